From an optimization exercise on the open Yosys and OpenROAD flow, aimed at small area and a short achievable clock period; shortcuts taken in it are not production practice.
RTL that was checked went through simulation tests only; none was proved equivalent to the original.
The runs stand in the order in which they began. Some may have run side by side, so a run need not build on the results above it, and the first need not be the original design.
Not every run is shown, and edits may drop behaviour that the tests do not exercise.
The RTL of runs 2 to 10, 19, 20 and 22 to 25 was laid out without a check of its function.
Power and IR drop assume default switching activity.

==> design.v <==
`timescale 1ns / 1ps
module MAF( 
    input clk,  
    input  [31:0] A, B,C,
    input  [1:0]  func,
    output [63:0] Result
    );
    wire [63:0] mult_out_reg;
    Pipeline1 P1(clk,A, B, func, mult_out_reg);
    Pipeline2 P2(clk,C, mult_out_reg, func, Result);
endmodule
module Pipeline1(
    input clk,
    input  [31:0] A,
    input  [31:0] B,
    input  [1:0] func,
    output [63:0] mult_out
    );
    reg [31:0] mux_w;
    always @(*) begin
        case(func)
            2'b00: mux_w <= B;
            2'b01: mux_w <= 32'h1;
            2'b10: mux_w <= B;
            2'b11: mux_w <= 32'h1;
        endcase
    end    
   assign mult_out = A * mux_w; 
endmodule
module Pipeline2(
    input clk,
    input  [31:0] c_reg,
    input  [63:0] mult_out_reg,
    input  [1:0] func_reg,
    output reg [63:0] Result
    );
    reg [31:0] mux_w;
    always @(*) begin
        case(func_reg)
            2'b00: mux_w <= 0;
            2'b01: mux_w <= c_reg;
            2'b10: mux_w <= c_reg;
            2'b11: mux_w <= 0;
        endcase
    end
   always @(posedge clk) begin
   Result <= mult_out_reg + mux_w;
   end
endmodule
==> run.sh <==
#!/bin/bash
# synth_recipe.tcl (not shown) runs the flow's synth.tcl, then flattens the netlist and writes it again
# the make line also repeats each setting of config.mk as NAME=value (left out here)
make -C /OpenROAD-flow-scripts/flow DESIGN_CONFIG=/design/flow/config.mk WORK_HOME=/design/flow/orfs CLKGATE_MAP_FILE= SYNTH_SCRIPT=/design/flow/synth_recipe.tcl finish
==> config.mk <==
export PLATFORM = sky130hd
export DESIGN_NAME = MAF
export DESIGN_NICKNAME = MAF
export VERILOG_FILES = /design/flow/design.v
export SDC_FILE = /design/flow/constraint.sdc
export NUM_CORES = 4
export LEC_CHECK = 0
export CAP_MARGIN = 20
export CORE_MARGIN = 2
export CORE_UTILIZATION = 40
export SLEW_MARGIN = 20
==> constraint.sdc <==
create_clock -name core_clock -period 10.0 [get_ports {clk}]
set_input_delay 2.0000 -clock core_clock [delete_from_list [all_inputs] [get_ports {clk}]]
set_output_delay 2.0000 -clock core_clock [all_outputs]
set_load 0.01 [all_outputs]
==> flow_metrics.py, run 1 <==
metrics = {
    "final_layout": {
        "mostFrequentLayoutCell": "inv_1",
        "drive_gt1_share_pct": 11.4,
        "layout_common_cells": "970 x inv_1, 920 x fa_1, 594 x and3_1",
        "area_delta_synth_final_pct": 17.4,
        "reg.largest.list": "P2.Result: 64 flops",
        "nets": 5604,
        "regMostFlops": "P2.Result",
        "largest_reg_flops": 64,
        "fillers": 8657,
    },
    "critical_path": {
        "cpMostUsedCell": "fa_1",
        "crit_family": "adder cells",
        "cp-start-kind": "primary input",
        "max_stage_delay_ps": 610,
        "crit_path_end_kind": "flop",
        "path_class": "primary input to flop",
        "worstPathArrival_ps": 10000,
        "path_max_fanout": 18,
        "worst_path_max_delay_cell": "fa_1",
        "worst-path-buf-inv": 13,
        "cp_data_required_time_ps": 10260,
    },
    "clock_network": {
        "cts_buffers": 9,
        "cts_hold_buf": 0,
        "cts_buffer_depth": 2,
        "htreeDepth": 3,
        "cts_sinks": 64,
        "clk_pin_slew_worst_paths_ps": 60,
        "cts_tree": "built",
        "cts_root_buffer": "clkbuf_16",
    },
    "grt": {
        "overflow": 0,
        "first_global_vias": 30900,
        "grt_max_degree": 53,
        "grt_pass1_wl_um": 177000,
        "antenna_found_initial": 2,
        "grt_use_total_pct": 24.7,
    },
    "timing": {
        "hold_viol_final": 0,
        "maxSlewHeadroom_pct": 62.6,
        "rsz0062_at_grt": "no",
        "hold_ws_ps": 2380,
        "slew_violations": 0,
        "timing.fmax_ghz": 0.103,
        "setup_tns_ps": 0,
        "period_share_pct": 97.4,
        "fin_crit_ps": 9740,
        "worst_pin_slew_ps": 555,
        "setup_viol": 0,
    },
    "yosys": {
        "synthArstFlopShare_pct": 0,
        "synth_flop_cell": "dfxtp_1",
        "synth_seq_cells": 64,
        "yosysSeqAreaShare_pct": 3.52,
        "ys.warnings.count": 2,
        "syn_avg_cell_area_um2": 9.03,
        "synth_nets": 5317,
        "synth_area_mm2": 0.0364,
        "yosysUniqueCellTypes": 56,
        "syn_inst": 4025,
        "synth_edf_count": 0,
    },
    "placement": {
        "io_buffers": 162,
        "gp_congestion": 0.935,
        "dp_hpwl_um": 94100,
    },
    "job": {
        "drv_cap": 0,
    },
    "route": {
        "wl_per_cell_um": 20.5,
        "vias": 28700,
        "viasPerCell": 5.23,
        "drtIter0Drc": 2035,
        "ant_nets": 0,
        "drt-total-wl_um": 113000,
        "firstDrtPassIters": 5,
        "drc_errors": 0,
    },
    "floorplan": {
        "dieWidth_um": 305,
        "pin_count": 163,
        "fp.coreArea_mm2": 0.0900,
        "placementRows": 110,
        "die_y_um": 305,
        "dieArea_mm2": 0.0933,
        "initial_utilization_pct": 40.4,
    },
    "outcome": {
        "status": "finished clean",
    },
    "hold_path": {
        "min_path_type": "primary input to flop",
    },
}
[logic make-up (layout without fill, tap and decap cells)]
kind of cell	count (synthesis)	after routing	share of synthesized area, %
other	0	2	0
AOI/OAI and AO/OA	211	211	3.86
xor gates and xnor gates	62	62	1.49
muxes	1	1	0.0275
DFF	64	64	3.52
buffers and inverters	1259	1551	13.0
and+or+nand+nor	1235	1235	17.9
adders and majority gates	1193	1193	60.2
[final timing paths]
path  depth (start not counted)     from       endpoint
max                          32  func[1]  P2.Result[61]
min                           3     C[0]   P2.Result[0]
[layout make-up]
class                           instances  area (um2)  area share, %
Antenna cell                            2        5.00         0.0117
Clock buffer                           11         233          0.545
Clock inverter                          5        33.8         0.0792
Inverter                              973        3650           8.56
Multi-Input combinational cell       2702       30700           72.0
Sequential cell                        64        1280           3.00
Tap cell                             1176        1470           3.45
Timing Repair Buffer                  562        5290           12.4
[through the flow]
stage | util, % | std cells | setup slack [ps] | instance area, um2
global placement | 46.3 | 5456 | -655 | 41700
detailed placement | 46.3 | 5456 | -671 | 41700
CTS | 46.8 | 5477 | -0.0133 | 42100
global route | 47.4 | 5493 | 80.0 | 42700
finish | 47.4 | 5495 | 261 | 42700
floorplan | - | 4025 | 97.3 | 36400
[layer usage]
layer  up-vias  share of wire, %  wire length [um]  global-route usage [%]
li1      12700                 -                 -                       -
met1     14900                39             44000                    31.7
met2      1004                51             57400                    43.2
met3       206               6.0              6800                    2.93
met4         0               4.0              4450                    8.52
met5         -                 0                 0                       0
[timing repair]
item                                    in CTS  in global routing
buffers inserted                             5                 13
pin swaps                                    8                 36
gates resized for setup                     32                 79
endpoints found under the setup margin      17                 29
gates cloned                                 1                  4
[synthesized netlist by cell type, drive strengths merged (23+ instances only)]
cell      n  area (um2)
a21oi    62         318
a21o     45         338
inv     973        3650
dfxtp    64        1280
and2     47         294
xor2     29         254
nor2     29         109
o21ai    34         170
nand2   461        1730
and3    599        3750
xnor2    33         289
nor2b    23         144
ha      265        3320
clkbuf  280        1050
fa      928       18600
Power of run 1 is left out: the tool's default activity adds up to more than one toggle a clock period on the data nets, which glitch-free logic cannot reach.
## Run 2: large edit since run 1, in outline
design.v: 49 -> 2395 lines; modules unchanged: 0
  MAF: edited, 10 -> 2394 lines, shown in part
  removed: Pipeline1, Pipeline2
==> module MAF, changes in run 2, first 110 of 2402 lines <==
@@ -1,10 +1,2394 @@
-module MAF( 
-    input clk,  
-    input  [31:0] A, B,C,
+module MAF(
+    input clk,
+    input  [31:0] A, B, C,
     input  [1:0]  func,
-    output [63:0] Result
+    output reg [63:0] Result
     );
-    wire [63:0] mult_out_reg;
-    Pipeline1 P1(clk,A, B, func, mult_out_reg);
-    Pipeline2 P2(clk,C, mult_out_reg, func, Result);
+    wire s1;
+    wire c2;
+    wire s3;
+    wire c4;
+    wire s5;
+    wire c6;
+    wire s7;
+    wire c8;
+    wire s9;
+    wire c10;
+    wire s11;
+    wire c12;
+    wire s13;
+    wire c14;
+    wire s15;
+    wire c16;
+    wire s17;
+    wire c18;
+    wire s19;
+    wire c20;
+    wire s21;
+    wire c22;
+    wire s23;
+    wire c24;
+    wire s25;
+    wire c26;
+    wire s27;
+    wire c28;
+    wire s29;
+    wire c30;
+    wire s31;
+    wire c32;
+    wire s33;
+    wire c34;
+    wire s35;
+    wire c36;
+    wire s37;
+    wire c38;
+    wire s39;
+    wire c40;
+    wire s41;
+    wire c42;
+    wire s43;
+    wire c44;
+    wire s45;
+    wire c46;
+    wire s47;
+    wire c48;
+    wire s49;
+    wire c50;
+    wire s51;
+    wire c52;
+    wire s53;
+    wire c54;
+    wire s55;
+    wire c56;
+    wire s57;
+    wire c58;
+    wire s59;
+    wire c60;
+    wire s61;
+    wire c62;
+    wire s63;
+    wire c64;
+    wire s65;
+    wire c66;
+    wire s67;
+    wire c68;
+    wire s69;
+    wire c70;
+    wire s71;
+    wire c72;
+    wire s73;
+    wire c74;
+    wire s75;
+    wire c76;
+    wire s77;
+    wire c78;
+    wire s79;
+    wire c80;
+    wire s81;
+    wire c82;
+    wire s83;
+    wire c84;
+    wire s85;
+    wire c86;
+    wire s87;
+    wire c88;
+    wire s89;
+    wire c90;
+    wire s91;
+    wire c92;
+    wire s93;
+    wire c94;
+    wire s95;
+    wire c96;
removed: run.sh
==> flow/run.sh (new file) <==
#!/bin/bash
# Standard ORFS layout, except that synthesis skips the quick generic ABC run
# inside `synth` (synth -noabc), so extract_fa sees the RTL's own XOR/majority
# structure and maps full adders without inverters around them.
set -euo pipefail
here=$(pwd)
sed '1s/yosys synth -nofsm -noshare/yosys synth -nofsm -noshare -noabc/' synth_recipe.tcl > my_synth.tcl
grep -q -- '-noabc' my_synth.tcl
sed "s#SYNTH_SCRIPT=[^ ]*#SYNTH_SCRIPT=$here/my_synth.tcl#" standard.sh > my_standard.sh
grep -q "SYNTH_SCRIPT=$here/my_synth.tcl" my_standard.sh
bash my_standard.sh synth > synth.log 2>&1
bash my_standard.sh finish > layout.log 2>&1
test -f out/final.def
==> standard.sh (new file) <==
#!/bin/bash
# synth_recipe.tcl (not shown) runs the flow's synth.tcl, then flattens the netlist and writes it again
# the make line also repeats each setting of config.mk as NAME=value (left out here)
make -C /OpenROAD-flow-scripts/flow DESIGN_CONFIG=/design/flow/config.mk WORK_HOME=/design/flow/orfs CLKGATE_MAP_FILE= SYNTH_SCRIPT=/design/flow/synth_recipe.tcl "${@:-finish}"
==> run 2 against run 1 <==
- non-clock buffer count shrank 210
- global-route usage grew 6.1 points
- cell count down 31%
- critical endpoint is now Result[35]
- die area down 25%
- area after synthesis fell by 25%
- via count is 16% lower
- sequential share of layout area is 1.1 points higher
- sequential cell count did not move
- count of clock-buffer cells in the layout fell by 2
- maximum frequency rose by 4.9%
- setup slack improved by 450 ps
==> flow_metrics.py, run 2 <==
metrics = {
    "critical_path": {
        "crit_family": "adder cells",
        "path_class": "primary input to flop",
        "cp-start-kind": "primary input",
        "worst_path_max_delay_cell": "clkdlybuf4s50_1",
        "crit_chain": "clkdlybuf4s50_1 -> or3b_2 -> a21oi_2 -> buf_12 -> buf_4 -> a22oi_1 -> xnor2_1 -> fa_1 -> fa_1 -> fa_1 -> fa_1 -> fa_1 -> ha_1 -> ha_1 -> nand4_1 -> nor3_1 -> o211ai_1 -> nand3_1 -> buf_4 -> a21boi_0 -> nor3_1 -> nor2_1 -> xnor2_1",
        "cp_data_required_time_ps": 10260,
        "crit_path_end_kind": "flop",
        "worst-path-buf-inv": 4,
        "cpMostUsedCell": "fa_1",
        "path_max_fanout": 15,
        "worstPathArrival_ps": 9550,
        "crit_start": "B[5]",
        "max_stage_delay_ps": 570,
    },
    "yosys": {
        "yosysSeqAreaShare_pct": 4.69,
        "synth_seq_cells": 64,
        "synth_flop_cell": "dfxtp_1",
        "yosys.area_share.simple_pct": 7.34,
        "ys.warnings.count": 1,
        "synth-compound-area-share_pct": 20.3,
        "synthMuxAreaShare_pct": 0.623,
        "synth_top_area_cell": "fa_1",
        "synth_top_family_by_area": "adder cells",
        "synth_area_mm2": 0.0273,
        "synthArstFlopShare_pct": 0,
        "yosysUniqueCellTypes": 66,
        "yosys.area.top_type_share_pct": 37.4,
        "synthXorXnorAreaFrac_pct": 18.3,
        "synth.most_common_cell": "xnor2_1",
        "netlist_top_cells_area": "fa_1 37%, xnor2_1 18%, a22oi_1 13%",
        "syn_inst": 2866,
        "syn_avg_cell_area_um2": 9.52,
        "synth_common_cells": "546 x xnor2_1, 510 x fa_1, 465 x a22oi_1",
        "synth_edf_count": 0,
        "synthAdderAreaFrac_pct": 43.2,
        "synth_nets": 3601,
    },
    "route": {
        "vias": 24100,
        "viasPerCell": 6.38,
        "wl_per_cell_um": 28.8,
        "drt-total-wl_um": 109000,
        "drc_errors": 0,
        "drtIter0Drc": 3116,
        "firstDrtPassIters": 8,
        "ant_nets": 0,
    },
    "hold_path": {
        "hold_start": "C[0]",
        "min_path_type": "primary input to flop",
    },
    "final_layout": {
        "reg.largest.list": "Result: 64 flops",
        "largest_reg_flops": 64,
        "drive_gt1_share_pct": 9.30,
        "fin_cells": 3778,
        "nets": 3632,
        "area_delta_synth_final_pct": 13.3,
        "layout_common_cells": "546 x xnor2_1, 510 x fa_1, 465 x a22oi_1",
        "mostFrequentLayoutCell": "xnor2_1",
        "regMostFlops": "Result",
    },
    "clock_network": {
        "post_cts_resized": 0,
        "cts_hold_buf": 0,
        "cts_buffer_depth": 2,
        "cts_root_buffer": "clkbuf_16",
        "cts_buffers": 9,
        "post-cts-setup-buffer-count": 0,
        "cts_sinks": 64,
        "htreeDepth": 3,
        "clk_pin_slew_worst_paths_ps": 70,
        "cts_tree": "built",
    },
    "grt": {
        "overflow": 0,
        "grt_pass1_wl_um": 162000,
        "grt_use_total_pct": 30.8,
        "first_global_vias": 25200,
        "grt_max_degree": 55,
        "antenna_found_initial": 3,
    },
    "placement": {
        "dp_slack_ps": 378,
        "dp_hpwl_um": 83400,
        "dp_cells": 3759,
        "io_buffers": 162,
        "gp_congestion": 1.01,
    },
    "outcome": {
        "status": "finished clean",
    },
    "floorplan": {
        "dieArea_mm2": 0.0703,
        "initial_utilization_pct": 40.5,
        "pin_count": 163,
        "fp.coreArea_mm2": 0.0674,
        "placementRows": 95,
        "die_y_um": 265,
        "dieWidth_um": 265,
    },
    "timing": {
        "worst_pin_slew_ps": 1160,
        "period_share_pct": 92.9,
        "rsz0062_at_grt": "no",
        "setup_viol": 0,
        "maxSlewHeadroom_pct": 22.5,
        "hold_ws_ps": 2470,
        "timing.fmax_ghz": 0.108,
        "setup_tns_ps": 0,
        "hold_viol_final": 0,
        "slew_violations": 0,
        "fin_crit_ps": 9290,
        "setup_ws_ps": 715,
    },
    "job": {
        "drv_cap": 0,
    },
}
## run 2: changes by cell type after synthesis, sizes merged, moves of 47 or more
cell,change
a21oi,+47
a22oi,+464
and3,-594
buf,+55
fa,-418
ha,-139
inv,-904
nand2,-352
nor2,+74
xnor2,+513
## run 2: path summary, 6_finish.rpt
check	to	slack, ps	cells past startpoint
worst max-delay path	Result[35]	710	23
worst min-delay path	Result[0]	2470	4
## run 2: area by class of cell
type | count | area (um2)
fill | 6328 | 36500
multi-input combinational | 2400 | 24700
timing repair buffer | 352 | 3250
sequential | 64 | 1280
tap | 873 | 1090
inverter | 70 | 263
clock buffer | 9 | 225
clock inverter | 7 | 103
antenna | 3 | 7.51
## run 2: cell families (layout without fill, tap and decap cells)
group,after synthesis,count (layout)
xor+xnor,571,571
compound gates,766,766
fa+ha+maj,636,636
buf+inv,402,438
other cells,0,3
mux,17,17
flops,64,64
simple gates,410,410
## run 2: per-layer routing
metal / global-route usage (%) / wire (um)
met3: 8.65 / 13600
met5: 0 / 0
met1: 43.0 / 44800
met4: 12.1 / 4300
met2: 44.9 / 46300
## run 2: worst min-delay path: stages
cell             delay [ps]
clkdlybuf4s50_1         460
and2_1                  120
ha_1                    130
ha_1                    120
## run 2: through the flow
| stage | util, % | area (um2) |
|---|---|---|
| floorplan | - | 27300 |
| global placement | 45.4 | 30600 |
| detailed placement | 45.4 | 30600 |
| CTS | 45.9 | 30900 |
| global route | 45.9 | 30900 |
| finish | 45.9 | 30900 |
Power of run 2 is left out for the same reason.
==> inputs of run 3 (changes only) <==
--- a/design.v
+++ b/design.v
@@ -1155,2 +1155,581 @@
     wire c1148;
+    wire pg1149;
+    wire pg1150;
+    wire pp1151;
+    wire pg1152;
+    wire pp1153;
+    wire pg1154;
+    wire pp1155;
+    wire pg1156;
+    wire pp1157;
+    wire pg1158;
+    wire pp1159;
+    wire pg1160;
+    wire pp1161;
+    wire pg1162;
+    wire pp1163;
+    wire pg1164;
+    wire pp1165;
+    wire pg1166;
+    wire pp1167;
+    wire pg1168;
+    wire pp1169;
+    wire pg1170;
+    wire pp1171;
+    wire pg1172;
+    wire pp1173;
+    wire pg1174;
+    wire pp1175;
+    wire pg1176;
+    wire pp1177;
+    wire pg1178;
+    wire pp1179;
+    wire pg1180;
+    wire pp1181;
+    wire pg1182;
+    wire pp1183;
+    wire pg1184;
+    wire pp1185;
+    wire pg1186;
+    wire pp1187;
+    wire pg1188;
+    wire pp1189;
+    wire pg1190;
+    wire pp1191;
+    wire pg1192;
+    wire pp1193;
+    wire pg1194;
+    wire pp1195;
+    wire pg1196;
+    wire pp1197;
+    wire pg1198;
+    wire pp1199;
+    wire pg1200;
+    wire pp1201;
+    wire pg1202;
+    wire pp1203;
+    wire pg1204;
+    wire pp1205;
+    wire pg1206;
+    wire pp1207;
+    wire pg1208;
+    wire pp1209;
+    wire pg1210;
+    wire pp1211;
+    wire pg1212;
+    wire pp1213;
+    wire pg1214;
+    wire pp1215;
+    wire pg1216;
+    wire pp1217;
+    wire pg1218;
+    wire pp1219;
+    wire pg1220;
+    wire pp1221;
+    wire pg1222;
+    wire pp1223;
+    wire pg1224;
+    wire pp1225;
+    wire pg1226;
+    wire pp1227;
+    wire pg1228;
+    wire pp1229;
+    wire pg1230;
+    wire pp1231;
+    wire pg1232;
+    wire pp1233;
+    wire pg1234;
+    wire pp1235;
+    wire pg1236;
+    wire pp1237;
+    wire pg1238;
+    wire pp1239;
+    wire pg1240;
+    wire pp1241;
+    wire pg1242;
+    wire pp1243;
+    wire pg1244;
+    wire pp1245;
+    wire pg1246;
+    wire pp1247;
+    wire pg1248;
+    wire pp1249;
+    wire pg1250;
+    wire pp1251;
+    wire pg1252;
+    wire pp1253;
+    wire pg1254;
+    wire pp1255;
+    wire pg1256;
+    wire pp1257;
+    wire pg1258;
+    wire pp1259;
+    wire pg1260;
+    wire pp1261;
+    wire pg1262;
+    wire pp1263;
+    wire pg1264;
+    wire pp1265;
+    wire pg1266;
+    wire pp1267;
+    wire pg1268;
+    wire pp1269;
+    wire pg1270;
+    wire pp1271;
+    wire pg1272;
+    wire pp1273;
+    wire pg1274;
+    wire pg1275;
+    wire pg1276;
+    wire pp1277;
+    wire pg1278;
+    wire pp1279;
+    wire pg1280;
+    wire pp1281;
+    wire pg1282;
+    wire pp1283;
+    wire pg1284;
+    wire pp1285;
+    wire pg1286;
+    wire pp1287;
+    wire pg1288;
+    wire pp1289;
+    wire pg1290;
+    wire pp1291;
+    wire pg1292;
+    wire pp1293;
+    wire pg1294;
+    wire pp1295;
+    wire pg1296;
+    wire pp1297;
+    wire pg1298;
+    wire pp1299;
+    wire pg1300;
+    wire pp1301;
+    wire pg1302;
+    wire pp1303;
+    wire pg1304;
+    wire pp1305;
+    wire pg1306;
+    wire pp1307;
+    wire pg1308;
+    wire pp1309;
+    wire pg1310;
+    wire pp1311;
+    wire pg1312;
+    wire pp1313;
+    wire pg1314;
+    wire pp1315;
+    wire pg1316;
+    wire pp1317;
+    wire pg1318;
+    wire pp1319;
+    wire pg1320;
+    wire pp1321;
+    wire pg1322;
+    wire pp1323;
+    wire pg1324;
+    wire pp1325;
+    wire pg1326;
+    wire pp1327;
+    wire pg1328;
+    wire pp1329;
+    wire pg1330;
+    wire pp1331;
+    wire pg1332;
+    wire pp1333;
+    wire pg1334;
+    wire pp1335;
+    wire pg1336;
+    wire pp1337;
+    wire pg1338;
+    wire pp1339;
+    wire pg1340;
+    wire pp1341;
+    wire pg1342;
+    wire pp1343;
+    wire pg1344;
+    wire pp1345;
+    wire pg1346;
+    wire pp1347;
+    wire pg1348;
+    wire pp1349;
+    wire pg1350;
+    wire pp1351;
+    wire pg1352;
+    wire pp1353;
+    wire pg1354;
+    wire pp1355;
+    wire pg1356;
+    wire pp1357;
+    wire pg1358;
+    wire pp1359;
+    wire pg1360;
+    wire pp1361;
+    wire pg1362;
+    wire pp1363;
+    wire pg1364;
+    wire pp1365;
+    wire pg1366;
+    wire pp1367;
+    wire pg1368;
+    wire pp1369;
+    wire pg1370;
+    wire pp1371;
+    wire pg1372;
+    wire pp1373;
+    wire pg1374;
+    wire pp1375;
+    wire pg1376;
+    wire pp1377;
+    wire pg1378;
+    wire pp1379;
+    wire pg1380;
+    wire pp1381;
+    wire pg1382;
+    wire pp1383;
+    wire pg1384;
+    wire pp1385;
+    wire pg1386;
+    wire pp1387;
+    wire pg1388;
+    wire pp1389;
+    wire pg1390;
+    wire pp1391;
+    wire pg1392;
+    wire pp1393;
+    wire pg1394;
+    wire pp1395;
+    wire pg1396;
+    wire pg1397;
+    wire pg1398;
+    wire pg1399;
+    wire pg1400;
+    wire pp1401;
+    wire pg1402;
+    wire pp1403;
+    wire pg1404;
+    wire pp1405;
+    wire pg1406;
+    wire pp1407;
+    wire pg1408;
+    wire pp1409;
+    wire pg1410;
+    wire pp1411;
+    wire pg1412;
+    wire pp1413;
+    wire pg1414;
+    wire pp1415;
+    wire pg1416;
+    wire pp1417;
+    wire pg1418;
+    wire pp1419;
+    wire pg1420;
+    wire pp1421;
+    wire pg1422;
+    wire pp1423;
+    wire pg1424;
+    wire pp1425;
+    wire pg1426;
+    wire pp1427;
+    wire pg1428;
+    wire pp1429;
+    wire pg1430;
+    wire pp1431;
+    wire pg1432;
+    wire pp1433;
+    wire pg1434;
+    wire pp1435;
+    wire pg1436;
+    wire pp1437;
+    wire pg1438;
+    wire pp1439;
+    wire pg1440;
+    wire pp1441;
+    wire pg1442;
+    wire pp1443;
+    wire pg1444;
+    wire pp1445;
+    wire pg1446;
+    wire pp1447;
+    wire pg1448;
+    wire pp1449;
+    wire pg1450;
+    wire pp1451;
+    wire pg1452;
+    wire pp1453;
+    wire pg1454;
+    wire pp1455;
+    wire pg1456;
+    wire pp1457;
+    wire pg1458;
+    wire pp1459;
+    wire pg1460;
+    wire pp1461;
+    wire pg1462;
+    wire pp1463;
+    wire pg1464;
+    wire pp1465;
+    wire pg1466;
+    wire pp1467;
+    wire pg1468;
+    wire pp1469;
+    wire pg1470;
+    wire pp1471;
+    wire pg1472;
+    wire pp1473;
+    wire pg1474;
+    wire pp1475;
+    wire pg1476;
+    wire pp1477;
+    wire pg1478;
+    wire pp1479;
+    wire pg1480;
+    wire pp1481;
+    wire pg1482;
+    wire pp1483;
+    wire pg1484;
+    wire pp1485;
+    wire pg1486;
+    wire pp1487;
+    wire pg1488;
+    wire pp1489;
+    wire pg1490;
+    wire pp1491;
+    wire pg1492;
+    wire pp1493;
+    wire pg1494;
+    wire pp1495;
+    wire pg1496;
+    wire pp1497;
+    wire pg1498;
+    wire pp1499;
+    wire pg1500;
+    wire pp1501;
+    wire pg1502;
+    wire pp1503;
+    wire pg1504;
+    wire pp1505;
+    wire pg1506;
+    wire pp1507;
+    wire pg1508;
+    wire pp1509;
+    wire pg1510;
+    wire pp1511;
+    wire pg1512;
+    wire pg1513;
+    wire pg1514;
+    wire pg1515;
+    wire pg1516;
+    wire pg1517;
+    wire pg1518;
+    wire pg1519;
+    wire pg1520;
+    wire pp1521;
+    wire pg1522;
+    wire pp1523;
+    wire pg1524;
+    wire pp1525;
+    wire pg1526;
+    wire pp1527;
+    wire pg1528;
+    wire pp1529;
+    wire pg1530;
+    wire pp1531;
+    wire pg1532;
+    wire pp1533;
+    wire pg1534;
+    wire pp1535;
+    wire pg1536;
+    wire pp1537;
+    wire pg1538;
+    wire pp1539;
+    wire pg1540;
+    wire pp1541;
+    wire pg1542;
+    wire pp1543;
+    wire pg1544;
+    wire pp1545;
+    wire pg1546;
+    wire pp1547;
+    wire pg1548;
+    wire pp1549;
+    wire pg1550;
+    wire pp1551;
+    wire pg1552;
+    wire pp1553;
+    wire pg1554;
+    wire pp1555;
+    wire pg1556;
+    wire pp1557;
+    wire pg1558;
+    wire pp1559;
+    wire pg1560;
+    wire pp1561;
+    wire pg1562;
+    wire pp1563;
+    wire pg1564;
+    wire pp1565;
+    wire pg1566;
+    wire pp1567;
+    wire pg1568;
+    wire pp1569;
+    wire pg1570;
+    wire pp1571;
+    wire pg1572;
+    wire pp1573;
+    wire pg1574;
+    wire pp1575;
+    wire pg1576;
+    wire pp1577;
+    wire pg1578;
+    wire pp1579;
+    wire pg1580;
+    wire pp1581;
+    wire pg1582;
+    wire pp1583;
+    wire pg1584;
+    wire pp1585;
+    wire pg1586;
+    wire pp1587;
+    wire pg1588;
+    wire pp1589;
+    wire pg1590;
+    wire pp1591;
+    wire pg1592;
+    wire pp1593;
+    wire pg1594;
+    wire pp1595;
+    wire pg1596;
+    wire pp1597;
+    wire pg1598;
+    wire pp1599;
+    wire pg1600;
+    wire pp1601;
+    wire pg1602;
+    wire pp1603;
+    wire pg1604;
+    wire pp1605;
+    wire pg1606;
+    wire pp1607;
+    wire pg1608;
+    wire pp1609;
+    wire pg1610;
+    wire pp1611;
+    wire pg1612;
+    wire pp1613;
+    wire pg1614;
+    wire pp1615;
+    wire pg1616;
+    wire pg1617;
+    wire pg1618;
+    wire pg1619;
+    wire pg1620;
+    wire pg1621;
+    wire pg1622;
+    wire pg1623;
+    wire pg1624;
+    wire pg1625;
+    wire pg1626;
+    wire pg1627;
+    wire pg1628;
+    wire pg1629;
+    wire pg1630;
+    wire pg1631;
+    wire pg1632;
+    wire pp1633;
+    wire pg1634;
+    wire pp1635;
+    wire pg1636;
+    wire pp1637;
+    wire pg1638;
+    wire pp1639;
+    wire pg1640;
+    wire pp1641;
+    wire pg1642;
+    wire pp1643;
+    wire pg1644;
+    wire pp1645;
+    wire pg1646;
+    wire pp1647;
+    wire pg1648;
+    wire pp1649;
+    wire pg1650;
+    wire pp1651;
+    wire pg1652;
+    wire pp1653;
+    wire pg1654;
+    wire pp1655;
+    wire pg1656;
+    wire pp1657;
+    wire pg1658;
+    wire pp1659;
+    wire pg1660;
+    wire pp1661;
+    wire pg1662;
+    wire pp1663;
+    wire pg1664;
+    wire pp1665;
+    wire pg1666;
+    wire pp1667;
+    wire pg1668;
+    wire pp1669;
+    wire pg1670;
+    wire pp1671;
+    wire pg1672;
+    wire pp1673;
+    wire pg1674;
+    wire pp1675;
+    wire pg1676;
+    wire pp1677;
+    wire pg1678;
+    wire pp1679;
+    wire pg1680;
+    wire pp1681;
+    wire pg1682;
+    wire pp1683;
+    wire pg1684;
+    wire pp1685;
+    wire pg1686;
+    wire pp1687;
+    wire pg1688;
+    wire pp1689;
+    wire pg1690;
+    wire pp1691;
+    wire pg1692;
+    wire pp1693;
+    wire pg1694;
+    wire pp1695;
+    wire pg1696;
+    wire pg1697;
+    wire pg1698;
+    wire pg1699;
+    wire pg1700;
+    wire pg1701;
+    wire pg1702;
+    wire pg1703;
+    wire pg1704;
+    wire pg1705;
+    wire pg1706;
+    wire pg1707;
+    wire pg1708;
+    wire pg1709;
+    wire pg1710;
+    wire pg1711;
+    wire pg1712;
+    wire pg1713;
+    wire pg1714;
+    wire pg1715;
+    wire pg1716;
+    wire pg1717;
+    wire pg1718;
+    wire pg1719;
+    wire pg1720;
+    wire pg1721;
+    wire pg1722;
+    wire pg1723;
+    wire pg1724;
+    wire pg1725;
+    wire pg1726;
+    wire pg1727;
     wire mul_n = func[0];
@@ -2392,3 +2971,584 @@
     wire [63:0] sum;
-    assign sum = ra + rb;
+    wire [63:0] g0 = ra & rb, p0 = ra ^ rb;
+    assign pg1149 = g0[1] | (p0[1] & g0[0]);
+    assign pg1150 = g0[2] | (p0[2] & g0[1]);
+    assign pp1151 = p0[2] & p0[1];
+    assign pg1152 = g0[3] | (p0[3] & g0[2]);
+    assign pp1153 = p0[3] & p0[2];
+    assign pg1154 = g0[4] | (p0[4] & g0[3]);
+    assign pp1155 = p0[4] & p0[3];
+    assign pg1156 = g0[5] | (p0[5] & g0[4]);
+    assign pp1157 = p0[5] & p0[4];
+    assign pg1158 = g0[6] | (p0[6] & g0[5]);
+    assign pp1159 = p0[6] & p0[5];
+    assign pg1160 = g0[7] | (p0[7] & g0[6]);
+    assign pp1161 = p0[7] & p0[6];
+    assign pg1162 = g0[8] | (p0[8] & g0[7]);
+    assign pp1163 = p0[8] & p0[7];
+    assign pg1164 = g0[9] | (p0[9] & g0[8]);
+    assign pp1165 = p0[9] & p0[8];
+    assign pg1166 = g0[10] | (p0[10] & g0[9]);
+    assign pp1167 = p0[10] & p0[9];
+    assign pg1168 = g0[11] | (p0[11] & g0[10]);
+    assign pp1169 = p0[11] & p0[10];
+    assign pg1170 = g0[12] | (p0[12] & g0[11]);
+    assign pp1171 = p0[12] & p0[11];
+    assign pg1172 = g0[13] | (p0[13] & g0[12]);
+    assign pp1173 = p0[13] & p0[12];
+    assign pg1174 = g0[14] | (p0[14] & g0[13]);
+    assign pp1175 = p0[14] & p0[13];
+    assign pg1176 = g0[15] | (p0[15] & g0[14]);
+    assign pp1177 = p0[15] & p0[14];
+    assign pg1178 = g0[16] | (p0[16] & g0[15]);
+    assign pp1179 = p0[16] & p0[15];
+    assign pg1180 = g0[17] | (p0[17] & g0[16]);
+    assign pp1181 = p0[17] & p0[16];
+    assign pg1182 = g0[18] | (p0[18] & g0[17]);
+    assign pp1183 = p0[18] & p0[17];
+    assign pg1184 = g0[19] | (p0[19] & g0[18]);
+    assign pp1185 = p0[19] & p0[18];
+    assign pg1186 = g0[20] | (p0[20] & g0[19]);
+    assign pp1187 = p0[20] & p0[19];
+    assign pg1188 = g0[21] | (p0[21] & g0[20]);
+    assign pp1189 = p0[21] & p0[20];
+    assign pg1190 = g0[22] | (p0[22] & g0[21]);
+    assign pp1191 = p0[22] & p0[21];
+    assign pg1192 = g0[23] | (p0[23] & g0[22]);
+    assign pp1193 = p0[23] & p0[22];
+    assign pg1194 = g0[24] | (p0[24] & g0[23]);
+    assign pp1195 = p0[24] & p0[23];
+    assign pg1196 = g0[25] | (p0[25] & g0[24]);
+    assign pp1197 = p0[25] & p0[24];
+    assign pg1198 = g0[26] | (p0[26] & g0[25]);
+    assign pp1199 = p0[26] & p0[25];
+    assign pg1200 = g0[27] | (p0[27] & g0[26]);
+    assign pp1201 = p0[27] & p0[26];
+    assign pg1202 = g0[28] | (p0[28] & g0[27]);
+    assign pp1203 = p0[28] & p0[27];
+    assign pg1204 = g0[29] | (p0[29] & g0[28]);
+    assign pp1205 = p0[29] & p0[28];
+    assign pg1206 = g0[30] | (p0[30] & g0[29]);
+    assign pp1207 = p0[30] & p0[29];
+    assign pg1208 = g0[31] | (p0[31] & g0[30]);
+    assign pp1209 = p0[31] & p0[30];
+    assign pg1210 = g0[32] | (p0[32] & g0[31]);
+    assign pp1211 = p0[32] & p0[31];
+    assign pg1212 = g0[33] | (p0[33] & g0[32]);
+    assign pp1213 = p0[33] & p0[32];
+    assign pg1214 = g0[34] | (p0[34] & g0[33]);
+    assign pp1215 = p0[34] & p0[33];
+    assign pg1216 = g0[35] | (p0[35] & g0[34]);
+    assign pp1217 = p0[35] & p0[34];
+    assign pg1218 = g0[36] | (p0[36] & g0[35]);
+    assign pp1219 = p0[36] & p0[35];
+    assign pg1220 = g0[37] | (p0[37] & g0[36]);
+    assign pp1221 = p0[37] & p0[36];
+    assign pg1222 = g0[38] | (p0[38] & g0[37]);
+    assign pp1223 = p0[38] & p0[37];
+    assign pg1224 = g0[39] | (p0[39] & g0[38]);
+    assign pp1225 = p0[39] & p0[38];
+    assign pg1226 = g0[40] | (p0[40] & g0[39]);
+    assign pp1227 = p0[40] & p0[39];
+    assign pg1228 = g0[41] | (p0[41] & g0[40]);
+    assign pp1229 = p0[41] & p0[40];
+    assign pg1230 = g0[42] | (p0[42] & g0[41]);
+    assign pp1231 = p0[42] & p0[41];
+    assign pg1232 = g0[43] | (p0[43] & g0[42]);
+    assign pp1233 = p0[43] & p0[42];
+    assign pg1234 = g0[44] | (p0[44] & g0[43]);
+    assign pp1235 = p0[44] & p0[43];
+    assign pg1236 = g0[45] | (p0[45] & g0[44]);
+    assign pp1237 = p0[45] & p0[44];
+    assign pg1238 = g0[46] | (p0[46] & g0[45]);
+    assign pp1239 = p0[46] & p0[45];
+    assign pg1240 = g0[47] | (p0[47] & g0[46]);
+    assign pp1241 = p0[47] & p0[46];
+    assign pg1242 = g0[48] | (p0[48] & g0[47]);
+    assign pp1243 = p0[48] & p0[47];
+    assign pg1244 = g0[49] | (p0[49] & g0[48]);
+    assign pp1245 = p0[49] & p0[48];
+    assign pg1246 = g0[50] | (p0[50] & g0[49]);
+    assign pp1247 = p0[50] & p0[49];
+    assign pg1248 = g0[51] | (p0[51] & g0[50]);
+    assign pp1249 = p0[51] & p0[50];
+    assign pg1250 = g0[52] | (p0[52] & g0[51]);
+    assign pp1251 = p0[52] & p0[51];
+    assign pg1252 = g0[53] | (p0[53] & g0[52]);
+    assign pp1253 = p0[53] & p0[52];
+    assign pg1254 = g0[54] | (p0[54] & g0[53]);
+    assign pp1255 = p0[54] & p0[53];
+    assign pg1256 = g0[55] | (p0[55] & g0[54]);
+    assign pp1257 = p0[55] & p0[54];
+    assign pg1258 = g0[56] | (p0[56] & g0[55]);
+    assign pp1259 = p0[56] & p0[55];
+    assign pg1260 = g0[57] | (p0[57] & g0[56]);
+    assign pp1261 = p0[57] & p0[56];
+    assign pg1262 = g0[58] | (p0[58] & g0[57]);
+    assign pp1263 = p0[58] & p0[57];
+    assign pg1264 = g0[59] | (p0[59] & g0[58]);
+    assign pp1265 = p0[59] & p0[58];
+    assign pg1266 = g0[60] | (p0[60] & g0[59]);
+    assign pp1267 = p0[60] & p0[59];
+    assign pg1268 = g0[61] | (p0[61] & g0[60]);
+    assign pp1269 = p0[61] & p0[60];
+    assign pg1270 = g0[62] | (p0[62] & g0[61]);
+    assign pp1271 = p0[62] & p0[61];
+    assign pg1272 = g0[63] | (p0[63] & g0[62]);
+    assign pp1273 = p0[63] & p0[62];
+    assign pg1274 = pg1150 | (pp1151 & g0[0]);
+    assign pg1275 = pg1152 | (pp1153 & pg1149);
+    assign pg1276 = pg1154 | (pp1155 & pg1150);
+    assign pp1277 = pp1155 & pp1151;
+    assign pg1278 = pg1156 | (pp1157 & pg1152);
+    assign pp1279 = pp1157 & pp1153;
+    assign pg1280 = pg1158 | (pp1159 & pg1154);
+    assign pp1281 = pp1159 & pp1155;
+    assign pg1282 = pg1160 | (pp1161 & pg1156);
+    assign pp1283 = pp1161 & pp1157;
+    assign pg1284 = pg1162 | (pp1163 & pg1158);
+    assign pp1285 = pp1163 & pp1159;
+    assign pg1286 = pg1164 | (pp1165 & pg1160);
+    assign pp1287 = pp1165 & pp1161;
+    assign pg1288 = pg1166 | (pp1167 & pg1162);
+    assign pp1289 = pp1167 & pp1163;
+    assign pg1290 = pg1168 | (pp1169 & pg1164);
+    assign pp1291 = pp1169 & pp1165;
+    assign pg1292 = pg1170 | (pp1171 & pg1166);
+    assign pp1293 = pp1171 & pp1167;
+    assign pg1294 = pg1172 | (pp1173 & pg1168);
+    assign pp1295 = pp1173 & pp1169;
+    assign pg1296 = pg1174 | (pp1175 & pg1170);
+    assign pp1297 = pp1175 & pp1171;
+    assign pg1298 = pg1176 | (pp1177 & pg1172);
+    assign pp1299 = pp1177 & pp1173;
+    assign pg1300 = pg1178 | (pp1179 & pg1174);
+    assign pp1301 = pp1179 & pp1175;
+    assign pg1302 = pg1180 | (pp1181 & pg1176);
+    assign pp1303 = pp1181 & pp1177;
+    assign pg1304 = pg1182 | (pp1183 & pg1178);
+    assign pp1305 = pp1183 & pp1179;
+    assign pg1306 = pg1184 | (pp1185 & pg1180);
+    assign pp1307 = pp1185 & pp1181;
+    assign pg1308 = pg1186 | (pp1187 & pg1182);
+    assign pp1309 = pp1187 & pp1183;
+    assign pg1310 = pg1188 | (pp1189 & pg1184);
+    assign pp1311 = pp1189 & pp1185;
+    assign pg1312 = pg1190 | (pp1191 & pg1186);
+    assign pp1313 = pp1191 & pp1187;
+    assign pg1314 = pg1192 | (pp1193 & pg1188);
+    assign pp1315 = pp1193 & pp1189;
+    assign pg1316 = pg1194 | (pp1195 & pg1190);
+    assign pp1317 = pp1195 & pp1191;
+    assign pg1318 = pg1196 | (pp1197 & pg1192);
+    assign pp1319 = pp1197 & pp1193;
+    assign pg1320 = pg1198 | (pp1199 & pg1194);
+    assign pp1321 = pp1199 & pp1195;
+    assign pg1322 = pg1200 | (pp1201 & pg1196);
+    assign pp1323 = pp1201 & pp1197;
+    assign pg1324 = pg1202 | (pp1203 & pg1198);
+    assign pp1325 = pp1203 & pp1199;
+    assign pg1326 = pg1204 | (pp1205 & pg1200);
+    assign pp1327 = pp1205 & pp1201;
+    assign pg1328 = pg1206 | (pp1207 & pg1202);
+    assign pp1329 = pp1207 & pp1203;
+    assign pg1330 = pg1208 | (pp1209 & pg1204);
+    assign pp1331 = pp1209 & pp1205;
+    assign pg1332 = pg1210 | (pp1211 & pg1206);
+    assign pp1333 = pp1211 & pp1207;
+    assign pg1334 = pg1212 | (pp1213 & pg1208);
+    assign pp1335 = pp1213 & pp1209;
+    assign pg1336 = pg1214 | (pp1215 & pg1210);
+    assign pp1337 = pp1215 & pp1211;
+    assign pg1338 = pg1216 | (pp1217 & pg1212);
+    assign pp1339 = pp1217 & pp1213;
+    assign pg1340 = pg1218 | (pp1219 & pg1214);
+    assign pp1341 = pp1219 & pp1215;
+    assign pg1342 = pg1220 | (pp1221 & pg1216);
+    assign pp1343 = pp1221 & pp1217;
+    assign pg1344 = pg1222 | (pp1223 & pg1218);
+    assign pp1345 = pp1223 & pp1219;
+    assign pg1346 = pg1224 | (pp1225 & pg1220);
+    assign pp1347 = pp1225 & pp1221;
+    assign pg1348 = pg1226 | (pp1227 & pg1222);
+    assign pp1349 = pp1227 & pp1223;
+    assign pg1350 = pg1228 | (pp1229 & pg1224);
+    assign pp1351 = pp1229 & pp1225;
+    assign pg1352 = pg1230 | (pp1231 & pg1226);
+    assign pp1353 = pp1231 & pp1227;
+    assign pg1354 = pg1232 | (pp1233 & pg1228);
+    assign pp1355 = pp1233 & pp1229;
+    assign pg1356 = pg1234 | (pp1235 & pg1230);
+    assign pp1357 = pp1235 & pp1231;
+    assign pg1358 = pg1236 | (pp1237 & pg1232);
+    assign pp1359 = pp1237 & pp1233;
+    assign pg1360 = pg1238 | (pp1239 & pg1234);
+    assign pp1361 = pp1239 & pp1235;
+    assign pg1362 = pg1240 | (pp1241 & pg1236);
+    assign pp1363 = pp1241 & pp1237;
+    assign pg1364 = pg1242 | (pp1243 & pg1238);
+    assign pp1365 = pp1243 & pp1239;
+    assign pg1366 = pg1244 | (pp1245 & pg1240);
+    assign pp1367 = pp1245 & pp1241;
+    assign pg1368 = pg1246 | (pp1247 & pg1242);
+    assign pp1369 = pp1247 & pp1243;
+    assign pg1370 = pg1248 | (pp1249 & pg1244);
+    assign pp1371 = pp1249 & pp1245;
+    assign pg1372 = pg1250 | (pp1251 & pg1246);
+    assign pp1373 = pp1251 & pp1247;
+    assign pg1374 = pg1252 | (pp1253 & pg1248);
+    assign pp1375 = pp1253 & pp1249;
+    assign pg1376 = pg1254 | (pp1255 & pg1250);
+    assign pp1377 = pp1255 & pp1251;
+    assign pg1378 = pg1256 | (pp1257 & pg1252);
+    assign pp1379 = pp1257 & pp1253;
+    assign pg1380 = pg1258 | (pp1259 & pg1254);
+    assign pp1381 = pp1259 & pp1255;
+    assign pg1382 = pg1260 | (pp1261 & pg1256);
+    assign pp1383 = pp1261 & pp1257;
+    assign pg1384 = pg1262 | (pp1263 & pg1258);
+    assign pp1385 = pp1263 & pp1259;
+    assign pg1386 = pg1264 | (pp1265 & pg1260);
+    assign pp1387 = pp1265 & pp1261;
+    assign pg1388 = pg1266 | (pp1267 & pg1262);
+    assign pp1389 = pp1267 & pp1263;
+    assign pg1390 = pg1268 | (pp1269 & pg1264);
+    assign pp1391 = pp1269 & pp1265;
+    assign pg1392 = pg1270 | (pp1271 & pg1266);
+    assign pp1393 = pp1271 & pp1267;
+    assign pg1394 = pg1272 | (pp1273 & pg1268);
+    assign pp1395 = pp1273 & pp1269;
+    assign pg1396 = pg1276 | (pp1277 & g0[0]);
+    assign pg1397 = pg1278 | (pp1279 & pg1149);
+    assign pg1398 = pg1280 | (pp1281 & pg1274);
+    assign pg1399 = pg1282 | (pp1283 & pg1275);
+    assign pg1400 = pg1284 | (pp1285 & pg1276);
+    assign pp1401 = pp1285 & pp1277;
+    assign pg1402 = pg1286 | (pp1287 & pg1278);
+    assign pp1403 = pp1287 & pp1279;
+    assign pg1404 = pg1288 | (pp1289 & pg1280);
+    assign pp1405 = pp1289 & pp1281;
+    assign pg1406 = pg1290 | (pp1291 & pg1282);
+    assign pp1407 = pp1291 & pp1283;
+    assign pg1408 = pg1292 | (pp1293 & pg1284);
+    assign pp1409 = pp1293 & pp1285;
+    assign pg1410 = pg1294 | (pp1295 & pg1286);
+    assign pp1411 = pp1295 & pp1287;
+    assign pg1412 = pg1296 | (pp1297 & pg1288);
+    assign pp1413 = pp1297 & pp1289;
+    assign pg1414 = pg1298 | (pp1299 & pg1290);
+    assign pp1415 = pp1299 & pp1291;
+    assign pg1416 = pg1300 | (pp1301 & pg1292);
+    assign pp1417 = pp1301 & pp1293;
+    assign pg1418 = pg1302 | (pp1303 & pg1294);
+    assign pp1419 = pp1303 & pp1295;
+    assign pg1420 = pg1304 | (pp1305 & pg1296);
+    assign pp1421 = pp1305 & pp1297;
+    assign pg1422 = pg1306 | (pp1307 & pg1298);
+    assign pp1423 = pp1307 & pp1299;
+    assign pg1424 = pg1308 | (pp1309 & pg1300);
+    assign pp1425 = pp1309 & pp1301;
+    assign pg1426 = pg1310 | (pp1311 & pg1302);
+    assign pp1427 = pp1311 & pp1303;
+    assign pg1428 = pg1312 | (pp1313 & pg1304);
+    assign pp1429 = pp1313 & pp1305;
+    assign pg1430 = pg1314 | (pp1315 & pg1306);
+    assign pp1431 = pp1315 & pp1307;
+    assign pg1432 = pg1316 | (pp1317 & pg1308);
+    assign pp1433 = pp1317 & pp1309;
+    assign pg1434 = pg1318 | (pp1319 & pg1310);
+    assign pp1435 = pp1319 & pp1311;
+    assign pg1436 = pg1320 | (pp1321 & pg1312);
+    assign pp1437 = pp1321 & pp1313;
+    assign pg1438 = pg1322 | (pp1323 & pg1314);
+    assign pp1439 = pp1323 & pp1315;
+    assign pg1440 = pg1324 | (pp1325 & pg1316);
+    assign pp1441 = pp1325 & pp1317;
+    assign pg1442 = pg1326 | (pp1327 & pg1318);
+    assign pp1443 = pp1327 & pp1319;
+    assign pg1444 = pg1328 | (pp1329 & pg1320);
+    assign pp1445 = pp1329 & pp1321;
+    assign pg1446 = pg1330 | (pp1331 & pg1322);
+    assign pp1447 = pp1331 & pp1323;
+    assign pg1448 = pg1332 | (pp1333 & pg1324);
+    assign pp1449 = pp1333 & pp1325;
+    assign pg1450 = pg1334 | (pp1335 & pg1326);
+    assign pp1451 = pp1335 & pp1327;
+    assign pg1452 = pg1336 | (pp1337 & pg1328);
+    assign pp1453 = pp1337 & pp1329;
+    assign pg1454 = pg1338 | (pp1339 & pg1330);
+    assign pp1455 = pp1339 & pp1331;
+    assign pg1456 = pg1340 | (pp1341 & pg1332);
+    assign pp1457 = pp1341 & pp1333;
+    assign pg1458 = pg1342 | (pp1343 & pg1334);
+    assign pp1459 = pp1343 & pp1335;
+    assign pg1460 = pg1344 | (pp1345 & pg1336);
+    assign pp1461 = pp1345 & pp1337;
+    assign pg1462 = pg1346 | (pp1347 & pg1338);
+    assign pp1463 = pp1347 & pp1339;
+    assign pg1464 = pg1348 | (pp1349 & pg1340);
+    assign pp1465 = pp1349 & pp1341;
+    assign pg1466 = pg1350 | (pp1351 & pg1342);
+    assign pp1467 = pp1351 & pp1343;
+    assign pg1468 = pg1352 | (pp1353 & pg1344);
+    assign pp1469 = pp1353 & pp1345;
+    assign pg1470 = pg1354 | (pp1355 & pg1346);
+    assign pp1471 = pp1355 & pp1347;
+    assign pg1472 = pg1356 | (pp1357 & pg1348);
+    assign pp1473 = pp1357 & pp1349;
+    assign pg1474 = pg1358 | (pp1359 & pg1350);
+    assign pp1475 = pp1359 & pp1351;
+    assign pg1476 = pg1360 | (pp1361 & pg1352);
+    assign pp1477 = pp1361 & pp1353;
+    assign pg1478 = pg1362 | (pp1363 & pg1354);
+    assign pp1479 = pp1363 & pp1355;
+    assign pg1480 = pg1364 | (pp1365 & pg1356);
+    assign pp1481 = pp1365 & pp1357;
+    assign pg1482 = pg1366 | (pp1367 & pg1358);
+    assign pp1483 = pp1367 & pp1359;
+    assign pg1484 = pg1368 | (pp1369 & pg1360);
+    assign pp1485 = pp1369 & pp1361;
+    assign pg1486 = pg1370 | (pp1371 & pg1362);
+    assign pp1487 = pp1371 & pp1363;
+    assign pg1488 = pg1372 | (pp1373 & pg1364);
+    assign pp1489 = pp1373 & pp1365;
+    assign pg1490 = pg1374 | (pp1375 & pg1366);
+    assign pp1491 = pp1375 & pp1367;
+    assign pg1492 = pg1376 | (pp1377 & pg1368);
+    assign pp1493 = pp1377 & pp1369;
+    assign pg1494 = pg1378 | (pp1379 & pg1370);
+    assign pp1495 = pp1379 & pp1371;
+    assign pg1496 = pg1380 | (pp1381 & pg1372);
+    assign pp1497 = pp1381 & pp1373;
+    assign pg1498 = pg1382 | (pp1383 & pg1374);
+    assign pp1499 = pp1383 & pp1375;
+    assign pg1500 = pg1384 | (pp1385 & pg1376);
+    assign pp1501 = pp1385 & pp1377;
+    assign pg1502 = pg1386 | (pp1387 & pg1378);
+    assign pp1503 = pp1387 & pp1379;
+    assign pg1504 = pg1388 | (pp1389 & pg1380);
+    assign pp1505 = pp1389 & pp1381;
+    assign pg1506 = pg1390 | (pp1391 & pg1382);
+    assign pp1507 = pp1391 & pp1383;
+    assign pg1508 = pg1392 | (pp1393 & pg1384);
+    assign pp1509 = pp1393 & pp1385;
+    assign pg1510 = pg1394 | (pp1395 & pg1386);
+    assign pp1511 = pp1395 & pp1387;
+    assign pg1512 = pg1400 | (pp1401 & g0[0]);
+    assign pg1513 = pg1402 | (pp1403 & pg1149);
+    assign pg1514 = pg1404 | (pp1405 & pg1274);
+    assign pg1515 = pg1406 | (pp1407 & pg1275);
+    assign pg1516 = pg1408 | (pp1409 & pg1396);
+    assign pg1517 = pg1410 | (pp1411 & pg1397);
+    assign pg1518 = pg1412 | (pp1413 & pg1398);
+    assign pg1519 = pg1414 | (pp1415 & pg1399);
+    assign pg1520 = pg1416 | (pp1417 & pg1400);
+    assign pp1521 = pp1417 & pp1401;
+    assign pg1522 = pg1418 | (pp1419 & pg1402);
+    assign pp1523 = pp1419 & pp1403;
+    assign pg1524 = pg1420 | (pp1421 & pg1404);
+    assign pp1525 = pp1421 & pp1405;
+    assign pg1526 = pg1422 | (pp1423 & pg1406);
+    assign pp1527 = pp1423 & pp1407;
+    assign pg1528 = pg1424 | (pp1425 & pg1408);
+    assign pp1529 = pp1425 & pp1409;
+    assign pg1530 = pg1426 | (pp1427 & pg1410);
+    assign pp1531 = pp1427 & pp1411;
+    assign pg1532 = pg1428 | (pp1429 & pg1412);
+    assign pp1533 = pp1429 & pp1413;
+    assign pg1534 = pg1430 | (pp1431 & pg1414);
+    assign pp1535 = pp1431 & pp1415;
+    assign pg1536 = pg1432 | (pp1433 & pg1416);
+    assign pp1537 = pp1433 & pp1417;
+    assign pg1538 = pg1434 | (pp1435 & pg1418);
+    assign pp1539 = pp1435 & pp1419;
+    assign pg1540 = pg1436 | (pp1437 & pg1420);
+    assign pp1541 = pp1437 & pp1421;
+    assign pg1542 = pg1438 | (pp1439 & pg1422);
+    assign pp1543 = pp1439 & pp1423;
+    assign pg1544 = pg1440 | (pp1441 & pg1424);
+    assign pp1545 = pp1441 & pp1425;
+    assign pg1546 = pg1442 | (pp1443 & pg1426);
+    assign pp1547 = pp1443 & pp1427;
+    assign pg1548 = pg1444 | (pp1445 & pg1428);
+    assign pp1549 = pp1445 & pp1429;
+    assign pg1550 = pg1446 | (pp1447 & pg1430);
+    assign pp1551 = pp1447 & pp1431;
+    assign pg1552 = pg1448 | (pp1449 & pg1432);
+    assign pp1553 = pp1449 & pp1433;
+    assign pg1554 = pg1450 | (pp1451 & pg1434);
+    assign pp1555 = pp1451 & pp1435;
+    assign pg1556 = pg1452 | (pp1453 & pg1436);
+    assign pp1557 = pp1453 & pp1437;
+    assign pg1558 = pg1454 | (pp1455 & pg1438);
+    assign pp1559 = pp1455 & pp1439;
+    assign pg1560 = pg1456 | (pp1457 & pg1440);
+    assign pp1561 = pp1457 & pp1441;
+    assign pg1562 = pg1458 | (pp1459 & pg1442);
+    assign pp1563 = pp1459 & pp1443;
+    assign pg1564 = pg1460 | (pp1461 & pg1444);
+    assign pp1565 = pp1461 & pp1445;
+    assign pg1566 = pg1462 | (pp1463 & pg1446);
+    assign pp1567 = pp1463 & pp1447;
+    assign pg1568 = pg1464 | (pp1465 & pg1448);
+    assign pp1569 = pp1465 & pp1449;
+    assign pg1570 = pg1466 | (pp1467 & pg1450);
+    assign pp1571 = pp1467 & pp1451;
+    assign pg1572 = pg1468 | (pp1469 & pg1452);
+    assign pp1573 = pp1469 & pp1453;
+    assign pg1574 = pg1470 | (pp1471 & pg1454);
+    assign pp1575 = pp1471 & pp1455;
+    assign pg1576 = pg1472 | (pp1473 & pg1456);
+    assign pp1577 = pp1473 & pp1457;
+    assign pg1578 = pg1474 | (pp1475 & pg1458);
+    assign pp1579 = pp1475 & pp1459;
+    assign pg1580 = pg1476 | (pp1477 & pg1460);
+    assign pp1581 = pp1477 & pp1461;
+    assign pg1582 = pg1478 | (pp1479 & pg1462);
+    assign pp1583 = pp1479 & pp1463;
+    assign pg1584 = pg1480 | (pp1481 & pg1464);
+    assign pp1585 = pp1481 & pp1465;
+    assign pg1586 = pg1482 | (pp1483 & pg1466);
+    assign pp1587 = pp1483 & pp1467;
+    assign pg1588 = pg1484 | (pp1485 & pg1468);
+    assign pp1589 = pp1485 & pp1469;
+    assign pg1590 = pg1486 | (pp1487 & pg1470);
+    assign pp1591 = pp1487 & pp1471;
+    assign pg1592 = pg1488 | (pp1489 & pg1472);
+    assign pp1593 = pp1489 & pp1473;
+    assign pg1594 = pg1490 | (pp1491 & pg1474);
+    assign pp1595 = pp1491 & pp1475;
+    assign pg1596 = pg1492 | (pp1493 & pg1476);
+    assign pp1597 = pp1493 & pp1477;
+    assign pg1598 = pg1494 | (pp1495 & pg1478);
+    assign pp1599 = pp1495 & pp1479;
+    assign pg1600 = pg1496 | (pp1497 & pg1480);
+    assign pp1601 = pp1497 & pp1481;
+    assign pg1602 = pg1498 | (pp1499 & pg1482);
+    assign pp1603 = pp1499 & pp1483;
+    assign pg1604 = pg1500 | (pp1501 & pg1484);
+    assign pp1605 = pp1501 & pp1485;
+    assign pg1606 = pg1502 | (pp1503 & pg1486);
+    assign pp1607 = pp1503 & pp1487;
+    assign pg1608 = pg1504 | (pp1505 & pg1488);
+    assign pp1609 = pp1505 & pp1489;
+    assign pg1610 = pg1506 | (pp1507 & pg1490);
+    assign pp1611 = pp1507 & pp1491;
+    assign pg1612 = pg1508 | (pp1509 & pg1492);
+    assign pp1613 = pp1509 & pp1493;
+    assign pg1614 = pg1510 | (pp1511 & pg1494);
+    assign pp1615 = pp1511 & pp1495;
+    assign pg1616 = pg1520 | (pp1521 & g0[0]);
+    assign pg1617 = pg1522 | (pp1523 & pg1149);
+    assign pg1618 = pg1524 | (pp1525 & pg1274);
+    assign pg1619 = pg1526 | (pp1527 & pg1275);
+    assign pg1620 = pg1528 | (pp1529 & pg1396);
+    assign pg1621 = pg1530 | (pp1531 & pg1397);
+    assign pg1622 = pg1532 | (pp1533 & pg1398);
+    assign pg1623 = pg1534 | (pp1535 & pg1399);
+    assign pg1624 = pg1536 | (pp1537 & pg1512);
+    assign pg1625 = pg1538 | (pp1539 & pg1513);
+    assign pg1626 = pg1540 | (pp1541 & pg1514);
+    assign pg1627 = pg1542 | (pp1543 & pg1515);
+    assign pg1628 = pg1544 | (pp1545 & pg1516);
+    assign pg1629 = pg1546 | (pp1547 & pg1517);
+    assign pg1630 = pg1548 | (pp1549 & pg1518);
+    assign pg1631 = pg1550 | (pp1551 & pg1519);
+    assign pg1632 = pg1552 | (pp1553 & pg1520);
+    assign pp1633 = pp1553 & pp1521;
+    assign pg1634 = pg1554 | (pp1555 & pg1522);
+    assign pp1635 = pp1555 & pp1523;
+    assign pg1636 = pg1556 | (pp1557 & pg1524);
+    assign pp1637 = pp1557 & pp1525;
+    assign pg1638 = pg1558 | (pp1559 & pg1526);
+    assign pp1639 = pp1559 & pp1527;
+    assign pg1640 = pg1560 | (pp1561 & pg1528);
+    assign pp1641 = pp1561 & pp1529;
+    assign pg1642 = pg1562 | (pp1563 & pg1530);
+    assign pp1643 = pp1563 & pp1531;
+    assign pg1644 = pg1564 | (pp1565 & pg1532);
+    assign pp1645 = pp1565 & pp1533;
+    assign pg1646 = pg1566 | (pp1567 & pg1534);
+    assign pp1647 = pp1567 & pp1535;
+    assign pg1648 = pg1568 | (pp1569 & pg1536);
+    assign pp1649 = pp1569 & pp1537;
+    assign pg1650 = pg1570 | (pp1571 & pg1538);
+    assign pp1651 = pp1571 & pp1539;
+    assign pg1652 = pg1572 | (pp1573 & pg1540);
+    assign pp1653 = pp1573 & pp1541;
+    assign pg1654 = pg1574 | (pp1575 & pg1542);
+    assign pp1655 = pp1575 & pp1543;
+    assign pg1656 = pg1576 | (pp1577 & pg1544);
+    assign pp1657 = pp1577 & pp1545;
+    assign pg1658 = pg1578 | (pp1579 & pg1546);
+    assign pp1659 = pp1579 & pp1547;
+    assign pg1660 = pg1580 | (pp1581 & pg1548);
+    assign pp1661 = pp1581 & pp1549;
+    assign pg1662 = pg1582 | (pp1583 & pg1550);
+    assign pp1663 = pp1583 & pp1551;
+    assign pg1664 = pg1584 | (pp1585 & pg1552);
+    assign pp1665 = pp1585 & pp1553;
+    assign pg1666 = pg1586 | (pp1587 & pg1554);
+    assign pp1667 = pp1587 & pp1555;
+    assign pg1668 = pg1588 | (pp1589 & pg1556);
+    assign pp1669 = pp1589 & pp1557;
+    assign pg1670 = pg1590 | (pp1591 & pg1558);
+    assign pp1671 = pp1591 & pp1559;
+    assign pg1672 = pg1592 | (pp1593 & pg1560);
+    assign pp1673 = pp1593 & pp1561;
+    assign pg1674 = pg1594 | (pp1595 & pg1562);
+    assign pp1675 = pp1595 & pp1563;
+    assign pg1676 = pg1596 | (pp1597 & pg1564);
+    assign pp1677 = pp1597 & pp1565;
+    assign pg1678 = pg1598 | (pp1599 & pg1566);
+    assign pp1679 = pp1599 & pp1567;
+    assign pg1680 = pg1600 | (pp1601 & pg1568);
+    assign pp1681 = pp1601 & pp1569;
+    assign pg1682 = pg1602 | (pp1603 & pg1570);
+    assign pp1683 = pp1603 & pp1571;
+    assign pg1684 = pg1604 | (pp1605 & pg1572);
+    assign pp1685 = pp1605 & pp1573;
+    assign pg1686 = pg1606 | (pp1607 & pg1574);
+    assign pp1687 = pp1607 & pp1575;
+    assign pg1688 = pg1608 | (pp1609 & pg1576);
+    assign pp1689 = pp1609 & pp1577;
+    assign pg1690 = pg1610 | (pp1611 & pg1578);
+    assign pp1691 = pp1611 & pp1579;
+    assign pg1692 = pg1612 | (pp1613 & pg1580);
+    assign pp1693 = pp1613 & pp1581;
+    assign pg1694 = pg1614 | (pp1615 & pg1582);
+    assign pp1695 = pp1615 & pp1583;
+    assign pg1696 = pg1632 | (pp1633 & g0[0]);
+    assign pg1697 = pg1634 | (pp1635 & pg1149);
+    assign pg1698 = pg1636 | (pp1637 & pg1274);
+    assign pg1699 = pg1638 | (pp1639 & pg1275);
+    assign pg1700 = pg1640 | (pp1641 & pg1396);
+    assign pg1701 = pg1642 | (pp1643 & pg1397);
+    assign pg1702 = pg1644 | (pp1645 & pg1398);
+    assign pg1703 = pg1646 | (pp1647 & pg1399);
+    assign pg1704 = pg1648 | (pp1649 & pg1512);
+    assign pg1705 = pg1650 | (pp1651 & pg1513);
+    assign pg1706 = pg1652 | (pp1653 & pg1514);
+    assign pg1707 = pg1654 | (pp1655 & pg1515);
+    assign pg1708 = pg1656 | (pp1657 & pg1516);
+    assign pg1709 = pg1658 | (pp1659 & pg1517);
+    assign pg1710 = pg1660 | (pp1661 & pg1518);
+    assign pg1711 = pg1662 | (pp1663 & pg1519);
+    assign pg1712 = pg1664 | (pp1665 & pg1616);
+    assign pg1713 = pg1666 | (pp1667 & pg1617);
+    assign pg1714 = pg1668 | (pp1669 & pg1618);
+    assign pg1715 = pg1670 | (pp1671 & pg1619);
+    assign pg1716 = pg1672 | (pp1673 & pg1620);
+    assign pg1717 = pg1674 | (pp1675 & pg1621);
+    assign pg1718 = pg1676 | (pp1677 & pg1622);
+    assign pg1719 = pg1678 | (pp1679 & pg1623);
+    assign pg1720 = pg1680 | (pp1681 & pg1624);
+    assign pg1721 = pg1682 | (pp1683 & pg1625);
+    assign pg1722 = pg1684 | (pp1685 & pg1626);
+    assign pg1723 = pg1686 | (pp1687 & pg1627);
+    assign pg1724 = pg1688 | (pp1689 & pg1628);
+    assign pg1725 = pg1690 | (pp1691 & pg1629);
+    assign pg1726 = pg1692 | (pp1693 & pg1630);
+    assign pg1727 = pg1694 | (pp1695 & pg1631);
+    wire [63:0] cin = {pg1726, pg1725, pg1724, pg1723, pg1722, pg1721, pg1720, pg1719, pg1718, pg1717, pg1716, pg1715, pg1714, pg1713, pg1712, pg1711, pg1710, pg1709, pg1708, pg1707, pg1706, pg1705, pg1704, pg1703, pg1702, pg1701, pg1700, pg1699, pg1698, pg1697, pg1696, pg1631, pg1630, pg1629, pg1628, pg1627, pg1626, pg1625, pg1624, pg1623, pg1622, pg1621, pg1620, pg1619, pg1618, pg1617, pg1616, pg1519, pg1518, pg1517, pg1516, pg1515, pg1514, pg1513, pg1512, pg1399, pg1398, pg1397, pg1396, pg1275, pg1274, pg1149, g0[0], 1'b0};
+    assign sum = p0 ^ cin;
     always @(posedge clk) Result <= sum;
==> flow/run.sh (replaced) <==
#!/bin/bash
# Standard ORFS layout with two changes:
#  - synthesis runs `synth -noabc` (the quick generic ABC pass inside synth is
#    skipped), so extract_fa sees the RTL's XOR/majority structure and maps
#    full adders without the inverters it otherwise puts around them;
#  - extra make variables from flow/make_args.txt (e.g. the port buffer cell).
# Each tool's output goes to its own log here and under orfs/logs.
set -euo pipefail
here=$(pwd)
sed '1s/yosys synth -nofsm -noshare/yosys synth -nofsm -noshare -noabc/' synth_recipe.tcl > my_synth.tcl
grep -q -- '-noabc' my_synth.tcl
sed "s#SYNTH_SCRIPT=[^ ]*#SYNTH_SCRIPT=$here/my_synth.tcl#" standard.sh > my_standard.sh
grep -q "SYNTH_SCRIPT=$here/my_synth.tcl" my_standard.sh
extra=()
if [[ -f flow/make_args.txt ]]; then
  while IFS= read -r line; do [[ -n "$line" ]] && extra+=("$line"); done < flow/make_args.txt
fi
bash my_standard.sh "${extra[@]}" synth > synth.log 2>&1
bash my_standard.sh "${extra[@]}" finish > layout.log 2>&1
test -f out/final.def
==> flow/make_args.txt (new file) <==
BUFFER_PORTS_ARGS=-buffer_cell sky130_fd_sc_hd__buf_2
--- a/config.mk
+++ b/config.mk
@@ -7,2 +7,3 @@
 export LEC_CHECK = 0
+export ABC_CLOCK_PERIOD_IN_PS = 4000
 export CAP_MARGIN = 20
==> run 3 against run 2 <==
- core utilization decreased by 2.1 points
- maximum frequency shrank 2.8%
- still clean
- global-route usage decreased by 0.090 points
- via count down 1.3%
- critical endpoint is now Result[54]
==> flow_metrics.py, run 3 <==
metrics = {
    "route": {
        "drt-total-wl_um": 108000,
        "drtIter0Drc": 3504,
        "drc_errors": 0,
        "ant_nets": 0,
        "wl_per_cell_um": 28.9,
        "firstDrtPassIters": 7,
        "vias": 23800,
        "viasPerCell": 6.40,
    },
    "critical_path": {
        "cpMostUsedCell": "fa_1",
        "crit_path_end_kind": "flop",
        "max_stage_delay_ps": 840,
        "crit_chain": "buf_4 -> nor2_2 -> buf_4 -> a22oi_1 -> xnor2_1 -> fa_1 -> fa_1 -> fa_1 -> fa_1 -> fa_1 -> fa_1 -> ha_1 -> ha_1 -> a21o_1 -> a21o_1 -> a21oi_1 -> buf_4 -> o21ai_0 -> a21oi_1 -> buf_4 -> buf_4 -> o21a_1 -> nand2_1 -> a221o_1",
        "worst-path-buf-inv": 5,
        "cp_data_required_time_ps": 10290,
        "crit_family": "adder cells",
        "worstPathArrival_ps": 9850,
        "path_max_fanout": 39,
        "cp-start-kind": "primary input",
        "path_class": "primary input to flop",
        "worst_path_max_delay_cell": "nor2_2",
    },
    "placement": {
        "dp_cells": 3701,
        "gp_congestion": 1.01,
        "io_buffers": 162,
        "dp_hpwl_um": 81800,
    },
    "final_layout": {
        "layout_common_cells": "548 x xnor2_1, 510 x fa_1, 465 x a22oi_1",
        "nets": 3574,
        "regArea_mm2": 0.00128,
        "area_delta_synth_final_pct": 8.50,
        "fin_cells": 3720,
        "multiInputGateArea_mm2": 0.0243,
        "largest_reg_flops": 64,
        "drive_gt1_share_pct": 13.3,
        "fillers": 6567,
        "regMostFlops": "Result",
        "reg.largest.list": "Result: 64 flops",
        "mostFrequentLayoutCell": "xnor2_1",
    },
    "grt": {
        "grt_max_degree": 40,
        "first_global_vias": 24400,
        "antenna_found_initial": 2,
        "grt_use_total_pct": 30.7,
        "grt_pass1_wl_um": 161000,
        "overflow": 0,
    },
    "yosys": {
        "yosys.area.top_type_share_pct": 37.8,
        "synth_nets": 3599,
        "syn_avg_cell_area_um2": 9.44,
        "yosysUniqueCellTypes": 63,
        "synth_edf_count": 0,
        "yosysSeqAreaShare_pct": 4.74,
        "synthArstFlopShare_pct": 0,
        "netlist_top_cells_area": "fa_1 38%, xnor2_1 18%, a22oi_1 13%",
        "synth_common_cells": "548 x xnor2_1, 510 x fa_1, 465 x a22oi_1",
        "synth_flop_cell": "dfxtp_1",
        "ys.warnings.count": 1,
        "syn_inst": 2864,
        "synth_seq_cells": 64,
        "synth_top_area_cell": "fa_1",
        "synth_area_mm2": 0.0270,
        "synth.most_common_cell": "xnor2_1",
    },
    "clock_network": {
        "cts_sinks": 64,
        "cts_buffer_depth": 2,
        "cts_tree": "built",
        "clk_pin_slew_worst_paths_ps": 70,
        "cts_buffers": 9,
        "htreeDepth": 3,
        "cts_root_buffer": "clkbuf_16",
        "cts_hold_buf": 0,
        "post-cts-setup-buffer-count": 0,
        "post_cts_resized": 0,
    },
    "floorplan": {
        "placementRows": 95,
        "pin_count": 163,
        "fp.coreArea_mm2": 0.0670,
        "dieArea_mm2": 0.0697,
        "dieWidth_um": 264,
        "initial_utilization_pct": 40.3,
        "die_y_um": 264,
    },
    "timing": {
        "period_share_pct": 95.5,
        "slew_violations": 0,
        "setup_viol": 0,
        "worst_pin_slew_ps": 1080,
        "setup_tns_ps": 0,
        "maxSlewHeadroom_pct": 27.8,
        "timing.fmax_ghz": 0.105,
        "rsz0062_at_grt": "no",
        "hold_viol_final": 0,
        "fin_crit_ps": 9550,
    },
    "hold_path": {
        "hold_end": "Result[0]",
        "min_path_type": "primary input to flop",
        "min_path_cells": 4,
        "hold_start": "C[0]",
    },
    "outcome": {
        "status": "finished clean",
    },
    "job": {
        "drv_cap": 0,
    },
}
==> run 3: changes by cell type after synthesis, moves of 10 or more <==
cell,before,now
mux2i_1,17,1
nor2b_1,34,19
nor3_1,20,10
a21oi_1,108,156
nand2b_1,21,2
a32o_1,31,0
inv_1,69,95
o22a_1,0,32
==> run 3: worst max path at each step <==
stage             from    endpoint  slack, ps  cells after the start
4_1_cts        func[0]  Result[49]        660                     24
2_1_floorplan  func[0]  Result[59]       1370                     24
5_1_grt        func[0]  Result[49]        310                     24
6_report       func[0]  Result[54]        450                     24
3_5_place_dp   func[0]  Result[49]        270                     24
3_3_place_gp   func[0]  Result[49]        410                     24
==> run 3: logic make-up (layout without fill, tap and decap cells) <==
| family | after synthesis | in the layout | share of synthesized area, % |
|---|---|---|---|
| AOI/OAI and AO/OA | 804 | 804 | 20.9 |
| adders and majority gates | 636 | 636 | 43.6 |
| xor gates and xnor gates | 571 | 571 | 18.5 |
| buffers and inverters | 434 | 414 | 6.02 |
| and+or+nand+nor | 353 | 353 | 6.20 |
| DFF | 64 | 64 | 4.74 |
| muxes | 2 | 2 | 0.0787 |
| other | 0 | 3 | 0 |
==> run 3: area by class of cell <==
type	count	share of cell area, %
diodes	3	0.0256
clock inverters	6	0.205
multi-input cells	2366	82.9
well taps	873	3.72
flip-flops and latches	64	4.37
repair buffers	303	6.76
inverters	95	1.22
clock buffers	10	0.780
==> run 3: layer usage <==
layer	wire length [um]	up-vias	part of all wire (%)	track usage [%]
met5	13	-	0.012	0
met4	3000	2	2.8	8.05
met3	16000	243	15	12.1
met2	44900	1815	42	44.0
met1	43600	12000	41	42.9
li1	-	9740	-	-
==> run 3: stage by stage <==
stage / setup WS (ps) / util [%] / instance area [um2] / hold slack [ps]
after floorplan: 1370 / - / 27000 / 2300
after global placement: 411 / 43.3 / 29000 / 2400
after detailed placement: 269 / 43.3 / 29000 / 2390
after CTS: 658 / 43.8 / 29300 / 2040
after global routing: 315 / 43.8 / 29300 / 2100
final: 447 / 43.8 / 29300 / 2050
Power of run 3 is left out for the same reason.
==> inputs of run 4 (changes only) <==
--- a/config.mk
+++ b/config.mk
@@ -10,3 +10,4 @@
 export CORE_MARGIN = 2
-export CORE_UTILIZATION = 40
+export CORE_UTILIZATION = 55
+export SETUP_SLACK_MARGIN = 2
 export SLEW_MARGIN = 20
==> run 4 against run 3 <==
- still clean on timing, DRC and antenna
- setup slack better by 1300 ps
- non-clock buffer count up 184
- hold slack better by 84 ps
- design area is 12% higher
- global-route usage up 13 points
- sequential cell count stayed put
==> flow_metrics.py, run 4 <==
metrics = {
    "job": {
        "drv_cap": 0,
    },
    "clock_network": {
        "cts_hold_buf": 0,
        "clk_pin_slew_worst_paths_ps": 70,
        "cts_tree": "built",
        "cts_root_buffer": "clkbuf_16",
        "htreeDepth": 3,
        "cts_sinks": 64,
        "cts_buffers": 9,
        "cts_buffer_depth": 2,
    },
    "yosys": {
        "synthArstFlopShare_pct": 0,
        "yosysSeqAreaShare_pct": 4.74,
        "synth_seq_cells": 64,
        "synth_edf_count": 0,
        "netlist_top_cells_area": "fa_1 38%, xnor2_1 18%, a22oi_1 13%",
        "yosysUniqueCellTypes": 63,
        "synth_nets": 3599,
        "synth.most_common_cell": "xnor2_1",
        "synth_flop_cell": "dfxtp_1",
        "synth_common_cells": "548 x xnor2_1, 510 x fa_1, 465 x a22oi_1",
        "yosys.area.top_type_share_pct": 37.8,
        "syn_avg_cell_area_um2": 9.44,
        "ys.warnings.count": 1,
        "synth_area_mm2": 0.0270,
        "synth_top_area_cell": "fa_1",
        "syn_inst": 2864,
    },
    "final_layout": {
        "reg.largest.list": "Result: 64 flops",
        "area_delta_synth_final_pct": 21.8,
        "regMostFlops": "Result",
        "drive_gt1_share_pct": 28.0,
        "nets": 3759,
        "largest_reg_flops": 64,
        "layout_common_cells": "528 x xnor2_1, 449 x a22oi_1, 394 x fa_1",
        "mostFrequentLayoutCell": "xnor2_1",
    },
    "route": {
        "wl_per_cell_um": 30.8,
        "ant_nets": 0,
        "viasPerCell": 6.87,
        "vias": 25400,
        "drt-total-wl_um": 114000,
        "drc_errors": 0,
        "firstDrtPassIters": 9,
        "drtIter0Drc": 3490,
    },
    "grt": {
        "grt_pass1_wl_um": 163000,
        "overflow": 0,
        "antenna_found_initial": 4,
        "grt_use_total_pct": 43.9,
        "first_global_vias": 25200,
        "grt_max_degree": 46,
    },
    "critical_path": {
        "worst-path-buf-inv": 4,
        "cp_data_required_time_ps": 10300,
        "max_stage_delay_ps": 570,
        "worstPathArrival_ps": 8580,
        "cp-start-kind": "primary input",
        "crit_path_end_kind": "flop",
        "path_class": "primary input to flop",
        "crit_family": "adder cells",
        "worst_path_max_delay_cell": "fa_1",
        "path_max_fanout": 6,
    },
    "floorplan": {
        "fp.coreArea_mm2": 0.0487,
        "placementRows": 81,
        "dieArea_mm2": 0.0510,
        "die_y_um": 226,
        "dieWidth_um": 226,
        "initial_utilization_pct": 55.5,
        "pin_count": 163,
    },
    "timing": {
        "hold_viol_final": 0,
        "setup_ws_ps": 1720,
        "timing.fmax_ghz": 0.121,
        "setup_viol": 0,
        "period_share_pct": 82.8,
        "slew_violations": 0,
        "worst_pin_slew_ps": 780,
        "hold_ws_ps": 2140,
        "setup_tns_ps": 0,
        "fin_crit_ps": 8280,
        "maxSlewHeadroom_pct": 48.0,
        "rsz0062_at_grt": "yes",
    },
    "outcome": {
        "status": "finished clean",
    },
    "hold_path": {
        "min_path_type": "primary input to flop",
        "hold_end": "Result[0]",
        "hold_start": "C[0]",
        "min_path_cells": 4,
    },
    "placement": {
        "dp_hpwl_um": 82000,
        "gp_congestion": 1.00,
        "io_buffers": 162,
        "dp_slack_ps": 149,
    },
}
## run 4: area by class of cell
| cell class | instances | area, um2 |
|---|---|---|
| clock inverters | 6 | 115 |
| flip-flops and latches | 64 | 1280 |
| diodes | 2 | 5.00 |
| multi-input cells | 2367 | 26000 |
| fillers | 3855 | 15800 |
| well taps | 664 | 831 |
| inverters | 95 | 357 |
| repair buffers | 487 | 4160 |
| clock buffers | 10 | 239 |
## run 4: metrics by stage
| stage | utilization [%] | instances | area, um2 |
|---|---|---|---|
| floorplan | - | 2864 | 27700 |
| global placement | 59.7 | 3525 | 29100 |
| detailed placement | 59.7 | 3525 | 29100 |
| CTS | 64.7 | 3652 | 31600 |
| global route | 67.6 | 3693 | 32900 |
| finish | 67.6 | 3695 | 32900 |
## run 4: timing repair
action	in CTS	in global routing
gates resized for setup	233	231
setup buffers	106	38
setup endpoints to repair	34	29
pin swaps	98	159
cloned	5	3
## run 4: logic make-up after synthesis
| kind of cell | count (synthesis) | synth area share [%] |
|---|---|---|
| multiplexers | 2 | 0.0787 |
| AND/OR/NAND/NOR | 353 | 6.20 |
| buffers and inverters | 434 | 6.02 |
| AO/OA/AOI/OAI | 804 | 20.9 |
| flip-flops | 64 | 4.74 |
| adder cells (fa/ha/maj) | 636 | 43.6 |
| XOR/XNOR | 571 | 18.5 |
## run 4: worst max path at each step
stage / start / end / slack [ps] / depth (start not counted)
CTS: B[9] / Result[59] / 1860 / 27
global placement: func[0] / Result[59] / 160 / 23
floorplan: func[0] / Result[59] / 1940 / 23
finish: B[8] / Result[63] / 1720 / 27
global route: B[23] / Result[61] / 1700 / 26
detailed placement: func[0] / Result[59] / 150 / 21
## run 4: routing by layer
metal	vias to the layer above	global-route usage [%]	share of wire [%]
met5	-	0	0.070
met4	8	18.5	5.5
met3	483	17.6	15
met2	2122	62.2	41
met1	12700	59.3	38
li1	10100	-	-
## run 4: worst min-delay path: cells and delay by family
kind / cells / cell delay, ps
buf+inv: 1 / 70
simple gates: 1 / 160
fa+ha+maj: 2 / 270
Power of run 4 is left out for the same reason.
--- run 5: outline of the changes from run 4 ---
design.v: 3555 -> 3538 lines; modules unchanged: 0
  MAF: edited, 3554 -> 3537 lines, shown in part
==> module MAF, changes in run 5, first 39 of 1793 lines <==
@@ -1733,88 +1733,71 @@
     wire pg1727;
-    wire mul_n = func[0];
-    wire addc  = func[0] ^ func[1];
-    wire [31:0] be = {B[31:1] & {31{~mul_n}}, B[0] | mul_n};
+    wire f0 = func[0];
+    wire addc = func[0] ^ func[1];
+    wire [31:0] be = {B[31:1] & {31{~f0}}, B[0] | f0};
     wire [31:0] ce = C & {32{addc}};
     wire [34:0] bx = {2'b00, be, 1'b0};
-    wire b0_2 = bx[2], b0_1 = bx[1], b0_0 = bx[0];
-    wire one0 = b0_1 ^ b0_0;
-    wire two0 = (b0_2 & ~b0_1 & ~b0_0) | (~b0_2 & b0_1 & b0_0);
-    wire neg0 = b0_2;
+    wire one0 = bx[1] ^ bx[0];
+    wire two0 = (bx[2] & ~bx[1] & ~bx[0]) | (~bx[2] & bx[1] & bx[0]);
+    wire neg0 = bx[2];
     wire [32:0] pp0 = (({1'b0, A} & {33{one0}}) | ({A, 1'b0} & {33{two0}})) ^ {33{neg0}};
-    wire b1_2 = bx[4], b1_1 = bx[3], b1_0 = bx[2];
-    wire one1 = b1_1 ^ b1_0;
-    wire two1 = (b1_2 & ~b1_1 & ~b1_0) | (~b1_2 & b1_1 & b1_0);
-    wire neg1 = b1_2;
+    wire one1 = bx[3] ^ bx[2];
+    wire two1 = (bx[4] & ~bx[3] & ~bx[2]) | (~bx[4] & bx[3] & bx[2]);
+    wire neg1 = bx[4];
     wire [32:0] pp1 = (({1'b0, A} & {33{one1}}) | ({A, 1'b0} & {33{two1}})) ^ {33{neg1}};
-    wire b2_2 = bx[6], b2_1 = bx[5], b2_0 = bx[4];
-    wire one2 = b2_1 ^ b2_0;
-    wire two2 = (b2_2 & ~b2_1 & ~b2_0) | (~b2_2 & b2_1 & b2_0);
-    wire neg2 = b2_2;
+    wire one2 = bx[5] ^ bx[4];
+    wire two2 = (bx[6] & ~bx[5] & ~bx[4]) | (~bx[6] & bx[5] & bx[4]);
+    wire neg2 = bx[6];
     wire [32:0] pp2 = (({1'b0, A} & {33{one2}}) | ({A, 1'b0} & {33{two2}})) ^ {33{neg2}};
-    wire b3_2 = bx[8], b3_1 = bx[7], b3_0 = bx[6];
-    wire one3 = b3_1 ^ b3_0;
-    wire two3 = (b3_2 & ~b3_1 & ~b3_0) | (~b3_2 & b3_1 & b3_0);
-    wire neg3 = b3_2;
+    wire one3 = bx[7] ^ bx[6];
==> flow/make_args.txt (replaced) <==
BUFFER_PORTS_ARGS=-buffer_cell sky130_fd_sc_hd__buf_4
--- a/config.mk
+++ b/config.mk
@@ -7,7 +7,6 @@
 export LEC_CHECK = 0
-export ABC_CLOCK_PERIOD_IN_PS = 4000
+export ABC_CLOCK_PERIOD_IN_PS = 1000
 export CAP_MARGIN = 20
 export CORE_MARGIN = 2
-export CORE_UTILIZATION = 55
-export SETUP_SLACK_MARGIN = 2
+export CORE_UTILIZATION = 40
 export SLEW_MARGIN = 20
==> run 5 against run 4 <==
- non-clock buffer count fell by 234
- design area fell by 10%
- setup slack got worse by 1000 ps
- still clean
==> flow_metrics.py, run 5 <==
metrics = {
    "placement": {
        "io_buffers": 162,
        "gp_congestion": 0.944,
        "dp_hpwl_um": 74600,
        "dp_cells": 3675,
    },
    "clock_network": {
        "cts_buffer_depth": 2,
        "cts_hold_buf": 0,
        "cts_root_buffer": "clkbuf_16",
        "post-cts-setup-buffer-count": 0,
        "clk_pin_slew_worst_paths_ps": 60,
        "cts_buffers": 9,
        "htreeDepth": 3,
        "post_cts_resized": 0,
        "cts_sinks": 64,
        "cts_tree": "built",
    },
    "final_layout": {
        "reg.largest.list": "Result: 64 flops",
        "fillers": 6343,
        "fin_cells": 3692,
        "largest_reg_flops": 64,
        "nets": 3548,
        "drive_gt1_share_pct": 12.2,
        "area_delta_synth_final_pct": 8.39,
        "final_util_pct": 43.9,
        "multiInputGateArea_mm2": 0.0245,
        "layout_common_cells": "548 x xnor2_1, 510 x fa_1, 466 x a22oi_1",
        "regMostFlops": "Result",
        "mostFrequentLayoutCell": "xnor2_1",
        "regArea_mm2": 0.00128,
    },
    "grt": {
        "antenna_found_initial": 2,
        "grt_max_degree": 42,
        "overflow": 0,
        "grt_use_total_pct": 29.2,
        "grt_pass1_wl_um": 156000,
        "first_global_vias": 24700,
    },
    "route": {
        "drtIter0Drc": 2891,
        "wl_per_cell_um": 28.3,
        "drt-total-wl_um": 104000,
        "drc_errors": 0,
        "firstDrtPassIters": 8,
        "viasPerCell": 6.38,
        "ant_nets": 0,
        "vias": 23500,
    },
    "floorplan": {
        "die_y_um": 265,
        "fp.coreArea_mm2": 0.0674,
        "placementRows": 95,
        "initial_utilization_pct": 40.5,
        "pin_count": 163,
        "dieWidth_um": 265,
        "dieArea_mm2": 0.0703,
    },
    "critical_path": {
        "path_class": "primary input to flop",
        "crit_start": "func[0]",
        "path_max_fanout": 41,
        "crit_path_end_kind": "flop",
        "cp_data_required_time_ps": 10230,
        "cp-start-kind": "primary input",
        "worstPathArrival_ps": 9540,
        "cp-endpoint": "Result[60]",
    },
    "timing": {
        "fin_crit_ps": 9300,
        "setup_tns_ps": 0,
        "period_share_pct": 93.0,
        "slew_violations": 0,
        "setup_viol": 0,
        "worst_pin_slew_ps": 1110,
        "rsz0062_at_grt": "no",
        "timing.fmax_ghz": 0.107,
        "maxSlewHeadroom_pct": 25.5,
        "hold_ws_ps": 2110,
        "hold_viol_final": 0,
    },
    "yosys": {
        "synth_flop_cell": "dfxtp_1",
        "syn_inst": 2880,
        "yosysUniqueCellTypes": 76,
        "synthMuxAreaShare_pct": 0,
        "ys.warnings.count": 1,
        "yosys.area_share.simple_pct": 6.35,
        "synth.most_common_cell": "xnor2_1",
        "synth_top_area_cell": "fa_1",
        "synth_area_mm2": 0.0273,
        "synthArstFlopShare_pct": 0,
        "synthAdderAreaFrac_pct": 43.2,
        "synthXorXnorAreaFrac_pct": 18.3,
        "netlist_top_cells_area": "fa_1 37%, xnor2_1 18%, a22oi_1 13%",
        "yosys.area.top_type_share_pct": 37.4,
        "syn_avg_cell_area_um2": 9.48,
        "synth_top_family_by_area": "adder cells",
        "yosysSeqAreaShare_pct": 4.69,
        "synth_common_cells": "548 x xnor2_1, 510 x fa_1, 466 x a22oi_1",
        "synth_edf_count": 0,
        "synth-compound-area-share_pct": 21.1,
        "synth_seq_cells": 64,
        "synth_nets": 3615,
    },
    "hold_path": {
        "min_path_type": "primary input to flop",
    },
    "job": {
        "drv_cap": 0,
    },
    "outcome": {
        "status": "finished clean",
    },
}
==> run 5: cell count changes after synthesis, sizes merged, moves of 3 or more <==
cell    before  now
inv         95  115
a21oi      157  153
a211oi       5    8
buf         63   42
clkbuf     276  289
o31ai        8    5
o21bai      12   16
o221ai       1    4
o21ai       45   36
nand2      106  109
==> run 5: per-layer routing <==
layer	up-vias	global-route usage, %	share of wire (%)	wire length, um
li1	9686	-	-	-
met1	11800	39.8	40	41700
met2	1796	43.3	43	44800
met3	260	10.3	14	14600
met4	2	9.38	3.0	3130
met5	-	0	0.012	13
==> run 5: final cells by class <==
cell class                 instances  area share, %
antenna                            1        0.00846
clock buffer                      10          0.774
clock inverter                     6          0.313
inverter                         115           1.46
multi-input combinational       2370           82.8
sequential                        64           4.33
tap                              873           3.69
timing repair buffer             253           6.63
==> run 5: worst min path at each step <==
stage,slack (ps),cells past startpoint,end,startpoint
final,2110,4,Result[0],C[0]
after global routing,2130,4,Result[0],C[0]
after CTS,2110,4,Result[0],C[0]
after detailed placement,2390,1,Result[57],Result[57]
after global placement,2390,1,Result[50],Result[50]
after floorplan,2300,0,Result[0],Result[0]
==> run 5: worst max-delay path, cell delays in order <==
cell and delay, ps:
buf_4 340, nor2_2 800, buf_4 350, a22oi_1 120, xnor2_1 190, fa_1 440, fa_1 480, fa_1 510
fa_1 430, fa_1 550, fa_1 420, ha_1 290, ha_1 440, nand2_1 210, a21o_1 200, a2111o_1 430
nor4_2 320, a211o_1 250, a311o_2 260, a41o_1 210, a31oi_1 100, xnor2_1 160
==> run 5: kinds of logic (layout without fill, tap and decap cells) <==
family | after synthesis | after routing
compound gates | 805 | 805
xor+xnor | 571 | 571
fa+ha+maj | 636 | 636
buf+inv | 446 | 384
flops | 64 | 64
other cells | 0 | 1
simple gates | 358 | 358
==> run 5: stage by stage <==
stage | setup slack (ps) | instance area, um2
floorplan | 1320 | 27300
global placement | 477 | 29300
detailed placement | 393 | 29300
CTS | 758 | 29600
global route | 376 | 29600
finish | 697 | 29600
Power of run 5 is left out for the same reason.
--- run 6: outline of the changes from run 5 ---
design.v: 3538 -> 3539 lines; modules unchanged: 0
  MAF: edited, 3537 -> 3538 lines, shown in part
==> module MAF as of run 6, first 125 of 3538 lines <==
module MAF(
    input clk,
    input  [31:0] A, B, C,
    input  [1:0]  func,
    output [63:0] Result
    );
    wire s1;
    wire c2;
    wire s3;
    wire c4;
    wire s5;
    wire c6;
    wire s7;
    wire c8;
    wire s9;
    wire c10;
    wire s11;
    wire c12;
    wire s13;
    wire c14;
    wire s15;
    wire c16;
    wire s17;
    wire c18;
    wire s19;
    wire c20;
    wire s21;
    wire c22;
    wire s23;
    wire c24;
    wire s25;
    wire c26;
    wire s27;
    wire c28;
    wire s29;
    wire c30;
    wire s31;
    wire c32;
    wire s33;
    wire c34;
    wire s35;
    wire c36;
    wire s37;
    wire c38;
    wire s39;
    wire c40;
    wire s41;
    wire c42;
    wire s43;
    wire c44;
    wire s45;
    wire c46;
    wire s47;
    wire c48;
    wire s49;
    wire c50;
    wire s51;
    wire c52;
    wire s53;
    wire c54;
    wire s55;
    wire c56;
    wire s57;
    wire c58;
    wire s59;
    wire c60;
    wire s61;
    wire c62;
    wire s63;
    wire c64;
    wire s65;
    wire c66;
    wire s67;
    wire c68;
    wire s69;
    wire c70;
    wire s71;
    wire c72;
    wire s73;
    wire c74;
    wire s75;
    wire c76;
    wire s77;
    wire c78;
    wire s79;
    wire c80;
    wire s81;
    wire c82;
    wire s83;
    wire c84;
    wire s85;
    wire c86;
    wire s87;
    wire c88;
    wire s89;
    wire c90;
    wire s91;
    wire c92;
    wire s93;
    wire c94;
    wire s95;
    wire c96;
    wire s97;
    wire c98;
    wire s99;
    wire c100;
    wire s101;
    wire c102;
    wire s103;
    wire c104;
    wire s105;
    wire c106;
    wire s107;
    wire c108;
    wire s109;
    wire c110;
    wire s111;
    wire c112;
    wire s113;
    wire c114;
    wire s115;
    wire c116;
    wire s117;
    wire c118;
    wire s119;
==> run 6 against run 5 <==
- count of clock-buffer cells in the layout grew 7
- critical path depth shrank 11
- sequential cell count grew 64
- largest cell class unchanged
- via count up 2.4%
- core utilization down 0.20 points
- routed wire length up 5.1%
- die area is 3.4% higher
==> flow_metrics.py, run 6 <==
metrics = {
    "final_layout": {
        "reg.largest.list": "r_a: 64 flops, r_b: 64 flops",
        "multiInputGateArea_mm2": 0.0243,
        "nets": 3534,
        "layout_common_cells": "542 x xnor2_1, 510 x fa_1, 465 x a22oi_1",
        "fillers": 6749,
        "regArea_mm2": 0.00256,
        "area_delta_synth_final_pct": 8.22,
        "fin_cells": 3753,
        "mostFrequentLayoutCell": "xnor2_1",
        "drive_gt1_share_pct": 10.9,
        "final_util_pct": 43.7,
    },
    "clock_network": {
        "cts_tree": "built",
        "cts_hold_buf": 0,
        "cts_buffer_depth": 2,
        "post_cts_resized": 0,
        "htreeDepth": 4,
        "cts_buffers": 17,
        "cts_root_buffer": "clkbuf_16",
        "cts_sinks": 128,
        "post-cts-setup-buffer-count": 0,
        "clk_pin_slew_worst_paths_ps": 60,
    },
    "critical_path": {
        "worstPathArrival_ps": 7030,
        "cp-start-kind": "primary input",
        "crit_path_end_kind": "flop",
        "path_max_fanout": 45,
        "path_class": "primary input to flop",
        "cp_data_required_time_ps": 10360,
    },
    "placement": {
        "dp_hpwl_um": 72700,
        "dp_slack_ps": 2790,
        "io_buffers": 162,
        "gp_congestion": 0.965,
        "dp_cells": 3718,
    },
    "yosys": {
        "syn_avg_cell_area_um2": 9.71,
        "yosysUniqueCellTypes": 61,
        "synthArstFlopShare_pct": 0,
        "syn_inst": 2906,
        "yosysSeqAreaShare_pct": 9.08,
        "synth_flop_cell": "dfxtp_1",
        "synth_edf_count": 0,
        "synth_common_cells": "542 x xnor2_1, 510 x fa_1, 465 x a22oi_1",
        "synth_top_area_cell": "fa_1",
        "yosys.area.top_type_share_pct": 36.2,
        "synth_seq_cells": 128,
        "synth.most_common_cell": "xnor2_1",
        "synth_area_mm2": 0.0282,
        "netlist_top_cells_area": "fa_1 36%, xnor2_1 17%, a22oi_1 12%",
        "synth_nets": 3641,
        "ys.warnings.count": 1,
    },
    "hold_path": {
        "hold_end": "r_a[0]",
        "min_path_type": "primary input to flop",
        "hold_start": "C[0]",
        "min_path_cells": 3,
    },
    "route": {
        "wl_per_cell_um": 29.2,
        "ant_nets": 0,
        "drtIter0Drc": 3139,
        "drc_errors": 0,
        "drt-total-wl_um": 110000,
        "viasPerCell": 6.42,
        "firstDrtPassIters": 7,
        "vias": 24100,
    },
    "timing": {
        "rsz0062_at_grt": "no",
        "hold_viol_final": 0,
        "period_share_pct": 66.8,
        "maxSlewHeadroom_pct": 23.5,
        "worst_pin_slew_ps": 1150,
        "timing.fmax_ghz": 0.150,
        "fin_crit_ps": 6680,
        "setup_viol": 0,
        "setup_tns_ps": 0,
        "slew_violations": 0,
        "setup_ws_ps": 3320,
    },
    "grt": {
        "overflow": 0,
        "grt_max_degree": 46,
        "first_global_vias": 25800,
        "grt_pass1_wl_um": 164000,
        "antenna_found_initial": 2,
        "grt_use_total_pct": 29.8,
    },
    "floorplan": {
        "placementRows": 97,
        "die_y_um": 270,
        "dieArea_mm2": 0.0727,
        "dieWidth_um": 270,
        "fp.coreArea_mm2": 0.0699,
        "initial_utilization_pct": 40.4,
        "pin_count": 163,
    },
    "pwr": {
        "p_leak_nw": 11.7,
        "ir_worst_vdd_v": 0.000198,
        "total_power_w": 0.0106,
        "p_per_area_mw_per_mm2": 346,
    },
    "outcome": {
        "status": "finished clean",
    },
    "job": {
        "drv_cap": 0,
    },
}
run 6: worst max-delay path by stage:
stage	startpoint	end	slack [ps]
after floorplan	func[0]	r_b[35]	3690
after global placement	func[0]	r_b[34]	2880
after detailed placement	func[0]	r_b[33]	2790
after CTS	func[0]	r_b[33]	3310
after global routing	func[0]	r_b[33]	3090
final	func[0]	r_b[33]	3320
run 6: worst max-delay path: stages:
cell and delay (ps):
buf_4 710, buf_4 560, xor2_2 320, buf_4 360
and2_1 230, fa_1 430, fa_1 530, fa_1 430
fa_1 470, fa_1 550, fa_1 420
run 6: area by class of cell:
| type | count | share of cell area [%] |
|---|---|---|
| multi-input cells | 2344 | 79.4 |
| flip-flops and latches | 128 | 8.39 |
| repair buffers | 209 | 5.24 |
| well taps | 940 | 3.85 |
| clock buffers | 17 | 1.39 |
| inverters | 99 | 1.22 |
| clock inverters | 15 | 0.483 |
| diodes | 1 | 0.00819 |
run 6: per-stage QoR:
stage | instance area [um2] | hold slack (ps)
5_1_grt | 30500 | 1890
2_1_floorplan | 28200 | 2250
3_3_place_gp | 29900 | 2390
6_report | 30500 | 1900
4_1_cts | 30500 | 1860
3_5_place_dp | 29900 | 2380
run 6: kinds of logic after synthesis:
logic type / count (synthesis) / share of synthesized area (%)
AO/OA/AOI/OAI: 779 / 19.4
buffers and inverters: 434 / 5.85
XOR/XNOR: 575 / 17.8
AND/OR/NAND/NOR: 353 / 6.01
multiplexers: 1 / 0.0355
flip-flops: 128 / 9.08
adder cells (fa/ha/maj): 636 / 41.8
run 6: per-layer routing:
metal | track usage [%] | share of wire (%) | up-vias
li1 | - | - | 9679
met1 | 38.5 | 38 | 12200
met2 | 45.1 | 44 | 1865
met3 | 9.31 | 13 | 407
met4 | 14.9 | 5.4 | 0
met5 | 0 | 0 | -
run 6: power by group:
group / switching [W] / internal [W] / leakage (nW)
sequential: 0.000107 / 0.000921 / 1.08
clock: 0.000283 / 0.000347 / 0.279
combinational: 0.00505 / 0.00386 / 10.3
total: 0.00544 / 0.00513 / 11.7
==> inputs of run 7 (changes only) <==
--- a/design.v
+++ b/design.v
@@ -5,3 +5,3 @@
     input  [1:0]  func,
-    output [63:0] Result
+    output reg [63:0] Result
     );
@@ -1155,3 +1155,2 @@
     wire c1148;
-    reg [63:0] r_a, r_b;
     wire pg1149;
@@ -2954,131 +2953,130 @@
     wire [63:0] rb = {s1147, s1145, s1143, s1141, s1139, s1137, s1135, s1133, s1131, s1129, s1127, s1125, s1123, s1121, s1119, s1117, s1115, s1113, s1111, s1109, s1107, s1105, s1103, s1101, s1099, s1097, s1095, s1093, s1091, s1089, s1087, s1085, s1083, s1081, s1079, s1077, s1075, s1073, s1071, s1069, s1067, s1065, s1063, s1061, s1059, s1057, s1055, s1053, s1051, s1049, s1047, s1045, s1043, s1041, s1039, s1037, s1035, s1033, s1031, s1029, s1027, s1025, s1023, pp0[0]};
-    always @(posedge clk) begin r_a <= ra[63:0]; r_b <= rb[63:0]; end
-    wire [63:0] hi_g = r_a[63:0] & r_b[63:0];
-    wire [63:0] hi_p = r_a[63:0] ^ r_b[63:0];
-    assign pg1149 = hi_g[1] | (hi_p[1] & hi_g[0]);
-    assign pg1150 = hi_g[2] | (hi_p[2] & hi_g[1]);
-    assign pp1151 = hi_p[2] & hi_p[1];
-    assign pg1152 = hi_g[3] | (hi_p[3] & hi_g[2]);
-    assign pp1153 = hi_p[3] & hi_p[2];
-    assign pg1154 = hi_g[4] | (hi_p[4] & hi_g[3]);
-    assign pp1155 = hi_p[4] & hi_p[3];
-    assign pg1156 = hi_g[5] | (hi_p[5] & hi_g[4]);
-    assign pp1157 = hi_p[5] & hi_p[4];
-    assign pg1158 = hi_g[6] | (hi_p[6] & hi_g[5]);
-    assign pp1159 = hi_p[6] & hi_p[5];
-    assign pg1160 = hi_g[7] | (hi_p[7] & hi_g[6]);
-    assign pp1161 = hi_p[7] & hi_p[6];
-    assign pg1162 = hi_g[8] | (hi_p[8] & hi_g[7]);
-    assign pp1163 = hi_p[8] & hi_p[7];
-    assign pg1164 = hi_g[9] | (hi_p[9] & hi_g[8]);
-    assign pp1165 = hi_p[9] & hi_p[8];
-    assign pg1166 = hi_g[10] | (hi_p[10] & hi_g[9]);
-    assign pp1167 = hi_p[10] & hi_p[9];
-    assign pg1168 = hi_g[11] | (hi_p[11] & hi_g[10]);
-    assign pp1169 = hi_p[11] & hi_p[10];
-    assign pg1170 = hi_g[12] | (hi_p[12] & hi_g[11]);
-    assign pp1171 = hi_p[12] & hi_p[11];
-    assign pg1172 = hi_g[13] | (hi_p[13] & hi_g[12]);
-    assign pp1173 = hi_p[13] & hi_p[12];
-    assign pg1174 = hi_g[14] | (hi_p[14] & hi_g[13]);
-    assign pp1175 = hi_p[14] & hi_p[13];
-    assign pg1176 = hi_g[15] | (hi_p[15] & hi_g[14]);
-    assign pp1177 = hi_p[15] & hi_p[14];
-    assign pg1178 = hi_g[16] | (hi_p[16] & hi_g[15]);
-    assign pp1179 = hi_p[16] & hi_p[15];
-    assign pg1180 = hi_g[17] | (hi_p[17] & hi_g[16]);
-    assign pp1181 = hi_p[17] & hi_p[16];
-    assign pg1182 = hi_g[18] | (hi_p[18] & hi_g[17]);
-    assign pp1183 = hi_p[18] & hi_p[17];
-    assign pg1184 = hi_g[19] | (hi_p[19] & hi_g[18]);
-    assign pp1185 = hi_p[19] & hi_p[18];
-    assign pg1186 = hi_g[20] | (hi_p[20] & hi_g[19]);
-    assign pp1187 = hi_p[20] & hi_p[19];
-    assign pg1188 = hi_g[21] | (hi_p[21] & hi_g[20]);
-    assign pp1189 = hi_p[21] & hi_p[20];
-    assign pg1190 = hi_g[22] | (hi_p[22] & hi_g[21]);
-    assign pp1191 = hi_p[22] & hi_p[21];
-    assign pg1192 = hi_g[23] | (hi_p[23] & hi_g[22]);
-    assign pp1193 = hi_p[23] & hi_p[22];
-    assign pg1194 = hi_g[24] | (hi_p[24] & hi_g[23]);
-    assign pp1195 = hi_p[24] & hi_p[23];
-    assign pg1196 = hi_g[25] | (hi_p[25] & hi_g[24]);
-    assign pp1197 = hi_p[25] & hi_p[24];
-    assign pg1198 = hi_g[26] | (hi_p[26] & hi_g[25]);
-    assign pp1199 = hi_p[26] & hi_p[25];
-    assign pg1200 = hi_g[27] | (hi_p[27] & hi_g[26]);
-    assign pp1201 = hi_p[27] & hi_p[26];
-    assign pg1202 = hi_g[28] | (hi_p[28] & hi_g[27]);
-    assign pp1203 = hi_p[28] & hi_p[27];
-    assign pg1204 = hi_g[29] | (hi_p[29] & hi_g[28]);
-    assign pp1205 = hi_p[29] & hi_p[28];
-    assign pg1206 = hi_g[30] | (hi_p[30] & hi_g[29]);
-    assign pp1207 = hi_p[30] & hi_p[29];
-    assign pg1208 = hi_g[31] | (hi_p[31] & hi_g[30]);
-    assign pp1209 = hi_p[31] & hi_p[30];
-    assign pg1210 = hi_g[32] | (hi_p[32] & hi_g[31]);
-    assign pp1211 = hi_p[32] & hi_p[31];
-    assign pg1212 = hi_g[33] | (hi_p[33] & hi_g[32]);
-    assign pp1213 = hi_p[33] & hi_p[32];
-    assign pg1214 = hi_g[34] | (hi_p[34] & hi_g[33]);
-    assign pp1215 = hi_p[34] & hi_p[33];
-    assign pg1216 = hi_g[35] | (hi_p[35] & hi_g[34]);
-    assign pp1217 = hi_p[35] & hi_p[34];
-    assign pg1218 = hi_g[36] | (hi_p[36] & hi_g[35]);
-    assign pp1219 = hi_p[36] & hi_p[35];
-    assign pg1220 = hi_g[37] | (hi_p[37] & hi_g[36]);
-    assign pp1221 = hi_p[37] & hi_p[36];
-    assign pg1222 = hi_g[38] | (hi_p[38] & hi_g[37]);
-    assign pp1223 = hi_p[38] & hi_p[37];
-    assign pg1224 = hi_g[39] | (hi_p[39] & hi_g[38]);
-    assign pp1225 = hi_p[39] & hi_p[38];
-    assign pg1226 = hi_g[40] | (hi_p[40] & hi_g[39]);
-    assign pp1227 = hi_p[40] & hi_p[39];
-    assign pg1228 = hi_g[41] | (hi_p[41] & hi_g[40]);
-    assign pp1229 = hi_p[41] & hi_p[40];
-    assign pg1230 = hi_g[42] | (hi_p[42] & hi_g[41]);
-    assign pp1231 = hi_p[42] & hi_p[41];
-    assign pg1232 = hi_g[43] | (hi_p[43] & hi_g[42]);
-    assign pp1233 = hi_p[43] & hi_p[42];
-    assign pg1234 = hi_g[44] | (hi_p[44] & hi_g[43]);
-    assign pp1235 = hi_p[44] & hi_p[43];
-    assign pg1236 = hi_g[45] | (hi_p[45] & hi_g[44]);
-    assign pp1237 = hi_p[45] & hi_p[44];
-    assign pg1238 = hi_g[46] | (hi_p[46] & hi_g[45]);
-    assign pp1239 = hi_p[46] & hi_p[45];
-    assign pg1240 = hi_g[47] | (hi_p[47] & hi_g[46]);
-    assign pp1241 = hi_p[47] & hi_p[46];
-    assign pg1242 = hi_g[48] | (hi_p[48] & hi_g[47]);
-    assign pp1243 = hi_p[48] & hi_p[47];
-    assign pg1244 = hi_g[49] | (hi_p[49] & hi_g[48]);
-    assign pp1245 = hi_p[49] & hi_p[48];
-    assign pg1246 = hi_g[50] | (hi_p[50] & hi_g[49]);
-    assign pp1247 = hi_p[50] & hi_p[49];
-    assign pg1248 = hi_g[51] | (hi_p[51] & hi_g[50]);
-    assign pp1249 = hi_p[51] & hi_p[50];
-    assign pg1250 = hi_g[52] | (hi_p[52] & hi_g[51]);
-    assign pp1251 = hi_p[52] & hi_p[51];
-    assign pg1252 = hi_g[53] | (hi_p[53] & hi_g[52]);
-    assign pp1253 = hi_p[53] & hi_p[52];
-    assign pg1254 = hi_g[54] | (hi_p[54] & hi_g[53]);
-    assign pp1255 = hi_p[54] & hi_p[53];
-    assign pg1256 = hi_g[55] | (hi_p[55] & hi_g[54]);
-    assign pp1257 = hi_p[55] & hi_p[54];
-    assign pg1258 = hi_g[56] | (hi_p[56] & hi_g[55]);
-    assign pp1259 = hi_p[56] & hi_p[55];
-    assign pg1260 = hi_g[57] | (hi_p[57] & hi_g[56]);
-    assign pp1261 = hi_p[57] & hi_p[56];
-    assign pg1262 = hi_g[58] | (hi_p[58] & hi_g[57]);
-    assign pp1263 = hi_p[58] & hi_p[57];
-    assign pg1264 = hi_g[59] | (hi_p[59] & hi_g[58]);
-    assign pp1265 = hi_p[59] & hi_p[58];
-    assign pg1266 = hi_g[60] | (hi_p[60] & hi_g[59]);
-    assign pp1267 = hi_p[60] & hi_p[59];
-    assign pg1268 = hi_g[61] | (hi_p[61] & hi_g[60]);
-    assign pp1269 = hi_p[61] & hi_p[60];
-    assign pg1270 = hi_g[62] | (hi_p[62] & hi_g[61]);
-    assign pp1271 = hi_p[62] & hi_p[61];
-    assign pg1272 = hi_g[63] | (hi_p[63] & hi_g[62]);
-    assign pp1273 = hi_p[63] & hi_p[62];
-    assign pg1274 = pg1150 | (pp1151 & hi_g[0]);
+    wire [63:0] fa_g = ra[63:0] & rb[63:0];
+    wire [63:0] fa_p = ra[63:0] ^ rb[63:0];
+    assign pg1149 = fa_g[1] | (fa_p[1] & fa_g[0]);
+    assign pg1150 = fa_g[2] | (fa_p[2] & fa_g[1]);
+    assign pp1151 = fa_p[2] & fa_p[1];
+    assign pg1152 = fa_g[3] | (fa_p[3] & fa_g[2]);
+    assign pp1153 = fa_p[3] & fa_p[2];
+    assign pg1154 = fa_g[4] | (fa_p[4] & fa_g[3]);
+    assign pp1155 = fa_p[4] & fa_p[3];
+    assign pg1156 = fa_g[5] | (fa_p[5] & fa_g[4]);
+    assign pp1157 = fa_p[5] & fa_p[4];
+    assign pg1158 = fa_g[6] | (fa_p[6] & fa_g[5]);
+    assign pp1159 = fa_p[6] & fa_p[5];
+    assign pg1160 = fa_g[7] | (fa_p[7] & fa_g[6]);
+    assign pp1161 = fa_p[7] & fa_p[6];
+    assign pg1162 = fa_g[8] | (fa_p[8] & fa_g[7]);
+    assign pp1163 = fa_p[8] & fa_p[7];
+    assign pg1164 = fa_g[9] | (fa_p[9] & fa_g[8]);
+    assign pp1165 = fa_p[9] & fa_p[8];
+    assign pg1166 = fa_g[10] | (fa_p[10] & fa_g[9]);
+    assign pp1167 = fa_p[10] & fa_p[9];
+    assign pg1168 = fa_g[11] | (fa_p[11] & fa_g[10]);
+    assign pp1169 = fa_p[11] & fa_p[10];
+    assign pg1170 = fa_g[12] | (fa_p[12] & fa_g[11]);
+    assign pp1171 = fa_p[12] & fa_p[11];
+    assign pg1172 = fa_g[13] | (fa_p[13] & fa_g[12]);
+    assign pp1173 = fa_p[13] & fa_p[12];
+    assign pg1174 = fa_g[14] | (fa_p[14] & fa_g[13]);
+    assign pp1175 = fa_p[14] & fa_p[13];
+    assign pg1176 = fa_g[15] | (fa_p[15] & fa_g[14]);
+    assign pp1177 = fa_p[15] & fa_p[14];
+    assign pg1178 = fa_g[16] | (fa_p[16] & fa_g[15]);
+    assign pp1179 = fa_p[16] & fa_p[15];
+    assign pg1180 = fa_g[17] | (fa_p[17] & fa_g[16]);
+    assign pp1181 = fa_p[17] & fa_p[16];
+    assign pg1182 = fa_g[18] | (fa_p[18] & fa_g[17]);
+    assign pp1183 = fa_p[18] & fa_p[17];
+    assign pg1184 = fa_g[19] | (fa_p[19] & fa_g[18]);
+    assign pp1185 = fa_p[19] & fa_p[18];
+    assign pg1186 = fa_g[20] | (fa_p[20] & fa_g[19]);
+    assign pp1187 = fa_p[20] & fa_p[19];
+    assign pg1188 = fa_g[21] | (fa_p[21] & fa_g[20]);
+    assign pp1189 = fa_p[21] & fa_p[20];
+    assign pg1190 = fa_g[22] | (fa_p[22] & fa_g[21]);
+    assign pp1191 = fa_p[22] & fa_p[21];
+    assign pg1192 = fa_g[23] | (fa_p[23] & fa_g[22]);
+    assign pp1193 = fa_p[23] & fa_p[22];
+    assign pg1194 = fa_g[24] | (fa_p[24] & fa_g[23]);
+    assign pp1195 = fa_p[24] & fa_p[23];
+    assign pg1196 = fa_g[25] | (fa_p[25] & fa_g[24]);
+    assign pp1197 = fa_p[25] & fa_p[24];
+    assign pg1198 = fa_g[26] | (fa_p[26] & fa_g[25]);
+    assign pp1199 = fa_p[26] & fa_p[25];
+    assign pg1200 = fa_g[27] | (fa_p[27] & fa_g[26]);
+    assign pp1201 = fa_p[27] & fa_p[26];
+    assign pg1202 = fa_g[28] | (fa_p[28] & fa_g[27]);
+    assign pp1203 = fa_p[28] & fa_p[27];
+    assign pg1204 = fa_g[29] | (fa_p[29] & fa_g[28]);
+    assign pp1205 = fa_p[29] & fa_p[28];
+    assign pg1206 = fa_g[30] | (fa_p[30] & fa_g[29]);
+    assign pp1207 = fa_p[30] & fa_p[29];
+    assign pg1208 = fa_g[31] | (fa_p[31] & fa_g[30]);
+    assign pp1209 = fa_p[31] & fa_p[30];
+    assign pg1210 = fa_g[32] | (fa_p[32] & fa_g[31]);
+    assign pp1211 = fa_p[32] & fa_p[31];
+    assign pg1212 = fa_g[33] | (fa_p[33] & fa_g[32]);
+    assign pp1213 = fa_p[33] & fa_p[32];
+    assign pg1214 = fa_g[34] | (fa_p[34] & fa_g[33]);
+    assign pp1215 = fa_p[34] & fa_p[33];
+    assign pg1216 = fa_g[35] | (fa_p[35] & fa_g[34]);
+    assign pp1217 = fa_p[35] & fa_p[34];
+    assign pg1218 = fa_g[36] | (fa_p[36] & fa_g[35]);
+    assign pp1219 = fa_p[36] & fa_p[35];
+    assign pg1220 = fa_g[37] | (fa_p[37] & fa_g[36]);
+    assign pp1221 = fa_p[37] & fa_p[36];
+    assign pg1222 = fa_g[38] | (fa_p[38] & fa_g[37]);
+    assign pp1223 = fa_p[38] & fa_p[37];
+    assign pg1224 = fa_g[39] | (fa_p[39] & fa_g[38]);
+    assign pp1225 = fa_p[39] & fa_p[38];
+    assign pg1226 = fa_g[40] | (fa_p[40] & fa_g[39]);
+    assign pp1227 = fa_p[40] & fa_p[39];
+    assign pg1228 = fa_g[41] | (fa_p[41] & fa_g[40]);
+    assign pp1229 = fa_p[41] & fa_p[40];
+    assign pg1230 = fa_g[42] | (fa_p[42] & fa_g[41]);
+    assign pp1231 = fa_p[42] & fa_p[41];
+    assign pg1232 = fa_g[43] | (fa_p[43] & fa_g[42]);
+    assign pp1233 = fa_p[43] & fa_p[42];
+    assign pg1234 = fa_g[44] | (fa_p[44] & fa_g[43]);
+    assign pp1235 = fa_p[44] & fa_p[43];
+    assign pg1236 = fa_g[45] | (fa_p[45] & fa_g[44]);
+    assign pp1237 = fa_p[45] & fa_p[44];
+    assign pg1238 = fa_g[46] | (fa_p[46] & fa_g[45]);
+    assign pp1239 = fa_p[46] & fa_p[45];
+    assign pg1240 = fa_g[47] | (fa_p[47] & fa_g[46]);
+    assign pp1241 = fa_p[47] & fa_p[46];
+    assign pg1242 = fa_g[48] | (fa_p[48] & fa_g[47]);
+    assign pp1243 = fa_p[48] & fa_p[47];
+    assign pg1244 = fa_g[49] | (fa_p[49] & fa_g[48]);
+    assign pp1245 = fa_p[49] & fa_p[48];
+    assign pg1246 = fa_g[50] | (fa_p[50] & fa_g[49]);
+    assign pp1247 = fa_p[50] & fa_p[49];
+    assign pg1248 = fa_g[51] | (fa_p[51] & fa_g[50]);
+    assign pp1249 = fa_p[51] & fa_p[50];
+    assign pg1250 = fa_g[52] | (fa_p[52] & fa_g[51]);
+    assign pp1251 = fa_p[52] & fa_p[51];
+    assign pg1252 = fa_g[53] | (fa_p[53] & fa_g[52]);
+    assign pp1253 = fa_p[53] & fa_p[52];
+    assign pg1254 = fa_g[54] | (fa_p[54] & fa_g[53]);
+    assign pp1255 = fa_p[54] & fa_p[53];
+    assign pg1256 = fa_g[55] | (fa_p[55] & fa_g[54]);
+    assign pp1257 = fa_p[55] & fa_p[54];
+    assign pg1258 = fa_g[56] | (fa_p[56] & fa_g[55]);
+    assign pp1259 = fa_p[56] & fa_p[55];
+    assign pg1260 = fa_g[57] | (fa_p[57] & fa_g[56]);
+    assign pp1261 = fa_p[57] & fa_p[56];
+    assign pg1262 = fa_g[58] | (fa_p[58] & fa_g[57]);
+    assign pp1263 = fa_p[58] & fa_p[57];
+    assign pg1264 = fa_g[59] | (fa_p[59] & fa_g[58]);
+    assign pp1265 = fa_p[59] & fa_p[58];
+    assign pg1266 = fa_g[60] | (fa_p[60] & fa_g[59]);
+    assign pp1267 = fa_p[60] & fa_p[59];
+    assign pg1268 = fa_g[61] | (fa_p[61] & fa_g[60]);
+    assign pp1269 = fa_p[61] & fa_p[60];
+    assign pg1270 = fa_g[62] | (fa_p[62] & fa_g[61]);
+    assign pp1271 = fa_p[62] & fa_p[61];
+    assign pg1272 = fa_g[63] | (fa_p[63] & fa_g[62]);
+    assign pp1273 = fa_p[63] & fa_p[62];
+    assign pg1274 = pg1150 | (pp1151 & fa_g[0]);
     assign pg1275 = pg1152 | (pp1153 & pg1149);
@@ -3204,3 +3202,3 @@
     assign pp1395 = pp1273 & pp1269;
-    assign pg1396 = pg1276 | (pp1277 & hi_g[0]);
+    assign pg1396 = pg1276 | (pp1277 & fa_g[0]);
     assign pg1397 = pg1278 | (pp1279 & pg1149);
@@ -3320,3 +3318,3 @@
     assign pp1511 = pp1395 & pp1387;
-    assign pg1512 = pg1400 | (pp1401 & hi_g[0]);
+    assign pg1512 = pg1400 | (pp1401 & fa_g[0]);
     assign pg1513 = pg1402 | (pp1403 & pg1149);
@@ -3424,3 +3422,3 @@
     assign pp1615 = pp1511 & pp1495;
-    assign pg1616 = pg1520 | (pp1521 & hi_g[0]);
+    assign pg1616 = pg1520 | (pp1521 & fa_g[0]);
     assign pg1617 = pg1522 | (pp1523 & pg1149);
@@ -3504,3 +3502,3 @@
     assign pp1695 = pp1615 & pp1583;
-    assign pg1696 = pg1632 | (pp1633 & hi_g[0]);
+    assign pg1696 = pg1632 | (pp1633 & fa_g[0]);
     assign pg1697 = pg1634 | (pp1635 & pg1149);
@@ -3536,4 +3534,5 @@
     assign pg1727 = pg1694 | (pp1695 & pg1631);
-    wire [63:0] hi_sum = hi_p ^ {pg1726, pg1725, pg1724, pg1723, pg1722, pg1721, pg1720, pg1719, pg1718, pg1717, pg1716, pg1715, pg1714, pg1713, pg1712, pg1711, pg1710, pg1709, pg1708, pg1707, pg1706, pg1705, pg1704, pg1703, pg1702, pg1701, pg1700, pg1699, pg1698, pg1697, pg1696, pg1631, pg1630, pg1629, pg1628, pg1627, pg1626, pg1625, pg1624, pg1623, pg1622, pg1621, pg1620, pg1619, pg1618, pg1617, pg1616, pg1519, pg1518, pg1517, pg1516, pg1515, pg1514, pg1513, pg1512, pg1399, pg1398, pg1397, pg1396, pg1275, pg1274, pg1149, hi_g[0], 1'b0};
-    assign Result = hi_sum;
+    wire [63:0] fa_sum = fa_p ^ {pg1726, pg1725, pg1724, pg1723, pg1722, pg1721, pg1720, pg1719, pg1718, pg1717, pg1716, pg1715, pg1714, pg1713, pg1712, pg1711, pg1710, pg1709, pg1708, pg1707, pg1706, pg1705, pg1704, pg1703, pg1702, pg1701, pg1700, pg1699, pg1698, pg1697, pg1696, pg1631, pg1630, pg1629, pg1628, pg1627, pg1626, pg1625, pg1624, pg1623, pg1622, pg1621, pg1620, pg1619, pg1618, pg1617, pg1616, pg1519, pg1518, pg1517, pg1516, pg1515, pg1514, pg1513, pg1512, pg1399, pg1398, pg1397, pg1396, pg1275, pg1274, pg1149, fa_g[0], 1'b0};
+    wire [63:0] sum = fa_sum;
+    always @(posedge clk) Result <= sum;
 endmodule
==> run 7 against run 6 <==
- still clean on timing, DRC and antenna
- setup slack worse by 2700 ps
- cell count is 3.2% lower
- critical path depth is 9 higher
- die area is 4.4% lower
- sequential share of layout area is 4.0 points lower
- global-route usage is 0.063 points higher
- largest cell class unchanged
==> flow_metrics.py, run 7 <==
metrics = {
    "route": {
        "wl_per_cell_um": 28.8,
        "viasPerCell": 6.38,
        "vias": 23200,
        "firstDrtPassIters": 6,
        "drtIter0Drc": 2823,
        "ant_nets": 0,
        "drc_errors": 0,
        "drt-total-wl_um": 104000,
    },
    "critical_path": {
        "path_class": "primary input to flop",
        "cp-endpoint": "Result[62]",
        "path_max_fanout": 51,
        "cp_data_required_time_ps": 10260,
        "crit_path_end_kind": "flop",
        "crit_chain": "buf_4 -> nor2b_4 -> inv_1 -> xnor2_1 -> fa_1 -> inv_1 -> fa_1 -> fa_1 -> fa_1 -> fa_1 -> fa_1 -> ha_1 -> nand4_1 -> or3_1 -> nor4_1 -> o21ai_1 -> nand3_1 -> a21oi_1 -> o31ai_1 -> xor2_1",
        "worst_path_max_delay_cell": "nor2b_4",
        "cp-start-kind": "primary input",
        "crit_start": "func[0]",
        "max_stage_delay_ps": 920,
        "cpMostUsedCell": "fa_1",
        "worstPathArrival_ps": 9630,
    },
    "placement": {
        "place_area_mm2": 0.0288,
        "gp_congestion": 0.956,
        "dp_hpwl_um": 75200,
        "dp_cells": 3617,
        "io_buffers": 162,
    },
    "grt": {
        "antenna_found_initial": 0,
        "first_global_vias": 24200,
        "grt_use_total_pct": 29.9,
        "grt_max_degree": 52,
        "overflow": 0,
        "grt_pass1_wl_um": 156000,
    },
    "final_layout": {
        "regMostFlops": "Result",
        "mostFrequentLayoutCell": "xnor2_1",
        "final_cell_area_mm2": 0.0291,
        "area_delta_synth_final_pct": 7.88,
        "largest_reg_flops": 64,
        "reg.largest.list": "Result: 64 flops",
        "diodes": 0,
        "nets": 3490,
        "fin_cells": 3633,
        "drive_gt1_share_pct": 12.0,
        "layout_common_cells": "542 x xnor2_1, 510 x fa_1, 465 x a22oi_1",
    },
    "floorplan": {
        "placementRows": 95,
        "dieArea_mm2": 0.0695,
        "fp.coreArea_mm2": 0.0669,
        "pin_count": 163,
        "initial_utilization_pct": 40.3,
        "die_y_um": 264,
        "dieWidth_um": 264,
    },
    "clock_network": {
        "cts_buffers": 9,
        "cts_buffer_depth": 2,
        "cts_sinks": 64,
        "cts_hold_buf": 0,
        "post_cts_resized": 0,
        "cts_tree": "built",
        "post-cts-setup-buffer-count": 0,
        "htreeDepth": 3,
        "clk_pin_slew_worst_paths_ps": 70,
        "cts_root_buffer": "clkbuf_16",
    },
    "yosys": {
        "yosys.area.top_type_share_pct": 37.9,
        "ys.warnings.count": 1,
        "syn_inst": 2836,
        "syn_avg_cell_area_um2": 9.51,
        "yosysSeqAreaShare_pct": 4.75,
        "synth_flop_cell": "dfxtp_1",
        "synth_area_mm2": 0.0270,
        "synth.most_common_cell": "xnor2_1",
        "synthArstFlopShare_pct": 0,
        "synth_common_cells": "542 x xnor2_1, 510 x fa_1, 465 x a22oi_1",
        "synth_nets": 3571,
        "netlist_top_cells_area": "fa_1 38%, xnor2_1 18%, a22oi_1 13%",
        "yosysUniqueCellTypes": 71,
        "synth_edf_count": 0,
        "synth_top_area_cell": "fa_1",
        "synth_seq_cells": 64,
    },
    "timing": {
        "hold_viol_final": 0,
        "setup_viol": 0,
        "setup_tns_ps": 0,
        "worst_pin_slew_ps": 1050,
        "maxSlewHeadroom_pct": 29.5,
        "rsz0062_at_grt": "no",
        "slew_violations": 0,
        "timing.fmax_ghz": 0.107,
        "fin_crit_ps": 9360,
        "period_share_pct": 93.6,
    },
    "outcome": {
        "status": "finished clean",
    },
    "hold_path": {
        "min_path_type": "primary input to flop",
        "hold_start": "C[0]",
    },
    "job": {
        "drv_cap": 0,
    },
}
==> run 7: cell types whose count changed in the layout (fill, tap and decap cells not counted), sizes merged, moves of 3 or more <==
cell    previous run  this run
inv              106       102
o21ai             36        40
a21oi            154       151
clkbuf            17        10
dfxtp            128        64
buf              209       239
==> run 7: final cells by class <==
class / instances / area [um2]
tap: 873 / 1090
sequential: 64 / 1280
clock buffer: 10 / 239
multi-input combinational: 2341 / 24200
inverter: 100 / 375
fill: 6381 / 37800
timing repair buffer: 239 / 1810
clock inverter: 6 / 66.3
==> run 7: worst min path at each step <==
| stage | endpoint | cells after the start |
|---|---|---|
| final | Result[0] | 4 |
| after global routing | Result[0] | 4 |
| after CTS | Result[0] | 4 |
| after detailed placement | Result[15] | 1 |
| after global placement | Result[6] | 1 |
| after floorplan | Result[0] | 0 |
==> run 7: worst max-delay path: cells and delay by family <==
family                   cells  cell delay (ps)
buffers and inverters        3              690
XOR/XNOR                     2              370
adder cells (fa/ha/maj)      7             3350
AO/OA/AOI/OAI                3             1020
AND/OR/NAND/NOR              5             2100
==> run 7: cell families after synthesis <==
logic type	synth area share (%)
AOI/OAI and AO/OA	20.4
adders and majority gates	43.7
xor gates and xnor gates	18.6
buffers and inverters	6.13
and+or+nand+nor	6.38
DFF	4.75
muxes	0.0371
==> run 7: layer usage <==
| layer | up-vias | routed length [um] | track usage, % | share of wire, % |
|---|---|---|---|---|
| met2 | 1517 | 47900 | 47.2 | 46 |
| met4 | 0 | 7720 | 19.1 | 7.4 |
| met1 | 11800 | 39000 | 37.1 | 37 |
| met3 | 399 | 9770 | 6.51 | 9.4 |
| met5 | - | 0 | 0 | 0 |
| li1 | 9497 | - | - | - |
==> run 7: stage by stage <==
step / setup slack (ps) / utilization, % / hold slack [ps]
finish: 638 / 43.5 / 2070
global placement: 409 / 43.0 / 2390
CTS: 795 / 43.5 / 2070
global route: 425 / 43.5 / 2110
floorplan: 1720 / - / 2300
detailed placement: 354 / 43.0 / 2390
Power of run 7 is left out: the tool's default activity adds up to more than one toggle a clock period on the data nets, which glitch-free logic cannot reach.
## Run 8: large edit since run 7, in outline
design.v: 3538 -> 2861 lines; modules unchanged: 0
  MAF: edited, 3537 -> 2860 lines, shown in part
==> module MAF, changes in run 8, first 98 of 1836 lines <==
@@ -4,3 +4,3 @@
     input  [1:0]  func,
-    output reg [63:0] Result
+    output [63:0] Result
     );
@@ -1154,581 +1154,243 @@
     wire c1148;
+    reg [63:0] r_a, r_b;
     wire pg1149;
-    wire pg1150;
-    wire pp1151;
-    wire pg1152;
-    wire pp1153;
-    wire pg1154;
-    wire pp1155;
-    wire pg1156;
-    wire pp1157;
-    wire pg1158;
-    wire pp1159;
-    wire pg1160;
-    wire pp1161;
-    wire pg1162;
-    wire pp1163;
-    wire pg1164;
-    wire pp1165;
-    wire pg1166;
-    wire pp1167;
-    wire pg1168;
-    wire pp1169;
-    wire pg1170;
-    wire pp1171;
-    wire pg1172;
-    wire pp1173;
-    wire pg1174;
-    wire pp1175;
-    wire pg1176;
-    wire pp1177;
-    wire pg1178;
-    wire pp1179;
-    wire pg1180;
-    wire pp1181;
-    wire pg1182;
-    wire pp1183;
-    wire pg1184;
-    wire pp1185;
-    wire pg1186;
-    wire pp1187;
-    wire pg1188;
-    wire pp1189;
-    wire pg1190;
-    wire pp1191;
-    wire pg1192;
-    wire pp1193;
-    wire pg1194;
-    wire pp1195;
-    wire pg1196;
-    wire pp1197;
-    wire pg1198;
-    wire pp1199;
-    wire pg1200;
-    wire pp1201;
-    wire pg1202;
-    wire pp1203;
-    wire pg1204;
-    wire pp1205;
-    wire pg1206;
-    wire pp1207;
-    wire pg1208;
-    wire pp1209;
-    wire pg1210;
-    wire pp1211;
-    wire pg1212;
-    wire pp1213;
-    wire pg1214;
-    wire pp1215;
-    wire pg1216;
-    wire pp1217;
-    wire pg1218;
-    wire pp1219;
-    wire pg1220;
-    wire pp1221;
-    wire pg1222;
-    wire pp1223;
-    wire pg1224;
-    wire pp1225;
-    wire pg1226;
-    wire pp1227;
-    wire pg1228;
-    wire pp1229;
-    wire pg1230;
-    wire pp1231;
-    wire pg1232;
-    wire pp1233;
-    wire pg1234;
-    wire pp1235;
-    wire pg1236;
-    wire pp1237;
-    wire pg1238;
--- a/config.mk
+++ b/config.mk
@@ -7,3 +7,2 @@
 export LEC_CHECK = 0
-export ABC_CLOCK_PERIOD_IN_PS = 1000
 export CAP_MARGIN = 20
@@ -11,2 +10,3 @@
 export CORE_UTILIZATION = 40
+export SETUP_SLACK_MARGIN = 3.5
 export SLEW_MARGIN = 20
==> run 8 against run 7 <==
- hold slack got worse by 190 ps
- still clean
- die area increased by 1.0%
- area after synthesis increased by 1.1%
- count of clock-buffer cells in the layout increased by 12
- largest cell class unchanged
==> flow_metrics.py, run 8 <==
metrics = {
    "final_layout": {
        "reg.largest.list": "r_a: 64 flops, r_b: 64 flops",
        "layout_common_cells": "540 x fa_1, 508 x xnor2_1, 465 x a22oi_1",
        "multiInputGateArea_mm2": 0.0236,
        "diodes": 0,
        "drive_gt1_share_pct": 12.2,
        "area_delta_synth_final_pct": 8.91,
        "regArea_mm2": 0.00256,
        "fillers": 6382,
        "nets": 3311,
        "mostFrequentLayoutCell": "fa_1",
    },
    "floorplan": {
        "dieWidth_um": 265,
        "dieArea_mm2": 0.0702,
        "die_y_um": 265,
        "fp.coreArea_mm2": 0.0673,
        "pin_count": 163,
        "placementRows": 95,
        "initial_utilization_pct": 40.5,
    },
    "route": {
        "vias": 21900,
        "drtIter0Drc": 2753,
        "wl_per_cell_um": 28.9,
        "drc_errors": 0,
        "firstDrtPassIters": 7,
        "drt-total-wl_um": 99100,
        "viasPerCell": 6.38,
        "ant_nets": 0,
    },
    "yosys": {
        "ys.warnings.count": 1,
        "syn_avg_cell_area_um2": 10.4,
        "synth_top_area_cell": "fa_1",
        "yosysSeqAreaShare_pct": 9.40,
        "yosys.area.top_type_share_pct": 39.7,
        "synth.most_common_cell": "fa_1",
        "synth_seq_cells": 128,
        "synth_area_mm2": 0.0273,
        "syn_inst": 2619,
        "synth_flop_cell": "dfxtp_1",
        "synth_common_cells": "541 x fa_1, 509 x xnor2_1, 465 x a22oi_1",
        "synth_nets": 3383,
        "synthArstFlopShare_pct": 0,
        "synth_edf_count": 0,
        "yosysUniqueCellTypes": 56,
        "netlist_top_cells_area": "fa_1 40%, xnor2_1 16%, a22oi_1 13%",
    },
    "hold_path": {
        "hold_start": "C[1]",
        "min_path_cells": 3,
        "min_path_type": "primary input to flop",
        "hold_end": "r_a[2]",
    },
    "grt": {
        "overflow": 0,
        "grt_pass1_wl_um": 149000,
        "grt_max_degree": 46,
        "grt_use_total_pct": 28.6,
        "first_global_vias": 23800,
        "antenna_found_initial": 2,
    },
    "critical_path": {
        "cp_data_required_time_ps": 8000,
        "path_max_fanout": 3,
        "cp-start-kind": "flop",
        "worstPathArrival_ps": 4450,
        "crit_path_end_kind": "primary output",
        "path_class": "flop to primary output",
    },
    "pwr": {
        "p_leak_nw": 11.4,
        "ir_worst_vdd_v": 0.000383,
        "p_per_area_mw_per_mm2": 308,
    },
    "clock_network": {
        "cts_root_buffer": "clkbuf_16",
        "cts_sinks": 128,
        "cts_tree": "built",
        "htreeDepth": 4,
        "cts_buffers": 17,
        "clk_pin_slew_worst_paths_ps": 70,
        "cts_buffer_depth": 2,
    },
    "timing": {
        "hold_viol_final": 0,
        "maxSlewHeadroom_pct": 24.4,
        "hold_ws_ps": 1880,
        "setup_viol": 0,
        "fin_crit_ps": 6450,
        "timing.fmax_ghz": 0.155,
        "setup_ws_ps": 3550,
        "slew_violations": 0,
        "setup_tns_ps": 0,
        "rsz0062_at_grt": "yes",
        "period_share_pct": 64.5,
        "worst_pin_slew_ps": 1130,
    },
    "placement": {
        "dp_slack_ps": 3030,
        "dp_hpwl_um": 65400,
        "io_buffers": 162,
        "gp_congestion": 0.878,
    },
    "outcome": {
        "status": "finished clean",
    },
    "job": {
        "drv_cap": 0,
    },
}
[run 8: cell families after synthesis]
family | Yosys count | synth area share [%]
compound gates | 612 | 16.7
simple gates | 282 | 5.19
buf+inv | 368 | 5.08
fa+ha+maj | 665 | 45.4
mux | 19 | 0.698
flops | 128 | 9.40
xor+xnor | 545 | 17.5
[run 8: worst max path at each step]
stage | cells past startpoint | from | slack, ps | endpoint
after floorplan | 12 | func[0] | 3680 | r_b[41]
after global placement | 13 | func[0] | 3070 | r_b[39]
after detailed placement | 13 | func[0] | 3030 | r_b[39]
after CTS | 15 | r_a[0] | 3520 | Result[63]
after global routing | 15 | r_a[0] | 3400 | Result[63]
final | 15 | r_a[0] | 3550 | Result[63]
[run 8: what timing repair did]
item | CTS | global route
pin swaps | 4 | 2
hold buffers | 0 | 0
setup buffers | 1 | 3
gates resized for setup | 8 | 4
setup endpoints to repair | 16 | 18
cloned | 0 | 0
[run 8: stage by stage]
step / power, W / instance area [um2] / utilization [%] / std cells
3_3_place_gp: 0.00827 / 29000 / 43.1 / 3397
6_report: 0.00915 / 29700 / 44.1 / 3433
4_1_cts: 0.00924 / 29600 / 44.1 / 3430
2_1_floorplan: 0.00586 / 27300 / - / 2619
3_5_place_dp: 0.00851 / 29000 / 43.1 / 3397
5_1_grt: 0.0101 / 29700 / 44.1 / 3433
[run 8: critical path, cell delays in order, from the launching register on]
cell	delay, ps
dfxtp_1	310
ha_1	220
fa_2	400
a211oi_4	270
o311a_1	270
or4_4	180
a211oi_4	100
or3_4	420
nor2b_4	170
o21a_4	220
a31o_4	250
a31o_1	220
fa_1	410
xnor2_2	160
xnor2_1	170
buf_4	160
[run 8: area by class of cell]
cell class              count  share of cell area (%)
multi-input cells        2123                    79.5
clock buffers              22                    1.60
flip-flops and latches    128                    8.63
well taps                 873                    3.68
clock inverters            10                   0.371
inverters                  62                   0.784
repair buffers            215                    5.45
[run 8: layer usage]
metal  wire length (um)  vias up  share of wire, %  track usage (%)
met5                 13        -             0.013                0
met1              36700    11300                37             35.2
met4               5370        2               5.4             15.7
met3               9640      347               9.7             6.55
li1                   -     8709                 -                -
met2              47400     1501                48             46.6
[run 8: power breakdown]
group	total (W)	leakage, nW	internal, W	switching (W)
clock network	0.000649	0.278	0.000382	0.000267
registers	0.00109	1.08	0.000922	0.000172
logic	0.00741	10.1	0.00344	0.00397
==> inputs of run 9 (changes only) <==
--- a/config.mk
+++ b/config.mk
@@ -7,2 +7,3 @@
 export LEC_CHECK = 0
+export ABC_AREA = 1
 export CAP_MARGIN = 20
==> run 9 against run 8 <==
- maximum frequency grew 0.17%
- global-route usage shrank 0.088 points
- cell count grew 4.7%
- power grew 3.0%
- clock power shrank 7.6%
- core utilization shrank 0.12 points
- design area grew 3.6%
- sequential share of layout area shrank 0.30 points
- area after synthesis grew 3.5%
- sequential cell count is the same
- first-iteration DRC count shrank 15%
- largest cell class unchanged
- largest power group unchanged
==> flow_metrics.py, run 9 <==
metrics = {
    "route": {
        "drc_errors": 0,
        "vias": 22100,
        "drtIter0Drc": 2342,
        "drt-total-wl_um": 102000,
        "ant_nets": 0,
        "wl_per_cell_um": 28.5,
        "viasPerCell": 6.14,
        "firstDrtPassIters": 5,
    },
    "outcome": {
        "status": "finished clean",
    },
    "yosys": {
        "synth-compound-area-share_pct": 18.1,
        "synth_nets": 3393,
        "synth_common_cells": "558 x xor2_1, 541 x fa_1, 280 x o22ai_1",
        "synthMuxAreaShare_pct": 0,
        "synthXorXnorAreaFrac_pct": 17.4,
        "synth_top_family_by_area": "adder cells",
        "synthArstFlopShare_pct": 0,
        "synth.most_common_cell": "xor2_1",
        "synth_top_area_cell": "fa_1",
        "yosys.area_share.simple_pct": 4.58,
        "synthAdderAreaFrac_pct": 43.9,
        "netlist_top_cells_area": "fa_1 38%, xor2_1 17%, o22ai_2 9.6%",
        "yosysSeqAreaShare_pct": 9.08,
        "synth_area_mm2": 0.0282,
        "synth_seq_cells": 128,
        "yosysUniqueCellTypes": 43,
        "syn_inst": 2629,
        "syn_avg_cell_area_um2": 10.7,
        "synth_edf_count": 0,
        "synth_flop_cell": "dfxtp_1",
        "yosys.area.top_type_share_pct": 38.4,
        "ys.warnings.count": 1,
    },
    "final_layout": {
        "area_delta_synth_final_pct": 9.01,
        "fillers": 6643,
        "layout_common_cells": "558 x xor2_1, 541 x fa_1, 280 x o22ai_1",
        "mostFrequentLayoutCell": "xor2_1",
        "reg.largest.list": "r_a: 64 flops, r_b: 64 flops",
        "drive_gt1_share_pct": 22.4,
        "nets": 3406,
    },
    "floorplan": {
        "fp.coreArea_mm2": 0.0699,
        "dieWidth_um": 270,
        "die_y_um": 270,
        "dieArea_mm2": 0.0727,
        "placementRows": 97,
        "pin_count": 163,
        "initial_utilization_pct": 40.4,
    },
    "critical_path": {
        "max_stage_delay_ps": 570,
        "crit_chain": "buf_12 -> nor2_4 -> buf_4 -> inv_2 -> o21ai_2 -> inv_4 -> o22ai_1 -> xor2_1 -> ha_1 -> fa_1 -> fa_1 -> fa_1 -> fa_1 -> fa_1",
        "worst_path_max_delay_cell": "buf_4",
        "cpMostUsedCell": "fa_1",
        "path_max_fanout": 32,
        "cp-start-kind": "primary input",
        "crit_path_end_kind": "flop",
        "worst-path-buf-inv": 4,
        "crit_family": "adder cells",
        "cp_data_required_time_ps": 10380,
        "worstPathArrival_ps": 6820,
        "path_class": "primary input to flop",
    },
    "clock_network": {
        "cts_root_buffer": "clkbuf_16",
        "cts_buffers": 17,
        "cts_sinks": 128,
        "htreeDepth": 4,
        "cts_hold_buf": 0,
        "clk_pin_slew_worst_paths_ps": 60,
        "cts_buffer_depth": 2,
        "cts_tree": "built",
    },
    "timing": {
        "timing.fmax_ghz": 0.155,
        "setup_tns_ps": 0,
        "hold_viol_final": 0,
        "rsz0062_at_grt": "no",
        "fin_crit_ps": 6440,
        "setup_viol": 0,
        "maxSlewHeadroom_pct": 27.2,
        "period_share_pct": 64.4,
        "worst_pin_slew_ps": 1090,
        "setup_ws_ps": 3560,
        "slew_violations": 0,
        "hold_ws_ps": 1860,
    },
    "placement": {
        "io_buffers": 162,
        "dp_hpwl_um": 68700,
        "gp_congestion": 0.936,
        "dp_slack_ps": 2410,
    },
    "pwr": {
        "ir_worst_vdd_v": 0.000233,
        "p_leak_nw": 14.3,
        "p_per_area_mw_per_mm2": 306,
    },
    "job": {
        "drv_cap": 0,
    },
    "hold_path": {
        "min_path_cells": 4,
        "min_path_type": "primary input to flop",
        "hold_start": "C[0]",
        "hold_end": "r_a[0]",
    },
    "grt": {
        "first_global_vias": 24500,
        "overflow": 0,
        "grt_use_total_pct": 28.5,
        "grt_pass1_wl_um": 155000,
        "antenna_found_initial": 2,
        "grt_max_degree": 37,
    },
}
-- run 9: what timing repair did --
item | 4_1_cts | 5_1_grt
endpoints found under the setup margin | 69 | 35
gates resized for setup | 17 | 19
gates cloned | 2 | 1
pin swaps | 5 | 3
setup buffers | 7 | 7
-- run 9: logic make-up after synthesis --
| family | Yosys count |
|---|---|
| AO/OA/AOI/OAI | 567 |
| buffers and inverters | 438 |
| flip-flops | 128 |
| adder cells (fa/ha/maj) | 665 |
| XOR/XNOR | 561 |
| AND/OR/NAND/NOR | 270 |
-- run 9: how the worst max path moves through the flow --
stage,to,depth (start not counted),slack (ps),start
after floorplan,r_b[34],16,3720,func[0]
after global placement,r_b[35],14,2410,func[0]
after detailed placement,r_b[28],14,2410,func[0]
after CTS,r_b[43],12,3500,func[0]
after global routing,r_b[38],15,3500,func[0]
final,r_b[37],14,3560,func[0]
-- run 9: layout make-up --
cell class                      count  area (um2)  share of cell area (%)
Antenna cell                        1        2.50                 0.00814
Clock buffer                       21         460                    1.50
Clock inverter                     11        81.3                   0.264
Inverter                          186         728                    2.37
Multi-Input combinational cell   2066       23800                    77.4
Sequential cell                   128        2560                    8.33
Tap cell                          940        1180                    3.82
Timing Repair Buffer              243        1950                    6.33
-- run 9: layer usage --
layer | vias to the layer above | part of all wire, % | track usage, %
met5 | - | 0.079 | 0.592
li1 | 8821 | - | -
met4 | 2 | 6.8 | 18.6
met1 | 11200 | 36 | 34.1
met3 | 436 | 11 | 8.25
met2 | 1610 | 46 | 44.7
-- run 9: report_power, final --
group / leakage, nW / internal [W] / switching [W] / total [W]
logic: 13.0 / 0.00354 / 0.00419 / 0.00772
registers: 1.08 / 0.000941 / 0.000159 / 0.00110
clock network: 0.260 / 0.000329 / 0.000271 / 0.000600
-- run 9: stage by stage --
stage	area [um2]	util [%]	std cells	total power (W)
floorplan	28200	-	2629	0.00615
global placement	29900	42.8	3546	0.00871
detailed placement	29900	42.8	3546	0.00893
CTS	30600	43.8	3587	0.00959
global route	30800	44.0	3595	0.0105
finish	30800	44.0	3596	0.00942
==> run 10: too many edits to list; what changed since run 9 <==
design.v: 2861 -> 3539 lines; modules unchanged: 0
  MAF: edited, 2860 -> 3538 lines, shown in part
==> module MAF, changes in run 10, first 99 of 1641 lines <==
@@ -1156,241 +1156,580 @@
     wire pg1149;
-    wire pp1150;
-    wire pg1151;
-    wire pp1152;
-    wire pg1153;
-    wire pp1154;
-    wire pg1155;
-    wire pp1156;
-    wire pg1157;
-    wire pp1158;
-    wire pg1159;
-    wire pp1160;
-    wire pg1161;
-    wire pp1162;
-    wire pg1163;
-    wire pp1164;
-    wire pg1165;
-    wire pp1166;
-    wire pg1167;
-    wire pp1168;
-    wire pg1169;
-    wire pp1170;
-    wire pg1171;
-    wire pp1172;
-    wire pg1173;
-    wire pp1174;
-    wire pg1175;
-    wire pp1176;
-    wire pg1177;
-    wire pp1178;
-    wire pg1179;
-    wire pp1180;
-    wire pg1181;
-    wire pp1182;
-    wire pg1183;
-    wire pp1184;
-    wire pg1185;
-    wire pp1186;
-    wire pg1187;
-    wire pp1188;
-    wire pg1189;
-    wire pp1190;
-    wire pg1191;
-    wire pp1192;
-    wire pg1193;
-    wire pp1194;
-    wire pg1195;
-    wire pp1196;
-    wire pg1197;
-    wire pp1198;
-    wire pg1199;
-    wire pp1200;
-    wire pg1201;
-    wire pp1202;
-    wire pg1203;
-    wire pp1204;
-    wire pg1205;
-    wire pp1206;
-    wire pg1207;
-    wire pp1208;
-    wire pg1209;
-    wire pp1210;
-    wire pg1211;
-    wire pp1212;
-    wire pg1213;
-    wire pp1214;
-    wire pg1215;
-    wire pp1216;
-    wire pg1217;
-    wire pp1218;
-    wire pg1219;
-    wire pp1220;
-    wire pg1221;
-    wire pp1222;
-    wire pg1223;
-    wire pp1224;
-    wire pg1225;
-    wire pp1226;
-    wire pg1227;
-    wire pp1228;
-    wire pg1229;
-    wire pp1230;
-    wire pg1231;
-    wire pp1232;
-    wire pg1233;
-    wire pp1234;
-    wire pg1235;
-    wire pp1236;
-    wire pg1237;
-    wire pp1238;
-    wire pg1239;
-    wire pp1240;
-    wire pg1241;
-    wire pp1242;
-    wire pg1243;
-    wire pp1244;
-    wire pg1245;
-    wire pp1246;
--- a/config.mk
+++ b/config.mk
@@ -7,3 +7,2 @@
 export LEC_CHECK = 0
-export ABC_AREA = 1
 export CAP_MARGIN = 20
@@ -11,3 +10,3 @@
 export CORE_UTILIZATION = 40
-export SETUP_SLACK_MARGIN = 3.5
+export SETUP_SLACK_MARGIN = 3.9
 export SLEW_MARGIN = 20
==> run 10 against run 9 <==
- setup slack gained 390 ps
- area after synthesis about the same
- critical endpoint is now r_b[29]
- clock power rose by 5.5%
- maximum frequency up 6.5%
- still clean on timing, DRC and antenna
- critical path depth down 4
- first-iteration DRC count up 31%
- sequential cell count is the same
- routed wire length rose by 5.4%
==> flow_metrics.py, run 10 <==
metrics = {
    "yosys": {
        "synth_nets": 3641,
        "yosys.area_share.simple_pct": 6.01,
        "synthXorXnorAreaFrac_pct": 17.8,
        "syn_avg_cell_area_um2": 9.71,
        "synth_flop_cell": "dfxtp_1",
        "synth_area_mm2": 0.0282,
        "synth_top_area_cell": "fa_1",
        "yosysSeqAreaShare_pct": 9.08,
        "synthArstFlopShare_pct": 0,
        "yosys.area.top_type_share_pct": 36.2,
        "netlist_top_cells_area": "fa_1 36%, xnor2_1 17%, a22oi_1 12%",
        "synthAdderAreaFrac_pct": 41.8,
        "syn_inst": 2906,
        "synth_edf_count": 0,
        "synth_common_cells": "542 x xnor2_1, 510 x fa_1, 465 x a22oi_1",
        "ys.warnings.count": 1,
        "synth_seq_cells": 128,
        "synth_top_family_by_area": "adder cells",
        "yosysUniqueCellTypes": 61,
        "synth-compound-area-share_pct": 19.4,
        "synth.most_common_cell": "xnor2_1",
        "synthMuxAreaShare_pct": 0.0355,
    },
    "timing": {
        "worst_pin_slew_ps": 1120,
        "hold_ws_ps": 1870,
        "rsz0062_at_grt": "yes",
        "period_share_pct": 60.5,
        "hold_viol_final": 0,
        "setup_viol": 0,
        "maxSlewHeadroom_pct": 25.4,
        "fin_crit_ps": 6050,
        "slew_violations": 0,
        "timing.fmax_ghz": 0.165,
        "setup_tns_ps": 0,
    },
    "grt": {
        "overflow": 0,
        "antenna_found_initial": 1,
        "grt_max_degree": 38,
        "grt_pass1_wl_um": 162000,
        "first_global_vias": 25300,
        "grt_use_total_pct": 29.6,
    },
    "route": {
        "firstDrtPassIters": 6,
        "drtIter0Drc": 3075,
        "viasPerCell": 6.31,
        "vias": 23800,
        "drc_errors": 0,
        "wl_per_cell_um": 28.6,
        "drt-total-wl_um": 108000,
        "ant_nets": 0,
    },
    "floorplan": {
        "pin_count": 163,
        "placementRows": 97,
        "dieWidth_um": 270,
        "die_y_um": 270,
        "fp.coreArea_mm2": 0.0699,
        "dieArea_mm2": 0.0727,
        "initial_utilization_pct": 40.4,
    },
    "placement": {
        "gp_congestion": 0.908,
        "place_area_mm2": 0.0299,
        "dp_cells": 3722,
        "io_buffers": 162,
        "dp_hpwl_um": 72700,
    },
    "final_layout": {
        "area_delta_synth_final_pct": 9.43,
        "multiInputGateArea_mm2": 0.0244,
        "drive_gt1_share_pct": 11.6,
        "final_cell_area_mm2": 0.0309,
        "reg.largest.list": "r_a: 64 flops, r_b: 64 flops",
        "regArea_mm2": 0.00256,
        "nets": 3550,
        "mostFrequentLayoutCell": "xnor2_1",
        "layout_common_cells": "541 x xnor2_1, 510 x fa_1, 464 x a22oi_1",
        "fin_cells": 3769,
        "fillers": 6749,
    },
    "critical_path": {
        "path_max_fanout": 25,
        "cp_data_required_time_ps": 10360,
        "cp-start-kind": "primary input",
        "worstPathArrival_ps": 6410,
        "crit_family": "adder cells",
        "worst-path-buf-inv": 2,
        "worst_path_max_delay_cell": "nor2b_4",
        "crit_chain": "buf_6 -> nor2b_4 -> buf_4 -> xnor2_1 -> fa_1 -> fa_1 -> fa_1 -> fa_1 -> fa_1 -> fa_1",
        "cpMostUsedCell": "fa_1",
        "max_stage_delay_ps": 610,
        "crit_path_end_kind": "flop",
        "path_class": "primary input to flop",
    },
    "clock_network": {
        "cts_buffer_depth": 2,
        "cts_root_buffer": "clkbuf_16",
        "clk_pin_slew_worst_paths_ps": 60,
        "cts_hold_buf": 0,
        "cts_tree": "built",
        "cts_sinks": 128,
        "cts_buffers": 17,
        "htreeDepth": 4,
    },
    "pwr": {
        "ir_worst_vdd_v": 0.000235,
        "p_leak_nw": 11.8,
        "p_per_area_mw_per_mm2": 339,
    },
    "outcome": {
        "status": "finished clean",
    },
    "hold_path": {
        "min_path_type": "primary input to flop",
    },
    "job": {
        "drv_cap": 0,
    },
}
## run 10: cell count changes after synthesis, moves of 33 or more
cell / previous run / this run
xnor2_1: 3 / 542
xor2_1: 558 / 33
a22oi_1: 0 / 465
o22ai_1: 280 / 0
o22ai_2: 216 / 0
clkbuf_1: 66 / 279
a21oi_1: 20 / 154
inv_1: 161 / 99
and2_1: 0 / 61
buf_2: 54 / 5
buf_1: 86 / 47
o21ai_0: 1 / 34
## run 10: timing repair
action,in CTS,in global routing
buffers inserted,3,8
setup endpoints to repair,55,39
gates resized for setup,20,22
gates cloned,0,1
pin swaps,0,6
## run 10: layout make-up
cell class | instances | area share (%)
Antenna cell | 1 | 0.00810
Clock buffer | 18 | 1.39
Clock inverter | 14 | 0.470
Inverter | 99 | 1.20
Multi-Input combinational cell | 2344 | 78.9
Sequential cell | 128 | 8.30
Tap cell | 940 | 3.81
Timing Repair Buffer | 225 | 5.97
## run 10: metal layers
layer	wire length, um	GRT usage [%]	vias to the layer above
li1	-	-	9705
met1	40800	37.8	11900
met3	14300	9.88	363
met5	13	0.197	-
met2	47000	44.4	1795
met4	5780	15.3	2
## run 10: tightest hold or removal path: stages
cell and delay [ps]:
buf_4 70, and2_1 110, ha_1 120
## run 10: power by group
group | internal, W | switching [W] | leakage [nW]
Sequential | 0.000921 | 0.000106 | 1.08
Clock | 0.000349 | 0.000284 | 0.273
Combinational | 0.00385 | 0.00496 | 10.5
Total | 0.00512 | 0.00535 | 11.8
## run 10: worst paths after layout
path,start,to,slack (ps),cells past startpoint
worst min-delay path,C[1],r_b[1],1870,3
worst max-delay path,func[0],r_b[29],3950,10
## run 10: logic make-up (layout without fill, tap and decap cells)
| kind of cell | after synthesis | after routing |
|---|---|---|
| adders and majority gates | 636 | 636 |
| buffers and inverters | 434 | 356 |
| other | 0 | 1 |
| muxes | 1 | 1 |
| AOI/OAI and AO/OA | 779 | 779 |
| DFF | 128 | 128 |
| xor gates and xnor gates | 575 | 575 |
| and+or+nand+nor | 353 | 353 |
## run 10: stage by stage
stage	util (%)	worst slack, ps	power, W
2_1_floorplan	-	3900	0.00650
6_report	44.2	3950	0.0105
5_1_grt	44.2	3860	0.0115
3_5_place_dp	42.8	3090	0.00976
4_1_cts	43.8	3930	0.0105
3_3_place_gp	42.8	3170	0.00958
==> inputs of run 11 (changes only) <==
--- a/design.v
+++ b/design.v
@@ -1220,3 +1220,3 @@
     wire pg1212;
-    wire pp1213;
+    wire pg1213;
     wire pg1214;
@@ -1284,3 +1284,3 @@
     wire pg1276;
-    wire pp1277;
+    wire pg1277;
     wire pg1278;
@@ -1342,9 +1342,9 @@
     wire pg1334;
-    wire pp1335;
+    wire pg1335;
     wire pg1336;
-    wire pp1337;
+    wire pg1337;
     wire pg1338;
-    wire pp1339;
+    wire pg1339;
     wire pg1340;
-    wire pp1341;
+    wire pg1341;
     wire pg1342;
@@ -1398,7 +1398,7 @@
     wire pg1390;
-    wire pp1391;
+    wire pg1391;
     wire pg1392;
-    wire pp1393;
+    wire pg1393;
     wire pg1394;
-    wire pp1395;
+    wire pg1395;
     wire pg1396;
@@ -1408,7 +1408,7 @@
     wire pg1400;
-    wire pp1401;
+    wire pg1401;
     wire pg1402;
-    wire pp1403;
+    wire pg1403;
     wire pg1404;
-    wire pp1405;
+    wire pg1405;
     wire pg1406;
@@ -1446,291 +1446,33 @@
     wire pg1438;
-    wire pp1439;
+    wire pg1439;
     wire pg1440;
-    wire pp1441;
+    wire pg1441;
     wire pg1442;
-    wire pp1443;
+    wire pg1443;
     wire pg1444;
-    wire pp1445;
+    wire pg1445;
     wire pg1446;
-    wire pp1447;
+    wire pg1447;
     wire pg1448;
-    wire pp1449;
+    wire pg1449;
     wire pg1450;
-    wire pp1451;
+    wire pg1451;
     wire pg1452;
-    wire pp1453;
+    wire pg1453;
     wire pg1454;
-    wire pp1455;
+    wire pg1455;
     wire pg1456;
-    wire pp1457;
+    wire pg1457;
     wire pg1458;
-    wire pp1459;
+    wire pg1459;
     wire pg1460;
-    wire pp1461;
+    wire pg1461;
     wire pg1462;
-    wire pp1463;
+    wire pg1463;
     wire pg1464;
-    wire pp1465;
+    wire pg1465;
     wire pg1466;
-    wire pp1467;
+    wire pg1467;
     wire pg1468;
-    wire pp1469;
-    wire pg1470;
-    wire pp1471;
-    wire pg1472;
-    wire pp1473;
-    wire pg1474;
-    wire pp1475;
-    wire pg1476;
-    wire pp1477;
-    wire pg1478;
-    wire pp1479;
-    wire pg1480;
-    wire pp1481;
-    wire pg1482;
-    wire pp1483;
-    wire pg1484;
-    wire pp1485;
-    wire pg1486;
-    wire pp1487;
-    wire pg1488;
-    wire pp1489;
-    wire pg1490;
-    wire pp1491;
-    wire pg1492;
-    wire pp1493;
-    wire pg1494;
-    wire pp1495;
-    wire pg1496;
-    wire pp1497;
-    wire pg1498;
-    wire pp1499;
-    wire pg1500;
-    wire pp1501;
-    wire pg1502;
-    wire pp1503;
-    wire pg1504;
-    wire pp1505;
-    wire pg1506;
-    wire pp1507;
-    wire pg1508;
-    wire pp1509;
-    wire pg1510;
-    wire pp1511;
-    wire pg1512;
-    wire pg1513;
-    wire pg1514;
-    wire pg1515;
-    wire pg1516;
-    wire pg1517;
-    wire pg1518;
-    wire pg1519;
-    wire pg1520;
-    wire pp1521;
-    wire pg1522;
-    wire pp1523;
-    wire pg1524;
-    wire pp1525;
-    wire pg1526;
-    wire pp1527;
-    wire pg1528;
-    wire pp1529;
-    wire pg1530;
-    wire pp1531;
-    wire pg1532;
-    wire pp1533;
-    wire pg1534;
-    wire pp1535;
-    wire pg1536;
-    wire pp1537;
-    wire pg1538;
-    wire pp1539;
-    wire pg1540;
-    wire pp1541;
-    wire pg1542;
-    wire pp1543;
-    wire pg1544;
-    wire pp1545;
-    wire pg1546;
-    wire pp1547;
-    wire pg1548;
-    wire pp1549;
-    wire pg1550;
-    wire pp1551;
-    wire pg1552;
-    wire pp1553;
-    wire pg1554;
-    wire pp1555;
-    wire pg1556;
-    wire pp1557;
-    wire pg1558;
-    wire pp1559;
-    wire pg1560;
-    wire pp1561;
-    wire pg1562;
-    wire pp1563;
-    wire pg1564;
-    wire pp1565;
-    wire pg1566;
-    wire pp1567;
-    wire pg1568;
-    wire pp1569;
-    wire pg1570;
-    wire pp1571;
-    wire pg1572;
-    wire pp1573;
-    wire pg1574;
-    wire pp1575;
-    wire pg1576;
-    wire pp1577;
-    wire pg1578;
-    wire pp1579;
-    wire pg1580;
-    wire pp1581;
-    wire pg1582;
-    wire pp1583;
-    wire pg1584;
-    wire pp1585;
-    wire pg1586;
-    wire pp1587;
-    wire pg1588;
-    wire pp1589;
-    wire pg1590;
-    wire pp1591;
-    wire pg1592;
-    wire pp1593;
-    wire pg1594;
-    wire pp1595;
-    wire pg1596;
-    wire pp1597;
-    wire pg1598;
-    wire pp1599;
-    wire pg1600;
-    wire pp1601;
-    wire pg1602;
-    wire pp1603;
-    wire pg1604;
-    wire pp1605;
-    wire pg1606;
-    wire pp1607;
-    wire pg1608;
-    wire pp1609;
-    wire pg1610;
-    wire pp1611;
-    wire pg1612;
-    wire pp1613;
-    wire pg1614;
-    wire pp1615;
-    wire pg1616;
-    wire pg1617;
-    wire pg1618;
-    wire pg1619;
-    wire pg1620;
-    wire pg1621;
-    wire pg1622;
-    wire pg1623;
-    wire pg1624;
-    wire pg1625;
-    wire pg1626;
-    wire pg1627;
-    wire pg1628;
-    wire pg1629;
-    wire pg1630;
-    wire pg1631;
-    wire pg1632;
-    wire pp1633;
-    wire pg1634;
-    wire pp1635;
-    wire pg1636;
-    wire pp1637;
-    wire pg1638;
-    wire pp1639;
-    wire pg1640;
-    wire pp1641;
-    wire pg1642;
-    wire pp1643;
-    wire pg1644;
-    wire pp1645;
-    wire pg1646;
-    wire pp1647;
-    wire pg1648;
-    wire pp1649;
-    wire pg1650;
-    wire pp1651;
-    wire pg1652;
-    wire pp1653;
-    wire pg1654;
-    wire pp1655;
-    wire pg1656;
-    wire pp1657;
-    wire pg1658;
-    wire pp1659;
-    wire pg1660;
-    wire pp1661;
-    wire pg1662;
-    wire pp1663;
-    wire pg1664;
-    wire pp1665;
-    wire pg1666;
-    wire pp1667;
-    wire pg1668;
-    wire pp1669;
-    wire pg1670;
-    wire pp1671;
-    wire pg1672;
-    wire pp1673;
-    wire pg1674;
-    wire pp1675;
-    wire pg1676;
-    wire pp1677;
-    wire pg1678;
-    wire pp1679;
-    wire pg1680;
-    wire pp1681;
-    wire pg1682;
-    wire pp1683;
-    wire pg1684;
-    wire pp1685;
-    wire pg1686;
-    wire pp1687;
-    wire pg1688;
-    wire pp1689;
-    wire pg1690;
-    wire pp1691;
-    wire pg1692;
-    wire pp1693;
-    wire pg1694;
-    wire pp1695;
-    wire pg1696;
-    wire pg1697;
-    wire pg1698;
-    wire pg1699;
-    wire pg1700;
-    wire pg1701;
-    wire pg1702;
-    wire pg1703;
-    wire pg1704;
-    wire pg1705;
-    wire pg1706;
-    wire pg1707;
-    wire pg1708;
-    wire pg1709;
-    wire pg1710;
-    wire pg1711;
-    wire pg1712;
-    wire pg1713;
-    wire pg1714;
-    wire pg1715;
-    wire pg1716;
-    wire pg1717;
-    wire pg1718;
-    wire pg1719;
-    wire pg1720;
-    wire pg1721;
-    wire pg1722;
-    wire pg1723;
-    wire pg1724;
-    wire pg1725;
-    wire pg1726;
-    wire pg1727;
+    wire pg1469;
     wire f0 = func[0];
@@ -2958,581 +2700,323 @@
     assign pg1149 = hi_g[1] | (hi_p[1] & hi_g[0]);
-    assign pg1150 = hi_g[2] | (hi_p[2] & hi_g[1]);
-    assign pp1151 = hi_p[2] & hi_p[1];
-    assign pg1152 = hi_g[3] | (hi_p[3] & hi_g[2]);
-    assign pp1153 = hi_p[3] & hi_p[2];
-    assign pg1154 = hi_g[4] | (hi_p[4] & hi_g[3]);
-    assign pp1155 = hi_p[4] & hi_p[3];
-    assign pg1156 = hi_g[5] | (hi_p[5] & hi_g[4]);
-    assign pp1157 = hi_p[5] & hi_p[4];
-    assign pg1158 = hi_g[6] | (hi_p[6] & hi_g[5]);
-    assign pp1159 = hi_p[6] & hi_p[5];
-    assign pg1160 = hi_g[7] | (hi_p[7] & hi_g[6]);
-    assign pp1161 = hi_p[7] & hi_p[6];
-    assign pg1162 = hi_g[8] | (hi_p[8] & hi_g[7]);
-    assign pp1163 = hi_p[8] & hi_p[7];
-    assign pg1164 = hi_g[9] | (hi_p[9] & hi_g[8]);
-    assign pp1165 = hi_p[9] & hi_p[8];
-    assign pg1166 = hi_g[10] | (hi_p[10] & hi_g[9]);
-    assign pp1167 = hi_p[10] & hi_p[9];
-    assign pg1168 = hi_g[11] | (hi_p[11] & hi_g[10]);
-    assign pp1169 = hi_p[11] & hi_p[10];
-    assign pg1170 = hi_g[12] | (hi_p[12] & hi_g[11]);
-    assign pp1171 = hi_p[12] & hi_p[11];
-    assign pg1172 = hi_g[13] | (hi_p[13] & hi_g[12]);
-    assign pp1173 = hi_p[13] & hi_p[12];
-    assign pg1174 = hi_g[14] | (hi_p[14] & hi_g[13]);
-    assign pp1175 = hi_p[14] & hi_p[13];
-    assign pg1176 = hi_g[15] | (hi_p[15] & hi_g[14]);
-    assign pp1177 = hi_p[15] & hi_p[14];
-    assign pg1178 = hi_g[16] | (hi_p[16] & hi_g[15]);
-    assign pp1179 = hi_p[16] & hi_p[15];
-    assign pg1180 = hi_g[17] | (hi_p[17] & hi_g[16]);
-    assign pp1181 = hi_p[17] & hi_p[16];
-    assign pg1182 = hi_g[18] | (hi_p[18] & hi_g[17]);
-    assign pp1183 = hi_p[18] & hi_p[17];
-    assign pg1184 = hi_g[19] | (hi_p[19] & hi_g[18]);
-    assign pp1185 = hi_p[19] & hi_p[18];
-    assign pg1186 = hi_g[20] | (hi_p[20] & hi_g[19]);
-    assign pp1187 = hi_p[20] & hi_p[19];
-    assign pg1188 = hi_g[21] | (hi_p[21] & hi_g[20]);
-    assign pp1189 = hi_p[21] & hi_p[20];
-    assign pg1190 = hi_g[22] | (hi_p[22] & hi_g[21]);
-    assign pp1191 = hi_p[22] & hi_p[21];
-    assign pg1192 = hi_g[23] | (hi_p[23] & hi_g[22]);
-    assign pp1193 = hi_p[23] & hi_p[22];
-    assign pg1194 = hi_g[24] | (hi_p[24] & hi_g[23]);
-    assign pp1195 = hi_p[24] & hi_p[23];
-    assign pg1196 = hi_g[25] | (hi_p[25] & hi_g[24]);
-    assign pp1197 = hi_p[25] & hi_p[24];
-    assign pg1198 = hi_g[26] | (hi_p[26] & hi_g[25]);
-    assign pp1199 = hi_p[26] & hi_p[25];
-    assign pg1200 = hi_g[27] | (hi_p[27] & hi_g[26]);
-    assign pp1201 = hi_p[27] & hi_p[26];
-    assign pg1202 = hi_g[28] | (hi_p[28] & hi_g[27]);
-    assign pp1203 = hi_p[28] & hi_p[27];
-    assign pg1204 = hi_g[29] | (hi_p[29] & hi_g[28]);
-    assign pp1205 = hi_p[29] & hi_p[28];
-    assign pg1206 = hi_g[30] | (hi_p[30] & hi_g[29]);
-    assign pp1207 = hi_p[30] & hi_p[29];
-    assign pg1208 = hi_g[31] | (hi_p[31] & hi_g[30]);
-    assign pp1209 = hi_p[31] & hi_p[30];
-    assign pg1210 = hi_g[32] | (hi_p[32] & hi_g[31]);
-    assign pp1211 = hi_p[32] & hi_p[31];
-    assign pg1212 = hi_g[33] | (hi_p[33] & hi_g[32]);
-    assign pp1213 = hi_p[33] & hi_p[32];
-    assign pg1214 = hi_g[34] | (hi_p[34] & hi_g[33]);
-    assign pp1215 = hi_p[34] & hi_p[33];
-    assign pg1216 = hi_g[35] | (hi_p[35] & hi_g[34]);
-    assign pp1217 = hi_p[35] & hi_p[34];
-    assign pg1218 = hi_g[36] | (hi_p[36] & hi_g[35]);
-    assign pp1219 = hi_p[36] & hi_p[35];
-    assign pg1220 = hi_g[37] | (hi_p[37] & hi_g[36]);
-    assign pp1221 = hi_p[37] & hi_p[36];
-    assign pg1222 = hi_g[38] | (hi_p[38] & hi_g[37]);
-    assign pp1223 = hi_p[38] & hi_p[37];
-    assign pg1224 = hi_g[39] | (hi_p[39] & hi_g[38]);
-    assign pp1225 = hi_p[39] & hi_p[38];
-    assign pg1226 = hi_g[40] | (hi_p[40] & hi_g[39]);
-    assign pp1227 = hi_p[40] & hi_p[39];
-    assign pg1228 = hi_g[41] | (hi_p[41] & hi_g[40]);
-    assign pp1229 = hi_p[41] & hi_p[40];
-    assign pg1230 = hi_g[42] | (hi_p[42] & hi_g[41]);
-    assign pp1231 = hi_p[42] & hi_p[41];
-    assign pg1232 = hi_g[43] | (hi_p[43] & hi_g[42]);
-    assign pp1233 = hi_p[43] & hi_p[42];
-    assign pg1234 = hi_g[44] | (hi_p[44] & hi_g[43]);
-    assign pp1235 = hi_p[44] & hi_p[43];
-    assign pg1236 = hi_g[45] | (hi_p[45] & hi_g[44]);
-    assign pp1237 = hi_p[45] & hi_p[44];
-    assign pg1238 = hi_g[46] | (hi_p[46] & hi_g[45]);
-    assign pp1239 = hi_p[46] & hi_p[45];
-    assign pg1240 = hi_g[47] | (hi_p[47] & hi_g[46]);
-    assign pp1241 = hi_p[47] & hi_p[46];
-    assign pg1242 = hi_g[48] | (hi_p[48] & hi_g[47]);
-    assign pp1243 = hi_p[48] & hi_p[47];
-    assign pg1244 = hi_g[49] | (hi_p[49] & hi_g[48]);
-    assign pp1245 = hi_p[49] & hi_p[48];
-    assign pg1246 = hi_g[50] | (hi_p[50] & hi_g[49]);
-    assign pp1247 = hi_p[50] & hi_p[49];
-    assign pg1248 = hi_g[51] | (hi_p[51] & hi_g[50]);
-    assign pp1249 = hi_p[51] & hi_p[50];
-    assign pg1250 = hi_g[52] | (hi_p[52] & hi_g[51]);
-    assign pp1251 = hi_p[52] & hi_p[51];
-    assign pg1252 = hi_g[53] | (hi_p[53] & hi_g[52]);
-    assign pp1253 = hi_p[53] & hi_p[52];
-    assign pg1254 = hi_g[54] | (hi_p[54] & hi_g[53]);
-    assign pp1255 = hi_p[54] & hi_p[53];
-    assign pg1256 = hi_g[55] | (hi_p[55] & hi_g[54]);
-    assign pp1257 = hi_p[55] & hi_p[54];
-    assign pg1258 = hi_g[56] | (hi_p[56] & hi_g[55]);
-    assign pp1259 = hi_p[56] & hi_p[55];
-    assign pg1260 = hi_g[57] | (hi_p[57] & hi_g[56]);
-    assign pp1261 = hi_p[57] & hi_p[56];
-    assign pg1262 = hi_g[58] | (hi_p[58] & hi_g[57]);
-    assign pp1263 = hi_p[58] & hi_p[57];
-    assign pg1264 = hi_g[59] | (hi_p[59] & hi_g[58]);
-    assign pp1265 = hi_p[59] & hi_p[58];
-    assign pg1266 = hi_g[60] | (hi_p[60] & hi_g[59]);
-    assign pp1267 = hi_p[60] & hi_p[59];
-    assign pg1268 = hi_g[61] | (hi_p[61] & hi_g[60]);
-    assign pp1269 = hi_p[61] & hi_p[60];
-    assign pg1270 = hi_g[62] | (hi_p[62] & hi_g[61]);
-    assign pp1271 = hi_p[62] & hi_p[61];
-    assign pg1272 = hi_g[63] | (hi_p[63] & hi_g[62]);
-    assign pp1273 = hi_p[63] & hi_p[62];
-    assign pg1274 = pg1150 | (pp1151 & hi_g[0]);
-    assign pg1275 = pg1152 | (pp1153 & pg1149);
-    assign pg1276 = pg1154 | (pp1155 & pg1150);
-    assign pp1277 = pp1155 & pp1151;
-    assign pg1278 = pg1156 | (pp1157 & pg1152);
-    assign pp1279 = pp1157 & pp1153;
-    assign pg1280 = pg1158 | (pp1159 & pg1154);
-    assign pp1281 = pp1159 & pp1155;
-    assign pg1282 = pg1160 | (pp1161 & pg1156);
-    assign pp1283 = pp1161 & pp1157;
-    assign pg1284 = pg1162 | (pp1163 & pg1158);
-    assign pp1285 = pp1163 & pp1159;
-    assign pg1286 = pg1164 | (pp1165 & pg1160);
-    assign pp1287 = pp1165 & pp1161;
-    assign pg1288 = pg1166 | (pp1167 & pg1162);
-    assign pp1289 = pp1167 & pp1163;
-    assign pg1290 = pg1168 | (pp1169 & pg1164);
-    assign pp1291 = pp1169 & pp1165;
-    assign pg1292 = pg1170 | (pp1171 & pg1166);
-    assign pp1293 = pp1171 & pp1167;
-    assign pg1294 = pg1172 | (pp1173 & pg1168);
-    assign pp1295 = pp1173 & pp1169;
-    assign pg1296 = pg1174 | (pp1175 & pg1170);
-    assign pp1297 = pp1175 & pp1171;
-    assign pg1298 = pg1176 | (pp1177 & pg1172);
-    assign pp1299 = pp1177 & pp1173;
-    assign pg1300 = pg1178 | (pp1179 & pg1174);
-    assign pp1301 = pp1179 & pp1175;
-    assign pg1302 = pg1180 | (pp1181 & pg1176);
-    assign pp1303 = pp1181 & pp1177;
-    assign pg1304 = pg1182 | (pp1183 & pg1178);
-    assign pp1305 = pp1183 & pp1179;
-    assign pg1306 = pg1184 | (pp1185 & pg1180);
-    assign pp1307 = pp1185 & pp1181;
-    assign pg1308 = pg1186 | (pp1187 & pg1182);
-    assign pp1309 = pp1187 & pp1183;
-    assign pg1310 = pg1188 | (pp1189 & pg1184);
-    assign pp1311 = pp1189 & pp1185;
-    assign pg1312 = pg1190 | (pp1191 & pg1186);
-    assign pp1313 = pp1191 & pp1187;
-    assign pg1314 = pg1192 | (pp1193 & pg1188);
-    assign pp1315 = pp1193 & pp1189;
-    assign pg1316 = pg1194 | (pp1195 & pg1190);
-    assign pp1317 = pp1195 & pp1191;
-    assign pg1318 = pg1196 | (pp1197 & pg1192);
-    assign pp1319 = pp1197 & pp1193;
-    assign pg1320 = pg1198 | (pp1199 & pg1194);
-    assign pp1321 = pp1199 & pp1195;
-    assign pg1322 = pg1200 | (pp1201 & pg1196);
-    assign pp1323 = pp1201 & pp1197;
-    assign pg1324 = pg1202 | (pp1203 & pg1198);
-    assign pp1325 = pp1203 & pp1199;
-    assign pg1326 = pg1204 | (pp1205 & pg1200);
-    assign pp1327 = pp1205 & pp1201;
-    assign pg1328 = pg1206 | (pp1207 & pg1202);
-    assign pp1329 = pp1207 & pp1203;
-    assign pg1330 = pg1208 | (pp1209 & pg1204);
-    assign pp1331 = pp1209 & pp1205;
-    assign pg1332 = pg1210 | (pp1211 & pg1206);
-    assign pp1333 = pp1211 & pp1207;
-    assign pg1334 = pg1212 | (pp1213 & pg1208);
-    assign pp1335 = pp1213 & pp1209;
-    assign pg1336 = pg1214 | (pp1215 & pg1210);
-    assign pp1337 = pp1215 & pp1211;
-    assign pg1338 = pg1216 | (pp1217 & pg1212);
-    assign pp1339 = pp1217 & pp1213;
-    assign pg1340 = pg1218 | (pp1219 & pg1214);
-    assign pp1341 = pp1219 & pp1215;
-    assign pg1342 = pg1220 | (pp1221 & pg1216);
-    assign pp1343 = pp1221 & pp1217;
-    assign pg1344 = pg1222 | (pp1223 & pg1218);
-    assign pp1345 = pp1223 & pp1219;
-    assign pg1346 = pg1224 | (pp1225 & pg1220);
-    assign pp1347 = pp1225 & pp1221;
-    assign pg1348 = pg1226 | (pp1227 & pg1222);
-    assign pp1349 = pp1227 & pp1223;
-    assign pg1350 = pg1228 | (pp1229 & pg1224);
-    assign pp1351 = pp1229 & pp1225;
-    assign pg1352 = pg1230 | (pp1231 & pg1226);
-    assign pp1353 = pp1231 & pp1227;
-    assign pg1354 = pg1232 | (pp1233 & pg1228);
-    assign pp1355 = pp1233 & pp1229;
-    assign pg1356 = pg1234 | (pp1235 & pg1230);
-    assign pp1357 = pp1235 & pp1231;
-    assign pg1358 = pg1236 | (pp1237 & pg1232);
-    assign pp1359 = pp1237 & pp1233;
-    assign pg1360 = pg1238 | (pp1239 & pg1234);
-    assign pp1361 = pp1239 & pp1235;
-    assign pg1362 = pg1240 | (pp1241 & pg1236);
-    assign pp1363 = pp1241 & pp1237;
-    assign pg1364 = pg1242 | (pp1243 & pg1238);
-    assign pp1365 = pp1243 & pp1239;
-    assign pg1366 = pg1244 | (pp1245 & pg1240);
-    assign pp1367 = pp1245 & pp1241;
-    assign pg1368 = pg1246 | (pp1247 & pg1242);
-    assign pp1369 = pp1247 & pp1243;
-    assign pg1370 = pg1248 | (pp1249 & pg1244);
-    assign pp1371 = pp1249 & pp1245;
-    assign pg1372 = pg1250 | (pp1251 & pg1246);
-    assign pp1373 = pp1251 & pp1247;
-    assign pg1374 = pg1252 | (pp1253 & pg1248);
-    assign pp1375 = pp1253 & pp1249;
-    assign pg1376 = pg1254 | (pp1255 & pg1250);
-    assign pp1377 = pp1255 & pp1251;
-    assign pg1378 = pg1256 | (pp1257 & pg1252);
-    assign pp1379 = pp1257 & pp1253;
-    assign pg1380 = pg1258 | (pp1259 & pg1254);
-    assign pp1381 = pp1259 & pp1255;
-    assign pg1382 = pg1260 | (pp1261 & pg1256);
-    assign pp1383 = pp1261 & pp1257;
-    assign pg1384 = pg1262 | (pp1263 & pg1258);
-    assign pp1385 = pp1263 & pp1259;
-    assign pg1386 = pg1264 | (pp1265 & pg1260);
-    assign pp1387 = pp1265 & pp1261;
-    assign pg1388 = pg1266 | (pp1267 & pg1262);
-    assign pp1389 = pp1267 & pp1263;
-    assign pg1390 = pg1268 | (pp1269 & pg1264);
-    assign pp1391 = pp1269 & pp1265;
-    assign pg1392 = pg1270 | (pp1271 & pg1266);
-    assign pp1393 = pp1271 & pp1267;
-    assign pg1394 = pg1272 | (pp1273 & pg1268);
-    assign pp1395 = pp1273 & pp1269;
-    assign pg1396 = pg1276 | (pp1277 & hi_g[0]);
-    assign pg1397 = pg1278 | (pp1279 & pg1149);
-    assign pg1398 = pg1280 | (pp1281 & pg1274);
-    assign pg1399 = pg1282 | (pp1283 & pg1275);
-    assign pg1400 = pg1284 | (pp1285 & pg1276);
-    assign pp1401 = pp1285 & pp1277;
-    assign pg1402 = pg1286 | (pp1287 & pg1278);
-    assign pp1403 = pp1287 & pp1279;
-    assign pg1404 = pg1288 | (pp1289 & pg1280);
-    assign pp1405 = pp1289 & pp1281;
-    assign pg1406 = pg1290 | (pp1291 & pg1282);
-    assign pp1407 = pp1291 & pp1283;
-    assign pg1408 = pg1292 | (pp1293 & pg1284);
-    assign pp1409 = pp1293 & pp1285;
-    assign pg1410 = pg1294 | (pp1295 & pg1286);
-    assign pp1411 = pp1295 & pp1287;
-    assign pg1412 = pg1296 | (pp1297 & pg1288);
-    assign pp1413 = pp1297 & pp1289;
-    assign pg1414 = pg1298 | (pp1299 & pg1290);
-    assign pp1415 = pp1299 & pp1291;
-    assign pg1416 = pg1300 | (pp1301 & pg1292);
-    assign pp1417 = pp1301 & pp1293;
-    assign pg1418 = pg1302 | (pp1303 & pg1294);
-    assign pp1419 = pp1303 & pp1295;
-    assign pg1420 = pg1304 | (pp1305 & pg1296);
-    assign pp1421 = pp1305 & pp1297;
-    assign pg1422 = pg1306 | (pp1307 & pg1298);
-    assign pp1423 = pp1307 & pp1299;
-    assign pg1424 = pg1308 | (pp1309 & pg1300);
-    assign pp1425 = pp1309 & pp1301;
-    assign pg1426 = pg1310 | (pp1311 & pg1302);
-    assign pp1427 = pp1311 & pp1303;
-    assign pg1428 = pg1312 | (pp1313 & pg1304);
-    assign pp1429 = pp1313 & pp1305;
-    assign pg1430 = pg1314 | (pp1315 & pg1306);
-    assign pp1431 = pp1315 & pp1307;
-    assign pg1432 = pg1316 | (pp1317 & pg1308);
-    assign pp1433 = pp1317 & pp1309;
-    assign pg1434 = pg1318 | (pp1319 & pg1310);
-    assign pp1435 = pp1319 & pp1311;
-    assign pg1436 = pg1320 | (pp1321 & pg1312);
-    assign pp1437 = pp1321 & pp1313;
-    assign pg1438 = pg1322 | (pp1323 & pg1314);
-    assign pp1439 = pp1323 & pp1315;
-    assign pg1440 = pg1324 | (pp1325 & pg1316);
-    assign pp1441 = pp1325 & pp1317;
-    assign pg1442 = pg1326 | (pp1327 & pg1318);
-    assign pp1443 = pp1327 & pp1319;
-    assign pg1444 = pg1328 | (pp1329 & pg1320);
-    assign pp1445 = pp1329 & pp1321;
-    assign pg1446 = pg1330 | (pp1331 & pg1322);
-    assign pp1447 = pp1331 & pp1323;
-    assign pg1448 = pg1332 | (pp1333 & pg1324);
-    assign pp1449 = pp1333 & pp1325;
-    assign pg1450 = pg1334 | (pp1335 & pg1326);
-    assign pp1451 = pp1335 & pp1327;
-    assign pg1452 = pg1336 | (pp1337 & pg1328);
-    assign pp1453 = pp1337 & pp1329;
-    assign pg1454 = pg1338 | (pp1339 & pg1330);
-    assign pp1455 = pp1339 & pp1331;
-    assign pg1456 = pg1340 | (pp1341 & pg1332);
-    assign pp1457 = pp1341 & pp1333;
-    assign pg1458 = pg1342 | (pp1343 & pg1334);
-    assign pp1459 = pp1343 & pp1335;
-    assign pg1460 = pg1344 | (pp1345 & pg1336);
-    assign pp1461 = pp1345 & pp1337;
-    assign pg1462 = pg1346 | (pp1347 & pg1338);
-    assign pp1463 = pp1347 & pp1339;
-    assign pg1464 = pg1348 | (pp1349 & pg1340);
-    assign pp1465 = pp1349 & pp1341;
-    assign pg1466 = pg1350 | (pp1351 & pg1342);
-    assign pp1467 = pp1351 & pp1343;
-    assign pg1468 = pg1352 | (pp1353 & pg1344);
-    assign pp1469 = pp1353 & pp1345;
-    assign pg1470 = pg1354 | (pp1355 & pg1346);
-    assign pp1471 = pp1355 & pp1347;
-    assign pg1472 = pg1356 | (pp1357 & pg1348);
-    assign pp1473 = pp1357 & pp1349;
-    assign pg1474 = pg1358 | (pp1359 & pg1350);
-    assign pp1475 = pp1359 & pp1351;
-    assign pg1476 = pg1360 | (pp1361 & pg1352);
-    assign pp1477 = pp1361 & pp1353;
-    assign pg1478 = pg1362 | (pp1363 & pg1354);
-    assign pp1479 = pp1363 & pp1355;
-    assign pg1480 = pg1364 | (pp1365 & pg1356);
-    assign pp1481 = pp1365 & pp1357;
-    assign pg1482 = pg1366 | (pp1367 & pg1358);
-    assign pp1483 = pp1367 & pp1359;
-    assign pg1484 = pg1368 | (pp1369 & pg1360);
-    assign pp1485 = pp1369 & pp1361;
-    assign pg1486 = pg1370 | (pp1371 & pg1362);
-    assign pp1487 = pp1371 & pp1363;
-    assign pg1488 = pg1372 | (pp1373 & pg1364);
-    assign pp1489 = pp1373 & pp1365;
-    assign pg1490 = pg1374 | (pp1375 & pg1366);
-    assign pp1491 = pp1375 & pp1367;
-    assign pg1492 = pg1376 | (pp1377 & pg1368);
-    assign pp1493 = pp1377 & pp1369;
-    assign pg1494 = pg1378 | (pp1379 & pg1370);
-    assign pp1495 = pp1379 & pp1371;
-    assign pg1496 = pg1380 | (pp1381 & pg1372);
-    assign pp1497 = pp1381 & pp1373;
-    assign pg1498 = pg1382 | (pp1383 & pg1374);
-    assign pp1499 = pp1383 & pp1375;
-    assign pg1500 = pg1384 | (pp1385 & pg1376);
-    assign pp1501 = pp1385 & pp1377;
-    assign pg1502 = pg1386 | (pp1387 & pg1378);
-    assign pp1503 = pp1387 & pp1379;
-    assign pg1504 = pg1388 | (pp1389 & pg1380);
-    assign pp1505 = pp1389 & pp1381;
-    assign pg1506 = pg1390 | (pp1391 & pg1382);
-    assign pp1507 = pp1391 & pp1383;
-    assign pg1508 = pg1392 | (pp1393 & pg1384);
-    assign pp1509 = pp1393 & pp1385;
-    assign pg1510 = pg1394 | (pp1395 & pg1386);
-    assign pp1511 = pp1395 & pp1387;
-    assign pg1512 = pg1400 | (pp1401 & hi_g[0]);
-    assign pg1513 = pg1402 | (pp1403 & pg1149);
-    assign pg1514 = pg1404 | (pp1405 & pg1274);
-    assign pg1515 = pg1406 | (pp1407 & pg1275);
-    assign pg1516 = pg1408 | (pp1409 & pg1396);
-    assign pg1517 = pg1410 | (pp1411 & pg1397);
-    assign pg1518 = pg1412 | (pp1413 & pg1398);
-    assign pg1519 = pg1414 | (pp1415 & pg1399);
-    assign pg1520 = pg1416 | (pp1417 & pg1400);
-    assign pp1521 = pp1417 & pp1401;
-    assign pg1522 = pg1418 | (pp1419 & pg1402);
-    assign pp1523 = pp1419 & pp1403;
-    assign pg1524 = pg1420 | (pp1421 & pg1404);
-    assign pp1525 = pp1421 & pp1405;
-    assign pg1526 = pg1422 | (pp1423 & pg1406);
-    assign pp1527 = pp1423 & pp1407;
-    assign pg1528 = pg1424 | (pp1425 & pg1408);
-    assign pp1529 = pp1425 & pp1409;
-    assign pg1530 = pg1426 | (pp1427 & pg1410);
-    assign pp1531 = pp1427 & pp1411;
-    assign pg1532 = pg1428 | (pp1429 & pg1412);
-    assign pp1533 = pp1429 & pp1413;
-    assign pg1534 = pg1430 | (pp1431 & pg1414);
-    assign pp1535 = pp1431 & pp1415;
-    assign pg1536 = pg1432 | (pp1433 & pg1416);
-    assign pp1537 = pp1433 & pp1417;
-    assign pg1538 = pg1434 | (pp1435 & pg1418);
-    assign pp1539 = pp1435 & pp1419;
-    assign pg1540 = pg1436 | (pp1437 & pg1420);
-    assign pp1541 = pp1437 & pp1421;
-    assign pg1542 = pg1438 | (pp1439 & pg1422);
-    assign pp1543 = pp1439 & pp1423;
-    assign pg1544 = pg1440 | (pp1441 & pg1424);
-    assign pp1545 = pp1441 & pp1425;
-    assign pg1546 = pg1442 | (pp1443 & pg1426);
-    assign pp1547 = pp1443 & pp1427;
-    assign pg1548 = pg1444 | (pp1445 & pg1428);
-    assign pp1549 = pp1445 & pp1429;
-    assign pg1550 = pg1446 | (pp1447 & pg1430);
-    assign pp1551 = pp1447 & pp1431;
-    assign pg1552 = pg1448 | (pp1449 & pg1432);
-    assign pp1553 = pp1449 & pp1433;
-    assign pg1554 = pg1450 | (pp1451 & pg1434);
-    assign pp1555 = pp1451 & pp1435;
-    assign pg1556 = pg1452 | (pp1453 & pg1436);
-    assign pp1557 = pp1453 & pp1437;
-    assign pg1558 = pg1454 | (pp1455 & pg1438);
-    assign pp1559 = pp1455 & pp1439;
-    assign pg1560 = pg1456 | (pp1457 & pg1440);
-    assign pp1561 = pp1457 & pp1441;
-    assign pg1562 = pg1458 | (pp1459 & pg1442);
-    assign pp1563 = pp1459 & pp1443;
-    assign pg1564 = pg1460 | (pp1461 & pg1444);
-    assign pp1565 = pp1461 & pp1445;
-    assign pg1566 = pg1462 | (pp1463 & pg1446);
-    assign pp1567 = pp1463 & pp1447;
-    assign pg1568 = pg1464 | (pp1465 & pg1448);
-    assign pp1569 = pp1465 & pp1449;
-    assign pg1570 = pg1466 | (pp1467 & pg1450);
-    assign pp1571 = pp1467 & pp1451;
-    assign pg1572 = pg1468 | (pp1469 & pg1452);
-    assign pp1573 = pp1469 & pp1453;
-    assign pg1574 = pg1470 | (pp1471 & pg1454);
-    assign pp1575 = pp1471 & pp1455;
-    assign pg1576 = pg1472 | (pp1473 & pg1456);
-    assign pp1577 = pp1473 & pp1457;
-    assign pg1578 = pg1474 | (pp1475 & pg1458);
-    assign pp1579 = pp1475 & pp1459;
-    assign pg1580 = pg1476 | (pp1477 & pg1460);
-    assign pp1581 = pp1477 & pp1461;
-    assign pg1582 = pg1478 | (pp1479 & pg1462);
-    assign pp1583 = pp1479 & pp1463;
-    assign pg1584 = pg1480 | (pp1481 & pg1464);
-    assign pp1585 = pp1481 & pp1465;
-    assign pg1586 = pg1482 | (pp1483 & pg1466);
-    assign pp1587 = pp1483 & pp1467;
-    assign pg1588 = pg1484 | (pp1485 & pg1468);
-    assign pp1589 = pp1485 & pp1469;
-    assign pg1590 = pg1486 | (pp1487 & pg1470);
-    assign pp1591 = pp1487 & pp1471;
-    assign pg1592 = pg1488 | (pp1489 & pg1472);
-    assign pp1593 = pp1489 & pp1473;
-    assign pg1594 = pg1490 | (pp1491 & pg1474);
-    assign pp1595 = pp1491 & pp1475;
-    assign pg1596 = pg1492 | (pp1493 & pg1476);
-    assign pp1597 = pp1493 & pp1477;
-    assign pg1598 = pg1494 | (pp1495 & pg1478);
-    assign pp1599 = pp1495 & pp1479;
-    assign pg1600 = pg1496 | (pp1497 & pg1480);
-    assign pp1601 = pp1497 & pp1481;
-    assign pg1602 = pg1498 | (pp1499 & pg1482);
-    assign pp1603 = pp1499 & pp1483;
-    assign pg1604 = pg1500 | (pp1501 & pg1484);
-    assign pp1605 = pp1501 & pp1485;
-    assign pg1606 = pg1502 | (pp1503 & pg1486);
-    assign pp1607 = pp1503 & pp1487;
-    assign pg1608 = pg1504 | (pp1505 & pg1488);
-    assign pp1609 = pp1505 & pp1489;
-    assign pg1610 = pg1506 | (pp1507 & pg1490);
-    assign pp1611 = pp1507 & pp1491;
-    assign pg1612 = pg1508 | (pp1509 & pg1492);
-    assign pp1613 = pp1509 & pp1493;
-    assign pg1614 = pg1510 | (pp1511 & pg1494);
-    assign pp1615 = pp1511 & pp1495;
-    assign pg1616 = pg1520 | (pp1521 & hi_g[0]);
-    assign pg1617 = pg1522 | (pp1523 & pg1149);
-    assign pg1618 = pg1524 | (pp1525 & pg1274);
-    assign pg1619 = pg1526 | (pp1527 & pg1275);
-    assign pg1620 = pg1528 | (pp1529 & pg1396);
-    assign pg1621 = pg1530 | (pp1531 & pg1397);
-    assign pg1622 = pg1532 | (pp1533 & pg1398);
-    assign pg1623 = pg1534 | (pp1535 & pg1399);
-    assign pg1624 = pg1536 | (pp1537 & pg1512);
-    assign pg1625 = pg1538 | (pp1539 & pg1513);
-    assign pg1626 = pg1540 | (pp1541 & pg1514);
-    assign pg1627 = pg1542 | (pp1543 & pg1515);
-    assign pg1628 = pg1544 | (pp1545 & pg1516);
-    assign pg1629 = pg1546 | (pp1547 & pg1517);
-    assign pg1630 = pg1548 | (pp1549 & pg1518);
-    assign pg1631 = pg1550 | (pp1551 & pg1519);
-    assign pg1632 = pg1552 | (pp1553 & pg1520);
-    assign pp1633 = pp1553 & pp1521;
-    assign pg1634 = pg1554 | (pp1555 & pg1522);
-    assign pp1635 = pp1555 & pp1523;
-    assign pg1636 = pg1556 | (pp1557 & pg1524);
-    assign pp1637 = pp1557 & pp1525;
-    assign pg1638 = pg1558 | (pp1559 & pg1526);
-    assign pp1639 = pp1559 & pp1527;
-    assign pg1640 = pg1560 | (pp1561 & pg1528);
-    assign pp1641 = pp1561 & pp1529;
-    assign pg1642 = pg1562 | (pp1563 & pg1530);
-    assign pp1643 = pp1563 & pp1531;
-    assign pg1644 = pg1564 | (pp1565 & pg1532);
-    assign pp1645 = pp1565 & pp1533;
-    assign pg1646 = pg1566 | (pp1567 & pg1534);
-    assign pp1647 = pp1567 & pp1535;
-    assign pg1648 = pg1568 | (pp1569 & pg1536);
-    assign pp1649 = pp1569 & pp1537;
-    assign pg1650 = pg1570 | (pp1571 & pg1538);
-    assign pp1651 = pp1571 & pp1539;
-    assign pg1652 = pg1572 | (pp1573 & pg1540);
-    assign pp1653 = pp1573 & pp1541;
-    assign pg1654 = pg1574 | (pp1575 & pg1542);
-    assign pp1655 = pp1575 & pp1543;
-    assign pg1656 = pg1576 | (pp1577 & pg1544);
-    assign pp1657 = pp1577 & pp1545;
-    assign pg1658 = pg1578 | (pp1579 & pg1546);
-    assign pp1659 = pp1579 & pp1547;
-    assign pg1660 = pg1580 | (pp1581 & pg1548);
-    assign pp1661 = pp1581 & pp1549;
-    assign pg1662 = pg1582 | (pp1583 & pg1550);
-    assign pp1663 = pp1583 & pp1551;
-    assign pg1664 = pg1584 | (pp1585 & pg1552);
-    assign pp1665 = pp1585 & pp1553;
-    assign pg1666 = pg1586 | (pp1587 & pg1554);
-    assign pp1667 = pp1587 & pp1555;
-    assign pg1668 = pg1588 | (pp1589 & pg1556);
-    assign pp1669 = pp1589 & pp1557;
-    assign pg1670 = pg1590 | (pp1591 & pg1558);
-    assign pp1671 = pp1591 & pp1559;
-    assign pg1672 = pg1592 | (pp1593 & pg1560);
-    assign pp1673 = pp1593 & pp1561;
-    assign pg1674 = pg1594 | (pp1595 & pg1562);
-    assign pp1675 = pp1595 & pp1563;
-    assign pg1676 = pg1596 | (pp1597 & pg1564);
-    assign pp1677 = pp1597 & pp1565;
-    assign pg1678 = pg1598 | (pp1599 & pg1566);
-    assign pp1679 = pp1599 & pp1567;
-    assign pg1680 = pg1600 | (pp1601 & pg1568);
-    assign pp1681 = pp1601 & pp1569;
-    assign pg1682 = pg1602 | (pp1603 & pg1570);
-    assign pp1683 = pp1603 & pp1571;
-    assign pg1684 = pg1604 | (pp1605 & pg1572);
-    assign pp1685 = pp1605 & pp1573;
-    assign pg1686 = pg1606 | (pp1607 & pg1574);
-    assign pp1687 = pp1607 & pp1575;
-    assign pg1688 = pg1608 | (pp1609 & pg1576);
-    assign pp1689 = pp1609 & pp1577;
-    assign pg1690 = pg1610 | (pp1611 & pg1578);
-    assign pp1691 = pp1611 & pp1579;
-    assign pg1692 = pg1612 | (pp1613 & pg1580);
-    assign pp1693 = pp1613 & pp1581;
-    assign pg1694 = pg1614 | (pp1615 & pg1582);
-    assign pp1695 = pp1615 & pp1583;
-    assign pg1696 = pg1632 | (pp1633 & hi_g[0]);
-    assign pg1697 = pg1634 | (pp1635 & pg1149);
-    assign pg1698 = pg1636 | (pp1637 & pg1274);
-    assign pg1699 = pg1638 | (pp1639 & pg1275);
-    assign pg1700 = pg1640 | (pp1641 & pg1396);
-    assign pg1701 = pg1642 | (pp1643 & pg1397);
-    assign pg1702 = pg1644 | (pp1645 & pg1398);
-    assign pg1703 = pg1646 | (pp1647 & pg1399);
-    assign pg1704 = pg1648 | (pp1649 & pg1512);
-    assign pg1705 = pg1650 | (pp1651 & pg1513);
-    assign pg1706 = pg1652 | (pp1653 & pg1514);
-    assign pg1707 = pg1654 | (pp1655 & pg1515);
-    assign pg1708 = pg1656 | (pp1657 & pg1516);
-    assign pg1709 = pg1658 | (pp1659 & pg1517);
-    assign pg1710 = pg1660 | (pp1661 & pg1518);
-    assign pg1711 = pg1662 | (pp1663 & pg1519);
-    assign pg1712 = pg1664 | (pp1665 & pg1616);
-    assign pg1713 = pg1666 | (pp1667 & pg1617);
-    assign pg1714 = pg1668 | (pp1669 & pg1618);
-    assign pg1715 = pg1670 | (pp1671 & pg1619);
-    assign pg1716 = pg1672 | (pp1673 & pg1620);
-    assign pg1717 = pg1674 | (pp1675 & pg1621);
-    assign pg1718 = pg1676 | (pp1677 & pg1622);
-    assign pg1719 = pg1678 | (pp1679 & pg1623);
-    assign pg1720 = pg1680 | (pp1681 & pg1624);
-    assign pg1721 = pg1682 | (pp1683 & pg1625);
-    assign pg1722 = pg1684 | (pp1685 & pg1626);
-    assign pg1723 = pg1686 | (pp1687 & pg1627);
-    assign pg1724 = pg1688 | (pp1689 & pg1628);
-    assign pg1725 = pg1690 | (pp1691 & pg1629);
-    assign pg1726 = pg1692 | (pp1693 & pg1630);
-    assign pg1727 = pg1694 | (pp1695 & pg1631);
-    wire [63:0] hi_sum = hi_p ^ {pg1726, pg1725, pg1724, pg1723, pg1722, pg1721, pg1720, pg1719, pg1718, pg1717, pg1716, pg1715, pg1714, pg1713, pg1712, pg1711, pg1710, pg1709, pg1708, pg1707, pg1706, pg1705, pg1704, pg1703, pg1702, pg1701, pg1700, pg1699, pg1698, pg1697, pg1696, pg1631, pg1630, pg1629, pg1628, pg1627, pg1626, pg1625, pg1624, pg1623, pg1622, pg1621, pg1620, pg1619, pg1618, pg1617, pg1616, pg1519, pg1518, pg1517, pg1516, pg1515, pg1514, pg1513, pg1512, pg1399, pg1398, pg1397, pg1396, pg1275, pg1274, pg1149, hi_g[0], 1'b0};
+    assign pg1150 = hi_g[3] | (hi_p[3] & hi_g[2]);
+    assign pp1151 = hi_p[3] & hi_p[2];
+    assign pg1152 = hi_g[5] | (hi_p[5] & hi_g[4]);
+    assign pp1153 = hi_p[5] & hi_p[4];
+    assign pg1154 = hi_g[7] | (hi_p[7] & hi_g[6]);
+    assign pp1155 = hi_p[7] & hi_p[6];
+    assign pg1156 = hi_g[9] | (hi_p[9] & hi_g[8]);
+    assign pp1157 = hi_p[9] & hi_p[8];
+    assign pg1158 = hi_g[11] | (hi_p[11] & hi_g[10]);
+    assign pp1159 = hi_p[11] & hi_p[10];
+    assign pg1160 = hi_g[13] | (hi_p[13] & hi_g[12]);
+    assign pp1161 = hi_p[13] & hi_p[12];
+    assign pg1162 = hi_g[15] | (hi_p[15] & hi_g[14]);
+    assign pp1163 = hi_p[15] & hi_p[14];
+    assign pg1164 = hi_g[17] | (hi_p[17] & hi_g[16]);
+    assign pp1165 = hi_p[17] & hi_p[16];
+    assign pg1166 = hi_g[19] | (hi_p[19] & hi_g[18]);
+    assign pp1167 = hi_p[19] & hi_p[18];
+    assign pg1168 = hi_g[21] | (hi_p[21] & hi_g[20]);
+    assign pp1169 = hi_p[21] & hi_p[20];
+    assign pg1170 = hi_g[23] | (hi_p[23] & hi_g[22]);
+    assign pp1171 = hi_p[23] & hi_p[22];
+    assign pg1172 = hi_g[25] | (hi_p[25] & hi_g[24]);
+    assign pp1173 = hi_p[25] & hi_p[24];
+    assign pg1174 = hi_g[27] | (hi_p[27] & hi_g[26]);
+    assign pp1175 = hi_p[27] & hi_p[26];
+    assign pg1176 = hi_g[29] | (hi_p[29] & hi_g[28]);
+    assign pp1177 = hi_p[29] & hi_p[28];
+    assign pg1178 = hi_g[31] | (hi_p[31] & hi_g[30]);
+    assign pp1179 = hi_p[31] & hi_p[30];
+    assign pg1180 = hi_g[33] | (hi_p[33] & hi_g[32]);
+    assign pp1181 = hi_p[33] & hi_p[32];
+    assign pg1182 = hi_g[35] | (hi_p[35] & hi_g[34]);
+    assign pp1183 = hi_p[35] & hi_p[34];
+    assign pg1184 = hi_g[37] | (hi_p[37] & hi_g[36]);
+    assign pp1185 = hi_p[37] & hi_p[36];
+    assign pg1186 = hi_g[39] | (hi_p[39] & hi_g[38]);
+    assign pp1187 = hi_p[39] & hi_p[38];
+    assign pg1188 = hi_g[41] | (hi_p[41] & hi_g[40]);
+    assign pp1189 = hi_p[41] & hi_p[40];
+    assign pg1190 = hi_g[43] | (hi_p[43] & hi_g[42]);
+    assign pp1191 = hi_p[43] & hi_p[42];
+    assign pg1192 = hi_g[45] | (hi_p[45] & hi_g[44]);
+    assign pp1193 = hi_p[45] & hi_p[44];
+    assign pg1194 = hi_g[47] | (hi_p[47] & hi_g[46]);
+    assign pp1195 = hi_p[47] & hi_p[46];
+    assign pg1196 = hi_g[49] | (hi_p[49] & hi_g[48]);
+    assign pp1197 = hi_p[49] & hi_p[48];
+    assign pg1198 = hi_g[51] | (hi_p[51] & hi_g[50]);
+    assign pp1199 = hi_p[51] & hi_p[50];
+    assign pg1200 = hi_g[53] | (hi_p[53] & hi_g[52]);
+    assign pp1201 = hi_p[53] & hi_p[52];
+    assign pg1202 = hi_g[55] | (hi_p[55] & hi_g[54]);
+    assign pp1203 = hi_p[55] & hi_p[54];
+    assign pg1204 = hi_g[57] | (hi_p[57] & hi_g[56]);
+    assign pp1205 = hi_p[57] & hi_p[56];
+    assign pg1206 = hi_g[59] | (hi_p[59] & hi_g[58]);
+    assign pp1207 = hi_p[59] & hi_p[58];
+    assign pg1208 = hi_g[61] | (hi_p[61] & hi_g[60]);
+    assign pp1209 = hi_p[61] & hi_p[60];
+    assign pg1210 = hi_g[63] | (hi_p[63] & hi_g[62]);
+    assign pp1211 = hi_p[63] & hi_p[62];
+    assign pg1212 = hi_g[2] | (hi_p[2] & pg1149);
+    assign pg1213 = pg1150 | (pp1151 & pg1149);
+    assign pg1214 = hi_g[6] | (hi_p[6] & pg1152);
+    assign pp1215 = hi_p[6] & pp1153;
+    assign pg1216 = pg1154 | (pp1155 & pg1152);
+    assign pp1217 = pp1155 & pp1153;
+    assign pg1218 = hi_g[10] | (hi_p[10] & pg1156);
+    assign pp1219 = hi_p[10] & pp1157;
+    assign pg1220 = pg1158 | (pp1159 & pg1156);
+    assign pp1221 = pp1159 & pp1157;
+    assign pg1222 = hi_g[14] | (hi_p[14] & pg1160);
+    assign pp1223 = hi_p[14] & pp1161;
+    assign pg1224 = pg1162 | (pp1163 & pg1160);
+    assign pp1225 = pp1163 & pp1161;
+    assign pg1226 = hi_g[18] | (hi_p[18] & pg1164);
+    assign pp1227 = hi_p[18] & pp1165;
+    assign pg1228 = pg1166 | (pp1167 & pg1164);
+    assign pp1229 = pp1167 & pp1165;
+    assign pg1230 = hi_g[22] | (hi_p[22] & pg1168);
+    assign pp1231 = hi_p[22] & pp1169;
+    assign pg1232 = pg1170 | (pp1171 & pg1168);
+    assign pp1233 = pp1171 & pp1169;
+    assign pg1234 = hi_g[26] | (hi_p[26] & pg1172);
+    assign pp1235 = hi_p[26] & pp1173;
+    assign pg1236 = pg1174 | (pp1175 & pg1172);
+    assign pp1237 = pp1175 & pp1173;
+    assign pg1238 = hi_g[30] | (hi_p[30] & pg1176);
+    assign pp1239 = hi_p[30] & pp1177;
+    assign pg1240 = pg1178 | (pp1179 & pg1176);
+    assign pp1241 = pp1179 & pp1177;
+    assign pg1242 = hi_g[34] | (hi_p[34] & pg1180);
+    assign pp1243 = hi_p[34] & pp1181;
+    assign pg1244 = pg1182 | (pp1183 & pg1180);
+    assign pp1245 = pp1183 & pp1181;
+    assign pg1246 = hi_g[38] | (hi_p[38] & pg1184);
+    assign pp1247 = hi_p[38] & pp1185;
+    assign pg1248 = pg1186 | (pp1187 & pg1184);
+    assign pp1249 = pp1187 & pp1185;
+    assign pg1250 = hi_g[42] | (hi_p[42] & pg1188);
+    assign pp1251 = hi_p[42] & pp1189;
+    assign pg1252 = pg1190 | (pp1191 & pg1188);
+    assign pp1253 = pp1191 & pp1189;
+    assign pg1254 = hi_g[46] | (hi_p[46] & pg1192);
+    assign pp1255 = hi_p[46] & pp1193;
+    assign pg1256 = pg1194 | (pp1195 & pg1192);
+    assign pp1257 = pp1195 & pp1193;
+    assign pg1258 = hi_g[50] | (hi_p[50] & pg1196);
+    assign pp1259 = hi_p[50] & pp1197;
+    assign pg1260 = pg1198 | (pp1199 & pg1196);
+    assign pp1261 = pp1199 & pp1197;
+    assign pg1262 = hi_g[54] | (hi_p[54] & pg1200);
+    assign pp1263 = hi_p[54] & pp1201;
+    assign pg1264 = pg1202 | (pp1203 & pg1200);
+    assign pp1265 = pp1203 & pp1201;
+    assign pg1266 = hi_g[58] | (hi_p[58] & pg1204);
+    assign pp1267 = hi_p[58] & pp1205;
+    assign pg1268 = pg1206 | (pp1207 & pg1204);
+    assign pp1269 = pp1207 & pp1205;
+    assign pg1270 = hi_g[62] | (hi_p[62] & pg1208);
+    assign pp1271 = hi_p[62] & pp1209;
+    assign pg1272 = pg1210 | (pp1211 & pg1208);
+    assign pp1273 = pp1211 & pp1209;
+    assign pg1274 = hi_g[4] | (hi_p[4] & pg1213);
+    assign pg1275 = pg1152 | (pp1153 & pg1213);
+    assign pg1276 = pg1214 | (pp1215 & pg1213);
+    assign pg1277 = pg1216 | (pp1217 & pg1213);
+    assign pg1278 = hi_g[12] | (hi_p[12] & pg1220);
+    assign pp1279 = hi_p[12] & pp1221;
+    assign pg1280 = pg1160 | (pp1161 & pg1220);
+    assign pp1281 = pp1161 & pp1221;
+    assign pg1282 = pg1222 | (pp1223 & pg1220);
+    assign pp1283 = pp1223 & pp1221;
+    assign pg1284 = pg1224 | (pp1225 & pg1220);
+    assign pp1285 = pp1225 & pp1221;
+    assign pg1286 = hi_g[20] | (hi_p[20] & pg1228);
+    assign pp1287 = hi_p[20] & pp1229;
+    assign pg1288 = pg1168 | (pp1169 & pg1228);
+    assign pp1289 = pp1169 & pp1229;
+    assign pg1290 = pg1230 | (pp1231 & pg1228);
+    assign pp1291 = pp1231 & pp1229;
+    assign pg1292 = pg1232 | (pp1233 & pg1228);
+    assign pp1293 = pp1233 & pp1229;
+    assign pg1294 = hi_g[28] | (hi_p[28] & pg1236);
+    assign pp1295 = hi_p[28] & pp1237;
+    assign pg1296 = pg1176 | (pp1177 & pg1236);
+    assign pp1297 = pp1177 & pp1237;
+    assign pg1298 = pg1238 | (pp1239 & pg1236);
+    assign pp1299 = pp1239 & pp1237;
+    assign pg1300 = pg1240 | (pp1241 & pg1236);
+    assign pp1301 = pp1241 & pp1237;
+    assign pg1302 = hi_g[36] | (hi_p[36] & pg1244);
+    assign pp1303 = hi_p[36] & pp1245;
+    assign pg1304 = pg1184 | (pp1185 & pg1244);
+    assign pp1305 = pp1185 & pp1245;
+    assign pg1306 = pg1246 | (pp1247 & pg1244);
+    assign pp1307 = pp1247 & pp1245;
+    assign pg1308 = pg1248 | (pp1249 & pg1244);
+    assign pp1309 = pp1249 & pp1245;
+    assign pg1310 = hi_g[44] | (hi_p[44] & pg1252);
+    assign pp1311 = hi_p[44] & pp1253;
+    assign pg1312 = pg1192 | (pp1193 & pg1252);
+    assign pp1313 = pp1193 & pp1253;
+    assign pg1314 = pg1254 | (pp1255 & pg1252);
+    assign pp1315 = pp1255 & pp1253;
+    assign pg1316 = pg1256 | (pp1257 & pg1252);
+    assign pp1317 = pp1257 & pp1253;
+    assign pg1318 = hi_g[52] | (hi_p[52] & pg1260);
+    assign pp1319 = hi_p[52] & pp1261;
+    assign pg1320 = pg1200 | (pp1201 & pg1260);
+    assign pp1321 = pp1201 & pp1261;
+    assign pg1322 = pg1262 | (pp1263 & pg1260);
+    assign pp1323 = pp1263 & pp1261;
+    assign pg1324 = pg1264 | (pp1265 & pg1260);
+    assign pp1325 = pp1265 & pp1261;
+    assign pg1326 = hi_g[60] | (hi_p[60] & pg1268);
+    assign pp1327 = hi_p[60] & pp1269;
+    assign pg1328 = pg1208 | (pp1209 & pg1268);
+    assign pp1329 = pp1209 & pp1269;
+    assign pg1330 = pg1270 | (pp1271 & pg1268);
+    assign pp1331 = pp1271 & pp1269;
+    assign pg1332 = pg1272 | (pp1273 & pg1268);
+    assign pp1333 = pp1273 & pp1269;
+    assign pg1334 = hi_g[8] | (hi_p[8] & pg1277);
+    assign pg1335 = pg1156 | (pp1157 & pg1277);
+    assign pg1336 = pg1218 | (pp1219 & pg1277);
+    assign pg1337 = pg1220 | (pp1221 & pg1277);
+    assign pg1338 = pg1278 | (pp1279 & pg1277);
+    assign pg1339 = pg1280 | (pp1281 & pg1277);
+    assign pg1340 = pg1282 | (pp1283 & pg1277);
+    assign pg1341 = pg1284 | (pp1285 & pg1277);
+    assign pg1342 = hi_g[24] | (hi_p[24] & pg1292);
+    assign pp1343 = hi_p[24] & pp1293;
+    assign pg1344 = pg1172 | (pp1173 & pg1292);
+    assign pp1345 = pp1173 & pp1293;
+    assign pg1346 = pg1234 | (pp1235 & pg1292);
+    assign pp1347 = pp1235 & pp1293;
+    assign pg1348 = pg1236 | (pp1237 & pg1292);
+    assign pp1349 = pp1237 & pp1293;
+    assign pg1350 = pg1294 | (pp1295 & pg1292);
+    assign pp1351 = pp1295 & pp1293;
+    assign pg1352 = pg1296 | (pp1297 & pg1292);
+    assign pp1353 = pp1297 & pp1293;
+    assign pg1354 = pg1298 | (pp1299 & pg1292);
+    assign pp1355 = pp1299 & pp1293;
+    assign pg1356 = pg1300 | (pp1301 & pg1292);
+    assign pp1357 = pp1301 & pp1293;
+    assign pg1358 = hi_g[40] | (hi_p[40] & pg1308);
+    assign pp1359 = hi_p[40] & pp1309;
+    assign pg1360 = pg1188 | (pp1189 & pg1308);
+    assign pp1361 = pp1189 & pp1309;
+    assign pg1362 = pg1250 | (pp1251 & pg1308);
+    assign pp1363 = pp1251 & pp1309;
+    assign pg1364 = pg1252 | (pp1253 & pg1308);
+    assign pp1365 = pp1253 & pp1309;
+    assign pg1366 = pg1310 | (pp1311 & pg1308);
+    assign pp1367 = pp1311 & pp1309;
+    assign pg1368 = pg1312 | (pp1313 & pg1308);
+    assign pp1369 = pp1313 & pp1309;
+    assign pg1370 = pg1314 | (pp1315 & pg1308);
+    assign pp1371 = pp1315 & pp1309;
+    assign pg1372 = pg1316 | (pp1317 & pg1308);
+    assign pp1373 = pp1317 & pp1309;
+    assign pg1374 = hi_g[56] | (hi_p[56] & pg1324);
+    assign pp1375 = hi_p[56] & pp1325;
+    assign pg1376 = pg1204 | (pp1205 & pg1324);
+    assign pp1377 = pp1205 & pp1325;
+    assign pg1378 = pg1266 | (pp1267 & pg1324);
+    assign pp1379 = pp1267 & pp1325;
+    assign pg1380 = pg1268 | (pp1269 & pg1324);
+    assign pp1381 = pp1269 & pp1325;
+    assign pg1382 = pg1326 | (pp1327 & pg1324);
+    assign pp1383 = pp1327 & pp1325;
+    assign pg1384 = pg1328 | (pp1329 & pg1324);
+    assign pp1385 = pp1329 & pp1325;
+    assign pg1386 = pg1330 | (pp1331 & pg1324);
+    assign pp1387 = pp1331 & pp1325;
+    assign pg1388 = pg1332 | (pp1333 & pg1324);
+    assign pp1389 = pp1333 & pp1325;
+    assign pg1390 = hi_g[16] | (hi_p[16] & pg1341);
+    assign pg1391 = pg1164 | (pp1165 & pg1341);
+    assign pg1392 = pg1226 | (pp1227 & pg1341);
+    assign pg1393 = pg1228 | (pp1229 & pg1341);
+    assign pg1394 = pg1286 | (pp1287 & pg1341);
+    assign pg1395 = pg1288 | (pp1289 & pg1341);
+    assign pg1396 = pg1290 | (pp1291 & pg1341);
+    assign pg1397 = pg1292 | (pp1293 & pg1341);
+    assign pg1398 = pg1342 | (pp1343 & pg1341);
+    assign pg1399 = pg1344 | (pp1345 & pg1341);
+    assign pg1400 = pg1346 | (pp1347 & pg1341);
+    assign pg1401 = pg1348 | (pp1349 & pg1341);
+    assign pg1402 = pg1350 | (pp1351 & pg1341);
+    assign pg1403 = pg1352 | (pp1353 & pg1341);
+    assign pg1404 = pg1354 | (pp1355 & pg1341);
+    assign pg1405 = pg1356 | (pp1357 & pg1341);
+    assign pg1406 = hi_g[48] | (hi_p[48] & pg1372);
+    assign pp1407 = hi_p[48] & pp1373;
+    assign pg1408 = pg1196 | (pp1197 & pg1372);
+    assign pp1409 = pp1197 & pp1373;
+    assign pg1410 = pg1258 | (pp1259 & pg1372);
+    assign pp1411 = pp1259 & pp1373;
+    assign pg1412 = pg1260 | (pp1261 & pg1372);
+    assign pp1413 = pp1261 & pp1373;
+    assign pg1414 = pg1318 | (pp1319 & pg1372);
+    assign pp1415 = pp1319 & pp1373;
+    assign pg1416 = pg1320 | (pp1321 & pg1372);
+    assign pp1417 = pp1321 & pp1373;
+    assign pg1418 = pg1322 | (pp1323 & pg1372);
+    assign pp1419 = pp1323 & pp1373;
+    assign pg1420 = pg1324 | (pp1325 & pg1372);
+    assign pp1421 = pp1325 & pp1373;
+    assign pg1422 = pg1374 | (pp1375 & pg1372);
+    assign pp1423 = pp1375 & pp1373;
+    assign pg1424 = pg1376 | (pp1377 & pg1372);
+    assign pp1425 = pp1377 & pp1373;
+    assign pg1426 = pg1378 | (pp1379 & pg1372);
+    assign pp1427 = pp1379 & pp1373;
+    assign pg1428 = pg1380 | (pp1381 & pg1372);
+    assign pp1429 = pp1381 & pp1373;
+    assign pg1430 = pg1382 | (pp1383 & pg1372);
+    assign pp1431 = pp1383 & pp1373;
+    assign pg1432 = pg1384 | (pp1385 & pg1372);
+    assign pp1433 = pp1385 & pp1373;
+    assign pg1434 = pg1386 | (pp1387 & pg1372);
+    assign pp1435 = pp1387 & pp1373;
+    assign pg1436 = pg1388 | (pp1389 & pg1372);
+    assign pp1437 = pp1389 & pp1373;
+    assign pg1438 = hi_g[32] | (hi_p[32] & pg1405);
+    assign pg1439 = pg1180 | (pp1181 & pg1405);
+    assign pg1440 = pg1242 | (pp1243 & pg1405);
+    assign pg1441 = pg1244 | (pp1245 & pg1405);
+    assign pg1442 = pg1302 | (pp1303 & pg1405);
+    assign pg1443 = pg1304 | (pp1305 & pg1405);
+    assign pg1444 = pg1306 | (pp1307 & pg1405);
+    assign pg1445 = pg1308 | (pp1309 & pg1405);
+    assign pg1446 = pg1358 | (pp1359 & pg1405);
+    assign pg1447 = pg1360 | (pp1361 & pg1405);
+    assign pg1448 = pg1362 | (pp1363 & pg1405);
+    assign pg1449 = pg1364 | (pp1365 & pg1405);
+    assign pg1450 = pg1366 | (pp1367 & pg1405);
+    assign pg1451 = pg1368 | (pp1369 & pg1405);
+    assign pg1452 = pg1370 | (pp1371 & pg1405);
+    assign pg1453 = pg1372 | (pp1373 & pg1405);
+    assign pg1454 = pg1406 | (pp1407 & pg1405);
+    assign pg1455 = pg1408 | (pp1409 & pg1405);
+    assign pg1456 = pg1410 | (pp1411 & pg1405);
+    assign pg1457 = pg1412 | (pp1413 & pg1405);
+    assign pg1458 = pg1414 | (pp1415 & pg1405);
+    assign pg1459 = pg1416 | (pp1417 & pg1405);
+    assign pg1460 = pg1418 | (pp1419 & pg1405);
+    assign pg1461 = pg1420 | (pp1421 & pg1405);
+    assign pg1462 = pg1422 | (pp1423 & pg1405);
+    assign pg1463 = pg1424 | (pp1425 & pg1405);
+    assign pg1464 = pg1426 | (pp1427 & pg1405);
+    assign pg1465 = pg1428 | (pp1429 & pg1405);
+    assign pg1466 = pg1430 | (pp1431 & pg1405);
+    assign pg1467 = pg1432 | (pp1433 & pg1405);
+    assign pg1468 = pg1434 | (pp1435 & pg1405);
+    assign pg1469 = pg1436 | (pp1437 & pg1405);
+    wire [63:0] hi_sum = hi_p ^ {pg1468, pg1467, pg1466, pg1465, pg1464, pg1463, pg1462, pg1461, pg1460, pg1459, pg1458, pg1457, pg1456, pg1455, pg1454, pg1453, pg1452, pg1451, pg1450, pg1449, pg1448, pg1447, pg1446, pg1445, pg1444, pg1443, pg1442, pg1441, pg1440, pg1439, pg1438, pg1405, pg1404, pg1403, pg1402, pg1401, pg1400, pg1399, pg1398, pg1397, pg1396, pg1395, pg1394, pg1393, pg1392, pg1391, pg1390, pg1341, pg1340, pg1339, pg1338, pg1337, pg1336, pg1335, pg1334, pg1277, pg1276, pg1275, pg1274, pg1213, pg1212, pg1149, hi_g[0], 1'b0};
     assign Result = hi_sum;
==> run 11 against run 10 <==
- die area fell by 3.2%
- power is 12% lower
- global-route usage fell by 2.0 points
- design area fell by 3.3%
- highest routed layer unchanged
- non-clock buffer count is 3 higher
- maximum frequency rose by 0.48%
- critical path depth stayed put
- cell count is 6.0% lower
- still clean
- largest power group unchanged
- combinational power down 14%
==> flow_metrics.py, run 11 <==
metrics = {
    "outcome": {
        "status": "finished clean",
    },
    "yosys": {
        "synth_top_family_by_area": "adder cells",
        "synth_flop_cell": "dfxtp_1",
        "synth_top_area_cell": "fa_1",
        "yosysUniqueCellTypes": 60,
        "synthArstFlopShare_pct": 0,
        "synthXorXnorAreaFrac_pct": 18.1,
        "synth_edf_count": 0,
        "ys.warnings.count": 1,
        "synthAdderAreaFrac_pct": 43.5,
        "synth-compound-area-share_pct": 18.4,
        "synth.most_common_cell": "xnor2_1",
        "yosysSeqAreaShare_pct": 9.39,
        "synth_common_cells": "531 x xnor2_1, 515 x fa_1, 465 x a22oi_1",
        "syn_inst": 2717,
        "synth_seq_cells": 128,
        "yosys.area_share.simple_pct": 4.84,
        "syn_avg_cell_area_um2": 10.0,
        "synthMuxAreaShare_pct": 0.0367,
        "yosys.area.top_type_share_pct": 37.8,
        "synth_area_mm2": 0.0273,
        "synth_nets": 3456,
        "netlist_top_cells_area": "fa_1 38%, xnor2_1 17%, a22oi_1 13%",
    },
    "floorplan": {
        "placementRows": 95,
        "die_y_um": 265,
        "dieArea_mm2": 0.0703,
        "fp.coreArea_mm2": 0.0674,
        "pin_count": 163,
        "initial_utilization_pct": 40.5,
        "dieWidth_um": 265,
    },
    "pwr": {
        "clockPowerShare_pct": 6.6,
        "p_sw_share_pct": 48.5,
        "p_int_w": 0.00476,
        "p_leak_nw": 11.6,
        "seq_power_share_pct": 11.2,
        "p_comb_share_pct": 82.1,
        "p_per_area_mw_per_mm2": 309,
        "power.switching_w": 0.00448,
        "ir_worst_vdd_v": 0.000286,
    },
    "critical_path": {
        "cp-start-kind": "primary input",
        "worstPathArrival_ps": 6390,
        "cp_data_required_time_ps": 10370,
        "path_class": "primary input to flop",
        "path_max_fanout": 48,
        "crit_path_end_kind": "flop",
    },
    "route": {
        "vias": 22100,
        "wl_per_cell_um": 27.0,
        "drtIter0Drc": 2463,
        "ant_nets": 0,
        "drc_errors": 0,
        "viasPerCell": 6.24,
        "firstDrtPassIters": 7,
        "drt-total-wl_um": 95700,
    },
    "timing": {
        "worst_pin_slew_ps": 896,
        "timing.fmax_ghz": 0.166,
        "hold_viol_final": 0,
        "setup_viol": 0,
        "hold_ws_ps": 1840,
        "slew_violations": 0,
        "period_share_pct": 60.2,
        "rsz0062_at_grt": "no",
        "setup_ws_ps": 3980,
        "maxSlewHeadroom_pct": 40.0,
        "setup_tns_ps": 0,
        "fin_crit_ps": 6020,
    },
    "clock_network": {
        "cts_buffers": 17,
        "cts_hold_buf": 0,
        "cts_tree": "built",
        "cts_sinks": 128,
        "htreeDepth": 4,
        "cts_buffer_depth": 2,
        "cts_root_buffer": "clkbuf_16",
        "clk_pin_slew_worst_paths_ps": 60,
    },
    "final_layout": {
        "mostFrequentLayoutCell": "xnor2_1",
        "fillers": 6291,
        "area_delta_synth_final_pct": 9.37,
        "nets": 3394,
        "drive_gt1_share_pct": 12.4,
        "layout_common_cells": "531 x xnor2_1, 514 x fa_1, 465 x a22oi_1",
        "reg.largest.list": "r_a: 64 flops, r_b: 64 flops",
    },
    "job": {
        "drv_cap": 0,
    },
    "placement": {
        "gp_congestion": 0.937,
        "dp_hpwl_um": 64200,
        "dp_slack_ps": 2910,
        "io_buffers": 162,
    },
    "hold_path": {
        "min_path_type": "primary input to flop",
    },
    "grt": {
        "grt_max_degree": 49,
        "first_global_vias": 23700,
        "antenna_found_initial": 4,
        "overflow": 0,
        "grt_pass1_wl_um": 146000,
        "grt_use_total_pct": 27.6,
    },
}
==> run 11: cell types whose count changed after synthesis, sizes merged, moves of 9 or more <==
cell    before  now
nand2      108   72
o211ai      10    1
a21oi      154  118
o21ai       36   17
clkbuf     279  268
xnor2      542  531
nand4       18    8
buf         56   43
nor2        94   82
==> run 11: worst paths after layout <==
path,start,cells past startpoint,slack (ps),to
max,func[0],10,3980,r_b[32]
min,C[0],3,1840,r_a[0]
==> run 11: logic make-up after synthesis <==
logic type	after synthesis
AOI/OAI and AO/OA	695
xor gates and xnor gates	563
adders and majority gates	640
buffers and inverters	418
DFF	128
muxes	1
and+or+nand+nor	272
==> run 11: per-stage QoR <==
step	instance area (um2)	total power, W	utilization [%]	cells
after detailed placement	29000	0.00857	43.1	3492
final	29900	0.00924	44.3	3542
after CTS	29800	0.00932	44.2	3541
after floorplan	27300	0.00599	-	2717
after global placement	29000	0.00835	43.1	3492
after global routing	29900	0.0103	44.3	3542
==> run 11: cell type report <==
type / count / area, um2 / area share (%)
flip-flops and latches: 128 / 2560 / 8.58
inverters: 107 / 402 / 1.35
multi-input cells: 2173 / 23500 / 78.6
well taps: 873 / 1090 / 3.66
clock inverters: 15 / 125 / 0.419
diodes: 1 / 2.50 / 0.00838
clock buffers: 17 / 425 / 1.43
repair buffers: 228 / 1770 / 5.93
==> run 11: power by group through the flow <==
stage	Combinational (W)	Sequential [W]	Clock, W
3_5_place_dp	0.00752	0.00105	0
5_1_grt	0.00855	0.00106	0.000647
6_report	0.00759	0.00104	0.000613
3_3_place_gp	0.00730	0.00105	0
2_1_floorplan	0.00499	0.000994	0
4_1_cts	0.00765	0.00104	0.000627
==> run 11: per-layer routing <==
layer	vias to the layer above	global-route usage (%)	share of wire, %
met5	-	0	0.043
met4	6	13.1	4.7
met3	287	7.92	11
met2	1453	42.7	45
met1	11300	35.6	39
li1	9063	-	-
==> run 11: worst max-delay path, cell delays in order <==
cell	delay, ps
buf_12	190
nor2b_4	640
buf_4	460
xnor2_1	150
fa_1	410
fa_1	610
fa_1	490
fa_1	410
fa_1	490
fa_1	470
==> run 11: timing repair <==
action	CTS	global route
buffers inserted	15	0
cloned	2	0
resized for setup	19	9
hold endpoints to repair	0	0
endpoints found under the setup margin	81	37
pin swaps	7	1
==> inputs of run 12 (changes only) <==
--- a/design.v
+++ b/design.v
@@ -1155,3 +1155,2 @@
     wire c1148;
-    reg [63:0] r_a, r_b;
     wire pg1149;
@@ -1168,3 +1167,3 @@
     wire pg1160;
-    wire pp1161;
+    wire pg1161;
     wire pg1162;
@@ -1178,11 +1177,14 @@
     wire pg1170;
-    wire pp1171;
+    wire pg1171;
     wire pg1172;
-    wire pp1173;
+    wire pg1173;
     wire pg1174;
-    wire pp1175;
+    wire pg1175;
     wire pg1176;
-    wire pp1177;
-    wire pg1178;
-    wire pp1179;
+    wire pg1177;
+    reg [11:0] r_lo;
+    reg r_c;
+    reg [51:0] r_a, r_b;
+    wire gc1178;
+    wire pg1179;
     wire pg1180;
@@ -1220,3 +1222,3 @@
     wire pg1212;
-    wire pg1213;
+    wire pp1213;
     wire pg1214;
@@ -1238,3 +1240,3 @@
     wire pg1230;
-    wire pp1231;
+    wire pg1231;
     wire pg1232;
@@ -1282,5 +1284,5 @@
     wire pg1274;
-    wire pg1275;
+    wire pp1275;
     wire pg1276;
-    wire pg1277;
+    wire pp1277;
     wire pg1278;
@@ -1288,5 +1290,5 @@
     wire pg1280;
-    wire pp1281;
+    wire pg1281;
     wire pg1282;
-    wire pp1283;
+    wire pg1283;
     wire pg1284;
@@ -1332,9 +1334,9 @@
     wire pg1324;
-    wire pp1325;
+    wire pg1325;
     wire pg1326;
-    wire pp1327;
+    wire pg1327;
     wire pg1328;
-    wire pp1329;
+    wire pg1329;
     wire pg1330;
-    wire pp1331;
+    wire pg1331;
     wire pg1332;
@@ -1342,9 +1344,9 @@
     wire pg1334;
-    wire pg1335;
+    wire pp1335;
     wire pg1336;
-    wire pg1337;
+    wire pp1337;
     wire pg1338;
-    wire pg1339;
+    wire pp1339;
     wire pg1340;
-    wire pg1341;
+    wire pp1341;
     wire pg1342;
@@ -1372,17 +1374,17 @@
     wire pg1364;
-    wire pp1365;
+    wire pg1365;
     wire pg1366;
-    wire pp1367;
+    wire pg1367;
     wire pg1368;
-    wire pp1369;
+    wire pg1369;
     wire pg1370;
-    wire pp1371;
+    wire pg1371;
     wire pg1372;
-    wire pp1373;
+    wire pg1373;
     wire pg1374;
-    wire pp1375;
+    wire pg1375;
     wire pg1376;
-    wire pp1377;
+    wire pg1377;
     wire pg1378;
-    wire pp1379;
+    wire pg1379;
     wire pg1380;
@@ -1396,3 +1398,3 @@
     wire pg1388;
-    wire pp1389;
+    wire pg1389;
     wire pg1390;
@@ -1414,65 +1416,3 @@
     wire pg1406;
-    wire pp1407;
-    wire pg1408;
-    wire pp1409;
-    wire pg1410;
-    wire pp1411;
-    wire pg1412;
-    wire pp1413;
-    wire pg1414;
-    wire pp1415;
-    wire pg1416;
-    wire pp1417;
-    wire pg1418;
-    wire pp1419;
-    wire pg1420;
-    wire pp1421;
-    wire pg1422;
-    wire pp1423;
-    wire pg1424;
-    wire pp1425;
-    wire pg1426;
-    wire pp1427;
-    wire pg1428;
-    wire pp1429;
-    wire pg1430;
-    wire pp1431;
-    wire pg1432;
-    wire pp1433;
-    wire pg1434;
-    wire pp1435;
-    wire pg1436;
-    wire pp1437;
-    wire pg1438;
-    wire pg1439;
-    wire pg1440;
-    wire pg1441;
-    wire pg1442;
-    wire pg1443;
-    wire pg1444;
-    wire pg1445;
-    wire pg1446;
-    wire pg1447;
-    wire pg1448;
-    wire pg1449;
-    wire pg1450;
-    wire pg1451;
-    wire pg1452;
-    wire pg1453;
-    wire pg1454;
-    wire pg1455;
-    wire pg1456;
-    wire pg1457;
-    wire pg1458;
-    wire pg1459;
-    wire pg1460;
-    wire pg1461;
-    wire pg1462;
-    wire pg1463;
-    wire pg1464;
-    wire pg1465;
-    wire pg1466;
-    wire pg1467;
-    wire pg1468;
-    wire pg1469;
+    wire pg1407;
     wire f0 = func[0];
@@ -2696,328 +2636,270 @@
     wire [63:0] rb = {s1147, s1145, s1143, s1141, s1139, s1137, s1135, s1133, s1131, s1129, s1127, s1125, s1123, s1121, s1119, s1117, s1115, s1113, s1111, s1109, s1107, s1105, s1103, s1101, s1099, s1097, s1095, s1093, s1091, s1089, s1087, s1085, s1083, s1081, s1079, s1077, s1075, s1073, s1071, s1069, s1067, s1065, s1063, s1061, s1059, s1057, s1055, s1053, s1051, s1049, s1047, s1045, s1043, s1041, s1039, s1037, s1035, s1033, s1031, s1029, s1027, s1025, s1023, pp0[0]};
-    always @(posedge clk) begin r_a <= ra[63:0]; r_b <= rb[63:0]; end
-    wire [63:0] hi_g = r_a[63:0] & r_b[63:0];
-    wire [63:0] hi_p = r_a[63:0] ^ r_b[63:0];
-    assign pg1149 = hi_g[1] | (hi_p[1] & hi_g[0]);
-    assign pg1150 = hi_g[3] | (hi_p[3] & hi_g[2]);
-    assign pp1151 = hi_p[3] & hi_p[2];
-    assign pg1152 = hi_g[5] | (hi_p[5] & hi_g[4]);
-    assign pp1153 = hi_p[5] & hi_p[4];
-    assign pg1154 = hi_g[7] | (hi_p[7] & hi_g[6]);
-    assign pp1155 = hi_p[7] & hi_p[6];
-    assign pg1156 = hi_g[9] | (hi_p[9] & hi_g[8]);
-    assign pp1157 = hi_p[9] & hi_p[8];
-    assign pg1158 = hi_g[11] | (hi_p[11] & hi_g[10]);
-    assign pp1159 = hi_p[11] & hi_p[10];
-    assign pg1160 = hi_g[13] | (hi_p[13] & hi_g[12]);
-    assign pp1161 = hi_p[13] & hi_p[12];
-    assign pg1162 = hi_g[15] | (hi_p[15] & hi_g[14]);
-    assign pp1163 = hi_p[15] & hi_p[14];
-    assign pg1164 = hi_g[17] | (hi_p[17] & hi_g[16]);
-    assign pp1165 = hi_p[17] & hi_p[16];
-    assign pg1166 = hi_g[19] | (hi_p[19] & hi_g[18]);
-    assign pp1167 = hi_p[19] & hi_p[18];
-    assign pg1168 = hi_g[21] | (hi_p[21] & hi_g[20]);
-    assign pp1169 = hi_p[21] & hi_p[20];
-    assign pg1170 = hi_g[23] | (hi_p[23] & hi_g[22]);
-    assign pp1171 = hi_p[23] & hi_p[22];
-    assign pg1172 = hi_g[25] | (hi_p[25] & hi_g[24]);
-    assign pp1173 = hi_p[25] & hi_p[24];
-    assign pg1174 = hi_g[27] | (hi_p[27] & hi_g[26]);
-    assign pp1175 = hi_p[27] & hi_p[26];
-    assign pg1176 = hi_g[29] | (hi_p[29] & hi_g[28]);
-    assign pp1177 = hi_p[29] & hi_p[28];
-    assign pg1178 = hi_g[31] | (hi_p[31] & hi_g[30]);
-    assign pp1179 = hi_p[31] & hi_p[30];
-    assign pg1180 = hi_g[33] | (hi_p[33] & hi_g[32]);
-    assign pp1181 = hi_p[33] & hi_p[32];
-    assign pg1182 = hi_g[35] | (hi_p[35] & hi_g[34]);
-    assign pp1183 = hi_p[35] & hi_p[34];
-    assign pg1184 = hi_g[37] | (hi_p[37] & hi_g[36]);
-    assign pp1185 = hi_p[37] & hi_p[36];
-    assign pg1186 = hi_g[39] | (hi_p[39] & hi_g[38]);
-    assign pp1187 = hi_p[39] & hi_p[38];
-    assign pg1188 = hi_g[41] | (hi_p[41] & hi_g[40]);
-    assign pp1189 = hi_p[41] & hi_p[40];
-    assign pg1190 = hi_g[43] | (hi_p[43] & hi_g[42]);
-    assign pp1191 = hi_p[43] & hi_p[42];
-    assign pg1192 = hi_g[45] | (hi_p[45] & hi_g[44]);
-    assign pp1193 = hi_p[45] & hi_p[44];
-    assign pg1194 = hi_g[47] | (hi_p[47] & hi_g[46]);
-    assign pp1195 = hi_p[47] & hi_p[46];
-    assign pg1196 = hi_g[49] | (hi_p[49] & hi_g[48]);
-    assign pp1197 = hi_p[49] & hi_p[48];
-    assign pg1198 = hi_g[51] | (hi_p[51] & hi_g[50]);
-    assign pp1199 = hi_p[51] & hi_p[50];
-    assign pg1200 = hi_g[53] | (hi_p[53] & hi_g[52]);
-    assign pp1201 = hi_p[53] & hi_p[52];
-    assign pg1202 = hi_g[55] | (hi_p[55] & hi_g[54]);
-    assign pp1203 = hi_p[55] & hi_p[54];
-    assign pg1204 = hi_g[57] | (hi_p[57] & hi_g[56]);
-    assign pp1205 = hi_p[57] & hi_p[56];
-    assign pg1206 = hi_g[59] | (hi_p[59] & hi_g[58]);
-    assign pp1207 = hi_p[59] & hi_p[58];
-    assign pg1208 = hi_g[61] | (hi_p[61] & hi_g[60]);
-    assign pp1209 = hi_p[61] & hi_p[60];
-    assign pg1210 = hi_g[63] | (hi_p[63] & hi_g[62]);
-    assign pp1211 = hi_p[63] & hi_p[62];
-    assign pg1212 = hi_g[2] | (hi_p[2] & pg1149);
-    assign pg1213 = pg1150 | (pp1151 & pg1149);
-    assign pg1214 = hi_g[6] | (hi_p[6] & pg1152);
-    assign pp1215 = hi_p[6] & pp1153;
-    assign pg1216 = pg1154 | (pp1155 & pg1152);
-    assign pp1217 = pp1155 & pp1153;
-    assign pg1218 = hi_g[10] | (hi_p[10] & pg1156);
-    assign pp1219 = hi_p[10] & pp1157;
-    assign pg1220 = pg1158 | (pp1159 & pg1156);
-    assign pp1221 = pp1159 & pp1157;
-    assign pg1222 = hi_g[14] | (hi_p[14] & pg1160);
-    assign pp1223 = hi_p[14] & pp1161;
-    assign pg1224 = pg1162 | (pp1163 & pg1160);
-    assign pp1225 = pp1163 & pp1161;
-    assign pg1226 = hi_g[18] | (hi_p[18] & pg1164);
-    assign pp1227 = hi_p[18] & pp1165;
-    assign pg1228 = pg1166 | (pp1167 & pg1164);
-    assign pp1229 = pp1167 & pp1165;
-    assign pg1230 = hi_g[22] | (hi_p[22] & pg1168);
-    assign pp1231 = hi_p[22] & pp1169;
-    assign pg1232 = pg1170 | (pp1171 & pg1168);
-    assign pp1233 = pp1171 & pp1169;
-    assign pg1234 = hi_g[26] | (hi_p[26] & pg1172);
-    assign pp1235 = hi_p[26] & pp1173;
-    assign pg1236 = pg1174 | (pp1175 & pg1172);
-    assign pp1237 = pp1175 & pp1173;
-    assign pg1238 = hi_g[30] | (hi_p[30] & pg1176);
-    assign pp1239 = hi_p[30] & pp1177;
-    assign pg1240 = pg1178 | (pp1179 & pg1176);
-    assign pp1241 = pp1179 & pp1177;
-    assign pg1242 = hi_g[34] | (hi_p[34] & pg1180);
-    assign pp1243 = hi_p[34] & pp1181;
-    assign pg1244 = pg1182 | (pp1183 & pg1180);
-    assign pp1245 = pp1183 & pp1181;
-    assign pg1246 = hi_g[38] | (hi_p[38] & pg1184);
-    assign pp1247 = hi_p[38] & pp1185;
-    assign pg1248 = pg1186 | (pp1187 & pg1184);
-    assign pp1249 = pp1187 & pp1185;
-    assign pg1250 = hi_g[42] | (hi_p[42] & pg1188);
-    assign pp1251 = hi_p[42] & pp1189;
-    assign pg1252 = pg1190 | (pp1191 & pg1188);
-    assign pp1253 = pp1191 & pp1189;
-    assign pg1254 = hi_g[46] | (hi_p[46] & pg1192);
-    assign pp1255 = hi_p[46] & pp1193;
-    assign pg1256 = pg1194 | (pp1195 & pg1192);
-    assign pp1257 = pp1195 & pp1193;
-    assign pg1258 = hi_g[50] | (hi_p[50] & pg1196);
-    assign pp1259 = hi_p[50] & pp1197;
-    assign pg1260 = pg1198 | (pp1199 & pg1196);
-    assign pp1261 = pp1199 & pp1197;
-    assign pg1262 = hi_g[54] | (hi_p[54] & pg1200);
-    assign pp1263 = hi_p[54] & pp1201;
-    assign pg1264 = pg1202 | (pp1203 & pg1200);
-    assign pp1265 = pp1203 & pp1201;
-    assign pg1266 = hi_g[58] | (hi_p[58] & pg1204);
-    assign pp1267 = hi_p[58] & pp1205;
-    assign pg1268 = pg1206 | (pp1207 & pg1204);
-    assign pp1269 = pp1207 & pp1205;
-    assign pg1270 = hi_g[62] | (hi_p[62] & pg1208);
-    assign pp1271 = hi_p[62] & pp1209;
-    assign pg1272 = pg1210 | (pp1211 & pg1208);
-    assign pp1273 = pp1211 & pp1209;
-    assign pg1274 = hi_g[4] | (hi_p[4] & pg1213);
-    assign pg1275 = pg1152 | (pp1153 & pg1213);
-    assign pg1276 = pg1214 | (pp1215 & pg1213);
-    assign pg1277 = pg1216 | (pp1217 & pg1213);
-    assign pg1278 = hi_g[12] | (hi_p[12] & pg1220);
-    assign pp1279 = hi_p[12] & pp1221;
-    assign pg1280 = pg1160 | (pp1161 & pg1220);
-    assign pp1281 = pp1161 & pp1221;
-    assign pg1282 = pg1222 | (pp1223 & pg1220);
-    assign pp1283 = pp1223 & pp1221;
-    assign pg1284 = pg1224 | (pp1225 & pg1220);
-    assign pp1285 = pp1225 & pp1221;
-    assign pg1286 = hi_g[20] | (hi_p[20] & pg1228);
-    assign pp1287 = hi_p[20] & pp1229;
-    assign pg1288 = pg1168 | (pp1169 & pg1228);
-    assign pp1289 = pp1169 & pp1229;
-    assign pg1290 = pg1230 | (pp1231 & pg1228);
-    assign pp1291 = pp1231 & pp1229;
-    assign pg1292 = pg1232 | (pp1233 & pg1228);
-    assign pp1293 = pp1233 & pp1229;
-    assign pg1294 = hi_g[28] | (hi_p[28] & pg1236);
-    assign pp1295 = hi_p[28] & pp1237;
-    assign pg1296 = pg1176 | (pp1177 & pg1236);
-    assign pp1297 = pp1177 & pp1237;
-    assign pg1298 = pg1238 | (pp1239 & pg1236);
-    assign pp1299 = pp1239 & pp1237;
-    assign pg1300 = pg1240 | (pp1241 & pg1236);
-    assign pp1301 = pp1241 & pp1237;
-    assign pg1302 = hi_g[36] | (hi_p[36] & pg1244);
-    assign pp1303 = hi_p[36] & pp1245;
-    assign pg1304 = pg1184 | (pp1185 & pg1244);
-    assign pp1305 = pp1185 & pp1245;
-    assign pg1306 = pg1246 | (pp1247 & pg1244);
-    assign pp1307 = pp1247 & pp1245;
-    assign pg1308 = pg1248 | (pp1249 & pg1244);
-    assign pp1309 = pp1249 & pp1245;
-    assign pg1310 = hi_g[44] | (hi_p[44] & pg1252);
-    assign pp1311 = hi_p[44] & pp1253;
-    assign pg1312 = pg1192 | (pp1193 & pg1252);
-    assign pp1313 = pp1193 & pp1253;
-    assign pg1314 = pg1254 | (pp1255 & pg1252);
-    assign pp1315 = pp1255 & pp1253;
-    assign pg1316 = pg1256 | (pp1257 & pg1252);
-    assign pp1317 = pp1257 & pp1253;
-    assign pg1318 = hi_g[52] | (hi_p[52] & pg1260);
-    assign pp1319 = hi_p[52] & pp1261;
-    assign pg1320 = pg1200 | (pp1201 & pg1260);
-    assign pp1321 = pp1201 & pp1261;
-    assign pg1322 = pg1262 | (pp1263 & pg1260);
-    assign pp1323 = pp1263 & pp1261;
-    assign pg1324 = pg1264 | (pp1265 & pg1260);
-    assign pp1325 = pp1265 & pp1261;
-    assign pg1326 = hi_g[60] | (hi_p[60] & pg1268);
-    assign pp1327 = hi_p[60] & pp1269;
-    assign pg1328 = pg1208 | (pp1209 & pg1268);
-    assign pp1329 = pp1209 & pp1269;
-    assign pg1330 = pg1270 | (pp1271 & pg1268);
-    assign pp1331 = pp1271 & pp1269;
-    assign pg1332 = pg1272 | (pp1273 & pg1268);
-    assign pp1333 = pp1273 & pp1269;
-    assign pg1334 = hi_g[8] | (hi_p[8] & pg1277);
-    assign pg1335 = pg1156 | (pp1157 & pg1277);
-    assign pg1336 = pg1218 | (pp1219 & pg1277);
-    assign pg1337 = pg1220 | (pp1221 & pg1277);
-    assign pg1338 = pg1278 | (pp1279 & pg1277);
-    assign pg1339 = pg1280 | (pp1281 & pg1277);
-    assign pg1340 = pg1282 | (pp1283 & pg1277);
-    assign pg1341 = pg1284 | (pp1285 & pg1277);
-    assign pg1342 = hi_g[24] | (hi_p[24] & pg1292);
-    assign pp1343 = hi_p[24] & pp1293;
-    assign pg1344 = pg1172 | (pp1173 & pg1292);
-    assign pp1345 = pp1173 & pp1293;
-    assign pg1346 = pg1234 | (pp1235 & pg1292);
-    assign pp1347 = pp1235 & pp1293;
-    assign pg1348 = pg1236 | (pp1237 & pg1292);
-    assign pp1349 = pp1237 & pp1293;
-    assign pg1350 = pg1294 | (pp1295 & pg1292);
-    assign pp1351 = pp1295 & pp1293;
-    assign pg1352 = pg1296 | (pp1297 & pg1292);
-    assign pp1353 = pp1297 & pp1293;
-    assign pg1354 = pg1298 | (pp1299 & pg1292);
-    assign pp1355 = pp1299 & pp1293;
-    assign pg1356 = pg1300 | (pp1301 & pg1292);
-    assign pp1357 = pp1301 & pp1293;
-    assign pg1358 = hi_g[40] | (hi_p[40] & pg1308);
-    assign pp1359 = hi_p[40] & pp1309;
-    assign pg1360 = pg1188 | (pp1189 & pg1308);
-    assign pp1361 = pp1189 & pp1309;
-    assign pg1362 = pg1250 | (pp1251 & pg1308);
-    assign pp1363 = pp1251 & pp1309;
-    assign pg1364 = pg1252 | (pp1253 & pg1308);
-    assign pp1365 = pp1253 & pp1309;
-    assign pg1366 = pg1310 | (pp1311 & pg1308);
-    assign pp1367 = pp1311 & pp1309;
-    assign pg1368 = pg1312 | (pp1313 & pg1308);
-    assign pp1369 = pp1313 & pp1309;
-    assign pg1370 = pg1314 | (pp1315 & pg1308);
-    assign pp1371 = pp1315 & pp1309;
-    assign pg1372 = pg1316 | (pp1317 & pg1308);
-    assign pp1373 = pp1317 & pp1309;
-    assign pg1374 = hi_g[56] | (hi_p[56] & pg1324);
-    assign pp1375 = hi_p[56] & pp1325;
-    assign pg1376 = pg1204 | (pp1205 & pg1324);
-    assign pp1377 = pp1205 & pp1325;
-    assign pg1378 = pg1266 | (pp1267 & pg1324);
-    assign pp1379 = pp1267 & pp1325;
-    assign pg1380 = pg1268 | (pp1269 & pg1324);
-    assign pp1381 = pp1269 & pp1325;
-    assign pg1382 = pg1326 | (pp1327 & pg1324);
-    assign pp1383 = pp1327 & pp1325;
-    assign pg1384 = pg1328 | (pp1329 & pg1324);
-    assign pp1385 = pp1329 & pp1325;
-    assign pg1386 = pg1330 | (pp1331 & pg1324);
-    assign pp1387 = pp1331 & pp1325;
-    assign pg1388 = pg1332 | (pp1333 & pg1324);
-    assign pp1389 = pp1333 & pp1325;
-    assign pg1390 = hi_g[16] | (hi_p[16] & pg1341);
-    assign pg1391 = pg1164 | (pp1165 & pg1341);
-    assign pg1392 = pg1226 | (pp1227 & pg1341);
-    assign pg1393 = pg1228 | (pp1229 & pg1341);
-    assign pg1394 = pg1286 | (pp1287 & pg1341);
-    assign pg1395 = pg1288 | (pp1289 & pg1341);
-    assign pg1396 = pg1290 | (pp1291 & pg1341);
-    assign pg1397 = pg1292 | (pp1293 & pg1341);
-    assign pg1398 = pg1342 | (pp1343 & pg1341);
-    assign pg1399 = pg1344 | (pp1345 & pg1341);
-    assign pg1400 = pg1346 | (pp1347 & pg1341);
-    assign pg1401 = pg1348 | (pp1349 & pg1341);
-    assign pg1402 = pg1350 | (pp1351 & pg1341);
-    assign pg1403 = pg1352 | (pp1353 & pg1341);
-    assign pg1404 = pg1354 | (pp1355 & pg1341);
-    assign pg1405 = pg1356 | (pp1357 & pg1341);
-    assign pg1406 = hi_g[48] | (hi_p[48] & pg1372);
-    assign pp1407 = hi_p[48] & pp1373;
-    assign pg1408 = pg1196 | (pp1197 & pg1372);
-    assign pp1409 = pp1197 & pp1373;
-    assign pg1410 = pg1258 | (pp1259 & pg1372);
-    assign pp1411 = pp1259 & pp1373;
-    assign pg1412 = pg1260 | (pp1261 & pg1372);
-    assign pp1413 = pp1261 & pp1373;
-    assign pg1414 = pg1318 | (pp1319 & pg1372);
-    assign pp1415 = pp1319 & pp1373;
-    assign pg1416 = pg1320 | (pp1321 & pg1372);
-    assign pp1417 = pp1321 & pp1373;
-    assign pg1418 = pg1322 | (pp1323 & pg1372);
-    assign pp1419 = pp1323 & pp1373;
-    assign pg1420 = pg1324 | (pp1325 & pg1372);
-    assign pp1421 = pp1325 & pp1373;
-    assign pg1422 = pg1374 | (pp1375 & pg1372);
-    assign pp1423 = pp1375 & pp1373;
-    assign pg1424 = pg1376 | (pp1377 & pg1372);
-    assign pp1425 = pp1377 & pp1373;
-    assign pg1426 = pg1378 | (pp1379 & pg1372);
-    assign pp1427 = pp1379 & pp1373;
-    assign pg1428 = pg1380 | (pp1381 & pg1372);
-    assign pp1429 = pp1381 & pp1373;
-    assign pg1430 = pg1382 | (pp1383 & pg1372);
-    assign pp1431 = pp1383 & pp1373;
-    assign pg1432 = pg1384 | (pp1385 & pg1372);
-    assign pp1433 = pp1385 & pp1373;
-    assign pg1434 = pg1386 | (pp1387 & pg1372);
-    assign pp1435 = pp1387 & pp1373;
-    assign pg1436 = pg1388 | (pp1389 & pg1372);
-    assign pp1437 = pp1389 & pp1373;
-    assign pg1438 = hi_g[32] | (hi_p[32] & pg1405);
-    assign pg1439 = pg1180 | (pp1181 & pg1405);
-    assign pg1440 = pg1242 | (pp1243 & pg1405);
-    assign pg1441 = pg1244 | (pp1245 & pg1405);
-    assign pg1442 = pg1302 | (pp1303 & pg1405);
-    assign pg1443 = pg1304 | (pp1305 & pg1405);
-    assign pg1444 = pg1306 | (pp1307 & pg1405);
-    assign pg1445 = pg1308 | (pp1309 & pg1405);
-    assign pg1446 = pg1358 | (pp1359 & pg1405);
-    assign pg1447 = pg1360 | (pp1361 & pg1405);
-    assign pg1448 = pg1362 | (pp1363 & pg1405);
-    assign pg1449 = pg1364 | (pp1365 & pg1405);
-    assign pg1450 = pg1366 | (pp1367 & pg1405);
-    assign pg1451 = pg1368 | (pp1369 & pg1405);
-    assign pg1452 = pg1370 | (pp1371 & pg1405);
-    assign pg1453 = pg1372 | (pp1373 & pg1405);
-    assign pg1454 = pg1406 | (pp1407 & pg1405);
-    assign pg1455 = pg1408 | (pp1409 & pg1405);
-    assign pg1456 = pg1410 | (pp1411 & pg1405);
-    assign pg1457 = pg1412 | (pp1413 & pg1405);
-    assign pg1458 = pg1414 | (pp1415 & pg1405);
-    assign pg1459 = pg1416 | (pp1417 & pg1405);
-    assign pg1460 = pg1418 | (pp1419 & pg1405);
-    assign pg1461 = pg1420 | (pp1421 & pg1405);
-    assign pg1462 = pg1422 | (pp1423 & pg1405);
-    assign pg1463 = pg1424 | (pp1425 & pg1405);
-    assign pg1464 = pg1426 | (pp1427 & pg1405);
-    assign pg1465 = pg1428 | (pp1429 & pg1405);
-    assign pg1466 = pg1430 | (pp1431 & pg1405);
-    assign pg1467 = pg1432 | (pp1433 & pg1405);
-    assign pg1468 = pg1434 | (pp1435 & pg1405);
-    assign pg1469 = pg1436 | (pp1437 & pg1405);
-    wire [63:0] hi_sum = hi_p ^ {pg1468, pg1467, pg1466, pg1465, pg1464, pg1463, pg1462, pg1461, pg1460, pg1459, pg1458, pg1457, pg1456, pg1455, pg1454, pg1453, pg1452, pg1451, pg1450, pg1449, pg1448, pg1447, pg1446, pg1445, pg1444, pg1443, pg1442, pg1441, pg1440, pg1439, pg1438, pg1405, pg1404, pg1403, pg1402, pg1401, pg1400, pg1399, pg1398, pg1397, pg1396, pg1395, pg1394, pg1393, pg1392, pg1391, pg1390, pg1341, pg1340, pg1339, pg1338, pg1337, pg1336, pg1335, pg1334, pg1277, pg1276, pg1275, pg1274, pg1213, pg1212, pg1149, hi_g[0], 1'b0};
-    assign Result = hi_sum;
+    wire [11:0] lo_g = ra[11:0] & rb[11:0];
+    wire [11:0] lo_p = ra[11:0] ^ rb[11:0];
+    assign pg1149 = lo_g[1] | (lo_p[1] & lo_g[0]);
+    assign pg1150 = lo_g[3] | (lo_p[3] & lo_g[2]);
+    assign pp1151 = lo_p[3] & lo_p[2];
+    assign pg1152 = lo_g[5] | (lo_p[5] & lo_g[4]);
+    assign pp1153 = lo_p[5] & lo_p[4];
+    assign pg1154 = lo_g[7] | (lo_p[7] & lo_g[6]);
+    assign pp1155 = lo_p[7] & lo_p[6];
+    assign pg1156 = lo_g[9] | (lo_p[9] & lo_g[8]);
+    assign pp1157 = lo_p[9] & lo_p[8];
+    assign pg1158 = lo_g[11] | (lo_p[11] & lo_g[10]);
+    assign pp1159 = lo_p[11] & lo_p[10];
+    assign pg1160 = lo_g[2] | (lo_p[2] & pg1149);
+    assign pg1161 = pg1150 | (pp1151 & pg1149);
+    assign pg1162 = lo_g[6] | (lo_p[6] & pg1152);
+    assign pp1163 = lo_p[6] & pp1153;
+    assign pg1164 = pg1154 | (pp1155 & pg1152);
+    assign pp1165 = pp1155 & pp1153;
+    assign pg1166 = lo_g[10] | (lo_p[10] & pg1156);
+    assign pp1167 = lo_p[10] & pp1157;
+    assign pg1168 = pg1158 | (pp1159 & pg1156);
+    assign pp1169 = pp1159 & pp1157;
+    assign pg1170 = lo_g[4] | (lo_p[4] & pg1161);
+    assign pg1171 = pg1152 | (pp1153 & pg1161);
+    assign pg1172 = pg1162 | (pp1163 & pg1161);
+    assign pg1173 = pg1164 | (pp1165 & pg1161);
+    assign pg1174 = lo_g[8] | (lo_p[8] & pg1173);
+    assign pg1175 = pg1156 | (pp1157 & pg1173);
+    assign pg1176 = pg1166 | (pp1167 & pg1173);
+    assign pg1177 = pg1168 | (pp1169 & pg1173);
+    wire [11:0] lo_sum = lo_p ^ {pg1176, pg1175, pg1174, pg1173, pg1172, pg1171, pg1170, pg1161, pg1160, pg1149, lo_g[0], 1'b0};
+    always @(posedge clk) begin r_lo <= lo_sum; r_c <= pg1177; end
+    always @(posedge clk) begin r_a <= ra[63:12]; r_b <= rb[63:12]; end
+    wire [51:0] hi_g = r_a[51:0] & r_b[51:0];
+    wire [51:0] hi_p = r_a[51:0] ^ r_b[51:0];
+    assign gc1178 = hi_g[0] | (hi_p[0] & r_c);
+    assign pg1179 = hi_g[1] | (hi_p[1] & gc1178);
+    assign pg1180 = hi_g[3] | (hi_p[3] & hi_g[2]);
+    assign pp1181 = hi_p[3] & hi_p[2];
+    assign pg1182 = hi_g[5] | (hi_p[5] & hi_g[4]);
+    assign pp1183 = hi_p[5] & hi_p[4];
+    assign pg1184 = hi_g[7] | (hi_p[7] & hi_g[6]);
+    assign pp1185 = hi_p[7] & hi_p[6];
+    assign pg1186 = hi_g[9] | (hi_p[9] & hi_g[8]);
+    assign pp1187 = hi_p[9] & hi_p[8];
+    assign pg1188 = hi_g[11] | (hi_p[11] & hi_g[10]);
+    assign pp1189 = hi_p[11] & hi_p[10];
+    assign pg1190 = hi_g[13] | (hi_p[13] & hi_g[12]);
+    assign pp1191 = hi_p[13] & hi_p[12];
+    assign pg1192 = hi_g[15] | (hi_p[15] & hi_g[14]);
+    assign pp1193 = hi_p[15] & hi_p[14];
+    assign pg1194 = hi_g[17] | (hi_p[17] & hi_g[16]);
+    assign pp1195 = hi_p[17] & hi_p[16];
+    assign pg1196 = hi_g[19] | (hi_p[19] & hi_g[18]);
+    assign pp1197 = hi_p[19] & hi_p[18];
+    assign pg1198 = hi_g[21] | (hi_p[21] & hi_g[20]);
+    assign pp1199 = hi_p[21] & hi_p[20];
+    assign pg1200 = hi_g[23] | (hi_p[23] & hi_g[22]);
+    assign pp1201 = hi_p[23] & hi_p[22];
+    assign pg1202 = hi_g[25] | (hi_p[25] & hi_g[24]);
+    assign pp1203 = hi_p[25] & hi_p[24];
+    assign pg1204 = hi_g[27] | (hi_p[27] & hi_g[26]);
+    assign pp1205 = hi_p[27] & hi_p[26];
+    assign pg1206 = hi_g[29] | (hi_p[29] & hi_g[28]);
+    assign pp1207 = hi_p[29] & hi_p[28];
+    assign pg1208 = hi_g[31] | (hi_p[31] & hi_g[30]);
+    assign pp1209 = hi_p[31] & hi_p[30];
+    assign pg1210 = hi_g[33] | (hi_p[33] & hi_g[32]);
+    assign pp1211 = hi_p[33] & hi_p[32];
+    assign pg1212 = hi_g[35] | (hi_p[35] & hi_g[34]);
+    assign pp1213 = hi_p[35] & hi_p[34];
+    assign pg1214 = hi_g[37] | (hi_p[37] & hi_g[36]);
+    assign pp1215 = hi_p[37] & hi_p[36];
+    assign pg1216 = hi_g[39] | (hi_p[39] & hi_g[38]);
+    assign pp1217 = hi_p[39] & hi_p[38];
+    assign pg1218 = hi_g[41] | (hi_p[41] & hi_g[40]);
+    assign pp1219 = hi_p[41] & hi_p[40];
+    assign pg1220 = hi_g[43] | (hi_p[43] & hi_g[42]);
+    assign pp1221 = hi_p[43] & hi_p[42];
+    assign pg1222 = hi_g[45] | (hi_p[45] & hi_g[44]);
+    assign pp1223 = hi_p[45] & hi_p[44];
+    assign pg1224 = hi_g[47] | (hi_p[47] & hi_g[46]);
+    assign pp1225 = hi_p[47] & hi_p[46];
+    assign pg1226 = hi_g[49] | (hi_p[49] & hi_g[48]);
+    assign pp1227 = hi_p[49] & hi_p[48];
+    assign pg1228 = hi_g[51] | (hi_p[51] & hi_g[50]);
+    assign pp1229 = hi_p[51] & hi_p[50];
+    assign pg1230 = hi_g[2] | (hi_p[2] & pg1179);
+    assign pg1231 = pg1180 | (pp1181 & pg1179);
+    assign pg1232 = hi_g[6] | (hi_p[6] & pg1182);
+    assign pp1233 = hi_p[6] & pp1183;
+    assign pg1234 = pg1184 | (pp1185 & pg1182);
+    assign pp1235 = pp1185 & pp1183;
+    assign pg1236 = hi_g[10] | (hi_p[10] & pg1186);
+    assign pp1237 = hi_p[10] & pp1187;
+    assign pg1238 = pg1188 | (pp1189 & pg1186);
+    assign pp1239 = pp1189 & pp1187;
+    assign pg1240 = hi_g[14] | (hi_p[14] & pg1190);
+    assign pp1241 = hi_p[14] & pp1191;
+    assign pg1242 = pg1192 | (pp1193 & pg1190);
+    assign pp1243 = pp1193 & pp1191;
+    assign pg1244 = hi_g[18] | (hi_p[18] & pg1194);
+    assign pp1245 = hi_p[18] & pp1195;
+    assign pg1246 = pg1196 | (pp1197 & pg1194);
+    assign pp1247 = pp1197 & pp1195;
+    assign pg1248 = hi_g[22] | (hi_p[22] & pg1198);
+    assign pp1249 = hi_p[22] & pp1199;
+    assign pg1250 = pg1200 | (pp1201 & pg1198);
+    assign pp1251 = pp1201 & pp1199;
+    assign pg1252 = hi_g[26] | (hi_p[26] & pg1202);
+    assign pp1253 = hi_p[26] & pp1203;
+    assign pg1254 = pg1204 | (pp1205 & pg1202);
+    assign pp1255 = pp1205 & pp1203;
+    assign pg1256 = hi_g[30] | (hi_p[30] & pg1206);
+    assign pp1257 = hi_p[30] & pp1207;
+    assign pg1258 = pg1208 | (pp1209 & pg1206);
+    assign pp1259 = pp1209 & pp1207;
+    assign pg1260 = hi_g[34] | (hi_p[34] & pg1210);
+    assign pp1261 = hi_p[34] & pp1211;
+    assign pg1262 = pg1212 | (pp1213 & pg1210);
+    assign pp1263 = pp1213 & pp1211;
+    assign pg1264 = hi_g[38] | (hi_p[38] & pg1214);
+    assign pp1265 = hi_p[38] & pp1215;
+    assign pg1266 = pg1216 | (pp1217 & pg1214);
+    assign pp1267 = pp1217 & pp1215;
+    assign pg1268 = hi_g[42] | (hi_p[42] & pg1218);
+    assign pp1269 = hi_p[42] & pp1219;
+    assign pg1270 = pg1220 | (pp1221 & pg1218);
+    assign pp1271 = pp1221 & pp1219;
+    assign pg1272 = hi_g[46] | (hi_p[46] & pg1222);
+    assign pp1273 = hi_p[46] & pp1223;
+    assign pg1274 = pg1224 | (pp1225 & pg1222);
+    assign pp1275 = pp1225 & pp1223;
+    assign pg1276 = hi_g[50] | (hi_p[50] & pg1226);
+    assign pp1277 = hi_p[50] & pp1227;
+    assign pg1278 = pg1228 | (pp1229 & pg1226);
+    assign pp1279 = pp1229 & pp1227;
+    assign pg1280 = hi_g[4] | (hi_p[4] & pg1231);
+    assign pg1281 = pg1182 | (pp1183 & pg1231);
+    assign pg1282 = pg1232 | (pp1233 & pg1231);
+    assign pg1283 = pg1234 | (pp1235 & pg1231);
+    assign pg1284 = hi_g[12] | (hi_p[12] & pg1238);
+    assign pp1285 = hi_p[12] & pp1239;
+    assign pg1286 = pg1190 | (pp1191 & pg1238);
+    assign pp1287 = pp1191 & pp1239;
+    assign pg1288 = pg1240 | (pp1241 & pg1238);
+    assign pp1289 = pp1241 & pp1239;
+    assign pg1290 = pg1242 | (pp1243 & pg1238);
+    assign pp1291 = pp1243 & pp1239;
+    assign pg1292 = hi_g[20] | (hi_p[20] & pg1246);
+    assign pp1293 = hi_p[20] & pp1247;
+    assign pg1294 = pg1198 | (pp1199 & pg1246);
+    assign pp1295 = pp1199 & pp1247;
+    assign pg1296 = pg1248 | (pp1249 & pg1246);
+    assign pp1297 = pp1249 & pp1247;
+    assign pg1298 = pg1250 | (pp1251 & pg1246);
+    assign pp1299 = pp1251 & pp1247;
+    assign pg1300 = hi_g[28] | (hi_p[28] & pg1254);
+    assign pp1301 = hi_p[28] & pp1255;
+    assign pg1302 = pg1206 | (pp1207 & pg1254);
+    assign pp1303 = pp1207 & pp1255;
+    assign pg1304 = pg1256 | (pp1257 & pg1254);
+    assign pp1305 = pp1257 & pp1255;
+    assign pg1306 = pg1258 | (pp1259 & pg1254);
+    assign pp1307 = pp1259 & pp1255;
+    assign pg1308 = hi_g[36] | (hi_p[36] & pg1262);
+    assign pp1309 = hi_p[36] & pp1263;
+    assign pg1310 = pg1214 | (pp1215 & pg1262);
+    assign pp1311 = pp1215 & pp1263;
+    assign pg1312 = pg1264 | (pp1265 & pg1262);
+    assign pp1313 = pp1265 & pp1263;
+    assign pg1314 = pg1266 | (pp1267 & pg1262);
+    assign pp1315 = pp1267 & pp1263;
+    assign pg1316 = hi_g[44] | (hi_p[44] & pg1270);
+    assign pp1317 = hi_p[44] & pp1271;
+    assign pg1318 = pg1222 | (pp1223 & pg1270);
+    assign pp1319 = pp1223 & pp1271;
+    assign pg1320 = pg1272 | (pp1273 & pg1270);
+    assign pp1321 = pp1273 & pp1271;
+    assign pg1322 = pg1274 | (pp1275 & pg1270);
+    assign pp1323 = pp1275 & pp1271;
+    assign pg1324 = hi_g[8] | (hi_p[8] & pg1283);
+    assign pg1325 = pg1186 | (pp1187 & pg1283);
+    assign pg1326 = pg1236 | (pp1237 & pg1283);
+    assign pg1327 = pg1238 | (pp1239 & pg1283);
+    assign pg1328 = pg1284 | (pp1285 & pg1283);
+    assign pg1329 = pg1286 | (pp1287 & pg1283);
+    assign pg1330 = pg1288 | (pp1289 & pg1283);
+    assign pg1331 = pg1290 | (pp1291 & pg1283);
+    assign pg1332 = hi_g[24] | (hi_p[24] & pg1298);
+    assign pp1333 = hi_p[24] & pp1299;
+    assign pg1334 = pg1202 | (pp1203 & pg1298);
+    assign pp1335 = pp1203 & pp1299;
+    assign pg1336 = pg1252 | (pp1253 & pg1298);
+    assign pp1337 = pp1253 & pp1299;
+    assign pg1338 = pg1254 | (pp1255 & pg1298);
+    assign pp1339 = pp1255 & pp1299;
+    assign pg1340 = pg1300 | (pp1301 & pg1298);
+    assign pp1341 = pp1301 & pp1299;
+    assign pg1342 = pg1302 | (pp1303 & pg1298);
+    assign pp1343 = pp1303 & pp1299;
+    assign pg1344 = pg1304 | (pp1305 & pg1298);
+    assign pp1345 = pp1305 & pp1299;
+    assign pg1346 = pg1306 | (pp1307 & pg1298);
+    assign pp1347 = pp1307 & pp1299;
+    assign pg1348 = hi_g[40] | (hi_p[40] & pg1314);
+    assign pp1349 = hi_p[40] & pp1315;
+    assign pg1350 = pg1218 | (pp1219 & pg1314);
+    assign pp1351 = pp1219 & pp1315;
+    assign pg1352 = pg1268 | (pp1269 & pg1314);
+    assign pp1353 = pp1269 & pp1315;
+    assign pg1354 = pg1270 | (pp1271 & pg1314);
+    assign pp1355 = pp1271 & pp1315;
+    assign pg1356 = pg1316 | (pp1317 & pg1314);
+    assign pp1357 = pp1317 & pp1315;
+    assign pg1358 = pg1318 | (pp1319 & pg1314);
+    assign pp1359 = pp1319 & pp1315;
+    assign pg1360 = pg1320 | (pp1321 & pg1314);
+    assign pp1361 = pp1321 & pp1315;
+    assign pg1362 = pg1322 | (pp1323 & pg1314);
+    assign pp1363 = pp1323 & pp1315;
+    assign pg1364 = hi_g[16] | (hi_p[16] & pg1331);
+    assign pg1365 = pg1194 | (pp1195 & pg1331);
+    assign pg1366 = pg1244 | (pp1245 & pg1331);
+    assign pg1367 = pg1246 | (pp1247 & pg1331);
+    assign pg1368 = pg1292 | (pp1293 & pg1331);
+    assign pg1369 = pg1294 | (pp1295 & pg1331);
+    assign pg1370 = pg1296 | (pp1297 & pg1331);
+    assign pg1371 = pg1298 | (pp1299 & pg1331);
+    assign pg1372 = pg1332 | (pp1333 & pg1331);
+    assign pg1373 = pg1334 | (pp1335 & pg1331);
+    assign pg1374 = pg1336 | (pp1337 & pg1331);
+    assign pg1375 = pg1338 | (pp1339 & pg1331);
+    assign pg1376 = pg1340 | (pp1341 & pg1331);
+    assign pg1377 = pg1342 | (pp1343 & pg1331);
+    assign pg1378 = pg1344 | (pp1345 & pg1331);
+    assign pg1379 = pg1346 | (pp1347 & pg1331);
+    assign pg1380 = hi_g[48] | (hi_p[48] & pg1362);
+    assign pp1381 = hi_p[48] & pp1363;
+    assign pg1382 = pg1226 | (pp1227 & pg1362);
+    assign pp1383 = pp1227 & pp1363;
+    assign pg1384 = pg1276 | (pp1277 & pg1362);
+    assign pp1385 = pp1277 & pp1363;
+    assign pg1386 = pg1278 | (pp1279 & pg1362);
+    assign pp1387 = pp1279 & pp1363;
+    assign pg1388 = hi_g[32] | (hi_p[32] & pg1379);
+    assign pg1389 = pg1210 | (pp1211 & pg1379);
+    assign pg1390 = pg1260 | (pp1261 & pg1379);
+    assign pg1391 = pg1262 | (pp1263 & pg1379);
+    assign pg1392 = pg1308 | (pp1309 & pg1379);
+    assign pg1393 = pg1310 | (pp1311 & pg1379);
+    assign pg1394 = pg1312 | (pp1313 & pg1379);
+    assign pg1395 = pg1314 | (pp1315 & pg1379);
+    assign pg1396 = pg1348 | (pp1349 & pg1379);
+    assign pg1397 = pg1350 | (pp1351 & pg1379);
+    assign pg1398 = pg1352 | (pp1353 & pg1379);
+    assign pg1399 = pg1354 | (pp1355 & pg1379);
+    assign pg1400 = pg1356 | (pp1357 & pg1379);
+    assign pg1401 = pg1358 | (pp1359 & pg1379);
+    assign pg1402 = pg1360 | (pp1361 & pg1379);
+    assign pg1403 = pg1362 | (pp1363 & pg1379);
+    assign pg1404 = pg1380 | (pp1381 & pg1379);
+    assign pg1405 = pg1382 | (pp1383 & pg1379);
+    assign pg1406 = pg1384 | (pp1385 & pg1379);
+    assign pg1407 = pg1386 | (pp1387 & pg1379);
+    wire [51:0] hi_sum = hi_p ^ {pg1406, pg1405, pg1404, pg1403, pg1402, pg1401, pg1400, pg1399, pg1398, pg1397, pg1396, pg1395, pg1394, pg1393, pg1392, pg1391, pg1390, pg1389, pg1388, pg1379, pg1378, pg1377, pg1376, pg1375, pg1374, pg1373, pg1372, pg1371, pg1370, pg1369, pg1368, pg1367, pg1366, pg1365, pg1364, pg1331, pg1330, pg1329, pg1328, pg1327, pg1326, pg1325, pg1324, pg1283, pg1282, pg1281, pg1280, pg1231, pg1230, pg1179, gc1178, r_c};
+    assign Result = {hi_sum, r_lo};
 endmodule
==> flow/make_args.txt (replaced) <==
BUFFER_PORTS_ARGS=-buffer_cell sky130_fd_sc_hd__buf_2
--- a/config.mk
+++ b/config.mk
@@ -10,3 +10,3 @@
 export CORE_UTILIZATION = 40
-export SETUP_SLACK_MARGIN = 3.9
+export SETUP_SLACK_MARGIN = 4.2
 export SLEW_MARGIN = 20
==> run 12 against run 11 <==
- sequential cell count down 11
- highest routed layer unchanged
- synthesized cell count down 1.1%
- sequential share of layout area fell by 0.86 points
- die area decreased by 1.3%
- core utilization increased by 1.0 points
- first-iteration DRC count rose by 20%
- maximum frequency rose by 2.3%
- critical endpoint is now r_b[25]
- via count increased by 1.4%
- combinational power fell by 1%
- global-route usage is 1.4 points higher
- critical path depth down 2
- largest power group unchanged
- non-clock buffer count grew 46
==> flow_metrics.py, run 12 <==
metrics = {
    "clock_network": {
        "htreeDepth": 4,
        "cts_root_buffer": "clkbuf_16",
        "clk_pin_slew_worst_paths_ps": 70,
        "cts_hold_buf": 0,
        "cts_sinks": 117,
        "cts_tree": "built",
        "cts_buffer_depth": 2,
        "cts_buffers": 17,
    },
    "grt": {
        "grt_use_total_pct": 28.9,
        "grt_use_met1_pct": 37.3,
        "first_global_vias": 24100,
        "met3_usage_pct": 12.2,
        "met2_usage_pct": 42.1,
        "busiest_layer": "met2",
        "overflow": 0,
        "grt_pass1_wl_um": 151000,
        "grt_max_degree": 38,
        "antenna_found_initial": 10,
    },
    "pwr": {
        "power.switching_w": 0.00452,
        "p_per_area_mw_per_mm2": 303,
        "p_comb_share_pct": 81.7,
        "p_leak_nw": 11.7,
        "ir_worst_vdd_v": 0.000201,
        "total_power_w": 0.00919,
        "clockPowerShare_pct": 7.3,
        "seq_power_share_pct": 11.0,
        "p_sw_share_pct": 49.2,
        "p_int_w": 0.00467,
    },
    "timing": {
        "maxSlewHeadroom_pct": 22.9,
        "worst_pin_slew_ps": 1160,
        "rsz0062_at_grt": "yes",
        "setup_viol": 0,
        "period_share_pct": 58.8,
        "slew_violations": 0,
        "fin_crit_ps": 5880,
        "timing.fmax_ghz": 0.170,
        "setup_tns_ps": 0,
        "hold_viol_final": 0,
    },
    "critical_path": {
        "worst_path_max_delay_cell": "buf_2",
        "worst-path-buf-inv": 1,
        "crit_family": "adder cells",
        "path_class": "primary input to flop",
        "crit_path_end_kind": "flop",
        "path_max_fanout": 34,
        "crit_chain": "buf_2 -> and2_1 -> fa_1 -> fa_1 -> fa_1 -> fa_1 -> fa_2 -> fa_1",
        "cp-start-kind": "primary input",
        "cp_data_required_time_ps": 10380,
        "worstPathArrival_ps": 6260,
        "cpMostUsedCell": "fa_1",
        "max_stage_delay_ps": 770,
    },
    "route": {
        "ant_nets": 0,
        "wl_per_cell_um": 28.1,
        "drtIter0Drc": 2949,
        "vias": 22400,
        "drt-total-wl_um": 100000,
        "firstDrtPassIters": 7,
        "viasPerCell": 6.29,
        "drc_errors": 0,
    },
    "yosys": {
        "syn_inst": 2686,
        "synth_nets": 3428,
        "synth_common_cells": "533 x xnor2_1, 520 x fa_1, 465 x a22oi_1",
        "yosysUniqueCellTypes": 53,
        "synth.most_common_cell": "xnor2_1",
        "ys.warnings.count": 1,
        "synth_area_mm2": 0.0269,
        "netlist_top_cells_area": "fa_1 39%, xnor2_1 17%, a22oi_1 13%",
        "syn_avg_cell_area_um2": 10.0,
        "synth_top_area_cell": "fa_1",
        "synth_seq_cells": 117,
        "yosysSeqAreaShare_pct": 8.69,
        "synth_flop_cell": "dfxtp_1",
        "synth_edf_count": 0,
        "yosys.area.top_type_share_pct": 38.6,
        "synthArstFlopShare_pct": 0,
    },
    "final_layout": {
        "regArea_mm2": 0.00234,
        "area_delta_synth_final_pct": 12.6,
        "reg.largest.list": "r_a: 52 flops, r_b: 52 flops, r_lo: 12 flops",
        "final_util_pct": 45.3,
        "multiInputGateArea_mm2": 0.0237,
        "mostFrequentLayoutCell": "xnor2_1",
        "fillers": 6257,
        "layout_common_cells": "527 x xnor2_1, 507 x fa_1, 465 x a22oi_1",
        "drive_gt1_share_pct": 15.5,
        "nets": 3419,
    },
    "placement": {
        "io_buffers": 162,
        "dp_hpwl_um": 64600,
        "gp_congestion": 0.922,
    },
    "outcome": {
        "status": "finished clean",
    },
    "floorplan": {
        "initial_utilization_pct": 40.3,
        "placementRows": 95,
        "dieWidth_um": 264,
        "fp.coreArea_mm2": 0.0669,
        "dieArea_mm2": 0.0695,
        "pin_count": 163,
        "die_y_um": 264,
    },
    "hold_path": {
        "hold_start": "C[0]",
        "min_path_cells": 4,
        "hold_end": "r_lo[0]",
        "min_path_type": "primary input to flop",
    },
    "job": {
        "drv_cap": 0,
    },
}
-- run 12: cell count changes after synthesis, sizes merged, moves of 8 or more --
| cell | delta |
|---|---|
| a21oi | -8 |
| dfxtp | -11 |
| nor2 | +8 |
| xor2 | -9 |
-- run 12: worst max path at each step --
stage | start | end | slack [ps] | cells past startpoint
6_report | A[3] | r_b[25] | 4120 | 8
5_1_grt | r_c | Result[62] | 4070 | 12
4_1_cts | r_c | Result[62] | 4110 | 12
3_5_place_dp | func[0] | r_b[26] | 2800 | 11
3_3_place_gp | func[0] | r_b[26] | 2850 | 11
2_1_floorplan | B[1] | r_b[18] | 4180 | 14
-- run 12: cell families (layout without fill, tap and decap cells) --
| family | Yosys count | count (layout) | share of synthesized area [%] |
|---|---|---|---|
| fa+ha+maj | 643 | 643 | 44.3 |
| other cells | 0 | 3 | 0 |
| xor+xnor | 556 | 556 | 18.1 |
| buf+inv | 410 | 407 | 5.71 |
| simple gates | 278 | 285 | 4.95 |
| flops | 117 | 117 | 8.69 |
| compound gates | 682 | 682 | 18.2 |
-- run 12: per-stage QoR --
| stage | hold WS, ps | instance area (um2) | setup WS (ps) | cells |
|---|---|---|---|---|
| finish | 1960 | 30300 | 4120 | 3566 |
| global route | 1980 | 30300 | 4070 | 3564 |
| CTS | 1930 | 29700 | 4110 | 3541 |
| detailed placement | 2400 | 28400 | 2800 | 3468 |
| global placement | 2400 | 28400 | 2850 | 3468 |
| floorplan | 2300 | 27500 | 4180 | 2686 |
-- run 12: per-layer routing --
layer	vias up	share of wire, %
li1	9090	-
met1	11300	39
met2	1688	43
met3	341	14
met4	18	4.4
met5	-	0.23
-- run 12: repair_timing --
item / in CTS / in global routing
endpoints found under the setup margin: 112 / 70
pin swaps: 20 / 23
gates resized for setup: 51 / 82
setup buffers: 33 / 19
cloned: 8 / 3
-- run 12: final cells by class --
class | count | area share (%)
multi-input cells | 2166 | 78.2
flip-flops and latches | 117 | 7.72
repair buffers | 274 | 7.13
well taps | 873 | 3.60
clock buffers | 18 | 1.45
inverters | 101 | 1.25
clock inverters | 14 | 0.577
diodes | 3 | 0.0247
-- run 12: power by group through the flow --
stage               registers, W  logic (W)  clock network (W)
finish                   0.00101    0.00751           0.000671
global route             0.00103    0.00850           0.000704
CTS                     0.000992    0.00743           0.000687
detailed placement       0.00100    0.00728                  0
global placement         0.00100    0.00704                  0
floorplan               0.000961    0.00502                  0
==> inputs of run 13 (changes only) <==
--- a/design.v
+++ b/design.v
@@ -5,3 +5,3 @@
     input  [1:0]  func,
-    output [63:0] Result
+    output reg [63:0] Result
     );
@@ -1167,3 +1167,3 @@
     wire pg1160;
-    wire pg1161;
+    wire pp1161;
     wire pg1162;
@@ -1177,14 +1177,11 @@
     wire pg1170;
-    wire pg1171;
+    wire pp1171;
     wire pg1172;
-    wire pg1173;
+    wire pp1173;
     wire pg1174;
-    wire pg1175;
+    wire pp1175;
     wire pg1176;
-    wire pg1177;
-    reg [11:0] r_lo;
-    reg r_c;
-    reg [51:0] r_a, r_b;
-    wire gc1178;
-    wire pg1179;
+    wire pp1177;
+    wire pg1178;
+    wire pp1179;
     wire pg1180;
@@ -1222,3 +1219,3 @@
     wire pg1212;
-    wire pp1213;
+    wire pg1213;
     wire pg1214;
@@ -1240,3 +1237,3 @@
     wire pg1230;
-    wire pg1231;
+    wire pp1231;
     wire pg1232;
@@ -1284,5 +1281,5 @@
     wire pg1274;
-    wire pp1275;
+    wire pg1275;
     wire pg1276;
-    wire pp1277;
+    wire pg1277;
     wire pg1278;
@@ -1290,5 +1287,5 @@
     wire pg1280;
-    wire pg1281;
+    wire pp1281;
     wire pg1282;
-    wire pg1283;
+    wire pp1283;
     wire pg1284;
@@ -1334,9 +1331,9 @@
     wire pg1324;
-    wire pg1325;
+    wire pp1325;
     wire pg1326;
-    wire pg1327;
+    wire pp1327;
     wire pg1328;
-    wire pg1329;
+    wire pp1329;
     wire pg1330;
-    wire pg1331;
+    wire pp1331;
     wire pg1332;
@@ -1344,9 +1341,9 @@
     wire pg1334;
-    wire pp1335;
+    wire pg1335;
     wire pg1336;
-    wire pp1337;
+    wire pg1337;
     wire pg1338;
-    wire pp1339;
+    wire pg1339;
     wire pg1340;
-    wire pp1341;
+    wire pg1341;
     wire pg1342;
@@ -1374,17 +1371,17 @@
     wire pg1364;
-    wire pg1365;
+    wire pp1365;
     wire pg1366;
-    wire pg1367;
+    wire pp1367;
     wire pg1368;
-    wire pg1369;
+    wire pp1369;
     wire pg1370;
-    wire pg1371;
+    wire pp1371;
     wire pg1372;
-    wire pg1373;
+    wire pp1373;
     wire pg1374;
-    wire pg1375;
+    wire pp1375;
     wire pg1376;
-    wire pg1377;
+    wire pp1377;
     wire pg1378;
-    wire pg1379;
+    wire pp1379;
     wire pg1380;
@@ -1398,3 +1395,3 @@
     wire pg1388;
-    wire pg1389;
+    wire pp1389;
     wire pg1390;
@@ -1416,3 +1413,65 @@
     wire pg1406;
-    wire pg1407;
+    wire pp1407;
+    wire pg1408;
+    wire pp1409;
+    wire pg1410;
+    wire pp1411;
+    wire pg1412;
+    wire pp1413;
+    wire pg1414;
+    wire pp1415;
+    wire pg1416;
+    wire pp1417;
+    wire pg1418;
+    wire pp1419;
+    wire pg1420;
+    wire pp1421;
+    wire pg1422;
+    wire pp1423;
+    wire pg1424;
+    wire pp1425;
+    wire pg1426;
+    wire pp1427;
+    wire pg1428;
+    wire pp1429;
+    wire pg1430;
+    wire pp1431;
+    wire pg1432;
+    wire pp1433;
+    wire pg1434;
+    wire pp1435;
+    wire pg1436;
+    wire pp1437;
+    wire pg1438;
+    wire pg1439;
+    wire pg1440;
+    wire pg1441;
+    wire pg1442;
+    wire pg1443;
+    wire pg1444;
+    wire pg1445;
+    wire pg1446;
+    wire pg1447;
+    wire pg1448;
+    wire pg1449;
+    wire pg1450;
+    wire pg1451;
+    wire pg1452;
+    wire pg1453;
+    wire pg1454;
+    wire pg1455;
+    wire pg1456;
+    wire pg1457;
+    wire pg1458;
+    wire pg1459;
+    wire pg1460;
+    wire pg1461;
+    wire pg1462;
+    wire pg1463;
+    wire pg1464;
+    wire pg1465;
+    wire pg1466;
+    wire pg1467;
+    wire pg1468;
+    wire pg1469;
     wire f0 = func[0];
@@ -2636,270 +2695,328 @@
     wire [63:0] rb = {s1147, s1145, s1143, s1141, s1139, s1137, s1135, s1133, s1131, s1129, s1127, s1125, s1123, s1121, s1119, s1117, s1115, s1113, s1111, s1109, s1107, s1105, s1103, s1101, s1099, s1097, s1095, s1093, s1091, s1089, s1087, s1085, s1083, s1081, s1079, s1077, s1075, s1073, s1071, s1069, s1067, s1065, s1063, s1061, s1059, s1057, s1055, s1053, s1051, s1049, s1047, s1045, s1043, s1041, s1039, s1037, s1035, s1033, s1031, s1029, s1027, s1025, s1023, pp0[0]};
-    wire [11:0] lo_g = ra[11:0] & rb[11:0];
-    wire [11:0] lo_p = ra[11:0] ^ rb[11:0];
-    assign pg1149 = lo_g[1] | (lo_p[1] & lo_g[0]);
-    assign pg1150 = lo_g[3] | (lo_p[3] & lo_g[2]);
-    assign pp1151 = lo_p[3] & lo_p[2];
-    assign pg1152 = lo_g[5] | (lo_p[5] & lo_g[4]);
-    assign pp1153 = lo_p[5] & lo_p[4];
-    assign pg1154 = lo_g[7] | (lo_p[7] & lo_g[6]);
-    assign pp1155 = lo_p[7] & lo_p[6];
-    assign pg1156 = lo_g[9] | (lo_p[9] & lo_g[8]);
-    assign pp1157 = lo_p[9] & lo_p[8];
-    assign pg1158 = lo_g[11] | (lo_p[11] & lo_g[10]);
-    assign pp1159 = lo_p[11] & lo_p[10];
-    assign pg1160 = lo_g[2] | (lo_p[2] & pg1149);
-    assign pg1161 = pg1150 | (pp1151 & pg1149);
-    assign pg1162 = lo_g[6] | (lo_p[6] & pg1152);
-    assign pp1163 = lo_p[6] & pp1153;
-    assign pg1164 = pg1154 | (pp1155 & pg1152);
-    assign pp1165 = pp1155 & pp1153;
-    assign pg1166 = lo_g[10] | (lo_p[10] & pg1156);
-    assign pp1167 = lo_p[10] & pp1157;
-    assign pg1168 = pg1158 | (pp1159 & pg1156);
-    assign pp1169 = pp1159 & pp1157;
-    assign pg1170 = lo_g[4] | (lo_p[4] & pg1161);
-    assign pg1171 = pg1152 | (pp1153 & pg1161);
-    assign pg1172 = pg1162 | (pp1163 & pg1161);
-    assign pg1173 = pg1164 | (pp1165 & pg1161);
-    assign pg1174 = lo_g[8] | (lo_p[8] & pg1173);
-    assign pg1175 = pg1156 | (pp1157 & pg1173);
-    assign pg1176 = pg1166 | (pp1167 & pg1173);
-    assign pg1177 = pg1168 | (pp1169 & pg1173);
-    wire [11:0] lo_sum = lo_p ^ {pg1176, pg1175, pg1174, pg1173, pg1172, pg1171, pg1170, pg1161, pg1160, pg1149, lo_g[0], 1'b0};
-    always @(posedge clk) begin r_lo <= lo_sum; r_c <= pg1177; end
-    always @(posedge clk) begin r_a <= ra[63:12]; r_b <= rb[63:12]; end
-    wire [51:0] hi_g = r_a[51:0] & r_b[51:0];
-    wire [51:0] hi_p = r_a[51:0] ^ r_b[51:0];
-    assign gc1178 = hi_g[0] | (hi_p[0] & r_c);
-    assign pg1179 = hi_g[1] | (hi_p[1] & gc1178);
-    assign pg1180 = hi_g[3] | (hi_p[3] & hi_g[2]);
-    assign pp1181 = hi_p[3] & hi_p[2];
-    assign pg1182 = hi_g[5] | (hi_p[5] & hi_g[4]);
-    assign pp1183 = hi_p[5] & hi_p[4];
-    assign pg1184 = hi_g[7] | (hi_p[7] & hi_g[6]);
-    assign pp1185 = hi_p[7] & hi_p[6];
-    assign pg1186 = hi_g[9] | (hi_p[9] & hi_g[8]);
-    assign pp1187 = hi_p[9] & hi_p[8];
-    assign pg1188 = hi_g[11] | (hi_p[11] & hi_g[10]);
-    assign pp1189 = hi_p[11] & hi_p[10];
-    assign pg1190 = hi_g[13] | (hi_p[13] & hi_g[12]);
-    assign pp1191 = hi_p[13] & hi_p[12];
-    assign pg1192 = hi_g[15] | (hi_p[15] & hi_g[14]);
-    assign pp1193 = hi_p[15] & hi_p[14];
-    assign pg1194 = hi_g[17] | (hi_p[17] & hi_g[16]);
-    assign pp1195 = hi_p[17] & hi_p[16];
-    assign pg1196 = hi_g[19] | (hi_p[19] & hi_g[18]);
-    assign pp1197 = hi_p[19] & hi_p[18];
-    assign pg1198 = hi_g[21] | (hi_p[21] & hi_g[20]);
-    assign pp1199 = hi_p[21] & hi_p[20];
-    assign pg1200 = hi_g[23] | (hi_p[23] & hi_g[22]);
-    assign pp1201 = hi_p[23] & hi_p[22];
-    assign pg1202 = hi_g[25] | (hi_p[25] & hi_g[24]);
-    assign pp1203 = hi_p[25] & hi_p[24];
-    assign pg1204 = hi_g[27] | (hi_p[27] & hi_g[26]);
-    assign pp1205 = hi_p[27] & hi_p[26];
-    assign pg1206 = hi_g[29] | (hi_p[29] & hi_g[28]);
-    assign pp1207 = hi_p[29] & hi_p[28];
-    assign pg1208 = hi_g[31] | (hi_p[31] & hi_g[30]);
-    assign pp1209 = hi_p[31] & hi_p[30];
-    assign pg1210 = hi_g[33] | (hi_p[33] & hi_g[32]);
-    assign pp1211 = hi_p[33] & hi_p[32];
-    assign pg1212 = hi_g[35] | (hi_p[35] & hi_g[34]);
-    assign pp1213 = hi_p[35] & hi_p[34];
-    assign pg1214 = hi_g[37] | (hi_p[37] & hi_g[36]);
-    assign pp1215 = hi_p[37] & hi_p[36];
-    assign pg1216 = hi_g[39] | (hi_p[39] & hi_g[38]);
-    assign pp1217 = hi_p[39] & hi_p[38];
-    assign pg1218 = hi_g[41] | (hi_p[41] & hi_g[40]);
-    assign pp1219 = hi_p[41] & hi_p[40];
-    assign pg1220 = hi_g[43] | (hi_p[43] & hi_g[42]);
-    assign pp1221 = hi_p[43] & hi_p[42];
-    assign pg1222 = hi_g[45] | (hi_p[45] & hi_g[44]);
-    assign pp1223 = hi_p[45] & hi_p[44];
-    assign pg1224 = hi_g[47] | (hi_p[47] & hi_g[46]);
-    assign pp1225 = hi_p[47] & hi_p[46];
-    assign pg1226 = hi_g[49] | (hi_p[49] & hi_g[48]);
-    assign pp1227 = hi_p[49] & hi_p[48];
-    assign pg1228 = hi_g[51] | (hi_p[51] & hi_g[50]);
-    assign pp1229 = hi_p[51] & hi_p[50];
-    assign pg1230 = hi_g[2] | (hi_p[2] & pg1179);
-    assign pg1231 = pg1180 | (pp1181 & pg1179);
-    assign pg1232 = hi_g[6] | (hi_p[6] & pg1182);
-    assign pp1233 = hi_p[6] & pp1183;
-    assign pg1234 = pg1184 | (pp1185 & pg1182);
-    assign pp1235 = pp1185 & pp1183;
-    assign pg1236 = hi_g[10] | (hi_p[10] & pg1186);
-    assign pp1237 = hi_p[10] & pp1187;
-    assign pg1238 = pg1188 | (pp1189 & pg1186);
-    assign pp1239 = pp1189 & pp1187;
-    assign pg1240 = hi_g[14] | (hi_p[14] & pg1190);
-    assign pp1241 = hi_p[14] & pp1191;
-    assign pg1242 = pg1192 | (pp1193 & pg1190);
-    assign pp1243 = pp1193 & pp1191;
-    assign pg1244 = hi_g[18] | (hi_p[18] & pg1194);
-    assign pp1245 = hi_p[18] & pp1195;
-    assign pg1246 = pg1196 | (pp1197 & pg1194);
-    assign pp1247 = pp1197 & pp1195;
-    assign pg1248 = hi_g[22] | (hi_p[22] & pg1198);
-    assign pp1249 = hi_p[22] & pp1199;
-    assign pg1250 = pg1200 | (pp1201 & pg1198);
-    assign pp1251 = pp1201 & pp1199;
-    assign pg1252 = hi_g[26] | (hi_p[26] & pg1202);
-    assign pp1253 = hi_p[26] & pp1203;
-    assign pg1254 = pg1204 | (pp1205 & pg1202);
-    assign pp1255 = pp1205 & pp1203;
-    assign pg1256 = hi_g[30] | (hi_p[30] & pg1206);
-    assign pp1257 = hi_p[30] & pp1207;
-    assign pg1258 = pg1208 | (pp1209 & pg1206);
-    assign pp1259 = pp1209 & pp1207;
-    assign pg1260 = hi_g[34] | (hi_p[34] & pg1210);
-    assign pp1261 = hi_p[34] & pp1211;
-    assign pg1262 = pg1212 | (pp1213 & pg1210);
-    assign pp1263 = pp1213 & pp1211;
-    assign pg1264 = hi_g[38] | (hi_p[38] & pg1214);
-    assign pp1265 = hi_p[38] & pp1215;
-    assign pg1266 = pg1216 | (pp1217 & pg1214);
-    assign pp1267 = pp1217 & pp1215;
-    assign pg1268 = hi_g[42] | (hi_p[42] & pg1218);
-    assign pp1269 = hi_p[42] & pp1219;
-    assign pg1270 = pg1220 | (pp1221 & pg1218);
-    assign pp1271 = pp1221 & pp1219;
-    assign pg1272 = hi_g[46] | (hi_p[46] & pg1222);
-    assign pp1273 = hi_p[46] & pp1223;
-    assign pg1274 = pg1224 | (pp1225 & pg1222);
-    assign pp1275 = pp1225 & pp1223;
-    assign pg1276 = hi_g[50] | (hi_p[50] & pg1226);
-    assign pp1277 = hi_p[50] & pp1227;
-    assign pg1278 = pg1228 | (pp1229 & pg1226);
-    assign pp1279 = pp1229 & pp1227;
-    assign pg1280 = hi_g[4] | (hi_p[4] & pg1231);
-    assign pg1281 = pg1182 | (pp1183 & pg1231);
-    assign pg1282 = pg1232 | (pp1233 & pg1231);
-    assign pg1283 = pg1234 | (pp1235 & pg1231);
-    assign pg1284 = hi_g[12] | (hi_p[12] & pg1238);
-    assign pp1285 = hi_p[12] & pp1239;
-    assign pg1286 = pg1190 | (pp1191 & pg1238);
-    assign pp1287 = pp1191 & pp1239;
-    assign pg1288 = pg1240 | (pp1241 & pg1238);
-    assign pp1289 = pp1241 & pp1239;
-    assign pg1290 = pg1242 | (pp1243 & pg1238);
-    assign pp1291 = pp1243 & pp1239;
-    assign pg1292 = hi_g[20] | (hi_p[20] & pg1246);
-    assign pp1293 = hi_p[20] & pp1247;
-    assign pg1294 = pg1198 | (pp1199 & pg1246);
-    assign pp1295 = pp1199 & pp1247;
-    assign pg1296 = pg1248 | (pp1249 & pg1246);
-    assign pp1297 = pp1249 & pp1247;
-    assign pg1298 = pg1250 | (pp1251 & pg1246);
-    assign pp1299 = pp1251 & pp1247;
-    assign pg1300 = hi_g[28] | (hi_p[28] & pg1254);
-    assign pp1301 = hi_p[28] & pp1255;
-    assign pg1302 = pg1206 | (pp1207 & pg1254);
-    assign pp1303 = pp1207 & pp1255;
-    assign pg1304 = pg1256 | (pp1257 & pg1254);
-    assign pp1305 = pp1257 & pp1255;
-    assign pg1306 = pg1258 | (pp1259 & pg1254);
-    assign pp1307 = pp1259 & pp1255;
-    assign pg1308 = hi_g[36] | (hi_p[36] & pg1262);
-    assign pp1309 = hi_p[36] & pp1263;
-    assign pg1310 = pg1214 | (pp1215 & pg1262);
-    assign pp1311 = pp1215 & pp1263;
-    assign pg1312 = pg1264 | (pp1265 & pg1262);
-    assign pp1313 = pp1265 & pp1263;
-    assign pg1314 = pg1266 | (pp1267 & pg1262);
-    assign pp1315 = pp1267 & pp1263;
-    assign pg1316 = hi_g[44] | (hi_p[44] & pg1270);
-    assign pp1317 = hi_p[44] & pp1271;
-    assign pg1318 = pg1222 | (pp1223 & pg1270);
-    assign pp1319 = pp1223 & pp1271;
-    assign pg1320 = pg1272 | (pp1273 & pg1270);
-    assign pp1321 = pp1273 & pp1271;
-    assign pg1322 = pg1274 | (pp1275 & pg1270);
-    assign pp1323 = pp1275 & pp1271;
-    assign pg1324 = hi_g[8] | (hi_p[8] & pg1283);
-    assign pg1325 = pg1186 | (pp1187 & pg1283);
-    assign pg1326 = pg1236 | (pp1237 & pg1283);
-    assign pg1327 = pg1238 | (pp1239 & pg1283);
-    assign pg1328 = pg1284 | (pp1285 & pg1283);
-    assign pg1329 = pg1286 | (pp1287 & pg1283);
-    assign pg1330 = pg1288 | (pp1289 & pg1283);
-    assign pg1331 = pg1290 | (pp1291 & pg1283);
-    assign pg1332 = hi_g[24] | (hi_p[24] & pg1298);
-    assign pp1333 = hi_p[24] & pp1299;
-    assign pg1334 = pg1202 | (pp1203 & pg1298);
-    assign pp1335 = pp1203 & pp1299;
-    assign pg1336 = pg1252 | (pp1253 & pg1298);
-    assign pp1337 = pp1253 & pp1299;
-    assign pg1338 = pg1254 | (pp1255 & pg1298);
-    assign pp1339 = pp1255 & pp1299;
-    assign pg1340 = pg1300 | (pp1301 & pg1298);
-    assign pp1341 = pp1301 & pp1299;
-    assign pg1342 = pg1302 | (pp1303 & pg1298);
-    assign pp1343 = pp1303 & pp1299;
-    assign pg1344 = pg1304 | (pp1305 & pg1298);
-    assign pp1345 = pp1305 & pp1299;
-    assign pg1346 = pg1306 | (pp1307 & pg1298);
-    assign pp1347 = pp1307 & pp1299;
-    assign pg1348 = hi_g[40] | (hi_p[40] & pg1314);
-    assign pp1349 = hi_p[40] & pp1315;
-    assign pg1350 = pg1218 | (pp1219 & pg1314);
-    assign pp1351 = pp1219 & pp1315;
-    assign pg1352 = pg1268 | (pp1269 & pg1314);
-    assign pp1353 = pp1269 & pp1315;
-    assign pg1354 = pg1270 | (pp1271 & pg1314);
-    assign pp1355 = pp1271 & pp1315;
-    assign pg1356 = pg1316 | (pp1317 & pg1314);
-    assign pp1357 = pp1317 & pp1315;
-    assign pg1358 = pg1318 | (pp1319 & pg1314);
-    assign pp1359 = pp1319 & pp1315;
-    assign pg1360 = pg1320 | (pp1321 & pg1314);
-    assign pp1361 = pp1321 & pp1315;
-    assign pg1362 = pg1322 | (pp1323 & pg1314);
-    assign pp1363 = pp1323 & pp1315;
-    assign pg1364 = hi_g[16] | (hi_p[16] & pg1331);
-    assign pg1365 = pg1194 | (pp1195 & pg1331);
-    assign pg1366 = pg1244 | (pp1245 & pg1331);
-    assign pg1367 = pg1246 | (pp1247 & pg1331);
-    assign pg1368 = pg1292 | (pp1293 & pg1331);
-    assign pg1369 = pg1294 | (pp1295 & pg1331);
-    assign pg1370 = pg1296 | (pp1297 & pg1331);
-    assign pg1371 = pg1298 | (pp1299 & pg1331);
-    assign pg1372 = pg1332 | (pp1333 & pg1331);
-    assign pg1373 = pg1334 | (pp1335 & pg1331);
-    assign pg1374 = pg1336 | (pp1337 & pg1331);
-    assign pg1375 = pg1338 | (pp1339 & pg1331);
-    assign pg1376 = pg1340 | (pp1341 & pg1331);
-    assign pg1377 = pg1342 | (pp1343 & pg1331);
-    assign pg1378 = pg1344 | (pp1345 & pg1331);
-    assign pg1379 = pg1346 | (pp1347 & pg1331);
-    assign pg1380 = hi_g[48] | (hi_p[48] & pg1362);
-    assign pp1381 = hi_p[48] & pp1363;
-    assign pg1382 = pg1226 | (pp1227 & pg1362);
-    assign pp1383 = pp1227 & pp1363;
-    assign pg1384 = pg1276 | (pp1277 & pg1362);
-    assign pp1385 = pp1277 & pp1363;
-    assign pg1386 = pg1278 | (pp1279 & pg1362);
-    assign pp1387 = pp1279 & pp1363;
-    assign pg1388 = hi_g[32] | (hi_p[32] & pg1379);
-    assign pg1389 = pg1210 | (pp1211 & pg1379);
-    assign pg1390 = pg1260 | (pp1261 & pg1379);
-    assign pg1391 = pg1262 | (pp1263 & pg1379);
-    assign pg1392 = pg1308 | (pp1309 & pg1379);
-    assign pg1393 = pg1310 | (pp1311 & pg1379);
-    assign pg1394 = pg1312 | (pp1313 & pg1379);
-    assign pg1395 = pg1314 | (pp1315 & pg1379);
-    assign pg1396 = pg1348 | (pp1349 & pg1379);
-    assign pg1397 = pg1350 | (pp1351 & pg1379);
-    assign pg1398 = pg1352 | (pp1353 & pg1379);
-    assign pg1399 = pg1354 | (pp1355 & pg1379);
-    assign pg1400 = pg1356 | (pp1357 & pg1379);
-    assign pg1401 = pg1358 | (pp1359 & pg1379);
-    assign pg1402 = pg1360 | (pp1361 & pg1379);
-    assign pg1403 = pg1362 | (pp1363 & pg1379);
-    assign pg1404 = pg1380 | (pp1381 & pg1379);
-    assign pg1405 = pg1382 | (pp1383 & pg1379);
-    assign pg1406 = pg1384 | (pp1385 & pg1379);
-    assign pg1407 = pg1386 | (pp1387 & pg1379);
-    wire [51:0] hi_sum = hi_p ^ {pg1406, pg1405, pg1404, pg1403, pg1402, pg1401, pg1400, pg1399, pg1398, pg1397, pg1396, pg1395, pg1394, pg1393, pg1392, pg1391, pg1390, pg1389, pg1388, pg1379, pg1378, pg1377, pg1376, pg1375, pg1374, pg1373, pg1372, pg1371, pg1370, pg1369, pg1368, pg1367, pg1366, pg1365, pg1364, pg1331, pg1330, pg1329, pg1328, pg1327, pg1326, pg1325, pg1324, pg1283, pg1282, pg1281, pg1280, pg1231, pg1230, pg1179, gc1178, r_c};
-    assign Result = {hi_sum, r_lo};
+    wire [63:0] fa_g = ra[63:0] & rb[63:0];
+    wire [63:0] fa_p = ra[63:0] ^ rb[63:0];
+    assign pg1149 = fa_g[1] | (fa_p[1] & fa_g[0]);
+    assign pg1150 = fa_g[3] | (fa_p[3] & fa_g[2]);
+    assign pp1151 = fa_p[3] & fa_p[2];
+    assign pg1152 = fa_g[5] | (fa_p[5] & fa_g[4]);
+    assign pp1153 = fa_p[5] & fa_p[4];
+    assign pg1154 = fa_g[7] | (fa_p[7] & fa_g[6]);
+    assign pp1155 = fa_p[7] & fa_p[6];
+    assign pg1156 = fa_g[9] | (fa_p[9] & fa_g[8]);
+    assign pp1157 = fa_p[9] & fa_p[8];
+    assign pg1158 = fa_g[11] | (fa_p[11] & fa_g[10]);
+    assign pp1159 = fa_p[11] & fa_p[10];
+    assign pg1160 = fa_g[13] | (fa_p[13] & fa_g[12]);
+    assign pp1161 = fa_p[13] & fa_p[12];
+    assign pg1162 = fa_g[15] | (fa_p[15] & fa_g[14]);
+    assign pp1163 = fa_p[15] & fa_p[14];
+    assign pg1164 = fa_g[17] | (fa_p[17] & fa_g[16]);
+    assign pp1165 = fa_p[17] & fa_p[16];
+    assign pg1166 = fa_g[19] | (fa_p[19] & fa_g[18]);
+    assign pp1167 = fa_p[19] & fa_p[18];
+    assign pg1168 = fa_g[21] | (fa_p[21] & fa_g[20]);
+    assign pp1169 = fa_p[21] & fa_p[20];
+    assign pg1170 = fa_g[23] | (fa_p[23] & fa_g[22]);
+    assign pp1171 = fa_p[23] & fa_p[22];
+    assign pg1172 = fa_g[25] | (fa_p[25] & fa_g[24]);
+    assign pp1173 = fa_p[25] & fa_p[24];
+    assign pg1174 = fa_g[27] | (fa_p[27] & fa_g[26]);
+    assign pp1175 = fa_p[27] & fa_p[26];
+    assign pg1176 = fa_g[29] | (fa_p[29] & fa_g[28]);
+    assign pp1177 = fa_p[29] & fa_p[28];
+    assign pg1178 = fa_g[31] | (fa_p[31] & fa_g[30]);
+    assign pp1179 = fa_p[31] & fa_p[30];
+    assign pg1180 = fa_g[33] | (fa_p[33] & fa_g[32]);
+    assign pp1181 = fa_p[33] & fa_p[32];
+    assign pg1182 = fa_g[35] | (fa_p[35] & fa_g[34]);
+    assign pp1183 = fa_p[35] & fa_p[34];
+    assign pg1184 = fa_g[37] | (fa_p[37] & fa_g[36]);
+    assign pp1185 = fa_p[37] & fa_p[36];
+    assign pg1186 = fa_g[39] | (fa_p[39] & fa_g[38]);
+    assign pp1187 = fa_p[39] & fa_p[38];
+    assign pg1188 = fa_g[41] | (fa_p[41] & fa_g[40]);
+    assign pp1189 = fa_p[41] & fa_p[40];
+    assign pg1190 = fa_g[43] | (fa_p[43] & fa_g[42]);
+    assign pp1191 = fa_p[43] & fa_p[42];
+    assign pg1192 = fa_g[45] | (fa_p[45] & fa_g[44]);
+    assign pp1193 = fa_p[45] & fa_p[44];
+    assign pg1194 = fa_g[47] | (fa_p[47] & fa_g[46]);
+    assign pp1195 = fa_p[47] & fa_p[46];
+    assign pg1196 = fa_g[49] | (fa_p[49] & fa_g[48]);
+    assign pp1197 = fa_p[49] & fa_p[48];
+    assign pg1198 = fa_g[51] | (fa_p[51] & fa_g[50]);
+    assign pp1199 = fa_p[51] & fa_p[50];
+    assign pg1200 = fa_g[53] | (fa_p[53] & fa_g[52]);
+    assign pp1201 = fa_p[53] & fa_p[52];
+    assign pg1202 = fa_g[55] | (fa_p[55] & fa_g[54]);
+    assign pp1203 = fa_p[55] & fa_p[54];
+    assign pg1204 = fa_g[57] | (fa_p[57] & fa_g[56]);
+    assign pp1205 = fa_p[57] & fa_p[56];
+    assign pg1206 = fa_g[59] | (fa_p[59] & fa_g[58]);
+    assign pp1207 = fa_p[59] & fa_p[58];
+    assign pg1208 = fa_g[61] | (fa_p[61] & fa_g[60]);
+    assign pp1209 = fa_p[61] & fa_p[60];
+    assign pg1210 = fa_g[63] | (fa_p[63] & fa_g[62]);
+    assign pp1211 = fa_p[63] & fa_p[62];
+    assign pg1212 = fa_g[2] | (fa_p[2] & pg1149);
+    assign pg1213 = pg1150 | (pp1151 & pg1149);
+    assign pg1214 = fa_g[6] | (fa_p[6] & pg1152);
+    assign pp1215 = fa_p[6] & pp1153;
+    assign pg1216 = pg1154 | (pp1155 & pg1152);
+    assign pp1217 = pp1155 & pp1153;
+    assign pg1218 = fa_g[10] | (fa_p[10] & pg1156);
+    assign pp1219 = fa_p[10] & pp1157;
+    assign pg1220 = pg1158 | (pp1159 & pg1156);
+    assign pp1221 = pp1159 & pp1157;
+    assign pg1222 = fa_g[14] | (fa_p[14] & pg1160);
+    assign pp1223 = fa_p[14] & pp1161;
+    assign pg1224 = pg1162 | (pp1163 & pg1160);
+    assign pp1225 = pp1163 & pp1161;
+    assign pg1226 = fa_g[18] | (fa_p[18] & pg1164);
+    assign pp1227 = fa_p[18] & pp1165;
+    assign pg1228 = pg1166 | (pp1167 & pg1164);
+    assign pp1229 = pp1167 & pp1165;
+    assign pg1230 = fa_g[22] | (fa_p[22] & pg1168);
+    assign pp1231 = fa_p[22] & pp1169;
+    assign pg1232 = pg1170 | (pp1171 & pg1168);
+    assign pp1233 = pp1171 & pp1169;
+    assign pg1234 = fa_g[26] | (fa_p[26] & pg1172);
+    assign pp1235 = fa_p[26] & pp1173;
+    assign pg1236 = pg1174 | (pp1175 & pg1172);
+    assign pp1237 = pp1175 & pp1173;
+    assign pg1238 = fa_g[30] | (fa_p[30] & pg1176);
+    assign pp1239 = fa_p[30] & pp1177;
+    assign pg1240 = pg1178 | (pp1179 & pg1176);
+    assign pp1241 = pp1179 & pp1177;
+    assign pg1242 = fa_g[34] | (fa_p[34] & pg1180);
+    assign pp1243 = fa_p[34] & pp1181;
+    assign pg1244 = pg1182 | (pp1183 & pg1180);
+    assign pp1245 = pp1183 & pp1181;
+    assign pg1246 = fa_g[38] | (fa_p[38] & pg1184);
+    assign pp1247 = fa_p[38] & pp1185;
+    assign pg1248 = pg1186 | (pp1187 & pg1184);
+    assign pp1249 = pp1187 & pp1185;
+    assign pg1250 = fa_g[42] | (fa_p[42] & pg1188);
+    assign pp1251 = fa_p[42] & pp1189;
+    assign pg1252 = pg1190 | (pp1191 & pg1188);
+    assign pp1253 = pp1191 & pp1189;
+    assign pg1254 = fa_g[46] | (fa_p[46] & pg1192);
+    assign pp1255 = fa_p[46] & pp1193;
+    assign pg1256 = pg1194 | (pp1195 & pg1192);
+    assign pp1257 = pp1195 & pp1193;
+    assign pg1258 = fa_g[50] | (fa_p[50] & pg1196);
+    assign pp1259 = fa_p[50] & pp1197;
+    assign pg1260 = pg1198 | (pp1199 & pg1196);
+    assign pp1261 = pp1199 & pp1197;
+    assign pg1262 = fa_g[54] | (fa_p[54] & pg1200);
+    assign pp1263 = fa_p[54] & pp1201;
+    assign pg1264 = pg1202 | (pp1203 & pg1200);
+    assign pp1265 = pp1203 & pp1201;
+    assign pg1266 = fa_g[58] | (fa_p[58] & pg1204);
+    assign pp1267 = fa_p[58] & pp1205;
+    assign pg1268 = pg1206 | (pp1207 & pg1204);
+    assign pp1269 = pp1207 & pp1205;
+    assign pg1270 = fa_g[62] | (fa_p[62] & pg1208);
+    assign pp1271 = fa_p[62] & pp1209;
+    assign pg1272 = pg1210 | (pp1211 & pg1208);
+    assign pp1273 = pp1211 & pp1209;
+    assign pg1274 = fa_g[4] | (fa_p[4] & pg1213);
+    assign pg1275 = pg1152 | (pp1153 & pg1213);
+    assign pg1276 = pg1214 | (pp1215 & pg1213);
+    assign pg1277 = pg1216 | (pp1217 & pg1213);
+    assign pg1278 = fa_g[12] | (fa_p[12] & pg1220);
+    assign pp1279 = fa_p[12] & pp1221;
+    assign pg1280 = pg1160 | (pp1161 & pg1220);
+    assign pp1281 = pp1161 & pp1221;
+    assign pg1282 = pg1222 | (pp1223 & pg1220);
+    assign pp1283 = pp1223 & pp1221;
+    assign pg1284 = pg1224 | (pp1225 & pg1220);
+    assign pp1285 = pp1225 & pp1221;
+    assign pg1286 = fa_g[20] | (fa_p[20] & pg1228);
+    assign pp1287 = fa_p[20] & pp1229;
+    assign pg1288 = pg1168 | (pp1169 & pg1228);
+    assign pp1289 = pp1169 & pp1229;
+    assign pg1290 = pg1230 | (pp1231 & pg1228);
+    assign pp1291 = pp1231 & pp1229;
+    assign pg1292 = pg1232 | (pp1233 & pg1228);
+    assign pp1293 = pp1233 & pp1229;
+    assign pg1294 = fa_g[28] | (fa_p[28] & pg1236);
+    assign pp1295 = fa_p[28] & pp1237;
+    assign pg1296 = pg1176 | (pp1177 & pg1236);
+    assign pp1297 = pp1177 & pp1237;
+    assign pg1298 = pg1238 | (pp1239 & pg1236);
+    assign pp1299 = pp1239 & pp1237;
+    assign pg1300 = pg1240 | (pp1241 & pg1236);
+    assign pp1301 = pp1241 & pp1237;
+    assign pg1302 = fa_g[36] | (fa_p[36] & pg1244);
+    assign pp1303 = fa_p[36] & pp1245;
+    assign pg1304 = pg1184 | (pp1185 & pg1244);
+    assign pp1305 = pp1185 & pp1245;
+    assign pg1306 = pg1246 | (pp1247 & pg1244);
+    assign pp1307 = pp1247 & pp1245;
+    assign pg1308 = pg1248 | (pp1249 & pg1244);
+    assign pp1309 = pp1249 & pp1245;
+    assign pg1310 = fa_g[44] | (fa_p[44] & pg1252);
+    assign pp1311 = fa_p[44] & pp1253;
+    assign pg1312 = pg1192 | (pp1193 & pg1252);
+    assign pp1313 = pp1193 & pp1253;
+    assign pg1314 = pg1254 | (pp1255 & pg1252);
+    assign pp1315 = pp1255 & pp1253;
+    assign pg1316 = pg1256 | (pp1257 & pg1252);
+    assign pp1317 = pp1257 & pp1253;
+    assign pg1318 = fa_g[52] | (fa_p[52] & pg1260);
+    assign pp1319 = fa_p[52] & pp1261;
+    assign pg1320 = pg1200 | (pp1201 & pg1260);
+    assign pp1321 = pp1201 & pp1261;
+    assign pg1322 = pg1262 | (pp1263 & pg1260);
+    assign pp1323 = pp1263 & pp1261;
+    assign pg1324 = pg1264 | (pp1265 & pg1260);
+    assign pp1325 = pp1265 & pp1261;
+    assign pg1326 = fa_g[60] | (fa_p[60] & pg1268);
+    assign pp1327 = fa_p[60] & pp1269;
+    assign pg1328 = pg1208 | (pp1209 & pg1268);
+    assign pp1329 = pp1209 & pp1269;
+    assign pg1330 = pg1270 | (pp1271 & pg1268);
+    assign pp1331 = pp1271 & pp1269;
+    assign pg1332 = pg1272 | (pp1273 & pg1268);
+    assign pp1333 = pp1273 & pp1269;
+    assign pg1334 = fa_g[8] | (fa_p[8] & pg1277);
+    assign pg1335 = pg1156 | (pp1157 & pg1277);
+    assign pg1336 = pg1218 | (pp1219 & pg1277);
+    assign pg1337 = pg1220 | (pp1221 & pg1277);
+    assign pg1338 = pg1278 | (pp1279 & pg1277);
+    assign pg1339 = pg1280 | (pp1281 & pg1277);
+    assign pg1340 = pg1282 | (pp1283 & pg1277);
+    assign pg1341 = pg1284 | (pp1285 & pg1277);
+    assign pg1342 = fa_g[24] | (fa_p[24] & pg1292);
+    assign pp1343 = fa_p[24] & pp1293;
+    assign pg1344 = pg1172 | (pp1173 & pg1292);
+    assign pp1345 = pp1173 & pp1293;
+    assign pg1346 = pg1234 | (pp1235 & pg1292);
+    assign pp1347 = pp1235 & pp1293;
+    assign pg1348 = pg1236 | (pp1237 & pg1292);
+    assign pp1349 = pp1237 & pp1293;
+    assign pg1350 = pg1294 | (pp1295 & pg1292);
+    assign pp1351 = pp1295 & pp1293;
+    assign pg1352 = pg1296 | (pp1297 & pg1292);
+    assign pp1353 = pp1297 & pp1293;
+    assign pg1354 = pg1298 | (pp1299 & pg1292);
+    assign pp1355 = pp1299 & pp1293;
+    assign pg1356 = pg1300 | (pp1301 & pg1292);
+    assign pp1357 = pp1301 & pp1293;
+    assign pg1358 = fa_g[40] | (fa_p[40] & pg1308);
+    assign pp1359 = fa_p[40] & pp1309;
+    assign pg1360 = pg1188 | (pp1189 & pg1308);
+    assign pp1361 = pp1189 & pp1309;
+    assign pg1362 = pg1250 | (pp1251 & pg1308);
+    assign pp1363 = pp1251 & pp1309;
+    assign pg1364 = pg1252 | (pp1253 & pg1308);
+    assign pp1365 = pp1253 & pp1309;
+    assign pg1366 = pg1310 | (pp1311 & pg1308);
+    assign pp1367 = pp1311 & pp1309;
+    assign pg1368 = pg1312 | (pp1313 & pg1308);
+    assign pp1369 = pp1313 & pp1309;
+    assign pg1370 = pg1314 | (pp1315 & pg1308);
+    assign pp1371 = pp1315 & pp1309;
+    assign pg1372 = pg1316 | (pp1317 & pg1308);
+    assign pp1373 = pp1317 & pp1309;
+    assign pg1374 = fa_g[56] | (fa_p[56] & pg1324);
+    assign pp1375 = fa_p[56] & pp1325;
+    assign pg1376 = pg1204 | (pp1205 & pg1324);
+    assign pp1377 = pp1205 & pp1325;
+    assign pg1378 = pg1266 | (pp1267 & pg1324);
+    assign pp1379 = pp1267 & pp1325;
+    assign pg1380 = pg1268 | (pp1269 & pg1324);
+    assign pp1381 = pp1269 & pp1325;
+    assign pg1382 = pg1326 | (pp1327 & pg1324);
+    assign pp1383 = pp1327 & pp1325;
+    assign pg1384 = pg1328 | (pp1329 & pg1324);
+    assign pp1385 = pp1329 & pp1325;
+    assign pg1386 = pg1330 | (pp1331 & pg1324);
+    assign pp1387 = pp1331 & pp1325;
+    assign pg1388 = pg1332 | (pp1333 & pg1324);
+    assign pp1389 = pp1333 & pp1325;
+    assign pg1390 = fa_g[16] | (fa_p[16] & pg1341);
+    assign pg1391 = pg1164 | (pp1165 & pg1341);
+    assign pg1392 = pg1226 | (pp1227 & pg1341);
+    assign pg1393 = pg1228 | (pp1229 & pg1341);
+    assign pg1394 = pg1286 | (pp1287 & pg1341);
+    assign pg1395 = pg1288 | (pp1289 & pg1341);
+    assign pg1396 = pg1290 | (pp1291 & pg1341);
+    assign pg1397 = pg1292 | (pp1293 & pg1341);
+    assign pg1398 = pg1342 | (pp1343 & pg1341);
+    assign pg1399 = pg1344 | (pp1345 & pg1341);
+    assign pg1400 = pg1346 | (pp1347 & pg1341);
+    assign pg1401 = pg1348 | (pp1349 & pg1341);
+    assign pg1402 = pg1350 | (pp1351 & pg1341);
+    assign pg1403 = pg1352 | (pp1353 & pg1341);
+    assign pg1404 = pg1354 | (pp1355 & pg1341);
+    assign pg1405 = pg1356 | (pp1357 & pg1341);
+    assign pg1406 = fa_g[48] | (fa_p[48] & pg1372);
+    assign pp1407 = fa_p[48] & pp1373;
+    assign pg1408 = pg1196 | (pp1197 & pg1372);
+    assign pp1409 = pp1197 & pp1373;
+    assign pg1410 = pg1258 | (pp1259 & pg1372);
+    assign pp1411 = pp1259 & pp1373;
+    assign pg1412 = pg1260 | (pp1261 & pg1372);
+    assign pp1413 = pp1261 & pp1373;
+    assign pg1414 = pg1318 | (pp1319 & pg1372);
+    assign pp1415 = pp1319 & pp1373;
+    assign pg1416 = pg1320 | (pp1321 & pg1372);
+    assign pp1417 = pp1321 & pp1373;
+    assign pg1418 = pg1322 | (pp1323 & pg1372);
+    assign pp1419 = pp1323 & pp1373;
+    assign pg1420 = pg1324 | (pp1325 & pg1372);
+    assign pp1421 = pp1325 & pp1373;
+    assign pg1422 = pg1374 | (pp1375 & pg1372);
+    assign pp1423 = pp1375 & pp1373;
+    assign pg1424 = pg1376 | (pp1377 & pg1372);
+    assign pp1425 = pp1377 & pp1373;
+    assign pg1426 = pg1378 | (pp1379 & pg1372);
+    assign pp1427 = pp1379 & pp1373;
+    assign pg1428 = pg1380 | (pp1381 & pg1372);
+    assign pp1429 = pp1381 & pp1373;
+    assign pg1430 = pg1382 | (pp1383 & pg1372);
+    assign pp1431 = pp1383 & pp1373;
+    assign pg1432 = pg1384 | (pp1385 & pg1372);
+    assign pp1433 = pp1385 & pp1373;
+    assign pg1434 = pg1386 | (pp1387 & pg1372);
+    assign pp1435 = pp1387 & pp1373;
+    assign pg1436 = pg1388 | (pp1389 & pg1372);
+    assign pp1437 = pp1389 & pp1373;
+    assign pg1438 = fa_g[32] | (fa_p[32] & pg1405);
+    assign pg1439 = pg1180 | (pp1181 & pg1405);
+    assign pg1440 = pg1242 | (pp1243 & pg1405);
+    assign pg1441 = pg1244 | (pp1245 & pg1405);
+    assign pg1442 = pg1302 | (pp1303 & pg1405);
+    assign pg1443 = pg1304 | (pp1305 & pg1405);
+    assign pg1444 = pg1306 | (pp1307 & pg1405);
+    assign pg1445 = pg1308 | (pp1309 & pg1405);
+    assign pg1446 = pg1358 | (pp1359 & pg1405);
+    assign pg1447 = pg1360 | (pp1361 & pg1405);
+    assign pg1448 = pg1362 | (pp1363 & pg1405);
+    assign pg1449 = pg1364 | (pp1365 & pg1405);
+    assign pg1450 = pg1366 | (pp1367 & pg1405);
+    assign pg1451 = pg1368 | (pp1369 & pg1405);
+    assign pg1452 = pg1370 | (pp1371 & pg1405);
+    assign pg1453 = pg1372 | (pp1373 & pg1405);
+    assign pg1454 = pg1406 | (pp1407 & pg1405);
+    assign pg1455 = pg1408 | (pp1409 & pg1405);
+    assign pg1456 = pg1410 | (pp1411 & pg1405);
+    assign pg1457 = pg1412 | (pp1413 & pg1405);
+    assign pg1458 = pg1414 | (pp1415 & pg1405);
+    assign pg1459 = pg1416 | (pp1417 & pg1405);
+    assign pg1460 = pg1418 | (pp1419 & pg1405);
+    assign pg1461 = pg1420 | (pp1421 & pg1405);
+    assign pg1462 = pg1422 | (pp1423 & pg1405);
+    assign pg1463 = pg1424 | (pp1425 & pg1405);
+    assign pg1464 = pg1426 | (pp1427 & pg1405);
+    assign pg1465 = pg1428 | (pp1429 & pg1405);
+    assign pg1466 = pg1430 | (pp1431 & pg1405);
+    assign pg1467 = pg1432 | (pp1433 & pg1405);
+    assign pg1468 = pg1434 | (pp1435 & pg1405);
+    assign pg1469 = pg1436 | (pp1437 & pg1405);
+    wire [63:0] fa_sum = fa_p ^ {pg1468, pg1467, pg1466, pg1465, pg1464, pg1463, pg1462, pg1461, pg1460, pg1459, pg1458, pg1457, pg1456, pg1455, pg1454, pg1453, pg1452, pg1451, pg1450, pg1449, pg1448, pg1447, pg1446, pg1445, pg1444, pg1443, pg1442, pg1441, pg1440, pg1439, pg1438, pg1405, pg1404, pg1403, pg1402, pg1401, pg1400, pg1399, pg1398, pg1397, pg1396, pg1395, pg1394, pg1393, pg1392, pg1391, pg1390, pg1341, pg1340, pg1339, pg1338, pg1337, pg1336, pg1335, pg1334, pg1277, pg1276, pg1275, pg1274, pg1213, pg1212, pg1149, fa_g[0], 1'b0};
+    wire [63:0] sum = fa_sum;
+    always @(posedge clk) Result <= sum;
 endmodule
--- a/config.mk
+++ b/config.mk
@@ -10,3 +10,3 @@
 export CORE_UTILIZATION = 40
-export SETUP_SLACK_MARGIN = 4.2
+export SETUP_SLACK_MARGIN = 2.0
 export SLEW_MARGIN = 20
==> run 13 against run 12 <==
- global-route usage about the same
- via count about the same
- non-clock buffer count increased by 130
- first-iteration DRC count decreased by 9.8%
- still clean on timing, DRC and antenna
- sequential cell count decreased by 53
- hold slack improved by 120 ps
- count of clock-buffer cells in the layout decreased by 3
==> flow_metrics.py, run 13 <==
metrics = {
    "yosys": {
        "synth_area_mm2": 0.0259,
        "syn_avg_cell_area_um2": 9.80,
        "yosysUniqueCellTypes": 56,
        "synth_seq_cells": 64,
        "syn_inst": 2643,
        "synth_flop_cell": "dfxtp_1",
        "synth_nets": 3382,
        "synth.most_common_cell": "xnor2_1",
        "synth_top_area_cell": "fa_1",
        "synth_edf_count": 0,
        "yosys.area.top_type_share_pct": 39.8,
        "netlist_top_cells_area": "fa_1 40%, xnor2_1 18%, a22oi_1 14%",
        "synthArstFlopShare_pct": 0,
        "ys.warnings.count": 1,
        "synth_common_cells": "532 x xnor2_1, 515 x fa_1, 467 x a22oi_1",
        "yosysSeqAreaShare_pct": 4.95,
    },
    "clock_network": {
        "cts_tree": "built",
        "cts_sinks": 64,
        "clk_pin_slew_worst_paths_ps": 60,
        "cts_buffers": 9,
        "htreeDepth": 3,
        "cts_hold_buf": 0,
        "cts_root_buffer": "clkbuf_16",
        "cts_buffer_depth": 2,
    },
    "final_layout": {
        "largest_reg_flops": 64,
        "final_util_pct": 47.1,
        "fillers": 5978,
        "nets": 3488,
        "area_delta_synth_final_pct": 16.7,
        "reg.largest.list": "Result: 64 flops",
        "mostFrequentLayoutCell": "xnor2_1",
        "regMostFlops": "Result",
        "layout_common_cells": "525 x xnor2_1, 483 x fa_1, 456 x a22oi_1",
        "drive_gt1_share_pct": 21.2,
    },
    "critical_path": {
        "cp_data_required_time_ps": 10330,
        "cp-endpoint": "Result[55]",
        "crit_path_end_kind": "flop",
        "path_max_fanout": 6,
        "path_class": "primary input to flop",
        "worstPathArrival_ps": 8670,
        "cp-start-kind": "primary input",
        "crit_start": "B[7]",
    },
    "placement": {
        "dp_slack_ps": 418,
        "dp_hpwl_um": 71000,
        "io_buffers": 162,
        "gp_congestion": 0.919,
    },
    "grt": {
        "first_global_vias": 23800,
        "grt_use_total_pct": 28.9,
        "grt_max_degree": 39,
        "antenna_found_initial": 8,
        "overflow": 0,
        "grt_pass1_wl_um": 146000,
    },
    "route": {
        "wl_per_cell_um": 26.9,
        "viasPerCell": 6.21,
        "vias": 22400,
        "ant_nets": 0,
        "firstDrtPassIters": 6,
        "drc_errors": 0,
        "drt-total-wl_um": 97300,
        "drtIter0Drc": 2660,
    },
    "timing": {
        "hold_viol_final": 0,
        "period_share_pct": 83.4,
        "timing.fmax_ghz": 0.120,
        "setup_ws_ps": 1660,
        "rsz0062_at_grt": "yes",
        "maxSlewHeadroom_pct": 46.0,
        "slew_violations": 0,
        "worst_pin_slew_ps": 810,
        "setup_tns_ps": 0,
        "fin_crit_ps": 8340,
        "setup_viol": 0,
    },
    "floorplan": {
        "placementRows": 93,
        "dieWidth_um": 259,
        "pin_count": 163,
        "initial_utilization_pct": 40.3,
        "dieArea_mm2": 0.0668,
        "fp.coreArea_mm2": 0.0642,
        "die_y_um": 259,
    },
    "hold_path": {
        "min_path_type": "primary input to flop",
        "min_path_cells": 4,
    },
    "outcome": {
        "status": "finished clean",
    },
    "job": {
        "drv_cap": 0,
    },
}
[run 13: changes by cell type after synthesis, moves of 4 or more]
cell	change
dfxtp_1	-53
buf_1	+8
nor3_1	+8
clkbuf_1	-7
nand3_1	-6
o21ai_0	+6
fa_1	-5
inv_1	-5
nand2_1	-5
a21oi_1	+4
xor2_1	+4
[run 13: critical path, cell delays in order]
cell and delay [ps]:
buf_8 100, or3b_4 400, a21oi_4 150, buf_12 140
buf_8 130, a22oi_2 80, xnor2_1 310, fa_2 490
fa_2 570, fa_2 460, fa_2 380, fa_2 540
fa_1 450, ha_4 230, and4_4 170, and2_4 160
a21o_2 210, o32a_4 400, a211oi_4 270, buf_12 180
o21bai_4 80, a2111o_1 400, a31oi_2 210, xnor2_1 130
[run 13: worst min path at each step]
| stage | startpoint | endpoint | slack [ps] |
|---|---|---|---|
| after floorplan | Result[0] | Result[0] | 2300 |
| after global placement | Result[7] | Result[7] | 2390 |
| after detailed placement | Result[20] | Result[20] | 2390 |
| after CTS | C[0] | Result[0] | 2060 |
| after global routing | C[0] | Result[0] | 2120 |
| final | C[0] | Result[0] | 2080 |
[run 13: routing by layer]
metal	routed length, um	track usage, %
met1	34900	34.3
met2	46800	48.6
met3	9170	5.90
met4	6380	16.8
met5	30	0
[run 13: kinds of logic after synthesis]
family          Yosys count  synth area share (%)
mux                       2                0.0773
compound gates          687                  19.0
xor+xnor                559                  18.9
buf+inv                 406                  5.88
simple gates            285                  5.40
flops                    64                  4.95
fa+ha+maj               640                  45.8
[run 13: per-stage QoR]
step | instances | hold slack [ps] | instance area [um2]
2_1_floorplan | 2643 | 2300 | 26300
3_3_place_gp | 3478 | 2390 | 27900
3_5_place_dp | 3478 | 2390 | 27900
4_1_cts | 3535 | 2060 | 29100
5_1_grt | 3612 | 2120 | 30200
6_report | 3613 | 2080 | 30200
[run 13: repair_timing]
action,in CTS,in global routing
gates cloned,1,1
gates resized for setup,99,83
setup endpoints to repair,39,38
buffers inserted,41,72
endpoints found under the hold margin,0,0
pin swaps,50,74
[run 13: cell type report]
type | instances | area [um2] | area share [%]
antenna | 5 | 12.5 | 0.0414
clock buffer | 15 | 268 | 0.886
inverter | 96 | 360 | 1.19
multi-input combinational | 2174 | 24100 | 79.6
sequential | 64 | 1280 | 4.24
tap | 855 | 1070 | 3.54
timing repair buffer | 404 | 3170 | 10.5
Power of run 13 is left out: the tool's default activity adds up to more than one toggle a clock period on the data nets, which glitch-free logic cannot reach.
==> inputs of run 14 (changes only) <==
==> design.v: back to that of run 12 <==
--- a/config.mk
+++ b/config.mk
@@ -9,4 +9,4 @@
 export CORE_MARGIN = 2
-export CORE_UTILIZATION = 40
-export SETUP_SLACK_MARGIN = 2.0
+export CORE_UTILIZATION = 65
+export SETUP_SLACK_MARGIN = 4.0
 export SLEW_MARGIN = 20
==> run 14 against run 13 <==
- largest cell class unchanged
- synthesized cell count grew 1.6%
- sequential cell count grew 53
- core utilization grew 24 points
==> flow_metrics.py, run 14 <==
metrics = {
    "outcome": {
        "status": "finished clean",
    },
    "route": {
        "wl_per_cell_um": 29.0,
        "drtIter0Drc": 3165,
        "vias": 22800,
        "viasPerCell": 7.12,
        "firstDrtPassIters": 10,
        "ant_nets": 0,
        "drc_errors": 0,
        "drt-total-wl_um": 93000,
    },
    "yosys": {
        "synth_nets": 3428,
        "synth_common_cells": "533 x xnor2_1, 520 x fa_1, 465 x a22oi_1",
        "yosys.area.top_type_share_pct": 38.6,
        "synth_edf_count": 0,
        "ys.warnings.count": 1,
        "synth_flop_cell": "dfxtp_1",
        "netlist_top_cells_area": "fa_1 39%, xnor2_1 17%, a22oi_1 13%",
        "synth_area_mm2": 0.0269,
        "yosysSeqAreaShare_pct": 8.69,
        "synthArstFlopShare_pct": 0,
        "synth.most_common_cell": "xnor2_1",
        "yosysUniqueCellTypes": 53,
        "syn_avg_cell_area_um2": 10.0,
        "synth_seq_cells": 117,
        "syn_inst": 2686,
        "synth_top_area_cell": "fa_1",
    },
    "critical_path": {
        "worst_path_max_delay_cell": "buf_4",
        "path_max_fanout": 46,
        "cp_data_required_time_ps": 10370,
        "worst-path-buf-inv": 2,
        "cp-start-kind": "primary input",
        "path_class": "primary input to flop",
        "worstPathArrival_ps": 6340,
        "max_stage_delay_ps": 540,
        "crit_path_end_kind": "flop",
        "cpMostUsedCell": "fa_1",
        "crit_chain": "buf_16 -> nor2b_4 -> buf_4 -> xnor2_1 -> fa_1 -> fa_1 -> fa_1 -> fa_1 -> fa_1 -> fa_1",
        "crit_family": "adder cells",
    },
    "timing": {
        "slew_violations": 0,
        "setup_viol": 0,
        "worst_pin_slew_ps": 998,
        "setup_tns_ps": 0,
        "hold_viol_final": 0,
        "period_share_pct": 59.7,
        "timing.fmax_ghz": 0.168,
        "fin_crit_ps": 5970,
        "rsz0062_at_grt": "yes",
        "maxSlewHeadroom_pct": 33.5,
    },
    "grt": {
        "first_global_vias": 24100,
        "antenna_found_initial": 8,
        "grt_pass1_wl_um": 143000,
        "grt_max_degree": 47,
        "grt_use_total_pct": 44.0,
        "overflow": 0,
    },
    "floorplan": {
        "dieWidth_um": 208,
        "placementRows": 74,
        "pin_count": 163,
        "initial_utilization_pct": 66.0,
        "dieArea_mm2": 0.0431,
        "fp.coreArea_mm2": 0.0408,
        "die_y_um": 208,
    },
    "final_layout": {
        "fillers": 3174,
        "drive_gt1_share_pct": 13.5,
        "fin_cells": 3204,
        "area_delta_synth_final_pct": 7.77,
        "final_util_pct": 71.1,
        "reg.largest.list": "r_a: 52 flops, r_b: 52 flops, r_lo: 12 flops",
        "mostFrequentLayoutCell": "xnor2_1",
        "layout_common_cells": "530 x xnor2_1, 518 x fa_1, 465 x a22oi_1",
        "nets": 3399,
        "final_cell_area_mm2": 0.0290,
    },
    "placement": {
        "dp_cells": 3144,
        "gp_congestion": 0.958,
        "place_area_mm2": 0.0280,
        "dp_hpwl_um": 61000,
        "io_buffers": 162,
    },
    "pwr": {
        "p_per_area_mw_per_mm2": 309,
        "ir_worst_vdd_v": 0.000417,
        "p_leak_nw": 11.5,
    },
    "clock_network": {
        "cts_buffers": 17,
        "cts_root_buffer": "clkbuf_16",
        "clk_pin_slew_worst_paths_ps": 60,
        "cts_buffer_depth": 2,
        "htreeDepth": 4,
        "cts_hold_buf": 0,
        "cts_sinks": 117,
        "cts_tree": "built",
    },
    "job": {
        "drv_cap": 0,
    },
    "hold_path": {
        "min_path_type": "primary input to flop",
    },
}
run 14: cell count changes in the layout (fill, tap and decap cells not counted), moves of 9 or more:
cell     change
a21oi_1     +13
a21oi_2     -13
a22oi_1      +9
a22oi_2     -11
buf_12      -29
buf_4      -114
dfxtp_1     +52
fa_1        +35
fa_2        -30
ha_4         -9
nor2_2      +14
nor2_4      -19
run 14: power breakdown:
group          total [W]  switching, W  internal, W
logic            0.00738       0.00406      0.00332
registers       0.000978      0.000105     0.000874
clock network   0.000616      0.000267     0.000349
total            0.00897       0.00443      0.00454
run 14: cell type report:
class,instances,area [um2],share of cell area (%)
flip-flops and latches,117,2340,8.07
multi-input cells,2164,23400,80.7
diodes,2,5.00,0.0172
clock buffers,19,443,1.53
inverters,101,379,1.31
clock inverters,13,125,0.431
repair buffers,256,1630,5.62
well taps,532,666,2.29
run 14: logic make-up after synthesis:
| family | after synthesis | share of synthesized area (%) |
|---|---|---|
| fa+ha+maj | 643 | 44.3 |
| xor+xnor | 556 | 18.1 |
| buf+inv | 410 | 5.71 |
| simple gates | 278 | 4.95 |
| compound gates | 682 | 18.2 |
| flops | 117 | 8.69 |
run 14: path summary, 6_finish.rpt:
check / from / to / slack (ps) / cells past startpoint
max: func[0] / r_b[19] / 4030 / 10
min: C[0] / r_lo[0] / 2020 / 4
run 14: metrics by stage:
stage | hold WS, ps | setup WS, ps | power, W
after global placement | 2390 | 3000 | 0.00795
after detailed placement | 2400 | 2870 | 0.00822
after CTS | 1970 | 3860 | 0.00896
final | 2020 | 4030 | 0.00897
after global routing | 2030 | 3960 | 0.00989
after floorplan | 2300 | 3980 | 0.00594
run 14: timing repair:
item | CTS | global route
buffers inserted | 5 | 16
pin swaps | 5 | 13
resized for setup | 22 | 32
endpoints found under the hold margin | 0 | 0
cloned | 4 | 1
setup endpoints to repair | 78 | 54
run 14: routing by layer:
layer	vias up	track usage, %	share of wire (%)
li1	9039	-	-
met1	11400	57.4	36
met2	1932	65.0	44
met3	423	15.6	14
met4	8	22.0	5.4
met5	-	0	0.059
==> inputs of run 15 (changes only) <==
--- a/config.mk
+++ b/config.mk
@@ -9,3 +9,3 @@
 export CORE_MARGIN = 2
-export CORE_UTILIZATION = 65
+export CORE_UTILIZATION = 55
 export SETUP_SLACK_MARGIN = 4.0
==> run 15 against run 14 <==
- count of clock-buffer cells in the layout stayed put
- non-clock buffer count is 9 higher
- core utilization is 11 points lower
- critical path depth is 2 higher
- first-iteration DRC count is 21% lower
- global-route usage is 6.4 points lower
- design area is 0.54% higher
- still clean on timing, DRC and antenna
- highest routed layer unchanged
- area after synthesis stayed put
- cell count is 3.0% higher
- sequential share of layout area hardly changed
==> flow_metrics.py, run 15 <==
metrics = {
    "pwr": {
        "ir_worst_vdd_v": 0.000222,
        "p_comb_share_pct": 82.3,
        "p_per_area_mw_per_mm2": 306,
        "p_leak_nw": 11.5,
        "p_sw_share_pct": 49.0,
        "power.switching_w": 0.00438,
        "clockPowerShare_pct": 6.9,
        "seq_power_share_pct": 10.8,
        "p_int_w": 0.00457,
    },
    "yosys": {
        "netlist_top_cells_area": "fa_1 39%, xnor2_1 17%, a22oi_1 13%",
        "syn_inst": 2686,
        "yosysSeqAreaShare_pct": 8.69,
        "ys.warnings.count": 1,
        "yosysUniqueCellTypes": 53,
        "synth_top_area_cell": "fa_1",
        "synth_nets": 3428,
        "synthArstFlopShare_pct": 0,
        "synth_area_mm2": 0.0269,
        "synth_seq_cells": 117,
        "synth.most_common_cell": "xnor2_1",
        "syn_avg_cell_area_um2": 10.0,
        "synth_flop_cell": "dfxtp_1",
        "yosys.area.top_type_share_pct": 38.6,
        "synth_common_cells": "533 x xnor2_1, 520 x fa_1, 465 x a22oi_1",
        "synth_edf_count": 0,
    },
    "grt": {
        "antenna_found_initial": 6,
        "overflow": 0,
        "first_global_vias": 23000,
        "grt_pass1_wl_um": 141000,
        "grt_max_degree": 47,
        "grt_use_total_pct": 37.6,
    },
    "floorplan": {
        "dieArea_mm2": 0.0508,
        "die_y_um": 225,
        "dieWidth_um": 225,
        "initial_utilization_pct": 55.4,
        "pin_count": 163,
        "placementRows": 81,
        "fp.coreArea_mm2": 0.0486,
    },
    "route": {
        "drtIter0Drc": 2507,
        "viasPerCell": 6.68,
        "wl_per_cell_um": 28.1,
        "vias": 22000,
        "drt-total-wl_um": 92700,
        "drc_errors": 0,
        "ant_nets": 0,
        "firstDrtPassIters": 6,
    },
    "critical_path": {
        "worst-path-buf-inv": 2,
        "path_max_fanout": 4,
        "crit_chain": "fa_2 -> fa_2 -> a211oi_4 -> o211ai_1 -> a31oi_1 -> buf_4 -> o32ai_4 -> and2b_2 -> o2111ai_4 -> nand3_2 -> o311ai_4 -> buf_2",
        "cp_data_required_time_ps": 8000,
        "cp-start-kind": "flop",
        "crit_family": "compound AO/OA/AOI/OAI gates",
        "cpMostUsedCell": "fa_2",
        "worstPathArrival_ps": 3970,
        "crit_path_end_kind": "primary output",
        "worst_path_max_delay_cell": "fa_2",
        "max_stage_delay_ps": 390,
        "path_class": "flop to primary output",
    },
    "clock_network": {
        "clk_pin_slew_worst_paths_ps": 60,
        "cts_buffer_depth": 2,
        "cts_tree": "built",
        "cts_root_buffer": "clkbuf_16",
        "cts_sinks": 117,
        "cts_hold_buf": 0,
        "cts_buffers": 17,
        "htreeDepth": 4,
    },
    "timing": {
        "setup_ws_ps": 4030,
        "maxSlewHeadroom_pct": 31.2,
        "rsz0062_at_grt": "yes",
        "slew_violations": 0,
        "period_share_pct": 59.7,
        "fin_crit_ps": 5970,
        "timing.fmax_ghz": 0.168,
        "hold_viol_final": 0,
        "worst_pin_slew_ps": 1030,
        "setup_tns_ps": 0,
        "setup_viol": 0,
    },
    "final_layout": {
        "mostFrequentLayoutCell": "xnor2_1",
        "drive_gt1_share_pct": 13.6,
        "layout_common_cells": "532 x xnor2_1, 518 x fa_1, 465 x a22oi_1",
        "reg.largest.list": "r_a: 52 flops, r_b: 52 flops, r_lo: 12 flops",
        "area_delta_synth_final_pct": 8.35,
        "nets": 3403,
    },
    "placement": {
        "dp_slack_ps": 2860,
        "gp_congestion": 0.900,
        "io_buffers": 162,
        "dp_hpwl_um": 62500,
    },
    "outcome": {
        "status": "finished clean",
    },
    "hold_path": {
        "min_path_type": "primary input to flop",
    },
    "job": {
        "drv_cap": 0,
    },
}
run 15: cell counts after synthesis:
No cell type changed its count.
run 15: what timing repair did:
item,4_1_cts,5_1_grt
buffers inserted,14,21
resized for setup,29,21
pin swaps,13,15
endpoints found under the setup margin,91,52
run 15: tightest hold or removal path: stages:
cell and delay [ps]:
buf_2 80, and2_1 120, ha_1 130, ha_1 120
run 15: cells by family after synthesis:
family | synth area share [%]
compound gates | 18.2
simple gates | 4.95
buf+inv | 5.71
xor+xnor | 18.1
fa+ha+maj | 44.3
flops | 8.69
run 15: final cells by class:
class / count / area (um2)
Antenna cell: 5 / 12.5
Tap cell: 622 / 778
Fill cell: 4125 / 19400
Clock buffer: 19 / 443
Inverter: 101 / 379
Timing Repair Buffer: 265 / 1700
Sequential cell: 117 / 2340
Clock inverter: 12 / 131
Multi-Input combinational cell: 2159 / 23400
run 15: through the flow:
stage / total power, W / cells / hold WS (ps) / utilization, % / area (um2)
finish: 0.00895 / 3300 / 1990 / 60.0 / 29200
global route: 0.00993 / 3295 / 2000 / 60.0 / 29200
CTS: 0.00896 / 3274 / 1950 / 59.4 / 28900
detailed placement: 0.00821 / 3229 / 2390 / 57.8 / 28100
global placement: 0.00801 / 3229 / 2400 / 57.8 / 28100
floorplan: 0.00594 / 2686 / 2300 / - / 27000
run 15: power groups by stage:
stage / clock network [W] / logic, W / registers, W
floorplan: 0 / 0.00498 / 0.000961
global placement: 0 / 0.00703 / 0.000974
detailed placement: 0 / 0.00723 / 0.000974
CTS: 0.000638 / 0.00736 / 0.000967
global route: 0.000650 / 0.00829 / 0.000989
finish: 0.000617 / 0.00736 / 0.000965
run 15: path summary, 6_finish.rpt:
check | slack, ps | to | cells after the start | start
setup / recovery | 4030 | Result[62] | 12 | r_b[0]
hold / removal | 1990 | r_lo[0] | 4 | C[0]
run 15: per-layer routing:
layer / GRT usage (%) / routed length (um)
met1: 50.2 / 36600
met2: 57.2 / 41700
met3: 11.9 / 11000
met4: 14.6 / 3280
met5: 0 / 25
==> inputs of run 16 (changes only) <==
==> design.v: back to that of run 13 <==
--- a/config.mk
+++ b/config.mk
@@ -10,3 +10,3 @@
 export CORE_UTILIZATION = 55
-export SETUP_SLACK_MARGIN = 4.0
+export SETUP_SLACK_MARGIN = 2.0
 export SLEW_MARGIN = 20
==> run 16 against run 15 <==
- still clean
- routed wire length is 3.1% higher
- hold slack better by 110 ps
- global-route usage is 1.8 points higher
- maximum frequency is 29% lower
- largest cell class unchanged
- highest routed layer is now met4
==> flow_metrics.py, run 16 <==
metrics = {
    "yosys": {
        "synth_nets": 3382,
        "synthArstFlopShare_pct": 0,
        "yosysSeqAreaShare_pct": 4.95,
        "synth-compound-area-share_pct": 19.0,
        "synth.most_common_cell": "xnor2_1",
        "syn_inst": 2643,
        "synthMuxAreaShare_pct": 0.0773,
        "syn_avg_cell_area_um2": 9.80,
        "yosys.area.top_type_share_pct": 39.8,
        "synth_edf_count": 0,
        "yosys.area_share.simple_pct": 5.40,
        "synth_seq_cells": 64,
        "yosysUniqueCellTypes": 56,
        "synth_area_mm2": 0.0259,
        "synthXorXnorAreaFrac_pct": 18.9,
        "synth_top_area_cell": "fa_1",
        "synth_top_family_by_area": "adder cells",
        "synth_common_cells": "532 x xnor2_1, 515 x fa_1, 467 x a22oi_1",
        "synthAdderAreaFrac_pct": 45.8,
        "netlist_top_cells_area": "fa_1 40%, xnor2_1 18%, a22oi_1 14%",
        "synth_flop_cell": "dfxtp_1",
        "ys.warnings.count": 1,
    },
    "timing": {
        "maxSlewHeadroom_pct": 39.4,
        "fin_crit_ps": 8420,
        "hold_ws_ps": 2100,
        "setup_ws_ps": 1580,
        "period_share_pct": 84.2,
        "hold_viol_final": 0,
        "worst_pin_slew_ps": 909,
        "timing.fmax_ghz": 0.119,
        "slew_violations": 0,
        "rsz0062_at_grt": "yes",
        "setup_viol": 0,
    },
    "final_layout": {
        "layout_common_cells": "526 x xnor2_1, 484 x fa_1, 462 x a22oi_1",
        "regMostFlops": "Result",
        "reg.largest.list": "Result: 64 flops",
        "largest_reg_flops": 64,
        "fillers": 3901,
        "area_delta_synth_final_pct": 13.8,
        "nets": 3463,
        "mostFrequentLayoutCell": "xnor2_1",
        "drive_gt1_share_pct": 20.0,
    },
    "clock_network": {
        "cts_buffer_depth": 2,
        "cts_tree": "built",
        "cts_root_buffer": "clkbuf_16",
        "cts_sinks": 64,
        "clk_pin_slew_worst_paths_ps": 70,
        "htreeDepth": 3,
        "cts_buffers": 9,
    },
    "critical_path": {
        "cp_data_required_time_ps": 10320,
        "path_max_fanout": 8,
        "crit_path_end_kind": "flop",
        "worstPathArrival_ps": 8740,
        "path_class": "primary input to flop",
        "cp-start-kind": "primary input",
    },
    "outcome": {
        "status": "finished clean",
    },
    "job": {
        "drv_cap": 0,
    },
    "grt": {
        "grt_pass1_wl_um": 146000,
        "overflow": 0,
        "antenna_found_initial": 13,
        "grt_max_degree": 36,
        "first_global_vias": 23500,
        "grt_use_total_pct": 39.4,
    },
    "route": {
        "drtIter0Drc": 2159,
        "firstDrtPassIters": 8,
        "drt-total-wl_um": 95500,
        "drc_errors": 0,
        "wl_per_cell_um": 28.5,
        "viasPerCell": 6.60,
        "vias": 22100,
        "ant_nets": 0,
    },
    "floorplan": {
        "pin_count": 163,
        "initial_utilization_pct": 55.7,
        "dieArea_mm2": 0.0489,
        "placementRows": 79,
        "die_y_um": 221,
        "fp.coreArea_mm2": 0.0466,
        "dieWidth_um": 221,
    },
    "hold_path": {
        "min_path_type": "primary input to flop",
    },
    "placement": {
        "gp_congestion": 0.940,
        "io_buffers": 162,
        "dp_hpwl_um": 69800,
        "dp_slack_ps": -55.2,
    },
}
## run 16: cell count changes after synthesis, sizes merged, moves of 6 or more
cell    before  now
dfxtp      117   64
nand3       13    7
o21ai       11   17
buf         42   50
nor3         8   15
clkbuf     267  260
## run 16: worst paths after layout
kind / end / cells after the start / slack (ps) / startpoint
min: Result[0] / 4 / 2100 / C[0]
max: Result[62] / 24 / 1580 / B[7]
## run 16: logic make-up after synthesis
kind of cell,after synthesis
fa+ha+maj,640
flops,64
xor+xnor,559
mux,2
simple gates,285
buf+inv,406
compound gates,687
## run 16: per-layer routing
layer | vias up | share of wire (%) | GRT usage (%)
met5 | - | 0 | 0
met4 | 0 | 7.6 | 27.0
met3 | 340 | 9.3 | 10.0
met2 | 1307 | 46 | 61.3
met1 | 11300 | 37 | 48.2
li1 | 9146 | - | -
## run 16: repair_timing
action                     in CTS  in global routing
hold buffers                    0                  0
setup endpoints to repair      37                 37
gates resized for setup        64                 65
setup buffers                  59                 20
pin swaps                      38                 53
gates cloned                    2                  1
## run 16: cell type report
cell class              count  area (um2)  share of cell area [%]
flip-flops and latches     64        1280                    4.35
multi-input cells        2175       24000                    81.3
clock inverters             7        72.6                   0.246
diodes                     12        30.0                   0.102
well taps                 607         759                    2.58
repair buffers            378        2780                    9.44
clock buffers               9         225                   0.764
inverters                  96         360                    1.22
## run 16: worst max-delay path, cell delays in order
cell and delay (ps):
buf_8 100, or3b_4 400, a21oi_4 270, buf_6 180, a22oi_2 90, xnor2_1 300
fa_2 520, fa_1 550, fa_2 460, fa_2 350, fa_1 510, fa_1 470
ha_4 320, and4_4 230, and2_4 150, nand4_1 110, buf_6 170, a2111oi_4 480
a211oi_4 50, buf_6 180, o31ai_4 380, a211oi_2 130, o21bai_1 170, xor2_1 140
## run 16: metrics by stage
stage | std cells | instance area (um2) | setup TNS [ps] | utilization [%]
after global routing | 3348 | 29500 | 0 | 63.3
after global placement | 3238 | 27700 | 0 | 59.6
final | 3348 | 29500 | 0 | 63.3
after detailed placement | 3238 | 27700 | -55.2 | 59.6
after CTS | 3315 | 28900 | 0 | 62.1
after floorplan | 2643 | 26300 | 0 | -
Power of run 16 is not shown: default switching activity piles up to over one toggle a cycle in this logic, so the estimate is an artifact.
==> inputs of run 17 (changes only) <==
==> design.v: back to that of run 12 <==
--- a/config.mk
+++ b/config.mk
@@ -7,6 +7,6 @@
 export LEC_CHECK = 0
-export CAP_MARGIN = 20
+export CAP_MARGIN = 0
 export CORE_MARGIN = 2
 export CORE_UTILIZATION = 55
-export SETUP_SLACK_MARGIN = 2.0
-export SLEW_MARGIN = 20
+export SETUP_SLACK_MARGIN = 4.0
+export SLEW_MARGIN = 0
==> run 17 against run 16 <==
- still clean on timing, DRC and antenna
- setup slack gained 2400 ps
- synthesized cell count up 1.6%
- via count is 0.27% lower
- first-iteration DRC count grew 16%
- largest cell class unchanged
==> flow_metrics.py, run 17 <==
metrics = {
    "critical_path": {
        "crit_path_end_kind": "primary output",
        "cp-start-kind": "flop",
        "worstPathArrival_ps": 3970,
        "path_max_fanout": 4,
        "worst_path_max_delay_cell": "fa_2",
        "cpMostUsedCell": "fa_2",
        "crit_chain": "fa_2 -> fa_2 -> a211oi_4 -> o211ai_1 -> a31oi_1 -> buf_4 -> o32ai_4 -> and2b_2 -> o2111ai_4 -> nand3_2 -> o311ai_4 -> buf_2",
        "path_class": "flop to primary output",
        "max_stage_delay_ps": 390,
        "cp_data_required_time_ps": 8000,
    },
    "grt": {
        "antenna_found_initial": 6,
        "grt_use_total_pct": 37.6,
        "overflow": 0,
        "grt_max_degree": 47,
        "grt_pass1_wl_um": 141000,
        "first_global_vias": 23000,
    },
    "placement": {
        "dp_hpwl_um": 62500,
        "dp_cells": 3229,
        "gp_congestion": 0.900,
        "io_buffers": 162,
        "dp_slack_ps": 2860,
    },
    "floorplan": {
        "pin_count": 163,
        "dieWidth_um": 225,
        "dieArea_mm2": 0.0508,
        "placementRows": 81,
        "initial_utilization_pct": 55.4,
        "fp.coreArea_mm2": 0.0486,
        "die_y_um": 225,
    },
    "clock_network": {
        "clk_pin_slew_worst_paths_ps": 60,
        "cts_buffers": 17,
        "cts_tree": "built",
        "cts_buffer_depth": 2,
        "htreeDepth": 4,
        "cts_sinks": 117,
        "cts_root_buffer": "clkbuf_16",
    },
    "yosys": {
        "netlist_top_cells_area": "fa_1 39%, xnor2_1 17%, a22oi_1 13%",
        "synth_edf_count": 0,
        "synth_flop_cell": "dfxtp_1",
        "synth_area_mm2": 0.0269,
        "synth_seq_cells": 117,
        "syn_inst": 2686,
        "synth_nets": 3428,
        "yosysSeqAreaShare_pct": 8.69,
        "synth_common_cells": "533 x xnor2_1, 520 x fa_1, 465 x a22oi_1",
        "synth_top_area_cell": "fa_1",
        "ys.warnings.count": 1,
        "yosys.area.top_type_share_pct": 38.6,
        "yosysUniqueCellTypes": 53,
        "synthArstFlopShare_pct": 0,
        "synth.most_common_cell": "xnor2_1",
        "syn_avg_cell_area_um2": 10.0,
    },
    "pwr": {
        "p_per_area_mw_per_mm2": 306,
        "p_leak_nw": 11.5,
        "total_power_w": 0.00895,
        "ir_worst_vdd_v": 0.000222,
    },
    "route": {
        "wl_per_cell_um": 28.1,
        "drtIter0Drc": 2507,
        "drc_errors": 0,
        "drt-total-wl_um": 92700,
        "ant_nets": 0,
        "vias": 22000,
        "viasPerCell": 6.68,
        "firstDrtPassIters": 6,
    },
    "timing": {
        "timing.fmax_ghz": 0.168,
        "slew_violations": 0,
        "worst_pin_slew_ps": 1030,
        "setup_viol": 0,
        "hold_viol_final": 0,
        "fin_crit_ps": 5970,
        "rsz0062_at_grt": "yes",
        "setup_ws_ps": 4030,
        "maxSlewHeadroom_pct": 31.2,
        "setup_tns_ps": 0,
        "period_share_pct": 59.7,
    },
    "final_layout": {
        "fillers": 4125,
        "reg.largest.list": "r_a: 52 flops, r_b: 52 flops, r_lo: 12 flops",
        "area_delta_synth_final_pct": 8.35,
        "mostFrequentLayoutCell": "xnor2_1",
        "fin_cells": 3300,
        "final_util_pct": 60.0,
        "nets": 3403,
        "drive_gt1_share_pct": 13.6,
        "layout_common_cells": "532 x xnor2_1, 518 x fa_1, 465 x a22oi_1",
    },
    "hold_path": {
        "min_path_type": "primary input to flop",
    },
    "job": {
        "drv_cap": 0,
    },
    "outcome": {
        "status": "finished clean",
    },
}
run 17: area by class of cell:
class	instances	area, um2	share of cell area, %
inverters	101	379	1.30
clock buffers	19	443	1.52
diodes	5	12.5	0.0429
flip-flops and latches	117	2340	8.03
well taps	622	778	2.67
clock inverters	12	131	0.450
multi-input cells	2159	23400	80.2
repair buffers	265	1700	5.82
run 17: per-stage QoR:
stage                     instance area (um2)  hold WS [ps]
after detailed placement                28100          2390
final                                   29200          1990
after CTS                               28900          1950
after global placement                  28100          2400
after global routing                    29200          2000
after floorplan                         27000          2300
run 17: layer usage:
layer	track usage (%)	vias to the layer above	wire [um]
li1	-	9037	-
met1	50.2	11200	36600
met2	57.2	1490	41700
met3	11.9	269	11000
met4	14.6	4	3280
met5	0	-	25
run 17: critical path, delay by kind of cell (launching register included):
kind,cells,cell delay [ps]
AO/OA/AOI/OAI,6,1520
adder cells (fa/ha/maj),2,780
AND/OR/NAND/NOR,2,470
buffers and inverters,2,380
flip-flops,1,330
run 17: kinds of logic after synthesis:
group	after synthesis	synth area share (%)
AO/OA/AOI/OAI	682	18.2
adder cells (fa/ha/maj)	643	44.3
XOR/XNOR	556	18.1
buffers and inverters	410	5.71
AND/OR/NAND/NOR	278	4.95
flip-flops	117	8.69
run 17: worst paths after layout:
path / end / start / depth (start not counted)
worst max-delay path: Result[62] / r_b[0] / 12
worst min-delay path: r_lo[0] / C[0] / 4
run 17: power breakdown:
| group | internal, W | switching [W] | total, W |
|---|---|---|---|
| Sequential | 0.000873 | 0.0000915 | 0.000965 |
| Combinational | 0.00332 | 0.00404 | 0.00736 |
| Clock | 0.000369 | 0.000248 | 0.000617 |
run 17: what timing repair did:
| item | CTS | global route |
|---|---|---|
| pin swaps | 13 | 15 |
| hold buffers | 0 | 0 |
| buffers inserted | 14 | 21 |
| setup endpoints to repair | 91 | 52 |
| resized for setup | 29 | 21 |
==> inputs of run 18 (changes only) <==
--- a/config.mk
+++ b/config.mk
@@ -7,3 +7,3 @@
 export LEC_CHECK = 0
-export CAP_MARGIN = 0
+export CAP_MARGIN = 20
 export CORE_MARGIN = 2
@@ -11,2 +11,3 @@
 export SETUP_SLACK_MARGIN = 4.0
-export SLEW_MARGIN = 0
+export SLEW_MARGIN = 20
+export TNS_END_PERCENT = 20
==> run 18 against run 17 <==
- combinational power rose by 0.5%
- synthesized cell count is the same
- clock power rose by 0.6%
- highest routed layer unchanged
==> flow_metrics.py, run 18 <==
metrics = {
    "outcome": {
        "status": "finished clean",
    },
    "yosys": {
        "yosys.area.top_type_share_pct": 38.6,
        "synth_common_cells": "533 x xnor2_1, 520 x fa_1, 465 x a22oi_1",
        "synth_edf_count": 0,
        "synth_top_area_cell": "fa_1",
        "yosysUniqueCellTypes": 53,
        "syn_avg_cell_area_um2": 10.0,
        "yosysSeqAreaShare_pct": 8.69,
        "synth_nets": 3428,
        "ys.warnings.count": 1,
        "netlist_top_cells_area": "fa_1 39%, xnor2_1 17%, a22oi_1 13%",
        "synthArstFlopShare_pct": 0,
        "syn_inst": 2686,
        "synth_flop_cell": "dfxtp_1",
        "synth.most_common_cell": "xnor2_1",
        "synth_area_mm2": 0.0269,
        "synth_seq_cells": 117,
    },
    "grt": {
        "grt_max_degree": 50,
        "first_global_vias": 23300,
        "antenna_found_initial": 7,
        "grt_pass1_wl_um": 142000,
        "overflow": 0,
        "grt_use_total_pct": 38.0,
    },
    "pwr": {
        "p_int_w": 0.00456,
        "p_sw_share_pct": 49.3,
        "clockPowerShare_pct": 6.9,
        "seq_power_share_pct": 10.8,
        "power.switching_w": 0.00443,
        "p_leak_nw": 11.6,
        "p_comb_share_pct": 82.3,
        "p_per_area_mw_per_mm2": 306,
        "ir_worst_vdd_v": 0.000215,
        "total_power_w": 0.00899,
    },
    "critical_path": {
        "cp-start-kind": "flop",
        "path_class": "flop to primary output",
        "worst-path-buf-inv": 3,
        "crit_chain": "fa_2 -> fa_2 -> a211oi_4 -> o211ai_1 -> a31oi_1 -> buf_4 -> o32ai_4 -> and2b_2 -> o2111ai_4 -> nand3_2 -> buf_4 -> xnor2_1 -> buf_2",
        "crit_path_end_kind": "primary output",
        "path_max_fanout": 4,
        "max_stage_delay_ps": 420,
        "crit_family": "compound AO/OA/AOI/OAI gates",
        "worst_path_max_delay_cell": "fa_2",
        "cp_data_required_time_ps": 8000,
        "worstPathArrival_ps": 4000,
    },
    "timing": {
        "period_share_pct": 60.0,
        "hold_viol_final": 0,
        "timing.fmax_ghz": 0.167,
        "slew_violations": 0,
        "rsz0062_at_grt": "yes",
        "setup_viol": 0,
        "setup_tns_ps": 0,
        "worst_pin_slew_ps": 1090,
        "setup_ws_ps": 4000,
        "fin_crit_ps": 6000,
        "maxSlewHeadroom_pct": 27.1,
    },
    "route": {
        "viasPerCell": 6.65,
        "drt-total-wl_um": 94300,
        "drc_errors": 0,
        "wl_per_cell_um": 28.5,
        "drtIter0Drc": 2580,
        "firstDrtPassIters": 8,
        "ant_nets": 0,
        "vias": 22000,
    },
    "floorplan": {
        "dieArea_mm2": 0.0508,
        "placementRows": 81,
        "pin_count": 163,
        "dieWidth_um": 225,
        "die_y_um": 225,
        "initial_utilization_pct": 55.4,
        "fp.coreArea_mm2": 0.0486,
    },
    "final_layout": {
        "regArea_mm2": 0.00234,
        "area_delta_synth_final_pct": 8.85,
        "nets": 3419,
        "layout_common_cells": "532 x xnor2_1, 518 x fa_1, 465 x a22oi_1",
        "fillers": 4173,
        "mostFrequentLayoutCell": "xnor2_1",
        "multiInputGateArea_mm2": 0.0234,
        "drive_gt1_share_pct": 14.1,
        "reg.largest.list": "r_a: 52 flops, r_b: 52 flops, r_lo: 12 flops",
    },
    "clock_network": {
        "cts_tree": "built",
        "cts_root_buffer": "clkbuf_16",
        "cts_sinks": 117,
        "cts_buffer_depth": 2,
        "htreeDepth": 4,
        "cts_buffers": 17,
        "clk_pin_slew_worst_paths_ps": 70,
    },
    "placement": {
        "io_buffers": 162,
        "dp_hpwl_um": 63300,
        "dp_slack_ps": 2770,
        "gp_congestion": 0.901,
    },
    "job": {
        "drv_cap": 0,
    },
    "hold_path": {
        "min_path_type": "primary input to flop",
    },
}
-- run 18: area by class of cell --
cell class,count,area share (%)
tap,622,2.65
multi-input combinational,2161,79.8
inverter,101,1.29
timing repair buffer,279,6.28
antenna,2,0.0171
clock inverter,14,0.478
sequential,117,7.99
clock buffer,18,1.50
-- run 18: path summary, 6_finish.rpt --
path	cells past startpoint	end	slack, ps	start
worst max-delay path	13	Result[61]	4000	r_c
worst min-delay path	4	r_lo[0]	1980	C[0]
-- run 18: cell families (layout without fill, tap and decap cells) --
| group | count (synthesis) | in the layout | synth area share (%) |
|---|---|---|---|
| fa+ha+maj | 643 | 643 | 44.3 |
| xor+xnor | 556 | 556 | 18.1 |
| buf+inv | 410 | 412 | 5.71 |
| simple gates | 278 | 280 | 4.95 |
| flops | 117 | 117 | 8.69 |
| other cells | 0 | 2 | 0 |
| compound gates | 682 | 682 | 18.2 |
-- run 18: routing by layer --
metal	up-vias	share of wire, %	track usage [%]
li1	9077	-	-
met1	11200	39	49.5
met2	1465	45	58.4
met3	296	11	12.0
met4	6	4.4	16.3
met5	-	0.036	0
-- run 18: power by group through the flow --
stage / sequential [W] / clock, W / combinational [W]
3_3_place_gp: 0.000976 / 0 / 0.00709
3_5_place_dp: 0.000975 / 0 / 0.00731
6_report: 0.000967 / 0.000621 / 0.00740
5_1_grt: 0.000992 / 0.000657 / 0.00833
2_1_floorplan: 0.000961 / 0 / 0.00498
4_1_cts: 0.000970 / 0.000640 / 0.00741
-- run 18: repair_timing --
action                                  CTS  global route
endpoints found under the setup margin   95            61
hold buffers                              0             0
setup buffers                            15            28
gates resized for setup                  27            28
gates cloned                              1             2
pin swaps                                11            12
-- run 18: metrics by stage --
stage	hold slack [ps]	instances	area [um2]	utilization [%]
floorplan	2300	2686	27000	-
global placement	2400	3234	28100	57.8
detailed placement	2390	3234	28100	57.8
CTS	1950	3282	29000	59.5
global route	2000	3312	29300	60.3
finish	1980	3314	29300	60.3
==> inputs of run 19 (changes only) <==
--- a/design.v
+++ b/design.v
@@ -1101,88 +1101,218 @@
     wire c1094;
-    wire s1095;
-    wire c1096;
-    wire s1097;
-    wire c1098;
-    wire s1099;
-    wire c1100;
-    wire s1101;
-    wire c1102;
-    wire s1103;
-    wire c1104;
-    wire s1105;
-    wire c1106;
-    wire s1107;
-    wire c1108;
-    wire s1109;
-    wire c1110;
-    wire s1111;
-    wire c1112;
-    wire s1113;
-    wire c1114;
-    wire s1115;
-    wire c1116;
-    wire s1117;
-    wire c1118;
-    wire s1119;
-    wire c1120;
-    wire s1121;
-    wire c1122;
-    wire s1123;
-    wire c1124;
-    wire s1125;
-    wire c1126;
-    wire s1127;
-    wire c1128;
-    wire s1129;
-    wire c1130;
-    wire s1131;
-    wire c1132;
-    wire s1133;
-    wire c1134;
-    wire s1135;
-    wire c1136;
-    wire s1137;
-    wire c1138;
-    wire s1139;
-    wire c1140;
-    wire s1141;
-    wire c1142;
-    wire s1143;
-    wire c1144;
-    wire s1145;
-    wire c1146;
-    wire s1147;
-    wire c1148;
-    wire pg1149;
-    wire pg1150;
-    wire pp1151;
-    wire pg1152;
-    wire pp1153;
-    wire pg1154;
-    wire pp1155;
-    wire pg1156;
-    wire pp1157;
-    wire pg1158;
-    wire pp1159;
-    wire pg1160;
-    wire pg1161;
-    wire pg1162;
-    wire pp1163;
-    wire pg1164;
-    wire pp1165;
-    wire pg1166;
-    wire pp1167;
-    wire pg1168;
-    wire pp1169;
-    wire pg1170;
-    wire pg1171;
-    wire pg1172;
-    wire pg1173;
-    wire pg1174;
-    wire pg1175;
-    wire pg1176;
-    wire pg1177;
+    wire pg1095;
+    wire pg1096;
+    wire pp1097;
+    wire pg1098;
+    wire pp1099;
+    wire pg1100;
+    wire pp1101;
+    wire pg1102;
+    wire pp1103;
+    wire pg1104;
+    wire pp1105;
+    wire pg1106;
+    wire pg1107;
+    wire pg1108;
+    wire pp1109;
+    wire pg1110;
+    wire pp1111;
+    wire pg1112;
+    wire pp1113;
+    wire pg1114;
+    wire pp1115;
+    wire pg1116;
+    wire pg1117;
+    wire pg1118;
+    wire pg1119;
+    wire pg1120;
+    wire pg1121;
+    wire pg1122;
+    wire pg1123;
     reg [11:0] r_lo;
     reg r_c;
-    reg [51:0] r_a, r_b;
+    reg q12_0;
+    reg q12_1;
+    reg q13_0;
+    reg q13_1;
+    reg q14_0;
+    reg q14_1;
+    reg q15_0;
+    reg q15_1;
+    reg q16_0;
+    reg q16_1;
+    reg q17_0;
+    reg q17_1;
+    reg q18_0;
+    reg q18_1;
+    reg q19_0;
+    reg q19_1;
+    reg q20_0;
+    reg q20_1;
+    reg q20_2;
+    reg q20_3;
+    reg q21_0;
+    reg q21_1;
+    reg q21_2;
+    reg q22_0;
+    reg q22_1;
+    reg q22_2;
+    reg q23_0;
+    reg q23_1;
+    reg q23_2;
+    reg q24_0;
+    reg q24_1;
+    reg q24_2;
+    reg q25_0;
+    reg q25_1;
+    reg q25_2;
+    reg q26_0;
+    reg q26_1;
+    reg q26_2;
+    reg q27_0;
+    reg q27_1;
+    reg q27_2;
+    reg q28_0;
+    reg q28_1;
+    reg q28_2;
+    reg q29_0;
+    reg q29_1;
+    reg q29_2;
+    reg q30_0;
+    reg q30_1;
+    reg q30_2;
+    reg q31_0;
+    reg q31_1;
+    reg q31_2;
+    reg q32_0;
+    reg q32_1;
+    reg q32_2;
+    reg q33_0;
+    reg q33_1;
+    reg q33_2;
+    reg q34_0;
+    reg q34_1;
+    reg q34_2;
+    reg q35_0;
+    reg q35_1;
+    reg q35_2;
+    reg q36_0;
+    reg q36_1;
+    reg q36_2;
+    reg q37_0;
+    reg q37_1;
+    reg q37_2;
+    reg q38_0;
+    reg q38_1;
+    reg q38_2;
+    reg q39_0;
+    reg q39_1;
+    reg q39_2;
+    reg q40_0;
+    reg q40_1;
+    reg q40_2;
+    reg q41_0;
+    reg q41_1;
+    reg q41_2;
+    reg q42_0;
+    reg q42_1;
+    reg q42_2;
+    reg q43_0;
+    reg q43_1;
+    reg q43_2;
+    reg q44_0;
+    reg q44_1;
+    reg q44_2;
+    reg q45_0;
+    reg q45_1;
+    reg q45_2;
+    reg q46_0;
+    reg q46_1;
+    reg q46_2;
+    reg q47_0;
+    reg q48_0;
+    reg q48_1;
+    reg q49_0;
+    reg q49_1;
+    reg q50_0;
+    reg q50_1;
+    reg q51_0;
+    reg q51_1;
+    reg q52_0;
+    reg q52_1;
+    reg q53_0;
+    reg q53_1;
+    reg q54_0;
+    reg q54_1;
+    reg q55_0;
+    reg q55_1;
+    reg q56_0;
+    reg q56_1;
+    reg q57_0;
+    reg q57_1;
+    reg q58_0;
+    reg q58_1;
+    reg q59_0;
+    reg q59_1;
+    reg q60_0;
+    reg q60_1;
+    reg q61_0;
+    reg q61_1;
+    reg q62_0;
+    reg q62_1;
+    reg q63_0;
+    reg q63_1;
+    wire s1124;
+    wire c1125;
+    wire s1126;
+    wire c1127;
+    wire s1128;
+    wire c1129;
+    wire s1130;
+    wire c1131;
+    wire s1132;
+    wire c1133;
+    wire s1134;
+    wire c1135;
+    wire s1136;
+    wire c1137;
+    wire s1138;
+    wire c1139;
+    wire s1140;
+    wire c1141;
+    wire s1142;
+    wire c1143;
+    wire s1144;
+    wire c1145;
+    wire s1146;
+    wire c1147;
+    wire s1148;
+    wire c1149;
+    wire s1150;
+    wire c1151;
+    wire s1152;
+    wire c1153;
+    wire s1154;
+    wire c1155;
+    wire s1156;
+    wire c1157;
+    wire s1158;
+    wire c1159;
+    wire s1160;
+    wire c1161;
+    wire s1162;
+    wire c1163;
+    wire s1164;
+    wire c1165;
+    wire s1166;
+    wire c1167;
+    wire s1168;
+    wire c1169;
+    wire s1170;
+    wire c1171;
+    wire s1172;
+    wire c1173;
+    wire s1174;
+    wire c1175;
+    wire s1176;
+    wire c1177;
     wire gc1178;
@@ -2546,126 +2676,260 @@
     assign c1060 = (s731 & c930) | (s731 & s931) | (c930 & s931);
-    assign s1061 = s735 ^ c932 ^ s933;
-    assign c1062 = (s735 & c932) | (s735 & s933) | (c932 & s933);
-    assign s1063 = s739 ^ c934 ^ s935;
-    assign c1064 = (s739 & c934) | (s739 & s935) | (c934 & s935);
-    assign s1065 = s743 ^ c936 ^ s937;
-    assign c1066 = (s743 & c936) | (s743 & s937) | (c936 & s937);
-    assign s1067 = s747 ^ c938 ^ s939;
-    assign c1068 = (s747 & c938) | (s747 & s939) | (c938 & s939);
-    assign s1069 = s751 ^ c940 ^ s941;
-    assign c1070 = (s751 & c940) | (s751 & s941) | (c940 & s941);
-    assign s1071 = s755 ^ c942 ^ s943;
-    assign c1072 = (s755 & c942) | (s755 & s943) | (c942 & s943);
-    assign s1073 = s759 ^ c944 ^ s945;
-    assign c1074 = (s759 & c944) | (s759 & s945) | (c944 & s945);
-    assign s1075 = s763 ^ c946 ^ s947;
-    assign c1076 = (s763 & c946) | (s763 & s947) | (c946 & s947);
-    assign s1077 = s767 ^ c948 ^ s949;
-    assign c1078 = (s767 & c948) | (s767 & s949) | (c948 & s949);
-    assign s1079 = s771 ^ c950 ^ s951;
-    assign c1080 = (s771 & c950) | (s771 & s951) | (c950 & s951);
-    assign s1081 = s775 ^ c952 ^ s953;
-    assign c1082 = (s775 & c952) | (s775 & s953) | (c952 & s953);
-    assign s1083 = s779 ^ c954 ^ s955;
-    assign c1084 = (s779 & c954) | (s779 & s955) | (c954 & s955);
-    assign s1085 = s783 ^ c956 ^ s957;
-    assign c1086 = (s783 & c956) | (s783 & s957) | (c956 & s957);
-    assign s1087 = s787 ^ c958 ^ s959;
-    assign c1088 = (s787 & c958) | (s787 & s959) | (c958 & s959);
-    assign s1089 = s791 ^ c960 ^ s961;
-    assign c1090 = (s791 & c960) | (s791 & s961) | (c960 & s961);
-    assign s1091 = s795 ^ c962 ^ s963;
-    assign c1092 = (s795 & c962) | (s795 & s963) | (c962 & s963);
-    assign s1093 = s799 ^ c964 ^ s965;
-    assign c1094 = (s799 & c964) | (s799 & s965) | (c964 & s965);
-    assign s1095 = s803 ^ c966 ^ s967;
-    assign c1096 = (s803 & c966) | (s803 & s967) | (c966 & s967);
-    assign s1097 = s807 ^ c968 ^ s969;
-    assign c1098 = (s807 & c968) | (s807 & s969) | (c968 & s969);
-    assign s1099 = s811 ^ c970 ^ s971;
-    assign c1100 = (s811 & c970) | (s811 & s971) | (c970 & s971);
-    assign s1101 = s815 ^ s973 ^ c972;
-    assign c1102 = (s815 & s973) | (s815 & c972) | (s973 & c972);
-    assign s1103 = c816 ^ s975 ^ c974;
-    assign c1104 = (c816 & s975) | (c816 & c974) | (s975 & c974);
-    assign s1105 = c820 ^ s977 ^ c976;
-    assign c1106 = (c820 & s977) | (c820 & c976) | (s977 & c976);
-    assign s1107 = c824 ^ s979 ^ c978;
-    assign c1108 = (c824 & s979) | (c824 & c978) | (s979 & c978);
-    assign s1109 = s831 ^ s981 ^ c980;
-    assign c1110 = (s831 & s981) | (s831 & c980) | (s981 & c980);
-    assign s1111 = s835 ^ s983 ^ c982;
-    assign c1112 = (s835 & s983) | (s835 & c982) | (s983 & c982);
-    assign s1113 = s839 ^ c984 ^ s985;
-    assign c1114 = (s839 & c984) | (s839 & s985) | (c984 & s985);
-    assign s1115 = s843 ^ c986 ^ s987;
-    assign c1116 = (s843 & c986) | (s843 & s987) | (c986 & s987);
-    assign s1117 = s847 ^ c988 ^ s989;
-    assign c1118 = (s847 & c988) | (s847 & s989) | (c988 & s989);
-    assign s1119 = s851 ^ s991 ^ c990;
-    assign c1120 = (s851 & s991) | (s851 & c990) | (s991 & c990);
-    assign s1121 = c852 ^ s993 ^ c992;
-    assign c1122 = (c852 & s993) | (c852 & c992) | (s993 & c992);
-    assign s1123 = c856 ^ s995 ^ c994;
-    assign c1124 = (c856 & s995) | (c856 & c994) | (s995 & c994);
-    assign s1125 = c860 ^ s997 ^ c996;
-    assign c1126 = (c860 & s997) | (c860 & c996) | (s997 & c996);
-    assign s1127 = c864 ^ s999 ^ c998;
-    assign c1128 = (c864 & s999) | (c864 & c998) | (s999 & c998);
-    assign s1129 = s871 ^ s1001 ^ c1000;
-    assign c1130 = (s871 & s1001) | (s871 & c1000) | (s1001 & c1000);
-    assign s1131 = c872 ^ s1003 ^ c1002;
-    assign c1132 = (c872 & s1003) | (c872 & c1002) | (s1003 & c1002);
-    assign s1133 = c876 ^ s1005 ^ c1004;
-    assign c1134 = (c876 & s1005) | (c876 & c1004) | (s1005 & c1004);
-    assign s1135 = c880 ^ s1007 ^ c1006;
-    assign c1136 = (c880 & s1007) | (c880 & c1006) | (s1007 & c1006);
-    assign s1137 = c884 ^ s1009 ^ c1008;
-    assign c1138 = (c884 & s1009) | (c884 & c1008) | (s1009 & c1008);
-    assign s1139 = c886 ^ s1011 ^ c1010;
-    assign c1140 = (c886 & s1011) | (c886 & c1010) | (s1011 & c1010);
-    assign s1141 = s893 ^ s1013 ^ c1012;
-    assign c1142 = (s893 & s1013) | (s893 & c1012) | (s1013 & c1012);
-    assign s1143 = c894 ^ s1015 ^ c1014;
-    assign c1144 = (c894 & s1015) | (c894 & c1014) | (s1015 & c1014);
-    assign s1145 = s1017 ^ pp15[32] ^ c1016;
-    assign c1146 = (s1017 & pp15[32]) | (s1017 & c1016) | (pp15[32] & c1016);
-    assign s1147 = ~neg15 ^ s1019 ^ c1018;
-    assign c1148 = (~neg15 & s1019) | (~neg15 & c1018) | (s1019 & c1018);
-    wire [63:0] ra = {c1146, c1144, c1142, c1140, c1138, c1136, c1134, c1132, c1130, c1128, c1126, c1124, c1122, c1120, c1118, c1116, c1114, c1112, c1110, c1108, c1106, c1104, c1102, c1100, c1098, c1096, c1094, c1092, c1090, c1088, c1086, c1084, c1082, c1080, c1078, c1076, c1074, c1072, c1070, c1068, c1066, c1064, c1062, c1060, c1058, c1056, c1054, c1052, c1050, c1048, c1046, c1044, c1042, c1040, c1038, c1036, c1034, c1032, c1030, c1028, c1026, c1024, c1022, s1021};
-    wire [63:0] rb = {s1147, s1145, s1143, s1141, s1139, s1137, s1135, s1133, s1131, s1129, s1127, s1125, s1123, s1121, s1119, s1117, s1115, s1113, s1111, s1109, s1107, s1105, s1103, s1101, s1099, s1097, s1095, s1093, s1091, s1089, s1087, s1085, s1083, s1081, s1079, s1077, s1075, s1073, s1071, s1069, s1067, s1065, s1063, s1061, s1059, s1057, s1055, s1053, s1051, s1049, s1047, s1045, s1043, s1041, s1039, s1037, s1035, s1033, s1031, s1029, s1027, s1025, s1023, pp0[0]};
-    wire [11:0] lo_g = ra[11:0] & rb[11:0];
-    wire [11:0] lo_p = ra[11:0] ^ rb[11:0];
-    assign pg1149 = lo_g[1] | (lo_p[1] & lo_g[0]);
-    assign pg1150 = lo_g[3] | (lo_p[3] & lo_g[2]);
-    assign pp1151 = lo_p[3] & lo_p[2];
-    assign pg1152 = lo_g[5] | (lo_p[5] & lo_g[4]);
-    assign pp1153 = lo_p[5] & lo_p[4];
-    assign pg1154 = lo_g[7] | (lo_p[7] & lo_g[6]);
-    assign pp1155 = lo_p[7] & lo_p[6];
-    assign pg1156 = lo_g[9] | (lo_p[9] & lo_g[8]);
-    assign pp1157 = lo_p[9] & lo_p[8];
-    assign pg1158 = lo_g[11] | (lo_p[11] & lo_g[10]);
-    assign pp1159 = lo_p[11] & lo_p[10];
-    assign pg1160 = lo_g[2] | (lo_p[2] & pg1149);
-    assign pg1161 = pg1150 | (pp1151 & pg1149);
-    assign pg1162 = lo_g[6] | (lo_p[6] & pg1152);
-    assign pp1163 = lo_p[6] & pp1153;
-    assign pg1164 = pg1154 | (pp1155 & pg1152);
-    assign pp1165 = pp1155 & pp1153;
-    assign pg1166 = lo_g[10] | (lo_p[10] & pg1156);
-    assign pp1167 = lo_p[10] & pp1157;
-    assign pg1168 = pg1158 | (pp1159 & pg1156);
-    assign pp1169 = pp1159 & pp1157;
-    assign pg1170 = lo_g[4] | (lo_p[4] & pg1161);
-    assign pg1171 = pg1152 | (pp1153 & pg1161);
-    assign pg1172 = pg1162 | (pp1163 & pg1161);
-    assign pg1173 = pg1164 | (pp1165 & pg1161);
-    assign pg1174 = lo_g[8] | (lo_p[8] & pg1173);
-    assign pg1175 = pg1156 | (pp1157 & pg1173);
-    assign pg1176 = pg1166 | (pp1167 & pg1173);
-    assign pg1177 = pg1168 | (pp1169 & pg1173);
-    wire [11:0] lo_sum = lo_p ^ {pg1176, pg1175, pg1174, pg1173, pg1172, pg1171, pg1170, pg1161, pg1160, pg1149, lo_g[0], 1'b0};
-    always @(posedge clk) begin r_lo <= lo_sum; r_c <= pg1177; end
-    always @(posedge clk) begin r_a <= ra[63:12]; r_b <= rb[63:12]; end
+    assign s1061 = s843 ^ c986 ^ s987;
+    assign c1062 = (s843 & c986) | (s843 & s987) | (c986 & s987);
+    assign s1063 = s847 ^ c988 ^ s989;
+    assign c1064 = (s847 & c988) | (s847 & s989) | (c988 & s989);
+    assign s1065 = s851 ^ s991 ^ c990;
+    assign c1066 = (s851 & s991) | (s851 & c990) | (s991 & c990);
+    assign s1067 = c852 ^ s993 ^ c992;
+    assign c1068 = (c852 & s993) | (c852 & c992) | (s993 & c992);
+    assign s1069 = c856 ^ s995 ^ c994;
+    assign c1070 = (c856 & s995) | (c856 & c994) | (s995 & c994);
+    assign s1071 = c860 ^ s997 ^ c996;
+    assign c1072 = (c860 & s997) | (c860 & c996) | (s997 & c996);
+    assign s1073 = c864 ^ s999 ^ c998;
+    assign c1074 = (c864 & s999) | (c864 & c998) | (s999 & c998);
+    assign s1075 = s871 ^ s1001 ^ c1000;
+    assign c1076 = (s871 & s1001) | (s871 & c1000) | (s1001 & c1000);
+    assign s1077 = c872 ^ s1003 ^ c1002;
+    assign c1078 = (c872 & s1003) | (c872 & c1002) | (s1003 & c1002);
+    assign s1079 = c876 ^ s1005 ^ c1004;
+    assign c1080 = (c876 & s1005) | (c876 & c1004) | (s1005 & c1004);
+    assign s1081 = c880 ^ s1007 ^ c1006;
+    assign c1082 = (c880 & s1007) | (c880 & c1006) | (s1007 & c1006);
+    assign s1083 = c884 ^ s1009 ^ c1008;
+    assign c1084 = (c884 & s1009) | (c884 & c1008) | (s1009 & c1008);
+    assign s1085 = c886 ^ s1011 ^ c1010;
+    assign c1086 = (c886 & s1011) | (c886 & c1010) | (s1011 & c1010);
+    assign s1087 = s893 ^ s1013 ^ c1012;
+    assign c1088 = (s893 & s1013) | (s893 & c1012) | (s1013 & c1012);
+    assign s1089 = c894 ^ s1015 ^ c1014;
+    assign c1090 = (c894 & s1015) | (c894 & c1014) | (s1015 & c1014);
+    assign s1091 = s1017 ^ pp15[32] ^ c1016;
+    assign c1092 = (s1017 & pp15[32]) | (s1017 & c1016) | (pp15[32] & c1016);
+    assign s1093 = ~neg15 ^ s1019 ^ c1018;
+    assign c1094 = (~neg15 & s1019) | (~neg15 & c1018) | (s1019 & c1018);
+    wire [11:0] la = {c1042, c1040, c1038, c1036, c1034, c1032, c1030, c1028, c1026, c1024, c1022, s1021};
+    wire [11:0] lb = {s1043, s1041, s1039, s1037, s1035, s1033, s1031, s1029, s1027, s1025, s1023, pp0[0]};
+    wire [11:0] lo_g = la[11:0] & lb[11:0];
+    wire [11:0] lo_p = la[11:0] ^ lb[11:0];
+    assign pg1095 = lo_g[1] | (lo_p[1] & lo_g[0]);
+    assign pg1096 = lo_g[3] | (lo_p[3] & lo_g[2]);
+    assign pp1097 = lo_p[3] & lo_p[2];
+    assign pg1098 = lo_g[5] | (lo_p[5] & lo_g[4]);
+    assign pp1099 = lo_p[5] & lo_p[4];
+    assign pg1100 = lo_g[7] | (lo_p[7] & lo_g[6]);
+    assign pp1101 = lo_p[7] & lo_p[6];
+    assign pg1102 = lo_g[9] | (lo_p[9] & lo_g[8]);
+    assign pp1103 = lo_p[9] & lo_p[8];
+    assign pg1104 = lo_g[11] | (lo_p[11] & lo_g[10]);
+    assign pp1105 = lo_p[11] & lo_p[10];
+    assign pg1106 = lo_g[2] | (lo_p[2] & pg1095);
+    assign pg1107 = pg1096 | (pp1097 & pg1095);
+    assign pg1108 = lo_g[6] | (lo_p[6] & pg1098);
+    assign pp1109 = lo_p[6] & pp1099;
+    assign pg1110 = pg1100 | (pp1101 & pg1098);
+    assign pp1111 = pp1101 & pp1099;
+    assign pg1112 = lo_g[10] | (lo_p[10] & pg1102);
+    assign pp1113 = lo_p[10] & pp1103;
+    assign pg1114 = pg1104 | (pp1105 & pg1102);
+    assign pp1115 = pp1105 & pp1103;
+    assign pg1116 = lo_g[4] | (lo_p[4] & pg1107);
+    assign pg1117 = pg1098 | (pp1099 & pg1107);
+    assign pg1118 = pg1108 | (pp1109 & pg1107);
+    assign pg1119 = pg1110 | (pp1111 & pg1107);
+    assign pg1120 = lo_g[8] | (lo_p[8] & pg1119);
+    assign pg1121 = pg1102 | (pp1103 & pg1119);
+    assign pg1122 = pg1112 | (pp1113 & pg1119);
+    assign pg1123 = pg1114 | (pp1115 & pg1119);
+    wire [11:0] lo_sum = lo_p ^ {pg1122, pg1121, pg1120, pg1119, pg1118, pg1117, pg1116, pg1107, pg1106, pg1095, lo_g[0], 1'b0};
+    always @(posedge clk) begin r_lo <= lo_sum; r_c <= pg1123; end
+    always @(posedge clk) begin
+        q12_0 <= c1044;
+        q12_1 <= s1045;
+        q13_0 <= c1046;
+        q13_1 <= s1047;
+        q14_0 <= c1048;
+        q14_1 <= s1049;
+        q15_0 <= c1050;
+        q15_1 <= s1051;
+        q16_0 <= c1052;
+        q16_1 <= s1053;
+        q17_0 <= c1054;
+        q17_1 <= s1055;
+        q18_0 <= c1056;
+        q18_1 <= s1057;
+        q19_0 <= c1058;
+        q19_1 <= s1059;
+        q20_0 <= s735;
+        q20_1 <= c932;
+        q20_2 <= s933;
+        q20_3 <= c1060;
+        q21_0 <= s739;
+        q21_1 <= c934;
+        q21_2 <= s935;
+        q22_0 <= s743;
+        q22_1 <= c936;
+        q22_2 <= s937;
+        q23_0 <= s747;
+        q23_1 <= c938;
+        q23_2 <= s939;
+        q24_0 <= s751;
+        q24_1 <= c940;
+        q24_2 <= s941;
+        q25_0 <= s755;
+        q25_1 <= c942;
+        q25_2 <= s943;
+        q26_0 <= s759;
+        q26_1 <= c944;
+        q26_2 <= s945;
+        q27_0 <= s763;
+        q27_1 <= c946;
+        q27_2 <= s947;
+        q28_0 <= s767;
+        q28_1 <= c948;
+        q28_2 <= s949;
+        q29_0 <= s771;
+        q29_1 <= c950;
+        q29_2 <= s951;
+        q30_0 <= s775;
+        q30_1 <= c952;
+        q30_2 <= s953;
+        q31_0 <= s779;
+        q31_1 <= c954;
+        q31_2 <= s955;
+        q32_0 <= s783;
+        q32_1 <= c956;
+        q32_2 <= s957;
+        q33_0 <= s787;
+        q33_1 <= c958;
+        q33_2 <= s959;
+        q34_0 <= s791;
+        q34_1 <= c960;
+        q34_2 <= s961;
+        q35_0 <= s795;
+        q35_1 <= c962;
+        q35_2 <= s963;
+        q36_0 <= s799;
+        q36_1 <= c964;
+        q36_2 <= s965;
+        q37_0 <= s803;
+        q37_1 <= c966;
+        q37_2 <= s967;
+        q38_0 <= s807;
+        q38_1 <= c968;
+        q38_2 <= s969;
+        q39_0 <= s811;
+        q39_1 <= c970;
+        q39_2 <= s971;
+        q40_0 <= s815;
+        q40_1 <= s973;
+        q40_2 <= c972;
+        q41_0 <= c816;
+        q41_1 <= s975;
+        q41_2 <= c974;
+        q42_0 <= c820;
+        q42_1 <= s977;
+        q42_2 <= c976;
+        q43_0 <= c824;
+        q43_1 <= s979;
+        q43_2 <= c978;
+        q44_0 <= s831;
+        q44_1 <= s981;
+        q44_2 <= c980;
+        q45_0 <= s835;
+        q45_1 <= s983;
+        q45_2 <= c982;
+        q46_0 <= s839;
+        q46_1 <= c984;
+        q46_2 <= s985;
+        q47_0 <= s1061;
+        q48_0 <= c1062;
+        q48_1 <= s1063;
+        q49_0 <= c1064;
+        q49_1 <= s1065;
+        q50_0 <= c1066;
+        q50_1 <= s1067;
+        q51_0 <= c1068;
+        q51_1 <= s1069;
+        q52_0 <= c1070;
+        q52_1 <= s1071;
+        q53_0 <= c1072;
+        q53_1 <= s1073;
+        q54_0 <= c1074;
+        q54_1 <= s1075;
+        q55_0 <= c1076;
+        q55_1 <= s1077;
+        q56_0 <= c1078;
+        q56_1 <= s1079;
+        q57_0 <= c1080;
+        q57_1 <= s1081;
+        q58_0 <= c1082;
+        q58_1 <= s1083;
+        q59_0 <= c1084;
+        q59_1 <= s1085;
+        q60_0 <= c1086;
+        q60_1 <= s1087;
+        q61_0 <= c1088;
+        q61_1 <= s1089;
+        q62_0 <= c1090;
+        q62_1 <= s1091;
+        q63_0 <= c1092;
+        q63_1 <= s1093;
+    end
+    assign s1124 = q20_0 ^ q20_1 ^ q20_2;
+    assign c1125 = (q20_0 & q20_1) | (q20_0 & q20_2) | (q20_1 & q20_2);
+    assign s1126 = q21_0 ^ q21_1 ^ q21_2;
+    assign c1127 = (q21_0 & q21_1) | (q21_0 & q21_2) | (q21_1 & q21_2);
+    assign s1128 = q22_0 ^ q22_1 ^ q22_2;
+    assign c1129 = (q22_0 & q22_1) | (q22_0 & q22_2) | (q22_1 & q22_2);
+    assign s1130 = q23_0 ^ q23_1 ^ q23_2;
+    assign c1131 = (q23_0 & q23_1) | (q23_0 & q23_2) | (q23_1 & q23_2);
+    assign s1132 = q24_0 ^ q24_1 ^ q24_2;
+    assign c1133 = (q24_0 & q24_1) | (q24_0 & q24_2) | (q24_1 & q24_2);
+    assign s1134 = q25_0 ^ q25_1 ^ q25_2;
+    assign c1135 = (q25_0 & q25_1) | (q25_0 & q25_2) | (q25_1 & q25_2);
+    assign s1136 = q26_0 ^ q26_1 ^ q26_2;
+    assign c1137 = (q26_0 & q26_1) | (q26_0 & q26_2) | (q26_1 & q26_2);
+    assign s1138 = q27_0 ^ q27_1 ^ q27_2;
+    assign c1139 = (q27_0 & q27_1) | (q27_0 & q27_2) | (q27_1 & q27_2);
+    assign s1140 = q28_0 ^ q28_1 ^ q28_2;
+    assign c1141 = (q28_0 & q28_1) | (q28_0 & q28_2) | (q28_1 & q28_2);
+    assign s1142 = q29_0 ^ q29_1 ^ q29_2;
+    assign c1143 = (q29_0 & q29_1) | (q29_0 & q29_2) | (q29_1 & q29_2);
+    assign s1144 = q30_0 ^ q30_1 ^ q30_2;
+    assign c1145 = (q30_0 & q30_1) | (q30_0 & q30_2) | (q30_1 & q30_2);
+    assign s1146 = q31_0 ^ q31_1 ^ q31_2;
+    assign c1147 = (q31_0 & q31_1) | (q31_0 & q31_2) | (q31_1 & q31_2);
+    assign s1148 = q32_0 ^ q32_1 ^ q32_2;
+    assign c1149 = (q32_0 & q32_1) | (q32_0 & q32_2) | (q32_1 & q32_2);
+    assign s1150 = q33_0 ^ q33_1 ^ q33_2;
+    assign c1151 = (q33_0 & q33_1) | (q33_0 & q33_2) | (q33_1 & q33_2);
+    assign s1152 = q34_0 ^ q34_1 ^ q34_2;
+    assign c1153 = (q34_0 & q34_1) | (q34_0 & q34_2) | (q34_1 & q34_2);
+    assign s1154 = q35_0 ^ q35_1 ^ q35_2;
+    assign c1155 = (q35_0 & q35_1) | (q35_0 & q35_2) | (q35_1 & q35_2);
+    assign s1156 = q36_0 ^ q36_1 ^ q36_2;
+    assign c1157 = (q36_0 & q36_1) | (q36_0 & q36_2) | (q36_1 & q36_2);
+    assign s1158 = q37_0 ^ q37_1 ^ q37_2;
+    assign c1159 = (q37_0 & q37_1) | (q37_0 & q37_2) | (q37_1 & q37_2);
+    assign s1160 = q38_0 ^ q38_1 ^ q38_2;
+    assign c1161 = (q38_0 & q38_1) | (q38_0 & q38_2) | (q38_1 & q38_2);
+    assign s1162 = q39_0 ^ q39_1 ^ q39_2;
+    assign c1163 = (q39_0 & q39_1) | (q39_0 & q39_2) | (q39_1 & q39_2);
+    assign s1164 = q40_0 ^ q40_1 ^ q40_2;
+    assign c1165 = (q40_0 & q40_1) | (q40_0 & q40_2) | (q40_1 & q40_2);
+    assign s1166 = q41_0 ^ q41_1 ^ q41_2;
+    assign c1167 = (q41_0 & q41_1) | (q41_0 & q41_2) | (q41_1 & q41_2);
+    assign s1168 = q42_0 ^ q42_1 ^ q42_2;
+    assign c1169 = (q42_0 & q42_1) | (q42_0 & q42_2) | (q42_1 & q42_2);
+    assign s1170 = q43_0 ^ q43_1 ^ q43_2;
+    assign c1171 = (q43_0 & q43_1) | (q43_0 & q43_2) | (q43_1 & q43_2);
+    assign s1172 = q44_0 ^ q44_1 ^ q44_2;
+    assign c1173 = (q44_0 & q44_1) | (q44_0 & q44_2) | (q44_1 & q44_2);
+    assign s1174 = q45_0 ^ q45_1 ^ q45_2;
+    assign c1175 = (q45_0 & q45_1) | (q45_0 & q45_2) | (q45_1 & q45_2);
+    assign s1176 = q46_0 ^ q46_1 ^ q46_2;
+    assign c1177 = (q46_0 & q46_1) | (q46_0 & q46_2) | (q46_1 & q46_2);
+    wire [51:0] r_a = {q63_0, q62_0, q61_0, q60_0, q59_0, q58_0, q57_0, q56_0, q55_0, q54_0, q53_0, q52_0, q51_0, q50_0, q49_0, q48_0, c1177, c1175, c1173, c1171, c1169, c1167, c1165, c1163, c1161, c1159, c1157, c1155, c1153, c1151, c1149, c1147, c1145, c1143, c1141, c1139, c1137, c1135, c1133, c1131, c1129, c1127, c1125, s1124, q19_0, q18_0, q17_0, q16_0, q15_0, q14_0, q13_0, q12_0};
+    wire [51:0] r_b = {q63_1, q62_1, q61_1, q60_1, q59_1, q58_1, q57_1, q56_1, q55_1, q54_1, q53_1, q52_1, q51_1, q50_1, q49_1, q48_1, q47_0, s1176, s1174, s1172, s1170, s1168, s1166, s1164, s1162, s1160, s1158, s1156, s1154, s1152, s1150, s1148, s1146, s1144, s1142, s1140, s1138, s1136, s1134, s1132, s1130, s1128, s1126, q20_3, q19_1, q18_1, q17_1, q16_1, q15_1, q14_1, q13_1, q12_1};
     wire [51:0] hi_g = r_a[51:0] & r_b[51:0];
--- a/config.mk
+++ b/config.mk
@@ -10,4 +10,3 @@
 export CORE_UTILIZATION = 55
-export SETUP_SLACK_MARGIN = 4.0
+export SETUP_SLACK_MARGIN = 4.3
 export SLEW_MARGIN = 20
-export TNS_END_PERCENT = 20
==> run 19 against run 18 <==
- power increased by 15%
- non-clock buffer count decreased by 26
- cell count increased by 0.69%
- highest routed layer unchanged
- die area increased by 1.9%
==> flow_metrics.py, run 19 <==
metrics = {
    "yosys": {
        "synth_area_mm2": 0.0275,
        "synth.most_common_cell": "xnor2_1",
        "yosysUniqueCellTypes": 61,
        "synth_edf_count": 0,
        "yosysSeqAreaShare_pct": 10.5,
        "synth_nets": 3439,
        "ys.warnings.count": 1,
        "yosys.area.top_type_share_pct": 37.9,
        "synthArstFlopShare_pct": 0,
        "synth_top_area_cell": "fa_1",
        "netlist_top_cells_area": "fa_1 38%, xnor2_1 17%, a22oi_1 13%",
        "syn_inst": 2697,
        "synth_seq_cells": 144,
        "syn_avg_cell_area_um2": 10.2,
        "synth_common_cells": "529 x xnor2_1, 520 x fa_1, 465 x a22oi_1",
        "synth_flop_cell": "dfxtp_1",
    },
    "final_layout": {
        "nets": 3401,
        "regMostFlops": "r_lo",
        "layout_common_cells": "527 x xnor2_1, 518 x fa_1, 465 x a22oi_1",
        "final_cell_area_mm2": 0.0300,
        "largest_reg_flops": 12,
        "mostFrequentLayoutCell": "xnor2_1",
        "drive_gt1_share_pct": 14.9,
        "area_delta_synth_final_pct": 9.19,
    },
    "grt": {
        "grt_use_total_pct": 37.6,
        "antenna_found_initial": 8,
        "overflow": 0,
        "grt_pass1_wl_um": 143000,
        "grt_max_degree": 58,
        "first_global_vias": 23600,
    },
    "clock_network": {
        "cts_buffer_depth": 2,
        "cts_tree": "built",
        "htreeDepth": 4,
        "cts_root_buffer": "clkbuf_16",
        "clk_pin_slew_worst_paths_ps": 60,
        "cts_buffers": 17,
        "cts_sinks": 144,
    },
    "pwr": {
        "p_per_area_mw_per_mm2": 343,
        "ir_worst_vdd_v": 0.000267,
        "p_leak_nw": 11.7,
    },
    "floorplan": {
        "dieArea_mm2": 0.0517,
        "initial_utilization_pct": 55.9,
        "dieWidth_um": 227,
        "placementRows": 81,
        "die_y_um": 227,
        "fp.coreArea_mm2": 0.0492,
        "pin_count": 163,
    },
    "timing": {
        "setup_tns_ps": 0,
        "setup_viol": 0,
        "worst_pin_slew_ps": 1390,
        "fin_crit_ps": 5890,
        "slew_violations": 0,
        "hold_viol_final": 0,
        "maxSlewHeadroom_pct": 7.53,
        "period_share_pct": 58.9,
        "timing.fmax_ghz": 0.170,
        "rsz0062_at_grt": "yes",
        "hold_ws_ps": 2070,
    },
    "critical_path": {
        "cp-start-kind": "flop",
        "crit_path_end_kind": "primary output",
        "path_max_fanout": 4,
        "worst_path_max_delay_cell": "a2111o_2",
        "crit_family": "compound AO/OA/AOI/OAI gates",
        "worstPathArrival_ps": 3890,
        "path_class": "flop to primary output",
        "cp_data_required_time_ps": 8000,
        "max_stage_delay_ps": 530,
        "worst-path-buf-inv": 2,
        "crit_chain": "fa_1 -> ha_4 -> nand4_1 -> a2111oi_4 -> o31ai_2 -> buf_4 -> a2111o_2 -> and2_4 -> o21ai_4 -> or2_4 -> xor2_1 -> buf_2",
    },
    "route": {
        "vias": 22200,
        "drt-total-wl_um": 94900,
        "ant_nets": 0,
        "wl_per_cell_um": 28.4,
        "drtIter0Drc": 2590,
        "viasPerCell": 6.65,
        "firstDrtPassIters": 9,
        "drc_errors": 0,
    },
    "placement": {
        "dp_hpwl_um": 61900,
        "gp_congestion": 0.883,
        "place_area_mm2": 0.0286,
        "io_buffers": 162,
    },
    "hold_path": {
        "min_path_type": "primary input to flop",
    },
    "outcome": {
        "status": "finished clean",
    },
    "job": {
        "drv_cap": 0,
    },
}
## run 19: changes by cell type in the layout (fill, tap and decap cells not counted), moves of 5 or more
cell,change
ha_4,+9
a21oi_2,+7
inv_1,-5
buf_4,-24
ha_1,-12
xor2_1,+5
nor2_1,-20
a21oi_1,-5
xnor2_1,-5
dfxtp_1,+25
## run 19: logic make-up after synthesis
group,after synthesis,synth area share [%]
DFF,144,10.5
adders and majority gates,643,43.5
and+or+nand+nor,262,4.76
AOI/OAI and AO/OA,682,17.9
buffers and inverters,409,5.59
xor gates and xnor gates,557,17.8
## run 19: worst paths after layout
| path | slack (ps) | depth (start not counted) | to | startpoint |
|---|---|---|---|---|
| worst min-delay path | 2070 | 4 | r_lo[0] | C[0] |
| worst max-delay path | 4110 | 12 | Result[61] | q26_2 |
## run 19: metal layers
metal / global-route usage (%) / share of wire (%)
met5: 0 / 0.086
met4: 16.5 / 4.1
met3: 13.6 / 13
met2: 55.2 / 43
met1: 50.2 / 39
## run 19: final cells by class
type,count,area [um2]
Fill cell,4156,19200
Timing Repair Buffer,253,1650
Antenna cell,1,2.50
Sequential cell,144,2890
Tap cell,664,831
Multi-Input combinational cell,2146,23700
Clock buffer,19,433
Inverter,97,364
Clock inverter,13,153
## run 19: report_power, final
group,internal [W],leakage (nW),switching [W]
clock network,0.000371,0.275,0.000295
registers,0.000985,1.21,0.000141
logic,0.00383,10.2,0.00468
total,0.00518,11.7,0.00511
## run 19: stage by stage
stage                     total power, W  worst slack (ps)  std cells  util, %
after floorplan                  0.00626              4270       2697        -
after CTS                         0.0100              3980       3326     60.4
after global placement           0.00870              3280       3270     58.3
after detailed placement         0.00884              3260       3270     58.3
final                             0.0103              4110       3337     61.0
after global routing              0.0113              3940       3337     61.0
## run 19: timing repair
action,4_1_cts,5_1_grt
resized for setup,51,55
pin swaps,28,13
endpoints found under the setup margin,100,57
hold buffers,0,0
buffers inserted,23,8
gates cloned,1,2
## Run 20: large edit since run 19, in outline
design.v: 3169 -> 3657 lines; modules unchanged: 0
  MAF: edited, 3168 -> 3656 lines, shown in part
==> module MAF, changes in run 20, first 100 of 1347 lines <==
@@ -1112,3 +1112,3 @@
     wire pg1106;
-    wire pg1107;
+    wire pp1107;
     wire pg1108;
@@ -1124,7 +1124,33 @@
     wire pg1118;
-    wire pg1119;
+    wire pp1119;
     wire pg1120;
-    wire pg1121;
+    wire pp1121;
     wire pg1122;
-    wire pg1123;
+    wire pp1123;
+    wire pg1124;
+    wire pp1125;
+    wire pg1126;
+    wire pp1127;
+    wire pg1128;
+    wire pp1129;
+    wire pg1130;
+    wire pp1131;
+    wire pg1132;
+    wire pp1133;
+    wire pg1134;
+    wire pg1135;
+    wire pg1136;
+    wire pg1137;
+    wire pg1138;
+    wire pp1139;
+    wire pg1140;
+    wire pp1141;
+    wire pg1142;
+    wire pp1143;
+    wire pg1144;
+    wire pp1145;
+    wire pg1146;
+    wire pg1147;
+    wire pg1148;
+    wire pg1149;
     reg [11:0] r_lo;
@@ -1262,28 +1288,2 @@
     reg q63_1;
-    wire s1124;
-    wire c1125;
-    wire s1126;
-    wire c1127;
-    wire s1128;
-    wire c1129;
-    wire s1130;
-    wire c1131;
-    wire s1132;
-    wire c1133;
-    wire s1134;
-    wire c1135;
-    wire s1136;
-    wire c1137;
-    wire s1138;
-    wire c1139;
-    wire s1140;
-    wire c1141;
-    wire s1142;
-    wire c1143;
-    wire s1144;
-    wire c1145;
-    wire s1146;
-    wire c1147;
-    wire s1148;
-    wire c1149;
     wire s1150;
@@ -1316,30 +1316,30 @@
     wire c1177;
-    wire gc1178;
-    wire pg1179;
-    wire pg1180;
-    wire pp1181;
-    wire pg1182;
-    wire pp1183;
-    wire pg1184;
-    wire pp1185;
-    wire pg1186;
-    wire pp1187;
-    wire pg1188;
-    wire pp1189;
-    wire pg1190;
-    wire pp1191;
-    wire pg1192;
-    wire pp1193;
-    wire pg1194;
-    wire pp1195;
-    wire pg1196;
-    wire pp1197;
-    wire pg1198;
-    wire pp1199;
-    wire pg1200;
-    wire pp1201;
-    wire pg1202;
-    wire pp1203;
-    wire pg1204;
==> run 20 against run 19 <==
- area after synthesis increased by 4.5%
- first-iteration DRC count increased by 9.5%
- synthesized cell count up 7.1%
- count of clock-buffer cells in the layout rose by 1
- setup slack better by 210 ps
- sequential cell count unchanged
- sequential share of layout area down 0.41 points
- maximum frequency rose by 3.6%
- die area increased by 4.4%
- core utilization fell by 0.062 points
- routed wire length increased by 11%
- critical path depth shrank 1
==> flow_metrics.py, run 20 <==
metrics = {
    "outcome": {
        "status": "finished clean",
    },
    "yosys": {
        "synth_flop_cell": "dfxtp_1",
        "yosys.area_share.simple_pct": 6.83,
        "netlist_top_cells_area": "fa_1 36%, xnor2_1 17%, a22oi_1 12%",
        "syn_inst": 2889,
        "synthXorXnorAreaFrac_pct": 17.3,
        "syn_avg_cell_area_um2": 9.93,
        "yosysSeqAreaShare_pct": 10.0,
        "synth_seq_cells": 144,
        "yosysUniqueCellTypes": 71,
        "synthArstFlopShare_pct": 0,
        "synth_common_cells": "542 x xnor2_1, 512 x fa_1, 467 x a22oi_1",
        "yosys.area.top_type_share_pct": 35.7,
        "synth_area_mm2": 0.0287,
        "synth_edf_count": 0,
        "synth_top_area_cell": "fa_1",
        "synthAdderAreaFrac_pct": 41.2,
        "synth_top_family_by_area": "adder cells",
        "synthMuxAreaShare_pct": 0.698,
        "synth-compound-area-share_pct": 18.6,
        "synth.most_common_cell": "xnor2_1",
        "ys.warnings.count": 1,
        "synth_nets": 3625,
    },
    "timing": {
        "setup_tns_ps": 0,
        "worst_pin_slew_ps": 1180,
        "period_share_pct": 56.8,
        "maxSlewHeadroom_pct": 21.1,
        "slew_violations": 0,
        "hold_viol_final": 0,
        "fin_crit_ps": 5680,
        "rsz0062_at_grt": "yes",
        "timing.fmax_ghz": 0.176,
        "setup_viol": 0,
    },
    "clock_network": {
        "cts_buffer_depth": 2,
        "cts_sinks": 144,
        "cts_tree": "built",
        "clk_pin_slew_worst_paths_ps": 70,
        "cts_root_buffer": "clkbuf_16",
        "cts_buffers": 17,
        "htreeDepth": 4,
    },
    "critical_path": {
        "path_max_fanout": 5,
        "cp_data_required_time_ps": 8000,
        "crit_path_end_kind": "primary output",
        "worstPathArrival_ps": 3680,
        "max_stage_delay_ps": 580,
        "path_class": "flop to primary output",
        "worst_path_max_delay_cell": "fa_1",
        "cpMostUsedCell": "a31oi_4",
        "cp-start-kind": "flop",
        "crit_chain": "fa_1 -> ha_4 -> o21a_4 -> a221o_1 -> a31oi_4 -> nor3_4 -> o211ai_4 -> a31oi_4 -> o211a_1 -> a2111oi_2 -> buf_2",
    },
    "route": {
        "drt-total-wl_um": 105000,
        "wl_per_cell_um": 29.8,
        "firstDrtPassIters": 7,
        "ant_nets": 0,
        "drtIter0Drc": 2836,
        "vias": 24000,
        "viasPerCell": 6.80,
        "drc_errors": 0,
    },
    "final_layout": {
        "area_delta_synth_final_pct": 9.19,
        "regMostFlops": "r_lo",
        "fillers": 4344,
        "largest_reg_flops": 12,
        "mostFrequentLayoutCell": "xnor2_1",
        "layout_common_cells": "542 x xnor2_1, 510 x fa_1, 466 x a22oi_1",
        "drive_gt1_share_pct": 15.0,
        "nets": 3572,
    },
    "job": {
        "drv_cap": 0,
    },
    "grt": {
        "grt_use_met1_pct": 53.1,
        "grt_pass1_wl_um": 156000,
        "met2_usage_pct": 57.2,
        "first_global_vias": 25200,
        "grt_use_total_pct": 39.3,
        "busiest_layer": "met2",
        "grt_max_degree": 52,
        "overflow": 0,
        "met3_usage_pct": 14.5,
        "antenna_found_initial": 9,
    },
    "placement": {
        "io_buffers": 162,
        "dp_hpwl_um": 68800,
        "gp_congestion": 0.916,
    },
    "floorplan": {
        "dieArea_mm2": 0.0540,
        "fp.coreArea_mm2": 0.0514,
        "pin_count": 163,
        "initial_utilization_pct": 55.8,
        "dieWidth_um": 232,
        "die_y_um": 232,
        "placementRows": 83,
    },
    "hold_path": {
        "min_path_type": "primary input to flop",
    },
}
-- run 20: changes by cell type in the layout (fill, tap and decap cells not counted), moves of 10 or more --
cell      previous run  this run
o21bai_1             2        12
nor2b_1              1        19
a21oi_1            104        77
nand2b_1             4        23
nand2_1             65       106
buf_4               70        80
nor2_1              40        59
a21o_1              12        27
inv_1               96        70
mux2i_1              0        20
xnor2_1            527       542
a32o_1               1        31
o22a_1              32         0
-- run 20: worst max-delay path: cells and delay by family (launching register included) --
kind,cells,cell delay (ps)
AOI/OAI and AO/OA,7,1760
buffers and inverters,1,200
and+or+nand+nor,1,100
adders and majority gates,2,810
DFF,1,320
-- run 20: metal layers --
metal | share of wire, % | up-vias | routed length [um]
met5 | 0.048 | - | 50
met4 | 3.6 | 8 | 3840
met3 | 13 | 314 | 14100
met2 | 43 | 1664 | 45700
met1 | 40 | 12200 | 41600
li1 | - | 9793 | -
-- run 20: final timing paths --
| kind | startpoint | end | slack (ps) | cells past startpoint |
|---|---|---|---|---|
| max | q29_0 | Result[50] | 4320 | 11 |
| min | C[0] | r_lo[0] | 1980 | 4 |
-- run 20: what timing repair did --
| action | 4_1_cts | 5_1_grt |
|---|---|---|
| resized for setup | 80 | 61 |
| setup buffers | 21 | 12 |
| setup endpoints to repair | 122 | 60 |
| hold buffers | 0 | 0 |
| pin swaps | 30 | 31 |
| gates cloned | 0 | 1 |
-- run 20: final cells by class --
class / instances / area, um2 / share of cell area, %
Multi-Input combinational cell: 2348 / 25100 / 80.1
Inverter: 71 / 270 / 0.862
Clock buffer: 20 / 467 / 1.49
Timing Repair Buffer: 254 / 1620 / 5.16
Clock inverter: 12 / 148 / 0.471
Sequential cell: 144 / 2890 / 9.21
Antenna cell: 4 / 10.0 / 0.0319
Tap cell: 680 / 851 / 2.72
-- run 20: through the flow --
step | setup WS (ps) | cells | area [um2] | utilization (%) | hold slack, ps
floorplan | 4230 | 2889 | 28700 | - | 2300
global placement | 3180 | 3461 | 29700 | 57.9 | 2400
detailed placement | 3090 | 3461 | 29700 | 57.9 | 2390
CTS | 4250 | 3514 | 30900 | 60.2 | 1950
global route | 4210 | 3529 | 31300 | 60.9 | 2020
finish | 4320 | 3533 | 31300 | 61.0 | 1980
-- run 20: logic make-up (layout without fill, tap and decap cells) --
family / Yosys count / after routing
compound gates: 729 / 729
fa+ha+maj: 637 / 637
xor+xnor: 567 / 567
buf+inv: 398 / 357
simple gates: 394 / 395
flops: 144 / 144
mux: 20 / 20
other cells: 0 / 4
Power of run 20 is not shown: the default activity estimate is doubtful for this run.
==> inputs of run 21 (changes only) <==
==> design.v: back to that of run 12 <==
--- a/config.mk
+++ b/config.mk
@@ -10,3 +10,4 @@
 export CORE_UTILIZATION = 55
-export SETUP_SLACK_MARGIN = 4.3
+export PLACE_DENSITY = 0.8
+export SETUP_SLACK_MARGIN = 4.0
 export SLEW_MARGIN = 20
==> run 21 against run 20 <==
- critical path depth up 1
- cell count is 6.8% lower
- design area fell by 6.4%
- sequential cell count shrank 27
- critical path type is now primary input to flop
==> flow_metrics.py, run 21 <==
metrics = {
    "grt": {
        "grt_use_total_pct": 37.6,
        "antenna_found_initial": 12,
        "grt_pass1_wl_um": 142000,
        "grt_max_degree": 50,
        "first_global_vias": 24600,
        "overflow": 0,
    },
    "yosys": {
        "syn_inst": 2686,
        "synth_flop_cell": "dfxtp_1",
        "yosysUniqueCellTypes": 53,
        "yosys.area.top_type_share_pct": 38.6,
        "synthArstFlopShare_pct": 0,
        "synth_seq_cells": 117,
        "synth_common_cells": "533 x xnor2_1, 520 x fa_1, 465 x a22oi_1",
        "synth_area_mm2": 0.0269,
        "synth.most_common_cell": "xnor2_1",
        "synth_top_area_cell": "fa_1",
        "ys.warnings.count": 1,
        "netlist_top_cells_area": "fa_1 39%, xnor2_1 17%, a22oi_1 13%",
        "syn_avg_cell_area_um2": 10.0,
        "synth_nets": 3428,
        "yosysSeqAreaShare_pct": 8.69,
        "synth_edf_count": 0,
    },
    "pwr": {
        "p_per_area_mw_per_mm2": 312,
        "total_power_w": 0.00915,
        "p_int_w": 0.00463,
        "ir_worst_vdd_v": 0.000213,
        "seq_power_share_pct": 10.9,
        "p_sw_share_pct": 49.4,
        "clockPowerShare_pct": 7.7,
        "p_leak_nw": 11.5,
        "power.switching_w": 0.00452,
        "p_comb_share_pct": 81.4,
    },
    "timing": {
        "rsz0062_at_grt": "yes",
        "period_share_pct": 60.5,
        "fin_crit_ps": 6050,
        "setup_ws_ps": 3950,
        "setup_tns_ps": 0,
        "timing.fmax_ghz": 0.165,
        "setup_viol": 0,
        "hold_ws_ps": 2010,
        "maxSlewHeadroom_pct": 21.7,
        "slew_violations": 0,
        "worst_pin_slew_ps": 1170,
        "hold_viol_final": 0,
    },
    "floorplan": {
        "fp.coreArea_mm2": 0.0486,
        "placementRows": 81,
        "die_y_um": 225,
        "pin_count": 163,
        "initial_utilization_pct": 55.4,
        "dieWidth_um": 225,
        "dieArea_mm2": 0.0508,
    },
    "route": {
        "wl_per_cell_um": 29.1,
        "drtIter0Drc": 3685,
        "ant_nets": 0,
        "vias": 23400,
        "viasPerCell": 7.11,
        "drt-total-wl_um": 95600,
        "firstDrtPassIters": 13,
        "drc_errors": 0,
    },
    "final_layout": {
        "nets": 3390,
        "reg.largest.list": "r_a: 52 flops, r_b: 52 flops, r_lo: 12 flops",
        "final_util_pct": 60.3,
        "layout_common_cells": "533 x xnor2_1, 519 x fa_1, 465 x a22oi_1",
        "mostFrequentLayoutCell": "xnor2_1",
        "area_delta_synth_final_pct": 8.83,
        "drive_gt1_share_pct": 13.1,
    },
    "critical_path": {
        "worstPathArrival_ps": 6390,
        "path_max_fanout": 12,
        "crit_path_end_kind": "flop",
        "cp-start-kind": "primary input",
        "cp_data_required_time_ps": 10340,
        "path_class": "primary input to flop",
    },
    "outcome": {
        "status": "finished clean",
    },
    "hold_path": {
        "min_path_type": "primary input to flop",
    },
    "clock_network": {
        "cts_buffers": 17,
        "htreeDepth": 4,
        "cts_buffer_depth": 2,
        "cts_sinks": 117,
        "cts_root_buffer": "clkbuf_16",
        "cts_hold_buf": 0,
        "cts_tree": "built",
        "clk_pin_slew_worst_paths_ps": 70,
    },
    "placement": {
        "dp_slack_ps": 2790,
        "gp_congestion": 0.968,
        "dp_hpwl_um": 60100,
        "io_buffers": 162,
    },
    "job": {
        "drv_cap": 0,
    },
}
==> run 21: changes by cell type after synthesis, moves of 11 or more <==
cell and change:
nand2_1 -44, o22a_1 +32, a32o_1 -31, inv_1 +30, dfxtp_1 -27, nand2b_1 -23
a21oi_1 +22, mux2i_1 -20, o21ai_0 -17, buf_2 -15, nor2b_1 -14, a21o_1 -12
buf_1 +11
==> run 21: metrics by stage <==
stage               cell area [um2]  cells
floorplan                     27000   2686
global placement              28000   3207
detailed placement            28000   3207
CTS                           28800   3249
global route                  29300   3287
finish                        29300   3291
==> run 21: metal layers <==
metal  vias to the layer above  share of wire, %  global-route usage (%)
li1                       9034                 -                       -
met2                      2380                42                    54.8
met3                       720                17                    18.4
met4                        10               7.4                    23.1
met5                         -             0.065                       0
met1                     11300                33                    44.5
==> run 21: power groups by stage <==
stage | clock [W] | combinational (W) | sequential [W]
2_1_floorplan | 0 | 0.00498 | 0.000961
3_3_place_gp | 0 | 0.00679 | 0.000989
3_5_place_dp | 0 | 0.00723 | 0.000995
4_1_cts | 0.000708 | 0.00733 | 0.000987
5_1_grt | 0.000725 | 0.00824 | 0.00101
6_report | 0.000704 | 0.00745 | 0.000996
==> run 21: layout make-up <==
class / instances / area [um2]
diodes: 8 / 20.0
clock buffers: 18 / 439
clock inverters: 14 / 200
fillers: 3841 / 19300
inverters: 101 / 379
multi-input cells: 2168 / 23500
flip-flops and latches: 117 / 2340
well taps: 622 / 778
repair buffers: 243 / 1660
==> run 21: critical path, stage by stage <==
cell,delay (ps)
buf_2,200
xnor2_1,700
nor2_4,60
buf_12,190
a22oi_1,190
xnor2_1,130
fa_1,440
fa_1,490
fa_1,480
fa_1,490
fa_1,570
fa_1,450
==> run 21: cells by family (layout without fill, tap and decap cells) <==
family | after synthesis | in the layout | synth area share (%)
AND/OR/NAND/NOR | 278 | 287 | 4.95
XOR/XNOR | 556 | 556 | 18.1
adder cells (fa/ha/maj) | 643 | 643 | 44.3
buffers and inverters | 410 | 376 | 5.71
AO/OA/AOI/OAI | 682 | 682 | 18.2
flip-flops | 117 | 117 | 8.69
other | 0 | 8 | 0
==> run 21: path summary, 6_finish.rpt <==
path  start      end  slack [ps]  cells after the start
min    C[0]  r_lo[0]        2010                      4
max   B[19]  r_b[26]        3950                     12
==> run 21: repair_timing <==
item,CTS,global route
resized for setup,24,28
setup endpoints to repair,82,45
cloned,9,2
pin swaps,8,10
setup buffers,1,32
==> inputs of run 22 (changes only) <==
==> design.v: back to that of run 19 <==
--- a/config.mk
+++ b/config.mk
@@ -11,3 +11,3 @@
 export PLACE_DENSITY = 0.8
-export SETUP_SLACK_MARGIN = 4.0
+export SETUP_SLACK_MARGIN = 4.3
 export SLEW_MARGIN = 20
==> run 22 against run 21 <==
- area after synthesis grew 1.9%
- first-iteration DRC count rose by 13%
- combinational power grew 17%
- setup slack improved by 140 ps
- critical path type is now flop to primary output
- largest cell class unchanged
- largest power group unchanged
- highest routed layer unchanged
==> flow_metrics.py, run 22 <==
metrics = {
    "yosys": {
        "yosysUniqueCellTypes": 61,
        "syn_inst": 2697,
        "yosysSeqAreaShare_pct": 10.5,
        "synth_top_area_cell": "fa_1",
        "synth_common_cells": "529 x xnor2_1, 520 x fa_1, 465 x a22oi_1",
        "synth_flop_cell": "dfxtp_1",
        "synth_area_mm2": 0.0275,
        "synthArstFlopShare_pct": 0,
        "yosys.area.top_type_share_pct": 37.9,
        "synth_nets": 3439,
        "netlist_top_cells_area": "fa_1 38%, xnor2_1 17%, a22oi_1 13%",
        "ys.warnings.count": 1,
        "syn_avg_cell_area_um2": 10.2,
        "synth_seq_cells": 144,
        "synth_edf_count": 0,
        "synth.most_common_cell": "xnor2_1",
    },
    "route": {
        "wl_met2_um": 40200,
        "viasPerCell": 7.04,
        "drtIter0Drc": 4166,
        "wl_per_cell_um": 28.3,
        "wl_met3_um": 15000,
        "drt-total-wl_um": 94600,
        "ant_nets": 0,
        "m1WireLength_um": 32500,
        "firstDrtPassIters": 13,
        "routed.top_layer": "met5",
        "vias": 23500,
        "drc_errors": 0,
    },
    "floorplan": {
        "initial_utilization_pct": 55.9,
        "pin_count": 163,
        "placementRows": 81,
        "dieWidth_um": 227,
        "fp.coreArea_mm2": 0.0492,
        "dieArea_mm2": 0.0517,
        "die_y_um": 227,
    },
    "critical_path": {
        "crit_chain": "fa_1 -> ha_4 -> nand2_4 -> a2111oi_4 -> o31ai_2 -> buf_4 -> a2111o_2 -> and2_4 -> o21ai_4 -> buf_6 -> o211ai_1 -> o311ai_2 -> buf_2",
        "crit_path_end_kind": "primary output",
        "cp_data_required_time_ps": 8000,
        "max_stage_delay_ps": 550,
        "cp-start-kind": "flop",
        "worstPathArrival_ps": 3910,
        "worst_path_max_delay_cell": "a2111o_2",
        "path_max_fanout": 3,
        "path_class": "flop to primary output",
    },
    "timing": {
        "timing.fmax_ghz": 0.169,
        "fin_crit_ps": 5910,
        "hold_ws_ps": 2030,
        "maxSlewHeadroom_pct": 15.4,
        "rsz0062_at_grt": "yes",
        "setup_tns_ps": 0,
        "worst_pin_slew_ps": 1270,
        "hold_viol_final": 0,
        "period_share_pct": 59.1,
        "setup_viol": 0,
        "slew_violations": 0,
    },
    "pwr": {
        "ir_worst_vdd_v": 0.000227,
        "p_leak_nw": 11.6,
        "p_per_area_mw_per_mm2": 347,
    },
    "clock_network": {
        "htreeDepth": 4,
        "cts_buffers": 17,
        "cts_buffer_depth": 2,
        "cts_tree": "built",
        "clk_pin_slew_worst_paths_ps": 70,
        "cts_sinks": 144,
        "cts_root_buffer": "clkbuf_16",
    },
    "grt": {
        "antenna_found_initial": 7,
        "grt_max_degree": 51,
        "overflow": 0,
        "first_global_vias": 25100,
        "grt_use_total_pct": 36.8,
        "grt_pass1_wl_um": 143000,
    },
    "hold_path": {
        "min_path_cells": 4,
        "min_path_type": "primary input to flop",
        "hold_end": "r_lo[0]",
        "hold_start": "C[0]",
    },
    "final_layout": {
        "regMostFlops": "r_lo",
        "layout_common_cells": "528 x xnor2_1, 516 x fa_1, 465 x a22oi_1",
        "drive_gt1_share_pct": 15.2,
        "regArea_mm2": 0.00289,
        "fin_cells": 3337,
        "nets": 3397,
        "fillers": 3803,
        "mostFrequentLayoutCell": "xnor2_1",
        "multiInputGateArea_mm2": 0.0238,
        "largest_reg_flops": 12,
        "area_delta_synth_final_pct": 9.48,
    },
    "placement": {
        "dp_hpwl_um": 61300,
        "gp_congestion": 0.958,
        "io_buffers": 162,
        "dp_cells": 3261,
    },
    "job": {
        "drv_cap": 0,
    },
    "outcome": {
        "status": "finished clean",
    },
}
==> run 22: cell types whose count changed after synthesis, moves of 4 or more <==
cell and change:
a21oi_1 +4, xor2_1 +5, buf_1 -4, inv_1 -4, xnor2_1 -4, clkbuf_1 +7, dfxtp_1 +27, nor2_1 -22
==> run 22: kinds of logic (layout without fill, tap and decap cells) <==
kind of cell             after synthesis  in the layout  synth area share, %
adder cells (fa/ha/maj)              643            643                 43.5
flip-flops                           144            144                 10.5
AND/OR/NAND/NOR                      262            268                 4.76
buffers and inverters                409            373                 5.59
XOR/XNOR                             557            557                 17.8
AO/OA/AOI/OAI                        682            683                 17.9
other                                  0              5                    0
==> run 22: how the worst max path moves through the flow <==
stage / cells after the start / startpoint / to / slack [ps]
2_1_floorplan: 15 / func[0] / r_lo[9] / 4270
3_3_place_gp: 14 / B[1] / r_c / 3280
3_5_place_dp: 11 / B[1] / r_lo[8] / 3190
4_1_cts: 12 / q26_2 / Result[61] / 4080
5_1_grt: 13 / q25_2 / Result[62] / 3980
6_report: 13 / q23_0 / Result[62] / 4090
==> run 22: critical path: cells and delay by family (launching register included) <==
family / cells / cell delay, ps
AOI/OAI and AO/OA: 6 / 1440
adders and majority gates: 2 / 850
buffers and inverters: 3 / 520
DFF: 1 / 320
and+or+nand+nor: 2 / 280
==> run 22: what timing repair did <==
action	in CTS	in global routing
gates cloned	3	4
hold buffers	0	0
resized for setup	44	75
buffers inserted	11	19
endpoints found under the setup margin	110	65
pin swaps	27	27
==> run 22: layer usage <==
layer	global-route usage, %	vias up
met5	0	-
met4	21.4	10
met3	15.7	713
met2	54.2	2343
met1	45.1	11400
li1	-	9062
==> run 22: cell type report <==
class | instances | area share [%]
inverters | 97 | 1.21
flip-flops and latches | 144 | 9.59
repair buffers | 244 | 5.29
multi-input cells | 2151 | 79.2
well taps | 664 | 2.76
clock inverters | 15 | 0.474
clock buffers | 17 | 1.41
diodes | 5 | 0.0416
==> run 22: through the flow <==
step | setup WS [ps] | total power, W | util, % | cell area (um2)
global route | 3980 | 0.0113 | 61.2 | 30100
global placement | 3280 | 0.00859 | 58.2 | 28600
detailed placement | 3190 | 0.00891 | 58.2 | 28600
finish | 4090 | 0.0104 | 61.2 | 30100
floorplan | 4270 | 0.00626 | - | 27500
CTS | 4080 | 0.00993 | 60.1 | 29500
==> run 22: power by group <==
part / switching, W / leakage (nW) / internal [W]
registers: 0.000145 / 1.21 / 0.000985
logic: 0.00486 / 10.1 / 0.00382
clock network: 0.000305 / 0.282 / 0.000328
==> run 23: too many edits to list; what changed since run 22 <==
design.v: 3169 -> 3538 lines; modules unchanged: 0
  MAF: edited, 3168 -> 3537 lines, shown in part
==> module MAF, changes in run 23, first 106 of 1886 lines <==
@@ -4,3 +4,3 @@
     input  [1:0]  func,
-    output [63:0] Result
+    output reg [63:0] Result
     );
@@ -1100,220 +1100,87 @@
     wire c1094;
-    wire pg1095;
-    wire pg1096;
-    wire pp1097;
-    wire pg1098;
-    wire pp1099;
-    wire pg1100;
-    wire pp1101;
-    wire pg1102;
-    wire pp1103;
-    wire pg1104;
-    wire pp1105;
-    wire pg1106;
-    wire pg1107;
-    wire pg1108;
-    wire pp1109;
-    wire pg1110;
-    wire pp1111;
-    wire pg1112;
-    wire pp1113;
-    wire pg1114;
-    wire pp1115;
-    wire pg1116;
-    wire pg1117;
-    wire pg1118;
-    wire pg1119;
-    wire pg1120;
-    wire pg1121;
-    wire pg1122;
-    wire pg1123;
-    reg [11:0] r_lo;
-    reg r_c;
-    reg q12_0;
-    reg q12_1;
-    reg q13_0;
-    reg q13_1;
-    reg q14_0;
-    reg q14_1;
-    reg q15_0;
-    reg q15_1;
-    reg q16_0;
-    reg q16_1;
-    reg q17_0;
-    reg q17_1;
-    reg q18_0;
-    reg q18_1;
-    reg q19_0;
-    reg q19_1;
-    reg q20_0;
-    reg q20_1;
-    reg q20_2;
-    reg q20_3;
-    reg q21_0;
-    reg q21_1;
-    reg q21_2;
-    reg q22_0;
-    reg q22_1;
-    reg q22_2;
-    reg q23_0;
-    reg q23_1;
-    reg q23_2;
-    reg q24_0;
-    reg q24_1;
-    reg q24_2;
-    reg q25_0;
-    reg q25_1;
-    reg q25_2;
-    reg q26_0;
-    reg q26_1;
-    reg q26_2;
-    reg q27_0;
-    reg q27_1;
-    reg q27_2;
-    reg q28_0;
-    reg q28_1;
-    reg q28_2;
-    reg q29_0;
-    reg q29_1;
-    reg q29_2;
-    reg q30_0;
-    reg q30_1;
-    reg q30_2;
-    reg q31_0;
-    reg q31_1;
-    reg q31_2;
-    reg q32_0;
-    reg q32_1;
-    reg q32_2;
-    reg q33_0;
-    reg q33_1;
-    reg q33_2;
-    reg q34_0;
-    reg q34_1;
-    reg q34_2;
-    reg q35_0;
-    reg q35_1;
-    reg q35_2;
-    reg q36_0;
-    reg q36_1;
-    reg q36_2;
--- a/config.mk
+++ b/config.mk
@@ -10,4 +10,3 @@
 export CORE_UTILIZATION = 55
-export PLACE_DENSITY = 0.8
-export SETUP_SLACK_MARGIN = 4.3
+export SETUP_SLACK_MARGIN = 2.3
 export SLEW_MARGIN = 20
==> run 23 against run 22 <==
- still clean
- first-iteration DRC count down 15%
- die area shrank 1.8%
- sequential cell count fell by 80
- hold slack better by 35 ps
- via count rose by 3.7%
- setup slack got worse by 2100 ps
- routed wire length rose by 12%
- maximum frequency decreased by 26%
- design area increased by 6.8%
- sequential share of layout area fell by 5.6 points
- core utilization increased by 4.9 points
- critical path depth increased by 8
- critical path type is now primary input to flop
==> flow_metrics.py, run 23 <==
metrics = {
    "clock_network": {
        "cts_buffer_depth": 2,
        "cts_sinks": 64,
        "cts_hold_buf": 0,
        "clk_pin_slew_worst_paths_ps": 60,
        "cts_buffers": 9,
        "htreeDepth": 3,
        "cts_tree": "built",
        "cts_root_buffer": "clkbuf_16",
    },
    "yosys": {
        "synth_flop_cell": "dfxtp_1",
        "synth_seq_cells": 64,
        "synth_top_area_cell": "fa_1",
        "yosys.area.top_type_share_pct": 37.9,
        "synth_area_mm2": 0.0270,
        "synth_edf_count": 0,
        "yosysUniqueCellTypes": 71,
        "ys.warnings.count": 1,
        "synth.most_common_cell": "xnor2_1",
        "netlist_top_cells_area": "fa_1 38%, xnor2_1 18%, a22oi_1 13%",
        "yosysSeqAreaShare_pct": 4.75,
        "synthArstFlopShare_pct": 0,
        "syn_avg_cell_area_um2": 9.51,
        "synth_nets": 3571,
        "syn_inst": 2836,
        "synth_common_cells": "542 x xnor2_1, 510 x fa_1, 465 x a22oi_1",
    },
    "route": {
        "firstDrtPassIters": 7,
        "drtIter0Drc": 3523,
        "wl_per_cell_um": 29.8,
        "viasPerCell": 6.82,
        "drt-total-wl_um": 106000,
        "drc_errors": 0,
        "ant_nets": 0,
        "vias": 24400,
    },
    "placement": {
        "place_area_mm2": 0.0286,
        "io_buffers": 162,
        "gp_congestion": 0.958,
        "dp_cells": 3407,
        "dp_hpwl_um": 74100,
    },
    "final_layout": {
        "drive_gt1_share_pct": 24.2,
        "nets": 3676,
        "final_cell_area_mm2": 0.0321,
        "reg.largest.list": "Result: 64 flops",
        "mostFrequentLayoutCell": "xnor2_1",
        "regMostFlops": "Result",
        "fin_cells": 3570,
        "largest_reg_flops": 64,
        "fillers": 3866,
        "area_delta_synth_final_pct": 19.1,
        "layout_common_cells": "524 x xnor2_1, 462 x fa_1, 443 x a22oi_1",
    },
    "timing": {
        "hold_ws_ps": 2070,
        "slew_violations": 0,
        "setup_tns_ps": 0,
        "rsz0062_at_grt": "yes",
        "maxSlewHeadroom_pct": 21.7,
        "fin_crit_ps": 8020,
        "timing.fmax_ghz": 0.125,
        "hold_viol_final": 0,
        "period_share_pct": 80.2,
        "setup_viol": 0,
        "worst_pin_slew_ps": 1160,
    },
    "outcome": {
        "status": "finished clean",
    },
    "floorplan": {
        "dieArea_mm2": 0.0508,
        "initial_utilization_pct": 55.4,
        "dieWidth_um": 225,
        "placementRows": 81,
        "fp.coreArea_mm2": 0.0486,
        "pin_count": 163,
        "die_y_um": 225,
    },
    "critical_path": {
        "crit_path_end_kind": "flop",
        "path_class": "primary input to flop",
        "path_max_fanout": 10,
        "worstPathArrival_ps": 8320,
        "cp_data_required_time_ps": 10310,
        "cp-start-kind": "primary input",
    },
    "grt": {
        "grt_pass1_wl_um": 155000,
        "grt_max_degree": 35,
        "first_global_vias": 24500,
        "antenna_found_initial": 3,
        "grt_use_total_pct": 41.5,
        "overflow": 0,
    },
    "hold_path": {
        "min_path_type": "primary input to flop",
    },
    "job": {
        "drv_cap": 0,
    },
}
[run 23: logic make-up after synthesis]
| family | Yosys count | synth area share, % |
|---|---|---|
| AO/OA/AOI/OAI | 778 | 20.4 |
| adder cells (fa/ha/maj) | 636 | 43.7 |
| XOR/XNOR | 573 | 18.6 |
| buffers and inverters | 431 | 6.13 |
| AND/OR/NAND/NOR | 353 | 6.38 |
| flip-flops | 64 | 4.75 |
| multiplexers | 1 | 0.0371 |
[run 23: per-stage QoR]
stage / utilization (%) / setup slack, ps
floorplan: - / 2200
global placement: 58.7 / 496
detailed placement: 58.7 / 460
CTS: 62.8 / 2090
global route: 66.0 / 1830
finish: 66.0 / 1980
[run 23: layer usage]
| layer | global-route usage (%) | vias up | part of all wire [%] |
|---|---|---|---|
| met3 | 14.4 | 382 | 14 |
| met1 | 56.3 | 12200 | 39 |
| met2 | 60.8 | 1910 | 42 |
| li1 | - | 9913 | - |
| met5 | 0 | - | 0.010 |
| met4 | 16.4 | 2 | 4.9 |
[run 23: path summary, 6_finish.rpt]
| kind | to | start | depth (start not counted) |
|---|---|---|---|
| setup / recovery | Result[63] | B[2] | 21 |
| hold / removal | Result[0] | C[0] | 4 |
[run 23: area by class of cell]
| cell class | instances | area (um2) | area share, % |
|---|---|---|---|
| tap | 622 | 778 | 2.42 |
| clock inverter | 6 | 60.1 | 0.187 |
| clock buffer | 10 | 229 | 0.713 |
| multi-input combinational | 2348 | 25600 | 79.6 |
| inverter | 100 | 375 | 1.17 |
| timing repair buffer | 418 | 3820 | 11.9 |
| sequential | 64 | 1280 | 3.99 |
| antenna | 2 | 5.00 | 0.0156 |
[run 23: critical path: stages]
cell      delay [ps]
buf_6            110
xnor2_4          180
nor2_4           320
a22oi_2          160
xnor2_2          270
fa_1             500
fa_1             580
fa_1             460
fa_2             380
fa_1             570
fa_1             470
ha_4             290
a21oi_2          150
o21bai_1         120
a21oi_2          220
nand3_4          110
nor4_4           610
o21ai_4          200
a31oi_4          240
nor2_1            90
a311oi_2         260
[run 23: timing repair]
item,4_1_cts,5_1_grt
gates cloned,16,8
buffers inserted,60,61
endpoints found under the hold margin,0,0
setup endpoints to repair,34,29
resized for setup,169,214
pin swaps,63,101
Power of run 23 is not shown: default switching activity piles up to over one toggle a cycle in this logic, so the estimate is an artifact.
==> run 24: too many edits to list; what changed since run 23 <==
design.v: 3538 -> 2904 lines; modules unchanged: 0
  MAF: edited, 3537 -> 2903 lines, shown in part
==> module MAF, changes in run 24, first 96 of 1594 lines <==
@@ -4,3 +4,3 @@
     input  [1:0]  func,
-    output reg [63:0] Result
+    output [63:0] Result
     );
@@ -1166,3 +1166,3 @@
     wire pg1160;
-    wire pp1161;
+    wire pg1161;
     wire pg1162;
@@ -1176,11 +1176,14 @@
     wire pg1170;
-    wire pp1171;
+    wire pg1171;
     wire pg1172;
-    wire pp1173;
+    wire pg1173;
     wire pg1174;
-    wire pp1175;
+    wire pg1175;
     wire pg1176;
-    wire pp1177;
-    wire pg1178;
-    wire pp1179;
+    wire pg1177;
+    reg [11:0] r_lo;
+    reg r_c;
+    reg [51:0] r_a, r_b;
+    wire gc1178;
+    wire pg1179;
     wire pg1180;
@@ -1236,3 +1239,3 @@
     wire pg1230;
-    wire pp1231;
+    wire pg1231;
     wire pg1232;
@@ -1280,3 +1283,3 @@
     wire pg1274;
-    wire pg1275;
+    wire pp1275;
     wire pg1276;
@@ -1286,5 +1289,5 @@
     wire pg1280;
-    wire pp1281;
+    wire pg1281;
     wire pg1282;
-    wire pp1283;
+    wire pg1283;
     wire pg1284;
@@ -1330,9 +1333,9 @@
     wire pg1324;
-    wire pp1325;
+    wire pg1325;
     wire pg1326;
-    wire pp1327;
+    wire pg1327;
     wire pg1328;
-    wire pp1329;
+    wire pg1329;
     wire pg1330;
-    wire pp1331;
+    wire pg1331;
     wire pg1332;
@@ -1370,17 +1373,17 @@
     wire pg1364;
-    wire pp1365;
+    wire pg1365;
     wire pg1366;
-    wire pp1367;
+    wire pg1367;
     wire pg1368;
-    wire pp1369;
+    wire pg1369;
     wire pg1370;
-    wire pp1371;
+    wire pg1371;
     wire pg1372;
-    wire pp1373;
+    wire pg1373;
     wire pg1374;
-    wire pp1375;
+    wire pg1375;
     wire pg1376;
-    wire pp1377;
+    wire pg1377;
     wire pg1378;
-    wire pp1379;
+    wire pg1379;
     wire pg1380;
@@ -1394,9 +1397,9 @@
     wire pg1388;
-    wire pp1389;
+    wire pg1389;
     wire pg1390;
-    wire pp1391;
+    wire pg1391;
--- a/config.mk
+++ b/config.mk
@@ -10,3 +10,3 @@
 export CORE_UTILIZATION = 55
-export SETUP_SLACK_MARGIN = 2.3
+export SETUP_SLACK_MARGIN = 4.0
 export SLEW_MARGIN = 20
==> run 24 against run 23 <==
- sequential share of layout area is 3.9 points higher
- die area is 0.86% lower
- count of clock-buffer cells in the layout is 8 higher
- via count is 9.0% lower
- critical path depth is 9 lower
- synthesized cell count is 7.2% lower
- critical path type is now flop to primary output
- critical endpoint is now Result[59]
- largest cell class unchanged
==> flow_metrics.py, run 24 <==
metrics = {
    "yosys": {
        "synth_edf_count": 0,
        "yosysSeqAreaShare_pct": 8.76,
        "synth_flop_cell": "dfxtp_1",
        "synth_seq_cells": 117,
        "netlist_top_cells_area": "fa_1 39%, xnor2_1 18%, a22oi_1 13%",
        "synth.most_common_cell": "xnor2_1",
        "ys.warnings.count": 1,
        "synth_nets": 3373,
        "syn_inst": 2631,
        "synth_common_cells": "535 x xnor2_1, 520 x fa_1, 465 x a22oi_1",
        "synthArstFlopShare_pct": 0,
        "syn_avg_cell_area_um2": 10.2,
        "synth_top_area_cell": "fa_1",
        "yosysUniqueCellTypes": 56,
        "synth_area_mm2": 0.0267,
        "yosys.area.top_type_share_pct": 38.9,
    },
    "final_layout": {
        "mostFrequentLayoutCell": "xnor2_1",
        "fin_cells": 3263,
        "layout_common_cells": "530 x xnor2_1, 490 x fa_1, 461 x a22oi_1",
        "nets": 3375,
        "reg.largest.list": "r_a: 52 flops, r_b: 52 flops, r_lo: 12 flops",
        "drive_gt1_share_pct": 16.2,
        "area_delta_synth_final_pct": 10.9,
    },
    "hold_path": {
        "hold_end": "r_lo[0]",
        "min_path_type": "primary input to flop",
        "min_path_cells": 4,
        "hold_start": "C[0]",
    },
    "timing": {
        "hold_viol_final": 0,
        "maxSlewHeadroom_pct": 21.2,
        "period_share_pct": 59.5,
        "slew_violations": 0,
        "fin_crit_ps": 5950,
        "setup_tns_ps": 0,
        "worst_pin_slew_ps": 1180,
        "hold_ws_ps": 1970,
        "timing.fmax_ghz": 0.168,
        "rsz0062_at_grt": "yes",
        "setup_viol": 0,
    },
    "grt": {
        "overflow": 0,
        "first_global_vias": 23600,
        "grt_max_degree": 56,
        "grt_use_total_pct": 39.4,
        "grt_pass1_wl_um": 146000,
        "antenna_found_initial": 7,
    },
    "placement": {
        "io_buffers": 162,
        "dp_hpwl_um": 65500,
        "dp_cells": 3174,
        "gp_congestion": 0.919,
    },
    "critical_path": {
        "crit_path_end_kind": "primary output",
        "worst_path_max_delay_cell": "o21ai_1",
        "worst-path-buf-inv": 1,
        "cp_data_required_time_ps": 8000,
        "cpMostUsedCell": "fa_2",
        "crit_family": "compound AO/OA/AOI/OAI gates",
        "cp-start-kind": "flop",
        "worstPathArrival_ps": 3950,
        "path_class": "flop to primary output",
        "crit_chain": "fa_2 -> fa_2 -> a211oi_2 -> o211ai_4 -> a21oi_4 -> nor4_4 -> o21ai_1 -> o21ai_2 -> a21boi_1 -> o21ai_0 -> xnor2_1 -> buf_2",
        "max_stage_delay_ps": 500,
        "path_max_fanout": 6,
    },
    "route": {
        "vias": 22200,
        "drt-total-wl_um": 98500,
        "drtIter0Drc": 2875,
        "drc_errors": 0,
        "ant_nets": 0,
        "firstDrtPassIters": 9,
        "wl_per_cell_um": 30.2,
        "viasPerCell": 6.80,
    },
    "floorplan": {
        "fp.coreArea_mm2": 0.0478,
        "die_y_um": 224,
        "dieArea_mm2": 0.0504,
        "pin_count": 163,
        "initial_utilization_pct": 55.9,
        "placementRows": 80,
        "dieWidth_um": 224,
    },
    "clock_network": {
        "htreeDepth": 4,
        "cts_buffer_depth": 2,
        "cts_root_buffer": "clkbuf_16",
        "cts_buffers": 17,
        "cts_sinks": 117,
        "cts_tree": "built",
        "clk_pin_slew_worst_paths_ps": 60,
    },
    "job": {
        "drv_cap": 0,
    },
    "outcome": {
        "status": "finished clean",
    },
    "pwr": {
        "p_leak_nw": 11.2,
        "ir_worst_vdd_v": 0.000326,
        "p_per_area_mw_per_mm2": 325,
    },
}
[run 24: changes by cell type after synthesis, moves of 11 or more]
| cell | delta |
|---|---|
| nand4_1 | -11 |
| a21oi_1 | -48 |
| nor2b_1 | -14 |
| nand2_1 | -54 |
| nor2_1 | -41 |
| o21ai_0 | -23 |
| clkbuf_1 | -21 |
| dfxtp_1 | +53 |
[run 24: how the worst max path moves through the flow]
stage	cells after the start	end	slack (ps)	from
final	12	Result[59]	4050	r_c
after global routing	14	Result[63]	3920	r_c
after CTS	13	Result[63]	3870	r_c
after detailed placement	12	r_b[24]	2610	B[5]
after global placement	12	r_b[24]	2700	B[5]
after floorplan	14	r_b[23]	3920	B[3]
[run 24: cell families (layout without fill, tap and decap cells)]
family | count (synthesis) | after routing | synth area share (%)
AO/OA/AOI/OAI | 672 | 673 | 18.1
XOR/XNOR | 559 | 559 | 18.3
adder cells (fa/ha/maj) | 643 | 643 | 44.7
buffers and inverters | 407 | 420 | 5.75
flip-flops | 117 | 117 | 8.76
other | 0 | 2 | 0
AND/OR/NAND/NOR | 233 | 234 | 4.37
[run 24: routing by layer]
metal | GRT usage, % | vias to the layer above | part of all wire (%)
li1 | - | 8926 | -
met1 | 51.6 | 11300 | 38
met2 | 59.3 | 1644 | 44
met3 | 13.3 | 344 | 13
met4 | 18.2 | 6 | 4.9
met5 | 0 | - | 0.045
[run 24: metrics by stage]
| stage | worst slack, ps | power, W | util (%) | cell area, um2 |
|---|---|---|---|---|
| final | 4050 | 0.00965 | 62.0 | 29700 |
| after global routing | 3920 | 0.0106 | 62.0 | 29600 |
| after CTS | 3870 | 0.00960 | 60.9 | 29200 |
| after detailed placement | 2610 | 0.00881 | 58.6 | 28000 |
| after global placement | 2700 | 0.00857 | 58.6 | 28000 |
| after floorplan | 3920 | 0.00632 | - | 27300 |
[run 24: power breakdown]
group / internal (W) / switching, W / leakage, nW / total [W]
logic: 0.00365 / 0.00437 / 9.96 / 0.00802
registers: 0.000895 / 0.000102 / 0.987 / 0.000998
clock network: 0.000372 / 0.000256 / 0.287 / 0.000629
[run 24: final cells by class]
cell class	instances	area (um2)
Antenna cell	2	5.00
Tap cell	615	769
Fill cell	4077	18200
Timing Repair Buffer	289	2200
Clock inverter	14	151
Multi-Input combinational cell	2109	23400
Inverter	99	390
Clock buffer	18	439
Sequential cell	117	2340
[run 24: repair_timing]
action,CTS,global route
resized for setup,77,38
pin swaps,22,28
setup buffers,23,23
cloned,2,7
hold buffers,0,0
endpoints found under the setup margin,96,57
==> inputs of run 25 (changes only) <==
--- a/config.mk
+++ b/config.mk
@@ -10,3 +10,3 @@
 export CORE_UTILIZATION = 55
-export SETUP_SLACK_MARGIN = 4.0
+export SETUP_SLACK_MARGIN = 4.2
 export SLEW_MARGIN = 20
==> run 25 against run 24 <==
- setup slack better by 15 ps
- critical endpoint is now Result[50]
- still clean on timing, DRC and antenna
- power is 3.3% higher
- count of clock-buffer cells in the layout unchanged
- first-iteration DRC count grew 13%
==> flow_metrics.py, run 25 <==
metrics = {
    "outcome": {
        "status": "finished clean",
    },
    "grt": {
        "antenna_found_initial": 5,
        "grt_max_degree": 36,
        "overflow": 0,
        "grt_pass1_wl_um": 149000,
        "first_global_vias": 23700,
        "grt_use_total_pct": 40.2,
    },
    "yosys": {
        "ys.warnings.count": 1,
        "synth_seq_cells": 117,
        "yosysUniqueCellTypes": 56,
        "synth_edf_count": 0,
        "synth.most_common_cell": "xnor2_1",
        "synth_top_area_cell": "fa_1",
        "yosysSeqAreaShare_pct": 8.76,
        "syn_inst": 2631,
        "synthArstFlopShare_pct": 0,
        "yosys.area.top_type_share_pct": 38.9,
        "netlist_top_cells_area": "fa_1 39%, xnor2_1 18%, a22oi_1 13%",
        "synth_flop_cell": "dfxtp_1",
        "synth_nets": 3373,
        "synth_common_cells": "535 x xnor2_1, 520 x fa_1, 465 x a22oi_1",
        "syn_avg_cell_area_um2": 10.2,
        "synth_area_mm2": 0.0267,
    },
    "clock_network": {
        "cts_hold_buf": 0,
        "cts_root_buffer": "clkbuf_16",
        "cts_tree": "built",
        "htreeDepth": 4,
        "cts_buffer_depth": 2,
        "cts_buffers": 17,
        "clk_pin_slew_worst_paths_ps": 70,
        "cts_sinks": 117,
    },
    "critical_path": {
        "crit_path_end_kind": "primary output",
        "cp-start-kind": "flop",
        "path_class": "flop to primary output",
        "worstPathArrival_ps": 3940,
        "cp_data_required_time_ps": 8000,
        "path_max_fanout": 4,
    },
    "final_layout": {
        "area_delta_synth_final_pct": 17.8,
        "drive_gt1_share_pct": 23.2,
        "reg.largest.list": "r_a: 52 flops, r_b: 52 flops, r_lo: 12 flops",
        "regArea_mm2": 0.00234,
        "multiInputGateArea_mm2": 0.0238,
        "mostFrequentLayoutCell": "xnor2_1",
        "layout_common_cells": "515 x xnor2_1, 445 x a22oi_1, 432 x fa_1",
        "fin_cells": 3360,
        "fillers": 3777,
        "nets": 3472,
    },
    "pwr": {
        "p_leak_nw": 12.0,
        "clockPowerShare_pct": 6.2,
        "ir_worst_vdd_v": 0.000379,
        "power.switching_w": 0.00484,
        "p_per_area_mw_per_mm2": 317,
        "seq_power_share_pct": 10.0,
        "p_int_w": 0.00513,
        "p_comb_share_pct": 83.8,
        "p_sw_share_pct": 48.5,
    },
    "route": {
        "wl_per_cell_um": 30.0,
        "drt-total-wl_um": 101000,
        "vias": 22900,
        "firstDrtPassIters": 6,
        "ant_nets": 0,
        "drtIter0Drc": 3237,
        "drc_errors": 0,
        "viasPerCell": 6.81,
    },
    "timing": {
        "rsz0062_at_grt": "yes",
        "setup_viol": 0,
        "timing.fmax_ghz": 0.168,
        "period_share_pct": 59.4,
        "slew_violations": 0,
        "setup_tns_ps": 0,
        "hold_ws_ps": 1930,
        "maxSlewHeadroom_pct": 29.7,
        "worst_pin_slew_ps": 1050,
        "hold_viol_final": 0,
        "fin_crit_ps": 5940,
    },
    "hold_path": {
        "hold_end": "r_b[51]",
        "min_path_cells": 3,
        "hold_start": "B[31]",
        "min_path_type": "primary input to flop",
    },
    "floorplan": {
        "die_y_um": 224,
        "dieArea_mm2": 0.0504,
        "dieWidth_um": 224,
        "pin_count": 163,
        "placementRows": 80,
        "fp.coreArea_mm2": 0.0478,
        "initial_utilization_pct": 55.9,
    },
    "placement": {
        "dp_hpwl_um": 65400,
        "dp_cells": 3175,
        "gp_congestion": 0.960,
        "io_buffers": 162,
    },
    "job": {
        "drv_cap": 0,
    },
}
==> run 25: changes by cell type in the layout (fill, tap and decap cells not counted), moves of 16 or more <==
| cell | previous run | this run |
|---|---|---|
| buf_4 | 101 | 156 |
| fa_1 | 490 | 432 |
| a22oi_1 | 461 | 445 |
| a22oi_2 | 4 | 20 |
| fa_2 | 30 | 88 |
| buf_12 | 15 | 34 |
==> run 25: power by group through the flow <==
stage	sequential (W)	clock (W)	combinational, W
detailed placement	0.00100	0	0.00783
global placement	0.000998	0	0.00763
finish	0.000994	0.000617	0.00836
CTS	0.000997	0.000633	0.00823
global route	0.00102	0.000650	0.00937
floorplan	0.000984	0	0.00540
==> run 25: kinds of logic after synthesis <==
logic type	synth area share, %
flip-flops	8.76
AO/OA/AOI/OAI	18.1
AND/OR/NAND/NOR	4.37
adder cells (fa/ha/maj)	44.7
XOR/XNOR	18.3
buffers and inverters	5.75
==> run 25: how the worst max path moves through the flow <==
stage,end,slack [ps],from,depth (start not counted)
global placement,r_b[27],2860,B[19],13
detailed placement,r_b[21],2840,B[11],13
CTS,Result[59],3990,r_c,12
finish,Result[50],4060,r_c,14
global route,Result[50],4000,r_c,14
floorplan,r_b[23],3920,func[0],12
==> run 25: layout make-up <==
cell class | instances | share of cell area (%)
multi-input combinational | 2112 | 75.7
tap | 615 | 2.44
clock buffer | 18 | 1.39
antenna | 2 | 0.0159
sequential | 117 | 7.44
clock inverter | 14 | 0.405
inverter | 99 | 1.35
timing repair buffer | 383 | 11.2
==> run 25: routing by layer <==
metal	part of all wire, %	GRT usage (%)	wire length (um)	up-vias
met1	37	52.3	37700	11600
met3	13	13.4	13000	383
met2	44	60.5	44700	1746
met5	0.040	0	40	-
met4	5.3	19.5	5330	6
li1	-	-	-	9136
==> run 25: metrics by stage <==
stage	instance area (um2)	power, W	worst slack [ps]	util [%]
2_1_floorplan	27400	0.00638	3920	-
6_report	31500	0.00997	4060	65.8
3_3_place_gp	28100	0.00863	2860	58.7
5_1_grt	31500	0.0110	4000	65.8
4_1_cts	30200	0.00986	3990	63.2
3_5_place_dp	28100	0.00883	2840	58.7
==> run 25: worst max-delay path: stages (launching register included) <==
cell      delay [ps]
dfxtp_2          320
fa_2             380
fa_2             390
a211oi_4         350
o211ai_4         150
a21oi_4          280
nor4_4            90
or2_4            280
a21oi_4          160
buf_12           150
inv_8             50
a221o_1          330
a21oi_2          150
xnor2_1          160
buf_2            170
==> run 25: repair_timing <==
| item | CTS | global route |
|---|---|---|
| setup buffers | 54 | 75 |
| pin swaps | 68 | 139 |
| cloned | 15 | 7 |
| endpoints found under the setup margin | 114 | 70 |
| gates resized for setup | 154 | 123 |

port drivers added, routing unchanged:
The flow's constraints put no driver on any port. The routed layouts listed below were extracted and timed again, unchanged, in two steps.
Step 1 assumes that a clkbuf_16 drives the clock port and a buf_2 every other input.
Step 2, shift: input delay + t, output delay - t, t = (earliest + latest rising clock arrival at the registers) / 2. This alone moves slack from input paths to output paths.
Slacks: ideal ports / drivers / drivers and shift; pairs: ideal ports / drivers.
run | t (ns) | setup WS [ns] | worst hold slack (ns) | latest minus earliest clock arrival (ns) | worst slew at a driven data input, ns
run 1 | 0.396 | 0.261 / 0.284 / -0.112 | 2.385 / 2.366 / 2.751 | 0.007 / 0.007 | 0.07
run 2 | 0.445 | 0.715 / 0.734 / 0.290 | 2.473 / 2.450 / 2.758 | 0.012 / 0.013 | 0.09
run 3 | 0.467 | 0.447 / 0.492 / 0.025 | 2.052 / 2.046 / 2.414 | 0.022 / 0.022 | 0.06
run 4 | 0.453 | 1.718 / 1.693 / 1.240 | 2.136 / 2.093 / 2.411 | 0.014 / 0.014 | 0.13
run 5 | 0.397 | 0.697 / 0.723 / 0.326 | 2.109 / 2.089 / 2.410 | 0.010 / 0.010 | 0.07
run 6 | 0.545 | 3.324 / 3.358 / 2.813 | 1.900 / 1.866 / 2.411 | 0.012 / 0.012 | 0.07
run 7 | 0.473 | 0.638 / 0.681 / 0.208 | 2.070 / 2.036 / 2.413 | 0.020 / 0.020 | 0.11
run 8 | 0.570 | 3.551 / 3.482 / 3.194 | 1.883 / 1.846 / 2.416 | 0.012 / 0.012 | 0.08
run 9 | 0.577 | 3.561 / 3.585 / 3.008 | 1.861 / 1.818 / 2.395 | 0.014 / 0.015 | 0.06
run 10 | 0.547 | 3.954 / 3.990 / 3.443 | 1.865 / 1.851 / 2.398 | 0.024 / 0.024 | 0.07
run 11 | 0.556 | 3.983 / 3.991 / 3.441 | 1.838 / 1.827 / 2.383 | 0.015 / 0.016 | 0.09
run 12 | 0.561 | 4.120 / 4.146 / 3.585 | 1.960 / 1.919 / 2.415 | 0.017 / 0.017 | 0.14
run 13 | 0.456 | 1.657 / 1.659 / 1.204 | 2.077 / 2.044 / 2.405 | 0.013 / 0.013 | 0.09
run 14 | 0.556 | 4.031 / 4.019 / 3.476 | 2.023 / 1.985 / 2.422 | 0.012 / 0.011 | 0.09
run 15 | 0.546 | 4.031 / 3.971 / 3.529 | 1.989 / 1.950 / 2.419 | 0.016 / 0.017 | 0.08
run 16 | 0.448 | 1.581 / 1.601 / 1.153 | 2.097 / 2.059 / 2.412 | 0.010 / 0.009 | 0.14
run 17 | 0.546 | 4.031 / 3.971 / 3.529 | 1.989 / 1.950 / 2.419 | 0.016 / 0.017 | 0.08
run 18 | 0.548 | 4.003 / 3.939 / 3.474 | 1.982 / 1.939 / 2.425 | 0.017 / 0.017 | 0.09
run 19 | 0.558 | 4.109 / 4.046 / 3.884 | 2.072 / 2.036 / 2.420 | 0.020 / 0.020 | 0.08
run 20 | 0.558 | 4.317 / 4.253 / 3.837 | 1.984 / 1.942 / 2.430 | 0.016 / 0.015 | 0.09
run 21 | 0.523 | 3.950 / 3.954 / 3.431 | 2.009 / 1.980 / 2.423 | 0.024 / 0.024 | 0.14
run 22 | 0.544 | 4.090 / 4.030 / 3.797 | 2.031 / 1.992 / 2.425 | 0.022 / 0.021 | 0.09
run 23 | 0.453 | 1.983 / 1.937 / 1.485 | 2.066 / 2.026 / 2.410 | 0.011 / 0.011 | 0.19
run 24 | 0.552 | 4.048 / 3.983 / 3.508 | 1.973 / 1.932 / 2.427 | 0.021 / 0.021 | 0.12
run 25 | 0.559 | 4.063 / 4.004 / 3.482 | 1.930 / 1.919 / 2.417 | 0.016 / 0.016 | 0.19
With both steps, setup timing fails in run 1, where it was met with ideal ports. For run 25, which loses most, drivers alone change the setup slack by -0.059 ns; drivers and shift together by -0.581 ns.
